This design comes from an exercise in tuning for small area on the open sky130 flow, not from production work.
RTL that was checked went through simulation tests only; none was proved equivalent to the original.
Order is by start time. A run may have started before the one above it ended, and the first run may already hold edits.
Not every run is shown, and edits may drop behaviour that the tests do not exercise.
For runs 2, 4 to 7, 12, 20 to 22 and 24 to 26, only the layout was checked, not whether the RTL still works.
The clock port is modelled as an ideal driver; clocking choices that lean on that would not hold on a real chip.

### design/flow/design.v
module D_FF 
(
d,  
clk, 
q);
parameter WIDTH = 1;
input clk;
input [WIDTH-1:0] d;
output [WIDTH-1:0] q;
reg [WIDTH-1:0] q;
always @ (posedge clk) 
q <= d;
endmodule
module D_FFR 
(
d, 
r, 
clk, 
q);
parameter WIDTH = 1;
input r;
input clk;
input [WIDTH-1:0] d;
output [WIDTH-1:0] q;
reg [WIDTH-1:0] q;
always @ (posedge clk) 
if ( r ) 
q <= {WIDTH{1'b0}};
else
q <= d;
endmodule
module D_FFRE
(
d,
en,
r,
clk,
q
);
parameter WIDTH = 1;
input en;
input r;
input clk;
input [WIDTH-1:0] d;
output [WIDTH-1:0] q;
reg [WIDTH-1:0] q;
always @ (posedge clk)
if ( r )
q <= {WIDTH{1'b0}};
else if (en)
q <= d;
else q <= q;
endmodule
module DIV_N(clk, reset, out);
    input clk;
    input reset;
    output out;
	 parameter n=17;
	 reg[n-1:0] q;
	 assign out=&q;
    always @(posedge clk)
	 if (reset) q<=0;else q<=q+1;
endmodule
module one_pulse(
   clk,
   in,
   out
   );
   input clk;
   input in;
   output out;
   wire last_value;
   D_FFR  last_value_storage (.clk(clk), .r(0), .d(in), .q(last_value));
   assign out = ~last_value && in;
endmodule
module debouncer(
       clk, 
		 in, 
		 out, 
		 reset, 
		 en);
	input clk;
	input reset;
	input en; 
	input in;
	output out;
	reg out;
	parameter WIDTH = 3;
	reg  timer_clr;
	wire [WIDTH-1:0] timer_q;
	    D_FFRE #(WIDTH) counter(.clk(clk), .d(timer_q+1'b1), .q(timer_q), .r(timer_clr || reset), .en(en));
   wire timer_done;
	assign  timer_done=&timer_q; 
	reg [1:0] next_state_d;
	wire [1:0] current_state_q;
	always @(*)
		begin
		  	case (current_state_q)
         2'b00 : begin
				out = 1'b0;
				timer_clr = 1'b1;
				if (~in) begin
					next_state_d = 2'b01;
					end
				else begin
					next_state_d = 2'b00;
					end
				end
          2'b01 : begin
				out = 1'b1;
				timer_clr = 1'b0;
				if (timer_done) begin
					next_state_d = 2'b10;
					end
				else begin
					next_state_d = 2'b01;
					end
				end
		   	2'b10: begin
				out = 1'b1;
				timer_clr = 1'b1;
				if (in) begin
					next_state_d = 2'b11;
					end
				else begin
					next_state_d = 2'b10;
					end
				end
			2'b11 : begin
				out = 1'b1;
				timer_clr = 1'b0;
				if (timer_done) begin
					next_state_d = 2'b00;
					end
				else begin
					next_state_d = 2'b11;
					end
				end
			default : begin
				out = 1'b0;
				timer_clr = 1'b1;
				next_state_d = 2'b00;
				end
			endcase
		end
	D_FFRE #(2) state(.clk(clk), .d(next_state_d), .q(current_state_q), .r(reset), .en(1'b1));
endmodule
module button_press_unit(
   clk,
   reset,
   in,
   out
   );
   parameter WIDTH = 17;
   input clk;
   input reset;
   input in;
   output out;
	wire en;
	DIV_N  #(WIDTH)  div_inst(
	 .clk(clk), 
	 .reset(reset),
    .out(en));
   wire button_sync;
   wire ff1_out;
	D_FF ff1(.clk(clk), .d(in), .q(ff1_out));
   D_FF ff2(.clk(clk), .d(ff1_out), .q(button_sync));
   wire button_debounced;
   debouncer #(3) debounce(.clk(clk), .reset(reset), .en(en), .in(button_sync), .out(button_debounced));
   one_pulse one_pulse(.clk(clk), .in(button_debounced), .out(out));
endmodule
module mcu(clk, reset, play_button, next, play, song, reset_play, song_done);
	input clk, reset;
	input song_done, play_button, next;
	output reg play,reset_play;
	output reg [1:0] song;
	parameter RESET = 3'b000, WAIT = 3'b001, NEXT = 3'b011, PLAY = 3'b010, END = 3'b110; 
	reg [2:0] state;
	always @(posedge clk)
	begin
	    if(reset)
	     begin  
		   state <= RESET;
			play <= 0;
			song <= 0;
			reset_play <= 1;
			end
		else
		case(state)
		RESET:
		begin
			reset_play <= 0;
			state <= WAIT;
		end
		WAIT:
		begin
			if(song_done == 1)
				begin 
					state <= END;
					play <= 0;
					reset_play <= 1;
				end	
				else
					if(next == 1)
					begin
					  state <= NEXT;
					  play <= 1;
			        reset_play <= 1;
			        song <= song +1;
					end  
						else
							if(play_button == 0)
							begin
							state <= PLAY;
	                  play <= 1;
			            reset_play <= 0;	
							end
		end
		END,NEXT,PLAY:
		begin
			reset_play <= 0;
			state <= WAIT;
		end
		default:;
		endcase
	end
endmodule
module song_rom (
	clk	,
	dout,
	addr	
	);
	input clk;
	output [11:0] dout;
	input [6:0] addr;
	reg [11:0] memory;
	reg [11:0] dout;
	always @(posedge clk)
		dout <= memory;
	always @(*)
		case (addr)
		7'd0: memory = {6'd49, 6'd12};	 
		7'd1: memory = {6'd1, 6'd8};	 
		7'd2: memory = {6'd51, 6'd12};	 
		7'd3: memory = {6'd3, 6'd8};	 
		7'd4: memory = {6'd52, 6'd12};	 
		7'd5: memory = {6'd4, 6'd8};	 
		7'd6: memory = {6'd54, 6'd12};	 
		7'd7: memory = {6'd6, 6'd8};	 
		7'd8: memory = {6'd56, 6'd12};	 
		7'd9: memory = {6'd8, 6'd8};	 
		7'd10: memory = {6'd57, 6'd12};	 
		7'd11: memory = {6'd9, 6'd8};	 
		7'd12: memory = {6'd59, 6'd12};	 
		7'd13: memory = {6'd11, 6'd8};	 
		7'd14: memory = {6'd13, 6'd12};	 
		7'd15: memory = {6'd25, 6'd8};	 
		7'd16: memory = {6'd15, 6'd12};	 
		7'd17: memory = {6'd27, 6'd8};	 
		7'd18: memory = {6'd16, 6'd12};	 
		7'd19: memory = {6'd28, 6'd8};	 
		7'd20: memory = {6'd18, 6'd12};	 
		7'd21: memory = {6'd30, 6'd8};	 
		7'd22: memory = {6'd20, 6'd12};	 
		7'd23: memory = {6'd32, 6'd8};	 
		7'd24: memory = {6'd21, 6'd12};	 
		7'd25: memory = {6'd33, 6'd8};	 
		7'd26: memory = {6'd23, 6'd12};	 
		7'd27: memory = {6'd35, 6'd8};	 
		7'd28: memory = {6'd37, 6'd0};	 
		7'd29: memory = {6'd37, 6'd0};	 
		7'd30: memory = {6'd0, 6'd0};	 
		7'd31: memory = {6'd0, 6'd0};	 
		7'd32: memory = {6'd35, 6'd36};	 
		7'd33: memory = {6'd42, 6'd36};	 
		7'd34: memory = {6'd38, 6'd54};	 
		7'd35: memory = {6'd37, 6'd18};	 
		7'd36: memory = {6'd35, 6'd18};	 
		7'd37: memory = {6'd38, 6'd18};	 
		7'd38: memory = {6'd37, 6'd18};	 
		7'd39: memory = {6'd35, 6'd18};	 
		7'd40: memory = {6'd34, 6'd18};	 
		7'd41: memory = {6'd37, 6'd18};	 
		7'd42: memory = {6'd30, 6'd36};	 
		7'd43: memory = {6'd35, 6'd18};	 
		7'd44: memory = {6'd30, 6'd18};	 
		7'd45: memory = {6'd37, 6'd18};	 
		7'd46: memory = {6'd30, 6'd18};	 
		7'd47: memory = {6'd38, 6'd18};	 
		7'd48: memory = {6'd37, 6'd9};	 
		7'd49: memory = {6'd35, 6'd9};	 
		7'd50: memory = {6'd37, 6'd18};	 
		7'd51: memory = {6'd30, 6'd18};	 
		7'd52: memory = {6'd35, 6'd18};	 
		7'd53: memory = {6'd30, 6'd9};	 
		7'd54: memory = {6'd35, 6'd9};	 
		7'd55: memory = {6'd37, 6'd18};	 
		7'd56: memory = {6'd30, 6'd9};	 
		7'd57: memory = {6'd37, 6'd9};	 
		7'd58: memory = {6'd38, 6'd18};	 
		7'd59: memory = {6'd37, 6'd9};	 
		7'd60: memory = {6'd35, 6'd9};	 
		7'd61: memory = {6'd37, 6'd9};	 
		7'd62: memory = {6'd30, 6'd9};	 
		7'd63: memory = {6'd42, 6'd9};	 
		7'd64: memory = {6'd43, 6'd6};	 
		7'd65: memory = {6'd44, 6'd8};	 
		7'd66: memory = {6'd0, 6'd34};	 
		7'd67: memory = {6'd46, 6'd6};	 
		7'd68: memory = {6'd47, 6'd8};	 
		7'd69: memory = {6'd0, 6'd34};	 
		7'd70: memory = {6'd43, 6'd6};	 
		7'd71: memory = {6'd44, 6'd8};	 
		7'd72: memory = {6'd0, 6'd10};	 
		7'd73: memory = {6'd46, 6'd6};	 
		7'd74: memory = {6'd47, 6'd8};	 
		7'd75: memory = {6'd0, 6'd10};	 
		7'd76: memory = {6'd52, 6'd6};	 
		7'd77: memory = {6'd51, 6'd8};	 
		7'd78: memory = {6'd0, 6'd10};	 
		7'd79: memory = {6'd44, 6'd6};	 
		7'd80: memory = {6'd47, 6'd8};	 
		7'd81: memory = {6'd0, 6'd10};	 
		7'd82: memory = {6'd51, 6'd6};	 
		7'd83: memory = {6'd50, 6'd56};	 
		7'd84: memory = {6'd49, 6'd8};	 
		7'd85: memory = {6'd47, 6'd8};	 
		7'd86: memory = {6'd44, 6'd8};	 
		7'd87: memory = {6'd42, 6'd8};	 
		7'd88: memory = {6'd44, 6'd40};	 
		7'd89: memory = {6'd0, 6'd60};	 
		7'd90: memory = {6'd43, 6'd6};	 
		7'd91: memory = {6'd44, 6'd14};	 
		7'd92: memory = {6'd0, 6'd28};	 
		7'd93: memory = {6'd46, 6'd6};	 
		7'd94: memory = {6'd47, 6'd16};	 
		7'd95: memory = {6'd0, 6'd26};	 
		7'd96: memory = {6'd0, 6'd0};	 
		7'd97: memory = {6'd0, 6'd0};	 
		7'd98: memory = {6'd0, 6'd0};	 
		7'd99: memory = {6'd0, 6'd0};	 
		7'd100: memory = {6'd0, 6'd0};	 
		7'd101: memory = {6'd0, 6'd0};	 
		7'd102: memory = {6'd0, 6'd0};	 
		7'd103: memory = {6'd0, 6'd0};	 
		7'd104: memory = {6'd0, 6'd0};	 
		7'd105: memory = {6'd0, 6'd0};	 
		7'd106: memory = {6'd0, 6'd0};	 
		7'd107: memory = {6'd0, 6'd0};	 
		7'd108: memory = {6'd0, 6'd0};	 
		7'd109: memory = {6'd0, 6'd0};	 
		7'd110: memory = {6'd0, 6'd0};	 
		7'd111: memory = {6'd0, 6'd0};	 
		7'd112: memory = {6'd0, 6'd0};	 
		7'd113: memory = {6'd0, 6'd0};	 
		7'd114: memory = {6'd0, 6'd0};	 
		7'd115: memory = {6'd0, 6'd0};	 
		7'd116: memory = {6'd0, 6'd0};	 
		7'd117: memory = {6'd0, 6'd0};	 
		7'd118: memory = {6'd0, 6'd0};	 
		7'd119: memory = {6'd0, 6'd0};	 
		7'd120: memory = {6'd0, 6'd0};	 
		7'd121: memory = {6'd0, 6'd0};	 
		7'd122: memory = {6'd0, 6'd0};	 
		7'd123: memory = {6'd0, 6'd0};	 
		7'd124: memory = {6'd0, 6'd0};	 
		7'd125: memory = {6'd0, 6'd0};	 
		7'd126: memory = {6'd0, 6'd0};	 
		7'd127: memory = {6'd0, 6'd0};	 
		default: memory = 12'd0;
		endcase
endmodule
module song_reader
(
clk,
reset,
play,
song,
song_done,
note,
duration,
new_note,
note_done
);
input clk, reset, play, note_done;
input [1:0] song;
output wire [5:0] note;
output wire [5:0] duration;
output wire song_done;
output reg new_note;
reg [1:0] state;
wire [11:0] sig;
reg [6:0] sound_addr;
reg [6:0] real_addr;
reg song_temp_done;
parameter RESET=2'b00, NEW_NOTE=2'b01, WAIT=2'b11, NEXT_NOTE=2'b10;
always @(posedge clk)
begin
	if(reset)
	begin
		state <= RESET;
	end
	else
	case(state)
		RESET:
		begin
			new_note <=0;
			sound_addr <= 0;
			real_addr <= 0;
			song_temp_done <= 1;
			if(play == 1)
				state <= NEW_NOTE;
			else
				state <= RESET;
		end
		NEW_NOTE:
		begin
			new_note <= 1;
			sound_addr <= sound_addr + 1;
			real_addr <= sound_addr + song * 32;
			if(sound_addr == 31)
			begin
				song_temp_done <= 1;
				sound_addr <= 0;
			end
			else
				song_temp_done <= 0;
			state <= WAIT;
		end
		WAIT:
		begin
			new_note <= 0;
			if(play == 1)
				begin
					if(note_done == 1)
						state <= NEXT_NOTE;
					else
						state <= WAIT;
				end
			else
				begin
					state <= RESET;
				end
		end
		NEXT_NOTE:
		begin
			new_note <= 0;
			state <= NEW_NOTE;
		end
		default:
		begin
			state <= RESET;
		end
	endcase 
end
song_rom new_rom(.clk(clk), .dout(sig), .addr(real_addr));
one_pulse song_end_pulse(.clk(clk), .in(song_temp_done), .out(song_done));
assign note = sig[11:6];
assign duration = sig[5:0];
endmodule
module frequency_rom (
	clk	,
	dout	,
	addr	
	);
	input clk;
	output [19:0] dout;
	input [5:0] addr;
	reg [19:0] memory;
	reg [19:0] dout;
	always @(posedge clk)
		dout <= memory;
	always @(*)
		case (addr)
		6'd0: memory = {10'd0, 10'd0};	 
		6'd1: memory = {10'd9, 10'd395};	 
		6'd2: memory = {10'd9, 10'd963};	 
		6'd3: memory = {10'd10, 10'd573};	 
		6'd4: memory = {10'd11, 10'd182};	 
		6'd5: memory = {10'd11, 10'd838};	 
		6'd6: memory = {10'd12, 10'd557};	 
		6'd7: memory = {10'd13, 10'd275};	 
		6'd8: memory = {10'd14, 10'd81};	 
		6'd9: memory = {10'd14, 10'd912};	 
		6'd10: memory = {10'd15, 10'd805};	 
		6'd11: memory = {10'd16, 10'd742};	 
		6'd12: memory = {10'd17, 10'd723};	 
		6'd13: memory = {10'd18, 10'd791};	 
		6'd14: memory = {10'd19, 10'd903};	 
		6'd15: memory = {10'd21, 10'd122};	 
		6'd16: memory = {10'd22, 10'd365};	 
		6'd17: memory = {10'd23, 10'd652};	 
		6'd18: memory = {10'd25, 10'd90};	 
		6'd19: memory = {10'd26, 10'd551};	 
		6'd20: memory = {10'd28, 10'd163};	 
		6'd21: memory = {10'd29, 10'd800};	 
		6'd22: memory = {10'd31, 10'd587};	 
		6'd23: memory = {10'd33, 10'd461};	 
		6'd24: memory = {10'd35, 10'd423};	 
		6'd25: memory = {10'd37, 10'd559};	 
		6'd26: memory = {10'd39, 10'd783};	 
		6'd27: memory = {10'd42, 10'd245};	 
		6'd28: memory = {10'd44, 10'd731};	 
		6'd29: memory = {10'd47, 10'd281};	 
		6'd30: memory = {10'd50, 10'd180};	 
		6'd31: memory = {10'd53, 10'd79};	 
		6'd32: memory = {10'd56, 10'd327};	 
		6'd33: memory = {10'd59, 10'd576};	 
		6'd34: memory = {10'd63, 10'd150};	 
		6'd35: memory = {10'd66, 10'd922};	 
		6'd36: memory = {10'd70, 10'd846};	 
		6'd37: memory = {10'd75, 10'd95};	 
		6'd38: memory = {10'd79, 10'd543};	 
		6'd39: memory = {10'd84, 10'd491};	 
		6'd40: memory = {10'd89, 10'd439};	 
		6'd41: memory = {10'd94, 10'd562};	 
		6'd42: memory = {10'd100, 10'd360};	 
		6'd43: memory = {10'd106, 10'd158};	 
		6'd44: memory = {10'd112, 10'd655};	 
		6'd45: memory = {10'd119, 10'd128};	 
		6'd46: memory = {10'd126, 10'd300};	 
		6'd47: memory = {10'd133, 10'd821};	 
		6'd48: memory = {10'd141, 10'd669};	 
		6'd49: memory = {10'd150, 10'd191};	 
		6'd50: memory = {10'd159, 10'd62};	 
		6'd51: memory = {10'd168, 10'd983};	 
		6'd52: memory = {10'd178, 10'd879};	 
		6'd53: memory = {10'd189, 10'd101};	 
		6'd54: memory = {10'd200, 10'd720};	 
		6'd55: memory = {10'd212, 10'd316};	 
		6'd56: memory = {10'd225, 10'd286};	 
		6'd57: memory = {10'd238, 10'd256};	 
		6'd58: memory = {10'd252, 10'd600};	 
		6'd59: memory = {10'd267, 10'd619};	 
		6'd60: memory = {10'd283, 10'd314};	 
		6'd61: memory = {10'd300, 10'd382};	 
		6'd62: memory = {10'd318, 10'd125};	 
		6'd63: memory = {10'd337, 10'd942};	 
		default: memory = 20'd0;
		endcase
endmodule
module sine_rom (
  clk, dout, addr,i
);
	input clk;
	input i;
	output [15 : 0] dout;
	input [9 : 0] addr;
	reg [15:0] memory;
	reg [15:0] dout;
	always @(posedge clk)
		begin
			if(i)
				dout <= ~memory;
			else
				dout <= memory;
		end
	always @(*)
		case (addr)
		10'd0: memory = 16'd0;
		10'd1: memory = 16'd50;
		10'd2: memory = 16'd101;
		10'd3: memory = 16'd151;
		10'd4: memory = 16'd201;
		10'd5: memory = 16'd251;
		10'd6: memory = 16'd302;
		10'd7: memory = 16'd352;
		10'd8: memory = 16'd402;
		10'd9: memory = 16'd452;
		10'd10: memory = 16'd503;
		10'd11: memory = 16'd553;
		10'd12: memory = 16'd603;
		10'd13: memory = 16'd653;
		10'd14: memory = 16'd704;
		10'd15: memory = 16'd754;
		10'd16: memory = 16'd804;
		10'd17: memory = 16'd854;
		10'd18: memory = 16'd905;
		10'd19: memory = 16'd955;
		10'd20: memory = 16'd1005;
		10'd21: memory = 16'd1055;
		10'd22: memory = 16'd1106;
		10'd23: memory = 16'd1156;
		10'd24: memory = 16'd1206;
		10'd25: memory = 16'd1256;
		10'd26: memory = 16'd1307;
		10'd27: memory = 16'd1357;
		10'd28: memory = 16'd1407;
		10'd29: memory = 16'd1457;
		10'd30: memory = 16'd1507;
		10'd31: memory = 16'd1558;
		10'd32: memory = 16'd1608;
		10'd33: memory = 16'd1658;
		10'd34: memory = 16'd1708;
		10'd35: memory = 16'd1758;
		10'd36: memory = 16'd1809;
		10'd37: memory = 16'd1859;
		10'd38: memory = 16'd1909;
		10'd39: memory = 16'd1959;
		10'd40: memory = 16'd2009;
		10'd41: memory = 16'd2059;
		10'd42: memory = 16'd2110;
		10'd43: memory = 16'd2160;
		10'd44: memory = 16'd2210;
		10'd45: memory = 16'd2260;
		10'd46: memory = 16'd2310;
		10'd47: memory = 16'd2360;
		10'd48: memory = 16'd2410;
		10'd49: memory = 16'd2461;
		10'd50: memory = 16'd2511;
		10'd51: memory = 16'd2561;
		10'd52: memory = 16'd2611;
		10'd53: memory = 16'd2661;
		10'd54: memory = 16'd2711;
		10'd55: memory = 16'd2761;
		10'd56: memory = 16'd2811;
		10'd57: memory = 16'd2861;
		10'd58: memory = 16'd2911;
		10'd59: memory = 16'd2962;
		10'd60: memory = 16'd3012;
		10'd61: memory = 16'd3062;
		10'd62: memory = 16'd3112;
		10'd63: memory = 16'd3162;
		10'd64: memory = 16'd3212;
		10'd65: memory = 16'd3262;
		10'd66: memory = 16'd3312;
		10'd67: memory = 16'd3362;
		10'd68: memory = 16'd3412;
		10'd69: memory = 16'd3462;
		10'd70: memory = 16'd3512;
		10'd71: memory = 16'd3562;
		10'd72: memory = 16'd3612;
		10'd73: memory = 16'd3662;
		10'd74: memory = 16'd3712;
		10'd75: memory = 16'd3761;
		10'd76: memory = 16'd3811;
		10'd77: memory = 16'd3861;
		10'd78: memory = 16'd3911;
		10'd79: memory = 16'd3961;
		10'd80: memory = 16'd4011;
		10'd81: memory = 16'd4061;
		10'd82: memory = 16'd4111;
		10'd83: memory = 16'd4161;
		10'd84: memory = 16'd4210;
		10'd85: memory = 16'd4260;
		10'd86: memory = 16'd4310;
		10'd87: memory = 16'd4360;
		10'd88: memory = 16'd4410;
		10'd89: memory = 16'd4460;
		10'd90: memory = 16'd4509;
		10'd91: memory = 16'd4559;
		10'd92: memory = 16'd4609;
		10'd93: memory = 16'd4659;
		10'd94: memory = 16'd4708;
		10'd95: memory = 16'd4758;
		10'd96: memory = 16'd4808;
		10'd97: memory = 16'd4858;
		10'd98: memory = 16'd4907;
		10'd99: memory = 16'd4957;
		10'd100: memory = 16'd5007;
		10'd101: memory = 16'd5056;
		10'd102: memory = 16'd5106;
		10'd103: memory = 16'd5156;
		10'd104: memory = 16'd5205;
		10'd105: memory = 16'd5255;
		10'd106: memory = 16'd5305;
		10'd107: memory = 16'd5354;
		10'd108: memory = 16'd5404;
		10'd109: memory = 16'd5453;
		10'd110: memory = 16'd5503;
		10'd111: memory = 16'd5552;
		10'd112: memory = 16'd5602;
		10'd113: memory = 16'd5651;
		10'd114: memory = 16'd5701;
		10'd115: memory = 16'd5750;
		10'd116: memory = 16'd5800;
		10'd117: memory = 16'd5849;
		10'd118: memory = 16'd5899;
		10'd119: memory = 16'd5948;
		10'd120: memory = 16'd5998;
		10'd121: memory = 16'd6047;
		10'd122: memory = 16'd6096;
		10'd123: memory = 16'd6146;
		10'd124: memory = 16'd6195;
		10'd125: memory = 16'd6245;
		10'd126: memory = 16'd6294;
		10'd127: memory = 16'd6343;
		10'd128: memory = 16'd6393;
		10'd129: memory = 16'd6442;
		10'd130: memory = 16'd6491;
		10'd131: memory = 16'd6540;
		10'd132: memory = 16'd6590;
		10'd133: memory = 16'd6639;
		10'd134: memory = 16'd6688;
		10'd135: memory = 16'd6737;
		10'd136: memory = 16'd6786;
		10'd137: memory = 16'd6836;
		10'd138: memory = 16'd6885;
		10'd139: memory = 16'd6934;
		10'd140: memory = 16'd6983;
		10'd141: memory = 16'd7032;
		10'd142: memory = 16'd7081;
		10'd143: memory = 16'd7130;
		10'd144: memory = 16'd7179;
		10'd145: memory = 16'd7228;
		10'd146: memory = 16'd7277;
		10'd147: memory = 16'd7326;
		10'd148: memory = 16'd7375;
		10'd149: memory = 16'd7424;
		10'd150: memory = 16'd7473;
		10'd151: memory = 16'd7522;
		10'd152: memory = 16'd7571;
		10'd153: memory = 16'd7620;
		10'd154: memory = 16'd7669;
		10'd155: memory = 16'd7718;
		10'd156: memory = 16'd7767;
		10'd157: memory = 16'd7815;
		10'd158: memory = 16'd7864;
		10'd159: memory = 16'd7913;
		10'd160: memory = 16'd7962;
		10'd161: memory = 16'd8010;
		10'd162: memory = 16'd8059;
		10'd163: memory = 16'd8108;
		10'd164: memory = 16'd8157;
		10'd165: memory = 16'd8205;
		10'd166: memory = 16'd8254;
		10'd167: memory = 16'd8303;
		10'd168: memory = 16'd8351;
		10'd169: memory = 16'd8400;
		10'd170: memory = 16'd8448;
		10'd171: memory = 16'd8497;
		10'd172: memory = 16'd8545;
		10'd173: memory = 16'd8594;
		10'd174: memory = 16'd8642;
		10'd175: memory = 16'd8691;
		10'd176: memory = 16'd8739;
		10'd177: memory = 16'd8788;
		10'd178: memory = 16'd8836;
		10'd179: memory = 16'd8885;
		10'd180: memory = 16'd8933;
		10'd181: memory = 16'd8981;
		10'd182: memory = 16'd9030;
		10'd183: memory = 16'd9078;
		10'd184: memory = 16'd9126;
		10'd185: memory = 16'd9175;
		10'd186: memory = 16'd9223;
		10'd187: memory = 16'd9271;
		10'd188: memory = 16'd9319;
		10'd189: memory = 16'd9367;
		10'd190: memory = 16'd9416;
		10'd191: memory = 16'd9464;
		10'd192: memory = 16'd9512;
		10'd193: memory = 16'd9560;
		10'd194: memory = 16'd9608;
		10'd195: memory = 16'd9656;
		10'd196: memory = 16'd9704;
		10'd197: memory = 16'd9752;
		10'd198: memory = 16'd9800;
		10'd199: memory = 16'd9848;
		10'd200: memory = 16'd9896;
		10'd201: memory = 16'd9944;
		10'd202: memory = 16'd9992;
		10'd203: memory = 16'd10039;
		10'd204: memory = 16'd10087;
		10'd205: memory = 16'd10135;
		10'd206: memory = 16'd10183;
		10'd207: memory = 16'd10231;
		10'd208: memory = 16'd10278;
		10'd209: memory = 16'd10326;
		10'd210: memory = 16'd10374;
		10'd211: memory = 16'd10421;
		10'd212: memory = 16'd10469;
		10'd213: memory = 16'd10517;
		10'd214: memory = 16'd10564;
		10'd215: memory = 16'd10612;
		10'd216: memory = 16'd10659;
		10'd217: memory = 16'd10707;
		10'd218: memory = 16'd10754;
		10'd219: memory = 16'd10802;
		10'd220: memory = 16'd10849;
		10'd221: memory = 16'd10897;
		10'd222: memory = 16'd10944;
		10'd223: memory = 16'd10992;
		10'd224: memory = 16'd11039;
		10'd225: memory = 16'd11086;
		10'd226: memory = 16'd11133;
		10'd227: memory = 16'd11181;
		10'd228: memory = 16'd11228;
		10'd229: memory = 16'd11275;
		10'd230: memory = 16'd11322;
		10'd231: memory = 16'd11370;
		10'd232: memory = 16'd11417;
		10'd233: memory = 16'd11464;
		10'd234: memory = 16'd11511;
		10'd235: memory = 16'd11558;
		10'd236: memory = 16'd11605;
		10'd237: memory = 16'd11652;
		10'd238: memory = 16'd11699;
		10'd239: memory = 16'd11746;
		10'd240: memory = 16'd11793;
		10'd241: memory = 16'd11840;
		10'd242: memory = 16'd11886;
		10'd243: memory = 16'd11933;
		10'd244: memory = 16'd11980;
		10'd245: memory = 16'd12027;
		10'd246: memory = 16'd12074;
		10'd247: memory = 16'd12120;
		10'd248: memory = 16'd12167;
		10'd249: memory = 16'd12214;
		10'd250: memory = 16'd12260;
		10'd251: memory = 16'd12307;
		10'd252: memory = 16'd12353;
		10'd253: memory = 16'd12400;
		10'd254: memory = 16'd12446;
		10'd255: memory = 16'd12493;
		10'd256: memory = 16'd12539;
		10'd257: memory = 16'd12586;
		10'd258: memory = 16'd12632;
		10'd259: memory = 16'd12679;
		10'd260: memory = 16'd12725;
		10'd261: memory = 16'd12771;
		10'd262: memory = 16'd12817;
		10'd263: memory = 16'd12864;
		10'd264: memory = 16'd12910;
		10'd265: memory = 16'd12956;
		10'd266: memory = 16'd13002;
		10'd267: memory = 16'd13048;
		10'd268: memory = 16'd13094;
		10'd269: memory = 16'd13141;
		10'd270: memory = 16'd13187;
		10'd271: memory = 16'd13233;
		10'd272: memory = 16'd13279;
		10'd273: memory = 16'd13324;
		10'd274: memory = 16'd13370;
		10'd275: memory = 16'd13416;
		10'd276: memory = 16'd13462;
		10'd277: memory = 16'd13508;
		10'd278: memory = 16'd13554;
		10'd279: memory = 16'd13599;
		10'd280: memory = 16'd13645;
		10'd281: memory = 16'd13691;
		10'd282: memory = 16'd13736;
		10'd283: memory = 16'd13782;
		10'd284: memory = 16'd13828;
		10'd285: memory = 16'd13873;
		10'd286: memory = 16'd13919;
		10'd287: memory = 16'd13964;
		10'd288: memory = 16'd14010;
		10'd289: memory = 16'd14055;
		10'd290: memory = 16'd14101;
		10'd291: memory = 16'd14146;
		10'd292: memory = 16'd14191;
		10'd293: memory = 16'd14236;
		10'd294: memory = 16'd14282;
		10'd295: memory = 16'd14327;
		10'd296: memory = 16'd14372;
		10'd297: memory = 16'd14417;
		10'd298: memory = 16'd14462;
		10'd299: memory = 16'd14507;
		10'd300: memory = 16'd14553;
		10'd301: memory = 16'd14598;
		10'd302: memory = 16'd14643;
		10'd303: memory = 16'd14688;
		10'd304: memory = 16'd14732;
		10'd305: memory = 16'd14777;
		10'd306: memory = 16'd14822;
		10'd307: memory = 16'd14867;
		10'd308: memory = 16'd14912;
		10'd309: memory = 16'd14956;
		10'd310: memory = 16'd15001;
		10'd311: memory = 16'd15046;
		10'd312: memory = 16'd15090;
		10'd313: memory = 16'd15135;
		10'd314: memory = 16'd15180;
		10'd315: memory = 16'd15224;
		10'd316: memory = 16'd15269;
		10'd317: memory = 16'd15313;
		10'd318: memory = 16'd15358;
		10'd319: memory = 16'd15402;
		10'd320: memory = 16'd15446;
		10'd321: memory = 16'd15491;
		10'd322: memory = 16'd15535;
		10'd323: memory = 16'd15579;
		10'd324: memory = 16'd15623;
		10'd325: memory = 16'd15667;
		10'd326: memory = 16'd15712;
		10'd327: memory = 16'd15756;
		10'd328: memory = 16'd15800;
		10'd329: memory = 16'd15844;
		10'd330: memory = 16'd15888;
		10'd331: memory = 16'd15932;
		10'd332: memory = 16'd15976;
		10'd333: memory = 16'd16019;
		10'd334: memory = 16'd16063;
		10'd335: memory = 16'd16107;
		10'd336: memory = 16'd16151;
		10'd337: memory = 16'd16195;
		10'd338: memory = 16'd16238;
		10'd339: memory = 16'd16282;
		10'd340: memory = 16'd16325;
		10'd341: memory = 16'd16369;
		10'd342: memory = 16'd16413;
		10'd343: memory = 16'd16456;
		10'd344: memory = 16'd16499;
		10'd345: memory = 16'd16543;
		10'd346: memory = 16'd16586;
		10'd347: memory = 16'd16630;
		10'd348: memory = 16'd16673;
		10'd349: memory = 16'd16716;
		10'd350: memory = 16'd16759;
		10'd351: memory = 16'd16802;
		10'd352: memory = 16'd16846;
		10'd353: memory = 16'd16889;
		10'd354: memory = 16'd16932;
		10'd355: memory = 16'd16975;
		10'd356: memory = 16'd17018;
		10'd357: memory = 16'd17061;
		10'd358: memory = 16'd17104;
		10'd359: memory = 16'd17146;
		10'd360: memory = 16'd17189;
		10'd361: memory = 16'd17232;
		10'd362: memory = 16'd17275;
		10'd363: memory = 16'd17317;
		10'd364: memory = 16'd17360;
		10'd365: memory = 16'd17403;
		10'd366: memory = 16'd17445;
		10'd367: memory = 16'd17488;
		10'd368: memory = 16'd17530;
		10'd369: memory = 16'd17573;
		10'd370: memory = 16'd17615;
		10'd371: memory = 16'd17657;
		10'd372: memory = 16'd17700;
		10'd373: memory = 16'd17742;
		10'd374: memory = 16'd17784;
		10'd375: memory = 16'd17827;
		10'd376: memory = 16'd17869;
		10'd377: memory = 16'd17911;
		10'd378: memory = 16'd17953;
		10'd379: memory = 16'd17995;
		10'd380: memory = 16'd18037;
		10'd381: memory = 16'd18079;
		10'd382: memory = 16'd18121;
		10'd383: memory = 16'd18163;
		10'd384: memory = 16'd18204;
		10'd385: memory = 16'd18246;
		10'd386: memory = 16'd18288;
		10'd387: memory = 16'd18330;
		10'd388: memory = 16'd18371;
		10'd389: memory = 16'd18413;
		10'd390: memory = 16'd18454;
		10'd391: memory = 16'd18496;
		10'd392: memory = 16'd18537;
		10'd393: memory = 16'd18579;
		10'd394: memory = 16'd18620;
		10'd395: memory = 16'd18661;
		10'd396: memory = 16'd18703;
		10'd397: memory = 16'd18744;
		10'd398: memory = 16'd18785;
		10'd399: memory = 16'd18826;
		10'd400: memory = 16'd18868;
		10'd401: memory = 16'd18909;
		10'd402: memory = 16'd18950;
		10'd403: memory = 16'd18991;
		10'd404: memory = 16'd19032;
		10'd405: memory = 16'd19072;
		10'd406: memory = 16'd19113;
		10'd407: memory = 16'd19154;
		10'd408: memory = 16'd19195;
		10'd409: memory = 16'd19236;
		10'd410: memory = 16'd19276;
		10'd411: memory = 16'd19317;
		10'd412: memory = 16'd19357;
		10'd413: memory = 16'd19398;
		10'd414: memory = 16'd19438;
		10'd415: memory = 16'd19479;
		10'd416: memory = 16'd19519;
		10'd417: memory = 16'd19560;
		10'd418: memory = 16'd19600;
		10'd419: memory = 16'd19640;
		10'd420: memory = 16'd19680;
		10'd421: memory = 16'd19721;
		10'd422: memory = 16'd19761;
		10'd423: memory = 16'd19801;
		10'd424: memory = 16'd19841;
		10'd425: memory = 16'd19881;
		10'd426: memory = 16'd19921;
		10'd427: memory = 16'd19961;
		10'd428: memory = 16'd20000;
		10'd429: memory = 16'd20040;
		10'd430: memory = 16'd20080;
		10'd431: memory = 16'd20120;
		10'd432: memory = 16'd20159;
		10'd433: memory = 16'd20199;
		10'd434: memory = 16'd20238;
		10'd435: memory = 16'd20278;
		10'd436: memory = 16'd20317;
		10'd437: memory = 16'd20357;
		10'd438: memory = 16'd20396;
		10'd439: memory = 16'd20436;
		10'd440: memory = 16'd20475;
		10'd441: memory = 16'd20514;
		10'd442: memory = 16'd20553;
		10'd443: memory = 16'd20592;
		10'd444: memory = 16'd20631;
		10'd445: memory = 16'd20670;
		10'd446: memory = 16'd20709;
		10'd447: memory = 16'd20748;
		10'd448: memory = 16'd20787;
		10'd449: memory = 16'd20826;
		10'd450: memory = 16'd20865;
		10'd451: memory = 16'd20904;
		10'd452: memory = 16'd20942;
		10'd453: memory = 16'd20981;
		10'd454: memory = 16'd21019;
		10'd455: memory = 16'd21058;
		10'd456: memory = 16'd21096;
		10'd457: memory = 16'd21135;
		10'd458: memory = 16'd21173;
		10'd459: memory = 16'd21212;
		10'd460: memory = 16'd21250;
		10'd461: memory = 16'd21288;
		10'd462: memory = 16'd21326;
		10'd463: memory = 16'd21364;
		10'd464: memory = 16'd21403;
		10'd465: memory = 16'd21441;
		10'd466: memory = 16'd21479;
		10'd467: memory = 16'd21516;
		10'd468: memory = 16'd21554;
		10'd469: memory = 16'd21592;
		10'd470: memory = 16'd21630;
		10'd471: memory = 16'd21668;
		10'd472: memory = 16'd21705;
		10'd473: memory = 16'd21743;
		10'd474: memory = 16'd21781;
		10'd475: memory = 16'd21818;
		10'd476: memory = 16'd21856;
		10'd477: memory = 16'd21893;
		10'd478: memory = 16'd21930;
		10'd479: memory = 16'd21968;
		10'd480: memory = 16'd22005;
		10'd481: memory = 16'd22042;
		10'd482: memory = 16'd22079;
		10'd483: memory = 16'd22116;
		10'd484: memory = 16'd22154;
		10'd485: memory = 16'd22191;
		10'd486: memory = 16'd22227;
		10'd487: memory = 16'd22264;
		10'd488: memory = 16'd22301;
		10'd489: memory = 16'd22338;
		10'd490: memory = 16'd22375;
		10'd491: memory = 16'd22411;
		10'd492: memory = 16'd22448;
		10'd493: memory = 16'd22485;
		10'd494: memory = 16'd22521;
		10'd495: memory = 16'd22558;
		10'd496: memory = 16'd22594;
		10'd497: memory = 16'd22631;
		10'd498: memory = 16'd22667;
		10'd499: memory = 16'd22703;
		10'd500: memory = 16'd22739;
		10'd501: memory = 16'd22776;
		10'd502: memory = 16'd22812;
		10'd503: memory = 16'd22848;
		10'd504: memory = 16'd22884;
		10'd505: memory = 16'd22920;
		10'd506: memory = 16'd22956;
		10'd507: memory = 16'd22991;
		10'd508: memory = 16'd23027;
		10'd509: memory = 16'd23063;
		10'd510: memory = 16'd23099;
		10'd511: memory = 16'd23134;
		10'd512: memory = 16'd23170;
		10'd513: memory = 16'd23205;
		10'd514: memory = 16'd23241;
		10'd515: memory = 16'd23276;
		10'd516: memory = 16'd23311;
		10'd517: memory = 16'd23347;
		10'd518: memory = 16'd23382;
		10'd519: memory = 16'd23417;
		10'd520: memory = 16'd23452;
		10'd521: memory = 16'd23487;
		10'd522: memory = 16'd23522;
		10'd523: memory = 16'd23557;
		10'd524: memory = 16'd23592;
		10'd525: memory = 16'd23627;
		10'd526: memory = 16'd23662;
		10'd527: memory = 16'd23697;
		10'd528: memory = 16'd23731;
		10'd529: memory = 16'd23766;
		10'd530: memory = 16'd23801;
		10'd531: memory = 16'd23835;
		10'd532: memory = 16'd23870;
		10'd533: memory = 16'd23904;
		10'd534: memory = 16'd23938;
		10'd535: memory = 16'd23973;
		10'd536: memory = 16'd24007;
		10'd537: memory = 16'd24041;
		10'd538: memory = 16'd24075;
		10'd539: memory = 16'd24109;
		10'd540: memory = 16'd24143;
		10'd541: memory = 16'd24177;
		10'd542: memory = 16'd24211;
		10'd543: memory = 16'd24245;
		10'd544: memory = 16'd24279;
		10'd545: memory = 16'd24312;
		10'd546: memory = 16'd24346;
		10'd547: memory = 16'd24380;
		10'd548: memory = 16'd24413;
		10'd549: memory = 16'd24447;
		10'd550: memory = 16'd24480;
		10'd551: memory = 16'd24514;
		10'd552: memory = 16'd24547;
		10'd553: memory = 16'd24580;
		10'd554: memory = 16'd24613;
		10'd555: memory = 16'd24647;
		10'd556: memory = 16'd24680;
		10'd557: memory = 16'd24713;
		10'd558: memory = 16'd24746;
		10'd559: memory = 16'd24779;
		10'd560: memory = 16'd24811;
		10'd561: memory = 16'd24844;
		10'd562: memory = 16'd24877;
		10'd563: memory = 16'd24910;
		10'd564: memory = 16'd24942;
		10'd565: memory = 16'd24975;
		10'd566: memory = 16'd25007;
		10'd567: memory = 16'd25040;
		10'd568: memory = 16'd25072;
		10'd569: memory = 16'd25105;
		10'd570: memory = 16'd25137;
		10'd571: memory = 16'd25169;
		10'd572: memory = 16'd25201;
		10'd573: memory = 16'd25233;
		10'd574: memory = 16'd25265;
		10'd575: memory = 16'd25297;
		10'd576: memory = 16'd25329;
		10'd577: memory = 16'd25361;
		10'd578: memory = 16'd25393;
		10'd579: memory = 16'd25425;
		10'd580: memory = 16'd25456;
		10'd581: memory = 16'd25488;
		10'd582: memory = 16'd25519;
		10'd583: memory = 16'd25551;
		10'd584: memory = 16'd25582;
		10'd585: memory = 16'd25614;
		10'd586: memory = 16'd25645;
		10'd587: memory = 16'd25676;
		10'd588: memory = 16'd25708;
		10'd589: memory = 16'd25739;
		10'd590: memory = 16'd25770;
		10'd591: memory = 16'd25801;
		10'd592: memory = 16'd25832;
		10'd593: memory = 16'd25863;
		10'd594: memory = 16'd25893;
		10'd595: memory = 16'd25924;
		10'd596: memory = 16'd25955;
		10'd597: memory = 16'd25986;
		10'd598: memory = 16'd26016;
		10'd599: memory = 16'd26047;
		10'd600: memory = 16'd26077;
		10'd601: memory = 16'd26108;
		10'd602: memory = 16'd26138;
		10'd603: memory = 16'd26168;
		10'd604: memory = 16'd26198;
		10'd605: memory = 16'd26229;
		10'd606: memory = 16'd26259;
		10'd607: memory = 16'd26289;
		10'd608: memory = 16'd26319;
		10'd609: memory = 16'd26349;
		10'd610: memory = 16'd26378;
		10'd611: memory = 16'd26408;
		10'd612: memory = 16'd26438;
		10'd613: memory = 16'd26468;
		10'd614: memory = 16'd26497;
		10'd615: memory = 16'd26527;
		10'd616: memory = 16'd26556;
		10'd617: memory = 16'd26586;
		10'd618: memory = 16'd26615;
		10'd619: memory = 16'd26644;
		10'd620: memory = 16'd26674;
		10'd621: memory = 16'd26703;
		10'd622: memory = 16'd26732;
		10'd623: memory = 16'd26761;
		10'd624: memory = 16'd26790;
		10'd625: memory = 16'd26819;
		10'd626: memory = 16'd26848;
		10'd627: memory = 16'd26876;
		10'd628: memory = 16'd26905;
		10'd629: memory = 16'd26934;
		10'd630: memory = 16'd26962;
		10'd631: memory = 16'd26991;
		10'd632: memory = 16'd27019;
		10'd633: memory = 16'd27048;
		10'd634: memory = 16'd27076;
		10'd635: memory = 16'd27104;
		10'd636: memory = 16'd27133;
		10'd637: memory = 16'd27161;
		10'd638: memory = 16'd27189;
		10'd639: memory = 16'd27217;
		10'd640: memory = 16'd27245;
		10'd641: memory = 16'd27273;
		10'd642: memory = 16'd27300;
		10'd643: memory = 16'd27328;
		10'd644: memory = 16'd27356;
		10'd645: memory = 16'd27384;
		10'd646: memory = 16'd27411;
		10'd647: memory = 16'd27439;
		10'd648: memory = 16'd27466;
		10'd649: memory = 16'd27493;
		10'd650: memory = 16'd27521;
		10'd651: memory = 16'd27548;
		10'd652: memory = 16'd27575;
		10'd653: memory = 16'd27602;
		10'd654: memory = 16'd27629;
		10'd655: memory = 16'd27656;
		10'd656: memory = 16'd27683;
		10'd657: memory = 16'd27710;
		10'd658: memory = 16'd27737;
		10'd659: memory = 16'd27764;
		10'd660: memory = 16'd27790;
		10'd661: memory = 16'd27817;
		10'd662: memory = 16'd27843;
		10'd663: memory = 16'd27870;
		10'd664: memory = 16'd27896;
		10'd665: memory = 16'd27923;
		10'd666: memory = 16'd27949;
		10'd667: memory = 16'd27975;
		10'd668: memory = 16'd28001;
		10'd669: memory = 16'd28027;
		10'd670: memory = 16'd28053;
		10'd671: memory = 16'd28079;
		10'd672: memory = 16'd28105;
		10'd673: memory = 16'd28131;
		10'd674: memory = 16'd28157;
		10'd675: memory = 16'd28182;
		10'd676: memory = 16'd28208;
		10'd677: memory = 16'd28234;
		10'd678: memory = 16'd28259;
		10'd679: memory = 16'd28284;
		10'd680: memory = 16'd28310;
		10'd681: memory = 16'd28335;
		10'd682: memory = 16'd28360;
		10'd683: memory = 16'd28385;
		10'd684: memory = 16'd28411;
		10'd685: memory = 16'd28436;
		10'd686: memory = 16'd28460;
		10'd687: memory = 16'd28485;
		10'd688: memory = 16'd28510;
		10'd689: memory = 16'd28535;
		10'd690: memory = 16'd28560;
		10'd691: memory = 16'd28584;
		10'd692: memory = 16'd28609;
		10'd693: memory = 16'd28633;
		10'd694: memory = 16'd28658;
		10'd695: memory = 16'd28682;
		10'd696: memory = 16'd28706;
		10'd697: memory = 16'd28730;
		10'd698: memory = 16'd28755;
		10'd699: memory = 16'd28779;
		10'd700: memory = 16'd28803;
		10'd701: memory = 16'd28827;
		10'd702: memory = 16'd28850;
		10'd703: memory = 16'd28874;
		10'd704: memory = 16'd28898;
		10'd705: memory = 16'd28922;
		10'd706: memory = 16'd28945;
		10'd707: memory = 16'd28969;
		10'd708: memory = 16'd28992;
		10'd709: memory = 16'd29016;
		10'd710: memory = 16'd29039;
		10'd711: memory = 16'd29062;
		10'd712: memory = 16'd29085;
		10'd713: memory = 16'd29108;
		10'd714: memory = 16'd29131;
		10'd715: memory = 16'd29154;
		10'd716: memory = 16'd29177;
		10'd717: memory = 16'd29200;
		10'd718: memory = 16'd29223;
		10'd719: memory = 16'd29246;
		10'd720: memory = 16'd29268;
		10'd721: memory = 16'd29291;
		10'd722: memory = 16'd29313;
		10'd723: memory = 16'd29336;
		10'd724: memory = 16'd29358;
		10'd725: memory = 16'd29380;
		10'd726: memory = 16'd29403;
		10'd727: memory = 16'd29425;
		10'd728: memory = 16'd29447;
		10'd729: memory = 16'd29469;
		10'd730: memory = 16'd29491;
		10'd731: memory = 16'd29513;
		10'd732: memory = 16'd29534;
		10'd733: memory = 16'd29556;
		10'd734: memory = 16'd29578;
		10'd735: memory = 16'd29599;
		10'd736: memory = 16'd29621;
		10'd737: memory = 16'd29642;
		10'd738: memory = 16'd29664;
		10'd739: memory = 16'd29685;
		10'd740: memory = 16'd29706;
		10'd741: memory = 16'd29728;
		10'd742: memory = 16'd29749;
		10'd743: memory = 16'd29770;
		10'd744: memory = 16'd29791;
		10'd745: memory = 16'd29812;
		10'd746: memory = 16'd29832;
		10'd747: memory = 16'd29853;
		10'd748: memory = 16'd29874;
		10'd749: memory = 16'd29894;
		10'd750: memory = 16'd29915;
		10'd751: memory = 16'd29936;
		10'd752: memory = 16'd29956;
		10'd753: memory = 16'd29976;
		10'd754: memory = 16'd29997;
		10'd755: memory = 16'd30017;
		10'd756: memory = 16'd30037;
		10'd757: memory = 16'd30057;
		10'd758: memory = 16'd30077;
		10'd759: memory = 16'd30097;
		10'd760: memory = 16'd30117;
		10'd761: memory = 16'd30136;
		10'd762: memory = 16'd30156;
		10'd763: memory = 16'd30176;
		10'd764: memory = 16'd30195;
		10'd765: memory = 16'd30215;
		10'd766: memory = 16'd30234;
		10'd767: memory = 16'd30253;
		10'd768: memory = 16'd30273;
		10'd769: memory = 16'd30292;
		10'd770: memory = 16'd30311;
		10'd771: memory = 16'd30330;
		10'd772: memory = 16'd30349;
		10'd773: memory = 16'd30368;
		10'd774: memory = 16'd30387;
		10'd775: memory = 16'd30406;
		10'd776: memory = 16'd30424;
		10'd777: memory = 16'd30443;
		10'd778: memory = 16'd30462;
		10'd779: memory = 16'd30480;
		10'd780: memory = 16'd30498;
		10'd781: memory = 16'd30517;
		10'd782: memory = 16'd30535;
		10'd783: memory = 16'd30553;
		10'd784: memory = 16'd30571;
		10'd785: memory = 16'd30589;
		10'd786: memory = 16'd30607;
		10'd787: memory = 16'd30625;
		10'd788: memory = 16'd30643;
		10'd789: memory = 16'd30661;
		10'd790: memory = 16'd30679;
		10'd791: memory = 16'd30696;
		10'd792: memory = 16'd30714;
		10'd793: memory = 16'd30731;
		10'd794: memory = 16'd30749;
		10'd795: memory = 16'd30766;
		10'd796: memory = 16'd30783;
		10'd797: memory = 16'd30800;
		10'd798: memory = 16'd30818;
		10'd799: memory = 16'd30835;
		10'd800: memory = 16'd30852;
		10'd801: memory = 16'd30868;
		10'd802: memory = 16'd30885;
		10'd803: memory = 16'd30902;
		10'd804: memory = 16'd30919;
		10'd805: memory = 16'd30935;
		10'd806: memory = 16'd30952;
		10'd807: memory = 16'd30968;
		10'd808: memory = 16'd30985;
		10'd809: memory = 16'd31001;
		10'd810: memory = 16'd31017;
		10'd811: memory = 16'd31033;
		10'd812: memory = 16'd31050;
		10'd813: memory = 16'd31066;
		10'd814: memory = 16'd31082;
		10'd815: memory = 16'd31097;
		10'd816: memory = 16'd31113;
		10'd817: memory = 16'd31129;
		10'd818: memory = 16'd31145;
		10'd819: memory = 16'd31160;
		10'd820: memory = 16'd31176;
		10'd821: memory = 16'd31191;
		10'd822: memory = 16'd31206;
		10'd823: memory = 16'd31222;
		10'd824: memory = 16'd31237;
		10'd825: memory = 16'd31252;
		10'd826: memory = 16'd31267;
		10'd827: memory = 16'd31282;
		10'd828: memory = 16'd31297;
		10'd829: memory = 16'd31312;
		10'd830: memory = 16'd31327;
		10'd831: memory = 16'd31341;
		10'd832: memory = 16'd31356;
		10'd833: memory = 16'd31371;
		10'd834: memory = 16'd31385;
		10'd835: memory = 16'd31400;
		10'd836: memory = 16'd31414;
		10'd837: memory = 16'd31428;
		10'd838: memory = 16'd31442;
		10'd839: memory = 16'd31456;
		10'd840: memory = 16'd31470;
		10'd841: memory = 16'd31484;
		10'd842: memory = 16'd31498;
		10'd843: memory = 16'd31512;
		10'd844: memory = 16'd31526;
		10'd845: memory = 16'd31539;
		10'd846: memory = 16'd31553;
		10'd847: memory = 16'd31567;
		10'd848: memory = 16'd31580;
		10'd849: memory = 16'd31593;
		10'd850: memory = 16'd31607;
		10'd851: memory = 16'd31620;
		10'd852: memory = 16'd31633;
		10'd853: memory = 16'd31646;
		10'd854: memory = 16'd31659;
		10'd855: memory = 16'd31672;
		10'd856: memory = 16'd31685;
		10'd857: memory = 16'd31698;
		10'd858: memory = 16'd31710;
		10'd859: memory = 16'd31723;
		10'd860: memory = 16'd31736;
		10'd861: memory = 16'd31748;
		10'd862: memory = 16'd31760;
		10'd863: memory = 16'd31773;
		10'd864: memory = 16'd31785;
		10'd865: memory = 16'd31797;
		10'd866: memory = 16'd31809;
		10'd867: memory = 16'd31821;
		10'd868: memory = 16'd31833;
		10'd869: memory = 16'd31845;
		10'd870: memory = 16'd31857;
		10'd871: memory = 16'd31869;
		10'd872: memory = 16'd31880;
		10'd873: memory = 16'd31892;
		10'd874: memory = 16'd31903;
		10'd875: memory = 16'd31915;
		10'd876: memory = 16'd31926;
		10'd877: memory = 16'd31937;
		10'd878: memory = 16'd31949;
		10'd879: memory = 16'd31960;
		10'd880: memory = 16'd31971;
		10'd881: memory = 16'd31982;
		10'd882: memory = 16'd31993;
		10'd883: memory = 16'd32004;
		10'd884: memory = 16'd32014;
		10'd885: memory = 16'd32025;
		10'd886: memory = 16'd32036;
		10'd887: memory = 16'd32046;
		10'd888: memory = 16'd32057;
		10'd889: memory = 16'd32067;
		10'd890: memory = 16'd32077;
		10'd891: memory = 16'd32087;
		10'd892: memory = 16'd32098;
		10'd893: memory = 16'd32108;
		10'd894: memory = 16'd32118;
		10'd895: memory = 16'd32128;
		10'd896: memory = 16'd32137;
		10'd897: memory = 16'd32147;
		10'd898: memory = 16'd32157;
		10'd899: memory = 16'd32166;
		10'd900: memory = 16'd32176;
		10'd901: memory = 16'd32185;
		10'd902: memory = 16'd32195;
		10'd903: memory = 16'd32204;
		10'd904: memory = 16'd32213;
		10'd905: memory = 16'd32223;
		10'd906: memory = 16'd32232;
		10'd907: memory = 16'd32241;
		10'd908: memory = 16'd32250;
		10'd909: memory = 16'd32258;
		10'd910: memory = 16'd32267;
		10'd911: memory = 16'd32276;
		10'd912: memory = 16'd32285;
		10'd913: memory = 16'd32293;
		10'd914: memory = 16'd32302;
		10'd915: memory = 16'd32310;
		10'd916: memory = 16'd32318;
		10'd917: memory = 16'd32327;
		10'd918: memory = 16'd32335;
		10'd919: memory = 16'd32343;
		10'd920: memory = 16'd32351;
		10'd921: memory = 16'd32359;
		10'd922: memory = 16'd32367;
		10'd923: memory = 16'd32375;
		10'd924: memory = 16'd32382;
		10'd925: memory = 16'd32390;
		10'd926: memory = 16'd32397;
		10'd927: memory = 16'd32405;
		10'd928: memory = 16'd32412;
		10'd929: memory = 16'd32420;
		10'd930: memory = 16'd32427;
		10'd931: memory = 16'd32434;
		10'd932: memory = 16'd32441;
		10'd933: memory = 16'd32448;
		10'd934: memory = 16'd32455;
		10'd935: memory = 16'd32462;
		10'd936: memory = 16'd32469;
		10'd937: memory = 16'd32476;
		10'd938: memory = 16'd32482;
		10'd939: memory = 16'd32489;
		10'd940: memory = 16'd32495;
		10'd941: memory = 16'd32502;
		10'd942: memory = 16'd32508;
		10'd943: memory = 16'd32514;
		10'd944: memory = 16'd32521;
		10'd945: memory = 16'd32527;
		10'd946: memory = 16'd32533;
		10'd947: memory = 16'd32539;
		10'd948: memory = 16'd32545;
		10'd949: memory = 16'd32550;
		10'd950: memory = 16'd32556;
		10'd951: memory = 16'd32562;
		10'd952: memory = 16'd32567;
		10'd953: memory = 16'd32573;
		10'd954: memory = 16'd32578;
		10'd955: memory = 16'd32584;
		10'd956: memory = 16'd32589;
		10'd957: memory = 16'd32594;
		10'd958: memory = 16'd32599;
		10'd959: memory = 16'd32604;
		10'd960: memory = 16'd32609;
		10'd961: memory = 16'd32614;
		10'd962: memory = 16'd32619;
		10'd963: memory = 16'd32624;
		10'd964: memory = 16'd32628;
		10'd965: memory = 16'd32633;
		10'd966: memory = 16'd32637;
		10'd967: memory = 16'd32642;
		10'd968: memory = 16'd32646;
		10'd969: memory = 16'd32650;
		10'd970: memory = 16'd32655;
		10'd971: memory = 16'd32659;
		10'd972: memory = 16'd32663;
		10'd973: memory = 16'd32667;
		10'd974: memory = 16'd32671;
		10'd975: memory = 16'd32674;
		10'd976: memory = 16'd32678;
		10'd977: memory = 16'd32682;
		10'd978: memory = 16'd32685;
		10'd979: memory = 16'd32689;
		10'd980: memory = 16'd32692;
		10'd981: memory = 16'd32696;
		10'd982: memory = 16'd32699;
		10'd983: memory = 16'd32702;
		10'd984: memory = 16'd32705;
		10'd985: memory = 16'd32708;
		10'd986: memory = 16'd32711;
		10'd987: memory = 16'd32714;
		10'd988: memory = 16'd32717;
		10'd989: memory = 16'd32720;
		10'd990: memory = 16'd32722;
		10'd991: memory = 16'd32725;
		10'd992: memory = 16'd32728;
		10'd993: memory = 16'd32730;
		10'd994: memory = 16'd32732;
		10'd995: memory = 16'd32735;
		10'd996: memory = 16'd32737;
		10'd997: memory = 16'd32739;
		10'd998: memory = 16'd32741;
		10'd999: memory = 16'd32743;
		10'd1000: memory = 16'd32745;
		10'd1001: memory = 16'd32747;
		10'd1002: memory = 16'd32748;
		10'd1003: memory = 16'd32750;
		10'd1004: memory = 16'd32752;
		10'd1005: memory = 16'd32753;
		10'd1006: memory = 16'd32755;
		10'd1007: memory = 16'd32756;
		10'd1008: memory = 16'd32757;
		10'd1009: memory = 16'd32758;
		10'd1010: memory = 16'd32759;
		10'd1011: memory = 16'd32760;
		10'd1012: memory = 16'd32761;
		10'd1013: memory = 16'd32762;
		10'd1014: memory = 16'd32763;
		10'd1015: memory = 16'd32764;
		10'd1016: memory = 16'd32765;
		10'd1017: memory = 16'd32765;
		10'd1018: memory = 16'd32766;
		10'd1019: memory = 16'd32766;
		10'd1020: memory = 16'd32766;
		10'd1021: memory = 16'd32767;
		10'd1022: memory = 16'd32767;
		10'd1023: memory = 16'd32767;
		default: memory = 16'd0;
		endcase
endmodule
module sine_reader(clk, reset, step_size, generate_next_sample, new_sample_ready, sample_out);
	input clk, reset, generate_next_sample;
	output new_sample_ready;
	input  [19:0] step_size;
	output [15:0] sample_out;
	reg	[21:0] raw_addr;
   reg [9:0] final_addr;
	wire [15:0] sample_temp_out;
   always @ (posedge clk)
      begin
         if ( reset )
            raw_addr <= {22{1'b0}};
         else if(generate_next_sample == 1)
            raw_addr <= raw_addr + step_size;
         else
            raw_addr <= raw_addr;
        if(raw_addr[20] == 1)
           begin
              if(raw_addr[19:10] == 0)
                 final_addr <= 1023;
              else
                 final_addr <= ~raw_addr[19:10] + 1;
           end
        else
           final_addr <= raw_addr[19:10];
     end
	sine_rom rom(.clk(clk), .dout(sample_out), .addr(final_addr), .i(raw_addr[21]));
	D_FFRE _sample_ready(.d(generate_next_sample), .en(1), .r(0), .clk(clk), .q(new_sample_ready));
endmodule
module note_player(
   clk,
   reset,
   play_enable,
   note_to_load,
   duration_to_load,
   done_with_note,
   load_new_note,
   beat,
   generate_next_sample,
   sample_out,
   new_sample_ready);
   input clk;
   input reset;
   input play_enable;
   input [5:0] note_to_load;
   input [5:0] duration_to_load;
   input load_new_note;
   output done_with_note;
   input beat;
   input generate_next_sample;
   output [15:0] sample_out;
   output new_sample_ready;
	wire[19:0] step_size;
	reg [5:0] count_number;
	sine_reader  sine_reader_inst(
   .clk(clk),
   .reset(reset),
    .step_size(step_size),
   .generate_next_sample(generate_next_sample), 
   .new_sample_ready(new_sample_ready),
   .sample_out(sample_out)
   );
	parameter RESET=0,PLAY=1,LOAD=2,DONE=3;
	reg [1:0] state;
	reg   done_with_note;
	reg   timer_clear;
	reg timer_done;
	reg[5:0] note;
	always @( posedge clk)
	begin
		 if (reset)	  
		     begin
    		    state<=RESET;
			    note<=6'b0;
				 done_with_note<=0;
				 timer_clear<=1;
			end
		 else
		 case (state)
		 	 RESET,LOAD,DONE:
			       if (~play_enable) 
					     begin 
							state<=RESET;
							note<=6'b0;
							done_with_note<=0;
				         timer_clear<=1;
						  end
					 else if(~load_new_note)	
					          begin 
							     state<=PLAY; 
								  done_with_note<=0;
				              timer_clear<=0;
							    end
					      else 
 							    begin 
								  state<=LOAD;
								  note<=note_to_load;
                          done_with_note<=0;
				              timer_clear<=1;
								 end
			 PLAY:
			      if(timer_done)  
					   begin 
						  state<=DONE;
						  note<=note_to_load;
						  done_with_note<=1;
				        timer_clear<=1;
					end
				 else if (~play_enable) 
					     begin 
							state<=RESET;
							note<=6'b0;
							done_with_note<=0;
				         timer_clear<=1;
						  end
					 else if(~load_new_note)	
					          begin 
							     state<=PLAY; 
								  done_with_note<=0;
				              timer_clear<=0;
							    end
					      else 
 							    begin 
								  state<=LOAD;
								  note<=note_to_load;
                          done_with_note<=0;
				              timer_clear<=1;
								 end
		    default: 
			   begin 
			    state<=RESET;
			    note<=6'b0;
				 done_with_note<=0;
				 timer_clear<=1;
				end
		endcase
		if(timer_clear)
		begin
			count_number <= 0;
			timer_done <= 0;
		end
		else
		begin
			if(beat)
				count_number <= count_number + 1;
				timer_done <= 0;
			if(count_number == duration_to_load)
			begin
				count_number <= 0;
				timer_done <= 1;
			end
			else
			   timer_done <= 0;
		end
	end
			frequency_rom rom_inst(.clk(clk), .dout(step_size), .addr(note));
	endmodule
module beat_generator(clk, ci,co,clear);
	parameter CounterBits = 3;
	parameter N = 5;
	input clk, ci;
	input clear;
	reg[CounterBits-1:0] count;	
   output reg co;
	always @(posedge clk)
	begin
	    if(clear)
	       begin
	          count <=0;
	          co <= 0;
	       end
	    else
	       begin 
	         if(~ci)
	            count <= count;
	         else
	         begin   
	            if((count+1) == N)
	               count <= 0;
	            else
	               count <= count +1;
	         end
	     co <= ci && (count == N-1);
	   end
	end
endmodule
module codec_conditioner(
   clk, reset,
   new_sample_in,
	latch_new_sample_in, 
   valid_sample,
   New_Frame,
	generate_next_sample );
   input clk;
   input reset;
   input [15:0] new_sample_in;
   input latch_new_sample_in;
   output generate_next_sample;
   input New_Frame;
   output [15:0] valid_sample;
   wire previous_new_frame;
   D_FFRE #(1) New_Frame_state(
      .clk(clk),
      .r(reset),
      .en(1'b1),
      .d(New_Frame),
      .q(previous_new_frame));
   assign generate_next_sample = New_Frame && ~previous_new_frame;
   wire [15:0] next_sample_latched;
   D_FFRE #(16) next_sample_latch(
      .clk(clk),
      .r(reset),
      .en(latch_new_sample_in),
      .d(new_sample_in),
      .q(next_sample_latched) );
   wire [15:0] latched_current_sample;
   D_FFRE #(16) current_sample_latch(
      .clk(clk),
      .r(reset),
      .en(generate_next_sample),
      .d(next_sample_latched),
      .q(latched_current_sample)   );
   assign valid_sample = (generate_next_sample) ? next_sample_latched 
	                                             : latched_current_sample;
endmodule
module music_player(
   clk,
   reset,
   play_button,
   next,       
   New_Frame, 
   sample_out,
  	play,
	song );
   parameter BEAT_COUNT = 1000;
   input clk;
   input reset;
   input play_button;
   input next;
   input New_Frame;
   output [15:0] sample_out;
   output play;
	output[1:0]song;
   wire reset_play;
   wire song_done;
   mcu mcu(
      .clk(clk),
      .reset(reset),
      .play_button(play_button),
      .next(next),
      .play(play),
      .reset_play(reset_play),
      .song(song),
      .song_done(song_done)  );
   wire [5:0] note_to_play;
   wire [5:0] duration_for_note;
   wire new_note;
   wire note_done;
   song_reader song_reader(
      .clk(clk),
      .reset(reset || reset_play),
      .play(play),
      .song(song),
      .song_done(song_done),
      .note(note_to_play),
      .duration(duration_for_note),
      .new_note(new_note),
      .note_done(note_done) );
   wire beat;
   wire generate_next_sample;
   wire [15:0] note_sample;
   wire note_sample_ready;
   note_player note_player(
      .clk(clk),
      .reset(reset || reset_play),
      .play_enable(play),
      .note_to_load(note_to_play),
      .duration_to_load(duration_for_note),
      .load_new_note(new_note),
      .done_with_note(note_done),
      .beat(beat),
      .generate_next_sample(generate_next_sample),
      .sample_out(note_sample),
      .new_sample_ready(note_sample_ready)	     );
   beat_generator #(.N(1000),.CounterBits(10)) beat_generator(
      .clk(clk),
      .ci(generate_next_sample),
      .co(beat),
      .clear(reset));
    wire new_sample_generated = generate_next_sample;
    codec_conditioner codec_conditioner(
       .clk(clk),
       .reset(reset),
       .new_sample_in(note_sample),
       .latch_new_sample_in(note_sample_ready),
       .generate_next_sample(generate_next_sample),
       .New_Frame(New_Frame),
       .valid_sample(sample_out) );
endmodule
module music_player_top(
	 play_button,   
	 next_button,   
	 reset_n,       
	 clk,
	 New_Frame,
	 sample_out,
	 play_led,
	 song_led);
	input 	clk;
	input 	play_button;
	input 	next_button;
	input    reset_n;
	input  New_Frame;
	output [15:0] sample_out;
	wire reset = ~reset_n;
	output [1:0] song_led;
	output play_led;
	wire next;
	button_press_unit next_button_press_unit(
	   .clk(clk),
	   .reset(reset),
	   .in(next_button),
	   .out(next));
	wire play;
	wire[1:0]song;
	music_player music_player_inst(
      .clk(clk),
      .reset(reset),
      .play_button(play_button),
      .next(next), 
      .New_Frame(New_Frame), 
      .sample_out(sample_out),
  	   .play(play),
		.song(song));
  assign	play_led=~play;
  assign song_led=~song;  
   endmodule
### design/flow/run.sh
#!/bin/bash
# synth_recipe.tcl (not shown) runs the flow's synth.tcl, then flattens the netlist and writes it again
# the make line also repeats each setting of config.mk as NAME=value (left out here)
make -C /OpenROAD-flow-scripts/flow DESIGN_CONFIG=/design/flow/config.mk WORK_HOME=/design/flow/orfs CLKGATE_MAP_FILE= SYNTH_SCRIPT=/design/flow/synth_recipe.tcl finish
### design/flow/config.mk
export PLATFORM = sky130hd
export DESIGN_NAME = music_player_top
export DESIGN_NICKNAME = music_player_top
export VERILOG_FILES = /design/flow/design.v
export SDC_FILE = /design/flow/constraint.sdc
export NUM_CORES = 8
export LEC_CHECK = 0
export CAP_MARGIN = 20
export CORE_MARGIN = 2
export CORE_UTILIZATION = 30
export SLEW_MARGIN = 20
export SYNTH_MEMORY_MAX_BITS = 32768
### design/flow/constraint.sdc
create_clock -name core_clock -period 10.0 [get_ports {clk}]
set_input_delay 2.0000 -clock core_clock [delete_from_list [all_inputs] [get_ports {clk}]]
set_output_delay 2.0000 -clock core_clock [all_outputs]
set_load 0.01 [all_outputs]
==> run_results.csv, run 1 <==
group,metric,value,unit
status,status,"no timing/DRC/antenna violations",
logic_synthesis,syn_inst,3109,
floorplan,dieArea,73400,um2
sta,max_freq,0.155,GHz
hold_path,min_to,"next_button_press_unit.ff2.q",
setup_path,max_stage_delay,1.20,ns
setup_path,path_class,"reg -> reg",
logic_synthesis,async_flop_share,0,%
clock_tree,cts_root_buf,"clkbuf_16",
clock_tree,h-tree-depth,4,
clock_tree,clk_pin_slew,0.09,ns
sta,max_slew_margin,10.6,%
logic_synthesis,synth_seq_cells,197,
hold_path,hold_depth,0,
placement,dp.cells,3877,
logic_synthesis,ys_types,109,
floorplan,fp.dieH,271,um
route,vias_per_cell,7.18,
setup_path,worstPathCellList,"inv_1, buf_4, ha_1, nor2b_1, and4_4, nor2_1, inv_1, ha_2, nor2b_1, mux2_2, nand2_1, o22ai_1, o21ai_0, and4b_1, o311ai_1, a32o_1",
run,max_cap_violations,0,
sta,tns,0,ns
sta,fin_ws,3.54,ns
sta,clock_skew,0.0436,ns
sta,rsz0062_at_grt,"no",
global_route,grt_pass1_wl,187000,um
sta,drv_slew,0,
floorplan,rows,97,
clock_tree,clock_latency,0.48,ns
clock_tree,cts_inserted_buffers,17,
floorplan,fp.dieW,271,um
sta,finalSetupViolations,0,
clock_tree,ctsResizeCount,0,
global_route,grt_remaining_overflow,0,
floorplan,pin_count,24,
route,drt_iter0_markers,5993,
route,firstDrtPassIters,15,
sta,max_slew.worst_pin.slew,1.34,ns
route,ant_nets,0,
finish,seqCellArea,4110,um2
placement,finalWeightedCongestion,1.12,
hold_path,worstHoldStart,"next_button_press_unit.ff1.q",
hold_path,holdCritPathClass,"reg -> reg",
setup_path,worst-path-max-fanout,23,
clock_tree,cts_hold_buf,0,
global_route,grt_usage,34.4,%
setup_path,reg2reg_slack,3.54,ns
route,drc,0,
sta,hold_ws,0.380,ns
logic_synthesis,ys_warn_count,20,
global_route,grt_pass1_vias,25400,
placement,dpl.hpwl,85800,um
setup_path,startpoint_type,"register",
sta,fin_crit,6.46,ns
floorplan,coreArea,70300,um2
route,wl_per_cell,33.5,um
logic_synthesis,synth.yosys.seq_area_share,19.2,%
route,wirelength,131000,um
setup_path,endpoint_kind,"register",
finish,drive_above_1_share,8.08,%
clock_tree,cts_buffer_depth,2,
logic_synthesis,synthFlopType,"dfxtp_1",
floorplan,initial_core_util,30.4,%
logic_synthesis,synth_fp_nets,3183,
clock_tree,post_cts_buffers,0,
sta,final-hold-violation-count,0,
setup_path,arrival,6.83,ns
finish,final_cell_mix,"a21oi_1 (334), o21ai_0 (333), nand2_1 (320), nor2_1 (214), dfxtp_1 (179)",
finish,nNetsFinal,3030,
route,vias,28200,
finish,layout_commonest_cell,"a21oi_1",
logic_synthesis,synth.avg_cell_area,6.87,um2
logic_synthesis,syn-cell-area,21400,um2
clock_tree,cts_tree,"done",
placement,io_buffers,23,
global_route,antenna_found_initial,17,
finish,final_cells,3926,
global_route,grt_max_degree,91,
clock_tree,cts_sinks,197,
finish,multiInputGateArea,15800,um2
logic_synthesis,synth_edf_count,16,
setup_path,ff2ff_path_depth,16,
finish,fillers,7586,
sta,period_share,64.6,%
finish,area_delta_synth_final,8.53,%
setup_path,required,10.36,ns
setup_path,crit_path_top_delay_cell,"o22ai_1",
placement,pre_cts_slack,3.96,ns
[critical path, delay by kind of cell, from the launching register on]
kind                       cells  cell delay (ns)
and+or+nand+nor                6             2.31
AOI/OAI and AO/OA              4             2.28
adders and majority gates      2             0.67
buffers and inverters          3             0.54
DFF                            1             0.32
muxes                          1             0.21
[synthesized netlist by cell type, types with 12 or more instances]
cell	number	area, um2
a311oi_1	39	342
and3_1	26	163
nor2_1	218	818
a21oi_1	335	1680
clkbuf_1	172	646
edfxtp_1	16	480
nor2b_1	42	263
a2111oi_0	14	123
a32oi_1	13	114
a31oi_1	77	482
nor4_1	24	150
and2_1	52	325
dfxtp_1	181	3620
nand4_1	19	119
or3_1	12	75.1
a22oi_1	18	135
a21boi_0	12	90.1
mux2i_1	42	420
o2111ai_1	12	105
o22ai_1	40	250
buf_1	30	113
buf_2	104	521
nand2b_1	26	163
o21ai_0	335	1680
a211oi_1	60	450
nand3_1	118	591
o31ai_1	29	218
a221oi_1	23	201
a21o_1	20	150
o311ai_0	27	236
o21a_1	14	105
nor3_1	101	505
o211ai_1	72	541
nand2_1	321	1200
xnor2_1	37	324
xor2_1	33	289
inv_1	54	203
o221ai_1	29	254
ha_1	68	851
[area by class of cell]
type                       instances  share of cell area (%)
clock buffer                      22                    2.14
tap                              940                    5.07
clock inverter                    10                   0.469
antenna                           17                   0.183
timing repair buffer             146                    5.12
multi-input combinational       2535                    68.4
sequential                       197                    17.7
inverter                          59                   0.961
[metal layers]
layer	vias to the layer above	global-route usage (%)	routed length [um]
li1	11500	-	-
met3	954	18.8	21400
met4	14	21.8	11800
met5	-	1.32	140
met1	13000	42.1	48400
met2	2735	45.9	49700
[per-stage QoR]
step / util [%] / instance area [um2]
4_1_cts: 32.9 / 23100
2_1_floorplan: - / 21400
6_report: 33.0 / 23200
5_1_grt: 32.9 / 23200
3_3_place_gp: 32.0 / 22500
3_5_place_dp: 32.1 / 22500
[kinds of logic (layout without fill, tap and decap cells)]
group           count (synthesis)  in the layout  synth area share (%)
compound gates               1318           1318                  40.0
fa+ha+maj                      71             71                  4.17
buf+inv                       377            237                  7.46
xor+xnor                       76             76                  3.44
simple gates                 1018           1018                  23.0
other cells                     0             17                     0
mux                            52             52                  2.72
flops                         197            197                  19.2
[worst max-delay path by stage]
stage          cells after the start             end
2_1_floorplan                     21        register
3_3_place_gp                       7  sample_out[12]
3_5_place_dp                       7   sample_out[6]
4_1_cts                            7   sample_out[6]
5_1_grt                           16        register
6_report                          16        register
[flip-flops by register name (all words and copies together), names as in the netlist, 2 cells and up, named ones only]
| signal | cells |
|---|---|
| music_player_inst.codec_conditioner.next_sample_latch.q | 16 |
| music_player_inst.note_player.sine_reader_inst.rom.dout | 16 |
| next_button_press_unit.div_inst.q | 17 |
| next_button_press_unit.debounce.state.q | 2 |
| music_player_inst.codec_conditioner.current_sample_latch.q | 16 |
| music_player_inst.note_player.sine_reader_inst.raw_addr | 22 |
| music_player_inst.song_reader.sound_addr | 7 |
| music_player_inst.note_player.rom_inst.dout | 19 |
| music_player_inst.note_player.note | 6 |
| music_player_inst.note_player.sine_reader_inst.rom.memory | 15 |
| music_player_inst.note_player.state | 2 |
| music_player_inst.song_reader.state | 2 |
| music_player_inst.song_reader.real_addr | 7 |
| music_player_inst.mcu.song | 2 |
| music_player_inst.mcu.state | 3 |
| music_player_inst.song_reader.new_rom.dout | 12 |
| music_player_inst.note_player.count_number | 6 |
| next_button_press_unit.debounce.counter.q | 3 |
| music_player_inst.beat_generator.count | 10 |
Power of run 1 is not shown: the default activity estimate is doubtful for this run.
==> run 2, diff against run 1 <==
==> design/flow/design.v (replaced) <==
module D_FF 
(
d,  
clk, 
q);
parameter WIDTH = 1;
input clk;
input [WIDTH-1:0] d;
output [WIDTH-1:0] q;
reg [WIDTH-1:0] q;
always @ (posedge clk) 
q <= d;
endmodule
module rca(a, b, ci, s, co);
   parameter W = 8;
   input [W-1:0] a, b;
   input ci;
   output [W-1:0] s;
   output co;
   wire [W:0] c;
   assign c[0] = ci;
   genvar i;
   generate for (i = 0; i < W; i = i + 1) begin : bit_
      assign s[i] = a[i] ^ b[i] ^ c[i];
      assign c[i+1] = (a[i] & b[i]) | (c[i] & (a[i] ^ b[i]));
   end endgenerate
   assign co = c[W];
endmodule
module inc(a, ci, s);
   parameter W = 8;
   input [W-1:0] a;
   input ci;
   output [W-1:0] s;
   wire [W:0] c;
   assign c[0] = ci;
   genvar i;
   generate for (i = 0; i < W; i = i + 1) begin : bit_
      assign s[i] = a[i] ^ c[i];
      assign c[i+1] = a[i] & c[i];
   end endgenerate
endmodule
module DIV_N(clk, reset, out);
   input clk;
   input reset;
   output out;
   parameter n = 17;
   reg [n-1:0] q;
   wire [n-1:0] q1;
   inc #(n) u_inc(.a(q), .ci(1'b1), .s(q1));
   assign out = &q;
   always @(posedge clk)
      if (reset) q <= 0; else q <= q1;
endmodule
module button_press_unit(clk, reset, in, out);
   input clk;
   input reset;
   input in;
   output out;
   reg ff1, ff2;
   always @(posedge clk) begin
      ff1 <= in;
      ff2 <= ff1;
   end
   wire en;
   DIV_N #(17) div_inst(.clk(clk), .reset(reset), .out(en));
   reg [1:0] state;
   reg [2:0] timer;
   wire timer_done = &timer;
   wire timer_clr = ~state[0];
   wire [2:0] timer1;
   inc #(3) u_tinc(.a(timer), .ci(1'b1), .s(timer1));
   always @(posedge clk) begin
      if (reset | timer_clr) timer <= 3'd0;
      else if (en) timer <= timer1;
      if (reset) state <= 2'b00;
      else case (state)
         2'b00: if (~ff2) state <= 2'b01;
         2'b01: if (timer_done) state <= 2'b10;
         2'b10: if (ff2) state <= 2'b11;
         2'b11: if (timer_done) state <= 2'b00;
      endcase
   end
   wire debounced = state[0] | state[1];
   reg last;
   always @(posedge clk) last <= debounced;
   assign out = debounced & ~last;
endmodule
module mcu(clk, reset, play_button, next, play, song, reset_play, song_done);
   input clk, reset;
   input song_done, play_button, next;
   output reg play, reset_play;
   output reg [1:0] song;
   reg waiting;
   always @(posedge clk) begin
      if (reset) begin
         waiting <= 1'b0;
         play <= 1'b0;
         song <= 2'd0;
         reset_play <= 1'b1;
      end else if (~waiting) begin
         waiting <= 1'b1;
         reset_play <= 1'b0;
      end else if (song_done) begin
         waiting <= 1'b0;
         play <= 1'b0;
         reset_play <= 1'b1;
      end else if (next) begin
         waiting <= 1'b0;
         play <= 1'b1;
         reset_play <= 1'b1;
         song <= {song[1] ^ song[0], ~song[0]};
      end else if (~play_button) begin
         waiting <= 1'b0;
         play <= 1'b1;
         reset_play <= 1'b0;
      end
   end
endmodule
module song_rom(dout, addr);
  output [11:0] dout;
  input [6:0] addr;
  assign dout =
    (addr[6] ?
      (addr[5] ?
        12'h0 :
        (addr[4] ?
          (addr[3] ?
            (addr[2] ?
              (addr[1] ?
                (addr[0] ?
                  12'h1a :
                  12'hbd0) :
                (addr[0] ?
                  12'hb86 :
                  12'h1c)) :
              (addr[1] ?
                (addr[0] ?
                  12'hb0e :
                  12'hac6) :
                (addr[0] ?
                  12'h3c :
                  12'hb28))) :
            (addr[2] ?
              (addr[1] ?
                (addr[0] ?
                  12'ha88 :
                  12'hb08) :
                (addr[0] ?
                  12'hbc8 :
                  12'hc48)) :
              (addr[1] ?
                (addr[0] ?
                  12'hcb8 :
                  12'hcc6) :
                (addr[0] ?
                  12'ha :
                  12'hbc8)))) :
          (addr[3] ?
            (addr[2] ?
              (addr[1] ?
                (addr[0] ?
                  12'hb06 :
                  12'ha) :
                (addr[0] ?
                  12'hcc8 :
                  12'hd06)) :
              (addr[1] ?
                (addr[0] ?
                  12'ha :
                  12'hbc8) :
                (addr[0] ?
                  12'hb86 :
                  12'ha))) :
            (addr[2] ?
              (addr[1] ?
                (addr[0] ?
                  12'hb08 :
                  12'hac6) :
                (addr[0] ?
                  12'h22 :
                  12'hbc8)) :
              (addr[1] ?
                (addr[0] ?
                  12'hb86 :
                  12'h22) :
                (addr[0] ?
                  12'hb08 :
                  12'hac6)))))) :
      (addr[5] ?
        (addr[4] ?
          (addr[3] ?
            (addr[2] ?
              (addr[1] ?
                (addr[0] ?
                  12'ha89 :
                  12'h789) :
                (addr[0] ?
                  12'h949 :
                  12'h8c9)) :
              (addr[1] ?
                (addr[0] ?
                  12'h949 :
                  12'h992) :
                (addr[0] ?
                  12'h949 :
                  12'h789))) :
            (addr[2] ?
              (addr[1] ?
                (addr[0] ?
                  12'h952 :
                  12'h8c9) :
                (addr[0] ?
                  12'h789 :
                  12'h8d2)) :
              (addr[1] ?
                (addr[0] ?
                  12'h792 :
                  12'h952) :
                (addr[0] ?
                  12'h8c9 :
                  12'h949)))) :
          (addr[3] ?
            (addr[2] ?
              (addr[1] ?
                (addr[0] ?
                  12'h992 :
                  12'h792) :
                (addr[0] ?
                  12'h952 :
                  12'h792)) :
              (addr[1] ?
                (addr[0] ?
                  12'h8d2 :
                  12'h7a4) :
                (addr[0] ?
                  12'h952 :
                  12'h892))) :
            (addr[2] ?
              (addr[1] ?
                (addr[0] ?
                  12'h8d2 :
                  12'h952) :
                (addr[0] ?
                  12'h992 :
                  12'h8d2)) :
              (addr[1] ?
                (addr[0] ?
                  12'h952 :
                  12'h9b6) :
                (addr[0] ?
                  12'haa4 :
                  12'h8e4))))) :
        (addr[4] ?
          (addr[3] ?
            (addr[2] ?
              (addr[1] ?
                12'h0 :
                12'h940) :
              (addr[1] ?
                (addr[0] ?
                  12'h8c8 :
                  12'h5cc) :
                (addr[0] ?
                  12'h848 :
                  12'h54c))) :
            (addr[2] ?
              (addr[1] ?
                (addr[0] ?
                  12'h808 :
                  12'h50c) :
                (addr[0] ?
                  12'h788 :
                  12'h48c)) :
              (addr[1] ?
                (addr[0] ?
                  12'h708 :
                  12'h40c) :
                (addr[0] ?
                  12'h6c8 :
                  12'h3cc)))) :
          (addr[3] ?
            (addr[2] ?
              (addr[1] ?
                (addr[0] ?
                  12'h648 :
                  12'h34c) :
                (addr[0] ?
                  12'h2c8 :
                  12'hecc)) :
              (addr[1] ?
                (addr[0] ?
                  12'h248 :
                  12'he4c) :
                (addr[0] ?
                  12'h208 :
                  12'he0c))) :
            (addr[2] ?
              (addr[1] ?
                (addr[0] ?
                  12'h188 :
                  12'hd8c) :
                (addr[0] ?
                  12'h108 :
                  12'hd0c)) :
              (addr[1] ?
                (addr[0] ?
                  12'hc8 :
                  12'hccc) :
                (addr[0] ?
                  12'h48 :
                  12'hc4c)))))));
endmodule
module song_reader(clk, reset, play, song, song_done, note, duration, new_note, note_done);
   input clk, reset, play, note_done;
   input [1:0] song;
   output [5:0] note;
   output [5:0] duration;
   output song_done;
   output reg new_note;
   localparam RESET = 2'b00, NEW_NOTE = 2'b01, WAIT = 2'b11, NEXT_NOTE = 2'b10;
   reg [1:0] state;
   reg [4:0] sound_m1;       
   reg song_temp_done;
   reg ld_zero, ld_note;     
   reg [1:0] song_d;         
   reg [6:0] rom_addr;       
   wire [4:0] sound_p1;
   inc #(5) u_sinc(.a(sound_m1), .ci(1'b1), .s(sound_p1));
   always @(posedge clk) begin
      ld_zero <= ~reset & (state == RESET);
      ld_note <= ~reset & (state == NEW_NOTE);
      song_d <= song;
      if (ld_zero) rom_addr <= 7'd0;
      else if (ld_note) rom_addr <= {song_d, sound_m1};
      if (reset)
         state <= RESET;
      else case (state)
         RESET: begin
            new_note <= 1'b0;
            sound_m1 <= 5'd31;
            song_temp_done <= 1'b1;
            if (play) state <= NEW_NOTE;
         end
         NEW_NOTE: begin
            new_note <= 1'b1;
            sound_m1 <= sound_p1;
            song_temp_done <= (sound_m1 == 5'd30);
            state <= WAIT;
         end
         WAIT: begin
            new_note <= 1'b0;
            if (~play) state <= RESET;
            else if (note_done) state <= NEXT_NOTE;
         end
         NEXT_NOTE: begin
            new_note <= 1'b0;
            state <= NEW_NOTE;
         end
      endcase
   end
   wire [11:0] sig;
   song_rom new_rom(.dout(sig), .addr(rom_addr));
   assign note = sig[11:6];
   assign duration = sig[5:0];
   reg std_last;
   always @(posedge clk) std_last <= song_temp_done;
   assign song_done = song_temp_done & ~std_last;
endmodule
module frequency_rom(dout, addr);
  output [19:0] dout;
  input [5:0] addr;
  assign dout =
    (addr[5] ?
      (addr[4] ?
        (addr[3] ?
          (addr[2] ?
            (addr[1] ?
              (addr[0] ?
                20'h547ae :
                20'h4f87d) :
              (addr[0] ?
                20'h4b17e :
                20'h46d3a)) :
            (addr[1] ?
              (addr[0] ?
                20'h42e6b :
                20'h3f258) :
              (addr[0] ?
                20'h3b900 :
                20'h3851e))) :
          (addr[2] ?
            (addr[1] ?
              (addr[0] ?
                20'h3513c :
                20'h322d0) :
              (addr[0] ?
                20'h2f465 :
                20'h2cb6f)) :
            (addr[1] ?
              (addr[0] ?
                20'h2a3d7 :
                20'h27c3e) :
              (addr[0] ?
                20'h258bf :
                20'h2369d)))) :
        (addr[3] ?
          (addr[2] ?
            (addr[1] ?
              (addr[0] ?
                20'h21735 :
                20'h1f92c) :
              (addr[0] ?
                20'h1dc80 :
                20'h1c28f)) :
            (addr[1] ?
              (addr[0] ?
                20'h1a89e :
                20'h19168) :
              (addr[0] ?
                20'h17a32 :
                20'h165b7))) :
          (addr[2] ?
            (addr[1] ?
              (addr[0] ?
                20'h151eb :
                20'h13e1f) :
              (addr[0] ?
                20'h12c5f :
                20'h11b4e)) :
            (addr[1] ?
              (addr[0] ?
                20'h10b9a :
                20'hfc96) :
              (addr[0] ?
                20'hee40 :
                20'he147))))) :
      (addr[4] ?
        (addr[3] ?
          (addr[2] ?
            (addr[1] ?
              (addr[0] ?
                20'hd44f :
                20'hc8b4) :
              (addr[0] ?
                20'hbd19 :
                20'hb2db)) :
            (addr[1] ?
              (addr[0] ?
                20'ha8f5 :
                20'h9f0f) :
              (addr[0] ?
                20'h962f :
                20'h8da7))) :
          (addr[2] ?
            (addr[1] ?
              (addr[0] ?
                20'h85cd :
                20'h7e4b) :
              (addr[0] ?
                20'h7720 :
                20'h70a3)) :
            (addr[1] ?
              (addr[0] ?
                20'h6a27 :
                20'h645a) :
              (addr[0] ?
                20'h5e8c :
                20'h596d)))) :
        (addr[3] ?
          (addr[2] ?
            (addr[1] ?
              (addr[0] ?
                20'h547a :
                20'h4f87) :
              (addr[0] ?
                20'h4b17 :
                20'h46d3)) :
            (addr[1] ?
              (addr[0] ?
                20'h42e6 :
                20'h3f25) :
              (addr[0] ?
                20'h3b90 :
                20'h3851))) :
          (addr[2] ?
            (addr[1] ?
              (addr[0] ?
                20'h3513 :
                20'h322d) :
              (addr[0] ?
                20'h2f46 :
                20'h2cb6)) :
            (addr[1] ?
              (addr[0] ?
                20'h2a3d :
                20'h27c3) :
              (addr[0] ?
                20'h258b :
                20'h0))))));
endmodule
module sine_rom(seg, sel, coef);
  input [3:0] seg;
  input [1:0] sel;
  output [19:0] coef;
  wire [5:0] addr = {seg, sel};
  assign coef =
    (addr[5] ?
      (addr[4] ?
        (addr[3] ?
          (addr[2] ?
            (addr[1] ?
              (addr[0] ?
                20'hfb13c :
                20'h9cf8) :
              (addr[0] ?
                20'hfb240 :
                20'hfff7c)) :
            (addr[1] ?
              (addr[0] ?
                20'hec826 :
                20'h133e6) :
              (addr[0] ?
                20'hfb697 :
                20'hffe9b))) :
          (addr[2] ?
            (addr[1] ?
              (addr[0] ?
                20'hd4da6 :
                20'h1beec) :
              (addr[0] ?
                20'hfbdee :
                20'hffdaa)) :
            (addr[1] ?
              (addr[0] ?
                20'hb5045 :
                20'h238d4) :
              (addr[0] ?
                20'hfc7af :
                20'hffce3)))) :
        (addr[3] ?
          (addr[2] ?
            (addr[1] ?
              (addr[0] ?
                20'h8e39a :
                20'h29cce) :
              (addr[0] ?
                20'hfd3c7 :
                20'hffc1a)) :
            (addr[1] ?
              (addr[0] ?
                20'h61f7c :
                20'h2e707) :
              (addr[0] ?
                20'hfe1b0 :
                20'hffb69))) :
          (addr[2] ?
            (addr[1] ?
              (addr[0] ?
                20'h31f21 :
                20'h314c9) :
              (addr[0] ?
                20'hff082 :
                20'hffb13)) :
            (addr[1] ?
              (addr[0] ?
                20'hfffe0 :
                20'h32438) :
              (addr[0] ?
                20'hffff8 :
                20'hffae2))))) :
      (addr[4] ?
        (addr[3] ?
          (addr[2] ?
            (addr[1] ?
              (addr[0] ?
                20'hfb13c :
                20'h9cf8) :
              (addr[0] ?
                20'hfb240 :
                20'hfff7c)) :
            (addr[1] ?
              (addr[0] ?
                20'hec826 :
                20'h133e6) :
              (addr[0] ?
                20'hfb697 :
                20'hffe9b))) :
          (addr[2] ?
            (addr[1] ?
              (addr[0] ?
                20'hd4da6 :
                20'h1beec) :
              (addr[0] ?
                20'hfbdee :
                20'hffdaa)) :
            (addr[1] ?
              (addr[0] ?
                20'hb5045 :
                20'h238d4) :
              (addr[0] ?
                20'hfc7af :
                20'hffce3)))) :
        (addr[3] ?
          (addr[2] ?
            (addr[1] ?
              (addr[0] ?
                20'h8e39a :
                20'h29cce) :
              (addr[0] ?
                20'hfd3c7 :
                20'hffc1a)) :
            (addr[1] ?
              (addr[0] ?
                20'h61f7c :
                20'h2e707) :
              (addr[0] ?
                20'hfe1b0 :
                20'hffb69))) :
          (addr[2] ?
            (addr[1] ?
              (addr[0] ?
                20'h31f21 :
                20'h314c9) :
              (addr[0] ?
                20'hff082 :
                20'hffb13)) :
            (addr[1] ?
              (addr[0] ?
                20'h11 :
                20'h32438) :
              (addr[0] ?
                20'hffff8 :
                20'hffae2))))));
endmodule
module sine_reader(clk, reset, rst_phase, step_size, gen, sample);
   input clk, reset, rst_phase, gen;
   input [19:0] step_size;
   output [15:0] sample;
   reg rst_d;
   reg [21:0] acc_phase;
   wire [21:0] phase_next;
   rca #(22) u_padd(.a(rst_d ? 22'd0 : acc_phase), .b(gen ? {2'b00, step_size} : 22'd0), .ci(1'b0), .s(phase_next), .co());
   always @(posedge clk) begin
      rst_d <= rst_phase;
      acc_phase <= phase_next;
   end
   reg sgn;
   reg [10:0] idx;
   always @(posedge clk)
      if (reset) begin
         sgn <= 1'b0;
         idx <= 11'd0;
      end else if (gen) begin
         sgn <= acc_phase[21] & ~rst_d;
         idx <= acc_phase[20:10];
      end
   wire h = idx[10];
   wire [10:0] n;
   inc #(11) u_ninc(.a({1'b0, idx[9:0] ^ {10{h}}}), .ci(h), .s(n));
   wire [3:0] seg = n[10:7];
   wire [6:0] x = n[6:0];
   reg [1:0] stage;
   reg [2:0] sub;
   reg [18:0] acc;
   reg [18:0] p;
   wire done = (stage == 2'd3) & (sub == 3'd0);
   wire [19:0] coef;
   sine_rom coef_rom(.seg(seg), .sel(stage), .coef(coef));
   wire [7:0] xs = {x, 1'b0};
   wire xbit = xs[sub];
   wire [19:0] opb = (sub == 3'd0) ? coef : (xbit ? {acc[18], acc} : 20'd0);
   wire [19:0] sum;
   rca #(20) u_add(.a({p[18], p}), .b(opb), .ci(1'b0), .s(sum), .co());
   wire [4:0] cnt1;
   inc #(5) u_cinc(.a({stage, sub}), .ci(1'b1), .s(cnt1));
   always @(posedge clk)
      if (reset | gen) begin
         stage <= 2'd0;
         sub <= 3'd0;
         p <= 19'd0;
      end else if (~done) begin
         {stage, sub} <= cnt1;
         if (sub == 3'd0) begin
            acc <= sum[18:0];
            p <= 19'd0;
         end else
            p <= sum[19:1];
      end
   assign sample = {sgn, sum[19:5] ^ {15{sgn}}};
endmodule
module note_player(clk, reset, play_enable, note_to_load, duration_to_load,
                   done_with_note, load_new_note, beat, step_size);
   input clk;
   input reset;
   input play_enable;
   input [5:0] note_to_load;
   input [5:0] duration_to_load;
   input load_new_note;
   output reg done_with_note;
   input beat;
   output [19:0] step_size;
   reg playing;
   reg timer_done;
   reg [5:0] note;
   reg [5:0] note_d;
   reg [5:0] count_number;
   wire [5:0] count_p;
   inc #(6) u_cinc(.a(count_number), .ci(beat), .s(count_p));
   always @(posedge clk) begin
      note_d <= note;
      if (reset) begin
         playing <= 1'b0;
         note <= 6'd0;
         done_with_note <= 1'b0;
      end else if (playing & timer_done) begin
         playing <= 1'b0;
         note <= note_to_load;
         done_with_note <= 1'b1;
      end else if (~play_enable) begin
         playing <= 1'b0;
         note <= 6'd0;
         done_with_note <= 1'b0;
      end else if (~load_new_note) begin
         playing <= 1'b1;
         done_with_note <= 1'b0;
      end else begin
         playing <= 1'b0;
         note <= note_to_load;
         done_with_note <= 1'b0;
      end
      if (~playing) begin
         count_number <= 6'd0;
         timer_done <= 1'b0;
      end else if (count_number == duration_to_load) begin
         count_number <= 6'd0;
         timer_done <= 1'b1;
      end else begin
         count_number <= count_p;
         timer_done <= 1'b0;
      end
   end
   frequency_rom rom_inst(.dout(step_size), .addr(note_d));
endmodule
module beat_generator(clk, ci, co, clear);
   parameter CounterBits = 3;
   parameter N = 5;
   input clk, ci;
   input clear;
   reg [CounterBits-1:0] count;
   output reg co;
   wire [CounterBits-1:0] count1;
   inc #(CounterBits) u_inc(.a(count), .ci(1'b1), .s(count1));
   always @(posedge clk)
      if (clear) begin
         count <= 0;
         co <= 1'b0;
      end else begin
         if (ci) count <= (count == N-1) ? 0 : count1;
         co <= ci && (count == N-1);
      end
endmodule
module codec_conditioner(clk, reset, new_sample_in, generate_next_sample, New_Frame, valid_sample);
   input clk;
   input reset;
   input [15:0] new_sample_in;
   output generate_next_sample;
   input New_Frame;
   output [15:0] valid_sample;
   reg previous_new_frame;
   reg [15:0] current;
   always @(posedge clk) begin
      previous_new_frame <= reset ? 1'b0 : New_Frame;
      if (reset) current <= 16'd0;
      else if (generate_next_sample) current <= new_sample_in;
   end
   assign generate_next_sample = New_Frame & ~previous_new_frame;
   assign valid_sample = generate_next_sample ? new_sample_in : current;
endmodule
module music_player(clk, reset, play_button, next, New_Frame, sample_out, play, song);
   input clk;
   input reset;
   input play_button;
   input next;
   input New_Frame;
   output [15:0] sample_out;
   output play;
   output [1:0] song;
   wire reset_play;
   wire song_done;
   mcu mcu(.clk(clk), .reset(reset), .play_button(play_button), .next(next),
      .play(play), .reset_play(reset_play), .song(song), .song_done(song_done));
   wire rst_play = reset | reset_play;
   wire [5:0] note_to_play;
   wire [5:0] duration_for_note;
   wire new_note;
   wire note_done;
   song_reader song_reader(.clk(clk), .reset(rst_play), .play(play), .song(song),
      .song_done(song_done), .note(note_to_play), .duration(duration_for_note),
      .new_note(new_note), .note_done(note_done));
   wire beat;
   wire gen;
   wire [19:0] step_size;
   note_player note_player(.clk(clk), .reset(rst_play), .play_enable(play),
      .note_to_load(note_to_play), .duration_to_load(duration_for_note),
      .load_new_note(new_note), .done_with_note(note_done), .beat(beat),
      .step_size(step_size));
   wire [15:0] note_sample;
   sine_reader sine_reader(.clk(clk), .reset(reset), .rst_phase(rst_play),
      .step_size(step_size), .gen(gen), .sample(note_sample));
   beat_generator #(.N(1000), .CounterBits(10)) beat_generator(.clk(clk),
      .ci(gen), .co(beat), .clear(reset));
   codec_conditioner codec_conditioner(.clk(clk), .reset(reset),
      .new_sample_in(note_sample), .generate_next_sample(gen),
      .New_Frame(New_Frame), .valid_sample(sample_out));
endmodule
module music_player_top(
	 play_button,   
	 next_button,   
	 reset_n,       
	 clk,
	 New_Frame,
	 sample_out,
	 play_led,
	 song_led);
	input 	clk;
	input 	play_button;
	input 	next_button;
	input    reset_n;
	input  New_Frame;
	output [15:0] sample_out;
	wire reset = ~reset_n;
	output [1:0] song_led;
	output play_led;
	wire next;
	button_press_unit next_button_press_unit(
	   .clk(clk),
	   .reset(reset),
	   .in(next_button),
	   .out(next));
	wire play;
	wire[1:0]song;
	music_player music_player_inst(
      .clk(clk),
      .reset(reset),
      .play_button(play_button),
      .next(next), 
      .New_Frame(New_Frame), 
      .sample_out(sample_out),
  	   .play(play),
		.song(song));
  assign	play_led=~play;
  assign song_led=~song;  
   endmodule
--- a/design/flow/config.mk
+++ b/design/flow/config.mk
@@ -6,7 +6,7 @@
 export NUM_CORES = 8
 export LEC_CHECK = 0
+export ABC_AREA = 1
 export CAP_MARGIN = 20
 export CORE_MARGIN = 2
-export CORE_UTILIZATION = 30
+export CORE_UTILIZATION = 40
 export SLEW_MARGIN = 20
-export SYNTH_MEMORY_MAX_BITS = 32768
==> run_results.csv, run 2 <==
group,metric,value,unit
status,status,"complete, but fails checks",
status,violations,"negative setup slack",
placement,io_buffers,23,
finish,layout_commonest_cell,"nand2_1",
logic_synthesis,syn_inst,1557,
setup_path,max_stage_delay,0.37,ns
sta,drv_slew,0,
sta,fin_ws,-2.05,ns
clock_tree,clock_latency,0.45,ns
placement,dpl.hpwl,23600,um
logic_synthesis,synthAdderAreaFrac,15.1,%
clock_tree,cts_buffer_depth,2,
logic_synthesis,synth.yosys.seq_area_share,33.4,%
floorplan,pin_count,24,
finish,largest_reg_flops,22,
logic_synthesis,synth_top_family_by_area,"simple AND/OR/NAND/NOR gates",
sta,max_slew_margin,38.1,%
clock_tree,cts_tree,"done",
finish,drive_above_1_share,17.4,%
route,vias_per_cell,5.22,
setup_path,worst_path_most_repeated_cell,"fa_2",
setup_path,r2r_start,"music_player_inst.sine_reader.idx[10]",
clock_tree,clk_pin_slew,0.07,ns
logic_synthesis,synth_area_leader_cell,"dfxtp_1",
logic_synthesis,synth_xor_area_share,1.38,%
route,firstDrtPassIters,6,
placement,finalWeightedCongestion,0.909,
logic_synthesis,ys_types,55,
finish,final_cell_mix,"nand2_1 (366), inv_1 (175), dfxtp_1 (149), buf_4 (143), nand3_1 (121)",
route,wl_per_cell,15.5,um
sta,max_slew.worst_pin.slew,0.928,ns
hold_path,worstHoldStart,"next_button_press_unit.ff1",
floorplan,initial_core_util,40.9,%
finish,reg_top3,"music_player_inst.sine_reader.acc_phase (22), music_player_inst.sine_reader.acc (19), music_player_inst.sine_reader.p (19)",
global_route,grt_max_degree,39,
sta,max_freq,0.0830,GHz
logic_synthesis,yosys-top-cells-count,"nand2_1 (370), inv_1 (185), dfxtp_1 (152), nand3_1 (128), nor2_1 (124)",
placement,dp.cells,2024,
global_route,grt_pass1_wl,53000,um
logic_synthesis,synth_fp_nets,1678,
clock_tree,cts_root_buf,"clkbuf_16",
logic_synthesis,synth_edf_count,26,
finish,top_register,"music_player_inst.sine_reader.acc_phase",
floorplan,coreArea,27900,um2
sta,rsz0062_at_grt,"yes",
floorplan,dieArea,30000,um2
logic_synthesis,synthMostInstantiatedCell,"nand2_1",
logic_synthesis,ys_warn_count,8,
setup_path,cp_top_family,"adder cells",
clock_tree,cts_hold_buf,0,
setup_path,worstSetupStartpoint,"music_player_inst.sine_reader.idx[10]",
sta,finalSetupViolations,7,
finish,nNetsFinal,1793,
global_route,grt_usage,21.5,%
logic_synthesis,syn-cell-area,11400,um2
setup_path,worst-path-max-fanout,4,
clock_tree,cts_sinks,178,
logic_synthesis,muxShareOfSynthArea,0,%
setup_path,startpoint_type,"register",
finish,n_antenna_cell,0,
finish,final_cells,2063,
logic_synthesis,synth_top_area_share,26.6,%
setup_path,required,8.00,ns
setup_path,crit_path_top_delay_cell,"dfxtp_4",
global_route,grt_remaining_overflow,0,
route,vias,10800,
logic_synthesis,synthFlopType,"dfxtp_1",
logic_synthesis,synth_seq_cells,178,
run,max_cap_violations,0,
sta,clock_skew,0.0302,ns
sta,fin_crit,12.05,ns
clock_tree,cts_inserted_buffers,17,
setup_path,endpoint_kind,"output port",
clock_tree,h-tree-depth,4,
floorplan,rows,61,
route,ant_nets,0,
floorplan,fp.dieW,173,um
sta,period_share,120,%
logic_synthesis,synth.avg_cell_area,7.34,um2
logic_synthesis,async_flop_share,0,%
sta,final-hold-violation-count,0,
route,drc,0,
sta,tns,-8.14,ns
setup_path,arrival,10.05,ns
setup_path,path_class,"reg -> out",
hold_path,holdCritPathClass,"reg -> reg",
finish,area_delta_synth_final,20.7,%
logic_synthesis,synth_compound_area_share,15.6,%
floorplan,fp.dieH,173,um
global_route,grt_pass1_vias,10200,
logic_synthesis,synth_simple_gate_area_share,25.1,%
global_route,antenna_found_initial,0,
setup_path,crit_buf_inv,6,
route,drt_iter0_markers,1021,
route,wirelength,32100,um
logic_synthesis,synth.area.top_cells,"dfxtp_1 (27%), nand2_1 (12%), ha_1 (8.8%)",
==> run 2: through the flow <==
step                utilization, %  worst slack [ns]  hold slack (ns)  area [um2]
finish                        49.4             -2.05            0.329       13800
global route                  49.4             -2.40            0.350       13800
CTS                           49.3             -2.12            0.331       13800
detailed placement            46.6             -2.25            0.313       13000
global placement              46.6             -2.10            0.310       13000
floorplan                        -             -1.39            0.310       11700
==> run 2: final timing paths <==
check	slack, ns	to	cells after the start
max	-2.05	sample_out[14]	44
min	0.33	next_button_press_unit.ff2	0
max reg2reg	0.41	music_player_inst.codec_conditioner.current[14]	44
min reg2reg	0.33	next_button_press_unit.ff2	0
==> run 2: cells by family (layout without fill, tap and decap cells) <==
family / Yosys count / count (layout)
adder cells (fa/ha/maj): 116 / 116
AO/OA/AOI/OAI: 300 / 300
buffers and inverters: 268 / 396
XOR/XNOR: 18 / 18
flip-flops: 178 / 178
AND/OR/NAND/NOR: 677 / 677
==> run 2: area by class of cell <==
| type | count | area [um2] |
|---|---|---|
| multi-input combinational | 1111 | 6830 |
| sequential | 178 | 3830 |
| fill | 2772 | 14100 |
| timing repair buffer | 166 | 1280 |
| tap | 378 | 473 |
| clock buffer | 17 | 425 |
| clock inverter | 15 | 220 |
| inverter | 198 | 746 |
==> run 2: worst register-to-register path, delay by kind of cell (launching register included) <==
kind,cells,cell delay (ns)
AOI/OAI and AO/OA,3,0.34
xor gates and xnor gates,1,0.15
adders and majority gates,28,7.70
buffers and inverters,4,0.23
DFF,1,0.37
and+or+nand+nor,8,0.67
==> run 2: per-layer routing <==
layer / share of wire (%) / vias up / GRT usage [%]
li1: - / 5390 / -
met1: 49 / 5014 / 31.1
met2: 44 / 307 / 33.7
met3: 5.3 / 49 / 3.03
met4: 1.6 / 0 / 5.58
met5: 0 / - / 0
==> run 2: what timing repair did <==
| action | 4_1_cts | 5_1_grt |
|---|---|---|
| endpoints found under the setup margin | 11 | 11 |
| setup buffers | 6 | 1 |
| gates resized for setup | 52 | 12 |
| pin swaps | 11 | 3 |
Power of run 2 is not shown: the default activity estimate is doubtful for this run.
==> run 3, diff against run 2 <==
--- a/design/flow/design.v
+++ b/design/flow/design.v
@@ -45,10 +45,10 @@
    output out;
    parameter n = 17;
-   reg [n-1:0] q;
-   wire [n-1:0] q1;
-   inc #(n) u_inc(.a(q), .ci(1'b1), .s(q1));
-   assign out = &q;
+   reg [16:0] q;
+   wire low_zero = ~|q[15:0];
+   assign out = q[16] & low_zero;
    always @(posedge clk)
-      if (reset) q <= 0; else q <= q1;
+      if (reset) q <= 17'd0;
+      else q <= {q[15:0], q[16] ^ q[13] ^ low_zero};
 endmodule
 module button_press_unit(clk, reset, in, out);
@@ -640,34 +640,34 @@
    reg [21:0] acc_phase;
    wire [21:0] phase_next;
-   rca #(22) u_padd(.a(rst_d ? 22'd0 : acc_phase), .b(gen ? {2'b00, step_size} : 22'd0), .ci(1'b0), .s(phase_next), .co());
+   rca #(22) u_padd(.a(rst_d ? 22'd0 : acc_phase), .b(gen ? {2'b00, step_size} : 22'd0),
+                    .ci(1'b0), .s(phase_next), .co());
    always @(posedge clk) begin
       rst_d <= rst_phase;
       acc_phase <= phase_next;
    end
+   wire h = acc_phase[20];
+   wire [10:0] n_next;
+   inc #(11) u_ninc(.a({1'b0, acc_phase[19:10] ^ {10{h}}}), .ci(h), .s(n_next));
    reg sgn;
-   reg [10:0] idx;
+   reg [10:0] n;
    always @(posedge clk)
       if (reset) begin
          sgn <= 1'b0;
-         idx <= 11'd0;
+         n <= 11'd0;
       end else if (gen) begin
          sgn <= acc_phase[21] & ~rst_d;
-         idx <= acc_phase[20:10];
+         n <= n_next;
       end
-   wire h = idx[10];
-   wire [10:0] n;
-   inc #(11) u_ninc(.a({1'b0, idx[9:0] ^ {10{h}}}), .ci(h), .s(n));
    wire [3:0] seg = n[10:7];
-   wire [6:0] x = n[6:0];
+   wire [7:0] xs = {n[6:0], 1'b0};
    reg [1:0] stage;
    reg [2:0] sub;
    reg [18:0] acc;
    reg [18:0] p;
-   wire done = (stage == 2'd3) & (sub == 3'd0);
+   wire done = (stage == 2'd3) & (sub == 3'd1);
+   wire load = (sub == 3'd0) & (stage != 2'd3);
    wire [19:0] coef;
    sine_rom coef_rom(.seg(seg), .sel(stage), .coef(coef));
-   wire [7:0] xs = {x, 1'b0};
-   wire xbit = xs[sub];
-   wire [19:0] opb = (sub == 3'd0) ? coef : (xbit ? {acc[18], acc} : 20'd0);
+   wire [19:0] opb = (sub == 3'd0) ? coef : (xs[sub] ? {acc[18], acc} : 20'd0);
    wire [19:0] sum;
    rca #(20) u_add(.a({p[18], p}), .b(opb), .ci(1'b0), .s(sum), .co());
@@ -681,5 +681,5 @@
       end else if (~done) begin
          {stage, sub} <= cnt1;
-         if (sub == 3'd0) begin
+         if (load) begin
             acc <= sum[18:0];
             p <= 19'd0;
@@ -687,5 +687,5 @@
             p <= sum[19:1];
       end
-   assign sample = {sgn, sum[19:5] ^ {15{sgn}}};
+   assign sample = {sgn, p[18:4] ^ {15{sgn}}};
 endmodule
 module note_player(clk, reset, play_enable, note_to_load, duration_to_load,
@@ -743,19 +743,18 @@
 endmodule
 module beat_generator(clk, ci, co, clear);
-   parameter CounterBits = 3;
-   parameter N = 5;
+   parameter CounterBits = 10;
+   parameter N = 1000;
    input clk, ci;
    input clear;
-   reg [CounterBits-1:0] count;
    output reg co;
-   wire [CounterBits-1:0] count1;
-   inc #(CounterBits) u_inc(.a(count), .ci(1'b1), .s(count1));
+   reg [9:0] count;
+   wire last = (count == 10'h2b2);
    always @(posedge clk)
       if (clear) begin
-         count <= 0;
+         count <= 10'd0;
          co <= 1'b0;
       end else begin
-         if (ci) count <= (count == N-1) ? 0 : count1;
-         co <= ci && (count == N-1);
+         if (ci) count <= last ? 10'd0 : {count[8:0], ~(count[9] ^ count[6])};
+         co <= ci & last;
       end
 endmodule
==> run_results.csv, run 3 <==
group,metric,value,unit
floorplan,dieArea,28900,um2
sta,drv_slew,0,
setup_path,required,10.32,ns
finish,layout_commonest_cell,"nand2_1",
route,firstDrtPassIters,5,
floorplan,pin_count,24,
logic_synthesis,syn_inst,1499,
logic_synthesis,synth_area_leader_cell,"dfxtp_1",
setup_path,startpoint_type,"input pin",
global_route,grt_max_degree,47,
clock_tree,cts_hold_buf,0,
clock_tree,cts_sinks,178,
floorplan,fp.dieW,170,um
placement,placed_area,11600,um2
clock_tree,h-tree-depth,4,
finish,drive_above_1_share,7.03,%
sta,finalSetupViolations,0,
global_route,grt_remaining_overflow,0,
finish,nNetsFinal,1607,
route,vias_per_cell,5.33,
placement,io_buffers,23,
global_route,antenna_found_initial,0,
logic_synthesis,synth_edf_count,26,
setup_path,crit_path_top_delay_cell,"fa_1",
sta,clock_skew,0.0141,ns
clock_tree,clock_latency,0.44,ns
setup_path,arrival,9.97,ns
setup_path,max_stage_delay,0.40,ns
clock_tree,cts_tree,"done",
setup_path,r2r_start,"music_player_inst.sine_reader.stage[1]",
logic_synthesis,synth.area.top_cells,"dfxtp_1 (28%), nand2_1 (14%), edfxtp_1 (7.1%)",
sta,period_share,96.5,%
global_route,grt_pass1_wl,48000,um
logic_synthesis,synth_fp_nets,1596,
finish,final_cell_mix,"nand2_1 (404), inv_1 (167), dfxtp_1 (149), nor2_1 (113), a21oi_1 (109)",
logic_synthesis,syn-cell-area,11000,um2
clock_tree,cts_inserted_buffers,17,
logic_synthesis,synthMostInstantiatedCell,"nand2_1",
route,wirelength,29400,um
route,drc,0,
logic_synthesis,synth.yosys.seq_area_share,34.7,%
floorplan,initial_core_util,40.8,%
setup_path,endpoint_kind,"register",
finish,finalInstanceArea,12300,um2
finish,top_register,"music_player_inst.sine_reader.acc_phase",
finish,reg_top3,"music_player_inst.sine_reader.acc_phase (22), music_player_inst.sine_reader.acc (19), music_player_inst.sine_reader.p (19)",
hold_path,min_to,"next_button_press_unit.ff2",
clock_tree,cts_root_buf,"clkbuf_16",
logic_synthesis,async_flop_share,0,%
logic_synthesis,synth_top_area_share,27.6,%
sta,max_freq,0.104,GHz
logic_synthesis,ys_warn_count,8,
sta,rsz0062_at_grt,"no",
placement,dpl.hpwl,21700,um
route,drt_iter0_markers,911,
hold_path,holdCritPathClass,"reg -> reg",
logic_synthesis,synthFlopType,"dfxtp_1",
sta,final-hold-violation-count,0,
floorplan,fp.dieH,170,um
sta,fin_crit,9.65,ns
route,vias,9944,
route,wl_per_cell,15.8,um
finish,n_antenna_cell,0,
setup_path,r2r_end,"music_player_inst.sine_reader.p[18]",
route,ant_nets,0,
hold_path,hold_depth,0,
hold_path,worstHoldStart,"next_button_press_unit.ff1",
placement,finalWeightedCongestion,0.981,
sta,max_slew_margin,40.1,%
setup_path,reg2reg_slack,0.50,ns
logic_synthesis,yosys-top-cells-count,"nand2_1 (404), inv_1 (168), dfxtp_1 (152), nor2_1 (114), a21oi_1 (109)",
floorplan,rows,60,
clock_tree,clk_pin_slew,0.08,ns
clock_tree,cts_buffer_depth,2,
sta,max_slew.worst_pin.slew,0.898,ns
logic_synthesis,synth.avg_cell_area,7.35,um2
global_route,grt_pass1_vias,9343,
logic_synthesis,synth_seq_cells,178,
setup_path,ff2ff_path_depth,34,
finish,area_delta_synth_final,11.4,%
run,max_cap_violations,0,
setup_path,worst-path-max-fanout,3,
setup_path,path_class,"in -> reg",
floorplan,coreArea,27000,um2
logic_synthesis,ys_types,54,
setup_path,worst_path_most_repeated_cell,"fa_1",
status,status,"no timing/DRC/antenna violations",
global_route,grt_usage,20.6,%
finish,largest_reg_flops,22,
-- run 3: cell type report --
cell class,count,area [um2]
clock buffers,17,425
clock inverters,15,181
fillers,2721,14800
inverters,182,687
multi-input cells,1073,6220
flip-flops and latches,178,3830
well taps,341,427
repair buffers,58,505
-- run 3: what timing repair did --
item / in CTS / in global routing
gates resized for setup: 3 / 8
endpoints found under the setup margin: 3 / 4
cloned: 0 / 0
pin swaps: 1 / 2
setup buffers: 0 / 1
-- run 3: worst max-delay path, delay by kind of cell --
kind | cells | cell delay [ns]
AO/OA/AOI/OAI | 1 | 0.10
AND/OR/NAND/NOR | 1 | 0.15
adder cells (fa/ha/maj) | 21 | 7.27
buffers and inverters | 5 | 0.47
-- run 3: cell families after synthesis --
family / synth area share (%)
AOI/OAI and AO/OA: 16.8
xor gates and xnor gates: 2.31
adders and majority gates: 12.9
buffers and inverters: 9.06
DFF: 34.7
and+or+nand+nor: 24.2
-- run 3: layer usage --
layer	vias up	wire (um)	GRT usage (%)
li1	4947	-	-
met1	4599	14000	28.9
met2	330	13200	32.5
met3	68	1400	2.35
met4	0	853	8.32
met5	-	0	0
-- run 3: worst max path at each step --
| stage | start | end |
|---|---|---|
| 2_1_floorplan | New_Frame | music_player_inst.sine_reader.acc_phase[20] |
| 3_3_place_gp | New_Frame | music_player_inst.sine_reader.acc_phase[20] |
| 3_5_place_dp | New_Frame | music_player_inst.sine_reader.acc_phase[20] |
| 4_1_cts | New_Frame | music_player_inst.sine_reader.acc_phase[20] |
| 5_1_grt | music_player_inst.sine_reader.stage[1] | music_player_inst.sine_reader.p[18] |
| 6_report | New_Frame | music_player_inst.sine_reader.acc_phase[20] |
-- run 3: metrics by stage --
step                      instances  setup TNS [ns]  util (%)  setup slack, ns  hold slack, ns
after floorplan                1499               0         -           0.0275           0.310
after global placement         1831           -1.80      43.0           -0.556           0.312
after detailed placement       1831           -2.08      43.0           -0.625           0.312
after CTS                      1863               0      45.3            0.224           0.330
after global routing           1864               0      45.4           0.0132           0.333
final                          1864               0      45.4            0.350           0.331
Power of run 3 is not shown: the default activity estimate is doubtful for this run.
==> run 4, diff against run 3 <==
--- a/design/flow/design.v
+++ b/design/flow/design.v
@@ -770,6 +770,5 @@
    always @(posedge clk) begin
       previous_new_frame <= reset ? 1'b0 : New_Frame;
-      if (reset) current <= 16'd0;
-      else if (generate_next_sample) current <= new_sample_in;
+      current <= reset ? 16'd0 : valid_sample;
    end
    assign generate_next_sample = New_Frame & ~previous_new_frame;
--- a/design/flow/config.mk
+++ b/design/flow/config.mk
@@ -7,6 +7,6 @@
 export LEC_CHECK = 0
 export ABC_AREA = 1
-export CAP_MARGIN = 20
+export CAP_MARGIN = 0
 export CORE_MARGIN = 2
 export CORE_UTILIZATION = 40
-export SLEW_MARGIN = 20
+export SLEW_MARGIN = 0
==> run_results.csv, run 4 <==
group,metric,value,unit
setup_path,path_class,"in -> reg",
sta,final-hold-violation-count,0,
logic_synthesis,synth.area.top_cells,"dfxtp_1 (27%), nand2_1 (14%), edfxtp_1 (7.0%)",
setup_path,max_stage_delay,0.50,ns
finish,nNetsFinal,1617,
logic_synthesis,syn-cell-area,11100,um2
route,drt_iter0_markers,886,
route,vias,10100,
setup_path,crit_path_top_delay_cell,"clkdlybuf4s50_1",
finish,layout_commonest_cell,"nand2_1",
logic_synthesis,muxShareOfSynthArea,0,%
global_route,grt_max_degree,41,
logic_synthesis,ys_warn_count,8,
clock_tree,cts_buffer_depth,2,
floorplan,rows,60,
route,wl_per_cell,15.7,um
route,firstDrtPassIters,5,
floorplan,dieArea,29100,um2
sta,rsz0062_at_grt,"no",
finish,drive_above_1_share,7.31,%
logic_synthesis,synth_area_leader_cell,"dfxtp_1",
placement,finalWeightedCongestion,0.958,
placement,placed_area,11700,um2
logic_synthesis,synth.avg_cell_area,7.34,um2
clock_tree,clk_pin_slew,0.06,ns
setup_path,endpoint_kind,"register",
placement,io_buffers,23,
floorplan,fp.dieH,170,um
clock_tree,clock_latency,0.44,ns
floorplan,fp.dieW,170,um
route,wirelength,29900,um
hold_path,holdCritPathClass,"reg -> reg",
route,drc,0,
sta,clock_skew,0.0123,ns
setup_path,startpoint_type,"input pin",
sta,tns,0,ns
logic_synthesis,synth_edf_count,26,
logic_synthesis,synth_compound_area_share,16.3,%
sta,period_share,97.1,%
floorplan,pin_count,24,
clock_tree,cts_sinks,178,
logic_synthesis,synthAdderAreaFrac,12.8,%
finish,reg_top3,"music_player_inst.sine_reader.acc_phase (22), music_player_inst.sine_reader.acc (19), music_player_inst.sine_reader.p (19)",
logic_synthesis,synth_top_area_share,27.4,%
setup_path,cp_top_family,"adder cells",
route,ant_nets,0,
clock_tree,h-tree-depth,4,
sta,max_slew.worst_pin.slew,0.903,ns
logic_synthesis,yosys-top-cells-count,"nand2_1 (407), inv_1 (165), dfxtp_1 (152), nor2_1 (131), a21oi_1 (102)",
sta,finalSetupViolations,0,
logic_synthesis,synth_top_family_by_area,"simple AND/OR/NAND/NOR gates",
logic_synthesis,synth_seq_cells,178,
logic_synthesis,synthFlopType,"dfxtp_1",
setup_path,worstSetupStartpoint,"New_Frame",
finish,finalInstanceArea,12300,um2
setup_path,arrival,10.03,ns
logic_synthesis,synth_fp_nets,1607,
sta,fin_crit,9.71,ns
logic_synthesis,synth_xor_area_share,2.29,%
setup_path,required,10.32,ns
clock_tree,cts_root_buf,"clkbuf_16",
route,vias_per_cell,5.28,
setup_path,crit_buf_inv,5,
setup_path,worst-path-max-fanout,2,
finish,area_delta_synth_final,10.8,%
logic_synthesis,synth_simple_gate_area_share,24.8,%
hold_path,worstHoldStart,"music_player_inst.mcu.song[1]",
floorplan,coreArea,27100,um2
global_route,grt_remaining_overflow,0,
sta,max_slew_margin,39.6,%
setup_path,worst_path_most_repeated_cell,"fa_1",
logic_synthesis,ys_types,54,
global_route,grt_usage,21.4,%
finish,final_cell_mix,"nand2_1 (406), inv_1 (163), dfxtp_1 (149), nor2_1 (131), a21oi_1 (102)",
logic_synthesis,async_flop_share,0,%
global_route,grt_pass1_wl,49500,um
finish,top_register,"music_player_inst.sine_reader.acc_phase",
global_route,antenna_found_initial,0,
logic_synthesis,synthMostInstantiatedCell,"nand2_1",
clock_tree,cts_inserted_buffers,17,
finish,n_antenna_cell,0,
finish,largest_reg_flops,22,
sta,max_freq,0.103,GHz
logic_synthesis,synth.yosys.seq_area_share,34.5,%
sta,drv_slew,0,
global_route,grt_pass1_vias,9515,
clock_tree,cts_tree,"done",
status,status,"no timing/DRC/antenna violations",
logic_synthesis,syn_inst,1510,
run,max_cap_violations,0,
setup_path,r2r_start,"music_player_inst.sine_reader.stage[0]",
placement,dpl.hpwl,22700,um
floorplan,initial_core_util,40.9,%
## run 4: cell count changes after synthesis, moves of 4 or more
cell | before | now
a21oi_1 | 109 | 102
nor2_1 | 114 | 131
o311ai_0 | 12 | 8
clkbuf_1 | 34 | 27
o22ai_1 | 14 | 18
buf_6 | 2 | 8
## run 4: metrics by stage
stage	instances	worst slack [ns]	hold slack, ns	utilization [%]
global placement	1870	-0.449	0.336	43.0
finish	1905	0.294	0.354	45.3
floorplan	1510	0.0197	0.310	-
CTS	1902	0.0388	0.352	45.2
detailed placement	1870	-0.543	0.338	43.0
global route	1905	0.00310	0.355	45.3
## run 4: final cells by class
| type | instances | area (um2) |
|---|---|---|
| Fill cell | 2749 | 14800 |
| Multi-Input combinational cell | 1089 | 6260 |
| Sequential cell | 178 | 3830 |
| Inverter | 180 | 692 |
| Tap cell | 372 | 465 |
| Timing Repair Buffer | 54 | 463 |
| Clock buffer | 18 | 429 |
| Clock inverter | 14 | 154 |
## run 4: metal layers
layer | track usage (%) | part of all wire, % | vias to the layer above
li1 | - | - | 4982
met2 | 33.7 | 44 | 385
met1 | 29.7 | 47 | 4620
met3 | 3.26 | 5.9 | 73
met5 | 0 | 0 | -
met4 | 8.06 | 2.7 | 0
## run 4: repair_timing
action | in CTS | in global routing
hold buffers | 0 | 0
resized for setup | 2 | 12
setup buffers | 0 | 3
endpoints found under the setup margin | 2 | 5
endpoints found under the hold margin | 0 | 0
## run 4: worst register-to-register path: cells and delay by family, from the launching register on
family	cells	cell delay, ns
buffers and inverters	3	0.34
xor gates and xnor gates	1	0.19
DFF	1	0.40
and+or+nand+nor	4	0.31
adders and majority gates	20	7.59
AOI/OAI and AO/OA	4	0.46
## run 4: cell families (layout without fill, tap and decap cells)
logic type | after synthesis | after routing
buf+inv | 243 | 266
xor+xnor | 29 | 29
flops | 178 | 178
compound gates | 301 | 301
simple gates | 667 | 667
fa+ha+maj | 92 | 92
## run 4: worst paths after layout
path	end	slack [ns]	cells after the start
worst max-delay path	music_player_inst.sine_reader.acc_phase[20]	0.29	28
worst max register to register	music_player_inst.sine_reader.p[18]	0.62	32
worst min-delay path	music_player_inst.song_reader.song_d[1]	0.35	0
worst min register to register	music_player_inst.song_reader.song_d[1]	0.35	0
Power of run 4 is not shown: the default activity estimate is doubtful for this run.
==> run 5, diff against run 4 <==
--- a/design/flow/config.mk
+++ b/design/flow/config.mk
@@ -7,6 +7,8 @@
 export LEC_CHECK = 0
 export ABC_AREA = 1
-export CAP_MARGIN = 0
+export CAP_MARGIN = 20
 export CORE_MARGIN = 2
 export CORE_UTILIZATION = 40
-export SLEW_MARGIN = 0
+export CTS_BUF_LIST = sky130_fd_sc_hd__clkbuf_8
+export CTS_CLUSTER_SIZE = 10
+export SLEW_MARGIN = 20
==> run_results.csv, run 5 <==
group,metric,value,unit
status,status,"no timing/DRC/antenna violations",
logic_synthesis,synth_area_leader_cell,"dfxtp_1",
logic_synthesis,synth_seq_cells,178,
route,top_layer,"met4",
floorplan,coreArea,27100,um2
sta,rsz0062_at_grt,"no",
clock_tree,post_cts_buffers,0,
clock_tree,ctsResizeCount,0,
logic_synthesis,synth_fp_nets,1607,
finish,area_delta_synth_final,8.90,%
logic_synthesis,synth_top_family_by_area,"simple AND/OR/NAND/NOR gates",
logic_synthesis,synth_compound_area_share,16.3,%
global_route,grt_pass1_vias,9489,
logic_synthesis,ys_types,54,
clock_tree,cts_tree,"done",
global_route,grt_max_degree,41,
setup_path,ff2ff_path_depth,32,
logic_synthesis,ys_warn_count,8,
floorplan,initial_core_util,40.9,%
hold_path,worstHoldStart,"music_player_inst.mcu.song[0]",
sta,finalSetupViolations,0,
route,firstDrtPassIters,6,
global_route,grt_usage,21.4,%
route,wirelength_met1,14200,um
setup_path,required,10.36,ns
setup_path,crit_path_top_delay_cell,"clkdlybuf4s50_1",
logic_synthesis,syn-cell-area,11100,um2
route,wirelength,29800,um
clock_tree,h-tree-depth,4,
floorplan,pin_count,24,
finish,reg_top3,"music_player_inst.sine_reader.acc_phase (22), music_player_inst.sine_reader.acc (19), music_player_inst.sine_reader.p (19)",
run,max_cap_violations,0,
finish,fillers,2774,
hold_path,hold_depth,0,
setup_path,startpoint_type,"input pin",
finish,final_cells,1902,
clock_tree,cts_root_buf,"clkbuf_8",
clock_tree,cts_inserted_buffers,17,
route,drt_iter0_markers,949,
sta,period_share,97.1,%
floorplan,rows,60,
placement,finalWeightedCongestion,0.958,
logic_synthesis,synth.yosys.seq_area_share,34.5,%
route,vias_per_cell,5.30,
route,ant_nets,0,
global_route,grt_pass1_wl,49400,um
sta,max_slew.worst_pin.slew,0.903,ns
logic_synthesis,synthMostInstantiatedCell,"nand2_1",
global_route,antenna_found_initial,0,
placement,dpl.hpwl,22700,um
setup_path,reg2reg_slack,0.64,ns
logic_synthesis,yosys-top-cells-count,"nand2_1 (407), inv_1 (165), dfxtp_1 (152), nor2_1 (131), a21oi_1 (102)",
hold_path,holdCritPathClass,"reg -> reg",
sta,drv_slew,0,
sta,final-hold-violation-count,0,
setup_path,endpoint_kind,"register",
finish,largest_reg_flops,22,
logic_synthesis,syn_inst,1510,
floorplan,fp.dieH,170,um
clock_tree,cts_buffer_depth,2,
clock_tree,cts_sinks,178,
logic_synthesis,synth.area.top_cells,"dfxtp_1 (27%), nand2_1 (14%), edfxtp_1 (7.0%)",
finish,n_antenna_cell,0,
logic_synthesis,muxShareOfSynthArea,0,%
setup_path,r2r_start,"music_player_inst.sine_reader.stage[0]",
setup_path,path_class,"in -> reg",
route,wl_met2,13200,um
sta,max_freq,0.103,GHz
setup_path,worst-path-max-fanout,2,
finish,final_cell_mix,"nand2_1 (406), inv_1 (164), dfxtp_1 (149), nor2_1 (131), a21oi_1 (102)",
setup_path,crit_buf_inv,5,
logic_synthesis,synth_xor_area_share,2.29,%
finish,multiInputGateArea,6260,um2
floorplan,fp.dieW,170,um
logic_synthesis,synth_top_area_share,27.4,%
sta,max_slew_margin,39.6,%
logic_synthesis,synth.avg_cell_area,7.34,um2
floorplan,dieArea,29100,um2
finish,seqCellArea,3830,um2
placement,io_buffers,23,
logic_synthesis,synth_edf_count,26,
route,vias,10100,
clock_tree,clock_latency,0.48,ns
global_route,grt_remaining_overflow,0,
sta,clock_skew,0.0153,ns
logic_synthesis,synth_simple_gate_area_share,24.8,%
finish,top_register,"music_player_inst.sine_reader.acc_phase",
setup_path,max_stage_delay,0.50,ns
logic_synthesis,synthFlopType,"dfxtp_1",
finish,layout_commonest_cell,"nand2_1",
placement,dp.cells,1870,
logic_synthesis,synthAdderAreaFrac,12.8,%
clock_tree,clk_pin_slew,0.09,ns
setup_path,r2r_end,"music_player_inst.sine_reader.p[18]",
logic_synthesis,async_flop_share,0,%
finish,nNetsFinal,1614,
setup_path,worst_path_most_repeated_cell,"fa_1",
route,drc,0,
sta,fin_crit,9.71,ns
hold_path,min_to,"music_player_inst.song_reader.song_d[0]",
route,wl_per_cell,15.7,um
setup_path,cp_top_family,"adder cells",
clock_tree,cts_hold_buf,0,
route,met3_length,1770,um
finish,drive_above_1_share,7.06,%
setup_path,arrival,10.07,ns
run 5: worst reg2reg max path: cells and delay by family, from the launching register on:
| family | cells | cell delay, ns |
|---|---|---|
| AO/OA/AOI/OAI | 4 | 0.46 |
| adder cells (fa/ha/maj) | 20 | 7.58 |
| buffers and inverters | 3 | 0.32 |
| AND/OR/NAND/NOR | 4 | 0.31 |
| XOR/XNOR | 1 | 0.19 |
| flip-flops | 1 | 0.41 |
run 5: logic make-up (layout without fill, tap and decap cells):
logic type,count (synthesis),count (layout)
xor+xnor,29,29
compound gates,301,301
flops,178,178
simple gates,667,667
fa+ha+maj,92,92
buf+inv,243,263
run 5: how the worst max path moves through the flow:
| stage | from | to | cells after the start |
|---|---|---|---|
| after global routing | music_player_inst.sine_reader.stage[1] | music_player_inst.sine_reader.p[18] | 32 |
| after global placement | New_Frame | music_player_inst.sine_reader.acc_phase[20] | 28 |
| final | New_Frame | music_player_inst.sine_reader.acc_phase[20] | 28 |
| after CTS | New_Frame | music_player_inst.sine_reader.acc_phase[20] | 28 |
| after detailed placement | New_Frame | music_player_inst.sine_reader.acc_phase[20] | 28 |
| after floorplan | New_Frame | music_player_inst.sine_reader.acc_phase[20] | 28 |
run 5: metal layers:
layer  up-vias  GRT usage [%]
met5         -              0
li1       4981              -
met4         0           7.21
met1      4671           29.9
met2       371           33.6
met3        60           3.52
run 5: through the flow:
stage	TNS [ns]	util, %	hold slack, ns	setup slack (ns)	area, um2
2_1_floorplan	0	-	0.310	0.0197	11100
4_1_cts	0	44.5	0.356	0.00724	12000
5_1_grt	0	44.6	0.359	0.0239	12100
3_5_place_dp	-1.74	43.0	0.338	-0.543	11700
6_report	0	44.6	0.357	0.290	12100
3_3_place_gp	-1.38	43.0	0.336	-0.449	11700
run 5: final cells by class:
class	instances	area share (%)
multi-input cells	1089	51.8
flip-flops and latches	178	31.7
inverters	180	5.75
well taps	372	3.85
repair buffers	51	3.65
clock buffers	17	1.94
clock inverters	15	1.31
Power of run 5 is not shown: the default activity estimate is doubtful for this run.
==> run 6, diff against run 5 <==
--- a/design/flow/design.v
+++ b/design/flow/design.v
@@ -322,5 +322,5 @@
    reg [4:0] sound_m1;       
    reg song_temp_done;
-   reg ld_zero, ld_note;     
+   reg ld_zero;              
    reg [1:0] song_d;         
    reg [6:0] rom_addr;       
@@ -329,8 +329,7 @@
    always @(posedge clk) begin
       ld_zero <= ~reset & (state == RESET);
-      ld_note <= ~reset & (state == NEW_NOTE);
       song_d <= song;
       if (ld_zero) rom_addr <= 7'd0;
-      else if (ld_note) rom_addr <= {song_d, sound_m1};
+      else if ((state == WAIT) & new_note) rom_addr <= {song_d, sound_m1};
       if (reset)
          state <= RESET;
==> design/flow/flow/run.sh (new file) <==
#!/bin/bash
# Own layout flow: the standard flow (standard.sh), with only the ABC
# script of synthesis replaced by an area-oriented one (flow/abc_area.script).
# Everything else -- registers, port buffers, CTS, repair, routing -- is the
# standard flow's.  Each tool's output goes to the ORFS logs under orfs/logs;
# make's own output goes to flow_make.log here.
set -euo pipefail
S=$PWD/scripts_area
rm -rf "$S"
cp -r "$FLOW_HOME/scripts" "$S"
cp flow/abc_area.script "$S/abc_area.script"
bash standard.sh SCRIPTS_DIR="$S" finish > flow_make.log 2>&1
==> design/flow/flow/abc_area.script (new file) <==
strash
&get -n
&deepsyn -T 60
&put
amap
topo
==> design/flow/standard.sh (new file) <==
#!/bin/bash
# synth_recipe.tcl (not shown) runs the flow's synth.tcl, then flattens the netlist and writes it again
# the make line also repeats each setting of config.mk as NAME=value (left out here)
make -C /OpenROAD-flow-scripts/flow DESIGN_CONFIG=/design/flow/config.mk WORK_HOME=/design/flow/orfs CLKGATE_MAP_FILE= SYNTH_SCRIPT=/design/flow/synth_recipe.tcl "${@:-finish}"
--- a/design/flow/config.mk
+++ b/design/flow/config.mk
@@ -11,4 +11,3 @@
 export CORE_UTILIZATION = 40
 export CTS_BUF_LIST = sky130_fd_sc_hd__clkbuf_8
-export CTS_CLUSTER_SIZE = 10
 export SLEW_MARGIN = 20
removed: design/flow/run.sh
==> run_results.csv, run 6 <==
group,metric,value,unit
status,status,"no timing/DRC/antenna violations",
clock_tree,h-tree-depth,4,
placement,dpl.hpwl,22200,um
route,drt_iter0_markers,1144,
logic_synthesis,yosys-top-cells-count,"clkinv_1 (183), nor2_1 (166), dfxtp_1 (151), o21ai_0 (109), nand2_1 (88)",
logic_synthesis,synthMostInstantiatedCell,"clkinv_1",
clock_tree,cts_hold_buf,0,
sta,max_slew.worst_pin.slew,0.903,ns
logic_synthesis,syn_inst,1203,
finish,n_antenna_cell,0,
sta,fin_ws,0.419,ns
logic_synthesis,synth_area_leader_cell,"dfxtp_1",
setup_path,worst_path_most_repeated_cell,"fa_2",
logic_synthesis,syn-cell-area,10100,um2
floorplan,dieArea,26500,um2
setup_path,endpoint_kind,"register",
finish,drive_above_1_share,9.67,%
run,max_cap_violations,0,
sta,max_slew_margin,39.3,%
global_route,antenna_found_initial,0,
sta,clock_skew,0.0139,ns
logic_synthesis,synth_top_area_share,30.0,%
route,drc,0,
clock_tree,cts_inserted_buffers,17,
route,vias_per_cell,5.65,
finish,seqCellArea,3810,um2
setup_path,startpoint_type,"input pin",
logic_synthesis,async_flop_share,0,%
finish,fillers,2482,
finish,fin_util,47.0,%
logic_synthesis,ys_types,48,
clock_tree,cts_root_buf,"clkbuf_8",
setup_path,crit_path_top_delay_cell,"fa_2",
finish,top_register,"music_player_inst.sine_reader.acc_phase",
clock_tree,clk_pin_slew,0.12,ns
logic_synthesis,synth_edf_count,26,
finish,finalInstanceArea,11700,um2
placement,finalWeightedCongestion,0.996,
sta,finalSetupViolations,0,
clock_tree,cts_buffer_depth,2,
floorplan,fp.dieW,163,um
logic_synthesis,synthFlopType,"dfxtp_1",
route,vias,9283,
route,wirelength,29400,um
sta,hold_ws,0.345,ns
logic_synthesis,synth_fp_nets,1304,
finish,area_delta_synth_final,16.6,%
sta,fin_crit,9.58,ns
floorplan,rows,58,
logic_synthesis,synth.yosys.seq_area_share,37.8,%
global_route,grt_pass1_wl,48100,um
setup_path,arrival,10.00,ns
global_route,grt_max_degree,41,
placement,pre_cts_slack,-0.466,ns
logic_synthesis,synth.area.top_cells,"dfxtp_1 (30%), edfxtp_1 (7.8%), ha_1 (7.5%)",
finish,multiInputGateArea,5720,um2
clock_tree,clock_latency,0.48,ns
floorplan,fp.dieH,163,um
placement,io_buffers,23,
hold_path,holdCritPathClass,"reg -> reg",
logic_synthesis,ys_warn_count,8,
clock_tree,cts_sinks,177,
placement,placed_area,11200,um2
global_route,grt_pass1_vias,9046,
global_route,grt_usage,22.9,%
floorplan,initial_core_util,40.3,%
finish,layout_commonest_cell,"clkinv_1",
route,ant_nets,0,
finish,largest_reg_flops,22,
logic_synthesis,synth_seq_cells,177,
route,wl_per_cell,17.9,um
floorplan,pin_count,24,
setup_path,path_class,"in -> reg",
floorplan,coreArea,25000,um2
clock_tree,cts_tree,"done",
logic_synthesis,synth.avg_cell_area,8.37,um2
route,firstDrtPassIters,9,
setup_path,required,10.41,ns
setup_path,max_stage_delay,0.35,ns
finish,nNetsFinal,1401,
finish,final_cell_mix,"clkinv_1 (177), nor2_1 (160), dfxtp_1 (150), o21ai_0 (106), nand2_1 (88)",
finish,reg_top3,"music_player_inst.sine_reader.acc_phase (22), music_player_inst.sine_reader.acc (19), music_player_inst.sine_reader.p (19)",
sta,final-hold-violation-count,0,
sta,drv_slew,0,
sta,period_share,95.8,%
setup_path,worst-path-max-fanout,7,
global_route,grt_remaining_overflow,0,
sta,max_freq,0.104,GHz
-- run 6: cell families after synthesis --
| family | count (synthesis) | synth area share, % |
|---|---|---|
| simple gates | 385 | 17.3 |
| buf+inv | 183 | 6.82 |
| compound gates | 361 | 23.4 |
| xor+xnor | 1 | 0.0870 |
| flops | 177 | 37.8 |
| fa+ha+maj | 96 | 14.6 |
-- run 6: what timing repair did --
item	4_1_cts	5_1_grt
resized for setup	0	10
buffers inserted	0	4
endpoints found under the setup margin	0	7
-- run 6: metal layers --
metal	share of wire, %	vias up	GRT usage [%]
met3	7.2	100	4.20
met2	43	411	34.6
li1	-	4480	-
met5	0	-	0
met4	3.1	0	8.21
met1	47	4292	32.7
-- run 6: metrics by stage --
stage               setup TNS (ns)  cells
finish                           0   1643
CTS                              0   1639
global placement             -1.44   1607
global route              -0.00548   1643
detailed placement           -1.51   1607
floorplan                  -0.0960   1203
-- run 6: final cells by class --
cell class | count | share of cell area [%]
Sequential cell | 177 | 32.4
Clock buffer | 17 | 1.99
Timing Repair Buffer | 78 | 5.50
Inverter | 183 | 6.00
Clock inverter | 15 | 1.84
Multi-Input combinational cell | 843 | 48.7
Tap cell | 330 | 3.52
-- run 6: path summary, 6_finish.rpt --
kind / start / slack, ns / to / cells past startpoint
worst max-delay path: New_Frame / 0.42 / music_player_inst.sine_reader.acc_phase[21] / 34
worst max register to register: music_player_inst.sine_reader.n[8] / 0.58 / music_player_inst.sine_reader.p[18] / 31
worst min-delay path: next_button_press_unit.ff1 / 0.34 / next_button_press_unit.ff2 / 0
worst min register to register: next_button_press_unit.ff1 / 0.34 / next_button_press_unit.ff2 / 0
-- run 6: worst max-delay path: cells and delay by family --
family	cells	cell delay [ns]
buffers and inverters	7	0.66
adders and majority gates	21	6.60
AOI/OAI and AO/OA	2	0.26
and+or+nand+nor	4	0.43
Power of run 6 is not shown: the default activity estimate is doubtful for this run.
==> run 7, diff against run 6 <==
--- a/design/flow/config.mk
+++ b/design/flow/config.mk
@@ -11,3 +11,4 @@
 export CORE_UTILIZATION = 40
 export CTS_BUF_LIST = sky130_fd_sc_hd__clkbuf_8
+export GPL_TIMING_DRIVEN = 0
 export SLEW_MARGIN = 20
==> run_results.csv, run 7 <==
group,metric,value,unit
placement,dpl.hpwl,21000,um
finish,n_antenna_cell,0,
floorplan,pin_count,24,
finish,layout_commonest_cell,"clkinv_1",
route,vias,9377,
clock_tree,cts_buffer_depth,2,
sta,max_slew_margin,40.5,%
finish,multiInputGateArea,5750,um2
finish,nNetsFinal,1372,
setup_path,cp_top_family,"adder cells",
placement,finalWeightedCongestion,0.952,
global_route,grt_pass1_vias,8740,
setup_path,endpoint_kind,"register",
sta,finalSetupViolations,0,
finish,top_register,"music_player_inst.sine_reader.acc_phase",
finish,fillers,2494,
sta,max_slew.worst_pin.slew,0.891,ns
route,ant_nets,0,
clock_tree,cts_inserted_buffers,17,
setup_path,max_stage_delay,0.35,ns
clock_tree,cts_tree,"done",
logic_synthesis,synth_top_area_share,30.0,%
finish,drive_above_1_share,9.50,%
route,wirelength,29200,um
hold_path,worstHoldStart,"music_player_inst.note_player.note[0]",
setup_path,crit_buf_inv,7,
logic_synthesis,synth_area_leader_cell,"dfxtp_1",
setup_path,worst_path_most_repeated_cell,"fa_2",
floorplan,fp.dieH,163,um
logic_synthesis,synth_seq_cells,177,
floorplan,coreArea,25000,um2
floorplan,rows,58,
hold_path,min_to,"music_player_inst.note_player.note_d[0]",
setup_path,ff2ff_path_depth,32,
sta,max_freq,0.102,GHz
hold_path,holdCritPathClass,"reg -> reg",
global_route,grt_remaining_overflow,0,
logic_synthesis,ys_types,48,
placement,placed_area,10900,um2
logic_synthesis,async_flop_share,0,%
setup_path,reg2reg_slack,0.33,ns
global_route,grt_max_degree,27,
setup_path,worst-path-max-fanout,8,
clock_tree,clock_latency,0.48,ns
hold_path,hold_depth,0,
global_route,grt_usage,22.5,%
logic_synthesis,synth.yosys.seq_area_share,37.8,%
logic_synthesis,syn-cell-area,10100,um2
clock_tree,h-tree-depth,4,
floorplan,dieArea,26500,um2
logic_synthesis,synth_fp_nets,1304,
clock_tree,cts_root_buf,"clkbuf_8",
route,firstDrtPassIters,6,
logic_synthesis,syn_inst,1203,
clock_tree,cts_sinks,177,
logic_synthesis,yosys-top-cells-count,"clkinv_1 (183), nor2_1 (166), dfxtp_1 (151), o21ai_0 (109), nand2_1 (88)",
clock_tree,clk_pin_slew,0.11,ns
setup_path,required,10.41,ns
finish,final_cell_mix,"clkinv_1 (169), nor2_1 (155), dfxtp_1 (144), o21ai_0 (105), nand2_1 (87)",
sta,fin_crit,9.79,ns
sta,period_share,97.9,%
run,max_cap_violations,0,
logic_synthesis,synth.area.top_cells,"dfxtp_1 (30%), edfxtp_1 (7.8%), ha_1 (7.5%)",
sta,tns,0,ns
setup_path,r2r_end,"music_player_inst.sine_reader.acc_phase[21]",
logic_synthesis,synthMostInstantiatedCell,"clkinv_1",
logic_synthesis,ys_warn_count,8,
setup_path,crit_path_top_delay_cell,"fa_2",
logic_synthesis,synthFlopType,"dfxtp_1",
route,vias_per_cell,5.81,
setup_path,r2r_start,"music_player_inst.note_player.note_d[0]",
floorplan,initial_core_util,40.3,%
logic_synthesis,synth_edf_count,26,
route,drc,0,
setup_path,startpoint_type,"input pin",
route,drt_iter0_markers,1179,
logic_synthesis,synth.avg_cell_area,8.37,um2
finish,finalInstanceArea,11600,um2
route,wl_per_cell,18.1,um
finish,largest_reg_flops,22,
placement,io_buffers,23,
floorplan,fp.dieW,163,um
finish,reg_top3,"music_player_inst.sine_reader.acc_phase (22), music_player_inst.sine_reader.acc (19), music_player_inst.sine_reader.p (19)",
status,status,"no timing/DRC/antenna violations",
setup_path,arrival,10.20,ns
finish,seqCellArea,3820,um2
sta,drv_slew,0,
sta,final-hold-violation-count,0,
global_route,grt_pass1_wl,47500,um
finish,area_delta_synth_final,15.1,%
sta,clock_skew,0.0174,ns
setup_path,path_class,"in -> reg",
global_route,antenna_found_initial,0,
## run 7: cell counts after synthesis
No cell type changed its count.
## run 7: kinds of logic (layout without fill, tap and decap cells)
| family | count (synthesis) | after routing | share of synthesized area [%] |
|---|---|---|---|
| AO/OA/AOI/OAI | 361 | 361 | 23.4 |
| adder cells (fa/ha/maj) | 96 | 96 | 14.6 |
| XOR/XNOR | 1 | 1 | 0.0870 |
| buffers and inverters | 183 | 263 | 6.82 |
| flip-flops | 177 | 177 | 37.8 |
| AND/OR/NAND/NOR | 385 | 386 | 17.3 |
## run 7: worst max-delay path by stage
stage                                                 from                                           to  cells after the start
finish                                           New_Frame  music_player_inst.sine_reader.acc_phase[21]                     34
global route                                     New_Frame  music_player_inst.sine_reader.acc_phase[21]                     34
CTS                 music_player_inst.sine_reader.stage[1]          music_player_inst.sine_reader.p[18]                     31
detailed placement                               New_Frame  music_player_inst.sine_reader.acc_phase[21]                     33
global placement                                 New_Frame  music_player_inst.sine_reader.acc_phase[21]                     33
floorplan                                        New_Frame  music_player_inst.sine_reader.acc_phase[21]                     32
## run 7: metal layers
layer  vias to the layer above  part of all wire, %  GRT usage [%]
met1                      4440                   47           33.2
met2                       435                   43           33.0
met5                         -                    0              0
met3                        72                  7.5           4.30
met4                         0                  2.7           7.44
li1                       4430                    -              -
## run 7: cell type report
type,count,area share [%]
Timing Repair inverter,1,0.0648
Multi-Input combinational cell,844,49.6
Inverter,183,6.26
Clock buffer,17,2.02
Clock inverter,15,1.72
Timing Repair Buffer,47,3.73
Sequential cell,177,33.0
Tap cell,330,3.56
## run 7: what timing repair did
action / CTS / global route
setup buffers: 5 / 15
endpoints found under the setup margin: 9 / 9
pin swaps: 3 / 4
hold buffers: 0 / 0
resized for setup: 7 / 37
cloned: 1 / 1
hold endpoints to repair: 0 / 0
## run 7: through the flow
stage	cells	util [%]	hold slack, ns	worst slack, ns
2_1_floorplan	1203	-	0.310	-0.0553
3_3_place_gp	1556	43.4	0.313	-1.43
3_5_place_dp	1560	43.7	0.326	-1.45
4_1_cts	1598	45.6	0.361	0.0216
5_1_grt	1614	46.4	0.370	-0.0301
6_report	1614	46.4	0.359	0.211
Power of run 7 is not shown: the default activity estimate is doubtful for this run.
==> run 8, diff against run 7 <==
--- a/design/flow/design.v
+++ b/design/flow/design.v
@@ -636,12 +636,18 @@
    input [19:0] step_size;
    output [15:0] sample;
-   reg rst_d;
+   reg rst_d, gen_d, carry;
    reg [21:0] acc_phase;
-   wire [21:0] phase_next;
-   rca #(22) u_padd(.a(rst_d ? 22'd0 : acc_phase), .b(gen ? {2'b00, step_size} : 22'd0),
-                    .ci(1'b0), .s(phase_next), .co());
+   wire [10:0] lo_next;
+   wire [10:0] hi_sum;
+   wire lo_co;
+   rca #(11) u_lo(.a(rst_d ? 11'd0 : acc_phase[10:0]), .b(gen ? step_size[10:0] : 11'd0),
+                  .ci(1'b0), .s(lo_next), .co(lo_co));
+   rca #(11) u_hi(.a(acc_phase[21:11]), .b(gen_d ? {2'b00, step_size[19:11]} : 11'd0),
+                  .ci(gen_d & carry), .s(hi_sum), .co());
    always @(posedge clk) begin
       rst_d <= rst_phase;
-      acc_phase <= phase_next;
+      gen_d <= gen;
+      carry <= lo_co;
+      acc_phase <= {rst_d ? 11'd0 : hi_sum, lo_next};
    end
    wire h = acc_phase[20];
@@ -689,5 +695,5 @@
 endmodule
 module note_player(clk, reset, play_enable, note_to_load, duration_to_load,
-                   done_with_note, load_new_note, beat, step_size);
+                   done_with_note, load_new_note, beat, gen, step_size);
    input clk;
    input reset;
@@ -698,4 +704,5 @@
    output reg done_with_note;
    input beat;
+   input gen;
    output [19:0] step_size;
    reg playing;
@@ -707,5 +714,5 @@
    inc #(6) u_cinc(.a(count_number), .ci(beat), .s(count_p));
    always @(posedge clk) begin
-      note_d <= note;
+      if (~gen) note_d <= note;    
       if (reset) begin
          playing <= 1'b0;
@@ -800,5 +807,5 @@
    note_player note_player(.clk(clk), .reset(rst_play), .play_enable(play),
       .note_to_load(note_to_play), .duration_to_load(duration_for_note),
-      .load_new_note(new_note), .done_with_note(note_done), .beat(beat),
+      .load_new_note(new_note), .done_with_note(note_done), .beat(beat), .gen(gen),
       .step_size(step_size));
    wire [15:0] note_sample;
==> run_results.csv, run 8 <==
group,metric,value,unit
placement,pre_cts_slack,-0.252,ns
clock_tree,cts_sinks,179,
finish,largest_reg_flops,22,
logic_synthesis,synthMostInstantiatedCell,"nor2_1",
route,vias,9100,
setup_path,crit_path_top_delay_cell,"fa_1",
status,status,"no timing/DRC/antenna violations",
sta,finalSetupViolations,0,
route,wl_per_cell,17.6,um
clock_tree,cts_root_buf,"clkbuf_8",
clock_tree,cts_tree,"done",
finish,nNetsFinal,1358,
floorplan,coreArea,25000,um2
placement,finalWeightedCongestion,0.937,
route,wirelength,28100,um
floorplan,rows,58,
floorplan,pin_count,24,
logic_synthesis,syn_inst,1208,
finish,drive_above_1_share,5.12,%
logic_synthesis,ys_warn_count,8,
setup_path,crit_buf_inv,2,
logic_synthesis,yosys-top-cells-count,"nor2_1 (210), clkinv_1 (188), dfxtp_1 (147), o21ai_0 (85), nand2_1 (78)",
finish,layout_commonest_cell,"nor2_1",
logic_synthesis,synth.area.top_cells,"dfxtp_1 (29%), edfxtp_1 (9.5%), nor2_1 (7.8%)",
floorplan,dieArea,26600,um2
clock_tree,clock_latency,0.47,ns
logic_synthesis,synth_seq_cells,179,
setup_path,path_class,"reg -> reg",
setup_path,cp_top_family,"adder cells",
clock_tree,clk_pin_slew,0.11,ns
route,ant_nets,0,
finish,fillers,2471,
global_route,grt_remaining_overflow,0,
logic_synthesis,async_flop_share,0,%
clock_tree,cts_inserted_buffers,17,
floorplan,fp.dieW,163,um
global_route,grt_pass1_wl,45600,um
setup_path,required,10.35,ns
setup_path,worst-path-max-fanout,8,
sta,fin_crit,9.48,ns
logic_synthesis,synth_fp_nets,1309,
placement,io_buffers,23,
logic_synthesis,synth_edf_count,32,
sta,fin_ws,0.521,ns
floorplan,initial_core_util,40.5,%
logic_synthesis,syn-cell-area,10100,um2
hold_path,holdCritPathClass,"reg -> reg",
finish,seqCellArea,3910,um2
global_route,grt_usage,21.6,%
sta,max_slew.worst_pin.slew,0.989,ns
global_route,grt_pass1_vias,8652,
logic_synthesis,synth_area_leader_cell,"dfxtp_1",
setup_path,endpoint_kind,"register",
route,drc,0,
sta,final-hold-violation-count,0,
global_route,grt_max_degree,42,
sta,max_slew_margin,33.8,%
logic_synthesis,synth_top_area_share,29.1,%
sta,clock_skew,0.0198,ns
finish,final_cell_mix,"nor2_1 (205), clkinv_1 (179), dfxtp_1 (144), o21ai_0 (83), nand2_1 (78)",
finish,area_delta_synth_final,12.1,%
setup_path,max_stage_delay,0.46,ns
logic_synthesis,synth.yosys.seq_area_share,38.5,%
sta,period_share,94.8,%
route,vias_per_cell,5.69,
finish,multiInputGateArea,5570,um2
clock_tree,cts_hold_buf,0,
finish,n_antenna_cell,0,
finish,reg_top3,"music_player_inst.sine_reader.acc_phase (22), music_player_inst.sine_reader.acc (19), music_player_inst.sine_reader.p (19)",
clock_tree,h-tree-depth,4,
setup_path,worst_path_most_repeated_cell,"fa_1",
finish,top_register,"music_player_inst.sine_reader.acc_phase",
sta,drv_slew,0,
floorplan,fp.dieH,163,um
route,firstDrtPassIters,7,
logic_synthesis,synthFlopType,"dfxtp_1",
global_route,antenna_found_initial,0,
logic_synthesis,ys_types,52,
sta,rsz0062_at_grt,"no",
setup_path,startpoint_type,"register",
placement,dpl.hpwl,20800,um
setup_path,arrival,9.83,ns
route,drt_iter0_markers,1053,
run,max_cap_violations,0,
logic_synthesis,synth.avg_cell_area,8.38,um2
clock_tree,cts_buffer_depth,2,
sta,max_freq,0.106,GHz
run 8: changes by cell type after synthesis, moves of 6 or more:
cell / change
nand2b_1: -8
or2_0: -10
nand2_1: -10
o31ai_1: -7
nor2_1: +44
o221ai_1: -9
edfxtp_1: +6
a222oi_1: +7
a22oi_1: -7
o21ai_0: -24
run 8: timing repair:
action                                  4_1_cts  5_1_grt
endpoints found under the setup margin        4        4
buffers inserted                              0        3
resized for setup                            11       14
pin swaps                                     0        1
run 8: per-layer routing:
layer  global-route usage [%]  vias up  wire length (um)
met5                        0        -                 0
met4                     9.90        0              1040
met3                     3.68      106              1990
met2                     31.8      436             11900
met1                     30.7     4185             13200
li1                         -     4373                 -
run 8: per-stage QoR:
step                      hold WS (ns)  instance area [um2]  setup TNS (ns)  instances  util (%)
after floorplan                  0.310                10100               0       1208         -
after global placement           0.311                10800          -0.729       1561      43.0
after detailed placement         0.316                10800          -0.467       1565      43.3
after CTS                        0.345                11300               0       1597      45.2
after global routing             0.353                11400               0       1600      45.4
final                            0.341                11400               0       1600      45.4
run 8: cells by family after synthesis:
group	Yosys count	synth area share, %
AOI/OAI and AO/OA	341	22.4
buffers and inverters	188	6.97
xor gates and xnor gates	3	0.259
and+or+nand+nor	401	17.3
adders and majority gates	96	14.5
DFF	179	38.5
run 8: final timing paths:
path,start,endpoint,slack [ns],cells past startpoint
max,music_player_inst.sine_reader.n[7],music_player_inst.sine_reader.p[18],0.52,29
min,next_button_press_unit.ff1,next_button_press_unit.ff2,0.34,0
max reg2reg,music_player_inst.sine_reader.n[7],music_player_inst.sine_reader.p[18],0.52,29
min reg2reg,next_button_press_unit.ff1,next_button_press_unit.ff2,0.34,0
run 8: cell type report:
type / count / area share, %
clock buffer: 17 / 2.06
multi-input combinational: 841 / 49.0
tap: 330 / 3.64
timing repair buffer: 30 / 2.67
inverter: 188 / 6.29
clock inverter: 15 / 1.88
sequential: 179 / 34.4
Power of run 8 is not shown: the default activity estimate is doubtful for this run.
==> run 9, diff against run 8 <==
==> design/flow/flow/run.sh (replaced) <==
#!/bin/bash
# Own layout flow: the standard flow (standard.sh) with three changes:
#  - synthesis maps with an area-oriented ABC script (flow/abc_area.script);
#  - port buffers are the smallest buffer (buf_1) instead of the default pick;
#  - CTS inserts no dummy loads.
# Registers, floorplan, power grid, tap cells, repair and routing are the
# standard flow's.  Each tool's output goes to the ORFS logs under orfs/logs;
# make's own output goes to flow_make.log here.
set -euo pipefail
S=$PWD/scripts_area
rm -rf "$S"
cp -r "$FLOW_HOME/scripts" "$S"
cp flow/abc_area.script "$S/abc_area.script"
bash standard.sh SCRIPTS_DIR="$S" \
  BUFFER_PORTS_ARGS="-buffer_cell sky130_fd_sc_hd__buf_1" \
  CTS_ARGS="-sink_clustering_enable -repair_clock_nets -dont_use_dummy_load -buf_list sky130_fd_sc_hd__clkbuf_8" \
  finish > flow_make.log 2>&1
==> run_results.csv, run 9 <==
group,metric,value,unit
status,status,"no timing/DRC/antenna violations",
clock_tree,cts_buffer_depth,2,
setup_path,endpoint_kind,"register",
floorplan,rows,58,
finish,largest_reg_flops,22,
finish,reg_top3,"music_player_inst.sine_reader.acc_phase (22), music_player_inst.sine_reader.acc (19), music_player_inst.sine_reader.p (19)",
logic_synthesis,ys_warn_count,8,
logic_synthesis,synth_fp_nets,1309,
clock_tree,cts_inserted_buffers,17,
global_route,grt_pass1_wl,45800,um
finish,nNetsFinal,1363,
finish,layout_commonest_cell,"nor2_1",
finish,area_delta_synth_final,8.96,%
floorplan,initial_core_util,40.5,%
global_route,grt_usage,21.5,%
sta,rsz0062_at_grt,"no",
floorplan,fp.dieW,163,um
logic_synthesis,synth.avg_cell_area,8.38,um2
route,vias_per_cell,5.77,
clock_tree,cts_tree,"done",
floorplan,dieArea,26600,um2
placement,finalWeightedCongestion,0.952,
sta,hold_ws,0.335,ns
floorplan,fp.dieH,163,um
finish,drive_above_1_share,4.13,%
logic_synthesis,synthFlopType,"dfxtp_1",
finish,multiInputGateArea,5560,um2
sta,max_slew_margin,27.6,%
floorplan,pin_count,24,
global_route,antenna_found_initial,0,
clock_tree,clock_latency,0.46,ns
route,drt_iter0_markers,1022,
clock_tree,cts_root_buf,"clkbuf_8",
route,firstDrtPassIters,6,
finish,finalInstanceArea,11000,um2
placement,placed_area,10700,um2
sta,final-hold-violation-count,0,
finish,top_register,"music_player_inst.sine_reader.acc_phase",
logic_synthesis,async_flop_share,0,%
logic_synthesis,yosys-top-cells-count,"nor2_1 (210), clkinv_1 (188), dfxtp_1 (147), o21ai_0 (85), nand2_1 (78)",
sta,drv_slew,0,
global_route,grt_max_degree,42,
logic_synthesis,synthMostInstantiatedCell,"nor2_1",
route,wirelength,28000,um
setup_path,arrival,9.79,ns
logic_synthesis,synth.yosys.seq_area_share,38.5,%
route,ant_nets,0,
route,drc,0,
global_route,grt_pass1_vias,8773,
setup_path,path_class,"reg -> reg",
logic_synthesis,syn_inst,1208,
setup_path,worst_path_most_repeated_cell,"fa_1",
run,max_cap_violations,0,
finish,n_antenna_cell,0,
placement,dpl.hpwl,20600,um
setup_path,startpoint_type,"register",
sta,clock_skew,0.0428,ns
placement,io_buffers,23,
sta,max_freq,0.106,GHz
logic_synthesis,ys_types,52,
sta,max_slew.worst_pin.slew,1.08,ns
sta,fin_crit,9.47,ns
global_route,grt_remaining_overflow,0,
sta,period_share,94.7,%
floorplan,coreArea,25000,um2
route,wl_per_cell,17.6,um
route,vias,9168,
logic_synthesis,synth_top_area_share,29.1,%
hold_path,holdCritPathClass,"reg -> reg",
clock_tree,h-tree-depth,4,
setup_path,required,10.32,ns
logic_synthesis,synth.area.top_cells,"dfxtp_1 (29%), edfxtp_1 (9.5%), nor2_1 (7.8%)",
setup_path,max_stage_delay,0.47,ns
setup_path,crit_path_top_delay_cell,"dfxtp_1",
setup_path,worst-path-max-fanout,8,
sta,finalSetupViolations,0,
clock_tree,cts_hold_buf,0,
logic_synthesis,synth_area_leader_cell,"dfxtp_1",
finish,fillers,2481,
finish,final_cell_mix,"nor2_1 (207), clkinv_1 (180), dfxtp_1 (143), o21ai_0 (83), nand2_1 (78)",
logic_synthesis,synth_seq_cells,179,
logic_synthesis,synth_edf_count,32,
clock_tree,clk_pin_slew,0.09,ns
finish,seqCellArea,3910,um2
logic_synthesis,syn-cell-area,10100,um2
clock_tree,cts_sinks,179,
==> run 9: cell counts after synthesis <==
Identical to the previous run, type by type.
==> run 9: what timing repair did <==
action	CTS	global route
setup buffers	0	8
resized for setup	7	16
hold endpoints to repair	0	0
endpoints found under the setup margin	3	5
==> run 9: cell families (layout without fill, tap and decap cells) <==
group / Yosys count / count (layout) / synth area share [%]
buf+inv: 188 / 240 / 6.97
compound gates: 341 / 341 / 22.4
flops: 179 / 179 / 38.5
simple gates: 401 / 401 / 17.3
xor+xnor: 3 / 3 / 0.259
fa+ha+maj: 96 / 96 / 14.5
==> run 9: worst paths after layout <==
kind,slack [ns],startpoint,endpoint,cells past startpoint
max,0.53,music_player_inst.sine_reader.n[7],music_player_inst.sine_reader.p[18],32
min,0.34,next_button_press_unit.ff1,next_button_press_unit.ff2,0
max reg2reg,0.53,music_player_inst.sine_reader.n[7],music_player_inst.sine_reader.p[18],32
min reg2reg,0.34,next_button_press_unit.ff1,next_button_press_unit.ff2,0
==> run 9: area by class of cell <==
type,count,area share [%]
multi-input cells,841,50.4
flip-flops and latches,179,35.4
inverters,188,6.52
well taps,330,3.74
clock buffers,17,2.12
repair buffers,35,1.78
==> run 9: stage by stage <==
stage | util, % | instances | TNS [ns] | setup slack, ns
6_report | 44.1 | 1590 | 0 | 0.530
2_1_floorplan | - | 1208 | 0 | 0.657
4_1_cts | 43.7 | 1582 | 0 | 0.0307
3_3_place_gp | 42.4 | 1561 | -0.735 | -0.292
3_5_place_dp | 42.7 | 1565 | -0.336 | -0.171
5_1_grt | 44.1 | 1590 | 0 | 0.0435
==> run 9: worst max-delay path, delay by kind of cell, from the launching register on <==
kind | cells | cell delay, ns
and+or+nand+nor | 4 | 0.63
buffers and inverters | 2 | 0.30
adders and majority gates | 19 | 7.20
AOI/OAI and AO/OA | 7 | 0.76
DFF | 1 | 0.47
==> run 9: per-layer routing <==
layer | up-vias | share of wire, % | global-route usage (%)
met5 | - | 0 | 0
met4 | 0 | 4.1 | 9.13
met3 | 96 | 7.7 | 4.72
met2 | 442 | 42 | 31.9
met1 | 4229 | 46 | 30.1
li1 | 4401 | - | -
Power of run 9 is not shown: the default activity estimate is doubtful for this run.
==> run 10, diff against run 9 <==
==> design/flow/flow/abc_area.script (replaced) <==
strash
&get -n
&deepsyn -J 100
&put
amap
topo
==> run_results.csv, run 10 <==
group,metric,value,unit
status,status,"no timing/DRC/antenna violations",
setup_path,worst-path-max-fanout,8,
sta,finalSetupViolations,0,
setup_path,startpoint_type,"register",
global_route,grt_remaining_overflow,0,
clock_tree,cts_root_buf,"clkbuf_8",
logic_synthesis,synth_area_leader_cell,"dfxtp_1",
floorplan,initial_core_util,40.5,%
route,vias_per_cell,5.77,
logic_synthesis,synth_top_area_share,29.1,%
floorplan,rows,58,
placement,io_buffers,23,
global_route,antenna_found_initial,0,
clock_tree,cts_hold_buf,0,
logic_synthesis,synthMostInstantiatedCell,"nor2_1",
clock_tree,clk_pin_slew,0.09,ns
route,vias,9168,
logic_synthesis,synth_edf_count,32,
finish,n_antenna_cell,0,
setup_path,r2r_start,"music_player_inst.sine_reader.n[7]",
sta,max_slew.worst_pin.slew,1.08,ns
logic_synthesis,synth.area.top_cells,"dfxtp_1 (29%), edfxtp_1 (9.5%), nor2_1 (7.8%)",
route,firstDrtPassIters,6,
setup_path,path_class,"reg -> reg",
finish,drive_above_1_share,4.13,%
setup_path,arrival,9.79,ns
clock_tree,cts_buffer_depth,2,
finish,final_cell_mix,"nor2_1 (207), clkinv_1 (180), dfxtp_1 (143), o21ai_0 (83), nand2_1 (78)",
finish,top_register,"music_player_inst.sine_reader.acc_phase",
setup_path,reg2reg_slack,0.53,ns
finish,area_delta_synth_final,8.96,%
setup_path,endpoint_kind,"register",
placement,finalWeightedCongestion,0.952,
logic_synthesis,ys_warn_count,8,
clock_tree,cts_sinks,179,
clock_tree,h-tree-depth,4,
logic_synthesis,syn-cell-area,10100,um2
global_route,grt_max_degree,42,
setup_path,worstSetupStartpoint,"music_player_inst.sine_reader.n[7]",
route,ant_nets,0,
logic_synthesis,ys_types,52,
logic_synthesis,yosys-top-cells-count,"nor2_1 (210), clkinv_1 (188), dfxtp_1 (147), o21ai_0 (85), nand2_1 (78)",
setup_path,worst_path_most_repeated_cell,"fa_1",
logic_synthesis,async_flop_share,0,%
clock_tree,cts_tree,"done",
logic_synthesis,synthFlopType,"dfxtp_1",
sta,drv_slew,0,
logic_synthesis,synth_seq_cells,179,
floorplan,pin_count,24,
sta,max_slew_margin,27.6,%
global_route,grt_pass1_wl,45800,um
logic_synthesis,syn_inst,1208,
logic_synthesis,synth.yosys.seq_area_share,38.5,%
route,drc,0,
sta,max_freq,0.106,GHz
finish,nNetsFinal,1363,
sta,rsz0062_at_grt,"no",
logic_synthesis,synth.avg_cell_area,8.38,um2
finish,reg_top3,"music_player_inst.sine_reader.acc_phase (22), music_player_inst.sine_reader.acc (19), music_player_inst.sine_reader.p (19)",
global_route,grt_usage,21.5,%
sta,final-hold-violation-count,0,
route,drt_iter0_markers,1022,
hold_path,holdCritPathClass,"reg -> reg",
global_route,grt_pass1_vias,8773,
setup_path,r2r_end,"music_player_inst.sine_reader.p[18]",
setup_path,crit_path_top_delay_cell,"dfxtp_1",
finish,layout_commonest_cell,"nor2_1",
route,wirelength,28000,um
route,wl_per_cell,17.6,um
sta,clock_skew,0.0428,ns
clock_tree,cts_inserted_buffers,17,
sta,tns,0,ns
run,max_cap_violations,0,
floorplan,fp.dieH,163,um
placement,dpl.hpwl,20600,um
setup_path,crit_end,"music_player_inst.sine_reader.p[18]",
sta,period_share,94.7,%
finish,largest_reg_flops,22,
floorplan,fp.dieW,163,um
setup_path,max_stage_delay,0.47,ns
finish,fillers,2481,
sta,fin_crit,9.47,ns
floorplan,coreArea,25000,um2
clock_tree,clock_latency,0.46,ns
floorplan,dieArea,26600,um2
logic_synthesis,synth_fp_nets,1309,
setup_path,required,10.32,ns
setup_path,ff2ff_path_depth,32,
[run 10: cell counts in the layout (fill, tap and decap cells not counted)]
Identical to the previous run, type by type.
[run 10: through the flow]
stage	hold slack (ns)	instance area, um2	instances	util [%]	setup WS, ns
floorplan	0.310	10100	1208	-	0.657
global placement	0.313	10600	1561	42.4	-0.292
detailed placement	0.317	10700	1565	42.7	-0.171
CTS	0.339	10900	1582	43.7	0.0307
global route	0.352	11000	1590	44.1	0.0435
finish	0.335	11000	1590	44.1	0.530
[run 10: what timing repair did]
| item | 4_1_cts | 5_1_grt |
|---|---|---|
| setup endpoints to repair | 3 | 5 |
| buffers inserted | 0 | 8 |
| resized for setup | 7 | 16 |
[run 10: how the worst min path moves through the flow]
stage                                     from                          to  slack [ns]  depth (start not counted)
floorplan           next_button_press_unit.ff1  next_button_press_unit.ff2        0.31                          0
global placement    next_button_press_unit.ff1  next_button_press_unit.ff2        0.31                          0
detailed placement  next_button_press_unit.ff1  next_button_press_unit.ff2        0.32                          0
CTS                 next_button_press_unit.ff1  next_button_press_unit.ff2        0.34                          0
global route        next_button_press_unit.ff1  next_button_press_unit.ff2        0.35                          0
finish              next_button_press_unit.ff1  next_button_press_unit.ff2        0.34                          0
[run 10: worst max-delay path, delay by kind of cell, from the launching register on]
family / cells / cell delay (ns)
simple gates: 4 / 0.63
fa+ha+maj: 19 / 7.20
buf+inv: 2 / 0.30
compound gates: 7 / 0.76
flops: 1 / 0.47
[run 10: final cells by class]
class                      count  area, um2  share of cell area [%]
multi-input combinational    841       5560                    50.4
sequential                   179       3910                    35.4
inverter                     188        719                    6.52
tap                          330        413                    3.74
clock buffer                  17        234                    2.12
timing repair buffer          35        196                    1.78
[run 10: routing by layer]
metal	GRT usage, %	wire [um]	vias up
met2	31.9	11700	442
met4	9.13	1150	0
met3	4.72	2150	96
met1	30.1	13000	4229
met5	0	0	-
li1	-	-	4401
[run 10: cells by family (layout without fill, tap and decap cells)]
kind of cell | Yosys count | after routing | share of synthesized area [%]
and+or+nand+nor | 401 | 401 | 17.3
AOI/OAI and AO/OA | 341 | 341 | 22.4
buffers and inverters | 188 | 240 | 6.97
DFF | 179 | 179 | 38.5
adders and majority gates | 96 | 96 | 14.5
xor gates and xnor gates | 3 | 3 | 0.259
Power of run 10 is not shown: the default activity estimate is doubtful for this run.
==> run 11, diff against run 10 <==
--- a/design/flow/config.mk
+++ b/design/flow/config.mk
@@ -9,5 +9,5 @@
 export CAP_MARGIN = 20
 export CORE_MARGIN = 2
-export CORE_UTILIZATION = 40
+export CORE_UTILIZATION = 60
 export CTS_BUF_LIST = sky130_fd_sc_hd__clkbuf_8
 export GPL_TIMING_DRIVEN = 0
==> run_results.csv, run 11 <==
group,metric,value,unit
status,status,"no timing/DRC/antenna violations",
clock_tree,clk_pin_slew,0.10,ns
floorplan,pin_count,24,
setup_path,crit_path_top_delay_cell,"nor2_1",
global_route,grt_usage,30.5,%
route,wl_per_cell,18.3,um
clock_tree,cts_hold_buf,0,
global_route,grt_max_degree,33,
setup_path,endpoint_kind,"register",
sta,period_share,95.3,%
setup_path,max_stage_delay,0.49,ns
logic_synthesis,synth.avg_cell_area,8.38,um2
route,drc,0,
logic_synthesis,muxShareOfSynthArea,0,%
finish,n_antenna_cell,0,
logic_synthesis,ys_types,52,
clock_tree,clock_latency,0.48,ns
sta,fin_crit,9.53,ns
logic_synthesis,synth.area.top_cells,"dfxtp_1 (29%), edfxtp_1 (9.5%), nor2_1 (7.8%)",
finish,fillers,1337,
finish,final_cell_mix,"nor2_1 (206), clkinv_1 (181), dfxtp_1 (143), o21ai_0 (85), nand2_1 (78)",
logic_synthesis,synthAdderAreaFrac,14.5,%
logic_synthesis,synth_compound_area_share,22.4,%
placement,finalWeightedCongestion,1.06,
logic_synthesis,async_flop_share,0,%
sta,clock_skew,0.0334,ns
setup_path,path_class,"reg -> reg",
logic_synthesis,synth_top_family_by_area,"compound AO/OA/AOI/OAI gates",
setup_path,required,10.30,ns
route,firstDrtPassIters,8,
sta,hold_ws,0.336,ns
global_route,grt_pass1_vias,8714,
logic_synthesis,yosys-top-cells-count,"nor2_1 (210), clkinv_1 (188), dfxtp_1 (147), o21ai_0 (85), nand2_1 (78)",
sta,finalSetupViolations,0,
clock_tree,cts_root_buf,"clkbuf_8",
logic_synthesis,synth_edf_count,32,
sta,max_slew.worst_pin.slew,0.990,ns
floorplan,initial_core_util,61.3,%
clock_tree,cts_sinks,179,
run,max_cap_violations,0,
logic_synthesis,syn-cell-area,10100,um2
logic_synthesis,synthFlopType,"dfxtp_1",
route,vias,9305,
global_route,grt_remaining_overflow,0,
clock_tree,h-tree-depth,4,
finish,largest_reg_flops,22,
placement,io_buffers,23,
finish,reg_top3,"music_player_inst.sine_reader.acc_phase (22), music_player_inst.sine_reader.acc (19), music_player_inst.sine_reader.p (19)",
placement,dpl.hpwl,19900,um
sta,final-hold-violation-count,0,
logic_synthesis,syn_inst,1208,
sta,drv_slew,0,
sta,fin_ws,0.469,ns
logic_synthesis,synth_xor_area_share,0.259,%
clock_tree,cts_tree,"done",
global_route,grt_pass1_wl,44000,um
setup_path,startpoint_type,"register",
floorplan,fp.dieW,134,um
setup_path,arrival,9.83,ns
logic_synthesis,synth.yosys.seq_area_share,38.5,%
setup_path,worst-path-max-fanout,7,
floorplan,rows,47,
placement,pre_cts_slack,-0.300,ns
route,vias_per_cell,6.30,
sta,rsz0062_at_grt,"no",
logic_synthesis,synth_area_leader_cell,"dfxtp_1",
clock_tree,cts_inserted_buffers,17,
route,ant_nets,0,
logic_synthesis,ys_warn_count,8,
route,wirelength,27100,um
floorplan,fp.dieH,134,um
logic_synthesis,synth_fp_nets,1309,
finish,area_delta_synth_final,7.58,%
floorplan,coreArea,16500,um2
sta,max_slew_margin,33.7,%
logic_synthesis,synth_simple_gate_area_share,17.3,%
hold_path,holdCritPathClass,"reg -> reg",
clock_tree,cts_buffer_depth,2,
logic_synthesis,synth_top_area_share,29.1,%
sta,max_freq,0.105,GHz
logic_synthesis,synthMostInstantiatedCell,"nor2_1",
floorplan,dieArea,17900,um2
route,drt_iter0_markers,1333,
logic_synthesis,synth_seq_cells,179,
finish,nNetsFinal,1360,
finish,layout_commonest_cell,"nor2_1",
global_route,antenna_found_initial,0,
finish,drive_above_1_share,4.22,%
finish,top_register,"music_player_inst.sine_reader.acc_phase",
## run 11: metrics by stage
step | instance area, um2 | utilization, % | instances | TNS [ns]
final | 10900 | 65.9 | 1477 | 0
after global routing | 10900 | 65.9 | 1477 | 0
after CTS | 10800 | 65.6 | 1474 | 0
after detailed placement | 10600 | 64.0 | 1455 | -0.635
after global placement | 10500 | 63.5 | 1451 | -0.468
after floorplan | 10100 | - | 1208 | 0
## run 11: final timing paths
kind,endpoint,slack [ns],from,cells past startpoint
setup / recovery,music_player_inst.sine_reader.p[18],0.47,music_player_inst.sine_reader.n[8],30
hold / removal,music_player_inst.song_reader.song_d[1],0.34,music_player_inst.mcu.song[1],0
setup reg to reg,music_player_inst.sine_reader.p[18],0.47,music_player_inst.sine_reader.n[8],30
hold reg to reg,music_player_inst.song_reader.song_d[1],0.34,music_player_inst.mcu.song[1],0
## run 11: cell type report
| type | instances | area [um2] | share of cell area [%] |
|---|---|---|---|
| sequential | 179 | 3910 | 35.9 |
| timing repair buffer | 32 | 186 | 1.71 |
| tap | 220 | 275 | 2.53 |
| multi-input combinational | 841 | 5580 | 51.2 |
| clock buffer | 17 | 234 | 2.15 |
| inverter | 188 | 714 | 6.56 |
## run 11: logic make-up (layout without fill, tap and decap cells)
family / Yosys count / after routing
XOR/XNOR: 3 / 3
AND/OR/NAND/NOR: 401 / 401
adder cells (fa/ha/maj): 96 / 96
AO/OA/AOI/OAI: 341 / 341
flip-flops: 179 / 179
buffers and inverters: 188 / 237
## run 11: layer usage
| metal | wire [um] | vias up | part of all wire, % | GRT usage (%) |
|---|---|---|---|---|
| li1 | - | 4364 | - | - |
| met1 | 11900 | 4298 | 44 | 43.6 |
| met2 | 11700 | 543 | 43 | 44.8 |
| met3 | 2530 | 100 | 9.4 | 7.11 |
| met4 | 977 | 0 | 3.6 | 12.6 |
| met5 | 0 | - | 0 | 0 |
## run 11: worst max-delay path: cells and delay by family, from the launching register on
| family | cells | cell delay, ns |
|---|---|---|
| DFF | 1 | 0.48 |
| adders and majority gates | 16 | 6.18 |
| AOI/OAI and AO/OA | 7 | 1.13 |
| buffers and inverters | 3 | 0.63 |
| and+or+nand+nor | 4 | 0.95 |
## run 11: what timing repair did
action                                  in CTS  in global routing
pin swaps                                    0                  1
endpoints found under the setup margin       5                  5
resized for setup                           12                 14
setup buffers                                2                  3
Power of run 11 is not shown: the default activity estimate is doubtful for this run.
==> run 12, diff against run 11 <==
--- a/design/flow/design.v
+++ b/design/flow/design.v
@@ -45,10 +45,12 @@
    output out;
    parameter n = 17;
-   reg [16:0] q;
-   wire low_zero = ~|q[15:0];
-   assign out = q[16] & low_zero;
+   localparam [16:0] ODD = 17'h0aaaa;
+   reg [16:0] p;
+   wire low_zero = (p[15:0] == ODD[15:0]);         
+   wire fb = p[16] ^ ~p[13] ^ low_zero;             
+   assign out = p[16] & low_zero;                   
    always @(posedge clk)
-      if (reset) q <= 17'd0;
-      else q <= {q[15:0], q[16] ^ q[13] ^ low_zero};
+      if (reset) p <= ODD;
+      else p <= {~p[15:0], fb};
 endmodule
 module button_press_unit(clk, reset, in, out);
--- a/design/flow/config.mk
+++ b/design/flow/config.mk
@@ -9,5 +9,5 @@
 export CAP_MARGIN = 20
 export CORE_MARGIN = 2
-export CORE_UTILIZATION = 60
+export CORE_UTILIZATION = 40
 export CTS_BUF_LIST = sky130_fd_sc_hd__clkbuf_8
 export GPL_TIMING_DRIVEN = 0
==> run_results.csv, run 12 <==
group,metric,value,unit
clock_tree,cts_root_buf,"clkbuf_8",
route,drc,0,
finish,top_register,"music_player_inst.sine_reader.acc_phase",
global_route,grt_pass1_vias,8655,
logic_synthesis,ys_types,50,
setup_path,max_stage_delay,0.45,ns
floorplan,fp.dieH,163,um
route,wl_per_cell,17.8,um
sta,max_slew_margin,38.3,%
setup_path,ff2ff_path_depth,29,
setup_path,reg2reg_slack,0.42,ns
sta,fin_crit,9.58,ns
setup_path,path_class,"reg -> reg",
hold_path,min_to,"next_button_press_unit.ff2",
setup_path,startpoint_type,"register",
hold_path,holdCritPathClass,"reg -> reg",
placement,io_buffers,23,
floorplan,initial_core_util,40.3,%
sta,period_share,95.8,%
logic_synthesis,synthFlopType,"dfxtp_1",
global_route,grt_usage,21.6,%
route,wirelength,27900,um
logic_synthesis,synth_fp_nets,1282,
logic_synthesis,yosys-top-cells-count,"nor2_1 (197), clkinv_1 (183), dfxtp_1 (147), nand2_1 (90), o21ai_0 (83)",
sta,rsz0062_at_grt,"no",
finish,nNetsFinal,1343,
route,vias_per_cell,5.79,
finish,reg_top3,"music_player_inst.sine_reader.acc_phase (22), music_player_inst.sine_reader.acc (19), music_player_inst.sine_reader.p (19)",
sta,finalSetupViolations,0,
route,top_layer,"met4",
logic_synthesis,syn_inst,1181,
setup_path,worst_path_most_repeated_cell,"fa_1",
setup_path,cp_top_family,"adder cells",
logic_synthesis,synth_area_leader_cell,"dfxtp_1",
logic_synthesis,synthMostInstantiatedCell,"nor2_1",
sta,max_freq,0.104,GHz
clock_tree,cts_sinks,179,
route,met3_length,2010,um
setup_path,crit_path_top_delay_cell,"fa_1",
finish,n_antenna_cell,0,
setup_path,crit_buf_inv,2,
route,vias,9095,
global_route,antenna_found_initial,0,
clock_tree,cts_tree,"done",
finish,layout_commonest_cell,"nor2_1",
floorplan,rows,58,
setup_path,required,10.35,ns
finish,largest_reg_flops,22,
logic_synthesis,syn-cell-area,10100,um2
finish,area_delta_synth_final,10.0,%
logic_synthesis,synth.avg_cell_area,8.51,um2
setup_path,r2r_start,"music_player_inst.sine_reader.n[7]",
floorplan,coreArea,25000,um2
clock_tree,cts_buffer_depth,2,
sta,max_slew.worst_pin.slew,0.922,ns
route,ant_nets,0,
route,drt_iter0_markers,943,
clock_tree,clk_pin_slew,0.09,ns
sta,final-hold-violation-count,0,
sta,drv_slew,0,
status,status,"no timing/DRC/antenna violations",
logic_synthesis,async_flop_share,0,%
hold_path,hold_depth,0,
setup_path,endpoint_kind,"register",
route,wirelength_met1,13200,um
clock_tree,h-tree-depth,4,
floorplan,fp.dieW,163,um
placement,dpl.hpwl,20500,um
logic_synthesis,synth.area.top_cells,"dfxtp_1 (29%), edfxtp_1 (9.6%), ha_1 (7.5%)",
logic_synthesis,synth_seq_cells,179,
global_route,grt_pass1_wl,45700,um
setup_path,worst-path-max-fanout,8,
floorplan,dieArea,26400,um2
sta,clock_skew,0.0461,ns
clock_tree,clock_latency,0.49,ns
global_route,grt_remaining_overflow,0,
route,wl_met2,11600,um
sta,tns,0,ns
setup_path,r2r_end,"music_player_inst.sine_reader.p[18]",
setup_path,arrival,9.93,ns
logic_synthesis,synth.yosys.seq_area_share,38.8,%
hold_path,worstHoldStart,"next_button_press_unit.ff1",
finish,final_cell_mix,"nor2_1 (187), clkinv_1 (176), dfxtp_1 (143), nand2_1 (90), o21ai_0 (82)",
logic_synthesis,ys_warn_count,8,
run,max_cap_violations,0,
logic_synthesis,synth_top_area_share,29.3,%
logic_synthesis,synth_edf_count,32,
clock_tree,cts_inserted_buffers,17,
route,firstDrtPassIters,8,
finish,drive_above_1_share,5.48,%
floorplan,pin_count,24,
placement,finalWeightedCongestion,1.01,
global_route,grt_max_degree,33,
[run 12: cell types whose count changed after synthesis, moves of 5 or more]
cell / previous run / this run
a211oi_1: 12 / 7
a21oi_1: 64 / 53
a222oi_1: 10 / 23
clkinv_1: 188 / 183
nand2_1: 78 / 90
nand3_1: 14 / 19
nor2_1: 210 / 197
nor2b_1: 43 / 26
o221ai_1: 5 / 12
o22ai_1: 50 / 40
or4_1: 4 / 9
[run 12: cell type report]
class | instances | area (um2)
clock buffer | 17 | 234
inverter | 183 | 697
tap | 330 | 413
fill | 2569 | 13900
sequential | 179 | 3910
multi-input combinational | 819 | 5530
timing repair buffer | 42 | 278
[run 12: how the worst max path moves through the flow]
| stage | slack, ns | start | cells after the start | end |
|---|---|---|---|---|
| floorplan | 0.44 | music_player_inst.sine_reader.sub[0] | 32 | music_player_inst.sine_reader.p[18] |
| global placement | -0.46 | music_player_inst.sine_reader.n[8] | 30 | music_player_inst.sine_reader.p[18] |
| detailed placement | -0.44 | music_player_inst.sine_reader.n[8] | 30 | music_player_inst.sine_reader.p[18] |
| CTS | 0.01 | music_player_inst.sine_reader.stage[1] | 32 | music_player_inst.sine_reader.p[18] |
| global route | 0.008 | music_player_inst.sine_reader.sub[0] | 35 | music_player_inst.sine_reader.p[18] |
| finish | 0.42 | music_player_inst.sine_reader.n[7] | 29 | music_player_inst.sine_reader.p[18] |
[run 12: metal layers]
layer  vias up  GRT usage, %
li1       4362             -
met3        79          4.53
met5         -             0
met4         0          9.05
met2       401          31.1
met1      4253          31.2
[run 12: cells by family after synthesis]
group,share of synthesized area [%]
fa+ha+maj,14.6
simple gates,17.2
flops,38.8
compound gates,22.5
buf+inv,6.83
[run 12: stage by stage]
stage	setup WS (ns)	std cells	hold slack (ns)	cell area, um2	util (%)
4_1_cts	0.0107	1555	0.340	10900	43.6
3_5_place_dp	-0.441	1538	0.319	10600	42.5
3_3_place_gp	-0.465	1534	0.311	10600	42.3
6_report	0.424	1570	0.337	11100	44.3
2_1_floorplan	0.435	1181	0.310	10100	-
5_1_grt	0.00837	1570	0.343	11100	44.3
[run 12: what timing repair did]
action,4_1_cts,5_1_grt
pin swaps,1,3
resized for setup,14,16
hold endpoints to repair,0,0
hold buffers,0,0
setup endpoints to repair,5,5
setup buffers,0,13
Power of run 12 is not shown: the default activity estimate is doubtful for this run.
==> run 13, diff against run 12 <==
--- a/design/flow/design.v
+++ b/design/flow/design.v
@@ -371,5 +371,5 @@
   output [19:0] dout;
   input [5:0] addr;
-  assign dout =
+  wire [6:0] d =
     (addr[5] ?
       (addr[4] ?
@@ -378,62 +378,62 @@
             (addr[1] ?
               (addr[0] ?
-                20'h547ae :
-                20'h4f87d) :
+                7'h2 :
+                7'h1) :
               (addr[0] ?
-                20'h4b17e :
-                20'h46d3a)) :
+                7'h0 :
+                7'h1b)) :
             (addr[1] ?
               (addr[0] ?
-                20'h42e6b :
-                20'h3f258) :
+                7'h1a :
+                7'h19) :
               (addr[0] ?
-                20'h3b900 :
-                20'h3851e))) :
+                7'h18 :
+                7'h17))) :
           (addr[2] ?
             (addr[1] ?
               (addr[0] ?
-                20'h3513c :
-                20'h322d0) :
+                7'h16 :
+                7'h15) :
               (addr[0] ?
-                20'h2f465 :
-                20'h2cb6f)) :
+                7'h14 :
+                7'h13)) :
             (addr[1] ?
               (addr[0] ?
-                20'h2a3d7 :
-                20'h27c3e) :
+                7'h12 :
+                7'h11) :
               (addr[0] ?
-                20'h258bf :
-                20'h2369d)))) :
+                7'h10 :
+                7'h2b)))) :
         (addr[3] ?
           (addr[2] ?
             (addr[1] ?
               (addr[0] ?
-                20'h21735 :
-                20'h1f92c) :
+                7'h2a :
+                7'h29) :
               (addr[0] ?
-                20'h1dc80 :
-                20'h1c28f)) :
+                7'h28 :
+                7'h27)) :
             (addr[1] ?
               (addr[0] ?
-                20'h1a89e :
-                20'h19168) :
+                7'h26 :
+                7'h25) :
               (addr[0] ?
-                20'h17a32 :
-                20'h165b7))) :
+                7'h24 :
+                7'h23))) :
           (addr[2] ?
             (addr[1] ?
               (addr[0] ?
-                20'h151eb :
-                20'h13e1f) :
+                7'h22 :
+                7'h21) :
               (addr[0] ?
-                20'h12c5f :
-                20'h11b4e)) :
+                7'h20 :
+                7'h3b)) :
             (addr[1] ?
               (addr[0] ?
-                20'h10b9a :
-                20'hfc96) :
+                7'h3a :
+                7'h39) :
               (addr[0] ?
-                20'hee40 :
-                20'he147))))) :
+                7'h38 :
+                7'h37))))) :
       (addr[4] ?
         (addr[3] ?
@@ -441,62 +441,90 @@
             (addr[1] ?
               (addr[0] ?
-                20'hd44f :
-                20'hc8b4) :
+                7'h36 :
+                7'h35) :
               (addr[0] ?
-                20'hbd19 :
-                20'hb2db)) :
+                7'h34 :
+                7'h33)) :
             (addr[1] ?
               (addr[0] ?
-                20'ha8f5 :
-                20'h9f0f) :
+                7'h32 :
+                7'h31) :
               (addr[0] ?
-                20'h962f :
-                20'h8da7))) :
+                7'h30 :
+                7'h4b))) :
           (addr[2] ?
             (addr[1] ?
               (addr[0] ?
-                20'h85cd :
-                20'h7e4b) :
+                7'h4a :
+                7'h49) :
               (addr[0] ?
-                20'h7720 :
-                20'h70a3)) :
+                7'h48 :
+                7'h47)) :
             (addr[1] ?
               (addr[0] ?
-                20'h6a27 :
-                20'h645a) :
+                7'h46 :
+                7'h45) :
               (addr[0] ?
-                20'h5e8c :
-                20'h596d)))) :
+                7'h44 :
+                7'h43)))) :
         (addr[3] ?
           (addr[2] ?
             (addr[1] ?
               (addr[0] ?
-                20'h547a :
-                20'h4f87) :
+                7'h42 :
+                7'h41) :
               (addr[0] ?
-                20'h4b17 :
-                20'h46d3)) :
+                7'h40 :
+                7'h5b)) :
             (addr[1] ?
               (addr[0] ?
-                20'h42e6 :
-                20'h3f25) :
-              (addr[0] ?
-                20'h3b90 :
-                20'h3851))) :
+                7'h5a :
+                7'h59) :
+              (addr[0] ?
+                7'h58 :
+                7'h57))) :
           (addr[2] ?
             (addr[1] ?
               (addr[0] ?
-                20'h3513 :
-                20'h322d) :
-              (addr[0] ?
-                20'h2f46 :
-                20'h2cb6)) :
-            (addr[1] ?
-              (addr[0] ?
-                20'h2a3d :
-                20'h27c3) :
-              (addr[0] ?
-                20'h258b :
-                20'h0))))));
+                7'h56 :
+                7'h55) :
+              (addr[0] ?
+                7'h54 :
+                7'h53)) :
+            (addr[1] ?
+              (addr[0] ?
+                7'h52 :
+                7'h51) :
+              (addr[0] ?
+                7'h50 :
+                7'hf))))));
+  wire [3:0] r = d[3:0];
+  wire [19:0] l =
+    (r[3] ?
+      (r[2] ?
+        20'h0 :
+        (r[1] ?
+          (r[0] ?
+            20'h8da74 :
+            20'h85cd6) :
+          (r[0] ?
+            20'h7e4b0 :
+            20'h77200))) :
+      (r[2] ?
+        (r[1] ?
+          (r[0] ?
+            20'h70a3c :
+            20'h6a278) :
+          (r[0] ?
+            20'h645a0 :
+            20'h5e8ca)) :
+        (r[1] ?
+          (r[0] ?
+            20'h596de :
+            20'h547ae) :
+          (r[0] ?
+            20'h4f87d :
+            20'h4b17e))));
+  assign dout = l >> d[6:4];
 endmodule
 module sine_rom(seg, sel, coef);
==> run_results.csv, run 13 <==
group,metric,value,unit
route,wl_per_cell,15.9,um
clock_tree,cts_buffer_depth,2,
route,ant_nets,0,
sta,drv_slew,0,
finish,n_antenna_cell,0,
logic_synthesis,synth.area.top_cells,"dfxtp_1 (30%), edfxtp_1 (9.7%), clkinv_1 (8.1%)",
floorplan,fp.dieW,161,um
logic_synthesis,synthFlopType,"dfxtp_1",
finish,largest_reg_flops,22,
floorplan,fp.dieH,161,um
logic_synthesis,ys_types,51,
global_route,antenna_found_initial,0,
placement,pre_cts_slack,-1.05,ns
logic_synthesis,syn-cell-area,9880,um2
finish,reg_top3,"music_player_inst.sine_reader.acc_phase (22), music_player_inst.sine_reader.acc (19), music_player_inst.sine_reader.p (19)",
logic_synthesis,synth_area_leader_cell,"dfxtp_1",
clock_tree,cts_sinks,179,
setup_path,worst-path-max-fanout,11,
placement,finalWeightedCongestion,1.01,
route,wirelength,23900,um
finish,layout_commonest_cell,"clkinv_1",
logic_synthesis,synth_fp_nets,1239,
floorplan,coreArea,24300,um2
logic_synthesis,syn_inst,1135,
logic_synthesis,synth_top_area_share,29.8,%
finish,final_cell_mix,"clkinv_1 (201), nor2_1 (147), dfxtp_1 (142), nand2_1 (77), o21ai_0 (70)",
logic_synthesis,yosys-top-cells-count,"clkinv_1 (214), nor2_1 (153), dfxtp_1 (147), nand2_1 (79), o21ai_0 (74)",
logic_synthesis,synth_seq_cells,179,
finish,fillers,2405,
finish,seqCellArea,3920,um2
clock_tree,cts_tree,"done",
setup_path,endpoint_kind,"register",
finish,final_cells,1509,
route,drt_iter0_markers,963,
run,max_cap_violations,0,
global_route,grt_max_degree,35,
hold_path,holdCritPathClass,"reg -> reg",
logic_synthesis,synth.yosys.seq_area_share,39.5,%
finish,top_register,"music_player_inst.sine_reader.acc_phase",
route,vias,8442,
finish,area_delta_synth_final,9.60,%
status,status,"no timing/DRC/antenna violations",
clock_tree,h-tree-depth,4,
placement,dp.cells,1484,
floorplan,rows,57,
sta,max_freq,0.106,GHz
logic_synthesis,synthMostInstantiatedCell,"clkinv_1",
route,firstDrtPassIters,7,
clock_tree,clock_latency,0.47,ns
setup_path,arrival,9.77,ns
sta,max_slew.worst_pin.slew,1.01,ns
setup_path,max_stage_delay,0.49,ns
logic_synthesis,synth_edf_count,32,
setup_path,worst_path_most_repeated_cell,"fa_1",
placement,io_buffers,23,
clock_tree,cts_root_buf,"clkbuf_8",
clock_tree,clk_pin_slew,0.08,ns
route,drc,0,
finish,drive_above_1_share,5.65,%
global_route,grt_pass1_wl,40400,um
setup_path,crit_path_top_delay_cell,"dfxtp_2",
sta,period_share,94.5,%
global_route,grt_usage,18.9,%
logic_synthesis,async_flop_share,0,%
finish,multiInputGateArea,5280,um2
floorplan,pin_count,24,
sta,max_slew_margin,32.0,%
sta,finalSetupViolations,0,
clock_tree,cts_hold_buf,0,
setup_path,required,10.32,ns
sta,clock_skew,0.0462,ns
setup_path,path_class,"reg -> reg",
route,vias_per_cell,5.59,
global_route,grt_remaining_overflow,0,
sta,fin_ws,0.549,ns
clock_tree,cts_inserted_buffers,17,
finish,nNetsFinal,1291,
global_route,grt_pass1_vias,8153,
sta,final-hold-violation-count,0,
floorplan,initial_core_util,40.6,%
sta,fin_crit,9.45,ns
placement,dpl.hpwl,17700,um
setup_path,startpoint_type,"register",
logic_synthesis,synth.avg_cell_area,8.71,um2
sta,rsz0062_at_grt,"no",
logic_synthesis,ys_warn_count,8,
floorplan,dieArea,26000,um2
## run 13: cell types whose count changed after synthesis, sizes merged, moves of 7 or more
cell / delta
nor2: -44
clkinv: +31
nand3: -17
nand2: -11
o21ai: -9
o22a: +9
o221ai: +7
o22ai: +7
## run 13: worst paths after layout
check	start	to	slack, ns	cells after the start
max	music_player_inst.sine_reader.stage[0]	music_player_inst.sine_reader.p[18]	0.55	28
min	next_button_press_unit.ff1	next_button_press_unit.ff2	0.33	0
max reg2reg	music_player_inst.sine_reader.stage[0]	music_player_inst.sine_reader.p[18]	0.55	28
min reg2reg	next_button_press_unit.ff1	next_button_press_unit.ff2	0.33	0
## run 13: per-stage QoR
step / area (um2) / hold WS (ns) / util, % / TNS [ns]
after CTS: 10700 / 0.334 / 44.0 / 0
after global placement: 10400 / 0.312 / 42.7 / -4.76
final: 10800 / 0.330 / 44.5 / 0
after detailed placement: 10400 / 0.315 / 42.8 / -5.31
after floorplan: 9880 / 0.310 / - / 0
after global routing: 10800 / 0.340 / 44.5 / 0
## run 13: layout make-up
class / instances / share of cell area (%)
plain buffers: 1 / 0.0347
clock buffers: 17 / 2.16
inverters: 214 / 7.69
multi-input cells: 741 / 48.7
flip-flops and latches: 179 / 36.1
well taps: 324 / 3.74
repair buffers: 33 / 1.52
## run 13: per-layer routing
layer	share of wire, %	track usage, %
met2	43	29.8
met3	6.7	3.67
met5	0	0
met1	48	26.4
met4	2.5	5.52
## run 13: critical path: cells and delay by family (launching register included)
family          cells  cell delay (ns)
compound gates      6             0.95
fa+ha+maj          18             7.26
buf+inv             3             0.57
flops               1             0.49
simple gates        1             0.05
## run 13: cells by family after synthesis
| group | share of synthesized area (%) |
|---|---|
| flops | 39.5 |
| fa+ha+maj | 15.3 |
| compound gates | 22.7 |
| buf+inv | 8.17 |
| xor+xnor | 0.177 |
| simple gates | 14.1 |
## run 13: repair_timing
action | CTS | global route
resized for setup | 19 | 28
hold endpoints to repair | 0 | 0
endpoints found under the setup margin | 7 | 7
pin swaps | 1 | 3
setup buffers | 2 | 6
Power of run 13 is not shown: the default activity estimate is doubtful for this run.
==> run 14, diff against run 13 <==
--- a/design/flow/flow/run.sh
+++ b/design/flow/flow/run.sh
@@ -15,3 +15,4 @@
   BUFFER_PORTS_ARGS="-buffer_cell sky130_fd_sc_hd__buf_1" \
   CTS_ARGS="-sink_clustering_enable -repair_clock_nets -dont_use_dummy_load -buf_list sky130_fd_sc_hd__clkbuf_8" \
+  RECOVER_POWER=100 \
   finish > flow_make.log 2>&1
==> run_results.csv, run 14 <==
group,metric,value,unit
status,status,"no timing/DRC/antenna violations",
setup_path,startpoint_type,"register",
floorplan,initial_core_util,40.6,%
run,max_cap_violations,0,
finish,layout_commonest_cell,"clkinv_1",
logic_synthesis,synth_edf_count,32,
setup_path,required,10.32,ns
floorplan,coreArea,24300,um2
logic_synthesis,synthMostInstantiatedCell,"clkinv_1",
setup_path,path_class,"reg -> reg",
finish,multiInputGateArea,5260,um2
clock_tree,cts_sinks,179,
global_route,antenna_found_initial,0,
floorplan,fp.dieH,161,um
finish,largest_reg_flops,22,
finish,reg_top3,"music_player_inst.sine_reader.acc_phase (22), music_player_inst.sine_reader.acc (19), music_player_inst.sine_reader.p (19)",
global_route,grt_usage,18.9,%
finish,n_antenna_cell,0,
clock_tree,cts_hold_buf,0,
finish,drive_above_1_share,5.23,%
route,drc,0,
sta,clock_skew,0.0461,ns
sta,max_freq,0.105,GHz
global_route,grt_remaining_overflow,0,
setup_path,max_stage_delay,0.50,ns
sta,period_share,94.9,%
clock_tree,cts_inserted_buffers,17,
sta,fin_crit,9.49,ns
setup_path,endpoint_kind,"register",
placement,finalWeightedCongestion,1.01,
setup_path,crit_path_top_delay_cell,"dfxtp_2",
clock_tree,cts_root_buf,"clkbuf_8",
logic_synthesis,synth.yosys.seq_area_share,39.5,%
logic_synthesis,async_flop_share,0,%
sta,rsz0062_at_grt,"no",
finish,final_cell_mix,"clkinv_1 (201), nor2_1 (148), dfxtp_1 (142), nand2_1 (77), o21ai_0 (70)",
floorplan,dieArea,26000,um2
logic_synthesis,syn_inst,1135,
route,ant_nets,0,
hold_path,holdCritPathClass,"reg -> reg",
sta,final-hold-violation-count,0,
setup_path,worst_path_most_repeated_cell,"fa_1",
clock_tree,cts_buffer_depth,2,
logic_synthesis,synth_top_area_share,29.8,%
sta,max_slew.worst_pin.slew,1.35,ns
global_route,grt_pass1_vias,8153,
logic_synthesis,synth.area.top_cells,"dfxtp_1 (30%), edfxtp_1 (9.7%), clkinv_1 (8.1%)",
route,firstDrtPassIters,6,
clock_tree,clock_latency,0.46,ns
logic_synthesis,synth_area_leader_cell,"dfxtp_1",
logic_synthesis,ys_warn_count,8,
route,vias,8431,
finish,fin_util,44.5,%
route,vias_per_cell,5.59,
placement,dpl.hpwl,17700,um
clock_tree,clk_pin_slew,0.08,ns
logic_synthesis,synth.avg_cell_area,8.71,um2
route,wirelength,24000,um
logic_synthesis,synthFlopType,"dfxtp_1",
floorplan,rows,57,
setup_path,arrival,9.81,ns
logic_synthesis,synth_fp_nets,1239,
finish,seqCellArea,3920,um2
finish,area_delta_synth_final,9.43,%
setup_path,worst-path-max-fanout,11,
sta,drv_slew,0,
sta,finalSetupViolations,0,
logic_synthesis,ys_types,51,
logic_synthesis,yosys-top-cells-count,"clkinv_1 (214), nor2_1 (153), dfxtp_1 (147), nand2_1 (79), o21ai_0 (74)",
clock_tree,h-tree-depth,4,
floorplan,fp.dieW,161,um
global_route,grt_pass1_wl,40400,um
finish,fillers,2407,
finish,top_register,"music_player_inst.sine_reader.acc_phase",
route,drt_iter0_markers,1022,
logic_synthesis,synth_seq_cells,179,
global_route,grt_max_degree,35,
placement,io_buffers,23,
clock_tree,cts_tree,"done",
floorplan,pin_count,24,
logic_synthesis,syn-cell-area,9880,um2
route,wl_per_cell,15.9,um
finish,nNetsFinal,1291,
sta,max_slew_margin,9.45,%
run 14: cell counts after synthesis:
Identical to the previous run, type by type.
run 14: timing repair:
action | in CTS | in global routing
gates resized for setup | 19 | 28
pin swaps | 1 | 3
buffers inserted | 2 | 6
setup endpoints to repair | 7 | 7
gates cloned | 0 | 0
run 14: worst max-delay path, delay by kind of cell (launching register included):
| family | cells | cell delay (ns) |
|---|---|---|
| DFF | 1 | 0.50 |
| and+or+nand+nor | 1 | 0.05 |
| AOI/OAI and AO/OA | 6 | 0.98 |
| buffers and inverters | 3 | 0.57 |
| adders and majority gates | 18 | 7.26 |
run 14: metal layers:
metal,wire length (um),vias up,part of all wire (%),global-route usage (%)
met5,0,-,0,0
met4,518,0,2.2,5.52
met3,1480,57,6.1,3.67
met2,10600,327,44,29.8
met1,11500,3906,48,26.4
li1,-,4141,-,-
run 14: final cells by class:
class | count | share of cell area [%]
Timing Repair Buffer | 33 | 1.49
Buffer | 1 | 0.0347
Clock buffer | 17 | 2.16
Multi-Input combinational cell | 741 | 48.7
Tap cell | 324 | 3.75
Inverter | 214 | 7.70
Sequential cell | 179 | 36.2
run 14: worst paths after layout:
path / start / endpoint / slack [ns] / cells past startpoint
worst max-delay path: music_player_inst.sine_reader.stage[0] / music_player_inst.sine_reader.p[18] / 0.51 / 28
worst min-delay path: next_button_press_unit.ff1 / next_button_press_unit.ff2 / 0.33 / 0
worst max register to register: music_player_inst.sine_reader.stage[0] / music_player_inst.sine_reader.p[18] / 0.51 / 28
worst min register to register: next_button_press_unit.ff1 / next_button_press_unit.ff2 / 0.33 / 0
run 14: logic make-up (layout without fill, tap and decap cells):
family	count (synthesis)	in the layout	synth area share, %
flops	179	179	39.5
buf+inv	215	265	8.17
compound gates	321	321	22.7
simple gates	319	319	14.1
fa+ha+maj	99	99	15.3
xor+xnor	2	2	0.177
run 14: metrics by stage:
step | instance area (um2) | setup slack (ns) | instances | hold WS, ns | TNS, ns
2_1_floorplan | 9880 | 0.317 | 1135 | 0.310 | 0
3_3_place_gp | 10400 | -1.02 | 1482 | 0.312 | -4.76
3_5_place_dp | 10400 | -1.05 | 1484 | 0.315 | -5.31
4_1_cts | 10700 | 0.00996 | 1503 | 0.334 | 0
5_1_grt | 10800 | 0.0487 | 1509 | 0.340 | 0
6_report | 10800 | 0.511 | 1509 | 0.330 | 0
Power of run 14 is not shown: the default activity estimate is doubtful for this run.
==> run 15, diff against run 14 <==
==> design/flow/flow/run.sh (replaced) <==
#!/bin/bash
# Own layout flow: the standard flow (standard.sh) with these changes:
#  - synthesis maps with an area-oriented ABC script (flow/abc_area.script);
#  - synthesis extracts only full adders (extract_fa -fa): half adders are
#    left to ABC, which maps incrementers and comparators better than fixed
#    half-adder cells (and leaves none whose sum output ends up unused);
#  - port buffers are the smallest buffer (buf_1) instead of the default pick;
#  - CTS inserts no dummy loads, and clock buffers whose sinks see a slew
#    over 100 ps after CTS are upsized (flow/post_cts.tcl);
#  - power recovery (downsizing cells off the critical paths) after global
#    routing's timing repair.
# Registers, floorplan, power grid, tap cells, repair and routing are the
# standard flow's.  Each tool's output goes to the ORFS logs under orfs/logs;
# make's own output goes to flow_make.log here.
set -euo pipefail
S=$PWD/scripts_area
rm -rf "$S"
cp -r "$FLOW_HOME/scripts" "$S"
cp flow/abc_area.script "$S/abc_area.script"
grep -q '^  extract_fa {\*}\[dont_use_extract_fa_args\]$' "$S/synth.tcl"
sed -i 's/^  extract_fa {\*}\[dont_use_extract_fa_args\]$/  extract_fa -fa/' "$S/synth.tcl"
grep -q '^  extract_fa -fa$' "$S/synth.tcl"
bash standard.sh SCRIPTS_DIR="$S" \
  BUFFER_PORTS_ARGS="-buffer_cell sky130_fd_sc_hd__buf_1" \
  CTS_ARGS="-sink_clustering_enable -repair_clock_nets -dont_use_dummy_load -buf_list sky130_fd_sc_hd__clkbuf_8" \
  RECOVER_POWER=100 \
  POST_CTS_TCL="$PWD/flow/post_cts.tcl" \
  finish > flow_make.log 2>&1
==> design/flow/flow/post_cts.tcl (new file) <==
estimate_parasitics -placement
set upsized 0
foreach inst [[ord::get_db_block] getInsts] {
  set master [[$inst getMaster] getName]
  if {$master ne "sky130_fd_sc_hd__clkbuf_8"} { continue }
  set name [$inst getName]
  set out [get_pins -of_objects [get_cells $name] -filter "direction==output"]
  set net [get_nets -of_objects $out]
  set worst 0.0
  foreach pin [get_pins -of_objects $net -filter "direction==input"] {
    foreach e {rise fall} {
      set s [get_property $pin slew_max_$e]
      if {$s > $worst} { set worst $s }
    }
  }
  if {$worst > 0.100} {
    puts "post_cts: $name worst sink slew [format %.3f $worst] ns, upsizing to clkbuf_16"
    replace_cell $name sky130_fd_sc_hd__clkbuf_16
    incr upsized
  }
}
puts "post_cts: upsized $upsized clock buffers"
if {$upsized > 0} {
  detailed_placement
  check_placement -verbose
  estimate_parasitics -placement
}
==> run_results.csv, run 15 <==
group,metric,value,unit
logic_synthesis,synth_edf_count,32,
logic_synthesis,synthMostInstantiatedCell,"clkinv_1",
route,drc,0,
route,ant_nets,0,
finish,n_antenna_cell,0,
finish,nNetsFinal,1223,
placement,dpl.hpwl,17500,um
hold_path,holdCritPathClass,"reg -> reg",
floorplan,fp.dieH,156,um
sta,drv_slew,0,
sta,hold_ws,0.329,ns
setup_path,required,10.28,ns
route,vias_per_cell,5.58,
setup_path,path_class,"reg -> reg",
finish,top_register,"music_player_inst.sine_reader.acc_phase",
route,vias,8168,
clock_tree,clock_latency,0.39,ns
floorplan,fp.dieW,156,um
logic_synthesis,syn_inst,1129,
route,drt_iter0_markers,762,
sta,period_share,95.8,%
floorplan,dieArea,24300,um2
logic_synthesis,synth.area.top_cells,"dfxtp_1 (32%), edfxtp_1 (10%), fa_1 (8.0%)",
logic_synthesis,async_flop_share,0,%
placement,placed_area,9700,um2
floorplan,rows,55,
logic_synthesis,synth_area_leader_cell,"dfxtp_1",
sta,max_slew.worst_pin.slew,1.00,ns
sta,fin_crit,9.58,ns
sta,clock_skew,0.0287,ns
global_route,antenna_found_initial,0,
global_route,grt_usage,20.1,%
placement,io_buffers,23,
route,firstDrtPassIters,5,
route,wl_per_cell,16.1,um
finish,area_delta_synth_final,9.33,%
sta,tns,0,ns
floorplan,initial_core_util,40.8,%
logic_synthesis,synth_seq_cells,179,
route,wirelength,23500,um
logic_synthesis,synth.yosys.seq_area_share,42.3,%
sta,final-hold-violation-count,0,
finish,finalInstanceArea,10100,um2
finish,final_cell_mix,"clkinv_1 (182), nor2_1 (173), dfxtp_1 (143), nand2_1 (112), o21ai_0 (93)",
sta,rsz0062_at_grt,"no",
run,max_cap_violations,0,
clock_tree,cts_sinks,179,
logic_synthesis,synth.avg_cell_area,8.18,um2
finish,layout_commonest_cell,"clkinv_1",
clock_tree,clk_pin_slew,0.07,ns
logic_synthesis,yosys-top-cells-count,"clkinv_1 (188), nor2_1 (175), dfxtp_1 (147), nand2_1 (112), o21ai_0 (93)",
logic_synthesis,ys_warn_count,8,
global_route,grt_pass1_vias,7749,
floorplan,pin_count,24,
setup_path,worst-path-max-fanout,20,
finish,drive_above_1_share,3.39,%
global_route,grt_remaining_overflow,0,
setup_path,arrival,9.85,ns
finish,reg_top3,"music_player_inst.sine_reader.acc_phase (22), music_player_inst.sine_reader.acc (19), music_player_inst.sine_reader.p (19)",
setup_path,startpoint_type,"register",
floorplan,coreArea,22600,um2
clock_tree,cts_tree,"done",
sta,max_slew_margin,33.3,%
setup_path,endpoint_kind,"register",
finish,largest_reg_flops,22,
placement,pre_cts_slack,-0.188,ns
logic_synthesis,synthFlopType,"dfxtp_1",
logic_synthesis,synth_fp_nets,1171,
sta,max_freq,0.104,GHz
global_route,grt_pass1_wl,39400,um
sta,finalSetupViolations,0,
status,status,"no timing/DRC/antenna violations",
logic_synthesis,synth_top_area_share,31.9,%
global_route,grt_max_degree,35,
sta,fin_ws,0.424,ns
logic_synthesis,syn-cell-area,9240,um2
logic_synthesis,ys_types,46,
placement,finalWeightedCongestion,0.937,
## run 15: cell types whose count changed after synthesis, moves of 10 or more
cell / change
a222oi_1: -19
o21ai_0: +19
nor2_1: +22
ha_1: -62
nor3_1: +13
o221ai_1: -11
o22a_1: -10
clkinv_1: -26
nand3_1: +10
nand2_1: +33
o211ai_1: +10
## run 15: cell type report
class | instances | area [um2]
repair buffers | 33 | 173
well taps | 285 | 357
multi-input cells | 762 | 4650
inverters | 188 | 723
flip-flops and latches | 179 | 3910
fillers | 2277 | 12500
clock buffers | 17 | 279
## run 15: worst paths after layout
check,start,to,slack [ns],cells past startpoint
worst min-delay path,next_button_press_unit.ff1,next_button_press_unit.ff2,0.33,0
worst max register to register,music_player_inst.sine_reader.n[9],music_player_inst.sine_reader.p[17],0.42,25
worst max-delay path,music_player_inst.sine_reader.n[9],music_player_inst.sine_reader.p[17],0.42,25
worst min register to register,next_button_press_unit.ff1,next_button_press_unit.ff2,0.33,0
## run 15: critical path, cell delays in order (launching register included)
cell and delay [ns]:
dfxtp_2 0.59, clkinvlp_4 0.31, nand2_1 0.22, o221ai_1 0.15
nor3_1 0.26, o32ai_1 0.17, fa_1 0.46, fa_1 0.42
fa_1 0.42, fa_1 0.43, fa_1 0.43, fa_1 0.43
fa_1 0.43, fa_1 0.42, fa_1 0.43, fa_1 0.43
fa_1 0.43, fa_1 0.42, fa_1 0.44, fa_1 0.44
fa_1 0.45, fa_1 0.41, clkinv_1 0.07, fa_1 0.20
fa_1 0.44, o22ai_1 0.19
## run 15: logic make-up (layout without fill, tap and decap cells)
group                    after synthesis  count (layout)  synth area share, %
AO/OA/AOI/OAI                        319             319                 22.8
adder cells (fa/ha/maj)               37              37                 8.02
buffers and inverters                188             238                 7.64
flip-flops                           179             179                 42.3
other                                  1               1               0.0406
AND/OR/NAND/NOR                      405             405                 19.2
## run 15: metal layers
layer | track usage (%) | up-vias | part of all wire [%]
met3 | 4.28 | 44 | 6.0
met4 | 6.38 | 0 | 2.2
met5 | 0 | - | 0
met2 | 30.1 | 264 | 43
li1 | - | 4074 | -
met1 | 29.1 | 3786 | 49
## run 15: stage by stage
| step | cells | utilization (%) |
|---|---|---|
| after global placement | 1437 | 42.7 |
| final | 1464 | 44.6 |
| after floorplan | 1129 | - |
| after detailed placement | 1438 | 42.8 |
| after global routing | 1464 | 44.6 |
Power of run 15 is not shown: the default activity estimate is doubtful for this run.
==> run 16, diff against run 15 <==
--- a/design/flow/config.mk
+++ b/design/flow/config.mk
@@ -7,8 +7,8 @@
 export LEC_CHECK = 0
 export ABC_AREA = 1
-export CAP_MARGIN = 20
+export CAP_MARGIN = 0
 export CORE_MARGIN = 2
 export CORE_UTILIZATION = 40
 export CTS_BUF_LIST = sky130_fd_sc_hd__clkbuf_8
 export GPL_TIMING_DRIVEN = 0
-export SLEW_MARGIN = 20
+export SLEW_MARGIN = 0
==> run_results.csv, run 16 <==
group,metric,value,unit
status,status,"no timing/DRC/antenna violations",
sta,finalSetupViolations,0,
finish,final_cell_mix,"clkinv_1 (182), nor2_1 (173), dfxtp_1 (142), nand2_1 (112), o21ai_0 (93)",
setup_path,startpoint_type,"register",
route,vias_per_cell,5.61,
setup_path,max_stage_delay,0.45,ns
logic_synthesis,syn_inst,1129,
sta,max_slew_margin,16.7,%
logic_synthesis,synth.yosys.seq_area_share,42.3,%
logic_synthesis,synth_fp_nets,1171,
hold_path,holdCritPathClass,"reg -> reg",
finish,largest_reg_flops,22,
sta,clock_skew,0.0317,ns
placement,io_buffers,23,
setup_path,worst_path_most_repeated_cell,"fa_1",
route,drt_iter0_markers,824,
logic_synthesis,ys_warn_count,8,
setup_path,cp_top_family,"adder cells",
logic_synthesis,synth_xor_area_share,0,%
setup_path,worst-path-max-fanout,10,
global_route,grt_remaining_overflow,0,
clock_tree,cts_tree,"done",
sta,period_share,95.1,%
finish,drive_above_1_share,2.98,%
logic_synthesis,synth_simple_gate_area_share,19.2,%
global_route,grt_usage,20.1,%
setup_path,path_class,"reg -> reg",
finish,top_register,"music_player_inst.sine_reader.acc_phase",
run,max_cap_violations,0,
sta,drv_slew,0,
logic_synthesis,synthAdderAreaFrac,8.02,%
placement,finalWeightedCongestion,0.937,
floorplan,rows,55,
logic_synthesis,synth_area_leader_cell,"dfxtp_1",
logic_synthesis,synthMostInstantiatedCell,"clkinv_1",
sta,fin_crit,9.51,ns
clock_tree,clock_latency,0.39,ns
logic_synthesis,syn-cell-area,9240,um2
sta,fin_ws,0.489,ns
logic_synthesis,muxShareOfSynthArea,0,%
setup_path,endpoint_kind,"register",
setup_path,crit_buf_inv,3,
global_route,antenna_found_initial,0,
finish,reg_top3,"music_player_inst.sine_reader.acc_phase (22), music_player_inst.sine_reader.acc (19), music_player_inst.sine_reader.p (19)",
logic_synthesis,synth.avg_cell_area,8.18,um2
floorplan,fp.dieW,156,um
sta,max_freq,0.105,GHz
placement,pre_cts_slack,-0.187,ns
setup_path,required,10.28,ns
route,firstDrtPassIters,5,
logic_synthesis,synthFlopType,"dfxtp_1",
route,vias,8185,
logic_synthesis,synth_top_family_by_area,"compound AO/OA/AOI/OAI gates",
finish,nNetsFinal,1219,
setup_path,arrival,9.79,ns
floorplan,initial_core_util,40.8,%
floorplan,dieArea,24300,um2
logic_synthesis,yosys-top-cells-count,"clkinv_1 (188), nor2_1 (175), dfxtp_1 (147), nand2_1 (112), o21ai_0 (93)",
setup_path,crit_path_top_delay_cell,"fa_1",
route,wirelength,23600,um
route,ant_nets,0,
clock_tree,clk_pin_slew,0.07,ns
logic_synthesis,ys_types,46,
logic_synthesis,synth_compound_area_share,22.8,%
finish,layout_commonest_cell,"clkinv_1",
logic_synthesis,synth_seq_cells,179,
placement,dpl.hpwl,17500,um
logic_synthesis,synth.area.top_cells,"dfxtp_1 (32%), edfxtp_1 (10%), fa_1 (8.0%)",
logic_synthesis,async_flop_share,0,%
clock_tree,cts_sinks,179,
route,wl_per_cell,16.1,um
floorplan,pin_count,24,
global_route,grt_max_degree,35,
finish,n_antenna_cell,0,
floorplan,coreArea,22600,um2
route,drc,0,
global_route,grt_pass1_wl,39300,um
floorplan,fp.dieH,156,um
sta,max_slew.worst_pin.slew,1.22,ns
global_route,grt_pass1_vias,7672,
sta,final-hold-violation-count,0,
logic_synthesis,synth_top_area_share,31.9,%
finish,area_delta_synth_final,8.71,%
logic_synthesis,synth_edf_count,32,
[run 16: metrics by stage]
step | hold WS [ns] | TNS, ns | cells | utilization [%] | instance area [um2]
6_report | 0.330 | 0 | 1460 | 44.3 | 10000
5_1_grt | 0.344 | -0.0308 | 1460 | 44.3 | 10000
2_1_floorplan | 0.310 | 0 | 1129 | - | 9240
3_5_place_dp | 0.315 | -0.280 | 1438 | 42.8 | 9690
3_3_place_gp | 0.318 | -1.10 | 1437 | 42.7 | 9680
[run 16: worst reg2reg max path, delay by kind of cell, from the launching register on]
kind | cells | cell delay [ns]
AOI/OAI and AO/OA | 4 | 0.61
DFF | 1 | 0.39
and+or+nand+nor | 5 | 0.54
adders and majority gates | 18 | 7.49
buffers and inverters | 3 | 0.39
[run 16: final timing paths]
check	startpoint	endpoint	slack (ns)	cells past startpoint
worst max-delay path	music_player_inst.sine_reader.stage[0]	music_player_inst.sine_reader.p[17]	0.49	30
worst max register to register	music_player_inst.sine_reader.stage[0]	music_player_inst.sine_reader.p[17]	0.49	30
worst min-delay path	next_button_press_unit.ff1	next_button_press_unit.ff2	0.33	0
worst min register to register	next_button_press_unit.ff1	next_button_press_unit.ff2	0.33	0
[run 16: routing by layer]
layer  up-vias  track usage, %  wire [um]
met4         0            6.55        457
met2       281            29.7      10200
met1      3792            29.7      11600
li1       4074               -          -
met3        38            3.58       1380
met5         -               0          0
[run 16: cell families after synthesis]
kind of cell / count (synthesis)
buffers and inverters: 188
AO/OA/AOI/OAI: 319
other: 1
adder cells (fa/ha/maj): 37
AND/OR/NAND/NOR: 405
flip-flops: 179
[run 16: area by class of cell]
type,instances,area (um2)
Fill cell,2253,12600
Multi-Input combinational cell,762,4640
Sequential cell,179,3920
Inverter,188,723
Tap cell,285,357
Clock buffer,17,279
Timing Repair Buffer,29,128
Power of run 16 is not shown: the default activity estimate is doubtful for this run.
==> run 17, diff against run 16 <==
--- a/design/flow/config.mk
+++ b/design/flow/config.mk
@@ -7,8 +7,9 @@
 export LEC_CHECK = 0
 export ABC_AREA = 1
-export CAP_MARGIN = 0
+export CAP_MARGIN = 20
 export CORE_MARGIN = 2
 export CORE_UTILIZATION = 40
 export CTS_BUF_LIST = sky130_fd_sc_hd__clkbuf_8
 export GPL_TIMING_DRIVEN = 0
-export SLEW_MARGIN = 0
+export PLACE_DENSITY = 0.8
+export SLEW_MARGIN = 20
==> run_results.csv, run 17 <==
group,metric,value,unit
floorplan,pin_count,24,
logic_synthesis,synth.avg_cell_area,8.18,um2
global_route,grt_pass1_vias,7768,
logic_synthesis,synth.yosys.seq_area_share,42.3,%
sta,period_share,95.4,%
finish,fillers,2144,
floorplan,rows,55,
route,vias_per_cell,5.69,
route,wirelength,22300,um
finish,reg_top3,"music_player_inst.sine_reader.acc_phase (22), music_player_inst.sine_reader.acc (19), music_player_inst.sine_reader.p (19)",
sta,hold_ws,0.333,ns
global_route,grt_util_met1,26.0,%
setup_path,required,10.27,ns
logic_synthesis,syn_inst,1129,
finish,nNetsFinal,1221,
status,status,"no timing/DRC/antenna violations",
logic_synthesis,synth_seq_cells,179,
placement,io_buffers,23,
route,drc,0,
finish,n_antenna_cell,0,
global_route,grt_max_degree,35,
placement,dpl.hpwl,16700,um
sta,finalSetupViolations,0,
sta,max_freq,0.105,GHz
logic_synthesis,async_flop_share,0,%
clock_tree,clk_pin_slew,0.09,ns
sta,final-hold-violation-count,0,
setup_path,max_stage_delay,0.45,ns
finish,largest_reg_flops,22,
logic_synthesis,synthFlopType,"dfxtp_1",
global_route,grt_usage,18.8,%
finish,final_cell_mix,"clkinv_1 (183), nor2_1 (174), dfxtp_1 (142), nand2_1 (112), o21ai_0 (93)",
hold_path,holdCritPathClass,"reg -> reg",
global_route,grtUsageMet3,3.11,%
route,drt_iter0_markers,797,
setup_path,crit_path_top_delay_cell,"fa_1",
global_route,grt_remaining_overflow,0,
logic_synthesis,synth.area.top_cells,"dfxtp_1 (32%), edfxtp_1 (10%), fa_1 (8.0%)",
sta,rsz0062_at_grt,"no",
logic_synthesis,synth_fp_nets,1171,
setup_path,worst-path-max-fanout,9,
finish,layout_commonest_cell,"clkinv_1",
logic_synthesis,ys_warn_count,8,
clock_tree,cts_tree,"done",
finish,drive_above_1_share,3.23,%
logic_synthesis,synth_top_area_share,31.9,%
route,ant_nets,0,
route,vias,8315,
floorplan,dieArea,24300,um2
logic_synthesis,ys_types,46,
setup_path,worst_path_most_repeated_cell,"fa_1",
sta,tns,0,ns
route,firstDrtPassIters,8,
sta,fin_crit,9.54,ns
finish,final_cells,1462,
setup_path,crit_buf_inv,3,
route,wl_per_cell,15.3,um
global_route,grt_pass1_wl,37500,um
clock_tree,clock_latency,0.39,ns
setup_path,path_class,"reg -> reg",
logic_synthesis,yosys-top-cells-count,"clkinv_1 (188), nor2_1 (175), dfxtp_1 (147), nand2_1 (112), o21ai_0 (93)",
placement,dp.cells,1438,
sta,clock_skew,0.0329,ns
clock_tree,cts_sinks,179,
logic_synthesis,syn-cell-area,9240,um2
logic_synthesis,synthMostInstantiatedCell,"clkinv_1",
floorplan,fp.dieH,156,um
run,max_cap_violations,0,
sta,max_slew_margin,11.9,%
setup_path,startpoint_type,"register",
global_route,grt_use_met2,29.6,%
floorplan,initial_core_util,40.8,%
logic_synthesis,synth_area_leader_cell,"dfxtp_1",
floorplan,fp.dieW,156,um
placement,finalWeightedCongestion,0.972,
setup_path,cp_top_family,"adder cells",
finish,top_register,"music_player_inst.sine_reader.acc_phase",
finish,fin_util,44.4,%
sta,max_slew.worst_pin.slew,1.29,ns
global_route,antenna_found_initial,0,
setup_path,arrival,9.82,ns
global_route,grt.busiest_layer,"met2",
logic_synthesis,synth_edf_count,32,
sta,drv_slew,0,
floorplan,coreArea,22600,um2
setup_path,endpoint_kind,"register",
finish,area_delta_synth_final,8.86,%
==> run 17: cell counts after synthesis <==
Identical to the previous run, type by type.
==> run 17: through the flow <==
stage               worst slack (ns)  area, um2
floorplan                      0.692       9240
global placement              -0.266       9680
detailed placement            -0.172       9700
global route                  0.0540      10100
finish                         0.456      10100
==> run 17: metal layers <==
| layer | up-vias | wire length [um] |
|---|---|---|
| met5 | - | 0 |
| met4 | 0 | 691 |
| met3 | 74 | 1510 |
| met2 | 359 | 9940 |
| met1 | 3816 | 10200 |
| li1 | 4066 | - |
==> run 17: final timing paths <==
path	from	to	slack [ns]	cells after the start
hold / removal	next_button_press_unit.ff1	next_button_press_unit.ff2	0.33	0
setup reg to reg	music_player_inst.sine_reader.n[7]	music_player_inst.sine_reader.p[17]	0.46	30
setup / recovery	music_player_inst.sine_reader.n[7]	music_player_inst.sine_reader.p[17]	0.46	30
hold reg to reg	next_button_press_unit.ff1	next_button_press_unit.ff2	0.33	0
==> run 17: layout make-up <==
cell class / instances / area, um2 / area share (%)
clock buffers: 17 / 268 / 2.66
multi-input cells: 762 / 4640 / 46.2
inverters: 188 / 721 / 7.17
flip-flops and latches: 179 / 3910 / 38.9
repair buffers: 31 / 154 / 1.53
well taps: 285 / 357 / 3.55
==> run 17: kinds of logic after synthesis <==
family	synth area share (%)
simple gates	19.2
compound gates	22.8
buf+inv	7.64
flops	42.3
fa+ha+maj	8.02
other cells	0.0406
Power of run 17 is not shown: the default activity estimate is doubtful for this run.
==> run 18, diff against run 17 <==
==> design/flow/flow/abc_area.script (replaced) <==
strash
&get -n
&deepsyn -J 100
&put
amap -F 4 -A 10
topo
--- a/design/flow/config.mk
+++ b/design/flow/config.mk
@@ -7,5 +7,5 @@
 export LEC_CHECK = 0
 export ABC_AREA = 1
-export CAP_MARGIN = 20
+export CAP_MARGIN = 0
 export CORE_MARGIN = 2
 export CORE_UTILIZATION = 40
@@ -13,3 +13,3 @@
 export GPL_TIMING_DRIVEN = 0
 export PLACE_DENSITY = 0.8
-export SLEW_MARGIN = 20
+export SLEW_MARGIN = 0
==> run_results.csv, run 18 <==
group,metric,value,unit
logic_synthesis,synth_simple_gate_area_share,19.1,%
global_route,grt_pass1_vias,7971,
run,max_cap_violations,1,
logic_synthesis,muxShareOfSynthArea,0,%
logic_synthesis,synth_top_family_by_area,"compound AO/OA/AOI/OAI gates",
logic_synthesis,synth_seq_cells,179,
finish,fin_util,44.4,%
finish,fillers,2148,
finish,nNetsFinal,1186,
finish,seqCellArea,3920,um2
clock_tree,clock_latency,0.39,ns
sta,period_share,95.0,%
logic_synthesis,syn-cell-area,9190,um2
finish,reg_top3,"music_player_inst.sine_reader.acc_phase (22), music_player_inst.sine_reader.acc (19), music_player_inst.sine_reader.p (19)",
sta,max_slew_margin,-9.50,%
logic_synthesis,yosys-top-cells-count,"clkinv_1 (168), nor2_1 (159), dfxtp_1 (147), o21ai_0 (86), nand2_1 (83)",
finish,layout_commonest_cell,"clkinv_1",
logic_synthesis,ys_types,50,
global_route,grt_usage,19.7,%
setup_path,ff2ff_path_depth,30,
global_route,grt_use_met2,31.1,%
placement,dp.cells,1401,
logic_synthesis,synth_fp_nets,1135,
finish,top_register,"music_player_inst.sine_reader.acc_phase",
floorplan,initial_core_util,40.7,%
sta,rsz0062_at_grt,"no",
global_route,grtUsageMet3,3.36,%
logic_synthesis,synth_area_leader_cell,"dfxtp_1",
sta,finalSetupViolations,0,
logic_synthesis,synth_xor_area_share,0.0953,%
setup_path,worst-path-max-fanout,12,
route,wl_per_cell,16.3,um
floorplan,rows,55,
finish,area_delta_synth_final,9.08,%
floorplan,fp.dieW,156,um
logic_synthesis,synth.yosys.seq_area_share,42.5,%
finish,final_cells,1427,
hold_path,hold_depth,0,
logic_synthesis,synth_compound_area_share,23.3,%
route,drc,0,
route,drt_iter0_markers,937,
floorplan,pin_count,24,
clock_tree,clk_pin_slew,0.08,ns
route,wirelength,23300,um
setup_path,worst_path_most_repeated_cell,"fa_1",
setup_path,arrival,9.79,ns
logic_synthesis,async_flop_share,0,%
placement,dpl.hpwl,16800,um
global_route,grt_max_degree,36,
clock_tree,cts_tree,"done",
finish,multiInputGateArea,4680,um2
floorplan,dieArea,24200,um2
logic_synthesis,synth_edf_count,32,
route,vias,8512,
global_route,grt_remaining_overflow,0,
placement,finalWeightedCongestion,1.04,
placement,io_buffers,23,
logic_synthesis,syn_inst,1093,
logic_synthesis,synthMostInstantiatedCell,"clkinv_1",
setup_path,endpoint_kind,"register",
status,violations,"max-capacitance violations, max-slew violations",
route,vias_per_cell,5.96,
logic_synthesis,synth.avg_cell_area,8.41,um2
setup_path,crit_path_top_delay_cell,"fa_1",
setup_path,path_class,"reg -> reg",
logic_synthesis,ys_warn_count,8,
global_route,antenna_found_initial,0,
route,firstDrtPassIters,7,
logic_synthesis,synth.area.top_cells,"dfxtp_1 (32%), edfxtp_1 (10%), fa_1 (8.1%)",
route,ant_nets,0,
sta,fin_crit,9.50,ns
sta,drv_slew,21,
clock_tree,cts_sinks,179,
sta,max_slew.worst_pin.slew,1.64,ns
finish,drive_above_1_share,3.59,%
finish,n_antenna_cell,0,
sta,final-hold-violation-count,0,
status,status,"complete, but fails checks",
logic_synthesis,synthAdderAreaFrac,8.06,%
sta,hold_ws,0.334,ns
sta,clock_skew,0.0323,ns
logic_synthesis,synth_top_area_share,32.0,%
setup_path,required,10.29,ns
finish,final_cell_mix,"clkinv_1 (161), nor2_1 (158), dfxtp_1 (142), o21ai_0 (85), nand2_1 (83)",
finish,largest_reg_flops,22,
global_route,grt.busiest_layer,"met2",
sta,max_freq,0.105,GHz
logic_synthesis,synthFlopType,"dfxtp_1",
global_route,grt_util_met1,26.6,%
setup_path,max_stage_delay,0.44,ns
setup_path,startpoint_type,"register",
hold_path,holdCritPathClass,"reg -> reg",
floorplan,coreArea,22600,um2
global_route,grt_pass1_wl,38900,um
floorplan,fp.dieH,156,um
[run 18: final timing paths]
path	start	endpoint	slack (ns)
worst min register to register	next_button_press_unit.ff1	next_button_press_unit.ff2	0.33
worst max-delay path	music_player_inst.sine_reader.stage[1]	music_player_inst.sine_reader.p[17]	0.50
worst max register to register	music_player_inst.sine_reader.stage[1]	music_player_inst.sine_reader.p[17]	0.50
worst min-delay path	next_button_press_unit.ff1	next_button_press_unit.ff2	0.33
[run 18: cells by family (layout without fill, tap and decap cells)]
kind of cell / Yosys count / in the layout
AND/OR/NAND/NOR: 386 / 386
AO/OA/AOI/OAI: 321 / 321
flip-flops: 179 / 179
buffers and inverters: 168 / 217
adder cells (fa/ha/maj): 37 / 37
other: 1 / 1
XOR/XNOR: 1 / 1
[run 18: stage by stage]
| stage | setup TNS, ns | setup slack [ns] | area [um2] |
|---|---|---|---|
| 5_1_grt | 0 | 0.0170 | 10000 |
| 2_1_floorplan | 0 | 0.503 | 9190 |
| 3_3_place_gp | -2.18 | -0.578 | 9640 |
| 3_5_place_dp | -1.78 | -0.494 | 9640 |
| 6_report | 0 | 0.500 | 10000 |
[run 18: per-layer routing]
| layer | share of wire, % | wire (um) |
|---|---|---|
| met5 | 0 | 0 |
| met4 | 3.7 | 863 |
| met3 | 7.6 | 1770 |
| met2 | 46 | 10600 |
| met1 | 43 | 10000 |
[run 18: worst max-delay path, delay by kind of cell (launching register included)]
family	cells	cell delay [ns]
adders and majority gates	18	7.41
AOI/OAI and AO/OA	4	0.67
and+or+nand+nor	5	0.51
DFF	1	0.41
buffers and inverters	3	0.38
[run 18: final cells by class]
| cell class | instances | share of cell area (%) |
|---|---|---|
| inverter | 168 | 6.49 |
| sequential | 179 | 39.0 |
| timing repair buffer | 32 | 1.53 |
| tap | 285 | 3.56 |
| multi-input combinational | 746 | 46.7 |
| clock buffer | 17 | 2.67 |
Power of run 18 is not shown: the default activity estimate is doubtful for this run.
==> run 19, diff against run 18 <==
--- a/design/flow/config.mk
+++ b/design/flow/config.mk
@@ -7,5 +7,5 @@
 export LEC_CHECK = 0
 export ABC_AREA = 1
-export CAP_MARGIN = 0
+export CAP_MARGIN = 20
 export CORE_MARGIN = 2
 export CORE_UTILIZATION = 40
@@ -13,3 +13,3 @@
 export GPL_TIMING_DRIVEN = 0
 export PLACE_DENSITY = 0.8
-export SLEW_MARGIN = 0
+export SLEW_MARGIN = 20
==> run_results.csv, run 19 <==
group,metric,value,unit
setup_path,r2r_start,"music_player_inst.sine_reader.stage[1]",
setup_path,path_class,"reg -> reg",
finish,largest_reg_flops,22,
route,drt_iter0_markers,927,
logic_synthesis,syn_inst,1093,
sta,period_share,96.0,%
sta,fin_crit,9.60,ns
floorplan,fp.dieW,156,um
placement,pre_cts_slack,-0.527,ns
hold_path,min_to,"next_button_press_unit.ff2",
route,wirelength,23500,um
placement,dp.cells,1402,
clock_tree,clk_pin_slew,0.07,ns
sta,drv_slew,0,
placement,placed_area,9660,um2
global_route,antenna_found_initial,0,
setup_path,worst_path_most_repeated_cell,"fa_1",
global_route,grt_max_degree,36,
route,wl_per_cell,16.4,um
logic_synthesis,ys_warn_count,8,
logic_synthesis,synthMostInstantiatedCell,"clkinv_1",
sta,max_freq,0.104,GHz
logic_synthesis,synth_seq_cells,179,
clock_tree,cts_sinks,179,
setup_path,max_stage_delay,0.45,ns
logic_synthesis,synth_edf_count,32,
finish,drive_above_1_share,4.00,%
setup_path,crit_path_top_delay_cell,"fa_1",
clock_tree,clock_latency,0.39,ns
global_route,grt_usage,19.4,%
route,firstDrtPassIters,9,
sta,finalSetupViolations,0,
sta,max_slew.worst_pin.slew,1.02,ns
logic_synthesis,yosys-top-cells-count,"clkinv_1 (168), nor2_1 (159), dfxtp_1 (147), o21ai_0 (86), nand2_1 (83)",
logic_synthesis,synth_top_area_share,32.0,%
logic_synthesis,syn-cell-area,9190,um2
finish,n_antenna_cell,0,
clock_tree,cts_tree,"done",
placement,io_buffers,23,
route,drc,0,
sta,clock_skew,0.0296,ns
finish,fillers,2190,
setup_path,endpoint_kind,"register",
sta,fin_ws,0.403,ns
logic_synthesis,synth.avg_cell_area,8.41,um2
finish,top_register,"music_player_inst.sine_reader.acc_phase",
finish,finalInstanceArea,10100,um2
route,vias,8467,
floorplan,dieArea,24200,um2
logic_synthesis,async_flop_share,0,%
floorplan,pin_count,24,
finish,layout_commonest_cell,"clkinv_1",
setup_path,r2r_end,"music_player_inst.sine_reader.p[17]",
hold_path,worstHoldStart,"next_button_press_unit.ff1",
setup_path,startpoint_type,"register",
logic_synthesis,ys_types,50,
logic_synthesis,synth.area.top_cells,"dfxtp_1 (32%), edfxtp_1 (10%), fa_1 (8.1%)",
sta,final-hold-violation-count,0,
global_route,grt_remaining_overflow,0,
finish,final_cell_mix,"clkinv_1 (162), nor2_1 (157), dfxtp_1 (142), o21ai_0 (85), nand2_1 (83)",
floorplan,rows,55,
logic_synthesis,synth.yosys.seq_area_share,42.5,%
sta,max_slew_margin,31.6,%
finish,area_delta_synth_final,9.76,%
finish,nNetsFinal,1194,
placement,dpl.hpwl,17000,um
setup_path,required,10.28,ns
sta,rsz0062_at_grt,"no",
logic_synthesis,synthFlopType,"dfxtp_1",
finish,reg_top3,"music_player_inst.sine_reader.acc_phase (22), music_player_inst.sine_reader.acc (19), music_player_inst.sine_reader.p (19)",
route,ant_nets,0,
logic_synthesis,synth_area_leader_cell,"dfxtp_1",
logic_synthesis,synth_fp_nets,1135,
setup_path,reg2reg_slack,0.40,ns
global_route,grt_pass1_vias,7882,
setup_path,ff2ff_path_depth,30,
floorplan,initial_core_util,40.7,%
finish,final_cells,1435,
global_route,grt_pass1_wl,38400,um
status,status,"no timing/DRC/antenna violations",
setup_path,worst-path-max-fanout,12,
hold_path,hold_depth,0,
run,max_cap_violations,0,
hold_path,holdCritPathClass,"reg -> reg",
setup_path,arrival,9.87,ns
route,vias_per_cell,5.90,
placement,finalWeightedCongestion,1.04,
floorplan,fp.dieH,156,um
floorplan,coreArea,22600,um2
-- run 19: changes by cell type in the layout (fill, tap and decap cells not counted), sizes merged --
cell | before | now
clkinv | 161 | 162
clkbuf | 18 | 20
clkinvlp | 4 | 3
buf | 31 | 37
-- run 19: how the worst max path moves through the flow --
stage | startpoint | end | slack, ns | depth (start not counted)
after floorplan | music_player_inst.sine_reader.n[8] | music_player_inst.sine_reader.p[17] | 0.50 | 30
after global placement | music_player_inst.sine_reader.n[8] | music_player_inst.sine_reader.p[17] | -0.58 | 30
after detailed placement | music_player_inst.sine_reader.n[8] | music_player_inst.sine_reader.p[17] | -0.53 | 30
after global routing | music_player_inst.sine_reader.stage[1] | music_player_inst.sine_reader.p[17] | 0.008 | 30
final | music_player_inst.sine_reader.stage[1] | music_player_inst.sine_reader.p[17] | 0.40 | 30
-- run 19: critical path, delay by kind of cell, from the launching register on --
family,cells,cell delay (ns)
buf+inv,3,0.34
flops,1,0.40
simple gates,5,0.51
fa+ha+maj,18,7.49
compound gates,4,0.76
-- run 19: kinds of logic (layout without fill, tap and decap cells) --
logic type,Yosys count,in the layout,share of synthesized area [%]
and+or+nand+nor,386,386,19.1
AOI/OAI and AO/OA,321,321,23.3
DFF,179,179,42.5
buffers and inverters,168,225,6.86
adders and majority gates,37,37,8.06
other,1,1,0.0408
xor gates and xnor gates,1,1,0.0953
-- run 19: final cells by class --
cell class	instances	area, um2	share of cell area, %
repair buffers	40	219	2.17
multi-input cells	746	4680	46.4
inverters	168	647	6.41
clock buffers	17	268	2.65
well taps	285	357	3.53
flip-flops and latches	179	3920	38.8
-- run 19: routing by layer --
| metal | GRT usage, % | share of wire [%] | wire length (um) | up-vias |
|---|---|---|---|---|
| met1 | 26.3 | 44 | 10400 | 4002 |
| li1 | - | - | - | 4017 |
| met2 | 30.7 | 46 | 10800 | 386 |
| met4 | 7.99 | 2.8 | 664 | 0 |
| met5 | 0 | 0 | 0 | - |
| met3 | 3.67 | 7.4 | 1730 | 62 |
-- run 19: through the flow --
step | hold slack (ns) | TNS [ns] | util, %
2_1_floorplan | 0.310 | 0 | -
3_3_place_gp | 0.311 | -2.18 | 42.7
3_5_place_dp | 0.314 | -1.94 | 42.8
5_1_grt | 0.351 | 0 | 44.7
6_report | 0.329 | 0 | 44.7
Power of run 19 is not shown: the default activity estimate is doubtful for this run.
==> run 20, diff against run 19 <==
--- a/design/flow/design.v
+++ b/design/flow/design.v
@@ -709,17 +709,11 @@
    wire [4:0] cnt1;
    inc #(5) u_cinc(.a({stage, sub}), .ci(1'b1), .s(cnt1));
-   always @(posedge clk)
-      if (reset | gen) begin
-         stage <= 2'd0;
-         sub <= 3'd0;
-         p <= 19'd0;
-      end else if (~done) begin
-         {stage, sub} <= cnt1;
-         if (load) begin
-            acc <= sum[18:0];
-            p <= 19'd0;
-         end else
-            p <= sum[19:1];
-      end
+   wire clr = reset | gen | load;
+   always @(posedge clk) begin
+      if (reset | gen) {stage, sub} <= 5'd0;
+      else if (~done) {stage, sub} <= cnt1;
+      if (load & ~reset & ~gen) acc <= sum[18:0];
+      if (clr | ~done) p <= clr ? 19'd0 : sum[19:1];
+   end
    assign sample = {sgn, p[18:4] ^ {15{sgn}}};
 endmodule
==> run_results.csv, run 20 <==
group,metric,value,unit
finish,fillers,2184,
finish,n_antenna_cell,0,
logic_synthesis,ys_types,46,
finish,top_register,"music_player_inst.sine_reader.acc_phase",
sta,hold_ws,0.332,ns
sta,fin_crit,9.63,ns
logic_synthesis,synth_top_area_share,27.6,%
logic_synthesis,synth_seq_cells,179,
finish,nNetsFinal,1190,
finish,seqCellArea,4100,um2
setup_path,path_class,"reg -> reg",
setup_path,arrival,9.76,ns
placement,dpl.hpwl,15700,um
setup_path,max_stage_delay,0.40,ns
finish,layout_commonest_cell,"nor2_1",
logic_synthesis,synth_fp_nets,1136,
logic_synthesis,yosys-top-cells-count,"nor2_1 (216), clkinv_1 (172), dfxtp_1 (128), o21ai_0 (92), nand2_1 (58)",
logic_synthesis,synth.avg_cell_area,8.50,um2
sta,max_slew.worst_pin.slew,1.60,ns
setup_path,crit_path_top_delay_cell,"fa_2",
logic_synthesis,syn-cell-area,9300,um2
sta,period_share,96.3,%
finish,final_cell_mix,"nor2_1 (212), clkinv_1 (166), dfxtp_1 (125), o21ai_0 (90), nand2_1 (58)",
logic_synthesis,synthFlopType,"dfxtp_1",
floorplan,pin_count,24,
route,vias_per_cell,5.67,
setup_path,required,10.13,ns
finish,area_delta_synth_final,10.3,%
clock_tree,cts_sinks,179,
floorplan,fp.dieH,156,um
route,drc,0,
setup_path,worst_path_most_repeated_cell,"fa_2",
route,ant_nets,0,
sta,max_slew_margin,-6.70,%
route,vias,8111,
logic_synthesis,async_flop_share,0,%
global_route,grt_pass1_wl,37000,um
setup_path,worst-path-max-fanout,12,
finish,reg_top3,"music_player_inst.sine_reader.acc_phase (22), music_player_inst.sine_reader.acc (19), music_player_inst.sine_reader.p (19)",
sta,final-hold-violation-count,0,
setup_path,endpoint_kind,"register",
clock_tree,cts_tree,"done",
setup_path,startpoint_type,"register",
sta,finalSetupViolations,0,
global_route,grt_max_degree,43,
logic_synthesis,ys_warn_count,8,
route,wirelength,21800,um
placement,io_buffers,23,
floorplan,fp.dieW,156,um
global_route,grt_pass1_vias,7967,
logic_synthesis,synth.yosys.seq_area_share,44.0,%
sta,max_freq,0.104,GHz
floorplan,rows,55,
route,firstDrtPassIters,6,
run,max_cap_violations,4,
logic_synthesis,synth_edf_count,51,
placement,finalWeightedCongestion,0.940,
floorplan,initial_core_util,40.9,%
logic_synthesis,syn_inst,1094,
logic_synthesis,synth.area.top_cells,"dfxtp_1 (28%), edfxtp_1 (16%), nor2_1 (8.7%)",
floorplan,coreArea,22700,um2
hold_path,holdCritPathClass,"reg -> reg",
sta,rsz0062_at_grt,"no",
finish,drive_above_1_share,6.02,%
finish,largest_reg_flops,22,
logic_synthesis,synthMostInstantiatedCell,"nor2_1",
finish,multiInputGateArea,4710,um2
sta,clock_skew,0.0320,ns
clock_tree,clk_pin_slew,0.09,ns
route,wl_per_cell,15.3,um
sta,drv_slew,114,
global_route,antenna_found_initial,0,
status,violations,"max-capacitance violations, max-slew violations",
floorplan,dieArea,24500,um2
logic_synthesis,synth_area_leader_cell,"dfxtp_1",
global_route,grt_remaining_overflow,0,
clock_tree,clock_latency,0.38,ns
global_route,grt_usage,18.4,%
status,status,"complete, but fails checks",
route,drt_iter0_markers,702,
## run 20: final timing paths
check	start	end	slack, ns	cells past startpoint
worst max-delay path	music_player_inst.sine_reader.stage[1]	music_player_inst.sine_reader.p[18]	0.37	35
worst min register to register	next_button_press_unit.ff1	next_button_press_unit.ff2	0.33	0
worst min-delay path	next_button_press_unit.ff1	next_button_press_unit.ff2	0.33	0
worst max register to register	music_player_inst.sine_reader.stage[1]	music_player_inst.sine_reader.p[18]	0.37	35
## run 20: logic make-up (layout without fill, tap and decap cells)
| logic type | count (synthesis) | after routing | synth area share (%) |
|---|---|---|---|
| other cells | 1 | 1 | 0.0403 |
| buf+inv | 172 | 224 | 6.94 |
| flops | 179 | 179 | 44.0 |
| fa+ha+maj | 37 | 37 | 7.97 |
| compound gates | 318 | 318 | 23.0 |
| xor+xnor | 1 | 1 | 0.0942 |
| simple gates | 386 | 386 | 17.9 |
## run 20: stage by stage
stage / instances / TNS [ns] / util, % / setup slack (ns) / instance area, um2
floorplan: 1094 / 0 / - / 0.0167 / 9350
global placement: 1402 / -5.47 / 43.1 / -0.927 / 9800
detailed placement: 1407 / -3.40 / 43.5 / -0.951 / 9880
global route: 1431 / 0 / 45.2 / 0.0112 / 10300
finish: 1431 / 0 / 45.2 / 0.367 / 10300
## run 20: layout make-up
cell class | count | area share [%]
Inverter | 172 | 6.44
Timing Repair Buffer | 35 | 1.68
Sequential cell | 179 | 40.0
Tap cell | 285 | 3.48
Clock buffer | 17 | 2.50
Multi-Input combinational cell | 743 | 45.9
## run 20: layer usage
layer | track usage (%) | up-vias | part of all wire (%)
met2 | 31.4 | 264 | 48
met1 | 23.8 | 3829 | 45
met3 | 2.74 | 35 | 5.4
met5 | 0 | - | 0
li1 | - | 3983 | -
met4 | 6.60 | 0 | 1.7
## run 20: worst max-delay path: cells and delay by family (launching register included)
family / cells / cell delay [ns]
flip-flops: 1 / 0.39
AND/OR/NAND/NOR: 8 / 1.08
AO/OA/AOI/OAI: 6 / 0.81
buffers and inverters: 3 / 0.28
adder cells (fa/ha/maj): 18 / 6.79
Power of run 20 is not shown: the default activity estimate is doubtful for this run.
==> run 21, diff against run 20 <==
--- a/design/flow/design.v
+++ b/design/flow/design.v
@@ -541,30 +541,30 @@
               (addr[0] ?
                 20'hfb13c :
-                20'h9cf8) :
+                20'h139f3) :
               (addr[0] ?
-                20'hfb240 :
-                20'hfff7c)) :
+                20'hec8ee :
+                20'hffbee)) :
             (addr[1] ?
               (addr[0] ?
-                20'hec826 :
-                20'h133e6) :
+                20'hec825 :
+                20'h267d3) :
               (addr[0] ?
-                20'hfb697 :
-                20'hffe9b))) :
+                20'heda55 :
+                20'hff4c6))) :
           (addr[2] ?
             (addr[1] ?
               (addr[0] ?
-                20'hd4da6 :
-                20'h1beec) :
+                20'hd4da5 :
+                20'h37dde) :
               (addr[0] ?
-                20'hfbdee :
-                20'hffdaa)) :
+                20'hef7bc :
+                20'hfed30)) :
             (addr[1] ?
               (addr[0] ?
-                20'hb5045 :
-                20'h238d4) :
+                20'hb5044 :
+                20'h471ad) :
               (addr[0] ?
-                20'hfc7af :
-                20'hffce3)))) :
+                20'hf1ebd :
+                20'hfe702)))) :
         (addr[3] ?
           (addr[2] ?
@@ -572,30 +572,30 @@
               (addr[0] ?
                 20'h8e39a :
-                20'h29cce) :
+                20'h5399c) :
               (addr[0] ?
-                20'hfd3c7 :
-                20'hffc1a)) :
+                20'hf4f10 :
+                20'hfe0ee)) :
             (addr[1] ?
               (addr[0] ?
-                20'h61f7c :
-                20'h2e707) :
+                20'h61f7b :
+                20'h5ce16) :
               (addr[0] ?
-                20'hfe1b0 :
-                20'hffb69))) :
+                20'hf86b5 :
+                20'hfdb44))) :
           (addr[2] ?
             (addr[1] ?
               (addr[0] ?
                 20'h31f21 :
-                20'h314c9) :
+                20'h62992) :
               (addr[0] ?
-                20'hff082 :
-                20'hffb13)) :
+                20'hfc209 :
+                20'hfd88a)) :
             (addr[1] ?
               (addr[0] ?
                 20'hfffe0 :
-                20'h32438) :
+                20'h64870) :
               (addr[0] ?
-                20'hffff8 :
-                20'hffae2))))) :
+                20'hfffe2 :
+                20'hfd6f8))))) :
       (addr[4] ?
         (addr[3] ?
@@ -604,30 +604,30 @@
               (addr[0] ?
                 20'hfb13c :
-                20'h9cf8) :
+                20'h139f3) :
               (addr[0] ?
-                20'hfb240 :
-                20'hfff7c)) :
+                20'hec8ee :
+                20'hffbee)) :
             (addr[1] ?
               (addr[0] ?
-                20'hec826 :
-                20'h133e6) :
+                20'hec825 :
+                20'h267d3) :
               (addr[0] ?
-                20'hfb697 :
-                20'hffe9b))) :
+                20'heda55 :
+                20'hff4c6))) :
           (addr[2] ?
             (addr[1] ?
               (addr[0] ?
-                20'hd4da6 :
-                20'h1beec) :
+                20'hd4da5 :
+                20'h37dde) :
               (addr[0] ?
-                20'hfbdee :
-                20'hffdaa)) :
+                20'hef7bc :
+                20'hfed30)) :
             (addr[1] ?
               (addr[0] ?
-                20'hb5045 :
-                20'h238d4) :
+                20'hb5044 :
+                20'h471ad) :
               (addr[0] ?
-                20'hfc7af :
-                20'hffce3)))) :
+                20'hf1ebd :
+                20'hfe702)))) :
         (addr[3] ?
           (addr[2] ?
@@ -635,30 +635,30 @@
               (addr[0] ?
                 20'h8e39a :
-                20'h29cce) :
+                20'h5399c) :
               (addr[0] ?
-                20'hfd3c7 :
-                20'hffc1a)) :
+                20'hf4f10 :
+                20'hfe0ee)) :
             (addr[1] ?
               (addr[0] ?
-                20'h61f7c :
-                20'h2e707) :
+                20'h61f7b :
+                20'h5ce16) :
               (addr[0] ?
-                20'hfe1b0 :
-                20'hffb69))) :
+                20'hf86b5 :
+                20'hfdb44))) :
           (addr[2] ?
             (addr[1] ?
               (addr[0] ?
                 20'h31f21 :
-                20'h314c9) :
+                20'h62992) :
               (addr[0] ?
-                20'hff082 :
-                20'hffb13)) :
+                20'hfc209 :
+                20'hfd88a)) :
             (addr[1] ?
               (addr[0] ?
                 20'h11 :
-                20'h32438) :
+                20'h64870) :
               (addr[0] ?
-                20'hffff8 :
-                20'hffae2))))));
+                20'hfffe2 :
+                20'hfd6f8))))));
 endmodule
 module sine_reader(clk, reset, rst_phase, step_size, gen, sample);
@@ -701,20 +701,19 @@
    reg [18:0] p;
    wire done = (stage == 2'd3) & (sub == 3'd1);
-   wire load = (sub == 3'd0) & (stage != 2'd3);
+   wire load = (sub == 3'd0);
    wire [19:0] coef;
    sine_rom coef_rom(.seg(seg), .sel(stage), .coef(coef));
-   wire [19:0] opb = (sub == 3'd0) ? coef : (xs[sub] ? {acc[18], acc} : 20'd0);
+   wire [19:0] opb = load ? coef : (xs[sub] ? {acc[18], acc} : 20'd0);
    wire [19:0] sum;
    rca #(20) u_add(.a({p[18], p}), .b(opb), .ci(1'b0), .s(sum), .co());
    wire [4:0] cnt1;
    inc #(5) u_cinc(.a({stage, sub}), .ci(1'b1), .s(cnt1));
-   wire clr = reset | gen | load;
    always @(posedge clk) begin
       if (reset | gen) {stage, sub} <= 5'd0;
       else if (~done) {stage, sub} <= cnt1;
-      if (load & ~reset & ~gen) acc <= sum[18:0];
-      if (clr | ~done) p <= clr ? 19'd0 : sum[19:1];
+      if (load & ~done) acc <= sum[19:1];
+      p <= (reset | gen | load) ? 19'd0 : sum[19:1];
    end
-   assign sample = {sgn, p[18:4] ^ {15{sgn}}};
+   assign sample = {sgn, acc[18:4] ^ {15{sgn}}};
 endmodule
 module note_player(clk, reset, play_enable, note_to_load, duration_to_load,
==> run_results.csv, run 21 <==
group,metric,value,unit
route,drt_iter0_markers,663,
setup_path,r2r_start,"music_player_inst.sine_reader.stage[1]",
floorplan,dieArea,24500,um2
finish,drive_above_1_share,8.00,%
hold_path,worstHoldStart,"next_button_press_unit.ff1",
global_route,antenna_found_initial,0,
floorplan,fp.dieH,157,um
logic_synthesis,synthFlopType,"dfxtp_1",
sta,fin_ws,0.248,ns
sta,clock_skew,0.0363,ns
floorplan,fp.dieW,157,um
global_route,grt_max_degree,43,
setup_path,r2r_end,"music_player_inst.sine_reader.p[18]",
logic_synthesis,syn_inst,1140,
finish,area_delta_synth_final,13.2,%
clock_tree,clk_pin_slew,0.07,ns
setup_path,worst_path_most_repeated_cell,"buf_4",
placement,placed_area,9880,um2
sta,max_slew.worst_pin.slew,1.64,ns
logic_synthesis,synth.avg_cell_area,8.17,um2
sta,max_freq,0.103,GHz
logic_synthesis,ys_warn_count,8,
logic_synthesis,synth_top_area_share,31.6,%
setup_path,reg2reg_slack,0.25,ns
clock_tree,cts_sinks,179,
setup_path,path_class,"reg -> reg",
finish,fin_util,46.3,%
setup_path,startpoint_type,"register",
logic_synthesis,synth.area.top_cells,"dfxtp_1 (32%), edfxtp_1 (10%), nor2_1 (8.8%)",
finish,final_cell_mix,"nor2_1 (214), clkinv_1 (189), dfxtp_1 (142), o21ai_0 (103), a21oi_1 (66)",
floorplan,pin_count,24,
sta,drv_slew,79,
placement,dpl.hpwl,15400,um
finish,top_register,"music_player_inst.sine_reader.acc_phase",
hold_path,hold_depth,0,
floorplan,initial_core_util,40.9,%
logic_synthesis,syn-cell-area,9310,um2
global_route,grt_pass1_wl,38800,um
route,vias_per_cell,5.52,
setup_path,arrival,10.02,ns
route,wl_per_cell,14.8,um
logic_synthesis,synth_fp_nets,1182,
setup_path,worst-path-max-fanout,13,
hold_path,min_to,"next_button_press_unit.ff2",
sta,finalSetupViolations,0,
logic_synthesis,yosys-top-cells-count,"nor2_1 (219), clkinv_1 (196), dfxtp_1 (147), o21ai_0 (105), a21oi_1 (68)",
route,vias,8488,
logic_synthesis,synth_area_leader_cell,"dfxtp_1",
clock_tree,clock_latency,0.39,ns
logic_synthesis,synth_seq_cells,179,
finish,finalInstanceArea,10500,um2
placement,finalWeightedCongestion,0.957,
finish,layout_commonest_cell,"nor2_1",
setup_path,ff2ff_path_depth,57,
finish,largest_reg_flops,22,
sta,period_share,97.5,%
placement,pre_cts_slack,-0.911,ns
global_route,grt_pass1_vias,8112,
status,violations,"max-capacitance violations, max-slew violations",
floorplan,coreArea,22800,um2
logic_synthesis,ys_types,47,
logic_synthesis,synth_edf_count,32,
global_route,grt_remaining_overflow,0,
finish,seqCellArea,3920,um2
route,wirelength,22700,um
setup_path,max_stage_delay,0.40,ns
route,firstDrtPassIters,5,
setup_path,worstSetupStartpoint,"music_player_inst.sine_reader.stage[1]",
finish,reg_top3,"music_player_inst.sine_reader.acc_phase (22), music_player_inst.sine_reader.acc (19), music_player_inst.sine_reader.p (19)",
sta,fin_crit,9.75,ns
setup_path,required,10.27,ns
logic_synthesis,async_flop_share,0,%
global_route,grt_usage,19.4,%
run,max_cap_violations,2,
setup_path,endpoint_kind,"register",
route,drc,0,
logic_synthesis,synthMostInstantiatedCell,"nor2_1",
route,ant_nets,0,
clock_tree,cts_tree,"done",
finish,nNetsFinal,1269,
sta,final-hold-violation-count,0,
placement,io_buffers,23,
finish,multiInputGateArea,4770,um2
finish,n_antenna_cell,0,
hold_path,holdCritPathClass,"reg -> reg",
sta,hold_ws,0.333,ns
finish,fillers,2146,
status,status,"complete, but fails checks",
setup_path,crit_path_top_delay_cell,"dfxtp_4",
sta,max_slew_margin,-9.64,%
floorplan,rows,55,
logic_synthesis,synth.yosys.seq_area_share,41.9,%
run 21: cell type report:
class	count	area share (%)
well taps	313	3.72
flip-flops and latches	179	37.2
inverters	196	7.33
multi-input cells	765	45.3
clock buffers	17	2.33
repair buffers	68	4.14
run 21: metrics by stage:
step,cells,TNS (ns)
after global placement,1476,-4.89
final,1538,0
after detailed placement,1480,-3.54
after floorplan,1140,0
after global routing,1538,-0.0214
run 21: layer usage:
layer  wire, um  GRT usage [%]
met5          0              0
met4        789           8.21
met3       1540           4.49
met2      10300           31.2
met1      10100           25.1
run 21: worst max-delay path by stage:
| stage | end | slack (ns) | cells after the start |
|---|---|---|---|
| after global placement | music_player_inst.sine_reader.p[18] | -0.91 | 31 |
| final | music_player_inst.sine_reader.p[18] | 0.25 | 57 |
| after floorplan | music_player_inst.sine_reader.p[18] | 0.02 | 27 |
| after detailed placement | music_player_inst.sine_reader.p[18] | -0.91 | 31 |
| after global routing | music_player_inst.sine_reader.p[18] | -0.02 | 59 |
run 21: kinds of logic (layout without fill, tap and decap cells):
kind of cell             Yosys count  after routing  synth area share [%]
other                              1              1                0.0403
flip-flops                       179            179                  41.9
adder cells (fa/ha/maj)           37             37                  7.95
XOR/XNOR                           1              1                0.0941
buffers and inverters            196            281                  7.90
AO/OA/AOI/OAI                    344            344                  24.6
AND/OR/NAND/NOR                  382            382                  17.5
run 21: worst max-delay path, delay by kind of cell, from the launching register on:
kind	cells	cell delay (ns)
AO/OA/AOI/OAI	5	0.40
flip-flops	1	0.40
buffers and inverters	33	3.26
adder cells (fa/ha/maj)	12	4.35
AND/OR/NAND/NOR	7	1.20
Power of run 21 is not shown: the default activity estimate is doubtful for this run.
==> run 22, diff against run 21 <==
--- a/design/flow/flow/run.sh
+++ b/design/flow/flow/run.sh
@@ -8,6 +8,4 @@
 #  - CTS inserts no dummy loads, and clock buffers whose sinks see a slew
 #    over 100 ps after CTS are upsized (flow/post_cts.tcl);
-#  - power recovery (downsizing cells off the critical paths) after global
-#    routing's timing repair.
 # Registers, floorplan, power grid, tap cells, repair and routing are the
 # standard flow's.  Each tool's output goes to the ORFS logs under orfs/logs;
@@ -24,5 +22,4 @@
   BUFFER_PORTS_ARGS="-buffer_cell sky130_fd_sc_hd__buf_1" \
   CTS_ARGS="-sink_clustering_enable -repair_clock_nets -dont_use_dummy_load -buf_list sky130_fd_sc_hd__clkbuf_8" \
-  RECOVER_POWER=100 \
   POST_CTS_TCL="$PWD/flow/post_cts.tcl" \
   finish > flow_make.log 2>&1
--- a/design/flow/config.mk
+++ b/design/flow/config.mk
@@ -12,4 +12,3 @@
 export CTS_BUF_LIST = sky130_fd_sc_hd__clkbuf_8
 export GPL_TIMING_DRIVEN = 0
-export PLACE_DENSITY = 0.8
 export SLEW_MARGIN = 20
==> run_results.csv, run 22 <==
group,metric,value,unit
logic_synthesis,synthFlopType,"dfxtp_1",
clock_tree,clock_latency,0.39,ns
finish,nNetsFinal,1237,
finish,layout_commonest_cell,"nor2_1",
setup_path,max_stage_delay,0.43,ns
clock_tree,clk_pin_slew,0.09,ns
logic_synthesis,syn_inst,1140,
finish,fin_util,45.4,%
run,max_cap_violations,0,
sta,final-hold-violation-count,0,
finish,area_delta_synth_final,11.0,%
logic_synthesis,synthMostInstantiatedCell,"nor2_1",
logic_synthesis,synth_top_area_share,31.6,%
setup_path,worst-path-max-fanout,15,
finish,largest_reg_flops,22,
placement,finalWeightedCongestion,0.960,
finish,drive_above_1_share,5.87,%
hold_path,holdCritPathClass,"reg -> reg",
setup_path,endpoint_kind,"register",
placement,dpl.hpwl,15500,um
sta,drv_slew,0,
status,status,"no timing/DRC/antenna violations",
sta,tns,0,ns
global_route,grt_max_degree,43,
logic_synthesis,synth_area_leader_cell,"dfxtp_1",
route,wirelength,21200,um
sta,fin_ws,0.450,ns
placement,dp.cells,1482,
route,firstDrtPassIters,5,
sta,finalSetupViolations,0,
route,ant_nets,0,
global_route,grt_pass1_wl,36600,um
sta,clock_skew,0.0298,ns
finish,fillers,2300,
clock_tree,cts_tree,"done",
finish,final_cells,1506,
logic_synthesis,async_flop_share,0,%
hold_path,hold_depth,0,
route,drt_iter0_markers,682,
setup_path,arrival,9.82,ns
logic_synthesis,yosys-top-cells-count,"nor2_1 (219), clkinv_1 (196), dfxtp_1 (147), o21ai_0 (105), a21oi_1 (68)",
clock_tree,cts_sinks,179,
logic_synthesis,synth.area.top_cells,"dfxtp_1 (32%), edfxtp_1 (10%), nor2_1 (8.8%)",
placement,io_buffers,23,
global_route,grt_usage,18.3,%
route,drc,0,
route,vias_per_cell,5.31,
floorplan,fp.dieH,157,um
global_route,antenna_found_initial,0,
sta,fin_crit,9.55,ns
hold_path,worstHoldStart,"next_button_press_unit.ff1",
logic_synthesis,ys_warn_count,8,
sta,period_share,95.5,%
logic_synthesis,synth_fp_nets,1182,
floorplan,pin_count,24,
logic_synthesis,synth.yosys.seq_area_share,41.9,%
logic_synthesis,syn-cell-area,9310,um2
logic_synthesis,ys_types,47,
logic_synthesis,synth_seq_cells,179,
setup_path,startpoint_type,"register",
sta,max_slew.worst_pin.slew,1.00,ns
setup_path,worstSetupStartpoint,"music_player_inst.sine_reader.n[7]",
floorplan,fp.dieW,157,um
setup_path,ff2ff_path_depth,34,
setup_path,crit_path_top_delay_cell,"fa_1",
finish,n_antenna_cell,0,
logic_synthesis,synth.avg_cell_area,8.17,um2
global_route,grt_pass1_vias,7580,
sta,max_freq,0.105,GHz
route,wl_per_cell,14.1,um
placement,pre_cts_slack,-0.909,ns
setup_path,path_class,"reg -> reg",
finish,top_register,"music_player_inst.sine_reader.acc_phase",
floorplan,dieArea,24500,um2
setup_path,required,10.27,ns
global_route,grt_remaining_overflow,0,
floorplan,coreArea,22800,um2
finish,final_cell_mix,"nor2_1 (209), clkinv_1 (189), dfxtp_1 (142), o21ai_0 (103), a21oi_1 (67)",
finish,reg_top3,"music_player_inst.sine_reader.acc_phase (22), music_player_inst.sine_reader.acc (19), music_player_inst.sine_reader.p (19)",
sta,rsz0062_at_grt,"no",
floorplan,initial_core_util,40.9,%
setup_path,r2r_start,"music_player_inst.sine_reader.n[7]",
floorplan,rows,55,
sta,max_slew_margin,32.1,%
logic_synthesis,synth_edf_count,32,
route,vias,7991,
-- run 22: metrics by stage --
step	cell area, um2	hold slack [ns]
2_1_floorplan	9330	0.310
3_3_place_gp	9810	0.314
3_5_place_dp	9910	0.321
5_1_grt	10300	0.354
6_report	10300	0.339
-- run 22: kinds of logic after synthesis --
kind of cell	share of synthesized area, %
adders and majority gates	7.95
buffers and inverters	7.90
other	0.0403
xor gates and xnor gates	0.0941
AOI/OAI and AO/OA	24.6
DFF	41.9
and+or+nand+nor	17.5
-- run 22: final timing paths --
check / slack [ns] / endpoint
max reg2reg: 0.45 / music_player_inst.sine_reader.p[18]
max: 0.45 / music_player_inst.sine_reader.p[18]
min: 0.34 / next_button_press_unit.ff2
min reg2reg: 0.34 / next_button_press_unit.ff2
-- run 22: cell type report --
type | count | area, um2 | share of cell area [%]
Multi-Input combinational cell | 765 | 4790 | 46.3
Sequential cell | 179 | 3920 | 37.9
Inverter | 196 | 767 | 7.42
Tap cell | 313 | 392 | 3.79
Clock buffer | 17 | 256 | 2.48
Timing Repair Buffer | 36 | 213 | 2.06
-- run 22: critical path, delay by kind of cell, from the launching register on --
family | cells | cell delay, ns
compound gates | 5 | 0.43
buf+inv | 1 | 0.10
flops | 1 | 0.41
fa+ha+maj | 18 | 7.22
simple gates | 10 | 1.27
-- run 22: routing by layer --
layer / share of wire, % / track usage, % / vias to the layer above
met5: 0 / 0 / -
met4: 1.4 / 5.42 / 0
met3: 4.2 / 3.02 / 26
met2: 44 / 28.1 / 189
met1: 51 / 26.5 / 3688
li1: - / - / 4088
Power of run 22 is not shown: the default activity estimate is doubtful for this run.
==> run 23, diff against run 22 <==
==> design/flow/design.v: back to that of run 13 <==
==> design/flow/flow/abc_area.script (replaced) <==
strash
&get -n
&deepsyn -J 100
&put
amap
topo
==> run_results.csv, run 23 <==
group,metric,value,unit
logic_synthesis,ys_types,46,
floorplan,fp.dieH,156,um
finish,area_delta_synth_final,9.36,%
global_route,grt_usage,20.1,%
clock_tree,cts_sinks,179,
finish,reg_top3,"music_player_inst.sine_reader.acc_phase (22), music_player_inst.sine_reader.acc (19), music_player_inst.sine_reader.p (19)",
placement,dpl.hpwl,17500,um
sta,max_slew_margin,33.3,%
sta,max_slew.worst_pin.slew,1.00,ns
route,firstDrtPassIters,7,
floorplan,dieArea,24300,um2
logic_synthesis,synthFlopType,"dfxtp_1",
finish,drive_above_1_share,3.48,%
setup_path,worst-path-max-fanout,20,
clock_tree,cts_tree,"done",
finish,top_register,"music_player_inst.sine_reader.acc_phase",
finish,largest_reg_flops,22,
sta,hold_ws,0.329,ns
finish,layout_commonest_cell,"clkinv_1",
logic_synthesis,synth.avg_cell_area,8.18,um2
placement,placed_area,9700,um2
logic_synthesis,synth_area_leader_cell,"dfxtp_1",
floorplan,initial_core_util,40.8,%
route,wl_per_cell,16.1,um
floorplan,fp.dieW,156,um
floorplan,rows,55,
route,wirelength,23500,um
finish,n_antenna_cell,0,
clock_tree,clk_pin_slew,0.07,ns
setup_path,endpoint_kind,"register",
sta,clock_skew,0.0285,ns
finish,nNetsFinal,1223,
logic_synthesis,syn-cell-area,9240,um2
global_route,antenna_found_initial,0,
finish,final_cell_mix,"clkinv_1 (182), nor2_1 (172), dfxtp_1 (143), nand2_1 (112), o21ai_0 (93)",
setup_path,startpoint_type,"register",
logic_synthesis,synth_seq_cells,179,
route,drc,0,
hold_path,holdCritPathClass,"reg -> reg",
setup_path,arrival,9.87,ns
sta,rsz0062_at_grt,"no",
floorplan,coreArea,22600,um2
global_route,grt_pass1_vias,7749,
sta,period_share,95.9,%
placement,finalWeightedCongestion,0.937,
route,vias,8179,
logic_synthesis,synth.area.top_cells,"dfxtp_1 (32%), edfxtp_1 (10%), fa_1 (8.0%)",
clock_tree,clock_latency,0.39,ns
sta,drv_slew,0,
floorplan,pin_count,24,
sta,finalSetupViolations,0,
route,ant_nets,0,
sta,fin_crit,9.59,ns
logic_synthesis,synth_edf_count,32,
status,status,"no timing/DRC/antenna violations",
sta,tns,0,ns
sta,max_freq,0.104,GHz
route,vias_per_cell,5.59,
finish,finalInstanceArea,10100,um2
logic_synthesis,syn_inst,1129,
global_route,grt_remaining_overflow,0,
placement,io_buffers,23,
logic_synthesis,ys_warn_count,8,
sta,final-hold-violation-count,0,
run,max_cap_violations,0,
global_route,grt_max_degree,35,
logic_synthesis,synth.yosys.seq_area_share,42.3,%
logic_synthesis,synth_fp_nets,1171,
setup_path,path_class,"reg -> reg",
logic_synthesis,yosys-top-cells-count,"clkinv_1 (188), nor2_1 (175), dfxtp_1 (147), nand2_1 (112), o21ai_0 (93)",
setup_path,required,10.28,ns
logic_synthesis,synthMostInstantiatedCell,"clkinv_1",
logic_synthesis,synth_top_area_share,31.9,%
global_route,grt_pass1_wl,39400,um
logic_synthesis,async_flop_share,0,%
route,drt_iter0_markers,762,
[run 23: cell types whose count changed after synthesis, moves of 16 or more]
cell and delta:
o22ai_1 +29, nand2_1 +49, o221ai_1 -21, a21oi_1 -17, nor2_1 -44, o221a_1 -16
[run 23: cell families (layout without fill, tap and decap cells)]
kind of cell    Yosys count  in the layout  synth area share [%]
simple gates            405            405                  19.2
compound gates          319            319                  22.8
buf+inv                 188            238                  7.64
flops                   179            179                  42.3
fa+ha+maj                37             37                  8.02
other cells               1              1                0.0406
[run 23: final timing paths]
path / start / end / slack (ns) / depth (start not counted)
setup / recovery: music_player_inst.sine_reader.n[9] / music_player_inst.sine_reader.p[17] / 0.41 / 25
hold / removal: next_button_press_unit.ff1 / next_button_press_unit.ff2 / 0.33 / 0
setup reg to reg: music_player_inst.sine_reader.n[9] / music_player_inst.sine_reader.p[17] / 0.41 / 25
hold reg to reg: next_button_press_unit.ff1 / next_button_press_unit.ff2 / 0.33 / 0
[run 23: cell type report]
cell class,count,area [um2]
Clock buffer,17,279
Fill cell,2277,12500
Inverter,188,723
Multi-Input combinational cell,762,4650
Sequential cell,179,3910
Tap cell,285,357
Timing Repair Buffer,33,173
[run 23: layer usage]
layer  vias up  wire length [um]  global-route usage (%)
met5         -                 0                       0
li1       4075                 -                       -
met1      3783             11400                    29.1
met2       277             10200                    30.1
met3        44              1460                    4.28
met4         0               512                    6.38
[run 23: metrics by stage]
| step | worst slack [ns] | utilization [%] | std cells |
|---|---|---|---|
| after floorplan | 0.692 | - | 1129 |
| after global placement | -0.349 | 42.7 | 1437 |
| after detailed placement | -0.188 | 42.8 | 1438 |
| after global routing | 0.00202 | 44.6 | 1464 |
| final | 0.409 | 44.6 | 1464 |
[run 23: critical path, stage by stage, from the launching register on]
cell and delay [ns]:
dfxtp_2 0.59, clkinvlp_4 0.31, nand2_1 0.22, o221ai_1 0.15
nor3_1 0.27, o32ai_1 0.17, fa_1 0.46, fa_1 0.42
fa_1 0.42, fa_1 0.43, fa_1 0.43, fa_1 0.43
fa_1 0.43, fa_1 0.42, fa_1 0.43, fa_1 0.43
fa_1 0.43, fa_1 0.42, fa_1 0.44, fa_1 0.44
fa_1 0.45, fa_1 0.41, clkinv_1 0.07, fa_1 0.20
fa_1 0.44, o22ai_1 0.19
Power of run 23 is not shown: the default activity estimate is doubtful for this run.
==> run 24, diff against run 23 <==
--- a/design/flow/design.v
+++ b/design/flow/design.v
@@ -686,12 +686,9 @@
    reg sgn;
    reg [10:0] n;
-   always @(posedge clk)
-      if (reset) begin
-         sgn <= 1'b0;
-         n <= 11'd0;
-      end else if (gen) begin
-         sgn <= acc_phase[21] & ~rst_d;
-         n <= n_next;
-      end
+   always @(posedge clk) begin
+      if (reset) sgn <= 1'b0;
+      else if (gen) sgn <= acc_phase[21] & ~rst_d;
+      if (gen) n <= n_next;
+   end
    wire [3:0] seg = n[10:7];
    wire [7:0] xs = {n[6:0], 1'b0};
@@ -710,5 +707,9 @@
    inc #(5) u_cinc(.a({stage, sub}), .ci(1'b1), .s(cnt1));
    always @(posedge clk)
-      if (reset | gen) begin
+      if (reset) begin
+         stage <= 2'd3;
+         sub <= 3'd1;
+         p <= 19'd0;
+      end else if (gen) begin
          stage <= 2'd0;
          sub <= 3'd0;
@@ -803,11 +804,13 @@
    output [15:0] valid_sample;
    reg previous_new_frame;
+   reg reset_d;
    reg [15:0] current;
    always @(posedge clk) begin
-      previous_new_frame <= reset ? 1'b0 : New_Frame;
-      current <= reset ? 16'd0 : valid_sample;
+      previous_new_frame <= New_Frame;
+      reset_d <= reset;
+      current <= valid_sample;
    end
    assign generate_next_sample = New_Frame & ~previous_new_frame;
-   assign valid_sample = generate_next_sample ? new_sample_in : current;
+   assign valid_sample = (generate_next_sample | reset_d) ? new_sample_in : current;
 endmodule
 module music_player(clk, reset, play_button, next, New_Frame, sample_out, play, song);
==> run_results.csv, run 24 <==
group,metric,value,unit
status,status,"no timing/DRC/antenna violations",
placement,finalWeightedCongestion,0.907,
route,wl_per_cell,15.3,um
sta,rsz0062_at_grt,"no",
finish,top_register,"music_player_inst.sine_reader.acc_phase",
hold_path,holdCritPathClass,"reg -> reg",
sta,max_slew_margin,32.7,%
setup_path,worst-path-max-fanout,7,
finish,reg_top3,"music_player_inst.sine_reader.acc_phase (22), music_player_inst.sine_reader.acc (19), music_player_inst.sine_reader.p (19)",
sta,fin_crit,9.53,ns
hold_path,worstHoldStart,"next_button_press_unit.ff1",
setup_path,r2r_start,"music_player_inst.sine_reader.n[7]",
global_route,grt_max_degree,30,
hold_path,min_to,"next_button_press_unit.ff2",
setup_path,ff2ff_path_depth,46,
setup_path,required,10.22,ns
setup_path,startpoint_type,"register",
logic_synthesis,syn-cell-area,9130,um2
finish,fin_util,45.4,%
global_route,antenna_found_initial,0,
setup_path,arrival,9.75,ns
floorplan,rows,55,
clock_tree,cts_tree,"done",
finish,finalInstanceArea,10200,um2
clock_tree,cts_sinks,180,
logic_synthesis,synth.area.top_cells,"dfxtp_1 (30%), edfxtp_1 (14%), nor2_1 (9.0%)",
sta,max_freq,0.105,GHz
route,drt_iter0_markers,615,
placement,io_buffers,23,
setup_path,path_class,"reg -> reg",
sta,tns,0,ns
logic_synthesis,yosys-top-cells-count,"nor2_1 (218), dfxtp_1 (137), clkinv_1 (122), nand2_1 (101), o21ai_0 (100)",
logic_synthesis,synth_edf_count,43,
finish,fillers,2227,
finish,area_delta_synth_final,11.9,%
global_route,grt_remaining_overflow,0,
finish,drive_above_1_share,6.72,%
sta,period_share,95.3,%
finish,n_antenna_cell,0,
sta,hold_ws,0.335,ns
floorplan,pin_count,24,
route,wirelength,21900,um
sta,finalSetupViolations,0,
route,firstDrtPassIters,5,
setup_path,endpoint_kind,"register",
clock_tree,clk_pin_slew,0.08,ns
floorplan,fp.dieH,155,um
floorplan,initial_core_util,40.6,%
logic_synthesis,synth.avg_cell_area,8.50,um2
finish,nNetsFinal,1189,
placement,dpl.hpwl,15700,um
logic_synthesis,synthMostInstantiatedCell,"nor2_1",
route,vias_per_cell,5.48,
logic_synthesis,synth_seq_cells,180,
route,ant_nets,0,
sta,clock_skew,0.0330,ns
logic_synthesis,synth_area_leader_cell,"dfxtp_1",
finish,largest_reg_flops,22,
sta,final-hold-violation-count,0,
logic_synthesis,syn_inst,1074,
logic_synthesis,ys_warn_count,8,
route,drc,0,
logic_synthesis,synth.yosys.seq_area_share,44.2,%
setup_path,reg2reg_slack,0.47,ns
logic_synthesis,ys_types,49,
placement,placed_area,9650,um2
finish,layout_commonest_cell,"nor2_1",
finish,final_cell_mix,"nor2_1 (213), dfxtp_1 (135), clkinv_1 (118), nand2_1 (101), o21ai_0 (96)",
sta,drv_slew,0,
route,vias,7842,
setup_path,r2r_end,"music_player_inst.sine_reader.p[18]",
floorplan,coreArea,22500,um2
logic_synthesis,synthFlopType,"dfxtp_1",
run,max_cap_violations,0,
hold_path,hold_depth,0,
setup_path,max_stage_delay,0.43,ns
floorplan,fp.dieW,155,um
floorplan,dieArea,24000,um2
global_route,grt_usage,18.9,%
clock_tree,clock_latency,0.39,ns
logic_synthesis,async_flop_share,0,%
global_route,grt_pass1_wl,37000,um
setup_path,crit_path_top_delay_cell,"fa_1",
setup_path,worst_path_most_repeated_cell,"buf_4",
logic_synthesis,synth_fp_nets,1116,
global_route,grt_pass1_vias,7380,
sta,max_slew.worst_pin.slew,1.01,ns
logic_synthesis,synth_top_area_share,30.1,%
run 24: cell count changes in the layout (fill, tap and decap cells not counted), sizes merged, moves of 11 or more:
cell    delta
a22oi     +22
clkinv    -61
nor2      +43
o211ai    -15
nand2     -11
buf       +22
o221a     +15
edfxtp    +11
o22a      +24
o22ai     -31
run 24: cell type report:
type	instances	area, um2	area share, %
repair buffers	54	343	3.36
multi-input cells	771	4730	46.3
inverters	122	467	4.57
plain buffers	1	3.75	0.0367
clock buffers	17	279	2.73
flip-flops and latches	180	4040	39.5
well taps	285	357	3.49
run 24: through the flow:
step | instances | setup WS (ns)
final | 1430 | 0.474
after global routing | 1430 | 0.0118
after detailed placement | 1387 | -0.998
after global placement | 1382 | -0.981
after floorplan | 1074 | 0.442
run 24: worst max-delay path, delay by kind of cell, from the launching register on:
family          cells  cell delay, ns
fa+ha+maj          15            5.75
buf+inv            19            1.82
compound gates      5            0.72
simple gates        7            0.64
flops               1            0.42
run 24: worst max-delay path by stage:
stage | startpoint | endpoint | slack [ns] | cells past startpoint
after floorplan | music_player_inst.sine_reader.sub[0] | music_player_inst.sine_reader.p[18] | 0.44 | 31
after global placement | music_player_inst.sine_reader.sub[0] | music_player_inst.sine_reader.p[18] | -0.98 | 31
after detailed placement | music_player_inst.sine_reader.sub[0] | music_player_inst.sine_reader.p[18] | -1.0 | 31
after global routing | music_player_inst.sine_reader.n[7] | music_player_inst.sine_reader.p[18] | 0.01 | 35
final | music_player_inst.sine_reader.n[7] | music_player_inst.sine_reader.p[18] | 0.47 | 46
run 24: kinds of logic after synthesis:
logic type      after synthesis  synth area share [%]
simple gates                418                  19.4
compound gates              314                  23.1
flops                       180                  44.2
buf+inv                     123                  5.06
fa+ha+maj                    37                  8.12
xor+xnor                      1                0.0960
other cells                   1                0.0411
run 24: routing by layer:
layer  up-vias  GRT usage [%]  share of wire, %
met5         -              0                 0
met4         0           5.56               1.8
met3        32           3.87               4.9
met2       215           29.1                44
met1      3626           27.0                49
li1       3969              -                 -
Power of run 24 is not shown: the default activity estimate is doubtful for this run.
==> run 25, diff against run 24 <==
--- a/design/flow/design.v
+++ b/design/flow/design.v
@@ -541,30 +541,30 @@
               (addr[0] ?
                 20'hfb13c :
-                20'h9cf8) :
+                20'h9cfc) :
               (addr[0] ?
-                20'hfb240 :
-                20'hfff7c)) :
+                20'hfb22e :
+                20'hfff8c)) :
             (addr[1] ?
               (addr[0] ?
                 20'hec826 :
-                20'h133e6) :
+                20'h133e2) :
               (addr[0] ?
-                20'hfb697 :
-                20'hffe9b))) :
+                20'hfb6a4 :
+                20'hffe92))) :
           (addr[2] ?
             (addr[1] ?
               (addr[0] ?
                 20'hd4da6 :
-                20'h1beec) :
+                20'h1beea) :
               (addr[0] ?
-                20'hfbdee :
-                20'hffdaa)) :
+                20'hfbdf6 :
+                20'hffda4)) :
             (addr[1] ?
               (addr[0] ?
-                20'hb5045 :
-                20'h238d4) :
+                20'hb5046 :
+                20'h238c6) :
               (addr[0] ?
-                20'hfc7af :
-                20'hffce3)))) :
+                20'hfc7c2 :
+                20'hffce0)))) :
         (addr[3] ?
           (addr[2] ?
@@ -572,30 +572,30 @@
               (addr[0] ?
                 20'h8e39a :
-                20'h29cce) :
+                20'h29cca) :
               (addr[0] ?
-                20'hfd3c7 :
-                20'hffc1a)) :
+                20'hfd3d2 :
+                20'hffc12)) :
             (addr[1] ?
               (addr[0] ?
                 20'h61f7c :
-                20'h2e707) :
+                20'h2e708) :
               (addr[0] ?
-                20'hfe1b0 :
-                20'hffb69))) :
+                20'hfe1ae :
+                20'hffb6a))) :
           (addr[2] ?
             (addr[1] ?
               (addr[0] ?
-                20'h31f21 :
-                20'h314c9) :
+                20'h31f22 :
+                20'h314c2) :
               (addr[0] ?
-                20'hff082 :
-                20'hffb13)) :
+                20'hff090 :
+                20'hffb0a)) :
             (addr[1] ?
               (addr[0] ?
                 20'hfffe0 :
-                20'h32438) :
+                20'h3243c) :
               (addr[0] ?
-                20'hffff8 :
-                20'hffae2))))) :
+                20'hffff2 :
+                20'hffae4))))) :
       (addr[4] ?
         (addr[3] ?
@@ -604,30 +604,30 @@
               (addr[0] ?
                 20'hfb13c :
-                20'h9cf8) :
+                20'h9cfc) :
               (addr[0] ?
-                20'hfb240 :
-                20'hfff7c)) :
+                20'hfb22e :
+                20'hfff8c)) :
             (addr[1] ?
               (addr[0] ?
                 20'hec826 :
-                20'h133e6) :
+                20'h133e2) :
               (addr[0] ?
-                20'hfb697 :
-                20'hffe9b))) :
+                20'hfb6a4 :
+                20'hffe92))) :
           (addr[2] ?
             (addr[1] ?
               (addr[0] ?
                 20'hd4da6 :
-                20'h1beec) :
+                20'h1beea) :
               (addr[0] ?
-                20'hfbdee :
-                20'hffdaa)) :
+                20'hfbdf6 :
+                20'hffda4)) :
             (addr[1] ?
               (addr[0] ?
-                20'hb5045 :
-                20'h238d4) :
+                20'hb5046 :
+                20'h238c6) :
               (addr[0] ?
-                20'hfc7af :
-                20'hffce3)))) :
+                20'hfc7c2 :
+                20'hffce0)))) :
         (addr[3] ?
           (addr[2] ?
@@ -635,30 +635,30 @@
               (addr[0] ?
                 20'h8e39a :
-                20'h29cce) :
+                20'h29cca) :
               (addr[0] ?
-                20'hfd3c7 :
-                20'hffc1a)) :
+                20'hfd3d2 :
+                20'hffc12)) :
             (addr[1] ?
               (addr[0] ?
                 20'h61f7c :
-                20'h2e707) :
+                20'h2e708) :
               (addr[0] ?
-                20'hfe1b0 :
-                20'hffb69))) :
+                20'hfe1ae :
+                20'hffb6a))) :
           (addr[2] ?
             (addr[1] ?
               (addr[0] ?
-                20'h31f21 :
-                20'h314c9) :
+                20'h31f22 :
+                20'h314c2) :
               (addr[0] ?
-                20'hff082 :
-                20'hffb13)) :
+                20'hff090 :
+                20'hffb0a)) :
             (addr[1] ?
               (addr[0] ?
-                20'h11 :
-                20'h32438) :
+                20'h10 :
+                20'h3243c) :
               (addr[0] ?
-                20'hffff8 :
-                20'hffae2))))));
+                20'hffff2 :
+                20'hffae4))))));
 endmodule
 module sine_reader(clk, reset, rst_phase, step_size, gen, sample);
@@ -686,9 +686,12 @@
    reg sgn;
    reg [10:0] n;
-   always @(posedge clk) begin
-      if (reset) sgn <= 1'b0;
-      else if (gen) sgn <= acc_phase[21] & ~rst_d;
-      if (gen) n <= n_next;
-   end
+   always @(posedge clk)
+      if (reset) begin
+         sgn <= 1'b0;
+         n <= 11'd0;
+      end else if (gen) begin
+         sgn <= acc_phase[21] & ~rst_d;
+         n <= n_next;
+      end
    wire [3:0] seg = n[10:7];
    wire [7:0] xs = {n[6:0], 1'b0};
@@ -707,9 +710,5 @@
    inc #(5) u_cinc(.a({stage, sub}), .ci(1'b1), .s(cnt1));
    always @(posedge clk)
-      if (reset) begin
-         stage <= 2'd3;
-         sub <= 3'd1;
-         p <= 19'd0;
-      end else if (gen) begin
+      if (reset | gen) begin
          stage <= 2'd0;
          sub <= 3'd0;
@@ -804,13 +803,11 @@
    output [15:0] valid_sample;
    reg previous_new_frame;
-   reg reset_d;
    reg [15:0] current;
    always @(posedge clk) begin
-      previous_new_frame <= New_Frame;
-      reset_d <= reset;
-      current <= valid_sample;
+      previous_new_frame <= reset ? 1'b0 : New_Frame;
+      current <= reset ? 16'd0 : valid_sample;
    end
    assign generate_next_sample = New_Frame & ~previous_new_frame;
-   assign valid_sample = (generate_next_sample | reset_d) ? new_sample_in : current;
+   assign valid_sample = generate_next_sample ? new_sample_in : current;
 endmodule
 module music_player(clk, reset, play_button, next, New_Frame, sample_out, play, song);
==> run_results.csv, run 25 <==
group,metric,value,unit
status,status,"no timing/DRC/antenna violations",
finish,largest_reg_flops,22,
global_route,grt_remaining_overflow,0,
global_route,grt_usage,18.8,%
route,firstDrtPassIters,6,
sta,clock_skew,0.0406,ns
global_route,grt_pass1_wl,37500,um
setup_path,worst-path-max-fanout,8,
setup_path,reg2reg_slack,0.48,ns
route,drt_iter0_markers,849,
setup_path,worstSetupStartpoint,"music_player_inst.sine_reader.sub[0]",
finish,seqCellArea,3920,um2
floorplan,dieArea,24300,um2
finish,drive_above_1_share,5.31,%
setup_path,max_stage_delay,0.45,ns
sta,drv_slew,0,
logic_synthesis,synthMostInstantiatedCell,"nor2_1",
logic_synthesis,synth.area.top_cells,"dfxtp_1 (32%), edfxtp_1 (10%), nor2_1 (9.5%)",
route,wl_met2,9540,um
route,wirelength,22000,um
logic_synthesis,synth_edf_count,32,
finish,nNetsFinal,1230,
logic_synthesis,synth_top_area_share,31.9,%
setup_path,path_class,"reg -> reg",
global_route,antenna_found_initial,0,
setup_path,cp.depth,31,
placement,finalWeightedCongestion,0.978,
logic_synthesis,synth_seq_cells,179,
logic_synthesis,synthFlopType,"dfxtp_1",
logic_synthesis,synth.avg_cell_area,8.17,um2
route,vias_per_cell,5.50,
clock_tree,clock_latency,0.39,ns
floorplan,fp.dieH,156,um
logic_synthesis,syn_inst,1128,
placement,dpl.hpwl,15800,um
logic_synthesis,ys_warn_count,8,
logic_synthesis,synth_fp_nets,1170,
setup_path,r2r_start,"music_player_inst.sine_reader.sub[0]",
logic_synthesis,async_flop_share,0,%
clock_tree,clk_pin_slew,0.08,ns
finish,multiInputGateArea,4790,um2
setup_path,worst_path_most_repeated_cell,"fa_1",
route,wirelength_met1,11200,um
floorplan,rows,55,
finish,fillers,2203,
finish,final_cell_mix,"nor2_1 (228), clkinv_1 (145), dfxtp_1 (140), o21ai_0 (110), nand2_1 (99)",
logic_synthesis,synth.yosys.seq_area_share,42.4,%
finish,layout_commonest_cell,"nor2_1",
sta,finalSetupViolations,0,
global_route,grt_pass1_vias,7586,
placement,io_buffers,23,
route,drc,0,
floorplan,pin_count,24,
placement,placed_area,9730,um2
route,top_layer,"met4",
floorplan,fp.dieW,156,um
floorplan,initial_core_util,40.7,%
finish,top_register,"music_player_inst.sine_reader.acc_phase",
sta,max_freq,0.105,GHz
hold_path,holdCritPathClass,"reg -> reg",
run,max_cap_violations,0,
finish,area_delta_synth_final,10.4,%
route,met3_length,1090,um
setup_path,crit_end,"music_player_inst.sine_reader.p[18]",
setup_path,startpoint_type,"register",
setup_path,arrival,9.76,ns
sta,fin_crit,9.52,ns
finish,finalInstanceArea,10200,um2
setup_path,cp_top_family,"adder cells",
hold_path,hold_depth,0,
setup_path,endpoint_kind,"register",
route,wl_per_cell,15.0,um
sta,max_slew.worst_pin.slew,0.899,ns
logic_synthesis,synth_area_leader_cell,"dfxtp_1",
setup_path,r2r_end,"music_player_inst.sine_reader.p[18]",
clock_tree,cts_tree,"done",
placement,pre_cts_slack,-0.788,ns
route,vias,8086,
logic_synthesis,syn-cell-area,9210,um2
finish,n_antenna_cell,0,
logic_synthesis,ys_types,46,
setup_path,crit_buf_inv,3,
logic_synthesis,yosys-top-cells-count,"nor2_1 (234), clkinv_1 (153), dfxtp_1 (147), o21ai_0 (115), nand2_1 (100)",
global_route,grt_max_degree,41,
sta,fin_ws,0.477,ns
setup_path,required,10.23,ns
route,ant_nets,0,
floorplan,coreArea,22600,um2
sta,max_slew_margin,39.7,%
sta,final-hold-violation-count,0,
setup_path,crit_path_top_delay_cell,"fa_1",
finish,reg_top3,"music_player_inst.sine_reader.acc_phase (22), music_player_inst.sine_reader.acc (19), music_player_inst.sine_reader.p (19)",
sta,period_share,95.2,%
setup_path,ff2ff_path_depth,31,
clock_tree,cts_sinks,179,
run 25: cell count changes in the layout (fill, tap and decap cells not counted), sizes merged, moves of 6 or more:
cell	change
edfxtp	-11
clkinv	+25
nor2	+16
o21ai	+15
o221ai	+12
o22a	-14
buf	-14
o22ai	-6
dfxtp	+10
run 25: how the worst min path moves through the flow:
stage | end | from | slack [ns]
detailed placement | next_button_press_unit.ff2 | next_button_press_unit.ff1 | 0.32
global placement | next_button_press_unit.ff2 | next_button_press_unit.ff1 | 0.32
global route | next_button_press_unit.ff2 | next_button_press_unit.ff1 | 0.36
finish | next_button_press_unit.ff2 | next_button_press_unit.ff1 | 0.34
floorplan | next_button_press_unit.ff2 | next_button_press_unit.ff1 | 0.31
run 25: layer usage:
layer  GRT usage [%]  vias to the layer above
li1                -                     4097
met2            28.7                      234
met3            3.50                       29
met5               0                        -
met4            4.50                        0
met1            27.8                     3726
run 25: cell type report:
class	count	share of cell area, %
well taps	285	3.51
inverters	153	5.83
multi-input cells	796	47.2
repair buffers	41	2.31
clock buffers	17	2.63
flip-flops and latches	179	38.6
run 25: per-stage QoR:
| step | hold slack, ns | cells | setup TNS (ns) | util, % |
|---|---|---|---|---|
| final | 0.339 | 1471 | 0 | 44.9 |
| after global routing | 0.358 | 1471 | -0.00167 | 44.9 |
| after detailed placement | 0.318 | 1441 | -3.12 | 43.0 |
| after global placement | 0.317 | 1436 | -4.62 | 42.6 |
| after floorplan | 0.310 | 1128 | 0 | - |
run 25: cells by family after synthesis:
| logic type | share of synthesized area (%) |
|---|---|
| compound gates | 24.1 |
| xor+xnor | 0.0951 |
| fa+ha+maj | 8.04 |
| buf+inv | 6.23 |
| flops | 42.4 |
| other cells | 0.0407 |
| simple gates | 19.2 |
run 25: worst reg2reg max path: cells and delay by family, from the launching register on:
kind | cells | cell delay, ns
flops | 1 | 0.39
buf+inv | 3 | 0.27
fa+ha+maj | 18 | 7.34
compound gates | 5 | 0.99
simple gates | 5 | 0.37
Power of run 25 is not shown: the default activity estimate is doubtful for this run.
==> run 26, diff against run 25 <==
--- a/design/flow/design.v
+++ b/design/flow/design.v
@@ -541,30 +541,30 @@
               (addr[0] ?
                 20'hfb13c :
-                20'h9cfc) :
+                20'h9cf8) :
               (addr[0] ?
-                20'hfb22e :
-                20'hfff8c)) :
+                20'hfb240 :
+                20'hfff7c)) :
             (addr[1] ?
               (addr[0] ?
                 20'hec826 :
-                20'h133e2) :
+                20'h133e6) :
               (addr[0] ?
-                20'hfb6a4 :
-                20'hffe92))) :
+                20'hfb697 :
+                20'hffe9b))) :
           (addr[2] ?
             (addr[1] ?
               (addr[0] ?
                 20'hd4da6 :
-                20'h1beea) :
+                20'h1beec) :
               (addr[0] ?
-                20'hfbdf6 :
-                20'hffda4)) :
+                20'hfbdee :
+                20'hffdaa)) :
             (addr[1] ?
               (addr[0] ?
-                20'hb5046 :
-                20'h238c6) :
+                20'hb5045 :
+                20'h238d4) :
               (addr[0] ?
-                20'hfc7c2 :
-                20'hffce0)))) :
+                20'hfc7af :
+                20'hffce3)))) :
         (addr[3] ?
           (addr[2] ?
@@ -572,30 +572,30 @@
               (addr[0] ?
                 20'h8e39a :
-                20'h29cca) :
+                20'h29cce) :
               (addr[0] ?
-                20'hfd3d2 :
-                20'hffc12)) :
+                20'hfd3c7 :
+                20'hffc1a)) :
             (addr[1] ?
               (addr[0] ?
                 20'h61f7c :
-                20'h2e708) :
+                20'h2e707) :
               (addr[0] ?
-                20'hfe1ae :
-                20'hffb6a))) :
+                20'hfe1b0 :
+                20'hffb69))) :
           (addr[2] ?
             (addr[1] ?
               (addr[0] ?
-                20'h31f22 :
-                20'h314c2) :
+                20'h31f21 :
+                20'h314c9) :
               (addr[0] ?
-                20'hff090 :
-                20'hffb0a)) :
+                20'hff082 :
+                20'hffb13)) :
             (addr[1] ?
               (addr[0] ?
                 20'hfffe0 :
-                20'h3243c) :
+                20'h32438) :
               (addr[0] ?
-                20'hffff2 :
-                20'hffae4))))) :
+                20'hffff8 :
+                20'hffae2))))) :
       (addr[4] ?
         (addr[3] ?
@@ -604,30 +604,30 @@
               (addr[0] ?
                 20'hfb13c :
-                20'h9cfc) :
+                20'h9cf8) :
               (addr[0] ?
-                20'hfb22e :
-                20'hfff8c)) :
+                20'hfb240 :
+                20'hfff7c)) :
             (addr[1] ?
               (addr[0] ?
                 20'hec826 :
-                20'h133e2) :
+                20'h133e6) :
               (addr[0] ?
-                20'hfb6a4 :
-                20'hffe92))) :
+                20'hfb697 :
+                20'hffe9b))) :
           (addr[2] ?
             (addr[1] ?
               (addr[0] ?
                 20'hd4da6 :
-                20'h1beea) :
+                20'h1beec) :
               (addr[0] ?
-                20'hfbdf6 :
-                20'hffda4)) :
+                20'hfbdee :
+                20'hffdaa)) :
             (addr[1] ?
               (addr[0] ?
-                20'hb5046 :
-                20'h238c6) :
+                20'hb5045 :
+                20'h238d4) :
               (addr[0] ?
-                20'hfc7c2 :
-                20'hffce0)))) :
+                20'hfc7af :
+                20'hffce3)))) :
         (addr[3] ?
           (addr[2] ?
@@ -635,30 +635,30 @@
               (addr[0] ?
                 20'h8e39a :
-                20'h29cca) :
+                20'h29cce) :
               (addr[0] ?
-                20'hfd3d2 :
-                20'hffc12)) :
+                20'hfd3c7 :
+                20'hffc1a)) :
             (addr[1] ?
               (addr[0] ?
                 20'h61f7c :
-                20'h2e708) :
+                20'h2e707) :
               (addr[0] ?
-                20'hfe1ae :
-                20'hffb6a))) :
+                20'hfe1b0 :
+                20'hffb69))) :
           (addr[2] ?
             (addr[1] ?
               (addr[0] ?
-                20'h31f22 :
-                20'h314c2) :
+                20'h31f21 :
+                20'h314c9) :
               (addr[0] ?
-                20'hff090 :
-                20'hffb0a)) :
+                20'hff082 :
+                20'hffb13)) :
             (addr[1] ?
               (addr[0] ?
-                20'h10 :
-                20'h3243c) :
+                20'h11 :
+                20'h32438) :
               (addr[0] ?
-                20'hffff2 :
-                20'hffae4))))));
+                20'hffff8 :
+                20'hffae2))))));
 endmodule
 module sine_reader(clk, reset, rst_phase, step_size, gen, sample);
@@ -698,29 +698,22 @@
    reg [1:0] stage;
    reg [2:0] sub;
-   reg [18:0] acc;
+   reg [19:0] acc;
    reg [18:0] p;
    wire done = (stage == 2'd3) & (sub == 3'd1);
-   wire load = (sub == 3'd0) & (stage != 2'd3);
+   wire load = (sub == 3'd0);
    wire [19:0] coef;
    sine_rom coef_rom(.seg(seg), .sel(stage), .coef(coef));
-   wire [19:0] opb = (sub == 3'd0) ? coef : (xs[sub] ? {acc[18], acc} : 20'd0);
+   wire [19:0] opb = load ? coef : (xs[sub] ? acc : 20'd0);
    wire [19:0] sum;
    rca #(20) u_add(.a({p[18], p}), .b(opb), .ci(1'b0), .s(sum), .co());
    wire [4:0] cnt1;
    inc #(5) u_cinc(.a({stage, sub}), .ci(1'b1), .s(cnt1));
-   always @(posedge clk)
-      if (reset | gen) begin
-         stage <= 2'd0;
-         sub <= 3'd0;
-         p <= 19'd0;
-      end else if (~done) begin
-         {stage, sub} <= cnt1;
-         if (load) begin
-            acc <= sum[18:0];
-            p <= 19'd0;
-         end else
-            p <= sum[19:1];
-      end
-   assign sample = {sgn, p[18:4] ^ {15{sgn}}};
+   always @(posedge clk) begin
+      if (reset | gen) {stage, sub} <= 5'd0;
+      else if (~done) {stage, sub} <= cnt1;
+      if (load) acc <= sum;
+      p <= (reset | gen | load) ? 19'd0 : sum[19:1];
+   end
+   assign sample = {sgn, acc[19:5] ^ {15{sgn}}};
 endmodule
 module note_player(clk, reset, play_enable, note_to_load, duration_to_load,
==> run_results.csv, run 26 <==
group,metric,value,unit
hold_path,holdCritPathClass,"reg -> reg",
logic_synthesis,ys_types,45,
placement,finalWeightedCongestion,0.963,
logic_synthesis,synthFlopType,"dfxtp_1",
placement,dp.cells,1434,
logic_synthesis,synth.yosys.seq_area_share,42.8,%
logic_synthesis,synth_top_area_share,32.0,%
setup_path,reg2reg_slack,0.43,ns
setup_path,crit_path_top_delay_cell,"fa_2",
floorplan,rows,55,
clock_tree,cts_sinks,180,
finish,largest_reg_flops,22,
floorplan,fp.dieW,156,um
global_route,grt_pass1_vias,7386,
setup_path,cp_top_family,"adder cells",
sta,max_slew.worst_pin.slew,0.956,ns
sta,finalSetupViolations,0,
global_route,grt_usage,18.1,%
setup_path,arrival,9.72,ns
logic_synthesis,synth_fp_nets,1162,
sta,clock_skew,0.0305,ns
finish,nNetsFinal,1221,
setup_path,worst_path_most_repeated_cell,"fa_2",
route,wl_per_cell,14.4,um
finish,layout_commonest_cell,"nor2_1",
setup_path,startpoint_type,"register",
global_route,grt_max_degree,40,
logic_synthesis,async_flop_share,0,%
finish,area_delta_synth_final,11.0,%
route,vias_per_cell,5.40,
route,firstDrtPassIters,5,
floorplan,dieArea,24200,um2
finish,reg_top3,"music_player_inst.sine_reader.acc_phase (22), music_player_inst.sine_reader.acc (20), music_player_inst.sine_reader.p (19)",
global_route,antenna_found_initial,0,
finish,n_antenna_cell,0,
finish,final_cells,1462,
placement,dpl.hpwl,15100,um
setup_path,r2r_end,"music_player_inst.sine_reader.acc[19]",
clock_tree,cts_tree,"done",
sta,final-hold-violation-count,0,
finish,finalInstanceArea,10200,um2
floorplan,coreArea,22600,um2
sta,drv_slew,0,
finish,top_register,"music_player_inst.sine_reader.acc_phase",
logic_synthesis,synth_edf_count,33,
setup_path,required,10.16,ns
placement,io_buffers,23,
finish,drive_above_1_share,6.29,%
sta,period_share,95.7,%
sta,max_freq,0.105,GHz
logic_synthesis,synth_area_leader_cell,"dfxtp_1",
clock_tree,clk_pin_slew,0.09,ns
setup_path,cp.depth,35,
setup_path,crit_end,"music_player_inst.sine_reader.acc[19]",
placement,placed_area,9770,um2
floorplan,fp.dieH,156,um
setup_path,worst-path-max-fanout,12,
logic_synthesis,synth.avg_cell_area,8.21,um2
setup_path,crit_buf_inv,3,
route,ant_nets,0,
sta,max_slew_margin,35.9,%
setup_path,r2r_start,"music_player_inst.sine_reader.stage[0]",
route,drt_iter0_markers,751,
sta,fin_crit,9.57,ns
setup_path,endpoint_kind,"register",
setup_path,path_class,"reg -> reg",
finish,final_cell_mix,"nor2_1 (230), clkinv_1 (177), dfxtp_1 (142), nand2_1 (77), o21ai_0 (76)",
floorplan,pin_count,24,
logic_synthesis,synth.area.top_cells,"dfxtp_1 (32%), edfxtp_1 (11%), nor2_1 (9.5%)",
route,drc,0,
logic_synthesis,synth_seq_cells,180,
setup_path,ff2ff_path_depth,35,
global_route,grt_remaining_overflow,0,
logic_synthesis,syn_inst,1120,
logic_synthesis,synthMostInstantiatedCell,"nor2_1",
setup_path,max_stage_delay,0.39,ns
logic_synthesis,syn-cell-area,9190,um2
setup_path,worstSetupStartpoint,"music_player_inst.sine_reader.stage[0]",
status,status,"no timing/DRC/antenna violations",
clock_tree,clock_latency,0.38,ns
floorplan,initial_core_util,40.7,%
global_route,grt_pass1_wl,36100,um
route,vias,7892,
run,max_cap_violations,0,
logic_synthesis,yosys-top-cells-count,"nor2_1 (233), clkinv_1 (183), dfxtp_1 (147), o21ai_0 (78), nand2_1 (77)",
route,wirelength,21100,um
logic_synthesis,ys_warn_count,8,
==> run 26: cell types whose count changed after synthesis, moves of 3 or more <==
cell,previous run,this run
nand2_1,100,77
o2111ai_1,3,0
or2_0,1,5
a21oi_1,57,64
nand3_1,16,11
nor3_1,30,39
o21a_1,9,14
clkinv_1,153,183
o21ai_0,115,78
a22oi_1,25,11
o22ai_1,9,24
a211oi_1,9,12
o22a_1,10,7
==> run 26: routing by layer <==
layer / vias up / routed length, um / GRT usage, %
li1: 4019 / - / -
met1: 3647 / 10600 / 26.7
met2: 198 / 9260 / 27.3
met3: 28 / 880 / 3.11
met4: 0 / 337 / 4.94
met5: - / 0 / 0
==> run 26: metrics by stage <==
step | setup TNS [ns] | worst slack (ns) | utilization (%) | hold slack (ns)
5_1_grt | -0.0198 | -0.0198 | 45.2 | 0.346
3_3_place_gp | -5.16 | -1.04 | 42.9 | 0.315
2_1_floorplan | 0 | 0.00338 | - | 0.310
3_5_place_dp | -2.61 | -0.829 | 43.3 | 0.317
6_report | 0 | 0.435 | 45.2 | 0.338
==> run 26: worst register-to-register path, delay by kind of cell, from the launching register on <==
kind	cells	cell delay (ns)
buffers and inverters	3	0.25
AND/OR/NAND/NOR	8	1.14
AO/OA/AOI/OAI	6	0.81
adder cells (fa/ha/maj)	18	6.78
flip-flops	1	0.36
==> run 26: cell type report <==
type	count	area [um2]
Inverter	183	711
Fill cell	2245	12400
Tap cell	285	357
Timing Repair Buffer	40	231
Sequential cell	180	3950
Multi-Input combinational cell	757	4700
Clock buffer	17	268
==> run 26: worst min path at each step <==
stage	from	end	slack, ns	depth (start not counted)
floorplan	next_button_press_unit.ff1	next_button_press_unit.ff2	0.31	0
global placement	next_button_press_unit.ff1	next_button_press_unit.ff2	0.32	0
detailed placement	next_button_press_unit.ff1	next_button_press_unit.ff2	0.32	0
global route	next_button_press_unit.ff1	next_button_press_unit.ff2	0.35	0
finish	next_button_press_unit.ff1	next_button_press_unit.ff2	0.34	0
==> run 26: cells by family (layout without fill, tap and decap cells) <==
group | count (synthesis) | in the layout | share of synthesized area, %
AO/OA/AOI/OAI | 312 | 312 | 23.0
XOR/XNOR | 1 | 1 | 0.0953
adder cells (fa/ha/maj) | 37 | 37 | 8.06
buffers and inverters | 183 | 240 | 7.47
flip-flops | 180 | 180 | 42.8
other | 1 | 1 | 0.0408
AND/OR/NAND/NOR | 406 | 406 | 18.6
Power of run 26 is not shown: the default activity estimate is doubtful for this run.
==> run 27, diff against run 26 <==
--- a/design/flow/design.v
+++ b/design/flow/design.v
@@ -698,22 +698,29 @@
    reg [1:0] stage;
    reg [2:0] sub;
-   reg [19:0] acc;
+   reg [18:0] acc;
    reg [18:0] p;
    wire done = (stage == 2'd3) & (sub == 3'd1);
-   wire load = (sub == 3'd0);
+   wire load = (sub == 3'd0) & (stage != 2'd3);
    wire [19:0] coef;
    sine_rom coef_rom(.seg(seg), .sel(stage), .coef(coef));
-   wire [19:0] opb = load ? coef : (xs[sub] ? acc : 20'd0);
+   wire [19:0] opb = (sub == 3'd0) ? coef : (xs[sub] ? {acc[18], acc} : 20'd0);
    wire [19:0] sum;
    rca #(20) u_add(.a({p[18], p}), .b(opb), .ci(1'b0), .s(sum), .co());
    wire [4:0] cnt1;
    inc #(5) u_cinc(.a({stage, sub}), .ci(1'b1), .s(cnt1));
-   always @(posedge clk) begin
-      if (reset | gen) {stage, sub} <= 5'd0;
-      else if (~done) {stage, sub} <= cnt1;
-      if (load) acc <= sum;
-      p <= (reset | gen | load) ? 19'd0 : sum[19:1];
-   end
-   assign sample = {sgn, acc[19:5] ^ {15{sgn}}};
+   always @(posedge clk)
+      if (reset | gen) begin
+         stage <= 2'd0;
+         sub <= 3'd0;
+         p <= 19'd0;
+      end else if (~done) begin
+         {stage, sub} <= cnt1;
+         if (load) begin
+            acc <= sum[18:0];
+            p <= 19'd0;
+         end else
+            p <= sum[19:1];
+      end
+   assign sample = {sgn, p[18:4] ^ {15{sgn}}};
 endmodule
 module note_player(clk, reset, play_enable, note_to_load, duration_to_load,
--- a/design/flow/flow/run.sh
+++ b/design/flow/flow/run.sh
@@ -23,3 +23,4 @@
   CTS_ARGS="-sink_clustering_enable -repair_clock_nets -dont_use_dummy_load -buf_list sky130_fd_sc_hd__clkbuf_8" \
   POST_CTS_TCL="$PWD/flow/post_cts.tcl" \
+  SKIP_CTS_REPAIR_TIMING=1 \
   finish > flow_make.log 2>&1
==> run_results.csv, run 27 <==
group,metric,value,unit
logic_synthesis,synthMostInstantiatedCell,"clkinv_1",
route,vias,8179,
finish,final_cell_mix,"clkinv_1 (182), nor2_1 (172), dfxtp_1 (142), nand2_1 (112), o21ai_0 (92)",
setup_path,worst_path_most_repeated_cell,"fa_1",
setup_path,worst-path-max-fanout,20,
sta,hold_ws,0.329,ns
setup_path,required,10.28,ns
setup_path,endpoint_kind,"register",
setup_path,crit_buf_inv,2,
logic_synthesis,synth.area.top_cells,"dfxtp_1 (32%), edfxtp_1 (10%), fa_1 (8.0%)",
finish,fillers,2259,
floorplan,coreArea,22600,um2
logic_synthesis,synth.yosys.seq_area_share,42.3,%
sta,rsz0062_at_grt,"no",
logic_synthesis,ys_warn_count,8,
route,drt_iter0_markers,875,
floorplan,rows,55,
finish,seqCellArea,3910,um2
placement,finalWeightedCongestion,0.937,
clock_tree,clock_latency,0.39,ns
logic_synthesis,syn-cell-area,9240,um2
finish,largest_reg_flops,22,
finish,n_antenna_cell,0,
route,firstDrtPassIters,7,
status,status,"no timing/DRC/antenna violations",
hold_path,holdCritPathClass,"reg -> reg",
setup_path,arrival,9.86,ns
clock_tree,clk_pin_slew,0.07,ns
floorplan,initial_core_util,40.8,%
logic_synthesis,synth_fp_nets,1171,
logic_synthesis,synth_area_leader_cell,"dfxtp_1",
global_route,grt_usage,20.1,%
sta,max_freq,0.104,GHz
logic_synthesis,yosys-top-cells-count,"clkinv_1 (188), nor2_1 (175), dfxtp_1 (147), nand2_1 (112), o21ai_0 (93)",
global_route,grt_pass1_wl,39300,um
floorplan,dieArea,24300,um2
setup_path,cp_top_family,"adder cells",
global_route,grt_max_degree,35,
logic_synthesis,synth_edf_count,32,
finish,area_delta_synth_final,9.73,%
logic_synthesis,syn_inst,1129,
global_route,grt_pass1_vias,7733,
sta,period_share,95.8,%
floorplan,fp.dieW,156,um
sta,max_slew.worst_pin.slew,0.992,ns
finish,multiInputGateArea,4650,um2
finish,nNetsFinal,1228,
sta,finalSetupViolations,0,
logic_synthesis,ys_types,46,
route,wirelength,23600,um
run,max_cap_violations,0,
global_route,grt_remaining_overflow,0,
placement,io_buffers,23,
route,drc,0,
route,wl_per_cell,16.1,um
global_route,antenna_found_initial,0,
finish,reg_top3,"music_player_inst.sine_reader.acc_phase (22), music_player_inst.sine_reader.acc (19), music_player_inst.sine_reader.p (19)",
floorplan,fp.dieH,156,um
route,vias_per_cell,5.57,
logic_synthesis,synth_top_area_share,31.9,%
route,ant_nets,0,
setup_path,path_class,"reg -> reg",
finish,layout_commonest_cell,"clkinv_1",
finish,top_register,"music_player_inst.sine_reader.acc_phase",
logic_synthesis,synthFlopType,"dfxtp_1",
setup_path,crit_path_top_delay_cell,"dfxtp_2",
setup_path,startpoint_type,"register",
sta,final-hold-violation-count,0,
logic_synthesis,synth_seq_cells,179,
placement,dpl.hpwl,17500,um
clock_tree,cts_sinks,179,
setup_path,max_stage_delay,0.59,ns
floorplan,pin_count,24,
sta,clock_skew,0.0317,ns
logic_synthesis,async_flop_share,0,%
sta,max_slew_margin,33.9,%
logic_synthesis,synth.avg_cell_area,8.18,um2
sta,drv_slew,0,
finish,drive_above_1_share,3.97,%
clock_tree,cts_tree,"done",
sta,fin_crit,9.58,ns
finish,fin_util,44.8,%
-- run 27: through the flow --
step | instance area (um2) | std cells | setup TNS, ns | setup WS [ns]
final | 10100 | 1469 | 0 | 0.421
after global routing | 10100 | 1469 | 0 | 0.00459
after detailed placement | 9700 | 1438 | -0.293 | -0.188
after global placement | 9680 | 1437 | -1.10 | -0.349
after floorplan | 9240 | 1129 | 0 | 0.692
-- run 27: metal layers --
layer | vias to the layer above | wire length [um] | global-route usage, %
li1 | 4079 | - | -
met1 | 3795 | 11700 | 29.0
met2 | 262 | 10200 | 30.0
met3 | 43 | 1270 | 4.33
met4 | 0 | 503 | 6.38
met5 | - | 0 | 0
-- run 27: cells by family (layout without fill, tap and decap cells) --
| kind of cell | Yosys count | count (layout) | share of synthesized area, % |
|---|---|---|---|
| fa+ha+maj | 37 | 37 | 8.02 |
| compound gates | 319 | 319 | 22.8 |
| buf+inv | 188 | 243 | 7.64 |
| other cells | 1 | 1 | 0.0406 |
| flops | 179 | 179 | 42.3 |
| simple gates | 405 | 405 | 19.2 |
-- run 27: path summary, 6_finish.rpt --
kind | start | endpoint | slack, ns | depth (start not counted)
max | music_player_inst.sine_reader.n[9] | music_player_inst.sine_reader.p[17] | 0.42 | 25
min | next_button_press_unit.ff1 | next_button_press_unit.ff2 | 0.33 | 0
max reg2reg | music_player_inst.sine_reader.n[9] | music_player_inst.sine_reader.p[17] | 0.42 | 25
min reg2reg | next_button_press_unit.ff1 | next_button_press_unit.ff2 | 0.33 | 0
-- run 27: area by class of cell --
cell class / count / share of cell area (%)
clock buffers: 17 / 2.75
inverters: 188 / 7.11
multi-input cells: 762 / 45.9
flip-flops and latches: 179 / 38.6
well taps: 285 / 3.52
repair buffers: 38 / 2.07
Power of run 27 is not shown: the default activity estimate is doubtful for this run.

## afterwards: timing with drivers on the ports
In the flow no input, the clock included, has a driving cell. The finished layouts below were timed again as built, in two steps. Step 1 assumes that a clkbuf_16 drives the clock port and a buf_2 every other input. Step 2, shift: input delay + t, output delay - t, t = (earliest + latest rising clock arrival at the registers) / 2. This alone moves slack from input paths to output paths. Three values: ideal, step 1, step 2; two values: the first two.
| run | t (ns) | setup WS [ns] | hold WS [ns] | clock arrival spread, ns | worst data-port slew with drivers (ns) |
|---|---|---|---|---|---|
| run 1 | 0.516 | 3.538 / 3.538 / 3.538 | 0.380 / 0.380 / 0.380 | 0.045 / 0.045 | 0.05 |
| run 2 | 0.487 | -2.049 / -2.098 / -1.611 | 0.329 / 0.329 / 0.329 | 0.031 / 0.030 | 0.03 |
| run 3 | 0.472 | 0.350 / 0.369 / -0.103 | 0.331 / 0.331 / 0.331 | 0.018 / 0.018 | 0.07 |
| run 4 | 0.482 | 0.294 / 0.312 / -0.170 | 0.354 / 0.354 / 0.354 | 0.013 / 0.013 | 0.04 |
| run 5 | 0.511 | 0.290 / 0.302 / -0.209 | 0.357 / 0.357 / 0.357 | 0.018 / 0.018 | 0.04 |
| run 6 | 0.510 | 0.419 / 0.425 / -0.085 | 0.345 / 0.345 / 0.345 | 0.024 / 0.024 | 0.03 |
| run 7 | 0.512 | 0.211 / 0.230 / -0.282 | 0.359 / 0.359 / 0.359 | 0.022 / 0.022 | 0.03 |
| run 8 | 0.499 | 0.521 / 0.521 / 0.521 | 0.341 / 0.341 / 0.341 | 0.025 / 0.024 | 0.04 |
| run 9 | 0.488 | 0.530 / 0.530 / 0.530 | 0.335 / 0.335 / 0.335 | 0.052 / 0.052 | 0.04 |
| run 10 | 0.488 | 0.530 / 0.530 / 0.530 | 0.335 / 0.335 / 0.335 | 0.052 / 0.052 | 0.04 |
| run 11 | 0.493 | 0.469 / 0.469 / 0.469 | 0.336 / 0.336 / 0.336 | 0.051 / 0.051 | 0.03 |
| run 12 | 0.509 | 0.424 / 0.424 / 0.424 | 0.337 / 0.337 / 0.337 | 0.050 / 0.050 | 0.03 |
| run 13 | 0.488 | 0.549 / 0.549 / 0.549 | 0.330 / 0.330 / 0.330 | 0.048 / 0.048 | 0.03 |
| run 14 | 0.485 | 0.511 / 0.511 / 0.511 | 0.330 / 0.330 / 0.330 | 0.048 / 0.048 | 0.03 |
| run 15 | 0.422 | 0.424 / 0.424 / 0.424 | 0.329 / 0.329 / 0.329 | 0.038 / 0.038 | 0.03 |
| run 16 | 0.425 | 0.489 / 0.489 / 0.489 | 0.330 / 0.330 / 0.330 | 0.036 / 0.036 | 0.03 |
| run 17 | 0.418 | 0.456 / 0.456 / 0.456 | 0.333 / 0.333 / 0.333 | 0.036 / 0.037 | 0.03 |
| run 18 | 0.420 | 0.500 / 0.500 / 0.500 | 0.334 / 0.334 / 0.334 | 0.036 / 0.036 | 0.04 |
| run 19 | 0.419 | 0.403 / 0.403 / 0.403 | 0.329 / 0.329 / 0.329 | 0.034 / 0.034 | 0.04 |
| run 20 | 0.416 | 0.367 / 0.367 / 0.367 | 0.332 / 0.332 / 0.332 | 0.038 / 0.038 | 0.04 |
| run 21 | 0.417 | 0.248 / 0.248 / 0.248 | 0.333 / 0.333 / 0.333 | 0.037 / 0.037 | 0.03 |
| run 22 | 0.415 | 0.450 / 0.450 / 0.450 | 0.339 / 0.339 / 0.339 | 0.036 / 0.036 | 0.03 |
| run 23 | 0.422 | 0.409 / 0.409 / 0.409 | 0.329 / 0.329 / 0.329 | 0.037 / 0.037 | 0.03 |
| run 24 | 0.421 | 0.474 / 0.474 / 0.474 | 0.335 / 0.335 / 0.335 | 0.033 / 0.033 | 0.03 |
| run 25 | 0.417 | 0.477 / 0.477 / 0.477 | 0.339 / 0.339 / 0.339 | 0.041 / 0.041 | 0.04 |
| run 26 | 0.420 | 0.435 / 0.435 / 0.435 | 0.338 / 0.338 / 0.338 | 0.043 / 0.042 | 0.03 |
| run 27 | 0.420 | 0.421 / 0.421 / 0.421 | 0.329 / 0.329 / 0.329 | 0.041 / 0.041 | 0.03 |
With both steps, setup timing fails in 5 of these runs, where it was met with ideal ports. For run 6, which loses most, drivers alone change the setup slack by +0.006 ns; drivers and shift together by -0.504 ns.
